What follows belongs to an exercise in optimizing a design on an open flow for small area, a short achievable clock period and few clock cycles; a production flow would make more cautious choices. RTL that was checked went through simulation tests only; none was proved equivalent to the original. Runs are listed by start time; runs that overlapped did not see each other's results, and the first one shown may already differ from the original design. The series may have gaps, and a smaller design here may also do less where the tests do not look. Function not checked in runs 1, 4 to 6, 10 to 12, 14, 15 and 17 to 28: the RTL went through the layout flow alone.

==> design/flow/design.v <==
module SP_wocg(
	clk,
	rst_n,
	in_valid,
	in_data,
	in_mode,
	out_valid,
	out_data
);
input clk, rst_n, in_valid;
input [2:0] in_mode;
input [8:0] in_data;
output reg out_valid;
output reg [8:0] out_data;
genvar idx;
integer i;
localparam IDLE = 4'b0000;
localparam INV  = 4'b0001;
localparam MUL  = 4'b0010;
localparam SORT = 4'b0100;
localparam SUM  = 4'b1000;
reg [3:0] cur_state,next_state;
reg [4:0] cnt;
reg [2:0] cnt_data;
reg [8:0] data_temp;
reg [10:0] data_sum [0:5]; 
reg [2:0] mode_r;
wire idle_state = cur_state == IDLE;
wire inv_in_valid  = cur_state[0] && cnt < 6;
wire mul_in_valid  = cur_state[1] && cnt < 6;
wire sort_in_valid = cur_state[2] && cnt < 6;
wire sum_in_valid  = cur_state[3] && cnt < 6;
wire inv_out_valid,mul_out_valid,sort_out_valid;
wire [8:0] inv_out_data,mul_out_data,sort_out_data;
wire [8:0] sum_mod_out_w;   
wire inv_done  = cur_state[0] && cnt == 'd18;
wire mul_done  = cur_state[1] && cnt == 'd12;
wire sort_done = cur_state[2] && cnt == 'd11;
reg  sum_done ;
wire mode0_cnt_flag = cur_state[3] && mode_r == 'd0 && cnt == 'd5;
always @(posedge clk or negedge rst_n) begin
	if (!rst_n) begin
		cur_state <= IDLE;
	end
	else begin
		cur_state <= next_state;
	end
end
always @(*) begin
	case(cur_state)
		IDLE : next_state = in_valid  ? in_mode[0] ? INV : in_mode[1] ? MUL : in_mode[2] ? SORT : SUM : IDLE;
		INV  : next_state = inv_done  ? mode_r[1] ? MUL : mode_r[2] ? SORT : SUM : INV;
		MUL  : next_state = mul_done  ? mode_r[2] ? SORT : SUM : MUL;
		SORT : next_state = sort_done ? SUM : SORT;
		SUM  : next_state = sum_done  ? IDLE : SUM;
		default : next_state = IDLE;
	endcase
end
always @(*) begin 
	if(cur_state[3]) begin
		if(mode_r == 'd0) sum_done = cnt == 'd12;
		else sum_done = cnt == 'd7;
	end
	else sum_done = 0;
end
always @(posedge clk or negedge rst_n) begin
	if (!rst_n) begin
		cnt <= 'd0;
	end
	else begin
		if(idle_state) cnt <= 'd0;
		else if(inv_done | mul_done | sort_done) cnt <= 'd0;
		else cnt <= cnt + 'd1;
	end
end
always @(posedge clk or negedge rst_n) begin
	if (!rst_n) begin
		cnt_data <= 'd0;
	end
	else begin
		if(inv_in_valid)  cnt_data <= cnt_data + 'd1;
		else if(mul_in_valid)  cnt_data <= cnt_data + 'd1;
		else if(sort_in_valid) cnt_data <= cnt_data + 'd1;
		else if(mode0_cnt_flag) cnt_data <= 'd1;
		else if(cur_state[3])  cnt_data <= cnt_data + 'd1;
		else if(inv_done | mul_done | sort_done | sum_done) cnt_data <= 'd0;
	end
end
always @(posedge clk or negedge rst_n) begin
	if (!rst_n) begin
		mode_r <= 'd0;
	end
	else if(in_valid && idle_state)begin
		mode_r <= in_mode;
	end
end
always @(posedge clk or negedge rst_n) begin
	if (!rst_n) begin
		data_temp <= 'd0;
	end
	else begin
		if(in_valid) data_temp <= in_data;
		else if(inv_out_valid)  data_temp <= inv_out_data;
		else if(mul_out_valid)  data_temp <= mul_out_data;
		else if(sort_out_valid) data_temp <= sort_out_data;
	end
end
always @(posedge clk or negedge rst_n) begin
	if (!rst_n) begin
		for(i=0;i<6;i=i+1) begin
			data_sum[i] <= 'd0;
		end
	end
	else begin
		if(inv_in_valid) begin
			data_sum[cnt_data] <= data_sum[cnt_data] + data_temp;   
		end
		else if(mul_in_valid)  begin 
			if(mode_r[0]) data_sum[cnt_data] <= data_sum[cnt_data] + data_temp;   
			else data_sum[cnt_data] <= data_sum[cnt_data] + (data_temp << 1);   
		end
		else if(sort_in_valid) begin
			if(mode_r[1:0] == 'd0) data_sum[cnt_data] <= (data_sum[cnt_data] + data_temp) + (data_temp << 1);   
			else if(mode_r[1]) data_sum[cnt_data] <= data_sum[cnt_data] + data_temp;  
			else data_sum[cnt_data] <= data_sum[cnt_data] + (data_temp << 1);  
		end
		else if(sum_in_valid)  begin
			if(mode_r[2:0] == 'd0) data_sum[cnt_data] <= data_sum[cnt_data] + (data_temp << 2);   
			else if(mode_r[2]) data_sum[cnt_data] <= data_sum[cnt_data] + data_temp;  
			else if(mode_r[1]) data_sum[cnt_data] <= data_sum[cnt_data] + (data_temp << 1);  
			else data_sum[cnt_data] <= (data_sum[cnt_data] + data_temp) + (data_temp << 1);  
		end
		else if(idle_state) begin
			for(i=0;i<6;i=i+1) begin
				data_sum[i] <= 'd0;
			end
		end
	end
end
always @(posedge clk or negedge rst_n) begin
	if (!rst_n) begin
		out_data <= 'd0;
	end
	else begin
		if(sum_done) out_data <= 'd0;
		else if(cur_state[3]) begin 
			if(mode_r == 'd0) out_data <= cnt > 'd5 ? sum_mod_out_w : 'd0;
			else out_data <= cnt > 'd0 ? sum_mod_out_w : 'd0;
		end
	end
end
always @(posedge clk or negedge rst_n) begin
	if (!rst_n) begin
		out_valid <= 0;
	end
	else begin
		if(sum_done) out_valid <= 0;
		else if(cur_state[3]) begin 
			if(mode_r == 'd0) out_valid <= cnt > 'd5 ? 1 : 0;
			else out_valid <= cnt > 'd0 ? 1 : 0;
		end
	end
end
Modular_Inv Inv_inst (.clk(clk),.rst_n(rst_n),.in_valid(inv_in_valid),.in_data(data_temp),.out_valid(inv_out_valid) ,.out_data(inv_out_data));
Modular_Mul Mul_inst (.clk(clk),.rst_n(rst_n),.in_valid(mul_in_valid),.in_data(data_temp),.out_valid(mul_out_valid) ,.out_data(mul_out_data));
Sort      Sort_inst (.clk(clk),.rst_n(rst_n),.in_valid(sort_in_valid),.in_data(data_temp),.out_valid(sort_out_valid),.out_data(sort_out_data));
Modular_509 U_inst_C(.in_data({7'd0,data_sum[cnt_data - 1]}),.out_data(sum_mod_out_w));
endmodule
module Modular_509(in_data,out_data);
parameter BIAS = 9'd509;
input [17:0] in_data;
output reg [8:0] out_data;
wire  [10:0] tmp = (in_data[8:0] + in_data[17:9]) + (in_data[17:9] << 1);
wire  [10:0] tmp_bias_509  = tmp - BIAS;
wire  [10:0] tmp_bias_1018 = tmp - (BIAS<<1);
wire  [10:0] tmp_bias_1527 = tmp - (BIAS<<1) - BIAS;
wire  [10:0] tmp_bias_2036 = tmp - (BIAS<<2);
always @(*) begin
	if(tmp < BIAS) out_data = tmp;
	else if(tmp_bias_509  < BIAS) out_data = tmp_bias_509 ;
	else if(tmp_bias_1018 < BIAS) out_data = tmp_bias_1018;
	else if(tmp_bias_1527 < BIAS) out_data = tmp_bias_1527;
	else out_data = tmp_bias_2036;
end
endmodule
module Modular_Inv(clk,rst_n,in_valid,in_data,out_valid,out_data);
input  [8:0] in_data;
input  clk,rst_n,in_valid;
output out_valid;
output [8:0] out_data;
localparam IDLE = 2'b00;
localparam CAL  = 2'b01;
localparam OUT  = 2'b10;
reg [1:0] cur_state,next_state;
reg [5:0] st_end_flag_r;
reg pulse;
reg [3:0] cnt;
reg [17:0] data_A_r[0:5],data_B_r[0:5];
wire cal_done = cnt == 'd12;
wire out_done = cnt == 'd5 && cur_state[1];
reg  [5:0] stall_flag_r;
wire  [8:0] modA_out_w[0:2];
wire  [8:0] modB_out_w[0:2];
reg  [17:0] modA_in_w [0:2];
reg  [17:0] modB_in_w [0:2];
wire [17:0] mulA_out_w[0:2];
wire [17:0] mulB_out_w[0:2];
reg   [8:0] mulA_in_w [0:2];
reg   [8:0] mulB_in_w [0:2];
genvar idx;
integer i;
assign out_valid = cur_state[1];
assign out_data = out_valid ? data_A_r[cnt] : 'd0;
always @(posedge clk or negedge rst_n) begin
	if (!rst_n) begin
		cur_state <= IDLE;
	end
	else begin
		cur_state <= next_state;
	end
end
always @(*) begin
	case(cur_state)
		IDLE:next_state = in_valid ? CAL : IDLE;
		CAL :next_state = cal_done ? OUT : CAL ;
		OUT :next_state = out_done ? IDLE: OUT ;
		default: next_state = IDLE;
	endcase
end
generate
	for(idx=0;idx<3;idx=idx+1) begin
		Modular_509 U_inst_A(.in_data(modA_in_w[idx]),.out_data(modA_out_w[idx]));
		Modular_509 U_inst_B(.in_data(modB_in_w[idx]),.out_data(modB_out_w[idx]));
	end
endgenerate
generate
	for(idx=0;idx<3;idx=idx+1) begin
		assign mulA_out_w[idx] =  mulA_in_w[idx] * mulB_in_w[idx];
		assign mulB_out_w[idx] =  mulB_in_w[idx] * mulB_in_w[idx];
	end
endgenerate
always @(*) begin 
	for(i=0;i<3;i=i+1) begin
		if(pulse)
			mulA_in_w[i] = data_A_r[2*i];
		else
			mulA_in_w[i] = data_A_r[2*i+1];
	end
end
always @(*) begin 
	for(i=0;i<3;i=i+1) begin
		if(pulse)
			mulB_in_w[i] = data_B_r[2*i];
		else
			mulB_in_w[i] = data_B_r[2*i+1];
	end
end
always @(*) begin 
	for(i=0;i<3;i=i+1) begin
		if(!pulse)
			modA_in_w[i] = data_A_r[2*i];
		else
			modA_in_w[i] = data_A_r[2*i+1];
	end
end
always @(*) begin 
	for(i=0;i<3;i=i+1) begin
		if(!pulse)
			modB_in_w[i] = data_B_r[2*i];
		else
			modB_in_w[i] = data_B_r[2*i+1];
	end
end
always @(posedge clk or negedge rst_n) begin
	if (!rst_n) begin
		cnt <= 'd0;
	end
	else begin
		if(in_valid) cnt <= cnt + 'd1;
		else if(cal_done | out_done) cnt <= 'd0;
		else if(cur_state[1]) cnt <= cnt + 'd1;
		else if(pulse) cnt <= cnt + 'd1;
	end
end
always @(posedge clk or negedge rst_n) begin
	if (!rst_n) begin
		stall_flag_r <= 'd0;
	end
	else begin
		if(cnt == 'd3 && cur_state[0]) stall_flag_r <= 6'b000001;
		else if(cnt == 'd4 && cur_state[0]) stall_flag_r <= 6'b000011;
		else stall_flag_r <= stall_flag_r << 1;
	end
end
always @(posedge clk or negedge rst_n) begin
	if (!rst_n) begin
		pulse <= 0;
	end
	else begin
		if(out_done) pulse <= 0;
		else if(cur_state[0] | cur_state[1]) pulse <= ~pulse;
	end
end
always @(posedge clk or negedge rst_n) begin
	if (!rst_n) begin
		st_end_flag_r <= 'd0;
	end
	else begin
		if(in_valid) st_end_flag_r[cnt] <= 1;
		else if(cur_state[1]) st_end_flag_r[cnt] <= 0;
	end
end
always @(posedge clk or negedge rst_n) begin
	if (!rst_n) begin
		for(i=0;i<6;i=i+1) begin
			data_A_r[i] <= 'd0;
		end
	end
	else begin
		for(i=0;i<6;i=i+2) begin  
			if(in_valid && cnt == i)  data_A_r[i] <= in_data;
			else if(stall_flag_r[i])  data_A_r[i] <= data_A_r[i];
			else if(st_end_flag_r[i]) data_A_r[i] <= !pulse ? modA_out_w[i>>1] : mulA_out_w[i>>1];
			else data_A_r[i] <= 'd0;
		end
		for(i=1;i<6;i=i+2) begin  
			if(in_valid && cnt == i)  data_A_r[i] <= in_data;
			else if(stall_flag_r[i])  data_A_r[i] <= data_A_r[i];
			else if(st_end_flag_r[i]) data_A_r[i] <= !pulse ? mulA_out_w[i>>1] : modA_out_w[i>>1];
			else data_A_r[i] <= 'd0;
		end
	end
end
always @(posedge clk or negedge rst_n) begin
	if (!rst_n) begin
		for(i=0;i<6;i=i+1) begin
			data_B_r[i] <= 'd0;
		end
	end
	else begin
		for(i=0;i<6;i=i+2) begin  
			if(in_valid && cnt == i) data_B_r[i] <= in_data*in_data;
			else if(st_end_flag_r[i]) data_B_r[i] <= !pulse ? modB_out_w[i>>1] : mulB_out_w[i>>1] ;
			else data_B_r[i] <= 'd0;
		end
		for(i=1;i<6;i=i+2) begin  
			if(in_valid && cnt == i) data_B_r[i] <= in_data*in_data;
			else if(st_end_flag_r[i]) data_B_r[i] <= !pulse ? mulB_out_w[i>>1] : modB_out_w[i>>1];
			else data_B_r[i] <= 'd0;
		end
	end
end
endmodule
module Modular_Mul(clk,rst_n,in_valid,in_data,out_valid,out_data);
input  [8:0] in_data;
input  clk,rst_n,in_valid;
output out_valid;
output [8:0] out_data;
localparam IDLE = 2'b00;
localparam CAL  = 2'b01;
localparam OUT  = 2'b10;
reg [1:0] cur_state,next_state;
reg [3:0] cnt;
reg [8:0] b_r[0:5];
reg [8:0] tmp_mod_r;
reg [8:0] tmp1_r;
reg [8:0] tmp2_r;
reg [8:0] tmp3_r;
reg [8:0] tmp4_r;
reg [17:0] tmp_r;
genvar idx;
integer i;
wire [8:0] mod_out_w;
reg  [8:0] in_mul_A_w,in_mul_B_w;
Modular_509 U_inst_C(.in_data(tmp_r),.out_data(mod_out_w));
assign out_valid = cur_state[1];
assign out_data  = out_valid ? tmp_mod_r : 'd0;
always @(posedge clk or negedge rst_n) begin
	if (!rst_n) begin
		cur_state <= IDLE;
	end
	else begin
		cur_state <= next_state;
	end
end
always @(*) begin
	case(cur_state)
		IDLE:next_state = in_valid ? CAL : IDLE;
		CAL :next_state = cnt == 'd10 ? OUT : CAL ;
		OUT :next_state = cnt == 'd0 ? IDLE: OUT ;
		default: next_state = IDLE;
	endcase
end
always @(*) begin
	if(in_valid) begin
		in_mul_A_w = b_r[0];
	end
	else begin
		case(cnt)
			'd5 :in_mul_A_w = b_r[0];
			'd6 :in_mul_A_w = tmp_mod_r;
			'd7 :in_mul_A_w = tmp2_r;
			'd8 :in_mul_A_w = tmp1_r;
			'd9 :in_mul_A_w = b_r[0];
			'd10:in_mul_A_w = b_r[1];
			'd11:in_mul_A_w = b_r[2];
			'd12:in_mul_A_w = b_r[3];
			'd13:in_mul_A_w = b_r[4];
			'd14:in_mul_A_w = b_r[5];
			default:in_mul_A_w = 'd0;
		endcase
	end
end
always @(*) begin
	if(in_valid) begin
		in_mul_B_w = in_data;
	end
	else begin
		case(cnt)
			'd5 :in_mul_B_w = b_r[5];
			'd6 :in_mul_B_w = tmp4_r;
			'd7 :in_mul_B_w = tmp4_r;
			'd8 :in_mul_B_w = tmp4_r;
			'd9 :in_mul_B_w = tmp_mod_r;
			'd10:in_mul_B_w = tmp_mod_r;
			'd11:in_mul_B_w = tmp3_r;
			'd12:in_mul_B_w = tmp3_r;
			'd13:in_mul_B_w = tmp1_r;
			'd14:in_mul_B_w = tmp2_r;
			default:in_mul_B_w = 'd0;
		endcase
	end
end
always @(posedge clk or negedge rst_n) begin
	if (!rst_n) begin
		cnt <= 'd0;
	end
	else begin
		if(cur_state[0] | cur_state[1]) cnt <= cnt + 'd1; 
		else if(cur_state == IDLE) cnt <= 'd0;
	end
end
always @(posedge clk or negedge rst_n) begin
	if (!rst_n) begin
		for(i=0;i<6;i=i+1) begin
			b_r[i] <= 'd0;
		end
	end
	else begin
		if(in_valid) begin
			for(i=0;i<5;i=i+1) begin
				b_r[0] <= in_data;
				b_r[i+1] <= b_r[i];
			end
		end
	end
end
always @(posedge clk or negedge rst_n) begin
	if (!rst_n) begin
		tmp_r <= 'd0;
	end
	else begin
		tmp_r <= in_mul_A_w * in_mul_B_w;
	end
end
always @(posedge clk or negedge rst_n) begin
	if (!rst_n) begin
		tmp_mod_r <= 'd0;
	end
	else begin
		tmp_mod_r <= mod_out_w;
	end
end
always @(posedge clk or negedge rst_n) begin
	if (!rst_n) begin
		tmp1_r <= 'd0;
	end
	else begin
		tmp1_r <= cur_state[1] ? tmp1_r : tmp_mod_r;
	end
end
always @(posedge clk or negedge rst_n) begin
	if (!rst_n) begin
		tmp2_r <= 'd0;
	end
	else begin
		tmp2_r <= cur_state[1] ? tmp2_r : tmp1_r;
	end
end
always @(posedge clk or negedge rst_n) begin
	if (!rst_n) begin
		tmp3_r <= 'd0;
	end
	else begin
		tmp3_r <= cur_state[1] ? tmp3_r : tmp2_r;
	end
end
always @(posedge clk or negedge rst_n) begin
	if (!rst_n) begin
		tmp4_r <= 'd0;
	end
	else begin
		tmp4_r <= tmp3_r;
	end
end
endmodule
module Sort(clk,rst_n,in_valid,in_data,out_valid,out_data);
input  [8:0] in_data;
input  clk,rst_n,in_valid;
output out_valid;
output [8:0] out_data;
integer i;
reg [8:0] data_r[0:5];
reg [4:0] st_flag_r;
reg [1:0] cur_state,next_state;
localparam IDLE = 2'b00;
localparam RD   = 2'b01;
localparam SORT = 2'b10;
localparam OUT  = 2'b11;
wire sort_done = st_flag_r == 'd1 && cur_state == SORT;
wire rd_done = st_flag_r[0] && cur_state == RD;
wire out_done = st_flag_r == 0 && cur_state == OUT;
assign out_valid = cur_state == OUT;
assign out_data  = out_valid ? data_r[5] : 'd0;
always @(posedge clk or negedge rst_n) begin
	if (!rst_n) begin
		cur_state <= IDLE;
	end
	else begin
		cur_state <= next_state;
	end
end
always @(*) begin
	case(cur_state)
		IDLE:next_state = in_valid  ? RD   : IDLE;
		RD  :next_state = rd_done   ? SORT : RD  ;
		SORT:next_state = sort_done ? OUT  : SORT;
		OUT: next_state = out_done  ? IDLE : OUT ;
		default: next_state = IDLE;
	endcase
end
always @(posedge clk or negedge rst_n) begin
	if (!rst_n) begin
		st_flag_r <= 'd0;
	end
	else if (cur_state == IDLE || sort_done) begin
		st_flag_r <= 'b10000;
	end
	else if(rd_done) begin
		st_flag_r <= 'b10101;
	end
	else begin
		st_flag_r <= st_flag_r >> 1;
	end
end
always @(posedge clk or negedge rst_n) begin
	if (!rst_n) begin
		for(i=0;i<6;i=i+1) begin
			data_r[i] <= 'd0;
		end
	end
	else begin
		if(in_valid) begin
			if(in_data > data_r[0]) begin
				data_r[0] <= in_data;
				data_r[1] <= data_r[0];
				data_r[2] <= data_r[1];
				data_r[3] <= data_r[2];
				data_r[4] <= data_r[3];
				data_r[5] <= data_r[4];
			end
			else begin
				data_r[1] <= in_data;
				data_r[2] <= data_r[1];
				data_r[3] <= data_r[2];
				data_r[4] <= data_r[3];
				data_r[5] <= data_r[4];
			end
		end
		else if(cur_state == SORT && st_flag_r[0]) begin   
      		for(i=1;i<5;i=i+2)
      		begin
      		  data_r[i  ] <= (data_r[i] < data_r[i+1]) ? data_r[i+1] : data_r[i  ];
      		  data_r[i+1] <= (data_r[i] < data_r[i+1]) ? data_r[i  ] : data_r[i+1];
      		end
		end
		else if(cur_state == SORT && !st_flag_r[0]) begin
      		for(i=2;i<5;i=i+2)
      		begin
      		  data_r[i  ] <= (data_r[i] < data_r[i+1]) ? data_r[i+1] : data_r[i  ];
      		  data_r[i+1] <= (data_r[i] < data_r[i+1]) ? data_r[i  ] : data_r[i+1];
      		end
		end
		else if(cur_state == OUT) begin
      		for(i=0;i<5;i=i+1)
      		begin
      		  data_r[i+1] <= data_r[i];
      		end
		end
		else if(cur_state == IDLE) begin
			for(i=0;i<6;i=i+1) begin
				data_r[i] <= 'd0;
			end
		end
	end
end
endmodule
==> design/flow/run.sh <==
#!/bin/bash
# synth_recipe.tcl (not shown) runs the flow's synth.tcl, then flattens the netlist and writes it again
# the make line also repeats each setting of config.mk as NAME=value (left out here)
make -C /OpenROAD-flow-scripts/flow DESIGN_CONFIG=/design/flow/config.mk WORK_HOME=/design/flow/orfs CLKGATE_MAP_FILE= SYNTH_SCRIPT=/design/flow/synth_recipe.tcl finish
==> design/flow/config.mk <==
export PLATFORM = sky130hd
export DESIGN_NAME = SP_wocg
export DESIGN_NICKNAME = SP_wocg
export VERILOG_FILES = /design/flow/design.v
export SDC_FILE = /design/flow/constraint.sdc
export NUM_CORES = 4
export LEC_CHECK = 0
export CAP_MARGIN = 20
export CORE_MARGIN = 2
export CORE_UTILIZATION = 40
export SLEW_MARGIN = 20
export SYNTH_MEMORY_MAX_BITS = 16384
==> design/flow/constraint.sdc <==
create_clock -name core_clock -period 8.0 [get_ports {clk}]
set_input_delay 1.6000 -clock core_clock [delete_from_list [all_inputs] [get_ports {clk}]]
set_output_delay 1.6000 -clock core_clock [all_outputs]
set_load 0.01 [all_outputs]
==> notes.md, run 1 <==
outcome=no timing/DRC/antenna violations; relative slew slack=18.7%; Post-synth EDFFs=0; Wirelength per Cell=21.2 um; DRT iter0 DRCs=4444; vias in the first global route=51800; Crit. End Element=flop; postcts setup bufs=0; Num CTS Buffers=68; TNS Setup=0 ns; fill count=14500; count of pins over their slew limit=0; synth cell count leaders=nand2_1 (790), inv_1 (699), nor2_1 (574), ha_1 (538), dfrtp_1 (519); CP max FO=50; count leader, synth=nand2_1; Sink Count=519; Synth async-reset ratio=100%; Yosys top cell by area=dfrtp_1; max-cap violations=0; slowest CP cell=dfrtp_4; Post-DP HPWL=144000 um; hold-fix buffers at CTS=0; Syn Nets=7869; Layout area overhead=8.42%; Met3 Wirelength=12000 um; Antenna Nets Post-Route=0; Syn Inst Count=6903; cts repair resizes=0; count of cell types in the netlist=101; Worst EP required=8.51 ns; Top Layer Used=met5; IO Port Bufs=24; CTS max path bufs=3; Avg Cell Area, Syn=8.65 um^2; largest net degree at the start of global routing=176; full die area=0.152 mm^2; H-tree depth=3; RSZ-0062 raised after global routing=false; M1 WL=82000 um; top cell type's share of synthesized area=21.8%; first-pass GRT wire length=297000 um; worst hold path class=flop to flop; Synth Register Bits=519; Max stage delay on crit path=0.92 ns; Initial Util=40.3%; crit path cell chain=buf_12 -> mux2_2 -> fa_1 -> ha_1 -> fa_1 -> inv_1 -> ha_1 -> nand3b_1 -> o21ai_0 -> nand4_1 -> or3_1 -> or4_4 -> a221oi_4 -> or2_1 -> nor3_2 -> o31a_1 -> a21oi_1 -> o221ai_1; final setup fails=0; DIE HEIGHT=390 um; Worst-path clk slew=0.06 ns; Setup Skew=0.0574 ns; Detailed Route WL=187000 um; fraction of layout cells with a size suffix above 1=8.46%; met2 routed WL=86700 um; Cell Rows=141; register area=0.0130 mm^2; routability cong.=0.933; GRT Residual Overflow=0; Final min period=7.30 ns; Tcrit/Tclk final=91.2%; Remaining DRCs=0; CTS tree=yes; ys flop type=dfrtp_1; num ports=25; Multi-input gate area=0.0430 mm^2; initial antenna violation count=7; Pre-Repair DR Iteration Count=10; Startpoint Class=flop; Synth Warn #=14; Root Driver=clkbuf_16; Worst EP arrival=7.80 ns; worst-margin pin slew=1.21 ns; most area-consuming cells after synthesis=dfrtp_1 (22%), fa_1 (14%), ha_1 (11%); clk latency of the worst-skew pair=0.68 ns; kind of critical path=flop to flop; NumNets Final=7816; width of the die=390 um; via count=52400; core area=0.148 mm^2; Mapped Area=0.0597 mm^2; vias per cell=5.93; Fmax=137 MHz; post-synthesis sequential area ratio=21.8%; Total GRT Usage=24.4%; final hold vios=0
[placed cells by master (no fill, tap or decap), types with 29 or more instances in the layout]
cell and instances:
mux2i_1 129, nand2b_1 49, o22ai_1 93, a22o_1 78, a222oi_1 49, ha_1 538, and2_1 65, xor2_1 75
o31ai_1 35, nor2_1 574, and3_1 41, nand4_1 41, inv_1 699, buf_4 137, a21o_1 99, o21a_1 59
nand3_1 109, mux2_2 241, nor2b_1 60, a21oi_1 320, fa_1 413, or3_1 37, o21ai_0 317, clkbuf_16 69
nor4_1 36, o211ai_1 45, nand2_1 789, o21bai_1 35, nor3_1 122, a221oi_1 78, a22oi_1 71, a211oi_1 86
o221ai_1 29, a31oi_1 52, xnor2_1 198, dfrtp_1 517
[area by class of cell]
class                           instances  share of cell area (%)
Multi-Input combinational cell       5378                    66.4
Sequential cell                       519                    20.1
Inverter                              719                    4.17
Tap cell                             1930                    3.73
Clock buffer                           94                    2.97
Timing Repair Buffer                  164                    2.06
Clock inverter                         28                   0.576
Antenna cell                            1                 0.00387
[flip-flops by register name (all words and copies together) (netlist names), 4 cells and up]
name	flops
Sort_inst.st_flag_r	5
Inv_inst.cnt	4
Inv_inst.st_end_flag_r	6
Mul_inst.tmp2_r	9
Inv_inst.data_B_r	108
cnt	5
cur_state	4
data_sum	66
Inv_inst.stall_flag_r	6
out_data	9
Mul_inst.b_r	54
Inv_inst.data_A_r	108
Sort_inst.data_r	54
data_temp	9
Mul_inst.tmp4_r	9
Mul_inst.cnt	4
Mul_inst.tmp3_r	9
Mul_inst.tmp_r	18
Mul_inst.tmp1_r	9
Mul_inst.tmp_mod_r	9
[stage by stage]
stage | util, % | area [um^2] | instances | hold WS [ns] | worst slack (ns)
2_1_floorplan | - | 59700 | 6903 | 0.370 | 1.35
3_3_place_gp | 42.2 | 62400 | 8710 | 0.381 | 0.955
3_5_place_dp | 42.2 | 62400 | 8710 | 0.396 | 0.798
4_1_cts | 43.7 | 64700 | 8832 | 0.388 | 0.763
5_1_grt | 43.7 | 64700 | 8832 | 0.402 | 0.124
6_report | 43.7 | 64700 | 8833 | 0.403 | 0.703
[kinds of logic (layout without fill, tap and decap cells)]
kind of cell    Yosys count  count (layout)  share of synthesized area [%]
simple gates           2038            2038                           15.5
compound gates         1728            1728                           20.0
buf+inv                1006            1005                           6.35
fa+ha+maj               951             951                           25.1
flops                   519             519                           21.8
mux                     370             370                           6.71
xor+xnor                291             291                           4.55
other cells               0               1                              0
[per-layer routing]
| layer | up-vias | GRT usage (%) |
|---|---|---|
| met5 | - | 0 |
| met4 | 10 | 8.13 |
| met3 | 366 | 3.93 |
| met2 | 1709 | 39.6 |
| met1 | 26000 | 33.1 |
| li1 | 24300 | - |
[final timing paths]
path / slack (ns) / end / from / cells after the start
worst min-delay path: 0.40 / Mul_inst.tmp4_r[2] / Mul_inst.tmp3_r[2] / 0
min in group asynchronous: 0.89 / out_data[1] / rst_n / 1
max in group asynchronous: 5.37 / Inv_inst.data_A_r[5][13] / rst_n / 3
worst max register to register: 0.70 / Inv_inst.data_B_r[1][8] / Inv_inst.pulse / 18
worst max-delay path: 0.70 / Inv_inst.data_B_r[1][8] / Inv_inst.pulse / 18
worst min register to register: 0.40 / Mul_inst.tmp4_r[2] / Mul_inst.tmp3_r[2] / 0
[critical path: cells and delay by family (launching register included)]
family,cells,cell delay [ns]
simple gates,6,2.08
fa+ha+maj,4,1.75
compound gates,5,1.41
flops,1,0.92
buf+inv,2,0.53
mux,1,0.40
Power of run 1 is not shown: the default activity estimate is doubtful for this run.
==> run 2: changes to the inputs <==
==> design/flow/design.v (replaced) <==
module SP_wocg(
	clk,
	rst_n,
	in_valid,
	in_data,
	in_mode,
	out_valid,
	out_data
);
input clk, rst_n, in_valid;
input [2:0] in_mode;
input [8:0] in_data;
output reg out_valid;
output reg [8:0] out_data;
integer k;
reg [4:0] cnt;           
reg [2:0] mode;
wire start = (cnt == 5'd0) && in_valid;
reg [4:0] os;
always @(*) begin
	case ({mode[2], mode[1]})
		2'b00: os = 5'd6;
		2'b10: os = 5'd9;
		2'b01: os = 5'd11;
		default: os = 5'd16;
	endcase
end
wire last = (cnt == os + 5'd5);
always @(posedge clk or negedge rst_n) begin
	if (!rst_n) cnt <= 5'd0;
	else if (start) cnt <= 5'd1;
	else if (cnt != 5'd0) cnt <= last ? 5'd0 : cnt + 5'd1;
end
always @(posedge clk) if (start) mode <= in_mode;
wire ph_in   = (cnt >= 5'd1)  && (cnt <= 5'd6);    
wire ph_nl   = (cnt >= 5'd2)  && (cnt <= 5'd7);    
wire ph_b    = (cnt >= 5'd3)  && (cnt <= 5'd8);    
wire ph_k    = mode[1] && (cnt >= 5'd8)  && (cnt <= 5'd13);   
wire ph_c    = mode[1] && (cnt >= 5'd10) && (cnt <= 5'd15);   
wire ph_out;              
reg  [2:0] oc;
reg  ph_o;
assign ph_out = ph_o;
always @(posedge clk or negedge rst_n) begin
	if (!rst_n) begin
		ph_o <= 1'b0;
		oc   <= 3'd0;
	end else begin
		ph_o <= (cnt != 5'd0) && (cnt + 5'd1 >= os) && !last;
		oc   <= ph_o ? oc + 3'd1 : 3'd0;
	end
end
function [8:0] qadd;     
	input [8:0] x, y;
	reg [8:0] s, s2;
	begin
		s  = {1'b0, x[7:0]} + {1'b0, y[7:0]};
		s2 = s - 9'd254;
		if (s >= 9'd254) qadd = {~(x[8] ^ y[8]), s2[7:0]};
		else             qadd = {x[8] ^ y[8], s[7:0]};
	end
endfunction
function [8:0] qsub;     
	input [8:0] x, y;
	reg [8:0] d, d2;
	begin
		d  = {1'b0, x[7:0]} - {1'b0, y[7:0]};
		d2 = d + 9'd254;
		if (d[8]) qsub = {~(x[8] ^ y[8]), d2[7:0]};
		else      qsub = {x[8] ^ y[8], d[7:0]};
	end
endfunction
function [8:0] madd;     
	input [8:0] x, y;
	reg [9:0] s, s1;
	begin
		s  = {1'b0, x} + {1'b0, y};
		s1 = s - 10'd509;
		madd = s1[9] ? s[8:0] : s1[8:0];
	end
endfunction
function [8:0] madd3;    
	input [8:0] x, y, z;
	reg [10:0] s, s1, s2;
	begin
		s  = {2'b0, x} + {2'b0, y} + {2'b0, z};
		s1 = s - 11'd509;
		s2 = s - 11'd1018;
		madd3 = !s2[10] ? s2[8:0] : !s1[10] ? s1[8:0] : s[8:0];
	end
endfunction
reg [8:0] a_r;
always @(posedge clk) a_r <= in_data;
wire       a_hi = a_r > 9'd254;
wire [8:0] a_f  = a_hi ? 9'd509 - a_r : a_r;
reg  [8:0] nlog_t;
always @(*) begin
	case (a_f[7:0])
      8'd0: nlog_t = 9'd0;
      8'd1: nlog_t = 9'd0;
      8'd2: nlog_t = 9'd509;
      8'd3: nlog_t = 9'd501;
      8'd4: nlog_t = 9'd508;
      8'd5: nlog_t = 9'd420;
      8'd6: nlog_t = 9'd500;
      8'd7: nlog_t = 9'd185;
      8'd8: nlog_t = 9'd507;
      8'd9: nlog_t = 9'd492;
      8'd10: nlog_t = 9'd419;
      8'd11: nlog_t = 9'd38;
      8'd12: nlog_t = 9'd499;
      8'd13: nlog_t = 9'd131;
      8'd14: nlog_t = 9'd184;
      8'd15: nlog_t = 9'd411;
      8'd16: nlog_t = 9'd506;
      8'd17: nlog_t = 9'd100;
      8'd18: nlog_t = 9'd491;
      8'd19: nlog_t = 9'd25;
      8'd20: nlog_t = 9'd418;
      8'd21: nlog_t = 9'd176;
      8'd22: nlog_t = 9'd37;
      8'd23: nlog_t = 9'd208;
      8'd24: nlog_t = 9'd498;
      8'd25: nlog_t = 9'd330;
      8'd26: nlog_t = 9'd130;
      8'd27: nlog_t = 9'd483;
      8'd28: nlog_t = 9'd183;
      8'd29: nlog_t = 9'd150;
      8'd30: nlog_t = 9'd410;
      8'd31: nlog_t = 9'd391;
      8'd32: nlog_t = 9'd505;
      8'd33: nlog_t = 9'd29;
      8'd34: nlog_t = 9'd99;
      8'd35: nlog_t = 9'd95;
      8'd36: nlog_t = 9'd490;
      8'd37: nlog_t = 9'd308;
      8'd38: nlog_t = 9'd24;
      8'd39: nlog_t = 9'd122;
      8'd40: nlog_t = 9'd417;
      8'd41: nlog_t = 9'd367;
      8'd42: nlog_t = 9'd175;
      8'd43: nlog_t = 9'd196;
      8'd44: nlog_t = 9'd36;
      8'd45: nlog_t = 9'd402;
      8'd46: nlog_t = 9'd207;
      8'd47: nlog_t = 9'd469;
      8'd48: nlog_t = 9'd497;
      8'd49: nlog_t = 9'd372;
      8'd50: nlog_t = 9'd329;
      8'd51: nlog_t = 9'd91;
      8'd52: nlog_t = 9'd129;
      8'd53: nlog_t = 9'd269;
      8'd54: nlog_t = 9'd482;
      8'd55: nlog_t = 9'd458;
      8'd56: nlog_t = 9'd182;
      8'd57: nlog_t = 9'd16;
      8'd58: nlog_t = 9'd149;
      8'd59: nlog_t = 9'd55;
      8'd60: nlog_t = 9'd409;
      8'd61: nlog_t = 9'd435;
      8'd62: nlog_t = 9'd390;
      8'd63: nlog_t = 9'd167;
      8'd64: nlog_t = 9'd504;
      8'd65: nlog_t = 9'd41;
      8'd66: nlog_t = 9'd28;
      8'd67: nlog_t = 9'd486;
      8'd68: nlog_t = 9'd98;
      8'd69: nlog_t = 9'd199;
      8'd70: nlog_t = 9'd94;
      8'd71: nlog_t = 9'd58;
      8'd72: nlog_t = 9'd489;
      8'd73: nlog_t = 9'd324;
      8'd74: nlog_t = 9'd307;
      8'd75: nlog_t = 9'd321;
      8'd76: nlog_t = 9'd23;
      8'd77: nlog_t = 9'd223;
      8'd78: nlog_t = 9'd121;
      8'd79: nlog_t = 9'd361;
      8'd80: nlog_t = 9'd416;
      8'd81: nlog_t = 9'd474;
      8'd82: nlog_t = 9'd366;
      8'd83: nlog_t = 9'd304;
      8'd84: nlog_t = 9'd174;
      8'd85: nlog_t = 9'd10;
      8'd86: nlog_t = 9'd195;
      8'd87: nlog_t = 9'd141;
      8'd88: nlog_t = 9'd35;
      8'd89: nlog_t = 9'd340;
      8'd90: nlog_t = 9'd401;
      8'd91: nlog_t = 9'd318;
      8'd92: nlog_t = 9'd206;
      8'd93: nlog_t = 9'd382;
      8'd94: nlog_t = 9'd468;
      8'd95: nlog_t = 9'd445;
      8'd96: nlog_t = 9'd496;
      8'd97: nlog_t = 9'd334;
      8'd98: nlog_t = 9'd371;
      8'd99: nlog_t = 9'd20;
      8'd100: nlog_t = 9'd328;
      8'd101: nlog_t = 9'd344;
      8'd102: nlog_t = 9'd90;
      8'd103: nlog_t = 9'd80;
      8'd104: nlog_t = 9'd128;
      8'd105: nlog_t = 9'd86;
      8'd106: nlog_t = 9'd268;
      8'd107: nlog_t = 9'd220;
      8'd108: nlog_t = 9'd481;
      8'd109: nlog_t = 9'd70;
      8'd110: nlog_t = 9'd457;
      8'd111: nlog_t = 9'd299;
      8'd112: nlog_t = 9'd181;
      8'd113: nlog_t = 9'd274;
      8'd114: nlog_t = 9'd15;
      8'd115: nlog_t = 9'd118;
      8'd116: nlog_t = 9'd148;
      8'd117: nlog_t = 9'd113;
      8'd118: nlog_t = 9'd54;
      8'd119: nlog_t = 9'd287;
      8'd120: nlog_t = 9'd408;
      8'd121: nlog_t = 9'd76;
      8'd122: nlog_t = 9'd434;
      8'd123: nlog_t = 9'd358;
      8'd124: nlog_t = 9'd389;
      8'd125: nlog_t = 9'd238;
      8'd126: nlog_t = 9'd166;
      8'd127: nlog_t = 9'd258;
      8'd128: nlog_t = 9'd503;
      8'd129: nlog_t = 9'd187;
      8'd130: nlog_t = 9'd40;
      8'd131: nlog_t = 9'd413;
      8'd132: nlog_t = 9'd27;
      8'd133: nlog_t = 9'd210;
      8'd134: nlog_t = 9'd485;
      8'd135: nlog_t = 9'd393;
      8'd136: nlog_t = 9'd97;
      8'd137: nlog_t = 9'd124;
      8'd138: nlog_t = 9'd198;
      8'd139: nlog_t = 9'd471;
      8'd140: nlog_t = 9'd93;
      8'd141: nlog_t = 9'd460;
      8'd142: nlog_t = 9'd57;
      8'd143: nlog_t = 9'd169;
      8'd144: nlog_t = 9'd488;
      8'd145: nlog_t = 9'd60;
      8'd146: nlog_t = 9'd323;
      8'd147: nlog_t = 9'd363;
      8'd148: nlog_t = 9'd306;
      8'd149: nlog_t = 9'd143;
      8'd150: nlog_t = 9'd320;
      8'd151: nlog_t = 9'd447;
      8'd152: nlog_t = 9'd22;
      8'd153: nlog_t = 9'd82;
      8'd154: nlog_t = 9'd222;
      8'd155: nlog_t = 9'd301;
      8'd156: nlog_t = 9'd120;
      8'd157: nlog_t = 9'd289;
      8'd158: nlog_t = 9'd360;
      8'd159: nlog_t = 9'd260;
      8'd160: nlog_t = 9'd415;
      8'd161: nlog_t = 9'd395;
      8'd162: nlog_t = 9'd473;
      8'd163: nlog_t = 9'd171;
      8'd164: nlog_t = 9'd365;
      8'd165: nlog_t = 9'd449;
      8'd166: nlog_t = 9'd303;
      8'd167: nlog_t = 9'd262;
      8'd168: nlog_t = 9'd173;
      8'd169: nlog_t = 9'd264;
      8'd170: nlog_t = 9'd9;
      8'd171: nlog_t = 9'd7;
      8'd172: nlog_t = 9'd194;
      8'd173: nlog_t = 9'd428;
      8'd174: nlog_t = 9'd140;
      8'd175: nlog_t = 9'd5;
      8'd176: nlog_t = 9'd34;
      8'd177: nlog_t = 9'd46;
      8'd178: nlog_t = 9'd339;
      8'd179: nlog_t = 9'd192;
      8'd180: nlog_t = 9'd400;
      8'd181: nlog_t = 9'd108;
      8'd182: nlog_t = 9'd317;
      8'd183: nlog_t = 9'd426;
      8'd184: nlog_t = 9'd205;
      8'd185: nlog_t = 9'd216;
      8'd186: nlog_t = 9'd381;
      8'd187: nlog_t = 9'd138;
      8'd188: nlog_t = 9'd467;
      8'd189: nlog_t = 9'd158;
      8'd190: nlog_t = 9'd444;
      8'd191: nlog_t = 9'd3;
      8'd192: nlog_t = 9'd495;
      8'd193: nlog_t = 9'd103;
      8'd194: nlog_t = 9'd333;
      8'd195: nlog_t = 9'd32;
      8'd196: nlog_t = 9'd370;
      8'd197: nlog_t = 9'd375;
      8'd198: nlog_t = 9'd19;
      8'd199: nlog_t = 9'd44;
      8'd200: nlog_t = 9'd327;
      8'd201: nlog_t = 9'd477;
      8'd202: nlog_t = 9'd343;
      8'd203: nlog_t = 9'd337;
      8'd204: nlog_t = 9'd89;
      8'd205: nlog_t = 9'd277;
      8'd206: nlog_t = 9'd79;
      8'd207: nlog_t = 9'd190;
      8'd208: nlog_t = 9'd127;
      8'd209: nlog_t = 9'd63;
      8'd210: nlog_t = 9'd85;
      8'd211: nlog_t = 9'd398;
      8'd212: nlog_t = 9'd267;
      8'd213: nlog_t = 9'd49;
      8'd214: nlog_t = 9'd219;
      8'd215: nlog_t = 9'd106;
      8'd216: nlog_t = 9'd480;
      8'd217: nlog_t = 9'd66;
      8'd218: nlog_t = 9'd69;
      8'd219: nlog_t = 9'd315;
      8'd220: nlog_t = 9'd456;
      8'd221: nlog_t = 9'd231;
      8'd222: nlog_t = 9'd298;
      8'd223: nlog_t = 9'd424;
      8'd224: nlog_t = 9'd180;
      8'd225: nlog_t = 9'd312;
      8'd226: nlog_t = 9'd273;
      8'd227: nlog_t = 9'd203;
      8'd228: nlog_t = 9'd14;
      8'd229: nlog_t = 9'd348;
      8'd230: nlog_t = 9'd117;
      8'd231: nlog_t = 9'd214;
      8'd232: nlog_t = 9'd147;
      8'd233: nlog_t = 9'd453;
      8'd234: nlog_t = 9'd112;
      8'd235: nlog_t = 9'd379;
      8'd236: nlog_t = 9'd53;
      8'd237: nlog_t = 9'd352;
      8'd238: nlog_t = 9'd286;
      8'd239: nlog_t = 9'd136;
      8'd240: nlog_t = 9'd407;
      8'd241: nlog_t = 9'd228;
      8'd242: nlog_t = 9'd75;
      8'd243: nlog_t = 9'd465;
      8'd244: nlog_t = 9'd433;
      8'd245: nlog_t = 9'd282;
      8'd246: nlog_t = 9'd357;
      8'd247: nlog_t = 9'd156;
      8'd248: nlog_t = 9'd388;
      8'd249: nlog_t = 9'd295;
      8'd250: nlog_t = 9'd237;
      8'd251: nlog_t = 9'd442;
      8'd252: nlog_t = 9'd165;
      8'd253: nlog_t = 9'd246;
      8'd254: nlog_t = 9'd257;
      8'd255: nlog_t = 9'd0;
	endcase
end
wire [8:0] nl_a = {nlog_t[8] ^ a_hi, nlog_t[7:0]};
reg  [8:0] e_in;
reg  [8:0] v_r;
reg  [8:0] ns;
reg  [8:0] exp_t;
always @(*) begin
	case (e_in[7:0])
      8'd0: exp_t = 9'd1;
      8'd1: exp_t = 9'd2;
      8'd2: exp_t = 9'd4;
      8'd3: exp_t = 9'd8;
      8'd4: exp_t = 9'd16;
      8'd5: exp_t = 9'd32;
      8'd6: exp_t = 9'd64;
      8'd7: exp_t = 9'd128;
      8'd8: exp_t = 9'd256;
      8'd9: exp_t = 9'd3;
      8'd10: exp_t = 9'd6;
      8'd11: exp_t = 9'd12;
      8'd12: exp_t = 9'd24;
      8'd13: exp_t = 9'd48;
      8'd14: exp_t = 9'd96;
      8'd15: exp_t = 9'd192;
      8'd16: exp_t = 9'd384;
      8'd17: exp_t = 9'd259;
      8'd18: exp_t = 9'd9;
      8'd19: exp_t = 9'd18;
      8'd20: exp_t = 9'd36;
      8'd21: exp_t = 9'd72;
      8'd22: exp_t = 9'd144;
      8'd23: exp_t = 9'd288;
      8'd24: exp_t = 9'd67;
      8'd25: exp_t = 9'd134;
      8'd26: exp_t = 9'd268;
      8'd27: exp_t = 9'd27;
      8'd28: exp_t = 9'd54;
      8'd29: exp_t = 9'd108;
      8'd30: exp_t = 9'd216;
      8'd31: exp_t = 9'd432;
      8'd32: exp_t = 9'd355;
      8'd33: exp_t = 9'd201;
      8'd34: exp_t = 9'd402;
      8'd35: exp_t = 9'd295;
      8'd36: exp_t = 9'd81;
      8'd37: exp_t = 9'd162;
      8'd38: exp_t = 9'd324;
      8'd39: exp_t = 9'd139;
      8'd40: exp_t = 9'd278;
      8'd41: exp_t = 9'd47;
      8'd42: exp_t = 9'd94;
      8'd43: exp_t = 9'd188;
      8'd44: exp_t = 9'd376;
      8'd45: exp_t = 9'd243;
      8'd46: exp_t = 9'd486;
      8'd47: exp_t = 9'd463;
      8'd48: exp_t = 9'd417;
      8'd49: exp_t = 9'd325;
      8'd50: exp_t = 9'd141;
      8'd51: exp_t = 9'd282;
      8'd52: exp_t = 9'd55;
      8'd53: exp_t = 9'd110;
      8'd54: exp_t = 9'd220;
      8'd55: exp_t = 9'd440;
      8'd56: exp_t = 9'd371;
      8'd57: exp_t = 9'd233;
      8'd58: exp_t = 9'd466;
      8'd59: exp_t = 9'd423;
      8'd60: exp_t = 9'd337;
      8'd61: exp_t = 9'd165;
      8'd62: exp_t = 9'd330;
      8'd63: exp_t = 9'd151;
      8'd64: exp_t = 9'd302;
      8'd65: exp_t = 9'd95;
      8'd66: exp_t = 9'd190;
      8'd67: exp_t = 9'd380;
      8'd68: exp_t = 9'd251;
      8'd69: exp_t = 9'd502;
      8'd70: exp_t = 9'd495;
      8'd71: exp_t = 9'd481;
      8'd72: exp_t = 9'd453;
      8'd73: exp_t = 9'd397;
      8'd74: exp_t = 9'd285;
      8'd75: exp_t = 9'd61;
      8'd76: exp_t = 9'd122;
      8'd77: exp_t = 9'd244;
      8'd78: exp_t = 9'd488;
      8'd79: exp_t = 9'd467;
      8'd80: exp_t = 9'd425;
      8'd81: exp_t = 9'd341;
      8'd82: exp_t = 9'd173;
      8'd83: exp_t = 9'd346;
      8'd84: exp_t = 9'd183;
      8'd85: exp_t = 9'd366;
      8'd86: exp_t = 9'd223;
      8'd87: exp_t = 9'd446;
      8'd88: exp_t = 9'd383;
      8'd89: exp_t = 9'd257;
      8'd90: exp_t = 9'd5;
      8'd91: exp_t = 9'd10;
      8'd92: exp_t = 9'd20;
      8'd93: exp_t = 9'd40;
      8'd94: exp_t = 9'd80;
      8'd95: exp_t = 9'd160;
      8'd96: exp_t = 9'd320;
      8'd97: exp_t = 9'd131;
      8'd98: exp_t = 9'd262;
      8'd99: exp_t = 9'd15;
      8'd100: exp_t = 9'd30;
      8'd101: exp_t = 9'd60;
      8'd102: exp_t = 9'd120;
      8'd103: exp_t = 9'd240;
      8'd104: exp_t = 9'd480;
      8'd105: exp_t = 9'd451;
      8'd106: exp_t = 9'd393;
      8'd107: exp_t = 9'd277;
      8'd108: exp_t = 9'd45;
      8'd109: exp_t = 9'd90;
      8'd110: exp_t = 9'd180;
      8'd111: exp_t = 9'd360;
      8'd112: exp_t = 9'd211;
      8'd113: exp_t = 9'd422;
      8'd114: exp_t = 9'd335;
      8'd115: exp_t = 9'd161;
      8'd116: exp_t = 9'd322;
      8'd117: exp_t = 9'd135;
      8'd118: exp_t = 9'd270;
      8'd119: exp_t = 9'd31;
      8'd120: exp_t = 9'd62;
      8'd121: exp_t = 9'd124;
      8'd122: exp_t = 9'd248;
      8'd123: exp_t = 9'd496;
      8'd124: exp_t = 9'd483;
      8'd125: exp_t = 9'd457;
      8'd126: exp_t = 9'd405;
      8'd127: exp_t = 9'd301;
      8'd128: exp_t = 9'd93;
      8'd129: exp_t = 9'd186;
      8'd130: exp_t = 9'd372;
      8'd131: exp_t = 9'd235;
      8'd132: exp_t = 9'd470;
      8'd133: exp_t = 9'd431;
      8'd134: exp_t = 9'd353;
      8'd135: exp_t = 9'd197;
      8'd136: exp_t = 9'd394;
      8'd137: exp_t = 9'd279;
      8'd138: exp_t = 9'd49;
      8'd139: exp_t = 9'd98;
      8'd140: exp_t = 9'd196;
      8'd141: exp_t = 9'd392;
      8'd142: exp_t = 9'd275;
      8'd143: exp_t = 9'd41;
      8'd144: exp_t = 9'd82;
      8'd145: exp_t = 9'd164;
      8'd146: exp_t = 9'd328;
      8'd147: exp_t = 9'd147;
      8'd148: exp_t = 9'd294;
      8'd149: exp_t = 9'd79;
      8'd150: exp_t = 9'd158;
      8'd151: exp_t = 9'd316;
      8'd152: exp_t = 9'd123;
      8'd153: exp_t = 9'd246;
      8'd154: exp_t = 9'd492;
      8'd155: exp_t = 9'd475;
      8'd156: exp_t = 9'd441;
      8'd157: exp_t = 9'd373;
      8'd158: exp_t = 9'd237;
      8'd159: exp_t = 9'd474;
      8'd160: exp_t = 9'd439;
      8'd161: exp_t = 9'd369;
      8'd162: exp_t = 9'd229;
      8'd163: exp_t = 9'd458;
      8'd164: exp_t = 9'd407;
      8'd165: exp_t = 9'd305;
      8'd166: exp_t = 9'd101;
      8'd167: exp_t = 9'd202;
      8'd168: exp_t = 9'd404;
      8'd169: exp_t = 9'd299;
      8'd170: exp_t = 9'd89;
      8'd171: exp_t = 9'd178;
      8'd172: exp_t = 9'd356;
      8'd173: exp_t = 9'd203;
      8'd174: exp_t = 9'd406;
      8'd175: exp_t = 9'd303;
      8'd176: exp_t = 9'd97;
      8'd177: exp_t = 9'd194;
      8'd178: exp_t = 9'd388;
      8'd179: exp_t = 9'd267;
      8'd180: exp_t = 9'd25;
      8'd181: exp_t = 9'd50;
      8'd182: exp_t = 9'd100;
      8'd183: exp_t = 9'd200;
      8'd184: exp_t = 9'd400;
      8'd185: exp_t = 9'd291;
      8'd186: exp_t = 9'd73;
      8'd187: exp_t = 9'd146;
      8'd188: exp_t = 9'd292;
      8'd189: exp_t = 9'd75;
      8'd190: exp_t = 9'd150;
      8'd191: exp_t = 9'd300;
      8'd192: exp_t = 9'd91;
      8'd193: exp_t = 9'd182;
      8'd194: exp_t = 9'd364;
      8'd195: exp_t = 9'd219;
      8'd196: exp_t = 9'd438;
      8'd197: exp_t = 9'd367;
      8'd198: exp_t = 9'd225;
      8'd199: exp_t = 9'd450;
      8'd200: exp_t = 9'd391;
      8'd201: exp_t = 9'd273;
      8'd202: exp_t = 9'd37;
      8'd203: exp_t = 9'd74;
      8'd204: exp_t = 9'd148;
      8'd205: exp_t = 9'd296;
      8'd206: exp_t = 9'd83;
      8'd207: exp_t = 9'd166;
      8'd208: exp_t = 9'd332;
      8'd209: exp_t = 9'd155;
      8'd210: exp_t = 9'd310;
      8'd211: exp_t = 9'd111;
      8'd212: exp_t = 9'd222;
      8'd213: exp_t = 9'd444;
      8'd214: exp_t = 9'd379;
      8'd215: exp_t = 9'd249;
      8'd216: exp_t = 9'd498;
      8'd217: exp_t = 9'd487;
      8'd218: exp_t = 9'd465;
      8'd219: exp_t = 9'd421;
      8'd220: exp_t = 9'd333;
      8'd221: exp_t = 9'd157;
      8'd222: exp_t = 9'd314;
      8'd223: exp_t = 9'd119;
      8'd224: exp_t = 9'd238;
      8'd225: exp_t = 9'd476;
      8'd226: exp_t = 9'd443;
      8'd227: exp_t = 9'd377;
      8'd228: exp_t = 9'd245;
      8'd229: exp_t = 9'd490;
      8'd230: exp_t = 9'd471;
      8'd231: exp_t = 9'd433;
      8'd232: exp_t = 9'd357;
      8'd233: exp_t = 9'd205;
      8'd234: exp_t = 9'd410;
      8'd235: exp_t = 9'd311;
      8'd236: exp_t = 9'd113;
      8'd237: exp_t = 9'd226;
      8'd238: exp_t = 9'd452;
      8'd239: exp_t = 9'd395;
      8'd240: exp_t = 9'd281;
      8'd241: exp_t = 9'd53;
      8'd242: exp_t = 9'd106;
      8'd243: exp_t = 9'd212;
      8'd244: exp_t = 9'd424;
      8'd245: exp_t = 9'd339;
      8'd246: exp_t = 9'd169;
      8'd247: exp_t = 9'd338;
      8'd248: exp_t = 9'd167;
      8'd249: exp_t = 9'd334;
      8'd250: exp_t = 9'd159;
      8'd251: exp_t = 9'd318;
      8'd252: exp_t = 9'd127;
      8'd253: exp_t = 9'd254;
      8'd254: exp_t = 9'd0;
      8'd255: exp_t = 9'd0;
	endcase
end
always @(posedge clk) v_r <= e_in[8] ? 9'd509 - exp_t : exp_t;
reg [8:0] rs [0:5];      
reg [8:0] rc [0:5];      
reg [2:0] rk [0:5];      
reg       rv [0:5];      
wire [8:0] kexp = mode[0] ? qsub(ns, rc[0]) : qsub(rc[0], ns);
always @(posedge clk) e_in <= ph_k ? kexp : nl_a;
always @(posedge clk) if (ph_nl) ns <= (cnt == 5'd2) ? e_in : qadd(ns, e_in);
wire [8:0] bval = mode[0] ? v_r : rs[1];
wire [8:0] sval = madd(rs[1], bval);
wire       ins_b = mode[2] && !mode[1] && ph_b;    
wire       ins_c = mode[2] && ph_c;                
wire       ins   = ins_b || ins_c;
wire [8:0] ins_x = mode[1] ? v_r : bval;
reg  [5:0] lt;
reg  [2:0] nrank;
always @(*) begin
	nrank = 3'd0;
	for (k = 0; k < 6; k = k + 1) begin
		lt[k] = ins_x < rc[k];
		nrank = nrank + {2'b0, rv[k] & ~lt[k]};
	end
end
always @(posedge clk) begin
	for (k = 0; k < 6; k = k + 1) begin
		rs[(k+1)%6] <= rs[k];
		rc[(k+1)%6] <= rc[k];
		rk[(k+1)%6] <= rk[k] + {2'b0, ins & rv[k] & lt[k]};
		rv[(k+1)%6] <= rv[k] & ~start;
	end
	if (ph_in) rs[0] <= a_r;
	if (ph_nl) rc[1] <= e_in;
	if (ph_b) begin
		rs[2] <= sval;
		rc[2] <= mode[1] ? rc[1] : bval;
	end
	if (ins_b) begin
		rk[2] <= nrank;
		rv[2] <= 1'b1;
	end
	if (ph_c) rc[3] <= v_r;
	if (ins_c) begin
		rk[3] <= nrank;
		rv[3] <= 1'b1;
	end
end
reg  [8:0] o_s, o_c, o_d;
always @(*) begin
	case ({mode[2], mode[1]})
		2'b10:   begin o_s = rs[1]; o_c = rc[1]; end
		2'b11:   begin o_s = rs[2]; o_c = rc[2]; end
		2'b01:   begin o_s = rs[3]; o_c = rc[3]; end
		default: begin o_s = rs[4]; o_c = rc[4]; end
	endcase
	o_d = 9'd0;
	for (k = 0; k < 6; k = k + 1)
		o_d = o_d | ((rk[k] == oc) ? rc[k] : 9'd0);
	if (!mode[2]) o_d = o_c;
end
wire [8:0] e_val = madd3(o_s, o_c, o_d);
always @(posedge clk or negedge rst_n) begin
	if (!rst_n) begin
		out_valid <= 1'b0;
		out_data  <= 9'd0;
	end else begin
		out_valid <= ph_out;
		out_data  <= ph_out ? e_val : 9'd0;
	end
end
endmodule
--- a/design/flow/config.mk
+++ b/design/flow/config.mk
@@ -5,8 +5,11 @@
 export SDC_FILE = /design/flow/constraint.sdc
 export NUM_CORES = 4
 export LEC_CHECK = 0
+export ABC_AREA = 1
+export ABC_CLOCK_PERIOD_IN_PS = 4000
 export CAP_MARGIN = 20
 export CORE_MARGIN = 2
 export CORE_UTILIZATION = 40
+export SETUP_SLACK_MARGIN = 4.0
 export SLEW_MARGIN = 20
 export SYNTH_MEMORY_MAX_BITS = 16384
==> run 2 against run 1 <==
Against the previous run: cell count down 59%; still clean; sequential cell count down 320; critical path depth up 9; synthesized area down 69%; worst setup slack better by 2.6 ns; register-to-register slack better by 2.6 ns; hold slack worse by 0.079 ns; critical path type unchanged.
==> notes.md, run 2 <==
ys flop type=dfxtp_1; Post-synth EDFFs=12 (+12); Mapped Area=0.0182 mm^2 (-69%); via count=22500 (-57%); Antenna Nets Post-Route=0 (unchanged); Cell Rows=78 (-45%); Final min period=4.71 ns (-2.58 ns); Max stage delay on crit path=0.49 ns (-0.43 ns); Worst Hold End=rs[1][1]; count leader, synth=nand2_1; Worst EP arrival=5.10 ns (-2.70 ns); Crit. End Element=flop; most area-consuming cells after synthesis=dfxtp_1 (18%), nand3_1 (17%), nand2_1 (13%); Post-DP HPWL=52500 um (-63%); Remaining DRCs=0 (unchanged); CP max FO=8 (-84%); CTS max path bufs=2 (-1); Worst-path clk slew=0.08 ns (+0.02 ns); Initial Util=40.3% (about the same); Worst EP required=8.39 ns (-0.12 ns); hold-fix buffers at CTS=0 (unchanged); Fmax=212 MHz (+55%); GRT Residual Overflow=0 (unchanged); Pre-Repair DR Iteration Count=12 (+2); Sink Count=199 (-62%); largest net degree at the start of global routing=58 (-67%); Avg Cell Area, Syn=6.52 um^2 (-25%); clk latency of the worst-skew pair=0.46 ns (-0.22 ns); H-tree depth=4 (+1); post-synthesis sequential area ratio=23.0% (+1.3 points); worst-margin pin slew=0.843 ns (-0.372 ns); worst reg2reg path endpoint=out_data[5]; most common cell after layout, fill and taps aside=nand2_1; NumNets Final=3165 (-60%); Synth async-reset ratio=9.55% (-90 points); Syn Inst Count=2794 (-60%); top cell type's share of synthesized area=18.5% (-3.3 points); fraction of layout cells with a size suffix above 1=25.2% (+17 points); most frequent cells in the layout=nand2_1 (529), nand3_1 (486), inv_1 (244); WHS Path Cells=0 (unchanged); Layout area overhead=32.9%; Num CTS Buffers=17 (-75%); Yosys top cell by area=dfxtp_1; relative slew slack=43.6% (+25 points); Detailed Route WL=85200 um (-54%); Wirelength per Cell=23.8 um (+12%); routability cong.=1.07 (+14%); Synth Register Bits=199 (-62%); DIE HEIGHT=217 um (-44%); max-cap violations=0 (unchanged); Regs by FF count=rc x54, rs x54, rk x18; Critical R2R Launch=mode[2]; full die area=0.0473 mm^2 (-69%); Synth Warn #=5 (-9); synth cell count leaders=nand2_1 (615), nand3_1 (603), inv_1 (283), o21ai_0 (180), dfxtp_1 (168); num ports=25 (unchanged); critical hold path startpoint=rs[0][1]; final setup fails=0 (unchanged); final hold vios=0 (unchanged); first-pass GRT wire length=122000 um (-59%); outcome=no timing/DRC/antenna violations; IO Port Bufs=24 (unchanged); vias per cell=6.28 (+5.9%); RSZ-0062 raised after global routing=true; Root Driver=clkbuf_16; Startpoint Class=flop; Antenna diodes=0 (-1); CTS tree=yes; Tcrit/Tclk final=58.9% (-32 points); Syn Nets=2990 (-62%); Setup Skew=0.0190 ns (-0.0385 ns); width of the die=217 um (-44%); Total GRT Usage=33.3% (+8.9 points); DRT iter0 DRCs=3352 (-25%); slowest CP cell=fa_1; initial antenna violation count=0 (-7); count of cell types in the netlist=55 (-46%); vias in the first global route=20900 (-60%); kind of critical path=flop to flop; flop2flop setup slack=3.29 ns (+2.58 ns); worst hold path class=flop to flop; core area=0.0452 mm^2 (-69%); Reg2Reg Depth=27 (+9); TNS Setup=0 ns (unchanged); count of pins over their slew limit=0 (unchanged)
[run 2: changes by cell type after synthesis, moves of 217 or more]
cell / change
clkbuf_1: -217
nand3_1: +494
mux2_2: -240
fa_1: -396
nor2_1: -439
dfrtp_1: -500
ha_1: -374
inv_1: -416
[run 2: metal layers]
| metal | up-vias | GRT usage, % | share of wire (%) |
|---|---|---|---|
| li1 | 9836 | - | - |
| met1 | 10300 | 40.7 | 37 |
| met2 | 1719 | 51.5 | 42 |
| met3 | 614 | 8.40 | 12 |
| met4 | 2 | 22.7 | 8.7 |
| met5 | - | 0.729 | 0.077 |
[run 2: worst max-delay path by stage]
stage	depth (start not counted)	slack, ns	end	startpoint
final	27	3.29	out_data[5]	mode[2]
after global routing	27	3.03	out_data[5]	mode[2]
after CTS	28	3.59	out_data[7]	mode[1]
after detailed placement	26	2.09	exp_t[8]	a_r[1]
after global placement	28	2.00	exp_t[4]	a_r[1]
after floorplan	31	3.49	out_data[7]	mode[1]
[run 2: through the flow]
stage                     instance area [um^2]  setup slack (ns)  hold slack (ns)  instances  util (%)
after floorplan                          18400              3.49            0.310       2794         -
after global placement                   18800              2.00            0.310       3300      41.5
after detailed placement                 18800              2.09            0.315       3300      41.5
after CTS                                22200              3.59            0.331       3485      49.0
after global routing                     24200              3.03            0.334       3582      53.6
final                                    24200              3.29            0.324       3582      53.6
[run 2: cells by family (layout without fill, tap and decap cells)]
family	Yosys count	after routing	synth area share, %
compound gates	475	475	14.9
xor+xnor	74	74	3.60
fa+ha+maj	181	181	13.1
buf+inv	433	605	10.3
flops	199	199	23.0
mux	1	1	0.0618
simple gates	1431	1447	35.0
[run 2: timing repair]
item                       4_1_cts  5_1_grt
buffers inserted               134       87
gates cloned                    19       10
setup endpoints to repair       46       27
pin swaps                       99      129
gates resized for setup        367      287
[run 2: final cells by class]
| type | count | area [um^2] |
|---|---|---|
| fill | 4230 | 21000 |
| tap | 600 | 751 |
| sequential | 199 | 4230 |
| timing repair inverter | 7 | 61.3 |
| multi-input combinational | 2178 | 14800 |
| inverter | 297 | 1240 |
| timing repair buffer | 269 | 2590 |
| clock inverter | 15 | 158 |
| clock buffer | 17 | 425 |
[run 2: worst max-delay path, delay by kind of cell (launching register included)]
kind / cells / cell delay (ns)
DFF: 1 / 0.38
adders and majority gates: 3 / 1.03
and+or+nand+nor: 10 / 1.03
buffers and inverters: 5 / 0.52
AOI/OAI and AO/OA: 8 / 1.50
xor gates and xnor gates: 1 / 0.19
Testbench counts for the RTL of run 2, summed over its fixed seeds: cycles 6,715.
Power of run 2 is not shown: the default activity estimate is doubtful for this run.
==> run 3: changes to the inputs <==
--- a/design/flow/config.mk
+++ b/design/flow/config.mk
@@ -6,10 +6,10 @@
 export NUM_CORES = 4
 export LEC_CHECK = 0
 export ABC_AREA = 1
-export ABC_CLOCK_PERIOD_IN_PS = 4000
+export ABC_CLOCK_PERIOD_IN_PS = 3000
 export CAP_MARGIN = 20
 export CORE_MARGIN = 2
 export CORE_UTILIZATION = 40
-export SETUP_SLACK_MARGIN = 4.0
+export SETUP_SLACK_MARGIN = 5.0
 export SLEW_MARGIN = 20
 export SYNTH_MEMORY_MAX_BITS = 16384
==> run 3 against run 2 <==
Against the previous run: register-to-register slack gained 0.07 ns; critical path type unchanged; fmax is 1.6% higher; sequential share of layout area is 2.0 points lower; largest cell class unchanged; die area unchanged; routed wire length is 7.3% higher; clock skew decreased by 0.0055 ns; final area increased by 13%; synthesized area unchanged; still clean on timing, DRC and antenna.
==> notes.md, run 3 <==
Synth Register Bits=199 (unchanged); Worst EP required=8.39 ns (about the same); CTS tree=yes; Synth Area in Compound Gates=14.9% (unchanged); final hold vios=0 (unchanged); count of pins over their slew limit=0 (unchanged); Fmax=216 MHz (+1.6%); relative slew slack=32.4% (-11 points); Regs by FF count=rc x54, rs x54, rk x18; fill count=3887 (-8.1%); Root Driver=clkbuf_16; CP max FO=8 (unchanged); H-tree depth=4 (unchanged); mux share of post-synthesis cell area=0.0618% (unchanged); final setup fails=0 (unchanged); Finished Layout Cells=3722 (+3.9%); Final min period=4.64 ns (-0.0745 ns); width of the die=217 um (unchanged); count leader, synth=nand2_1; Simple-Gate Fraction of Synth Area=35.0% (unchanged); most frequent cells in the layout=nand2_1 (478), nand3_1 (407), buf_4 (268); Yosys top cell by area=dfxtp_1; Worst-path clk slew=0.08 ns (about the same); Pre-Repair DR Iteration Count=13 (+1); Crit. End Element=flop; Layout area overhead=50.1%; kind of critical path=flop to flop; Syn Nets=2990 (unchanged); Syn Inst Count=2794 (unchanged); via count=23200 (+3.1%); clk latency of the worst-skew pair=0.47 ns (about the same); Tcrit/Tclk final=58.0% (-0.93 points); Startpoint Class=flop; TNS Setup=0 ns (unchanged); DP Cell Count=3302 (+0.061%); max-cap violations=0 (unchanged); Post-synth EDFFs=12 (unchanged); routability cong.=0.997 (-6.5%); initial antenna violation count=3 (+3); worst-margin pin slew=1.01 ns (+0.167 ns); num ports=25 (unchanged); core area=0.0452 mm^2 (unchanged); Detailed Route WL=91400 um (+7.3%); largest net degree at the start of global routing=53 (-8.6%); full die area=0.0473 mm^2 (unchanged); gr busiest metal=met2; outcome=no timing/DRC/antenna violations; first-pass GRT wire length=131000 um (+6.9%); RSZ-0062 raised after global routing=true; most common cell after layout, fill and taps aside=nand2_1; main combinational cell family by area after synthesis=simple AND/OR/NAND/NOR gates; met2 usage in global routing=56.9% (+5.4 points); Setup Skew=0.0135 ns (-0.00547 ns); count of cell types in the netlist=55 (unchanged); worst hold path class=flop to flop; Initial Util=40.3% (unchanged); met3 Resource Use GR=9.04% (+0.64 points); post-synthesis sequential area ratio=23.0% (unchanged); Worst EP arrival=5.03 ns (-0.07 ns); met1 usage=43.0% (+2.4 points); design area=0.0274 mm^2 (+13%); fraction of layout cells with a size suffix above 1=35.9% (+11 points); DIE HEIGHT=217 um (unchanged); Antenna Nets Post-Route=0 (unchanged); Synth Area in XOR/XNOR=3.60% (unchanged); DRT iter0 DRCs=3404 (+1.6%); Remaining DRCs=0 (unchanged); top cell type's share of synthesized area=18.5% (unchanged); Post-Synth Adder-Cell Area=13.1% (unchanged); Cell Rows=78 (unchanged); Num CTS Buffers=17 (unchanged); synth cell count leaders=nand2_1 (615), nand3_1 (603), inv_1 (283), o21ai_0 (180), dfxtp_1 (168); Synth async-reset ratio=9.55% (unchanged); most area-consuming cells after synthesis=dfxtp_1 (18%), nand3_1 (17%), nand2_1 (13%); ys flop type=dfxtp_1; Wirelength per Cell=24.6 um (+3.2%); Placement Cell Area=0.0191 mm^2 (+1.6%); vias per cell=6.23 (-0.77%); GRT Residual Overflow=0 (unchanged); Avg Cell Area, Syn=6.52 um^2 (unchanged); IO Port Bufs=24 (unchanged); Synth Warn #=5 (unchanged); Post-DP HPWL=54300 um (+3.4%); CTS max path bufs=2 (unchanged); Mapped Area=0.0182 mm^2 (unchanged); Sink Count=199 (unchanged); NumNets Final=3304 (+4.4%); vias in the first global route=21900 (+4.8%); Total GRT Usage=36.1% (+2.8 points)
run 3: cell counts after synthesis:
No cell type changed its count.
run 3: through the flow:
step	utilization, %	setup slack (ns)	hold slack [ns]
finish	60.5	3.36	0.328
global route	60.5	3.23	0.336
CTS	54.4	3.56	0.328
detailed placement	42.2	2.40	0.312
global placement	42.2	2.46	0.310
floorplan	-	3.49	0.310
run 3: cells by family after synthesis:
kind of cell,count (synthesis)
muxes,1
and+or+nand+nor,1431
DFF,199
adders and majority gates,181
xor gates and xnor gates,74
AOI/OAI and AO/OA,475
buffers and inverters,433
run 3: metal layers:
layer  up-vias  share of wire (%)
li1      10100                  -
met1     10700                 36
met2      1701                 44
met4         0                8.3
met5         -                  0
met3       630                 11
run 3: cell type report:
| type | count | area, um^2 | area share, % |
|---|---|---|---|
| repair buffers | 402 | 3930 | 14.4 |
| repair inverters | 6 | 65.1 | 0.238 |
| clock buffers | 18 | 450 | 1.65 |
| inverters | 297 | 1310 | 4.79 |
| multi-input cells | 2185 | 16500 | 60.2 |
| flip-flops and latches | 199 | 4240 | 15.5 |
| diodes | 1 | 2.50 | 0.00915 |
| well taps | 600 | 751 | 2.74 |
| clock inverters | 14 | 151 | 0.554 |
run 3: final timing paths:
path	from	to	cells after the start	slack (ns)
setup / recovery	mode[2]	out_data[7]	25	3.36
hold / removal	rs[0][8]	rs[1][8]	0	0.33
setup reg to reg	mode[2]	out_data[7]	25	3.36
hold reg to reg	rs[0][8]	rs[1][8]	0	0.33
max in group asynchronous	rst_n	cnt[1]	1	5.83
min in group asynchronous	rst_n	oc[0]	1	1.60
run 3: worst max-delay path, stage by stage, from the launching register on:
cell	delay (ns)
edfxtp_1	0.52
buf_6	0.18
ha_4	0.16
buf_4	0.18
a221oi_2	0.24
a21oi_1	0.09
o32a_1	0.19
fa_1	0.56
ha_4	0.24
a21oi_2	0.15
inv_1	0.08
nand3_1	0.09
nand2_1	0.10
a21oi_4	0.18
xor2_2	0.10
nor2_1	0.10
nand2_1	0.10
nor2_1	0.23
a31oi_4	0.15
buf_4	0.18
nor2_1	0.19
nor2_4	0.06
nor2_2	0.11
nand2_1	0.09
o21a_1	0.18
nor2_1	0.11
run 3: repair_timing:
item	4_1_cts	5_1_grt
pin swaps	222	230
endpoints found under the setup margin	62	59
hold buffers	0	0
cloned	29	9
setup buffers	225	124
resized for setup	633	363
endpoints found under the hold margin	0	0
Power of run 3 is left out: the tool's default activity adds up to more than one toggle a clock period on the data nets, which glitch-free logic cannot reach.
==> run 4: changes to the inputs <==
--- a/design/flow/design.v
+++ b/design/flow/design.v
@@ -37,6 +37,7 @@
 wire ph_b    = (cnt >= 5'd3)  && (cnt <= 5'd8);    
 wire ph_k    = mode[1] && (cnt >= 5'd8)  && (cnt <= 5'd13);   
 wire ph_c    = mode[1] && (cnt >= 5'd10) && (cnt <= 5'd15);   
+wire ph_s    = ph_c || (!mode[1] && (cnt >= 5'd4) && (cnt <= 5'd9));   
 wire ph_out;              
 reg  [2:0] oc;
 reg  ph_o;
@@ -79,16 +80,6 @@
 		madd = s1[9] ? s[8:0] : s1[8:0];
 	end
 endfunction
-function [8:0] madd3;    
-	input [8:0] x, y, z;
-	reg [10:0] s, s1, s2;
-	begin
-		s  = {2'b0, x} + {2'b0, y} + {2'b0, z};
-		s1 = s - 11'd509;
-		s2 = s - 11'd1018;
-		madd3 = !s2[10] ? s2[8:0] : !s1[10] ? s1[8:0] : s[8:0];
-	end
-endfunction
 reg [8:0] a_r;
 always @(posedge clk) a_r <= in_data;
 wire       a_hi = a_r > 9'd254;
@@ -624,7 +615,7 @@
 reg [8:0] rc [0:5];      
 reg [2:0] rk [0:5];      
 reg       rv [0:5];      
-wire [8:0] kexp = mode[0] ? qsub(ns, rc[0]) : qsub(rc[0], ns);
+wire [8:0] kexp = qsub(mode[0] ? ns : rc[0], mode[0] ? rc[0] : ns);
 always @(posedge clk) e_in <= ph_k ? kexp : nl_a;
 always @(posedge clk) if (ph_nl) ns <= (cnt == 5'd2) ? e_in : qadd(ns, e_in);
 wire [8:0] bval = mode[0] ? v_r : rs[1];
@@ -660,6 +651,7 @@
 		rv[2] <= 1'b1;
 	end
 	if (ph_c) rc[3] <= v_r;
+	if (ph_s) rs[3] <= madd(rs[2], mode[1] ? v_r : rc[2]);
 	if (ins_c) begin
 		rk[3] <= nrank;
 		rv[3] <= 1'b1;
@@ -678,7 +670,7 @@
 		o_d = o_d | ((rk[k] == oc) ? rc[k] : 9'd0);
 	if (!mode[2]) o_d = o_c;
 end
-wire [8:0] e_val = madd3(o_s, o_c, o_d);
+wire [8:0] e_val = madd(o_s, o_d);
 always @(posedge clk or negedge rst_n) begin
 	if (!rst_n) begin
 		out_valid <= 1'b0;
--- a/design/flow/config.mk
+++ b/design/flow/config.mk
@@ -6,10 +6,11 @@
 export NUM_CORES = 4
 export LEC_CHECK = 0
 export ABC_AREA = 1
-export ABC_CLOCK_PERIOD_IN_PS = 3000
+export ABC_CLOCK_PERIOD_IN_PS = 4000
 export CAP_MARGIN = 20
 export CORE_MARGIN = 2
 export CORE_UTILIZATION = 40
-export SETUP_SLACK_MARGIN = 5.0
+export SETUP_SLACK_MARGIN = 4.5
 export SLEW_MARGIN = 20
 export SYNTH_MEMORY_MAX_BITS = 16384
+export TNS_END_PERCENT = 5
==> run 4 against run 3 <==
Against the previous run: still clean; synthesized cell count increased by 3.5%; register-to-register slack improved by 0.38 ns; first-iteration DRC count shrank 2.4%; die area rose by 1.9%; non-clock buffer count decreased by 205; synthesized area grew 1.9%; count of clock-buffer cells in the layout stayed put; global-route usage is 0.32 points lower; clock skew increased by 0.0017 ns; highest routed layer is now met5.
==> notes.md, run 4 <==
ys flop type=dfxtp_1; Crit. End Element=flop; Root Driver=clkbuf_16; most frequent cells in the layout=nand2_1 (646), nand3_1 (534), inv_1 (252); count leader, synth=nand2_1; Mapped Area=0.0186 mm^2 (+1.9%); width of the die=219 um (+0.93%); initial antenna violation count=1 (-2); Pre-Repair DR Iteration Count=8 (-5); max-cap violations=0 (unchanged); TNS Setup=0 ns (unchanged); DRT iter0 DRCs=3323 (-2.4%); core area=0.0456 mm^2 (+0.86%); Sink Count=199 (unchanged); kind of critical path=flop to flop; relative slew slack=42.6% (+10 points); Post-synth EDFFs=12 (unchanged); worst-margin pin slew=0.859 ns (-0.151 ns); Regs by FF count=rc x54, rs x54, rk x18; vias per cell=6.20 (-0.45%); Worst EP arrival=4.60 ns (-0.43 ns); RSZ-0062 raised after global routing=true; num ports=25 (unchanged); Synth Warn #=5 (unchanged); Worst EP required=8.34 ns (-0.05 ns); Max stage delay on crit path=0.53 ns (-0.03 ns); top cell type's share of synthesized area=18.1% (-0.34 points); CP max FO=8 (unchanged); largest net degree at the start of global routing=38 (-28%); Setup Skew=0.0152 ns (+0.00168 ns); slowest CP cell=dfrtp_2; Simple-Gate Fraction of Synth Area=36.8% (+1.8 points); DIE HEIGHT=219 um (+0.93%); CTS max path bufs=2 (unchanged); Antenna Nets Post-Route=0 (unchanged); mux share of post-synthesis cell area=0.728% (+0.67 points); Remaining DRCs=0 (unchanged); Post-DP HPWL=56700 um (+4.6%); routability cong.=1.07 (+7.4%); hold-fix buffers at CTS=0 (unchanged); first-pass GRT wire length=130000 um (-0.36%); Post-Synth Adder-Cell Area=11.8% (-1.3 points); Wirelength per Cell=24.0 um (-2.3%); Cell Rows=78 (unchanged); final setup fails=0 (unchanged); Fmax=235 MHz (+8.9%); NumNets Final=3170 (-4.1%); via count=22300 (-3.8%); vias in the first global route=21400 (-2.3%); Synth Area in Compound Gates=13.8% (-1.1 points); Yosys top cell by area=dfxtp_1; Synth Register Bits=199 (unchanged); Syn Nets=3078 (+2.9%); worst hold path class=flop to flop; fin util=50.9% (-9.6 points); Antenna diodes=0 (-1); Final min period=4.26 ns (-0.380 ns); main combinational cell family by area after synthesis=simple AND/OR/NAND/NOR gates; outcome=no timing/DRC/antenna violations; Layout area overhead=25.0%; Worst-path clk slew=0.08 ns (about the same); synth cell count leaders=nand2_1 (704), nand3_1 (599), inv_1 (275), dfxtp_1 (168), nor2_1 (164); Tcrit/Tclk final=53.3% (-4.7 points); GRT Residual Overflow=0 (unchanged); Detailed Route WL=86300 um (-5.6%); full die area=0.0482 mm^2 (+1.9%); Startpoint Class=flop; count of pins over their slew limit=0 (unchanged); most numerous cell on the critical path=nand2_1; final hold vios=0 (unchanged); IO Port Bufs=24 (unchanged); Syn Inst Count=2892 (+3.5%); Avg Cell Area, Syn=6.42 um^2 (-1.6%); post-synthesis sequential area ratio=22.6% (-0.43 points); most common cell after layout, fill and taps aside=nand2_1; fraction of layout cells with a size suffix above 1=18.3% (-18 points); Synth Area in XOR/XNOR=4.01% (+0.41 points); CTS tree=yes; count of cell types in the netlist=53 (-3.6%); Synth async-reset ratio=9.55% (unchanged); Initial Util=40.7% (+0.42 points); Num CTS Buffers=17 (unchanged); most area-consuming cells after synthesis=dfxtp_1 (18%), nand3_1 (16%), nand2_1 (14%); Total GRT Usage=35.8% (-0.32 points); clk latency of the worst-skew pair=0.46 ns (about the same); H-tree depth=4 (unchanged)
run 4: changes by cell type after synthesis, moves of 8 or more:
cell / previous run / this run
nand2_1: 615 / 704
nor2_1: 135 / 164
o22ai_1: 29 / 48
o21ai_0: 180 / 163
mux2_2: 1 / 12
a21oi_1: 144 / 134
fa_1: 17 / 8
nand3_2: 6 / 15
inv_1: 283 / 275
run 4: area by class of cell:
cell class	instances	area (um^2)
timing repair buffer	197	2100
clock buffer	18	429
sequential	199	4220
clock inverter	14	135
timing repair inverter	5	31.3
tap	600	751
inverter	285	1150
fill	4447	22400
multi-input combinational	2279	14400
run 4: critical path, delay by kind of cell (launching register included):
family                     cells  cell delay [ns]
xor gates and xnor gates       2             0.42
AOI/OAI and AO/OA              6             0.91
DFF                            1             0.53
adders and majority gates      1             0.29
buffers and inverters          4             0.59
and+or+nand+nor               13             1.36
run 4: metal layers:
layer | part of all wire, % | track usage, % | routed length, um
met3 | 11 | 9.24 | 9360
met4 | 6.8 | 21.4 | 5830
met2 | 44 | 56.1 | 37700
met5 | 0.012 | 0 | 10
met1 | 39 | 43.9 | 33400
run 4: logic make-up (layout without fill, tap and decap cells):
family	after synthesis	in the layout
xor gates and xnor gates	85	85
AOI/OAI and AO/OA	448	449
DFF	199	199
buffers and inverters	430	519
muxes	12	12
adders and majority gates	171	171
and+or+nand+nor	1547	1562
run 4: metrics by stage:
| step | cell area (um^2) | std cells | hold slack, ns | setup slack (ns) |
|---|---|---|---|---|
| after floorplan | 18700 | 2892 | 0.310 | 4.09 |
| after global placement | 19000 | 3398 | 0.311 | 2.10 |
| after detailed placement | 19000 | 3398 | 0.312 | 2.08 |
| after CTS | 22700 | 3579 | 0.328 | 3.73 |
| after global routing | 23200 | 3597 | 0.335 | 3.49 |
| final | 23200 | 3597 | 0.329 | 3.74 |
run 4: path summary, 6_finish.rpt:
check	start	to	slack (ns)	depth (start not counted)
hold / removal	rs[0][1]	rs[1][1]	0.33	0
setup / recovery	oc[2]	out_data[4]	3.74	26
setup reg to reg	oc[2]	out_data[4]	3.74	26
max in group asynchronous	rst_n	oc[0]	5.79	1
min in group asynchronous	rst_n	out_data[5]	1.63	1
hold reg to reg	rs[0][1]	rs[1][1]	0.33	0
run 4: timing repair:
item	in CTS	in global routing
endpoints found under the hold margin	0	0
gates resized for setup	368	69
setup endpoints to repair	60	65
pin swaps	76	43
gates cloned	29	0
setup buffers	120	18
Power of run 4 is not shown: the default activity estimate is doubtful for this run.
==> run 5: changes to the inputs <==
--- a/design/flow/design.v
+++ b/design/flow/design.v
@@ -13,52 +13,14 @@
 output reg out_valid;
 output reg [8:0] out_data;
 integer k;
-reg [4:0] cnt;           
-reg [2:0] mode;
-wire start = (cnt == 5'd0) && in_valid;
-reg [4:0] os;
-always @(*) begin
-	case ({mode[2], mode[1]})
-		2'b00: os = 5'd6;
-		2'b10: os = 5'd9;
-		2'b01: os = 5'd11;
-		default: os = 5'd16;
-	endcase
-end
-wire last = (cnt == os + 5'd5);
-always @(posedge clk or negedge rst_n) begin
-	if (!rst_n) cnt <= 5'd0;
-	else if (start) cnt <= 5'd1;
-	else if (cnt != 5'd0) cnt <= last ? 5'd0 : cnt + 5'd1;
-end
-always @(posedge clk) if (start) mode <= in_mode;
-wire ph_in   = (cnt >= 5'd1)  && (cnt <= 5'd6);    
-wire ph_nl   = (cnt >= 5'd2)  && (cnt <= 5'd7);    
-wire ph_b    = (cnt >= 5'd3)  && (cnt <= 5'd8);    
-wire ph_k    = mode[1] && (cnt >= 5'd8)  && (cnt <= 5'd13);   
-wire ph_c    = mode[1] && (cnt >= 5'd10) && (cnt <= 5'd15);   
-wire ph_s    = ph_c || (!mode[1] && (cnt >= 5'd4) && (cnt <= 5'd9));   
-wire ph_out;              
-reg  [2:0] oc;
-reg  ph_o;
-assign ph_out = ph_o;
-always @(posedge clk or negedge rst_n) begin
-	if (!rst_n) begin
-		ph_o <= 1'b0;
-		oc   <= 3'd0;
-	end else begin
-		ph_o <= (cnt != 5'd0) && (cnt + 5'd1 >= os) && !last;
-		oc   <= ph_o ? oc + 3'd1 : 3'd0;
-	end
-end
 function [8:0] qadd;     
 	input [8:0] x, y;
-	reg [8:0] s, s2;
+	reg [9:0] s, s2;
 	begin
-		s  = {1'b0, x[7:0]} + {1'b0, y[7:0]};
-		s2 = s - 9'd254;
-		if (s >= 9'd254) qadd = {~(x[8] ^ y[8]), s2[7:0]};
-		else             qadd = {x[8] ^ y[8], s[7:0]};
+		s  = {2'b0, x[7:0]} + {2'b0, y[7:0]};
+		s2 = {2'b0, x[7:0]} + {2'b0, y[7:0]} + 10'd258;   
+		if (s2[9]) qadd = {~(x[8] ^ y[8]), s2[7:0]};
+		else       qadd = {x[8] ^ y[8], s[7:0]};
 	end
 endfunction
 function [8:0] qsub;     
@@ -66,27 +28,162 @@
 	reg [8:0] d, d2;
 	begin
 		d  = {1'b0, x[7:0]} - {1'b0, y[7:0]};
-		d2 = d + 9'd254;
+		d2 = {1'b0, x[7:0]} - {1'b0, y[7:0]} + 9'd254;
 		if (d[8]) qsub = {~(x[8] ^ y[8]), d2[7:0]};
 		else      qsub = {x[8] ^ y[8], d[7:0]};
 	end
 endfunction
-function [8:0] madd;     
+function [8:0] maddq;    
 	input [8:0] x, y;
+	input       n;
 	reg [9:0] s, s1;
 	begin
-		s  = {1'b0, x} + {1'b0, y};
-		s1 = s - 10'd509;
-		madd = s1[9] ? s[8:0] : s1[8:0];
+		if (n) begin
+			s  = {1'b0, x} - {1'b0, y};
+			s1 = {1'b0, x} - {1'b0, y} + 10'd509;
+			maddq = s[9] ? s1[8:0] : s[8:0];
+		end else begin
+			s  = {1'b0, x} + {1'b0, y};
+			s1 = {1'b0, x} + {1'b0, y} + 10'd3;      
+			maddq = (s1[9] | s[9]) ? s1[8:0] : s[8:0];
+		end
+	end
+endfunction
+function [2:0] pop6;
+	input [5:0] v;
+	begin
+		case (v)
+			6'd0: pop6 = 3'd0;
+			6'd1: pop6 = 3'd1;
+			6'd2: pop6 = 3'd1;
+			6'd3: pop6 = 3'd2;
+			6'd4: pop6 = 3'd1;
+			6'd5: pop6 = 3'd2;
+			6'd6: pop6 = 3'd2;
+			6'd7: pop6 = 3'd3;
+			6'd8: pop6 = 3'd1;
+			6'd9: pop6 = 3'd2;
+			6'd10: pop6 = 3'd2;
+			6'd11: pop6 = 3'd3;
+			6'd12: pop6 = 3'd2;
+			6'd13: pop6 = 3'd3;
+			6'd14: pop6 = 3'd3;
+			6'd15: pop6 = 3'd4;
+			6'd16: pop6 = 3'd1;
+			6'd17: pop6 = 3'd2;
+			6'd18: pop6 = 3'd2;
+			6'd19: pop6 = 3'd3;
+			6'd20: pop6 = 3'd2;
+			6'd21: pop6 = 3'd3;
+			6'd22: pop6 = 3'd3;
+			6'd23: pop6 = 3'd4;
+			6'd24: pop6 = 3'd2;
+			6'd25: pop6 = 3'd3;
+			6'd26: pop6 = 3'd3;
+			6'd27: pop6 = 3'd4;
+			6'd28: pop6 = 3'd3;
+			6'd29: pop6 = 3'd4;
+			6'd30: pop6 = 3'd4;
+			6'd31: pop6 = 3'd5;
+			6'd32: pop6 = 3'd1;
+			6'd33: pop6 = 3'd2;
+			6'd34: pop6 = 3'd2;
+			6'd35: pop6 = 3'd3;
+			6'd36: pop6 = 3'd2;
+			6'd37: pop6 = 3'd3;
+			6'd38: pop6 = 3'd3;
+			6'd39: pop6 = 3'd4;
+			6'd40: pop6 = 3'd2;
+			6'd41: pop6 = 3'd3;
+			6'd42: pop6 = 3'd3;
+			6'd43: pop6 = 3'd4;
+			6'd44: pop6 = 3'd3;
+			6'd45: pop6 = 3'd4;
+			6'd46: pop6 = 3'd4;
+			6'd47: pop6 = 3'd5;
+			6'd48: pop6 = 3'd2;
+			6'd49: pop6 = 3'd3;
+			6'd50: pop6 = 3'd3;
+			6'd51: pop6 = 3'd4;
+			6'd52: pop6 = 3'd3;
+			6'd53: pop6 = 3'd4;
+			6'd54: pop6 = 3'd4;
+			6'd55: pop6 = 3'd5;
+			6'd56: pop6 = 3'd3;
+			6'd57: pop6 = 3'd4;
+			6'd58: pop6 = 3'd4;
+			6'd59: pop6 = 3'd5;
+			6'd60: pop6 = 3'd4;
+			6'd61: pop6 = 3'd5;
+			6'd62: pop6 = 3'd5;
+			6'd63: pop6 = 3'd6;
+		endcase
 	end
 endfunction
+reg [4:0] cnt;           
+reg [2:0] mode;
+wire start = (cnt == 5'd0) && in_valid;
+reg [4:0] os;            
+always @(*) begin
+	case ({mode[2], mode[1]})
+		2'b00: os = 5'd6;
+		2'b10: os = 5'd10;
+		2'b01: os = 5'd11;
+		default: os = 5'd17;
+	endcase
+end
+wire last = (cnt == os + 5'd5);
+wire [4:0] cnt_n = start ? 5'd1 : (cnt == 5'd0 || last) ? 5'd0 : cnt + 5'd1;
+wire [2:0] mode_n = start ? in_mode : mode;
+always @(posedge clk or negedge rst_n) begin
+	if (!rst_n) cnt <= 5'd0;
+	else        cnt <= cnt_n;
+end
+always @(posedge clk) if (start) mode <= in_mode;
+reg ph_in;       
+reg ph_nl;       
+reg ph_b;        
+reg ph_k;        
+reg ph_c;        
+reg ph_s;        
+reg ins_3;       
+reg ins_4;       
+reg ph_o;        
+reg first;       
+reg [2:0] oc;
+always @(posedge clk or negedge rst_n) begin
+	if (!rst_n) begin
+		ph_in <= 1'b0; ph_nl <= 1'b0; ph_b <= 1'b0; ph_k <= 1'b0;
+		ph_c <= 1'b0; ph_s <= 1'b0; ins_3 <= 1'b0; ins_4 <= 1'b0;
+		ph_o <= 1'b0; first <= 1'b0; oc <= 3'd0;
+	end else begin
+		ph_in <= (cnt_n >= 5'd1) && (cnt_n <= 5'd6);
+		ph_nl <= (cnt_n >= 5'd2) && (cnt_n <= 5'd7);
+		first <= (cnt_n == 5'd2);
+		ph_b  <= (cnt_n >= 5'd3) && (cnt_n <= 5'd8);
+		ph_k  <= mode_n[1] && (cnt_n >= 5'd8) && (cnt_n <= 5'd13);
+		ph_c  <= mode_n[1] && (cnt_n >= 5'd10) && (cnt_n <= 5'd15);
+		ph_s  <= mode_n[1] ? (cnt_n >= 5'd10) && (cnt_n <= 5'd15)
+		                   : (cnt_n >= 5'd4) && (cnt_n <= 5'd9);
+		ins_3 <= mode_n[2] && !mode_n[1] && (cnt_n >= 5'd4) && (cnt_n <= 5'd9);
+		ins_4 <= mode_n[2] && mode_n[1] && (cnt_n >= 5'd11) && (cnt_n <= 5'd16);
+		ph_o  <= (cnt_n != 5'd0) && (cnt_n >= os);
+		oc    <= ph_o ? oc + 3'd1 : 3'd0;
+	end
+end
 reg [8:0] a_r;
-always @(posedge clk) a_r <= in_data;
-wire       a_hi = a_r > 9'd254;
-wire [8:0] a_f  = a_hi ? 9'd509 - a_r : a_r;
+reg [7:0] af_r;          
+reg       ahi_r;         
+wire      in_hi = in_data > 9'd254;
+wire [8:0] in_f = in_hi ? 9'd509 - in_data : in_data;
+always @(posedge clk) begin
+	a_r   <= in_data;
+	af_r  <= in_f[7:0];
+	ahi_r <= in_hi;
+end
 reg  [8:0] nlog_t;
 always @(*) begin
-	case (a_f[7:0])
+	case (af_r)
       8'd0: nlog_t = 9'd0;
       8'd1: nlog_t = 9'd0;
       8'd2: nlog_t = 9'd509;
@@ -345,10 +442,11 @@
       8'd255: nlog_t = 9'd0;
 	endcase
 end
-wire [8:0] nl_a = {nlog_t[8] ^ a_hi, nlog_t[7:0]};
+wire [8:0] nl_a = {nlog_t[8] ^ ahi_r, nlog_t[7:0]};
 reg  [8:0] e_in;
-reg  [8:0] v_r;
 reg  [8:0] ns;
+reg  [8:0] t_r;          
+reg        tq_r;         
 reg  [8:0] exp_t;
 always @(*) begin
 	case (e_in[7:0])
@@ -610,29 +708,32 @@
       8'd255: exp_t = 9'd0;
 	endcase
 end
-always @(posedge clk) v_r <= e_in[8] ? 9'd509 - exp_t : exp_t;
+always @(posedge clk) begin
+	t_r  <= exp_t;
+	tq_r <= e_in[8];
+end
+wire [8:0] v_r = tq_r ? 9'd509 - t_r : t_r;
 reg [8:0] rs [0:5];      
 reg [8:0] rc [0:5];      
 reg [2:0] rk [0:5];      
 reg       rv [0:5];      
-wire [8:0] kexp = qsub(mode[0] ? ns : rc[0], mode[0] ? rc[0] : ns);
-always @(posedge clk) e_in <= ph_k ? kexp : nl_a;
-always @(posedge clk) if (ph_nl) ns <= (cnt == 5'd2) ? e_in : qadd(ns, e_in);
+reg [8:0] x_r;           
+wire [8:0] k_x = mode[0] ? ns : rc[0];
+wire [8:0] k_y = mode[0] ? rc[0] : ns;
+always @(posedge clk) e_in <= ph_k ? qsub(k_x, k_y) : nl_a;
+always @(posedge clk) if (ph_nl) ns <= first ? e_in : qadd(ns, e_in);
 wire [8:0] bval = mode[0] ? v_r : rs[1];
-wire [8:0] sval = madd(rs[1], bval);
-wire       ins_b = mode[2] && !mode[1] && ph_b;    
-wire       ins_c = mode[2] && ph_c;                
-wire       ins   = ins_b || ins_c;
-wire [8:0] ins_x = mode[1] ? v_r : bval;
+always @(posedge clk) x_r <= mode[1] ? v_r : bval;
+wire       ins = ins_3 || ins_4;
 reg  [5:0] lt;
-reg  [2:0] nrank;
+reg  [5:0] ge;
 always @(*) begin
-	nrank = 3'd0;
 	for (k = 0; k < 6; k = k + 1) begin
-		lt[k] = ins_x < rc[k];
-		nrank = nrank + {2'b0, rv[k] & ~lt[k]};
+		lt[k] = x_r < rc[k];
+		ge[k] = rv[k] & ~lt[k];
 	end
 end
+wire [2:0] nrank = pop6(ge);
 always @(posedge clk) begin
 	for (k = 0; k < 6; k = k + 1) begin
 		rs[(k+1)%6] <= rs[k];
@@ -643,41 +744,40 @@
 	if (ph_in) rs[0] <= a_r;
 	if (ph_nl) rc[1] <= e_in;
 	if (ph_b) begin
-		rs[2] <= sval;
+		rs[2] <= maddq(rs[1], mode[0] ? t_r : rs[1], mode[0] & tq_r);
 		rc[2] <= mode[1] ? rc[1] : bval;
 	end
-	if (ins_b) begin
-		rk[2] <= nrank;
-		rv[2] <= 1'b1;
-	end
 	if (ph_c) rc[3] <= v_r;
-	if (ph_s) rs[3] <= madd(rs[2], mode[1] ? v_r : rc[2]);
-	if (ins_c) begin
+	if (ph_s) rs[3] <= maddq(rs[2], mode[1] ? t_r : rc[2], mode[1] & tq_r);
+	if (ins_3) begin
 		rk[3] <= nrank;
 		rv[3] <= 1'b1;
 	end
+	if (ins_4) begin
+		rk[4] <= nrank;
+		rv[4] <= 1'b1;
+	end
 end
 reg  [8:0] o_s, o_c, o_d;
 always @(*) begin
 	case ({mode[2], mode[1]})
-		2'b10:   begin o_s = rs[1]; o_c = rc[1]; end
-		2'b11:   begin o_s = rs[2]; o_c = rc[2]; end
-		2'b01:   begin o_s = rs[3]; o_c = rc[3]; end
-		default: begin o_s = rs[4]; o_c = rc[4]; end
+		2'b00:   begin o_s = rs[4]; o_c = rc[4]; end
+		2'b10:   begin o_s = rs[2]; o_c = rc[2]; end
+		default: begin o_s = rs[3]; o_c = rc[3]; end
 	endcase
 	o_d = 9'd0;
 	for (k = 0; k < 6; k = k + 1)
 		o_d = o_d | ((rk[k] == oc) ? rc[k] : 9'd0);
 	if (!mode[2]) o_d = o_c;
 end
-wire [8:0] e_val = madd(o_s, o_d);
+wire [8:0] e_val = maddq(o_s, o_d, 1'b0);
 always @(posedge clk or negedge rst_n) begin
 	if (!rst_n) begin
 		out_valid <= 1'b0;
 		out_data  <= 9'd0;
 	end else begin
-		out_valid <= ph_out;
-		out_data  <= ph_out ? e_val : 9'd0;
+		out_valid <= ph_o;
+		out_data  <= ph_o ? e_val : 9'd0;
 	end
 end
 endmodule
--- a/design/flow/config.mk
+++ b/design/flow/config.mk
@@ -6,7 +6,7 @@
 export NUM_CORES = 4
 export LEC_CHECK = 0
 export ABC_AREA = 1
-export ABC_CLOCK_PERIOD_IN_PS = 4000
+export ABC_CLOCK_PERIOD_IN_PS = 3500
 export CAP_MARGIN = 20
 export CORE_MARGIN = 2
 export CORE_UTILIZATION = 40
==> run 5 against run 4 <==
Against the previous run: via count grew 6.9%; worst setup slack gained 0.70 ns; still clean; fmax grew 20%; synthesized area grew 11%; hold slack lost 0.0042 ns; critical path type unchanged; core utilization shrank 3.8 points.
==> notes.md, run 5 <==
Crit. End Element=flop; GRT Residual Overflow=0 (unchanged); Fmax=281 MHz (+20%); fraction of layout cells with a size suffix above 1=11.4% (-6.9 points); core area=0.0511 mm^2 (+12%); synth cell count leaders=nand2_1 (821), nand3_1 (526), inv_1 (352), o21ai_0 (239), nor2_1 (209); Tcrit/Tclk final=44.5% (-8.7 points); Worst EP required=8.47 ns (+0.13 ns); count of pins over their slew limit=0 (unchanged); H-tree depth=1 (-3); final setup fails=0 (unchanged); Critical path origin=mode[1]; Synth Warn #=5 (unchanged); Post-synth EDFFs=10 (-2); Synth async-reset ratio=12.8% (+3.2 points); Num CTS Buffers=27 (+10); most common cell after layout, fill and taps aside=nand2_1; Mapped Area=0.0206 mm^2 (+11%); CP max FO=20 (+12); Regs by FF count=rc x54, rs x54, rk x18; ys flop type=dfxtp_1; Syn Inst Count=3261 (+13%); RSZ-0062 raised after global routing=true; WHS Path Cells=0 (unchanged); CTS max path bufs=3 (+1); Detailed Route WL=86700 um (+0.53%); clk latency of the worst-skew pair=0.56 ns (+0.10 ns); initial antenna violation count=1 (unchanged); vias in the first global route=22400 (+4.8%); Syn Nets=3458 (+12%); Worst-path clk slew=0.06 ns (-0.02 ns); Synth Register Bits=219 (+10%); full die area=0.0532 mm^2 (+10%); Layout area overhead=17.1%; Post-DP HPWL=60800 um (+7.2%); via count=23800 (+6.9%); Root Driver=clkbuf_16; top cell type's share of synthesized area=17.6% (-0.48 points); Antenna Nets Post-Route=0 (unchanged); max-cap violations=0 (unchanged); largest net degree at the start of global routing=61 (+61%); num ports=25 (unchanged); Sink Count=219 (+10%); Finished Layout Cells=3979 (+11%); kind of critical path=flop to flop; Initial Util=40.2% (-0.52 points); critical hold path startpoint=rs[0][4]; worst-margin pin slew=0.911 ns (+0.0518 ns); width of the die=231 um (+5.1%); count leader, synth=nand2_1; NumNets Final=3474 (+9.6%); DRT iter0 DRCs=2890 (-13%); Reg2Reg Depth=20 (-23%); Worst EP arrival=4.03 ns (-0.57 ns); relative slew slack=39.3% (-3.3 points); Remaining DRCs=0 (unchanged); outcome=no timing/DRC/antenna violations; Cell Rows=83 (+6.4%); Avg Cell Area, Syn=6.30 um^2 (-1.8%); Startpoint Class=flop; Wirelength per Cell=21.8 um (-9.1%); Setup Skew=0.0291 ns (+0.0139 ns); DIE HEIGHT=231 um (+5.1%); Yosys top cell by area=dfxtp_1; routability cong.=1.02 (-4.7%); vias per cell=5.99 (-3.4%); Critical R2R Launch=mode[1]; final hold vios=0 (unchanged); DP Cell Count=3841 (+13%); post-synthesis sequential area ratio=22.5% (-0.11 points); Final min period=3.56 ns (-0.698 ns); count of cell types in the netlist=59 (+11%); worst hold path class=flop to flop; most area-consuming cells after synthesis=dfxtp_1 (18%), nand2_1 (15%), nand3_1 (13%); fill count=5320 (+20%); hold-fix buffers at CTS=0 (unchanged); Total GRT Usage=31.2% (-4.5 points); TNS Setup=0 ns (unchanged); Pre-Repair DR Iteration Count=8 (unchanged); first-pass GRT wire length=131000 um (+0.22%); most frequent cells in the layout=nand2_1 (790), nand3_1 (495), inv_1 (334); CTS tree=yes; IO Port Bufs=24 (unchanged); Hold WS=0.324 ns (-0.00418 ns); flop2flop setup slack=4.44 ns (+0.70 ns)
run 5: final timing paths:
check / end
min: rs[1][4]
min in group asynchronous: out_data[7]
max reg2reg: out_data[0]
max: out_data[0]
max in group asynchronous: oc[1]
min reg2reg: rs[1][4]
run 5: per-stage QoR:
stage / cell area, um^2 / setup slack [ns] / util (%)
floorplan: 20600 / 4.46 / -
global placement: 21200 / 2.55 / 41.5
detailed placement: 21200 / 2.59 / 41.5
CTS: 23400 / 4.30 / 45.7
global route: 24100 / 4.29 / 47.1
finish: 24100 / 4.44 / 47.1
run 5: kinds of logic after synthesis:
group	Yosys count	share of synthesized area (%)
AND/OR/NAND/NOR	1672	35.4
AO/OA/AOI/OAI	571	16.2
buffers and inverters	514	10.0
flip-flops	219	22.5
adder cells (fa/ha/maj)	182	11.3
XOR/XNOR	94	4.13
multiplexers	9	0.493
run 5: per-layer routing:
layer	part of all wire, %	vias up	global-route usage, %
met5	0	-	0
li1	-	11000	-
met3	8.5	392	4.50
met4	6.6	0	17.6
met2	45	1376	50.6
met1	40	11100	39.9
run 5: final cells by class:
cell class / instances / area, um^2 / area share, %
Clock inverter: 11 / 124 / 0.515
Tap cell: 680 / 851 / 3.53
Timing Repair Buffer: 123 / 1290 / 5.35
Multi-Input combinational cell: 2537 / 14900 / 62.1
Sequential cell: 219 / 4640 / 19.3
Clock buffer: 39 / 792 / 3.29
Inverter: 366 / 1420 / 5.90
Timing Repair inverter: 3 / 17.5 / 0.0728
Antenna cell: 1 / 2.50 / 0.0104
run 5: critical path, stage by stage, from the launching register on:
cell,delay (ns)
dfxtp_4,0.36
clkinvlp_4,0.20
ha_4,0.22
buf_6,0.16
nor2_4,0.27
buf_4,0.19
a221oi_1,0.09
a21oi_2,0.26
ha_4,0.28
nand2_1,0.09
inv_1,0.05
nand4_1,0.06
o211ai_1,0.08
buf_4,0.16
xor2_4,0.21
nand3_2,0.14
nor2_4,0.16
nand2_4,0.11
nand2_8,0.11
o21ai_1,0.07
nor2_2,0.17
run 5: timing repair:
action                                 in CTS  in global routing
endpoints found under the hold margin       0                  0
pin swaps                                  19                 35
cloned                                     14                  4
setup endpoints to repair                  43                 44
gates resized for setup                   163                110
setup buffers                              44                 25
Power of run 5 is left out: the tool's default activity adds up to more than one toggle a clock period on the data nets, which glitch-free logic cannot reach.
==> run 6: changes to the inputs <==
--- a/design/flow/config.mk
+++ b/design/flow/config.mk
@@ -10,7 +10,5 @@
 export CAP_MARGIN = 20
 export CORE_MARGIN = 2
 export CORE_UTILIZATION = 40
-export SETUP_SLACK_MARGIN = 4.5
 export SLEW_MARGIN = 20
 export SYNTH_MEMORY_MAX_BITS = 16384
-export TNS_END_PERCENT = 5
==> run 6 against run 5 <==
Against the previous run: via count shrank 3.4%; sequential cell count is the same; clock skew shrank 0.0035 ns; still clean on timing, DRC and antenna; die area is the same; sequential share of layout area grew 1.7 points; first-iteration DRC count grew 1.3%; core utilization shrank 4.0 points; non-clock buffer count shrank 72; critical path depth shrank 4; final area shrank 8.4%; critical path type is now primary input to flop.
==> notes.md, run 6 <==
num ports=25 (unchanged); final hold vios=0 (unchanged); Synth async-reset ratio=12.8% (unchanged); full die area=0.0532 mm^2 (unchanged); Yosys top cell by area=dfxtp_1; Tcrit/Tclk final=69.6% (+25 points); Fmax=180 MHz (-36%); Setup Skew=0.0257 ns (-0.00347 ns); most common cell after layout, fill and taps aside=nand2_1; post-synthesis sequential area ratio=22.5% (unchanged); Place WS=2.04 ns (-0.544 ns); RSZ-0062 raised after global routing=false; CTS tree=yes; Root Driver=clkbuf_16; final setup fails=0 (unchanged); synth cell count leaders=nand2_1 (821), nand3_1 (526), inv_1 (352), o21ai_0 (239), nor2_1 (209); Crit. End Element=flop; count of pins over their slew limit=0 (unchanged); Synth Register Bits=219 (unchanged); count of cell types in the netlist=59 (unchanged); crit path cell chain=clkdlybuf4s50_1 -> ha_1 -> nand3_1 -> nor2_1 -> nand2_4 -> nand3_1 -> nand2_1 -> ha_1 -> inv_1 -> nand3_1 -> nand3_1 -> nand3_1 -> nand3_1 -> nand3_1 -> nand3_1 -> nand2_1; largest net degree at the start of global routing=78 (+28%); slowest CP cell=clkdlybuf4s50_1; TNS Setup=0 ns (unchanged); postcts setup bufs=0 (-100%); Cell Rows=83 (unchanged); Worst EP arrival=6.02 ns (+1.99 ns); vias in the first global route=21400 (-4.5%); Antenna Nets Post-Route=0 (unchanged); Antenna diodes=0 (-1); via count=23000 (-3.4%); DIE HEIGHT=231 um (unchanged); Initial Util=40.2% (unchanged); worst-margin pin slew=1.09 ns (+0.178 ns); most frequent cells in the layout=nand2_1 (818), nand3_1 (526), inv_1 (352); Layout area overhead=7.29%; final worst setup slack=2.43 ns (-2.01 ns); width of the die=231 um (unchanged); Sink Count=219 (unchanged); max-cap violations=0 (unchanged); Avg Cell Area, Syn=6.30 um^2 (unchanged); most numerous cell on the critical path=nand3_1; Post-synth EDFFs=10 (unchanged); Worst-path clk slew=0.07 ns (about the same); NumNets Final=3390 (-2.4%); count leader, synth=nand2_1; Final min period=5.57 ns (+2.01 ns); Remaining DRCs=0 (unchanged); core area=0.0511 mm^2 (unchanged); top cell type's share of synthesized area=17.6% (unchanged); Worst EP required=8.45 ns (-0.02 ns); vias per cell=5.92 (-1.2%); Startpoint Class=primary input; outcome=no timing/DRC/antenna violations; kind of critical path=primary input to flop; Wirelength per Cell=20.8 um (-4.7%); IO Port Bufs=24 (unchanged); worst hold path class=flop to flop; Mapped Area=0.0206 mm^2 (unchanged); Pre-Repair DR Iteration Count=9 (+1); clk latency of the worst-skew pair=0.56 ns (about the same); Syn Inst Count=3261 (unchanged); first-pass GRT wire length=123000 um (-5.8%); Post-DP HPWL=60300 um (-0.81%); buffer and inverter count on the worst path=2 (-3); Num CTS Buffers=27 (unchanged); Hold WS=0.327 ns (+0.00246 ns); relative slew slack=27.2% (-12 points); Syn Nets=3458 (unchanged); CP top delay family=simple AND/OR/NAND/NOR gates; routability cong.=1.04 (+2.0%); initial antenna violation count=4 (+3); Regs by FF count=rc x54, rs x54, rk x18; CP max FO=18 (-10%); H-tree depth=1 (unchanged); Detailed Route WL=80800 um (-6.8%); DRT iter0 DRCs=2929 (+1.3%); hold-fix buffers at CTS=0 (unchanged); GRT Residual Overflow=0 (unchanged); Total GRT Usage=29.3% (-2.0 points); Synth Warn #=5 (unchanged); most area-consuming cells after synthesis=dfxtp_1 (18%), nand2_1 (15%), nand3_1 (13%); Max stage delay on crit path=1.19 ns (+0.83 ns); CTS max path bufs=3 (unchanged); ys flop type=dfxtp_1; fraction of layout cells with a size suffix above 1=4.33% (-7.1 points); cts repair resizes=0 (-100%)
run 6: cell type report:
class | count | area, um^2
Sequential cell | 219 | 4630
Tap cell | 680 | 851
Clock inverter | 9 | 78.8
Fill cell | 5514 | 29000
Inverter | 366 | 1370
Timing Repair Buffer | 51 | 443
Clock buffer | 39 | 792
Multi-Input combinational cell | 2528 | 13900
run 6: path summary, 6_finish.rpt:
check / from / to / slack [ns] / cells after the start
min: rs[0][1] / rs[1][1] / 0.33 / 0
min reg2reg: rs[0][1] / rs[1][1] / 0.33 / 0
max reg2reg: mode[1] / out_data[1] / 2.73 / 19
max: in_data[1] / nlog_t[8] / 2.43 / 16
min in group asynchronous: rst_n / out_data[5] / 1.45 / 2
max in group asynchronous: rst_n / cnt[3] / 6.23 / 2
run 6: stage by stage:
step / area, um^2 / util (%) / std cells
3_5_place_dp: 21200 / 41.5 / 3844
6_report: 22000 / 43.2 / 3892
4_1_cts: 22000 / 43.2 / 3892
2_1_floorplan: 20600 / - / 3261
3_3_place_gp: 21200 / 41.5 / 3844
5_1_grt: 22000 / 43.2 / 3892
run 6: cells by family (layout without fill, tap and decap cells):
kind of cell / count (synthesis) / after routing / synth area share [%]
compound gates: 571 / 571 / 16.2
simple gates: 1672 / 1672 / 35.4
fa+ha+maj: 182 / 182 / 11.3
xor+xnor: 94 / 94 / 4.13
buf+inv: 514 / 465 / 10.0
flops: 219 / 219 / 22.5
mux: 9 / 9 / 0.493
run 6: layer usage:
| layer | up-vias | part of all wire (%) | GRT usage, % |
|---|---|---|---|
| met5 | - | 0.053 | 0 |
| met4 | 6 | 5.8 | 15.3 |
| met3 | 316 | 9.1 | 4.76 |
| met2 | 1287 | 45 | 47.2 |
| met1 | 10600 | 40 | 37.6 |
| li1 | 10800 | - | - |
Power of run 6 is left out for the same reason.
==> run 7: changes to the inputs <==
--- a/design/flow/design.v
+++ b/design/flow/design.v
@@ -38,15 +38,18 @@
 	input       n;
 	reg [9:0] s, s1;
 	begin
-		if (n) begin
-			s  = {1'b0, x} - {1'b0, y};
-			s1 = {1'b0, x} - {1'b0, y} + 10'd509;
-			maddq = s[9] ? s1[8:0] : s[8:0];
-		end else begin
-			s  = {1'b0, x} + {1'b0, y};
-			s1 = {1'b0, x} + {1'b0, y} + 10'd3;      
-			maddq = (s1[9] | s[9]) ? s1[8:0] : s[8:0];
-		end
+		s  = {1'b0, x} + {1'b0, y ^ {9{n}}} + {9'd0, n};    
+		s1 = s + (n ? 10'd509 : 10'd3);                     
+		maddq = (n ? ~s[9] : s1[9]) ? s1[8:0] : s[8:0];
+	end
+endfunction
+function [8:0] madd;     
+	input [8:0] x, y;
+	reg [9:0] s, s1;
+	begin
+		s  = {1'b0, x} + {1'b0, y};
+		s1 = {1'b0, x} + {1'b0, y} + 10'd3;      
+		madd = s1[9] ? s1[8:0] : s[8:0];
 	end
 endfunction
 function [2:0] pop6;
@@ -770,7 +773,7 @@
 		o_d = o_d | ((rk[k] == oc) ? rc[k] : 9'd0);
 	if (!mode[2]) o_d = o_c;
 end
-wire [8:0] e_val = maddq(o_s, o_d, 1'b0);
+wire [8:0] e_val = madd(o_s, o_d);
 always @(posedge clk or negedge rst_n) begin
 	if (!rst_n) begin
 		out_valid <= 1'b0;
--- a/design/flow/config.mk
+++ b/design/flow/config.mk
@@ -10,5 +10,7 @@
 export CAP_MARGIN = 20
 export CORE_MARGIN = 2
 export CORE_UTILIZATION = 40
+export SETUP_SLACK_MARGIN = 4.5
 export SLEW_MARGIN = 20
 export SYNTH_MEMORY_MAX_BITS = 16384
+export TNS_END_PERCENT = 5
==> run 7 against run 6 <==
Against the previous run: sequential cell count is the same; synthesized area down 3.9%; largest cell class unchanged; core utilization grew 3.2 points; synthesized cell count shrank 5.2%; global-route usage rose by 1.0 points; routed wire length shrank 1.2%; critical path depth fell by 1.
==> notes.md, run 7 <==
outcome=no timing/DRC/antenna violations; Avg Cell Area, Syn=6.39 um^2 (+1.4%); Synth async-reset ratio=12.8% (unchanged); gr busiest metal=met2; NumNets Final=3259 (-3.9%); post-synthesis sequential area ratio=23.4% (+0.92 points); met1 usage=38.2% (+0.61 points); initial antenna violation count=1 (-3); buffer and inverter count on the worst path=5 (+3); final setup fails=0 (unchanged); Synth Warn #=5 (unchanged); width of the die=226 um (-2.0%); routability cong.=1.02 (-1.6%); Critical R2R Launch=mode[0]; max-cap violations=0 (unchanged); count of cell types in the netlist=61 (+3.4%); Fmax=264 MHz (+47%); Num CTS Buffers=27 (unchanged); core area=0.0488 mm^2 (-4.4%); Worst EP required=8.44 ns (about the same); flop2flop setup slack=4.32 ns (+1.59 ns); count leader, synth=nand2_1; Syn Nets=3273 (-5.3%); most area-consuming cells after synthesis=dfxtp_1 (18%), nand2_1 (15%), nand3_1 (13%); fraction of layout cells with a size suffix above 1=10.3% (+6.0 points); Max stage delay on crit path=0.54 ns (-0.65 ns); met3 Resource Use GR=5.14% (+0.38 points); DRT iter0 DRCs=2852 (-2.6%); CTS tree=yes; Reg2Reg Depth=23 (+4); Worst Setup EP=nlog_t[7]; vias in the first global route=21000 (-1.7%); worst-margin pin slew=1.05 ns (-0.0363 ns); Worst-path clk slew=0.06 ns (about the same); vias per cell=5.94 (+0.28%); Hold WS=0.324 ns (-0.00330 ns); most common cell after layout, fill and taps aside=nand2_1; Startpoint Class=primary input; hold-fix buffers at CTS=0 (unchanged); DIE HEIGHT=226 um (-2.0%); Layout area overhead=14.6%; Sink Count=219 (unchanged); first-pass GRT wire length=121000 um (-1.4%); H-tree depth=1 (unchanged); full die area=0.0511 mm^2 (-3.9%); Place WS=2.45 ns (+0.410 ns); Pre-Repair DR Iteration Count=8 (-1); met2 usage in global routing=49.7% (+2.5 points); Wirelength per Cell=21.2 um (+2.2%); Post-synth EDFFs=10 (unchanged); Worst EP arrival=4.23 ns (-1.79 ns); Post-DP HPWL=56400 um (-6.5%); Syn Inst Count=3090 (-5.2%); count of pins over their slew limit=0 (unchanged); Synth Register Bits=219 (unchanged); RSZ-0062 raised after global routing=true; Antenna Nets Post-Route=0 (unchanged); Crit. End Element=flop; final worst setup slack=4.21 ns (+1.78 ns); Mapped Area=0.0197 mm^2 (-3.9%); critical path depth in cells=15 (-1); CP max FO=8 (-10); Final min period=3.79 ns (-1.78 ns); Root Driver=clkbuf_16; Regs by FF count=rc x54, rs x54, rk x18; kind of critical path=primary input to flop; ys flop type=dfxtp_1; num ports=25 (unchanged); clk latency of the worst-skew pair=0.56 ns (about the same); Initial Util=40.4% (+0.19 points); Total GRT Usage=30.3% (+1.0 points); most frequent cells in the layout=nand2_1 (754), nand3_1 (481), inv_1 (302); Finished Layout Cells=3763 (-3.3%); worst hold path class=flop to flop; most numerous cell on the critical path=nand3_1; relative slew slack=29.5% (+2.4 points); worst reg2reg path endpoint=rs[2][1]; GRT Residual Overflow=0 (unchanged); slowest CP cell=clkdlybuf4s50_1; largest net degree at the start of global routing=67 (-14%); CP top delay family=simple AND/OR/NAND/NOR gates; via count=22300 (-3.0%); Detailed Route WL=79900 um (-1.2%); synth cell count leaders=nand2_1 (775), nand3_1 (509), inv_1 (318), o21ai_0 (217), nor2_1 (202); Setup Skew=0.0207 ns (-0.00499 ns); Tcrit/Tclk final=47.4% (-22 points); Cell Rows=81 (-2.4%); crit path cell chain=clkdlybuf4s50_1 -> clkinvlp_4 -> buf_4 -> buf_12 -> nand3_2 -> nand2_8 -> ha_4 -> inv_1 -> nand3_2 -> nand3_1 -> nand3_1 -> nand3_1 -> nand3_1 -> nand3_1 -> nand2_1; Yosys top cell by area=dfxtp_1; final hold vios=0 (unchanged); top cell type's share of synthesized area=18.4% (+0.72 points); CTS max path bufs=3 (unchanged); Critical path origin=in_data[8]; TNS Setup=0 ns (unchanged); Remaining DRCs=0 (unchanged); DP Cell Count=3661 (-4.8%); IO Port Bufs=24 (unchanged)
-- run 7: cell families after synthesis --
logic type               share of synthesized area, %
AND/OR/NAND/NOR                                  34.8
AO/OA/AOI/OAI                                    16.2
buffers and inverters                            9.67
flip-flops                                       23.4
adder cells (fa/ha/maj)                          10.8
XOR/XNOR                                         4.58
multiplexers                                    0.513
-- run 7: routing by layer --
metal | share of wire (%) | vias to the layer above
met5 | 0 | -
met4 | 5.8 | 0
met2 | 45 | 1266
met3 | 9.0 | 324
li1 | - | 10400
met1 | 40 | 10300
-- run 7: worst reg2reg max path, delay by kind of cell (launching register included) --
family,cells,cell delay (ns)
AO/OA/AOI/OAI,6,0.90
XOR/XNOR,1,0.22
AND/OR/NAND/NOR,9,0.90
adder cells (fa/ha/maj),2,0.62
flip-flops,1,0.43
buffers and inverters,5,0.58
-- run 7: worst min path at each step --
stage,start,slack (ns),end,cells after the start
6_report,rs[0][3],0.32,rs[1][3],0
5_1_grt,rs[0][2],0.33,rs[1][2],0
4_1_cts,rs[0][3],0.33,rs[1][3],0
3_5_place_dp,rs[0][4],0.31,rs[1][4],0
3_3_place_gp,rs[0][3],0.31,rs[1][3],0
2_1_floorplan,rs[0][0],0.31,rs[1][0],0
-- run 7: layout make-up --
type                    count  area (um^2)
well taps                 664          831
repair inverters            3         16.3
multi-input cells        2405        14100
clock inverters            17          194
diodes                      2         5.00
repair buffers             91          818
clock buffers              33          761
inverters                 329         1280
flip-flops and latches    219         4640
fillers                  5037        26200
-- run 7: what timing repair did --
item / 4_1_cts / 5_1_grt
buffers inserted: 28 / 12
hold endpoints to repair: 0 / 0
cloned: 7 / 3
resized for setup: 149 / 68
endpoints found under the setup margin: 37 / 46
pin swaps: 23 / 24
-- run 7: metrics by stage --
step                      cell area, um^2  utilization [%]
after CTS                           22200             45.5
after floorplan                     19900                -
after detailed placement            20400             41.8
final                               22600             46.3
after global routing                22600             46.3
after global placement              20400             41.8
Testbench counts for the RTL of run 7, summed over its fixed seeds: cycles 6,903.
Power of run 7 is left out for the same reason.
==> run 8: too many edits to list; what changed since run 7 <==
design/flow/design.v: 786 -> 782 lines; modules unchanged: 0
  SP_wocg: edited, 786 -> 782 lines, shown in part
==> module SP_wocg, changes in run 8, first 50 of 1143 lines <==
@@ -143,24 +143,22 @@
 	else        cnt <= cnt_n;
 end
 always @(posedge clk) if (start) mode <= in_mode;
-reg ph_in;       
 reg ph_nl;       
 reg ph_b;        
 reg ph_k;        
 reg ph_c;        
 reg ph_s;        
-reg ins_3;       
 reg ins_4;       
+reg ins_5;       
 reg ph_o;        
 reg first;       
 reg [2:0] oc;
 always @(posedge clk or negedge rst_n) begin
 	if (!rst_n) begin
-		ph_in <= 1'b0; ph_nl <= 1'b0; ph_b <= 1'b0; ph_k <= 1'b0;
-		ph_c <= 1'b0; ph_s <= 1'b0; ins_3 <= 1'b0; ins_4 <= 1'b0;
+		ph_nl <= 1'b0; ph_b <= 1'b0; ph_k <= 1'b0;
+		ph_c <= 1'b0; ph_s <= 1'b0; ins_4 <= 1'b0; ins_5 <= 1'b0;
 		ph_o <= 1'b0; first <= 1'b0; oc <= 3'd0;
 	end else begin
-		ph_in <= (cnt_n >= 5'd1) && (cnt_n <= 5'd6);
 		ph_nl <= (cnt_n >= 5'd2) && (cnt_n <= 5'd7);
 		first <= (cnt_n == 5'd2);
 		ph_b  <= (cnt_n >= 5'd3) && (cnt_n <= 5'd8);
@@ -168,20 +166,18 @@
 		ph_c  <= mode_n[1] && (cnt_n >= 5'd10) && (cnt_n <= 5'd15);
 		ph_s  <= mode_n[1] ? (cnt_n >= 5'd10) && (cnt_n <= 5'd15)
 		                   : (cnt_n >= 5'd4) && (cnt_n <= 5'd9);
-		ins_3 <= mode_n[2] && !mode_n[1] && (cnt_n >= 5'd4) && (cnt_n <= 5'd9);
-		ins_4 <= mode_n[2] && mode_n[1] && (cnt_n >= 5'd11) && (cnt_n <= 5'd16);
+		ins_4 <= mode_n[2] && !mode_n[1] && (cnt_n >= 5'd4) && (cnt_n <= 5'd9);
+		ins_5 <= mode_n[2] && mode_n[1] && (cnt_n >= 5'd11) && (cnt_n <= 5'd16);
 		ph_o  <= (cnt_n != 5'd0) && (cnt_n >= os);
 		oc    <= ph_o ? oc + 3'd1 : 3'd0;
 	end
 end
-reg [8:0] a_r;
 reg [7:0] af_r;          
 reg       ahi_r;         
-wire      in_hi = in_data > 9'd254;
-wire [8:0] in_f = in_hi ? 9'd509 - in_data : in_data;
+wire      in_hi = in_data[8];
+wire [7:0] in_f = in_hi ? ~in_data[7:0] - 8'd2 : in_data[7:0];    
 always @(posedge clk) begin
-	a_r   <= in_data;
-	af_r  <= in_f[7:0];
==> run 8 against run 7 <==
Against the previous run: clock skew is 0.0025 ns lower; sequential cell count is 10 lower; synthesized cell count is 4.3% lower; largest cell class unchanged; critical endpoint is now nlog_t[2]; count of clock-buffer cells in the layout is 3 higher; non-clock buffer count is 47 higher; global-route usage is 2.9 points higher; fmax is 0.13% lower; final area is 1.7% lower.
==> notes.md, run 8 <==
worst hold path class=flop to flop; Pre-Repair DR Iteration Count=9 (+1); worst-margin pin slew=1.09 ns (+0.0359 ns); Simple-Gate Fraction of Synth Area=31.6% (-3.2 points); met2 routed WL=38800 um (+7.9%); Post-Synth Adder-Cell Area=11.3% (+0.42 points); TNS Setup=0 ns (unchanged); Antenna Nets Post-Route=0 (unchanged); routability cong.=1.03 (+0.93%); most frequent cells in the layout=nand2_1 (728), inv_1 (341), nand3_1 (329); Max stage delay on crit path=0.43 ns (-0.11 ns); fraction of layout cells with a size suffix above 1=11.9% (+1.6 points); Post-DP HPWL=61300 um (+8.6%); max-cap violations=0 (unchanged); Hold WS=0.319 ns (-0.00466 ns); RSZ-0062 raised after global routing=true; GRT Residual Overflow=0 (unchanged); M1 WL=32300 um (+0.50%); post-synthesis sequential area ratio=23.5% (+0.040 points); largest net degree at the start of global routing=51 (-24%); Fmax=264 MHz (-0.13%); Detailed Route WL=85000 um (+6.5%); Worst-path clk slew=0.08 ns (+0.02 ns); relative slew slack=27.4% (-2.1 points); most area-consuming cells after synthesis=dfxtp_1 (18%), nand2_1 (15%), ha_1 (11%); Startpoint Class=primary input; CTS tree=yes; IO Port Bufs=24 (unchanged); Tcrit/Tclk final=47.4% (+0.063 points); final hold vios=0 (unchanged); synth cell count leaders=nand2_1 (767), inv_1 (360), nand3_1 (339), o21ai_0 (241), nor2_1 (192); Crit. End Element=flop; Antenna diodes=0 (-2); Syn Inst Count=2956 (-4.3%); num ports=25 (unchanged); Yosys top cell by area=dfxtp_1; count of pins over their slew limit=0 (unchanged); core area=0.0466 mm^2 (-4.7%); vias per cell=6.06 (+2.2%); DIE HEIGHT=221 um (-2.3%); CP max FO=8 (unchanged); Post-synth EDFFs=10 (unchanged); Num CTS Buffers=24 (-11%); full die area=0.0488 mm^2 (-4.5%); Synth async-reset ratio=12.9% (+0.13 points); most common cell after layout, fill and taps aside=nand2_1; Final min period=3.79 ns (+0.00504 ns); Worst EP arrival=4.24 ns (about the same); buffer and inverter count on the worst path=5 (unchanged); Mapped Area=0.0188 mm^2 (-4.6%); NumNets Final=3198 (-1.9%); Root Driver=clkbuf_16; kind of critical path=primary input to flop; final setup fails=0 (unchanged); Synth Area in Compound Gates=19.4% (+3.2 points); Avg Cell Area, Syn=6.37 um^2 (-0.28%); Syn Nets=3138 (-4.1%); Regs by FF count=rc x54, rs x54, rk x18; clk latency of the worst-skew pair=0.54 ns (-0.02 ns); H-tree depth=1 (unchanged); outcome=no timing/DRC/antenna violations; Total GRT Usage=33.2% (+2.9 points); register area=0.00444 mm^2 (-4.3%); initial antenna violation count=0 (-1); Top Layer Used=met4; fill count=4758 (-5.5%); Wirelength per Cell=23.4 um (+10%); Initial Util=40.4% (about the same); count leader, synth=nand2_1; Remaining DRCs=0 (unchanged); Cell Rows=79 (-2.5%); Sink Count=209 (-4.6%); top cell type's share of synthesized area=18.3% (-0.071 points); ys flop type=dfxtp_1; main combinational cell family by area after synthesis=simple AND/OR/NAND/NOR gates; mux share of post-synthesis cell area=0% (-0.51 points); CP top delay family=simple AND/OR/NAND/NOR gates; Worst EP required=8.44 ns (about the same); count of cell types in the netlist=53 (-13%); Setup Skew=0.0182 ns (-0.00248 ns); width of the die=221 um (-2.3%); fin util=47.8% (+1.5 points); Synth Register Bits=209 (-4.6%); slowest CP cell=clkdlybuf4s50_1; Synth Warn #=5 (unchanged); DRT iter0 DRCs=2476 (-13%); Synth Area in XOR/XNOR=4.42% (-0.15 points); crit path cell chain=clkdlybuf4s50_1 -> buf_8 -> ha_1 -> inv_1 -> nand2_2 -> nand2_8 -> nor2_1 -> buf_4 -> clkinvlp_4 -> nor2_1 -> nor2_2 -> nand3_2 -> o211ai_1 -> nand3_1 -> nand3_1 -> nand2_1; Met3 Wirelength=7630 um (+5.6%); CTS max path bufs=3 (unchanged); via count=22100 (-1.2%); Layout area overhead=18.1%; first-pass GRT wire length=127000 um (+4.3%); vias in the first global route=21100 (+0.12%); Multi-input gate area=0.0134 mm^2 (-4.7%)
## run 8: worst register-to-register path, delay by kind of cell, from the launching register on
| family | cells | cell delay [ns] |
|---|---|---|
| fa+ha+maj | 1 | 0.54 |
| flops | 1 | 0.62 |
| buf+inv | 3 | 0.75 |
| simple gates | 3 | 0.87 |
| compound gates | 3 | 0.74 |
## run 8: repair_timing
item | CTS | global route
hold buffers | 0 | 0
cloned | 9 | 2
pin swaps | 46 | 24
endpoints found under the setup margin | 45 | 43
setup buffers | 68 | 14
resized for setup | 186 | 84
## run 8: cell type report
type                    count  area share, %
repair buffers            138           5.96
clock buffers              36           3.36
well taps                 607           3.42
flip-flops and latches    209           20.0
multi-input cells        2269           60.3
inverters                 372           6.71
clock inverters             8          0.219
repair inverters            2         0.0731
## run 8: worst paths after layout
kind / slack (ns) / start / depth (start not counted) / to
min: 0.32 / rs[1][6] / 0 / rs[2][6]
max in group asynchronous: 6.27 / rst_n / 2 / oc[1]
max: 4.21 / in_data[1] / 16 / nlog_t[2]
min in group asynchronous: 1.44 / rst_n / 2 / out_valid
max reg2reg: 4.25 / e_in[1] / 10 / t_r[4]
min reg2reg: 0.32 / rs[1][6] / 0 / rs[2][6]
## run 8: layer usage
layer	GRT usage (%)	vias to the layer above
met3	5.92	397
li1	-	10100
met5	0	-
met2	54.7	1333
met1	40.0	10200
met4	20.7	0
## run 8: stage by stage
step / cells / cell area (um^2) / worst slack, ns
global placement: 3504 / 19600 / 2.58
global route: 3641 / 22200 / 4.07
floorplan: 2956 / 18900 / 4.43
detailed placement: 3504 / 19600 / 2.65
CTS: 3625 / 21800 / 4.30
finish: 3641 / 22200 / 4.21
## run 8: cells by family (layout without fill, tap and decap cells)
family          after synthesis  after routing
xor+xnor                     93             93
compound gates              605            605
buf+inv                     483            556
simple gates               1399           1404
flops                       209            209
fa+ha+maj                   167            167
Testbench counts for the RTL of run 8, summed over its fixed seeds: cycles 6,903.
Power of run 8 is left out for the same reason.
==> run 9: changes to the inputs <==
--- a/design/flow/design.v
+++ b/design/flow/design.v
@@ -131,8 +131,8 @@
 	case ({mode[2], mode[1]})
 		2'b00: os = 5'd6;
 		2'b10: os = 5'd10;
-		2'b01: os = 5'd11;
-		default: os = 5'd17;
+		2'b01: os = 5'd10;
+		default: os = 5'd16;
 	endcase
 end
 wire last = (cnt == os + 5'd5);
@@ -146,28 +146,28 @@
 reg ph_nl;       
 reg ph_b;        
 reg ph_k;        
+reg k_first;     
 reg ph_c;        
 reg ph_s;        
-reg ins_4;       
-reg ins_5;       
+reg ins;         
 reg ph_o;        
 reg first;       
 reg [2:0] oc;
 always @(posedge clk or negedge rst_n) begin
 	if (!rst_n) begin
 		ph_nl <= 1'b0; ph_b <= 1'b0; ph_k <= 1'b0;
-		ph_c <= 1'b0; ph_s <= 1'b0; ins_4 <= 1'b0; ins_5 <= 1'b0;
+		ph_c <= 1'b0; ph_s <= 1'b0; ins <= 1'b0; k_first <= 1'b0;
 		ph_o <= 1'b0; first <= 1'b0; oc <= 3'd0;
 	end else begin
 		ph_nl <= (cnt_n >= 5'd2) && (cnt_n <= 5'd7);
 		first <= (cnt_n == 5'd2);
 		ph_b  <= (cnt_n >= 5'd3) && (cnt_n <= 5'd8);
-		ph_k  <= mode_n[1] && (cnt_n >= 5'd8) && (cnt_n <= 5'd13);
-		ph_c  <= mode_n[1] && (cnt_n >= 5'd10) && (cnt_n <= 5'd15);
-		ph_s  <= mode_n[1] ? (cnt_n >= 5'd10) && (cnt_n <= 5'd15)
-		                   : (cnt_n >= 5'd4) && (cnt_n <= 5'd9);
-		ins_4 <= mode_n[2] && !mode_n[1] && (cnt_n >= 5'd4) && (cnt_n <= 5'd9);
-		ins_5 <= mode_n[2] && mode_n[1] && (cnt_n >= 5'd11) && (cnt_n <= 5'd16);
+		ph_k  <= mode_n[1] && (cnt_n >= 5'd7) && (cnt_n <= 5'd12);
+		k_first <= (cnt_n == 5'd7);
+		ph_c  <= mode_n[1] && (cnt_n >= 5'd9) && (cnt_n <= 5'd14);
+		ph_s  <= !mode_n[1] && (cnt_n >= 5'd4) && (cnt_n <= 5'd9);
+		ins   <= mode_n[2] && (mode_n[1] ? (cnt_n >= 5'd10) && (cnt_n <= 5'd15)
+		                                 : (cnt_n >= 5'd4) && (cnt_n <= 5'd9));
 		ph_o  <= (cnt_n != 5'd0) && (cnt_n >= os);
 		oc    <= ph_o ? oc + 3'd1 : 3'd0;
 	end
@@ -717,19 +717,22 @@
 reg [2:0] rk [0:5];      
 reg       rv [0:5];      
 reg [8:0] x_r;           
-wire [8:0] k_x = mode[0] ? ns : rc[1];
-wire [8:0] k_y = mode[0] ? rc[1] : ns;
+wire [8:0] ns_n = first ? e_in : qadd(ns, e_in);
+wire [8:0] ns_x = k_first ? ns_n : ns;
+wire [8:0] k_x = mode[0] ? ns_x : rc[0];
+wire [8:0] k_y = mode[0] ? rc[0] : ns_x;
 always @(posedge clk) e_in <= ph_k ? qsub(k_x, k_y) : nl_a;
-always @(posedge clk) if (ph_nl) ns <= first ? e_in : qadd(ns, e_in);
+always @(posedge clk) if (ph_nl) ns <= ns_n;
 wire [8:0] bval = mode[0] ? v_r : rs[2];
 always @(posedge clk) x_r <= mode[1] ? v_r : bval;
-wire       ins = ins_4 || ins_5;
+wire [8:0] s_y = (mode[0] | ph_c) ? t_r : rs[2];
+wire       s_n = (mode[0] | ph_c) & tq_r;
 reg  [5:0] lt;
 reg  [5:0] ge;
 always @(*) begin
 	for (k = 0; k < 6; k = k + 1) begin
-		lt[k] = x_r < rc[k];
-		ge[k] = rv[k] & ~lt[k];
+		lt[k] = (k != 3) && (x_r < rc[k]);
+		ge[k] = (k != 3) && rv[k] && !lt[k];
 	end
 end
 wire [2:0] nrank = pop6(ge);
@@ -742,28 +745,20 @@
 	end
 	if (in_valid) rs[0] <= in_data;
 	if (ph_nl) rc[2] <= e_in;
-	if (ph_b) begin
-		rs[3] <= maddq(rs[2], mode[0] ? t_r : rs[2], mode[0] & tq_r);
-		rc[3] <= mode[1] ? rc[2] : bval;
+	if (ph_b || ph_c) begin
+		rs[3] <= maddq(rs[2], s_y, s_n);
+		rc[3] <= ph_c ? v_r : mode[1] ? rc[2] : bval;
 	end
-	if (ph_c) rc[4] <= v_r;
-	if (ph_s) rs[4] <= maddq(rs[3], mode[1] ? t_r : rc[3], mode[1] & tq_r);
-	if (ins_4) begin
+	if (ph_s) rs[4] <= madd(rs[3], rc[3]);
+	if (ins) begin
 		rk[4] <= nrank;
 		rv[4] <= 1'b1;
 	end
-	if (ins_5) begin
-		rk[5] <= nrank;
-		rv[5] <= 1'b1;
-	end
 end
 reg  [8:0] o_s, o_c, o_d;
 always @(*) begin
-	case ({mode[2], mode[1]})
-		2'b00:   begin o_s = rs[5]; o_c = rc[5]; end
-		2'b10:   begin o_s = rs[3]; o_c = rc[3]; end
-		default: begin o_s = rs[4]; o_c = rc[4]; end
-	endcase
+	if (mode[2] | mode[1]) begin o_s = rs[3]; o_c = rc[3]; end
+	else                   begin o_s = rs[5]; o_c = rc[5]; end
 	o_d = 9'd0;
 	for (k = 0; k < 6; k = k + 1)
 		o_d = o_d | ((rk[k] == oc) ? rc[k] : 9'd0);
==> run 9 against run 8 <==
Against the previous run: synthesized cell count down 6.6%; non-clock buffer count is 12 lower; first-iteration DRC count is 21% higher; via count fell by 6.6%; count of clock-buffer cells in the layout shrank 5.
==> notes.md, run 9 <==
main combinational cell family by area after synthesis=simple AND/OR/NAND/NOR gates; Crit. End Element=flop; num ports=25 (unchanged); largest net degree at the start of global routing=66 (+29%); vias per cell=6.05 (-0.19%); Setup Skew=0.0158 ns (-0.00241 ns); Total GRT Usage=33.0% (-0.20 points); GRT Residual Overflow=0 (unchanged); most common cell after layout, fill and taps aside=nand2_1; Wirelength per Cell=23.2 um (-0.48%); H-tree depth=1 (unchanged); Post-Synth Adder-Cell Area=11.3% (about the same); Regs by FF count=rc x54, rs x54, rk x18; slowest CP cell=dlygate4sd2_1; RSZ-0062 raised after global routing=true; Layout area overhead=16.8%; CP top delay family=simple AND/OR/NAND/NOR gates; Worst EP arrival=4.75 ns (+0.51 ns); CTS tree=yes; count of pins over their slew limit=0 (unchanged); TNS Setup=0 ns (unchanged); Max stage delay on crit path=0.46 ns (+0.03 ns); Num CTS Buffers=24 (unchanged); DIE HEIGHT=216 um (-2.2%); ys flop type=dfxtp_1; Synth async-reset ratio=12.9% (unchanged); most frequent cells in the layout=nand2_1 (616), inv_1 (301), nor2_1 (220); Post-synth EDFFs=10 (unchanged); max-cap violations=0 (unchanged); Syn Nets=2935 (-6.5%); outcome=no timing/DRC/antenna violations; Synth Register Bits=209 (unchanged); CTS max path bufs=3 (unchanged); Initial Util=40.6% (+0.15 points); most area-consuming cells after synthesis=dfxtp_1 (19%), nand2_1 (13%), ha_1 (11%); buffer and inverter count on the worst path=4 (-1); Syn Inst Count=2761 (-6.6%); full die area=0.0467 mm^2 (-4.4%); top cell type's share of synthesized area=19.1% (+0.85 points); NumNets Final=2973 (-7.0%); Remaining DRCs=0 (unchanged); width of the die=216 um (-2.2%); Synth Warn #=5 (unchanged); worst-margin pin slew=1.14 ns (+0.0545 ns); final hold vios=0 (unchanged); count leader, synth=nand2_1; Simple-Gate Fraction of Synth Area=26.6% (-5.0 points); Startpoint Class=primary input; post-synthesis sequential area ratio=24.6% (+1.1 points); CP max FO=15 (+7); Mapped Area=0.0180 mm^2 (-4.5%); Synth Area in XOR/XNOR=4.42% (about the same); Avg Cell Area, Syn=6.52 um^2 (+2.3%); Pre-Repair DR Iteration Count=7 (-2); crit path cell chain=dlygate4sd2_1 -> inv_1 -> nand2_1 -> nand2_2 -> ha_1 -> inv_1 -> nand2_1 -> inv_1 -> nor2_1 -> nand2_1 -> a31oi_1 -> o21ai_0 -> nand3_1 -> nand3_1 -> nand2_1; Final min period=4.28 ns (+0.485 ns); Worst-path clk slew=0.07 ns (about the same); Tcrit/Tclk final=53.5% (+6.1 points); worst hold path class=flop to flop; initial antenna violation count=0 (unchanged); kind of critical path=primary input to flop; via count=20600 (-6.6%); DRT iter0 DRCs=2986 (+21%); Fmax=234 MHz (-11%); Synth Area in Compound Gates=23.5% (+4.1 points); final setup fails=0 (unchanged); clk latency of the worst-skew pair=0.55 ns (about the same); Detailed Route WL=79200 um (-6.8%); vias in the first global route=19700 (-6.6%); hold-fix buffers at CTS=0 (unchanged); Yosys top cell by area=dfxtp_1; fraction of layout cells with a size suffix above 1=11.5% (-0.47 points); Worst EP required=8.47 ns (+0.03 ns); relative slew slack=23.7% (-3.7 points); Antenna diodes=0 (unchanged); Antenna Nets Post-Route=0 (unchanged); synth cell count leaders=nand2_1 (633), inv_1 (312), nor2_1 (237), o21ai_0 (226), nand3_1 (197); most numerous cell on the critical path=nand2_1; Sink Count=209 (unchanged); routability cong.=1.04 (+0.39%); mux share of post-synthesis cell area=0.118% (+0.12 points); count of cell types in the netlist=66 (+25%); IO Port Bufs=24 (unchanged); Cell Rows=77 (-2.5%); first-pass GRT wire length=120000 um (-5.6%); Post-DP HPWL=57100 um (-6.7%); core area=0.0443 mm^2 (-4.8%); Root Driver=clkbuf_16
## run 9: changes by cell type in the layout (fill, tap and decap cells not counted), sizes merged, moves of 9 or more
cell	previous run	this run
a31oi	23	33
o22ai	12	32
a21oi	135	181
nand4	30	20
nand3	343	198
ha	163	154
nor2	196	241
inv	361	324
a211oi	7	22
buf	110	99
a221oi	19	6
nand2	780	640
## run 9: final cells by class
| cell class | instances | area, um^2 |
|---|---|---|
| clock inverters | 13 | 146 |
| flip-flops and latches | 209 | 4440 |
| multi-input cells | 2107 | 12600 |
| fillers | 4561 | 23300 |
| inverters | 331 | 1290 |
| clock buffers | 31 | 657 |
| well taps | 592 | 741 |
| repair buffers | 126 | 1160 |
## run 9: logic make-up (layout without fill, tap and decap cells)
kind of cell | after synthesis | count (layout)
flip-flops | 209 | 209
XOR/XNOR | 90 | 90
AO/OA/AOI/OAI | 701 | 701
adder cells (fa/ha/maj) | 159 | 159
AND/OR/NAND/NOR | 1153 | 1155
buffers and inverters | 447 | 501
multiplexers | 2 | 2
## run 9: final timing paths
check	from	to	slack, ns	cells past startpoint
min in group asynchronous	rst_n	out_valid	1.43	2
max in group asynchronous	rst_n	ph_c	6.27	2
worst max register to register	ns[0]	e_in[6]	3.83	28
worst min register to register	rs[0][3]	rs[1][3]	0.32	0
worst max-delay path	in_data[8]	nlog_t[4]	3.72	15
worst min-delay path	rs[0][3]	rs[1][3]	0.32	0
## run 9: timing repair
action,CTS,global route
endpoints found under the setup margin,48,52
gates resized for setup,152,35
setup buffers,55,16
pin swaps,47,29
gates cloned,4,1
## run 9: per-layer routing
layer | vias up | global-route usage [%] | part of all wire (%)
met5 | - | 0 | 0
met4 | 0 | 13.2 | 4.7
met3 | 228 | 5.38 | 9.7
met2 | 1147 | 50.9 | 43
met1 | 9787 | 45.8 | 43
li1 | 9471 | - | -
## run 9: stage by stage
step	util [%]	cell area (um^2)	cells	hold slack, ns	setup WS [ns]
CTS	46.8	20700	3392	0.321	3.94
detailed placement	42.5	18800	3289	0.312	2.38
finish	47.4	21000	3409	0.318	3.72
global route	47.4	21000	3409	0.327	3.60
floorplan	-	18100	2761	0.310	4.02
global placement	42.5	18800	3289	0.310	2.25
Testbench counts for the RTL of run 9, summed over its fixed seeds: cycles 6,708.
Power of run 9 is not shown: the default activity estimate is doubtful for this run.
==> run 10: changes to the inputs <==
--- a/design/flow/design.v
+++ b/design/flow/design.v
@@ -131,7 +131,7 @@
 	case ({mode[2], mode[1]})
 		2'b00: os = 5'd6;
 		2'b10: os = 5'd10;
-		2'b01: os = 5'd10;
+		2'b01: os = 5'd11;
 		default: os = 5'd16;
 	endcase
 end
@@ -149,14 +149,15 @@
 reg k_first;     
 reg ph_c;        
 reg ph_s;        
-reg ins;         
+reg ins_4;       
+reg ins_5;       
 reg ph_o;        
 reg first;       
 reg [2:0] oc;
 always @(posedge clk or negedge rst_n) begin
 	if (!rst_n) begin
 		ph_nl <= 1'b0; ph_b <= 1'b0; ph_k <= 1'b0;
-		ph_c <= 1'b0; ph_s <= 1'b0; ins <= 1'b0; k_first <= 1'b0;
+		ph_c <= 1'b0; ph_s <= 1'b0; ins_4 <= 1'b0; ins_5 <= 1'b0; k_first <= 1'b0;
 		ph_o <= 1'b0; first <= 1'b0; oc <= 3'd0;
 	end else begin
 		ph_nl <= (cnt_n >= 5'd2) && (cnt_n <= 5'd7);
@@ -165,9 +166,10 @@
 		ph_k  <= mode_n[1] && (cnt_n >= 5'd7) && (cnt_n <= 5'd12);
 		k_first <= (cnt_n == 5'd7);
 		ph_c  <= mode_n[1] && (cnt_n >= 5'd9) && (cnt_n <= 5'd14);
-		ph_s  <= !mode_n[1] && (cnt_n >= 5'd4) && (cnt_n <= 5'd9);
-		ins   <= mode_n[2] && (mode_n[1] ? (cnt_n >= 5'd10) && (cnt_n <= 5'd15)
-		                                 : (cnt_n >= 5'd4) && (cnt_n <= 5'd9));
+		ph_s  <= mode_n[1] ? (cnt_n >= 5'd9) && (cnt_n <= 5'd14)
+		                   : (cnt_n >= 5'd4) && (cnt_n <= 5'd9);
+		ins_4 <= mode_n[2] && !mode_n[1] && (cnt_n >= 5'd4) && (cnt_n <= 5'd9);
+		ins_5 <= mode_n[2] && mode_n[1] && (cnt_n >= 5'd10) && (cnt_n <= 5'd15);
 		ph_o  <= (cnt_n != 5'd0) && (cnt_n >= os);
 		oc    <= ph_o ? oc + 3'd1 : 3'd0;
 	end
@@ -716,23 +718,19 @@
 reg [8:0] rc [0:5];      
 reg [2:0] rk [0:5];      
 reg       rv [0:5];      
-reg [8:0] x_r;           
-wire [8:0] ns_n = first ? e_in : qadd(ns, e_in);
-wire [8:0] ns_x = k_first ? ns_n : ns;
-wire [8:0] k_x = mode[0] ? ns_x : rc[0];
-wire [8:0] k_y = mode[0] ? rc[0] : ns_x;
+wire [8:0] k_z = k_first ? 9'd0 : rc[1];
+wire [8:0] k_x = mode[0] ? ns : k_z;
+wire [8:0] k_y = mode[0] ? k_z : ns;
 always @(posedge clk) e_in <= ph_k ? qsub(k_x, k_y) : nl_a;
-always @(posedge clk) if (ph_nl) ns <= ns_n;
+always @(posedge clk) if (ph_nl) ns <= first ? e_in : qadd(ns, e_in);
 wire [8:0] bval = mode[0] ? v_r : rs[2];
-always @(posedge clk) x_r <= mode[1] ? v_r : bval;
-wire [8:0] s_y = (mode[0] | ph_c) ? t_r : rs[2];
-wire       s_n = (mode[0] | ph_c) & tq_r;
+wire       ins = ins_4 || ins_5;
 reg  [5:0] lt;
 reg  [5:0] ge;
 always @(*) begin
 	for (k = 0; k < 6; k = k + 1) begin
-		lt[k] = (k != 3) && (x_r < rc[k]);
-		ge[k] = (k != 3) && rv[k] && !lt[k];
+		lt[k] = (ins_5 ? rc[4] : rc[3]) < rc[k];    
+		ge[k] = rv[k] & ~lt[k];
 	end
 end
 wire [2:0] nrank = pop6(ge);
@@ -745,20 +743,28 @@
 	end
 	if (in_valid) rs[0] <= in_data;
 	if (ph_nl) rc[2] <= e_in;
-	if (ph_b || ph_c) begin
-		rs[3] <= maddq(rs[2], s_y, s_n);
-		rc[3] <= ph_c ? v_r : mode[1] ? rc[2] : bval;
+	if (ph_b) begin
+		rs[3] <= maddq(rs[2], mode[0] ? t_r : rs[2], mode[0] & tq_r);
+		rc[3] <= mode[1] ? rc[2] : bval;
 	end
-	if (ph_s) rs[4] <= madd(rs[3], rc[3]);
-	if (ins) begin
+	if (ph_c) rc[4] <= v_r;
+	if (ph_s) rs[4] <= maddq(rs[3], mode[1] ? t_r : rc[3], mode[1] & tq_r);
+	if (ins_4) begin
 		rk[4] <= nrank;
 		rv[4] <= 1'b1;
 	end
+	if (ins_5) begin
+		rk[5] <= nrank;
+		rv[5] <= 1'b1;
+	end
 end
 reg  [8:0] o_s, o_c, o_d;
 always @(*) begin
-	if (mode[2] | mode[1]) begin o_s = rs[3]; o_c = rc[3]; end
-	else                   begin o_s = rs[5]; o_c = rc[5]; end
+	case ({mode[2], mode[1]})
+		2'b00:   begin o_s = rs[5]; o_c = rc[5]; end
+		2'b01:   begin o_s = rs[4]; o_c = rc[4]; end
+		default: begin o_s = rs[3]; o_c = rc[3]; end
+	endcase
 	o_d = 9'd0;
 	for (k = 0; k < 6; k = k + 1)
 		o_d = o_d | ((rk[k] == oc) ? rc[k] : 9'd0);
--- a/design/flow/config.mk
+++ b/design/flow/config.mk
@@ -10,7 +10,7 @@
 export CAP_MARGIN = 20
 export CORE_MARGIN = 2
 export CORE_UTILIZATION = 40
-export SETUP_SLACK_MARGIN = 4.5
+export SETUP_SLACK_MARGIN = 4.0
 export SLEW_MARGIN = 20
 export SYNTH_MEMORY_MAX_BITS = 16384
 export TNS_END_PERCENT = 5
==> run 10 against run 9 <==
Against the previous run: core utilization down 2.1 points; routed wire length up 0.93%; non-clock buffer count down 42; final area up 0.68%; sequential cell count down 8; die area up 5.4%; fmax up 7.6%; cell count up 4.7%; synthesized cell count up 7.0%; clock skew up 0.011 ns.
==> notes.md, run 10 <==
core area=0.0467 mm^2 (+5.3%); Pre-Repair DR Iteration Count=6 (-1); M1 WL=33100 um (-2.2%); Setup Skew=0.0272 ns (+0.0114 ns); Crit. End Element=flop; CTS max path bufs=3 (unchanged); routability cong.=1.04 (+0.74%); Num CTS Buffers=24 (unchanged); Yosys top cell by area=dfxtp_1; Met3 Wirelength=6680 um (-13%); Final min period=3.98 ns (-0.302 ns); initial antenna violation count=1 (+1); clk latency of the worst-skew pair=0.56 ns (about the same); via count=21300 (+3.3%); hold-fix buffers at CTS=0 (unchanged); relative slew slack=34.8% (+11 points); Fmax=251 MHz (+7.6%); first-pass GRT wire length=120000 um (+0.64%); fraction of layout cells with a size suffix above 1=7.90% (-3.6 points); vias per cell=5.97 (-1.3%); final setup fails=0 (unchanged); top cell type's share of synthesized area=17.2% (-2.0 points); Layout area overhead=11.4%; kind of critical path=primary input to flop; slowest CP cell=clkdlybuf4s50_1; largest net degree at the start of global routing=61 (-7.6%); ys flop type=dfxtp_1; full die area=0.0492 mm^2 (+5.4%); most common cell after layout, fill and taps aside=nand2_1; Mapped Area=0.0190 mm^2 (+5.5%); Synth Register Bits=201 (-3.8%); RSZ-0062 raised after global routing=true; synth cell count leaders=nand2_1 (784), inv_1 (329), nand3_1 (322), o21ai_0 (212), nor2_1 (181); max-cap violations=0 (unchanged); count leader, synth=nand2_1; Synth Warn #=5 (unchanged); final hold vios=0 (unchanged); Placement Cell Area=0.0196 mm^2 (+4.3%); Max stage delay on crit path=0.54 ns (+0.08 ns); Antenna diodes=0 (unchanged); DIE HEIGHT=222 um (+2.7%); CP max FO=14 (-1); Top Layer Used=met4; Regs by FF count=rc x54, rs x54, rk x18; TNS Setup=0 ns (unchanged); Remaining DRCs=0 (unchanged); H-tree depth=1 (unchanged); Tcrit/Tclk final=49.7% (-3.8 points); Root Driver=clkbuf_16; Avg Cell Area, Syn=6.43 um^2 (-1.4%); Post-synth EDFFs=10 (unchanged); num ports=25 (unchanged); worst-margin pin slew=0.977 ns (-0.166 ns); Worst EP required=8.46 ns (about the same); Cell Rows=79 (+2.6%); Initial Util=40.7% (+0.096 points); crit path cell chain=clkdlybuf4s50_1 -> inv_1 -> nand2_1 -> nand2_2 -> inv_4 -> ha_1 -> inv_1 -> nor2_1 -> nand2_2 -> inv_1 -> nor2_1 -> o211ai_1 -> nand3_1 -> nand3_1 -> nand3_1 -> nand2_1; vias in the first global route=20300 (+3.3%); worst hold path class=flop to flop; width of the die=222 um (+2.7%); CTS tree=yes; DRT iter0 DRCs=2076 (-30%); Antenna Nets Post-Route=0 (unchanged); Sink Count=201 (-3.8%); Worst EP arrival=4.44 ns (-0.31 ns); Detailed Route WL=80000 um (+0.93%); GRT Residual Overflow=0 (unchanged); most frequent cells in the layout=nand2_1 (774), inv_1 (324), nand3_1 (321); fill count=4831 (+5.9%); met2 routed WL=35300 um (+3.8%); Syn Nets=3147 (+7.2%); Post-DP HPWL=59600 um (+4.4%); post-synthesis sequential area ratio=22.5% (-2.1 points); count of cell types in the netlist=59 (-11%); count of pins over their slew limit=0 (unchanged); IO Port Bufs=24 (unchanged); NumNets Final=3138 (+5.5%); Wirelength per Cell=22.4 um (-3.6%); design area=0.0212 mm^2 (+0.68%); Worst-path clk slew=0.08 ns (about the same); Synth async-reset ratio=13.9% (+1.0 points); Startpoint Class=primary input; Total GRT Usage=31.2% (-1.8 points); most area-consuming cells after synthesis=dfxtp_1 (17%), nand2_1 (16%), ha_1 (11%); Syn Inst Count=2954 (+7.0%); outcome=no timing/DRC/antenna violations
-- run 10: layout make-up --
class / count / area, um^2 / share of cell area, %
repair buffers: 84 / 766 / 3.62
multi-input cells: 2286 / 13200 / 62.4
inverters: 348 / 1380 / 6.51
clock inverters: 15 / 123 / 0.580
well taps: 607 / 759 / 3.59
clock buffers: 28 / 658 / 3.11
flip-flops and latches: 201 / 4280 / 20.2
-- run 10: worst paths after layout --
path,from,to,slack [ns],cells after the start
max,in_data[0],nlog_t[8],4.02,16
min,rs[1][3],rs[2][3],0.32,0
max reg2reg,mode[0],rs[3][8],4.08,26
min reg2reg,rs[1][3],rs[2][3],0.32,0
max in group asynchronous,rst_n,oc[2],6.27,2
min in group asynchronous,rst_n,out_data[3],1.44,2
-- run 10: cells by family after synthesis --
group	count (synthesis)	synth area share, %
flip-flops	201	22.5
adder cells (fa/ha/maj)	178	11.9
AND/OR/NAND/NOR	1385	30.8
buffers and inverters	469	9.94
AO/OA/AOI/OAI	623	20.2
XOR/XNOR	98	4.68
-- run 10: worst max-delay path, delay by kind of cell --
| family | cells | cell delay (ns) |
|---|---|---|
| and+or+nand+nor | 9 | 1.20 |
| buffers and inverters | 5 | 1.17 |
| adders and majority gates | 1 | 0.27 |
| AOI/OAI and AO/OA | 1 | 0.19 |
-- run 10: stage by stage --
stage               instances  hold slack, ns  utilization, %  worst slack [ns]
floorplan                2954           0.310               -              4.24
global placement         3492           0.310            42.1              2.52
detailed placement       3492           0.315            42.1              2.60
CTS                      3549           0.317            44.4              3.96
global route             3569           0.332            45.3              3.77
finish                   3569           0.320            45.3              4.02
-- run 10: what timing repair did --
item | CTS | global route
gates cloned | 1 | 2
hold endpoints to repair | 0 | 0
gates resized for setup | 51 | 72
pin swaps | 5 | 15
setup endpoints to repair | 36 | 39
setup buffers | 13 | 18
-- run 10: routing by layer --
metal | vias up | track usage, %
li1 | 9960 | -
met1 | 9869 | 39.9
met2 | 1170 | 50.0
met3 | 312 | 5.25
met4 | 0 | 17.1
met5 | - | 0
Power of run 10 is not shown: default switching activity piles up to over one toggle a cycle in this logic, so the estimate is an artifact.
==> run 11: changes to the inputs <==
--- a/design/flow/config.mk
+++ b/design/flow/config.mk
@@ -10,7 +10,7 @@
 export CAP_MARGIN = 20
 export CORE_MARGIN = 2
 export CORE_UTILIZATION = 40
-export SETUP_SLACK_MARGIN = 4.0
+export SETUP_SLACK_MARGIN = 4.4
 export SLEW_MARGIN = 20
 export SYNTH_MEMORY_MAX_BITS = 16384
 export TNS_END_PERCENT = 5
==> run 11 against run 10 <==
Against the previous run: non-clock buffer count is 19 higher; count of clock-buffer cells in the layout increased by 6; register-to-register slack improved by 0.11 ns; critical endpoint unchanged; critical path depth is 3 lower; sequential cell count unchanged; highest routed layer unchanged; via count grew 1.2%; synthesized area did not move; clock skew down 0.012 ns; routed wire length rose by 3.1%; worst setup slack improved by 0.054 ns.
==> notes.md, run 11 <==
outcome=no timing/DRC/antenna violations; ys flop type=dfxtp_1; Cell Rows=79 (unchanged); critical path depth in cells=13 (-3); relative slew slack=30.5% (-4.3 points); full die area=0.0492 mm^2 (unchanged); Worst EP arrival=4.35 ns (-0.09 ns); num ports=25 (unchanged); DP Cell Count=3495 (+0.086%); Post-DP HPWL=60600 um (+1.7%); Worst-path clk slew=0.07 ns (about the same); Antenna diodes=0 (unchanged); Synth Warn #=5 (unchanged); Synth Register Bits=201 (unchanged); RSZ-0062 raised after global routing=true; worst hold path class=flop to flop; Regs by FF count=rc x54, rs x54, rk x18; kind of critical path=primary input to flop; Finished Layout Cells=3593 (+0.67%); worst-margin pin slew=1.03 ns (+0.0539 ns); Initial Util=40.7% (unchanged); slowest CP cell=clkdlybuf4s50_1; Tcrit/Tclk final=49.0% (-0.68 points); DIE HEIGHT=222 um (unchanged); Startpoint Class=primary input; Total GRT Usage=32.3% (+1.1 points); most area-consuming cells after synthesis=dfxtp_1 (17%), nand2_1 (16%), ha_1 (11%); initial antenna violation count=0 (-1); vias per cell=6.00 (+0.54%); Fmax=255 MHz (+1.4%); Mapped Area=0.0190 mm^2 (unchanged); GRT Residual Overflow=0 (unchanged); Worst EP required=8.43 ns (-0.03 ns); core area=0.0467 mm^2 (unchanged); largest net degree at the start of global routing=61 (unchanged); post-synthesis sequential area ratio=22.5% (unchanged); Reg2Reg Depth=25 (-3.8%); top cell type's share of synthesized area=17.2% (unchanged); Yosys top cell by area=dfxtp_1; vias in the first global route=20500 (+1.0%); most common cell after layout, fill and taps aside=nand2_1; max-cap violations=0 (unchanged); Setup Skew=0.0148 ns (-0.0124 ns); via count=21600 (+1.2%); most numerous cell on the critical path=nand2_1; count of pins over their slew limit=0 (unchanged); H-tree depth=1 (unchanged); crit path cell chain=clkdlybuf4s50_1 -> nand2_1 -> nand2_4 -> inv_6 -> ha_2 -> inv_1 -> nand2_2 -> nand2_1 -> nand2_1 -> o221ai_1 -> nand3_1 -> nand3_1 -> nand2_1; Detailed Route WL=82500 um (+3.1%); Avg Cell Area, Syn=6.43 um^2 (unchanged); TNS Setup=0 ns (unchanged); flop2flop setup slack=4.19 ns (+0.11 ns); Antenna Nets Post-Route=0 (unchanged); CTS max path bufs=3 (unchanged); DRT iter0 DRCs=2338 (+13%); worst reg2reg path endpoint=rs[3][8]; Wirelength per Cell=22.9 um (+2.4%); NumNets Final=3160 (+0.70%); clk latency of the worst-skew pair=0.55 ns (about the same); fraction of layout cells with a size suffix above 1=9.78% (+1.9 points); CP top delay family=simple AND/OR/NAND/NOR gates; Synth async-reset ratio=13.9% (unchanged); Syn Nets=3147 (unchanged); Critical path origin=in_data[0]; final hold vios=0 (unchanged); most frequent cells in the layout=nand2_1 (767), inv_1 (319), nand3_1 (318); Max stage delay on crit path=0.57 ns (+0.03 ns); width of the die=222 um (unchanged); first-pass GRT wire length=124000 um (+3.2%); CP max FO=14 (unchanged); Num CTS Buffers=25 (+4.2%); Syn Inst Count=2954 (unchanged); synth cell count leaders=nand2_1 (784), inv_1 (329), nand3_1 (322), o21ai_0 (212), nor2_1 (181); Critical R2R Launch=mode[0]; Sink Count=201 (unchanged); Worst Setup EP=nlog_t[8]; Crit. End Element=flop; Final min period=3.92 ns (-0.0542 ns); CTS tree=yes; Root Driver=clkbuf_16; Remaining DRCs=0 (unchanged); routability cong.=1.05 (+0.75%); count of cell types in the netlist=59 (unchanged); Pre-Repair DR Iteration Count=6 (unchanged); IO Port Bufs=24 (unchanged); buffer and inverter count on the worst path=3 (-2); count leader, synth=nand2_1; Hold WS=0.319 ns (-0.000509 ns); Layout area overhead=13.8%; Post-synth EDFFs=10 (unchanged); final setup fails=0 (unchanged)
-- run 11: cell counts after synthesis --
No cell type changed its count.
-- run 11: logic make-up (layout without fill, tap and decap cells) --
logic type	count (synthesis)	after routing	synth area share (%)
buffers and inverters	469	499	9.94
AOI/OAI and AO/OA	623	623	20.2
xor gates and xnor gates	98	98	4.68
DFF	201	201	22.5
and+or+nand+nor	1385	1387	30.8
adders and majority gates	178	178	11.9
-- run 11: area by class of cell --
type | instances | area, um^2
Multi-Input combinational cell | 2286 | 13400
Timing Repair inverter | 2 | 17.5
Tap cell | 607 | 759
Timing Repair Buffer | 103 | 931
Inverter | 348 | 1380
Clock inverter | 12 | 160
Fill cell | 4876 | 25100
Clock buffer | 34 | 711
Sequential cell | 201 | 4290
-- run 11: worst min-delay path by stage --
stage	end	from	slack (ns)	cells after the start
6_report	rs[2][6]	rs[1][6]	0.32	0
5_1_grt	rs[1][1]	rs[0][1]	0.33	0
4_1_cts	rs[1][4]	rs[0][4]	0.32	0
3_5_place_dp	rs[2][0]	rs[1][0]	0.31	0
3_3_place_gp	rs[2][2]	rs[1][2]	0.31	0
2_1_floorplan	rs[1][0]	rs[0][0]	0.31	0
-- run 11: metal layers --
metal / GRT usage, % / routed length, um / up-vias
met5: 0 / 0 / -
met4: 15.4 / 4440 / 0
met3: 5.06 / 6950 / 292
met2: 52.8 / 37200 / 1160
met1: 41.7 / 33800 / 10100
li1: - / - / 10000
-- run 11: metrics by stage --
step | util (%) | instance area, um^2 | worst slack, ns
3_5_place_dp | 42.1 | 19700 | 2.50
4_1_cts | 45.5 | 21200 | 4.16
5_1_grt | 46.3 | 21600 | 3.97
6_report | 46.3 | 21600 | 4.08
3_3_place_gp | 42.1 | 19700 | 2.48
2_1_floorplan | - | 19000 | 4.40
-- run 11: what timing repair did --
item	CTS	global route
pin swaps	17	29
cloned	5	1
hold buffers	0	0
setup buffers	25	21
resized for setup	122	55
setup endpoints to repair	40	47
Power of run 11 is left out for the same reason.
==> run 12: changes to the inputs <==
--- a/design/flow/design.v
+++ b/design/flow/design.v
@@ -23,6 +23,13 @@
 		else       qadd = {x[8] ^ y[8], s[7:0]};
 	end
 endfunction
+function [8:0] qneg;     
+	input [8:0] x;
+	begin
+		if (x[7:0] == 8'd0) qneg = x;
+		else                qneg = {~x[8], 8'd254 - x[7:0]};
+	end
+endfunction
 function [8:0] qsub;     
 	input [8:0] x, y;
 	reg [8:0] d, d2;
@@ -131,7 +138,7 @@
 	case ({mode[2], mode[1]})
 		2'b00: os = 5'd6;
 		2'b10: os = 5'd10;
-		2'b01: os = 5'd11;
+		2'b01: os = 5'd10;
 		default: os = 5'd16;
 	endcase
 end
@@ -147,17 +154,19 @@
 reg ph_b;        
 reg ph_k;        
 reg k_first;     
+reg ph_z;        
+reg z_first;
 reg ph_c;        
 reg ph_s;        
-reg ins_4;       
-reg ins_5;       
+reg ins;         
 reg ph_o;        
 reg first;       
 reg [2:0] oc;
 always @(posedge clk or negedge rst_n) begin
 	if (!rst_n) begin
 		ph_nl <= 1'b0; ph_b <= 1'b0; ph_k <= 1'b0;
-		ph_c <= 1'b0; ph_s <= 1'b0; ins_4 <= 1'b0; ins_5 <= 1'b0; k_first <= 1'b0;
+		ph_c <= 1'b0; ph_s <= 1'b0; ins <= 1'b0; k_first <= 1'b0;
+		ph_z <= 1'b0; z_first <= 1'b0;
 		ph_o <= 1'b0; first <= 1'b0; oc <= 3'd0;
 	end else begin
 		ph_nl <= (cnt_n >= 5'd2) && (cnt_n <= 5'd7);
@@ -165,11 +174,12 @@
 		ph_b  <= (cnt_n >= 5'd3) && (cnt_n <= 5'd8);
 		ph_k  <= mode_n[1] && (cnt_n >= 5'd7) && (cnt_n <= 5'd12);
 		k_first <= (cnt_n == 5'd7);
+		ph_z  <= (cnt_n >= 5'd3) && (cnt_n <= 5'd6);
+		z_first <= (cnt_n == 5'd3);
 		ph_c  <= mode_n[1] && (cnt_n >= 5'd9) && (cnt_n <= 5'd14);
-		ph_s  <= mode_n[1] ? (cnt_n >= 5'd9) && (cnt_n <= 5'd14)
-		                   : (cnt_n >= 5'd4) && (cnt_n <= 5'd9);
-		ins_4 <= mode_n[2] && !mode_n[1] && (cnt_n >= 5'd4) && (cnt_n <= 5'd9);
-		ins_5 <= mode_n[2] && mode_n[1] && (cnt_n >= 5'd10) && (cnt_n <= 5'd15);
+		ph_s  <= !mode_n[1] && (cnt_n >= 5'd4) && (cnt_n <= 5'd9);
+		ins   <= mode_n[2] && (mode_n[1] ? (cnt_n >= 5'd10) && (cnt_n <= 5'd15)
+		                                 : (cnt_n >= 5'd4) && (cnt_n <= 5'd9));
 		ph_o  <= (cnt_n != 5'd0) && (cnt_n >= os);
 		oc    <= ph_o ? oc + 3'd1 : 3'd0;
 	end
@@ -718,19 +728,23 @@
 reg [8:0] rc [0:5];      
 reg [2:0] rk [0:5];      
 reg       rv [0:5];      
-wire [8:0] k_z = k_first ? 9'd0 : rc[1];
-wire [8:0] k_x = mode[0] ? ns : k_z;
-wire [8:0] k_y = mode[0] ? k_z : ns;
-always @(posedge clk) e_in <= ph_k ? qsub(k_x, k_y) : nl_a;
+reg  [8:0] zs;           
+wire [8:0] z_t = mode[0] ? e_in : qneg(e_in);
+wire [8:0] z_n = qadd(zs, z_t);
+always @(posedge clk) if (ph_z) zs <= z_first ? z_t : z_n;
+wire [8:0] k_x = mode[0] ? ns : rc[0];
+wire [8:0] k_y = mode[0] ? rc[0] : ns;
+always @(posedge clk) e_in <= ph_k ? (k_first ? z_n : qsub(k_x, k_y)) : nl_a;
 always @(posedge clk) if (ph_nl) ns <= first ? e_in : qadd(ns, e_in);
 wire [8:0] bval = mode[0] ? v_r : rs[2];
-wire       ins = ins_4 || ins_5;
+wire [8:0] s_y = (mode[0] | ph_c) ? t_r : rs[2];
+wire       s_n = (mode[0] | ph_c) & tq_r;
 reg  [5:0] lt;
 reg  [5:0] ge;
 always @(*) begin
 	for (k = 0; k < 6; k = k + 1) begin
-		lt[k] = (ins_5 ? rc[4] : rc[3]) < rc[k];    
-		ge[k] = rv[k] & ~lt[k];
+		lt[k] = (k != 3) && (rc[3] < rc[k]);
+		ge[k] = (k != 3) && rv[k] && !lt[k];
 	end
 end
 wire [2:0] nrank = pop6(ge);
@@ -743,28 +757,20 @@
 	end
 	if (in_valid) rs[0] <= in_data;
 	if (ph_nl) rc[2] <= e_in;
-	if (ph_b) begin
-		rs[3] <= maddq(rs[2], mode[0] ? t_r : rs[2], mode[0] & tq_r);
-		rc[3] <= mode[1] ? rc[2] : bval;
-	end
-	if (ph_c) rc[4] <= v_r;
-	if (ph_s) rs[4] <= maddq(rs[3], mode[1] ? t_r : rc[3], mode[1] & tq_r);
-	if (ins_4) begin
+	if (ph_b || ph_c) begin
+		rs[3] <= maddq(rs[2], s_y, s_n);
+		rc[3] <= ph_c ? v_r : mode[1] ? rc[2] : bval;
+	end
+	if (ph_s) rs[4] <= madd(rs[3], rc[3]);
+	if (ins) begin
 		rk[4] <= nrank;
 		rv[4] <= 1'b1;
 	end
-	if (ins_5) begin
-		rk[5] <= nrank;
-		rv[5] <= 1'b1;
-	end
 end
 reg  [8:0] o_s, o_c, o_d;
 always @(*) begin
-	case ({mode[2], mode[1]})
-		2'b00:   begin o_s = rs[5]; o_c = rc[5]; end
-		2'b01:   begin o_s = rs[4]; o_c = rc[4]; end
-		default: begin o_s = rs[3]; o_c = rc[3]; end
-	endcase
+	if (mode[2] | mode[1]) begin o_s = rs[3]; o_c = rc[3]; end
+	else                   begin o_s = rs[5]; o_c = rc[5]; end
 	o_d = 9'd0;
 	for (k = 0; k < 6; k = k + 1)
 		o_d = o_d | ((rk[k] == oc) ? rc[k] : 9'd0);
--- a/design/flow/config.mk
+++ b/design/flow/config.mk
@@ -10,7 +10,7 @@
 export CAP_MARGIN = 20
 export CORE_MARGIN = 2
 export CORE_UTILIZATION = 40
-export SETUP_SLACK_MARGIN = 4.4
+export SETUP_SLACK_MARGIN = 4.0
 export SLEW_MARGIN = 20
 export SYNTH_MEMORY_MAX_BITS = 16384
 export TNS_END_PERCENT = 5
==> run 12 against run 11 <==
Against the previous run: fmax is 4.0% lower; critical endpoint is now nlog_t[2]; synthesized cell count rose by 2.9%; critical path type unchanged; non-clock buffer count unchanged; global-route usage up 0.47 points; core utilization fell by 0.083 points; first-iteration DRC count increased by 22%; sequential cell count is 10 higher; sequential share of layout area is 0.93 points higher; routed wire length increased by 2.1%; critical path depth is 2 higher; clock skew up 0.0034 ns.
==> notes.md, run 12 <==
top cell type's share of synthesized area=16.9% (-0.25 points); Syn Nets=3221 (+2.4%); DRT iter0 DRCs=2842 (+22%); Startpoint Class=primary input; CTS max path bufs=3 (unchanged); Sink Count=211 (+5.0%); outcome=no timing/DRC/antenna violations; Num CTS Buffers=25 (unchanged); Synth Warn #=5 (unchanged); num ports=25 (unchanged); Root Driver=clkbuf_16; Setup Skew=0.0182 ns (+0.00340 ns); NumNets Final=3237 (+2.4%); initial antenna violation count=2 (+2); RSZ-0062 raised after global routing=true; Mapped Area=0.0193 mm^2 (+1.5%); count of cell types in the netlist=56 (-5.1%); worst hold path class=flop to flop; most numerous cell on the critical path=nand2_1; Tcrit/Tclk final=51.1% (+2.1 points); final setup fails=0 (unchanged); vias in the first global route=20900 (+2.0%); Post-DP HPWL=62400 um (+2.8%); fraction of layout cells with a size suffix above 1=8.62% (-1.2 points); GRT Residual Overflow=0 (unchanged); most common cell after layout, fill and taps aside=nand2_1; Pre-Repair DR Iteration Count=8 (+2); core area=0.0476 mm^2 (+2.1%); Synth async-reset ratio=13.7% (-0.19 points); Worst-path clk slew=0.07 ns (about the same); Cell Rows=80 (+1.3%); post-synthesis sequential area ratio=23.7% (+1.2 points); Antenna Nets Post-Route=0 (unchanged); Yosys top cell by area=dfxtp_1; Wirelength per Cell=22.8 um (-0.68%); Worst EP required=8.46 ns (+0.03 ns); worst-margin pin slew=1.11 ns (+0.0791 ns); Remaining DRCs=0 (unchanged); Synth Register Bits=211 (+5.0%); TNS Setup=0 ns (unchanged); kind of critical path=primary input to flop; Placement Cell Area=0.0201 mm^2 (+2.1%); via count=22200 (+2.8%); most area-consuming cells after synthesis=dfxtp_1 (17%), nand2_1 (16%), ha_1 (10%); slowest CP cell=clkdlybuf4s50_1; Post-synth EDFFs=19 (+9); Worst EP arrival=4.54 ns (+0.19 ns); Regs by FF count=rc x54, rs x54, rk x18; DIE HEIGHT=223 um (+0.74%); crit path cell chain=clkdlybuf4s50_1 -> inv_1 -> ha_1 -> nand2_1 -> o21ai_2 -> buf_6 -> nand2_1 -> nand2_1 -> inv_1 -> a21oi_1 -> nor2_1 -> o21ai_0 -> nand3_1 -> nand3_1 -> nand2_1; Total GRT Usage=32.8% (+0.47 points); Layout area overhead=14.3%; width of the die=223 um (+0.74%); vias per cell=6.01 (about the same); count of pins over their slew limit=0 (unchanged); fill count=5027 (+3.1%); final hold vios=0 (unchanged); ys flop type=dfxtp_1; DP Cell Count=3597 (+2.9%); max-cap violations=0 (unchanged); most frequent cells in the layout=nand2_1 (789), inv_1 (338), nand3_1 (307); CTS tree=yes; relative slew slack=25.2% (-5.3 points); Finished Layout Cells=3692 (+2.8%); clk latency of the worst-skew pair=0.56 ns (about the same); Initial Util=40.4% (-0.25 points); first-pass GRT wire length=126000 um (+1.8%); count leader, synth=nand2_1; CP max FO=27 (+13); Fmax=245 MHz (-4.0%); full die area=0.0500 mm^2 (+1.5%); H-tree depth=1 (unchanged); Syn Inst Count=3040 (+2.9%); Avg Cell Area, Syn=6.34 um^2 (-1.4%); IO Port Bufs=24 (unchanged); hold-fix buffers at CTS=0 (unchanged); routability cong.=1.04 (-1.2%); flop2flop setup slack=3.94 ns (-0.25 ns); design area=0.0220 mm^2 (+1.9%); Final min period=4.09 ns (+0.165 ns); synth cell count leaders=nand2_1 (809), inv_1 (346), nand3_1 (316), nor2_1 (229), o21ai_0 (225); register area=0.00457 mm^2 (+6.7%); Multi-input gate area=0.0134 mm^2 (+0.35%); Crit. End Element=flop; Detailed Route WL=84100 um (+2.1%); largest net degree at the start of global routing=71 (+16%); Max stage delay on crit path=0.55 ns (-0.02 ns)
-- run 12: changes by cell type in the layout (fill, tap and decap cells not counted), moves of 16 or more --
cell      before  now
nand2_1      767  789
o21ai_1       34   15
a21oi_1      126  148
inv_1        319  338
a221oi_1      19    3
nand4_1       24   54
nor2_1       166  216
-- run 12: per-stage QoR --
stage / setup slack, ns / utilization, % / hold WS [ns]
final: 3.91 / 46.2 / 0.326
after floorplan: 4.16 / - / 0.310
after global placement: 2.89 / 42.1 / 0.310
after CTS: 3.88 / 44.7 / 0.328
after global routing: 3.75 / 46.2 / 0.331
after detailed placement: 2.89 / 42.1 / 0.312
-- run 12: what timing repair did --
item | in CTS | in global routing
pin swaps | 4 | 34
resized for setup | 52 | 102
endpoints found under the setup margin | 43 | 44
gates cloned | 1 | 1
setup buffers | 11 | 34
-- run 12: kinds of logic after synthesis --
family / after synthesis / synth area share [%]
flops: 211 / 23.7
simple gates: 1472 / 32.3
buf+inv: 477 / 9.56
compound gates: 617 / 19.0
fa+ha+maj: 166 / 11.0
xor+xnor: 97 / 4.53
-- run 12: critical path, delay by kind of cell --
family | cells | cell delay [ns]
AO/OA/AOI/OAI | 3 | 0.47
adder cells (fa/ha/maj) | 1 | 0.31
buffers and inverters | 4 | 1.14
AND/OR/NAND/NOR | 7 | 0.99
-- run 12: per-layer routing --
metal	GRT usage (%)	vias up	wire length (um)
met5	0	-	8
met3	5.76	286	7450
met4	15.6	2	4460
li1	-	10300	-
met1	44.4	10400	35800
met2	50.5	1228	36400
-- run 12: path summary, 6_finish.rpt --
kind / cells past startpoint / end / startpoint
min reg2reg: 0 / rs[1][5] / rs[0][5]
max: 15 / nlog_t[2] / in_data[2]
max reg2reg: 26 / rs[3][4] / ph_c
min in group asynchronous: 1 / oc[2] / rst_n
min: 0 / rs[1][5] / rs[0][5]
max in group asynchronous: 1 / ph_c / rst_n
-- run 12: layout make-up --
| type | count | area share, % |
|---|---|---|
| antenna | 2 | 0.0227 |
| clock inverter | 15 | 1.02 |
| tap | 615 | 3.49 |
| sequential | 211 | 20.8 |
| multi-input combinational | 2353 | 60.9 |
| timing repair buffer | 103 | 4.16 |
| inverter | 362 | 6.40 |
| clock buffer | 31 | 3.27 |
Power of run 12 is left out for the same reason.
==> run 13: changes to the inputs <==
--- a/design/flow/design.v
+++ b/design/flow/design.v
@@ -23,13 +23,6 @@
 		else       qadd = {x[8] ^ y[8], s[7:0]};
 	end
 endfunction
-function [8:0] qneg;     
-	input [8:0] x;
-	begin
-		if (x[7:0] == 8'd0) qneg = x;
-		else                qneg = {~x[8], 8'd254 - x[7:0]};
-	end
-endfunction
 function [8:0] qsub;     
 	input [8:0] x, y;
 	reg [8:0] d, d2;
@@ -154,8 +147,6 @@
 reg ph_b;        
 reg ph_k;        
 reg k_first;     
-reg ph_z;        
-reg z_first;
 reg ph_c;        
 reg ph_s;        
 reg ins;         
@@ -166,7 +157,6 @@
 	if (!rst_n) begin
 		ph_nl <= 1'b0; ph_b <= 1'b0; ph_k <= 1'b0;
 		ph_c <= 1'b0; ph_s <= 1'b0; ins <= 1'b0; k_first <= 1'b0;
-		ph_z <= 1'b0; z_first <= 1'b0;
 		ph_o <= 1'b0; first <= 1'b0; oc <= 3'd0;
 	end else begin
 		ph_nl <= (cnt_n >= 5'd2) && (cnt_n <= 5'd7);
@@ -174,8 +164,6 @@
 		ph_b  <= (cnt_n >= 5'd3) && (cnt_n <= 5'd8);
 		ph_k  <= mode_n[1] && (cnt_n >= 5'd7) && (cnt_n <= 5'd12);
 		k_first <= (cnt_n == 5'd7);
-		ph_z  <= (cnt_n >= 5'd3) && (cnt_n <= 5'd6);
-		z_first <= (cnt_n == 5'd3);
 		ph_c  <= mode_n[1] && (cnt_n >= 5'd9) && (cnt_n <= 5'd14);
 		ph_s  <= !mode_n[1] && (cnt_n >= 5'd4) && (cnt_n <= 5'd9);
 		ins   <= mode_n[2] && (mode_n[1] ? (cnt_n >= 5'd10) && (cnt_n <= 5'd15)
@@ -728,14 +716,12 @@
 reg [8:0] rc [0:5];      
 reg [2:0] rk [0:5];      
 reg       rv [0:5];      
-reg  [8:0] zs;           
-wire [8:0] z_t = mode[0] ? e_in : qneg(e_in);
-wire [8:0] z_n = qadd(zs, z_t);
-always @(posedge clk) if (ph_z) zs <= z_first ? z_t : z_n;
-wire [8:0] k_x = mode[0] ? ns : rc[0];
-wire [8:0] k_y = mode[0] ? rc[0] : ns;
-always @(posedge clk) e_in <= ph_k ? (k_first ? z_n : qsub(k_x, k_y)) : nl_a;
-always @(posedge clk) if (ph_nl) ns <= first ? e_in : qadd(ns, e_in);
+wire [8:0] ns_n = first ? e_in : qadd(ns, e_in);
+wire [8:0] ns_x = k_first ? ns_n : ns;
+wire [8:0] k_x = mode[0] ? ns_x : rc[0];
+wire [8:0] k_y = mode[0] ? rc[0] : ns_x;
+always @(posedge clk) e_in <= ph_k ? qsub(k_x, k_y) : nl_a;
+always @(posedge clk) if (ph_nl) ns <= ns_n;
 wire [8:0] bval = mode[0] ? v_r : rs[2];
 wire [8:0] s_y = (mode[0] | ph_c) ? t_r : rs[2];
 wire       s_n = (mode[0] | ph_c) & tq_r;
==> run 13 against run 12 <==
Against the previous run: still clean on timing, DRC and antenna; register-to-register slack lost 0.10 ns; routed wire length shrank 5.8%; final area down 9.7%; worst setup slack got worse by 0.19 ns; critical endpoint is now nlog_t[6]; largest cell class unchanged.
==> notes.md, run 13 <==
Mapped Area=0.0177 mm^2 (-8.0%); Regs by FF count=rc x54, rs x54, rk x18; Num CTS Buffers=17 (-32%); Antenna Nets Post-Route=0 (unchanged); Total GRT Usage=33.5% (+0.75 points); vias per cell=6.07 (+1.0%); Critical R2R Launch=ns[0]; worst reg2reg path endpoint=e_in[7]; Post-Synth Adder-Cell Area=11.4% (+0.47 points); most common cell after layout, fill and taps aside=nand2_1; Wirelength per Cell=23.9 um (+4.9%); main combinational cell family by area after synthesis=simple AND/OR/NAND/NOR gates; worst hold path class=flop to flop; flop2flop setup slack=3.84 ns (-0.10 ns); relative slew slack=34.5% (+9.4 points); critical hold path startpoint=rs[4][4]; Post-synth EDFFs=10 (-9); NumNets Final=2886 (-11%); Worst EP arrival=4.68 ns (+0.14 ns); Crit. End Element=flop; post-synthesis sequential area ratio=23.9% (+0.26 points); H-tree depth=4 (+3); Post-DP HPWL=59200 um (-5.1%); Avg Cell Area, Syn=6.54 um^2 (+3.2%); Pre-Repair DR Iteration Count=6 (-2); count of pins over their slew limit=0 (unchanged); Syn Nets=2884 (-10%); kind of critical path=primary input to flop; Root Driver=clkbuf_16; DIE HEIGHT=214 um (-4.0%); full die area=0.0460 mm^2 (-7.9%); Synth Register Bits=200 (-5.2%); core area=0.0439 mm^2 (-7.8%); worst-margin pin slew=0.972 ns (-0.139 ns); first-pass GRT wire length=118000 um (-6.7%); outcome=no timing/DRC/antenna violations; count of cell types in the netlist=68 (+21%); vias in the first global route=18900 (-9.6%); WHS Path Cells=0 (unchanged); final hold vios=0 (unchanged); synth cell count leaders=nand2_1 (577), inv_1 (321), nor2_1 (236), o21ai_0 (236), nand3_1 (230); Layout area overhead=12.2%; routability cong.=1.02 (-2.1%); initial antenna violation count=2 (unchanged); Sink Count=200 (-5.2%); Startpoint Class=primary input; Reg2Reg Depth=23 (-12%); Tcrit/Tclk final=53.5% (+2.4 points); Remaining DRCs=0 (unchanged); Initial Util=40.3% (-0.11 points); Synth async-reset ratio=13.5% (-0.24 points); Antenna diodes=0 (-2); Yosys top cell by area=dfxtp_1; clk latency of the worst-skew pair=0.46 ns (-0.10 ns); most frequent cells in the layout=nand2_1 (558), inv_1 (316), nand3_1 (227); via count=20100 (-9.2%); RSZ-0062 raised after global routing=true; top cell type's share of synthesized area=18.4% (+1.5 points); CTS tree=yes; TNS Setup=0 ns (unchanged); Synth Area in Compound Gates=22.8% (+3.8 points); Setup Skew=0.0158 ns (-0.00239 ns); Syn Inst Count=2710 (-11%); GRT Residual Overflow=0 (unchanged); Synth Warn #=5 (unchanged); largest net degree at the start of global routing=59 (-17%); fin util=45.2% (-0.97 points); width of the die=214 um (-4.0%); Cell Rows=77 (-3.8%); DRT iter0 DRCs=2527 (-11%); most area-consuming cells after synthesis=dfxtp_1 (18%), nand2_1 (12%), ha_1 (11%); CTS max path bufs=2 (-1); Worst-path clk slew=0.08 ns (about the same); max-cap violations=0 (unchanged); mux share of post-synthesis cell area=0.0565% (+0.056 points); final setup fails=0 (unchanged); num ports=25 (unchanged); Synth Area in XOR/XNOR=5.01% (+0.49 points); Fmax=234 MHz (-4.4%); Simple-Gate Fraction of Synth Area=27.1% (-5.2 points); count leader, synth=nand2_1; IO Port Bufs=24 (unchanged); CP max FO=21 (-22%); Worst Hold End=rs[5][4]; hold-fix buffers at CTS=0 (unchanged); Final min period=4.28 ns (+0.189 ns); fraction of layout cells with a size suffix above 1=8.51% (-0.10 points); Worst EP required=8.40 ns (-0.06 ns); Detailed Route WL=79300 um (-5.8%); ys flop type=dfxtp_1
run 13: cell count changes after synthesis, moves of 9 or more:
cell / previous run / this run
a31oi_1: 27 / 37
clkbuf_1: 83 / 69
edfxtp_1: 19 / 10
inv_1: 346 / 321
nand2_1: 809 / 577
nand3_1: 316 / 230
nand4_1: 54 / 28
o21ai_0: 225 / 236
o21ai_1: 8 / 31
o311ai_0: 6 / 17
run 13: kinds of logic after synthesis:
family / Yosys count
flops: 200
simple gates: 1134
compound gates: 675
buf+inv: 443
xor+xnor: 98
mux: 1
fa+ha+maj: 159
run 13: how the worst max path moves through the flow:
stage | from | end
floorplan | e_in[0] | e_in[6]
global placement | in_data[1] | nlog_t[0]
detailed placement | in_data[1] | nlog_t[0]
CTS | mode[0] | rs[3][7]
global route | ns[0] | e_in[2]
finish | in_data[2] | nlog_t[6]
run 13: layout make-up:
class                           count  area (um^2)
Clock buffer                       18          439
Clock inverter                     14          163
Fill cell                        4644        24100
Inverter                          336         1290
Multi-Input combinational cell   2067        12200
Sequential cell                   200         4260
Tap cell                          592          741
Timing Repair Buffer               90          778
run 13: per-layer routing:
layer  track usage [%]  routed length (um)  vias up
met1              43.7               32200     9402
li1                  -                   -     9214
met5                 0                   0        -
met3              6.13                7710      262
met2              52.5               34600     1256
met4              18.2                4730        0
run 13: worst max-delay path: stages:
cell	delay, ns
clkdlybuf4s50_1	0.56
inv_1	0.14
ha_1	0.29
nand2_1	0.08
nand2_4	0.21
inv_6	0.13
nand2_1	0.28
inv_1	0.16
o311ai_0	0.75
nand3_1	0.17
nand3_1	0.13
nand3_1	0.07
nand2_1	0.10
run 13: what timing repair did:
item / in CTS / in global routing
setup buffers: 23 / 11
pin swaps: 24 / 35
setup endpoints to repair: 35 / 35
gates resized for setup: 65 / 61
run 13: per-stage QoR:
stage          area (um^2)  hold slack (ns)  setup slack [ns]  cells
2_1_floorplan        17700            0.310              4.02   2710
3_3_place_gp         18500            0.311              2.64   3251
3_5_place_dp         18500            0.312              2.71   3251
4_1_cts              19500            0.329              3.89   3306
5_1_grt              19900            0.336              3.62   3317
6_report             19900            0.329              3.72   3317
Testbench counts for the RTL of run 13, summed over its fixed seeds: cycles 6,708.
Power of run 13 is not shown: the default activity estimate is doubtful for this run.
==> run 14: changes to the inputs <==
--- a/design/flow/design.v
+++ b/design/flow/design.v
@@ -52,77 +52,6 @@
 		madd = s1[9] ? s1[8:0] : s[8:0];
 	end
 endfunction
-function [2:0] pop6;
-	input [5:0] v;
-	begin
-		case (v)
-			6'd0: pop6 = 3'd0;
-			6'd1: pop6 = 3'd1;
-			6'd2: pop6 = 3'd1;
-			6'd3: pop6 = 3'd2;
-			6'd4: pop6 = 3'd1;
-			6'd5: pop6 = 3'd2;
-			6'd6: pop6 = 3'd2;
-			6'd7: pop6 = 3'd3;
-			6'd8: pop6 = 3'd1;
-			6'd9: pop6 = 3'd2;
-			6'd10: pop6 = 3'd2;
-			6'd11: pop6 = 3'd3;
-			6'd12: pop6 = 3'd2;
-			6'd13: pop6 = 3'd3;
-			6'd14: pop6 = 3'd3;
-			6'd15: pop6 = 3'd4;
-			6'd16: pop6 = 3'd1;
-			6'd17: pop6 = 3'd2;
-			6'd18: pop6 = 3'd2;
-			6'd19: pop6 = 3'd3;
-			6'd20: pop6 = 3'd2;
-			6'd21: pop6 = 3'd3;
-			6'd22: pop6 = 3'd3;
-			6'd23: pop6 = 3'd4;
-			6'd24: pop6 = 3'd2;
-			6'd25: pop6 = 3'd3;
-			6'd26: pop6 = 3'd3;
-			6'd27: pop6 = 3'd4;
-			6'd28: pop6 = 3'd3;
-			6'd29: pop6 = 3'd4;
-			6'd30: pop6 = 3'd4;
-			6'd31: pop6 = 3'd5;
-			6'd32: pop6 = 3'd1;
-			6'd33: pop6 = 3'd2;
-			6'd34: pop6 = 3'd2;
-			6'd35: pop6 = 3'd3;
-			6'd36: pop6 = 3'd2;
-			6'd37: pop6 = 3'd3;
-			6'd38: pop6 = 3'd3;
-			6'd39: pop6 = 3'd4;
-			6'd40: pop6 = 3'd2;
-			6'd41: pop6 = 3'd3;
-			6'd42: pop6 = 3'd3;
-			6'd43: pop6 = 3'd4;
-			6'd44: pop6 = 3'd3;
-			6'd45: pop6 = 3'd4;
-			6'd46: pop6 = 3'd4;
-			6'd47: pop6 = 3'd5;
-			6'd48: pop6 = 3'd2;
-			6'd49: pop6 = 3'd3;
-			6'd50: pop6 = 3'd3;
-			6'd51: pop6 = 3'd4;
-			6'd52: pop6 = 3'd3;
-			6'd53: pop6 = 3'd4;
-			6'd54: pop6 = 3'd4;
-			6'd55: pop6 = 3'd5;
-			6'd56: pop6 = 3'd3;
-			6'd57: pop6 = 3'd4;
-			6'd58: pop6 = 3'd4;
-			6'd59: pop6 = 3'd5;
-			6'd60: pop6 = 3'd4;
-			6'd61: pop6 = 3'd5;
-			6'd62: pop6 = 3'd5;
-			6'd63: pop6 = 3'd6;
-		endcase
-	end
-endfunction
 reg [4:0] cnt;           
 reg [2:0] mode;
 wire start = (cnt == 5'd0) && in_valid;
@@ -152,12 +81,11 @@
 reg ins;         
 reg ph_o;        
 reg first;       
-reg [2:0] oc;
 always @(posedge clk or negedge rst_n) begin
 	if (!rst_n) begin
 		ph_nl <= 1'b0; ph_b <= 1'b0; ph_k <= 1'b0;
 		ph_c <= 1'b0; ph_s <= 1'b0; ins <= 1'b0; k_first <= 1'b0;
-		ph_o <= 1'b0; first <= 1'b0; oc <= 3'd0;
+		ph_o <= 1'b0; first <= 1'b0;
 	end else begin
 		ph_nl <= (cnt_n >= 5'd2) && (cnt_n <= 5'd7);
 		first <= (cnt_n == 5'd2);
@@ -169,7 +97,6 @@
 		ins   <= mode_n[2] && (mode_n[1] ? (cnt_n >= 5'd10) && (cnt_n <= 5'd15)
 		                                 : (cnt_n >= 5'd4) && (cnt_n <= 5'd9));
 		ph_o  <= (cnt_n != 5'd0) && (cnt_n >= os);
-		oc    <= ph_o ? oc + 3'd1 : 3'd0;
 	end
 end
 reg [7:0] af_r;          
@@ -714,7 +641,6 @@
 wire [8:0] v_r = tq_r ? 9'd509 - t_r : t_r;
 reg [8:0] rs [0:5];      
 reg [8:0] rc [0:5];      
-reg [2:0] rk [0:5];      
 reg       rv [0:5];      
 wire [8:0] ns_n = first ? e_in : qadd(ns, e_in);
 wire [8:0] ns_x = k_first ? ns_n : ns;
@@ -725,20 +651,16 @@
 wire [8:0] bval = mode[0] ? v_r : rs[2];
 wire [8:0] s_y = (mode[0] | ph_c) ? t_r : rs[2];
 wire       s_n = (mode[0] | ph_c) & tq_r;
-reg  [5:0] lt;
-reg  [5:0] ge;
+reg  [5:0] gt;           
 always @(*) begin
-	for (k = 0; k < 6; k = k + 1) begin
-		lt[k] = (k != 3) && (rc[3] < rc[k]);
-		ge[k] = (k != 3) && rv[k] && !lt[k];
-	end
+	for (k = 0; k < 6; k = k + 1)
+		gt[k] = (k == 3) || (rv[k] && (rc[3] < rc[k]));
 end
-wire [2:0] nrank = pop6(ge);
 always @(posedge clk) begin
 	for (k = 0; k < 6; k = k + 1) begin
 		rs[(k+1)%6] <= rs[k];
-		rc[(k+1)%6] <= rc[k];
-		rk[(k+1)%6] <= rk[k] + {2'b0, ins & rv[k] & lt[k]};
+		if (ins && gt[k]) rc[(k+1)%6] <= gt[(k+1)%6] ? rc[(k+1)%6] : rc[3];
+		else              rc[(k+1)%6] <= rc[k];
 		rv[(k+1)%6] <= rv[k] & ~start;
 	end
 	if (in_valid) rs[0] <= in_data;
@@ -748,21 +670,10 @@
 		rc[3] <= ph_c ? v_r : mode[1] ? rc[2] : bval;
 	end
 	if (ph_s) rs[4] <= madd(rs[3], rc[3]);
-	if (ins) begin
-		rk[4] <= nrank;
-		rv[4] <= 1'b1;
-	end
-end
-reg  [8:0] o_s, o_c, o_d;
-always @(*) begin
-	if (mode[2] | mode[1]) begin o_s = rs[3]; o_c = rc[3]; end
-	else                   begin o_s = rs[5]; o_c = rc[5]; end
-	o_d = 9'd0;
-	for (k = 0; k < 6; k = k + 1)
-		o_d = o_d | ((rk[k] == oc) ? rc[k] : 9'd0);
-	if (!mode[2]) o_d = o_c;
+	if (ins) rv[4] <= 1'b1;
 end
-wire [8:0] e_val = madd(o_s, o_d);
+wire       o_3 = mode[2] | mode[1];
+wire [8:0] e_val = madd(o_3 ? rs[3] : rs[5], o_3 ? rc[3] : rc[5]);
 always @(posedge clk or negedge rst_n) begin
 	if (!rst_n) begin
 		out_valid <= 1'b0;
==> run 14 against run 13 <==
Against the previous run: register-to-register slack better by 0.03 ns; count of clock-buffer cells in the layout stayed put; sequential cell count is 21 lower; hold slack worse by 0.0082 ns; core utilization is 0.17 points higher; global-route usage is 0.41 points lower; synthesized area is 2.5% lower; highest routed layer is now met5; routed wire length is 4.5% lower.
==> notes.md, run 14 <==
outcome=no timing/DRC/antenna violations; Wirelength per Cell=23.4 um (-2.0%); Worst EP required=8.36 ns (-0.04 ns); core area=0.0429 mm^2 (-2.4%); fill count=4466 (-3.8%); first-pass GRT wire length=112000 um (-5.2%); clk latency of the worst-skew pair=0.49 ns (+0.03 ns); top cell type's share of synthesized area=13.5% (-4.9 points); Initial Util=40.3% (about the same); CTS tree=yes; met2 usage in global routing=49.6% (-2.9 points); Final min period=4.16 ns (-0.120 ns); Post-synth EDFFs=64 (+54); final setup fails=0 (unchanged); via count=19700 (-2.4%); Tcrit/Tclk final=52.0% (-1.5 points); flop2flop setup slack=3.87 ns (+0.03 ns); Antenna diodes=0 (unchanged); hold-fix buffers at CTS=0 (unchanged); kind of critical path=primary input to flop; Worst EP arrival=4.52 ns (-0.16 ns); vias in the first global route=18200 (-4.0%); Synth async-reset ratio=13.4% (-0.092 points); count of pins over their slew limit=0 (unchanged); Cell Rows=76 (-1.3%); H-tree depth=4 (unchanged); num ports=25 (unchanged); met3 Resource Use GR=6.75% (+0.62 points); Antenna Nets Post-Route=0 (unchanged); Synth Area in XOR/XNOR=3.76% (-1.2 points); most common cell after layout, fill and taps aside=nand2_1; max-cap violations=0 (unchanged); count leader, synth=nand2_1; Synth Register Bits=179 (-11%); NumNets Final=2788 (-3.4%); Setup Skew=0.0320 ns (+0.0162 ns); worst-margin pin slew=1.06 ns (+0.0837 ns); Crit. End Element=flop; post-synthesis sequential area ratio=25.1% (+1.2 points); Simple-Gate Fraction of Synth Area=29.2% (+2.0 points); Num CTS Buffers=17 (unchanged); IO Port Bufs=24 (unchanged); vias per cell=6.08 (+0.22%); GRT Residual Overflow=0 (unchanged); met1 usage=45.4% (+1.7 points); Yosys top cell by area=nand2_1; relative slew slack=29.4% (-5.2 points); Finished Layout Cells=3231 (-2.6%); DRT iter0 DRCs=2398 (-5.1%); Root Driver=clkbuf_16; most frequent cells in the layout=nand2_1 (602), inv_1 (285), nand3_1 (252); Avg Cell Area, Syn=6.56 um^2 (+0.26%); Syn Nets=2791 (-3.2%); Worst-path clk slew=0.07 ns (about the same); DP Cell Count=3156 (-2.9%); Sink Count=179 (-11%); Regs by FF count=rc x54, rs x54; initial antenna violation count=1 (-1); ys flop type=dfxtp_1; synth cell count leaders=nand2_1 (622), inv_1 (291), nand3_1 (261), nor2_1 (196), o21ai_0 (194); Post-Synth Adder-Cell Area=10.4% (-1.1 points); Startpoint Class=primary input; Remaining DRCs=0 (unchanged); Layout area overhead=12.7%; Detailed Route WL=75700 um (-4.5%); RSZ-0062 raised after global routing=true; DIE HEIGHT=212 um (-1.2%); Post-DP HPWL=55900 um (-5.6%); final hold vios=0 (unchanged); Synth Area in Compound Gates=21.1% (-1.6 points); Mapped Area=0.0173 mm^2 (-2.5%); CTS max path bufs=2 (unchanged); Fmax=241 MHz (+2.9%); TNS Setup=0 ns (unchanged); Syn Inst Count=2636 (-2.7%); mux share of post-synthesis cell area=0.384% (+0.33 points); largest net degree at the start of global routing=69 (+17%); routability cong.=1.09 (+7.1%); Total GRT Usage=33.1% (-0.41 points); count of cell types in the netlist=68 (unchanged); fraction of layout cells with a size suffix above 1=10.3% (+1.8 points); Synth Warn #=4 (-1); CP max FO=36 (+71%); full die area=0.0449 mm^2 (-2.4%); most area-consuming cells after synthesis=nand2_1 (14%), edfxtp_1 (11%), dfxtp_1 (11%); gr busiest metal=met2; worst hold path class=flop to flop; Pre-Repair DR Iteration Count=8 (+2); width of the die=212 um (-1.2%); main combinational cell family by area after synthesis=simple AND/OR/NAND/NOR gates
[run 14: changes by cell type in the layout (fill, tap and decap cells not counted), sizes merged, moves of 11 or more]
cell    change
dfxtp      -72
edfxtp     +54
ha         -19
nand2      +42
nand3      +30
nor2       -36
o211ai     +11
o21ai      -15
o22ai      -17
xnor2      -13
xor2       -15
[run 14: cell type report]
type	count	area (um^2)	share of cell area, %
inverter	332	1270	6.54
clock buffer	18	439	2.25
multi-input combinational	2014	11700	60.2
clock inverter	14	153	0.784
timing repair buffer	89	785	4.03
tap	585	732	3.76
sequential	179	4360	22.4
[run 14: stage by stage]
stage	setup slack [ns]	utilization [%]	hold WS (ns)	cell area (um^2)
after floorplan	4.01	-	0.310	17300
after global placement	2.68	42.0	0.310	18000
after detailed placement	2.69	42.0	0.312	18000
after CTS	3.77	44.1	0.325	18900
after global routing	3.63	45.4	0.323	19500
final	3.84	45.4	0.321	19500
[run 14: repair_timing]
action,in CTS,in global routing
cloned,1,2
endpoints found under the setup margin,35,37
buffers inserted,21,19
pin swaps,18,45
gates resized for setup,47,100
[run 14: worst max-delay path: stages]
cell,delay (ns)
clkdlybuf4s50_1,0.54
nand3_1,0.14
nand2_1,0.18
xor2_4,0.58
inv_4,0.34
or2_1,0.45
o31ai_1,0.29
nand3_1,0.11
nand3_1,0.18
nand2_1,0.07
[run 14: worst paths after layout]
check	startpoint	to	cells past startpoint
max in group asynchronous	rst_n	ph_c	1
min in group asynchronous	rst_n	out_valid	1
worst max-delay path	in_data[2]	nlog_t[6]	10
worst min register to register	rs[0][1]	rs[1][1]	0
worst min-delay path	rs[0][1]	rs[1][1]	0
worst max register to register	mode[0]	rs[3][7]	24
[run 14: kinds of logic (layout without fill, tap and decap cells)]
kind of cell    after synthesis  count (layout)
compound gates              615             616
xor+xnor                     70              70
fa+ha+maj                   140             140
buf+inv                     445             453
flops                       179             179
mux                           6               6
simple gates               1181            1182
[run 14: layer usage]
layer,up-vias,routed length [um]
met2,1226,32600
met5,-,12
met3,266,7460
met4,2,3770
met1,9197,31900
li1,8964,-
Power of run 14 is not shown: the default activity estimate is doubtful for this run.
==> run 15: changes to the inputs <==
--- a/design/flow/design.v
+++ b/design/flow/design.v
@@ -38,8 +38,8 @@
 	input       n;
 	reg [9:0] s, s1;
 	begin
-		s  = {1'b0, x} + {1'b0, y ^ {9{n}}} + {9'd0, n};    
-		s1 = s + (n ? 10'd509 : 10'd3);                     
+		s  = {1'b0, x} + {1'b0, y ^ {9{n}}} + {9'd0, n};             
+		s1 = {1'b0, x} + {1'b0, y ^ {9{n}}} + (n ? 10'd510 : 10'd3);  
 		maddq = (n ? ~s[9] : s1[9]) ? s1[8:0] : s[8:0];
 	end
 endfunction
@@ -79,13 +79,15 @@
 reg ph_c;        
 reg ph_s;        
 reg ins;         
+reg s3_t;        
+reg s3_n;        
 reg ph_o;        
 reg first;       
 always @(posedge clk or negedge rst_n) begin
 	if (!rst_n) begin
 		ph_nl <= 1'b0; ph_b <= 1'b0; ph_k <= 1'b0;
 		ph_c <= 1'b0; ph_s <= 1'b0; ins <= 1'b0; k_first <= 1'b0;
-		ph_o <= 1'b0; first <= 1'b0;
+		ph_o <= 1'b0; first <= 1'b0; s3_t <= 1'b0; s3_n <= 1'b0;
 	end else begin
 		ph_nl <= (cnt_n >= 5'd2) && (cnt_n <= 5'd7);
 		first <= (cnt_n == 5'd2);
@@ -97,6 +99,8 @@
 		ins   <= mode_n[2] && (mode_n[1] ? (cnt_n >= 5'd10) && (cnt_n <= 5'd15)
 		                                 : (cnt_n >= 5'd4) && (cnt_n <= 5'd9));
 		ph_o  <= (cnt_n != 5'd0) && (cnt_n >= os);
+		s3_t  <= mode_n[0] || (mode_n[1] && (cnt_n >= 5'd9) && (cnt_n <= 5'd14));
+		s3_n  <= (mode_n[0] || (mode_n[1] && (cnt_n >= 5'd9) && (cnt_n <= 5'd14))) && e_in[8];
 	end
 end
 reg [7:0] af_r;          
@@ -649,8 +653,8 @@
 always @(posedge clk) e_in <= ph_k ? qsub(k_x, k_y) : nl_a;
 always @(posedge clk) if (ph_nl) ns <= ns_n;
 wire [8:0] bval = mode[0] ? v_r : rs[2];
-wire [8:0] s_y = (mode[0] | ph_c) ? t_r : rs[2];
-wire       s_n = (mode[0] | ph_c) & tq_r;
+wire [8:0] s_y = s3_t ? t_r : rs[2];
+wire       s_n = s3_n;
 reg  [5:0] gt;           
 always @(*) begin
 	for (k = 0; k < 6; k = k + 1)
==> run 15 against run 14 <==
Against the previous run: critical path type unchanged; synthesized cell count is 1.1% lower; cell count is 1.1% lower; largest cell class unchanged; hold slack better by 0.0050 ns; synthesized area increased by 0.78%; via count decreased by 1.9%.
==> notes.md, run 15 <==
outcome=no timing/DRC/antenna violations; kind of critical path=primary input to flop; IO Port Bufs=24 (unchanged); Num CTS Buffers=17 (unchanged); max-cap violations=0 (unchanged); Fmax=226 MHz (-6.0%); Post-synth EDFFs=63 (-1.6%); relative slew slack=26.5% (-2.8 points); Setup Skew=0.0153 ns (-0.0167 ns); Tcrit/Tclk final=55.3% (+3.3 points); Simple-Gate Fraction of Synth Area=27.8% (-1.4 points); H-tree depth=4 (unchanged); top cell type's share of synthesized area=12.8% (-0.67 points); main combinational cell family by area after synthesis=simple AND/OR/NAND/NOR gates; Syn Inst Count=2607 (-1.1%); CP max FO=42 (+17%); Cell Rows=76 (unchanged); TNS Setup=0 ns (unchanged); GRT Residual Overflow=0 (unchanged); clk latency of the worst-skew pair=0.45 ns (-0.04 ns); Layout area overhead=10.9%; most area-consuming cells after synthesis=nand2_1 (13%), edfxtp_1 (11%), dfxtp_1 (11%); routability cong.=1.05 (-3.3%); DRT iter0 DRCs=2580 (+7.6%); Synth Area in Compound Gates=22.1% (+0.92 points); NumNets Final=2754 (-1.2%); Synth Warn #=4 (unchanged); CTS tree=yes; most common cell after layout, fill and taps aside=nand2_1; vias per cell=6.03 (-0.80%); Startpoint Class=primary input; Crit. End Element=flop; fraction of layout cells with a size suffix above 1=8.59% (-1.7 points); Synth Area in XOR/XNOR=4.31% (+0.55 points); final setup fails=0 (unchanged); largest net degree at the start of global routing=75 (+8.7%); Pre-Repair DR Iteration Count=7 (-1); synth cell count leaders=nand2_1 (596), inv_1 (310), o21ai_0 (245), nand3_1 (233), nor2_1 (191); Worst EP required=8.31 ns (-0.05 ns); most frequent cells in the layout=nand2_1 (579), inv_1 (309), o21ai_0 (238); Worst EP arrival=4.73 ns (+0.21 ns); count leader, synth=nand2_1; CTS max path bufs=2 (unchanged); Synth async-reset ratio=14.4% (+0.96 points); Regs by FF count=rc x54, rs x54; Post-DP HPWL=56100 um (+0.46%); vias in the first global route=18300 (+0.76%); Sink Count=181 (+1.1%); post-synthesis sequential area ratio=25.2% (+0.035 points); Initial Util=40.5% (+0.23 points); first-pass GRT wire length=113000 um (+1.1%); hold-fix buffers at CTS=0 (unchanged); Mapped Area=0.0174 mm^2 (+0.78%); Root Driver=clkbuf_16; final hold vios=0 (unchanged); worst-margin pin slew=1.10 ns (+0.0425 ns); core area=0.0430 mm^2 (+0.22%); initial antenna violation count=2 (+1); worst hold path class=flop to flop; ys flop type=dfxtp_1; RSZ-0062 raised after global routing=true; count of pins over their slew limit=0 (unchanged); width of the die=213 um (+0.38%); Worst-path clk slew=0.08 ns (about the same); Final min period=4.42 ns (+0.265 ns); Detailed Route WL=75800 um (+0.17%); DIE HEIGHT=213 um (+0.38%); mux share of post-synthesis cell area=0.172% (-0.21 points); num ports=25 (unchanged); Post-Synth Adder-Cell Area=10.6% (+0.21 points); count of cell types in the netlist=74 (+8.8%); via count=19300 (-1.9%); Yosys top cell by area=nand2_1; Avg Cell Area, Syn=6.68 um^2 (+1.9%); full die area=0.0452 mm^2 (+0.77%); Synth Register Bits=181 (+1.1%); fill count=4533 (+1.5%); Wirelength per Cell=23.7 um (+1.3%); Syn Nets=2766 (-0.90%); Remaining DRCs=0 (unchanged); Total GRT Usage=33.5% (+0.33 points); Antenna Nets Post-Route=0 (unchanged)
run 15: changes by cell type in the layout (fill, tap and decap cells not counted), sizes merged, moves of 9 or more:
cell    previous run  this run
nor3              29        19
o21ai            254       272
inv              336       322
a21oi            155       143
nand3            264       237
buf               65        56
nor2             207       198
o221ai             9        21
xor2              46        56
nand2            630       615
run 15: layout make-up:
cell class	instances	area, um^2	share of cell area, %
diodes	1	2.50	0.0130
clock buffers	23	499	2.58
clock inverters	9	80.1	0.415
inverters	325	1230	6.35
multi-input cells	1990	11700	60.5
flip-flops and latches	181	4390	22.8
well taps	585	732	3.79
repair buffers	80	701	3.63
run 15: through the flow:
| step | utilization (%) | cells | hold WS, ns | instance area [um^2] | worst slack (ns) |
|---|---|---|---|---|---|
| after global placement | 42.4 | 3139 | 0.311 | 18200 | 2.60 |
| final | 44.9 | 3194 | 0.326 | 19300 | 3.58 |
| after detailed placement | 42.4 | 3139 | 0.314 | 18200 | 2.65 |
| after floorplan | - | 2607 | 0.310 | 17500 | 4.00 |
| after global routing | 44.9 | 3193 | 0.328 | 19300 | 3.40 |
| after CTS | 44.5 | 3187 | 0.327 | 19100 | 3.78 |
run 15: critical path: stages:
cell and delay (ns):
clkdlybuf4s50_1 0.61, nand3_1 0.15, nand2_1 0.18, xor2_4 0.33, buf_4 0.39, buf_4 0.47, nand4_1 0.26, nand3_1 0.15
a21oi_1 0.07, o21ai_0 0.33, o21ai_0 0.15
run 15: what timing repair did:
item | 4_1_cts | 5_1_grt
setup endpoints to repair | 40 | 45
setup buffers | 16 | 6
resized for setup | 59 | 29
hold endpoints to repair | 0 | 0
pin swaps | 24 | 31
run 15: cell families after synthesis:
logic type | Yosys count
xor gates and xnor gates | 81
muxes | 3
buffers and inverters | 436
DFF | 181
adders and majority gates | 144
and+or+nand+nor | 1127
AOI/OAI and AO/OA | 635
run 15: per-layer routing:
layer  routed length (um)  vias to the layer above  global-route usage (%)
li1                     -                     8877                       -
met1                31000                     8972                    44.2
met4                 4400                        0                    17.1
met2                33600                     1158                    53.1
met5                    0                        -                       0
met3                 6840                      268                    5.02
run 15: worst paths after layout:
| check | start | to | slack [ns] | depth (start not counted) |
|---|---|---|---|---|
| min in group asynchronous | rst_n | s3_t | 1.53 | 2 |
| hold reg to reg | rs[1][3] | rs[2][3] | 0.33 | 0 |
| setup / recovery | in_data[2] | nlog_t[8] | 3.58 | 11 |
| hold / removal | rs[1][3] | rs[2][3] | 0.33 | 0 |
| max in group asynchronous | rst_n | out_data[7] | 6.13 | 2 |
| setup reg to reg | ns[0] | e_in[6] | 3.60 | 26 |
Power of run 15 is left out: the tool's default activity adds up to more than one toggle a clock period on the data nets, which glitch-free logic cannot reach.
==> run 16: changes to the inputs <==
--- a/design/flow/design.v
+++ b/design/flow/design.v
@@ -38,8 +38,8 @@
 	input       n;
 	reg [9:0] s, s1;
 	begin
-		s  = {1'b0, x} + {1'b0, y ^ {9{n}}} + {9'd0, n};             
-		s1 = {1'b0, x} + {1'b0, y ^ {9{n}}} + (n ? 10'd510 : 10'd3);  
+		s  = {1'b0, x} + {1'b0, y ^ {9{n}}} + {9'd0, n};    
+		s1 = s + (n ? 10'd509 : 10'd3);                     
 		maddq = (n ? ~s[9] : s1[9]) ? s1[8:0] : s[8:0];
 	end
 endfunction
@@ -75,32 +75,28 @@
 reg ph_nl;       
 reg ph_b;        
 reg ph_k;        
-reg k_first;     
+reg ph_ns;       
 reg ph_c;        
 reg ph_s;        
 reg ins;         
-reg s3_t;        
-reg s3_n;        
 reg ph_o;        
 reg first;       
 always @(posedge clk or negedge rst_n) begin
 	if (!rst_n) begin
 		ph_nl <= 1'b0; ph_b <= 1'b0; ph_k <= 1'b0;
-		ph_c <= 1'b0; ph_s <= 1'b0; ins <= 1'b0; k_first <= 1'b0;
-		ph_o <= 1'b0; first <= 1'b0; s3_t <= 1'b0; s3_n <= 1'b0;
+		ph_c <= 1'b0; ph_s <= 1'b0; ins <= 1'b0; ph_ns <= 1'b0;
+		ph_o <= 1'b0; first <= 1'b0;
 	end else begin
 		ph_nl <= (cnt_n >= 5'd2) && (cnt_n <= 5'd7);
-		first <= (cnt_n == 5'd2);
+		first <= (cnt_n == 5'd1);
+		ph_ns <= (cnt_n >= 5'd1) && (cnt_n <= 5'd6);
 		ph_b  <= (cnt_n >= 5'd3) && (cnt_n <= 5'd8);
 		ph_k  <= mode_n[1] && (cnt_n >= 5'd7) && (cnt_n <= 5'd12);
-		k_first <= (cnt_n == 5'd7);
 		ph_c  <= mode_n[1] && (cnt_n >= 5'd9) && (cnt_n <= 5'd14);
 		ph_s  <= !mode_n[1] && (cnt_n >= 5'd4) && (cnt_n <= 5'd9);
 		ins   <= mode_n[2] && (mode_n[1] ? (cnt_n >= 5'd10) && (cnt_n <= 5'd15)
 		                                 : (cnt_n >= 5'd4) && (cnt_n <= 5'd9));
 		ph_o  <= (cnt_n != 5'd0) && (cnt_n >= os);
-		s3_t  <= mode_n[0] || (mode_n[1] && (cnt_n >= 5'd9) && (cnt_n <= 5'd14));
-		s3_n  <= (mode_n[0] || (mode_n[1] && (cnt_n >= 5'd9) && (cnt_n <= 5'd14))) && e_in[8];
 	end
 end
 reg [7:0] af_r;          
@@ -646,15 +642,13 @@
 reg [8:0] rs [0:5];      
 reg [8:0] rc [0:5];      
 reg       rv [0:5];      
-wire [8:0] ns_n = first ? e_in : qadd(ns, e_in);
-wire [8:0] ns_x = k_first ? ns_n : ns;
-wire [8:0] k_x = mode[0] ? ns_x : rc[0];
-wire [8:0] k_y = mode[0] ? rc[0] : ns_x;
+wire [8:0] k_x = mode[0] ? ns : rc[0];
+wire [8:0] k_y = mode[0] ? rc[0] : ns;
 always @(posedge clk) e_in <= ph_k ? qsub(k_x, k_y) : nl_a;
-always @(posedge clk) if (ph_nl) ns <= ns_n;
+always @(posedge clk) if (ph_ns) ns <= first ? nl_a : qadd(ns, nl_a);
 wire [8:0] bval = mode[0] ? v_r : rs[2];
-wire [8:0] s_y = s3_t ? t_r : rs[2];
-wire       s_n = s3_n;
+wire [8:0] s_y = (mode[0] | ph_c) ? t_r : rs[2];
+wire       s_n = (mode[0] | ph_c) & tq_r;
 reg  [5:0] gt;           
 always @(*) begin
 	for (k = 0; k < 6; k = k + 1)
==> run 16 against run 15 <==
Against the previous run: sequential cell count down 2; synthesized area shrank 2.6%; via count decreased by 2.5%; clock skew up 0.0096 ns; fmax rose by 9.3%; worst setup slack gained 0.38 ns; synthesized cell count decreased by 1.3%; sequential share of layout area up 0.59 points; critical path depth fell by 1; core utilization fell by 0.51 points; die area shrank 2.6%.
==> notes.md, run 16 <==
Initial Util=40.4% (-0.083 points); most frequent cells in the layout=nand2_1 (608), inv_1 (289), o21ai_0 (225); Crit. End Element=flop; most common cell after layout, fill and taps aside=nand2_1; num ports=25 (unchanged); fraction of layout cells with a size suffix above 1=7.22% (-1.4 points); RSZ-0062 raised after global routing=true; Worst Hold End=rs[2][3]; CTS max path bufs=2 (unchanged); Worst EP required=8.34 ns (+0.03 ns); Cell Rows=75 (-1.3%); full die area=0.0441 mm^2 (-2.6%); post-synthesis sequential area ratio=25.6% (+0.44 points); initial antenna violation count=2 (unchanged); GRT Residual Overflow=0 (unchanged); Max stage delay on crit path=0.49 ns (-0.12 ns); worst reg2reg path endpoint=t_r[3]; critical hold path startpoint=rs[1][3]; Syn Inst Count=2572 (-1.3%); Worst EP arrival=4.39 ns (-0.34 ns); kind of critical path=primary input to flop; vias in the first global route=17900 (-2.3%); WHS Path Cells=0 (unchanged); Synth Register Bits=179 (-1.1%); Remaining DRCs=0 (unchanged); final setup fails=0 (unchanged); CTS tree=yes; NumNets Final=2704 (-1.8%); DRT iter0 DRCs=2276 (-12%); Tcrit/Tclk final=50.5% (-4.7 points); IO Port Bufs=24 (unchanged); worst-margin pin slew=1.24 ns (+0.137 ns); Final min period=4.04 ns (-0.377 ns); Synth Warn #=4 (unchanged); TNS Setup=0 ns (unchanged); Root Driver=clkbuf_16; worst hold path class=flop to flop; core area=0.0419 mm^2 (-2.4%); Antenna diodes=0 (-1); DP Cell Count=3057 (-2.6%); first-pass GRT wire length=110000 um (-2.5%); slowest CP cell=clkdlybuf4s50_1; final hold vios=0 (unchanged); largest net degree at the start of global routing=63 (-16%); Post-DP HPWL=55500 um (-1.1%); Finished Layout Cells=3103 (-2.8%); design area=0.0186 mm^2 (-3.5%); count of cell types in the netlist=63 (-15%); Post-synth EDFFs=64 (+1.6%); Placement Cell Area=0.0177 mm^2 (-3.0%); Mapped Area=0.0170 mm^2 (-2.6%); Antenna Nets Post-Route=0 (unchanged); Layout area overhead=9.88%; Detailed Route WL=74000 um (-2.4%); relative slew slack=15.5% (-11 points); clk latency of the worst-skew pair=0.47 ns (+0.02 ns); Hold WS=0.324 ns (-0.00184 ns); Avg Cell Area, Syn=6.60 um^2 (-1.3%); Reg2Reg Depth=10 (-62%); Total GRT Usage=33.3% (-0.19 points); flop2flop setup slack=4.05 ns (+0.45 ns); count leader, synth=nand2_1; top cell type's share of synthesized area=13.6% (+0.76 points); count of pins over their slew limit=0 (unchanged); max-cap violations=0 (unchanged); Critical R2R Launch=e_in[2]; via count=18800 (-2.5%); synth cell count leaders=nand2_1 (615), inv_1 (294), nor2_1 (237), o21ai_0 (234), nand3_1 (201); crit path cell chain=clkdlybuf4s50_1 -> ha_1 -> o21ai_2 -> nand2_8 -> buf_16 -> nand2_1 -> nor2_1 -> o221ai_1 -> a31oi_1 -> a22o_1; vias per cell=6.06 (+0.35%); outcome=no timing/DRC/antenna violations; CP max FO=49 (+17%); Syn Nets=2725 (-1.5%); Sink Count=179 (-1.1%); DIE HEIGHT=210 um (-1.3%); Yosys top cell by area=nand2_1; ys flop type=dfxtp_1; Fmax=247 MHz (+9.3%); Synth async-reset ratio=13.4% (-0.96 points); Worst-path clk slew=0.08 ns (about the same); Pre-Repair DR Iteration Count=6 (-1); Startpoint Class=primary input; most area-consuming cells after synthesis=nand2_1 (14%), edfxtp_1 (11%), dfxtp_1 (11%); Regs by FF count=rc x54, rs x54; routability cong.=1.02 (-2.7%); width of the die=210 um (-1.3%); Wirelength per Cell=23.9 um (+0.48%); Setup Skew=0.0248 ns (+0.00957 ns); Num CTS Buffers=17 (unchanged); H-tree depth=4 (unchanged)
run 16: critical path: cells and delay by family:
family          cells  cell delay, ns
fa+ha+maj           1            0.26
compound gates      4            1.14
buf+inv             2            0.73
simple gates        3            0.62
run 16: per-layer routing:
layer | global-route usage, % | wire length, um | vias up
li1 | - | - | 8694
met1 | 41.8 | 29600 | 8796
met2 | 53.4 | 33200 | 1013
met3 | 4.80 | 5710 | 289
met4 | 21.6 | 5490 | 0
met5 | 0 | 0 | -
run 16: stage by stage:
step	util [%]	setup slack (ns)
finish	44.4	3.96
global route	44.4	3.91
CTS	43.7	3.78
detailed placement	42.2	2.66
global placement	42.2	2.50
floorplan	-	4.16
run 16: cells by family after synthesis:
| family | after synthesis | synth area share, % |
|---|---|---|
| buffers and inverters | 424 | 9.66 |
| AOI/OAI and AO/OA | 602 | 21.4 |
| muxes | 3 | 0.199 |
| and+or+nand+nor | 1151 | 28.8 |
| adders and majority gates | 138 | 10.4 |
| xor gates and xnor gates | 75 | 3.92 |
| DFF | 179 | 25.6 |
run 16: area by class of cell:
cell class	instances	area [um^2]
Inverter	316	1220
Clock buffer	19	454
Timing Repair Buffer	66	612
Fill cell	4419	23300
Multi-Input combinational cell	1970	11200
Sequential cell	179	4350
Timing Repair inverter	1	5.00
Tap cell	539	674
Clock inverter	13	154
run 16: worst max-delay path by stage:
stage	startpoint	slack, ns	depth (start not counted)	endpoint
3_5_place_dp	in_data[1]	2.66	14	nlog_t[6]
4_1_cts	in_data[2]	3.78	11	nlog_t[7]
3_3_place_gp	in_data[1]	2.50	14	nlog_t[8]
2_1_floorplan	in_data[8]	4.16	13	nlog_t[2]
5_1_grt	in_data[2]	3.91	13	nlog_t[1]
6_report	in_data[2]	3.96	10	nlog_t[7]
run 16: timing repair:
action	CTS	global route
endpoints found under the setup margin	19	29
hold buffers	0	0
gates cloned	0	2
gates resized for setup	14	75
pin swaps	0	6
setup buffers	1	11
endpoints found under the hold margin	0	0
Testbench counts for the RTL of run 16, summed over its fixed seeds: cycles 6,708.
Power of run 16 is not shown: the default activity estimate is doubtful for this run.
==> run 17: changes to the inputs <==
--- a/design/flow/design.v
+++ b/design/flow/design.v
@@ -66,7 +66,6 @@
 end
 wire last = (cnt == os + 5'd5);
 wire [4:0] cnt_n = start ? 5'd1 : (cnt == 5'd0 || last) ? 5'd0 : cnt + 5'd1;
-wire [2:0] mode_n = start ? in_mode : mode;
 always @(posedge clk or negedge rst_n) begin
 	if (!rst_n) cnt <= 5'd0;
 	else        cnt <= cnt_n;
@@ -87,16 +86,16 @@
 		ph_c <= 1'b0; ph_s <= 1'b0; ins <= 1'b0; ph_ns <= 1'b0;
 		ph_o <= 1'b0; first <= 1'b0;
 	end else begin
-		ph_nl <= (cnt_n >= 5'd2) && (cnt_n <= 5'd7);
-		first <= (cnt_n == 5'd1);
-		ph_ns <= (cnt_n >= 5'd1) && (cnt_n <= 5'd6);
-		ph_b  <= (cnt_n >= 5'd3) && (cnt_n <= 5'd8);
-		ph_k  <= mode_n[1] && (cnt_n >= 5'd7) && (cnt_n <= 5'd12);
-		ph_c  <= mode_n[1] && (cnt_n >= 5'd9) && (cnt_n <= 5'd14);
-		ph_s  <= !mode_n[1] && (cnt_n >= 5'd4) && (cnt_n <= 5'd9);
-		ins   <= mode_n[2] && (mode_n[1] ? (cnt_n >= 5'd10) && (cnt_n <= 5'd15)
-		                                 : (cnt_n >= 5'd4) && (cnt_n <= 5'd9));
-		ph_o  <= (cnt_n != 5'd0) && (cnt_n >= os);
+		ph_nl <= (cnt >= 5'd1) && (cnt <= 5'd6);
+		first <= start;
+		ph_ns <= start || ((cnt >= 5'd1) && (cnt <= 5'd5));
+		ph_b  <= (cnt >= 5'd2) && (cnt <= 5'd7);
+		ph_k  <= mode[1] && (cnt >= 5'd6) && (cnt <= 5'd11);
+		ph_c  <= mode[1] && (cnt >= 5'd8) && (cnt <= 5'd13);
+		ph_s  <= !mode[1] && (cnt >= 5'd3) && (cnt <= 5'd8);
+		ins   <= mode[2] && (mode[1] ? (cnt >= 5'd9) && (cnt <= 5'd14)
+		                             : (cnt >= 5'd3) && (cnt <= 5'd8));
+		ph_o  <= (cnt != 5'd0) && !last && (cnt + 5'd1 >= os);
 	end
 end
 reg [7:0] af_r;          
==> run 17 against run 16 <==
Against the previous run: sequential share of layout area about the same; die area decreased by 0.73%; register-to-register slack about the same; worst setup slack improved by 0.0089 ns; critical endpoint is now nlog_t[6].
==> notes.md, run 17 <==
Crit. End Element=flop; CTS tree=yes; via count=19000 (+0.98%); Regs by FF count=rc x54, rs x54; width of the die=209 um (-0.36%); Simple-Gate Fraction of Synth Area=26.4% (-2.4 points); Yosys top cell by area=nand2_1; Post-Synth Adder-Cell Area=10.5% (+0.078 points); Syn Nets=2678 (-1.7%); most area-consuming cells after synthesis=nand2_1 (13%), edfxtp_1 (12%), dfxtp_1 (11%); outcome=no timing/DRC/antenna violations; Synth async-reset ratio=13.4% (unchanged); most common cell after layout, fill and taps aside=nand2_1; Synth Area in XOR/XNOR=4.00% (+0.081 points); RSZ-0062 raised after global routing=true; mux share of post-synthesis cell area=0.327% (+0.13 points); final worst setup slack=3.96 ns (+0.00891 ns); Antenna Nets Post-Route=0 (unchanged); Avg Cell Area, Syn=6.67 um^2 (+1.1%); DRT iter0 DRCs=2650 (+16%); fin util=44.8% (+0.33 points); Post-DP HPWL=58100 um (+4.6%); final setup fails=0 (unchanged); Num CTS Buffers=17 (unchanged); Remaining DRCs=0 (unchanged); Pre-Repair DR Iteration Count=9 (+3); Synth Warn #=4 (unchanged); worst-margin pin slew=1.05 ns (-0.183 ns); Detailed Route WL=77600 um (+4.8%); kind of critical path=primary input to flop; full die area=0.0437 mm^2 (-0.73%); Cell Rows=75 (unchanged); largest net degree at the start of global routing=67 (+6.3%); DIE HEIGHT=209 um (-0.36%); CP max FO=15 (-69%); relative slew slack=29.1% (+14 points); ys flop type=dfxtp_1; most frequent cells in the layout=nand2_1 (562), inv_1 (306), o21ai_0 (254); GRT Residual Overflow=0 (unchanged); Sink Count=179 (unchanged); Root Driver=clkbuf_16; Synth Area in Compound Gates=22.9% (+1.5 points); Fmax=248 MHz (+0.22%); clk latency of the worst-skew pair=0.51 ns (+0.04 ns); NumNets Final=2676 (-1.0%); post-synthesis sequential area ratio=25.9% (+0.31 points); Antenna diodes=0 (unchanged); count of cell types in the netlist=67 (+6.3%); worst hold path class=flop to flop; max-cap violations=0 (unchanged); vias per cell=6.17 (+1.9%); Worst-path clk slew=0.09 ns (about the same); H-tree depth=4 (unchanged); fraction of layout cells with a size suffix above 1=7.29% (+0.080 points); Place WS=2.58 ns (-0.0800 ns); Tcrit/Tclk final=50.4% (-0.11 points); IO Port Bufs=24 (unchanged); top cell type's share of synthesized area=12.7% (-0.88 points); vias in the first global route=17600 (-1.5%); Layout area overhead=11.0%; Synth Register Bits=179 (unchanged); final hold vios=0 (unchanged); core area=0.0418 mm^2 (-0.45%); CTS max path bufs=2 (unchanged); Worst EP required=8.39 ns (+0.05 ns); routability cong.=1.09 (+6.3%); Setup Skew=0.0379 ns (+0.0130 ns); count leader, synth=nand2_1; initial antenna violation count=2 (unchanged); Syn Inst Count=2525 (-1.8%); first-pass GRT wire length=114000 um (+2.9%); Final min period=4.04 ns (-0.00891 ns); num ports=25 (unchanged); Startpoint Class=primary input; synth cell count leaders=nand2_1 (571), inv_1 (311), o21ai_0 (270), nor2_1 (206), nand3_1 (193); Mapped Area=0.0168 mm^2 (-0.75%); fill count=4342 (-1.7%); count of pins over their slew limit=0 (unchanged); Worst EP arrival=4.43 ns (+0.04 ns); main combinational cell family by area after synthesis=simple AND/OR/NAND/NOR gates; Wirelength per Cell=25.2 um (+5.8%); TNS Setup=0 ns (unchanged); Initial Util=40.3% (-0.12 points); Post-synth EDFFs=66 (+3.1%); Total GRT Usage=34.8% (+1.5 points)
[run 17: changes by cell type after synthesis, sizes merged, moves of 5 or more]
cell     change
nand2       -50
nor2        -35
o21ai       +24
a21oi       +21
nand3        -9
a31oi        -7
o31ai        +6
a211oi       -5
inv          +5
nand3b       -5
nor3         -5
o2111ai      -5
o211ai       +5
[run 17: worst paths after layout]
| check | depth (start not counted) | to | startpoint | slack, ns |
|---|---|---|---|---|
| max in group asynchronous | 2 | first | rst_n | 6.22 |
| max | 10 | nlog_t[6] | in_data[1] | 3.96 |
| max reg2reg | 16 | out_data[8] | mode[1] | 4.06 |
| min reg2reg | 0 | rs[2][1] | rs[1][1] | 0.33 |
| min in group asynchronous | 2 | out_data[4] | rst_n | 1.45 |
| min | 0 | rs[2][1] | rs[1][1] | 0.33 |
[run 17: area by class of cell]
class                           instances  area (um^2)  area share (%)
Timing Repair Buffer                   83          764            4.09
Tap cell                              539          674            3.61
Multi-Input combinational cell       1917        11100            59.1
Clock inverter                         15          159           0.850
Sequential cell                       179         4370            23.4
Clock buffer                           17          425            2.28
Timing Repair inverter                  1         5.00          0.0268
Inverter                              324         1240            6.66
[run 17: repair_timing]
action | in CTS | in global routing
hold endpoints to repair | 0 | 0
cloned | 0 | 3
pin swaps | 2 | 3
setup buffers | 5 | 19
resized for setup | 51 | 51
setup endpoints to repair | 27 | 27
hold buffers | 0 | 0
[run 17: critical path, stage by stage]
cell and delay (ns):
clkdlybuf4s15_2 0.44, ha_1 0.31, inv_1 0.12, o41ai_1 0.53
xor2_1 0.12, buf_4 0.24, inv_1 0.51, nand3_1 0.28
o211ai_1 0.18, nand2_1 0.08
[run 17: through the flow]
step,hold WS (ns),cells,instance area (um^2)
global placement,0.311,3016,17600
detailed placement,0.312,3016,17600
CTS,0.329,3053,18300
global route,0.330,3075,18700
floorplan,0.310,2525,16800
finish,0.328,3075,18700
[run 17: kinds of logic (layout without fill, tap and decap cells)]
kind of cell	Yosys count	in the layout
xor+xnor	76	76
mux	5	5
compound gates	648	648
buf+inv	430	440
simple gates	1049	1050
flops	179	179
fa+ha+maj	138	138
[run 17: layer usage]
| metal | part of all wire (%) | wire length, um | vias to the layer above | track usage, % |
|---|---|---|---|---|
| met5 | 0.030 | 23 | - | 0 |
| met3 | 11 | 8350 | 292 | 9.38 |
| li1 | - | - | 8619 | - |
| met2 | 42 | 32300 | 1224 | 51.7 |
| met4 | 6.3 | 4860 | 4 | 18.6 |
| met1 | 41 | 32000 | 8837 | 45.9 |
Power of run 17 is not shown: the default activity estimate is doubtful for this run.
==> run 18: changes to the inputs <==
--- a/design/flow/design.v
+++ b/design/flow/design.v
@@ -59,9 +59,9 @@
 always @(*) begin
 	case ({mode[2], mode[1]})
 		2'b00: os = 5'd6;
-		2'b10: os = 5'd10;
+		2'b10: os = 5'd9;
 		2'b01: os = 5'd10;
-		default: os = 5'd16;
+		default: os = 5'd15;
 	endcase
 end
 wire last = (cnt == os + 5'd5);
@@ -93,8 +93,8 @@
 		ph_k  <= mode[1] && (cnt >= 5'd6) && (cnt <= 5'd11);
 		ph_c  <= mode[1] && (cnt >= 5'd8) && (cnt <= 5'd13);
 		ph_s  <= !mode[1] && (cnt >= 5'd3) && (cnt <= 5'd8);
-		ins   <= mode[2] && (mode[1] ? (cnt >= 5'd9) && (cnt <= 5'd14)
-		                             : (cnt >= 5'd3) && (cnt <= 5'd8));
+		ins   <= mode[2] && (mode[1] ? (cnt >= 5'd8) && (cnt <= 5'd13)
+		                             : (cnt >= 5'd2) && (cnt <= 5'd7));
 		ph_o  <= (cnt != 5'd0) && !last && (cnt + 5'd1 >= os);
 	end
 end
@@ -641,6 +641,7 @@
 reg [8:0] rs [0:5];      
 reg [8:0] rc [0:5];      
 reg       rv [0:5];      
+reg [8:0] x_r;           
 wire [8:0] k_x = mode[0] ? ns : rc[0];
 wire [8:0] k_y = mode[0] ? rc[0] : ns;
 always @(posedge clk) e_in <= ph_k ? qsub(k_x, k_y) : nl_a;
@@ -648,15 +649,16 @@
 wire [8:0] bval = mode[0] ? v_r : rs[2];
 wire [8:0] s_y = (mode[0] | ph_c) ? t_r : rs[2];
 wire       s_n = (mode[0] | ph_c) & tq_r;
+wire [8:0] x = mode[1] ? v_r : bval;
 reg  [5:0] gt;           
 always @(*) begin
 	for (k = 0; k < 6; k = k + 1)
-		gt[k] = (k == 3) || (rv[k] && (rc[3] < rc[k]));
+		gt[k] = (k == 2) || (rv[k] && (x < rc[k]));
 end
 always @(posedge clk) begin
 	for (k = 0; k < 6; k = k + 1) begin
 		rs[(k+1)%6] <= rs[k];
-		if (ins && gt[k]) rc[(k+1)%6] <= gt[(k+1)%6] ? rc[(k+1)%6] : rc[3];
+		if (ins && gt[k]) rc[(k+1)%6] <= (gt[(k+1)%6] && k != 1) ? rc[(k+1)%6] : x;
 		else              rc[(k+1)%6] <= rc[k];
 		rv[(k+1)%6] <= rv[k] & ~start;
 	end
@@ -664,13 +666,21 @@
 	if (ph_nl) rc[2] <= e_in;
 	if (ph_b || ph_c) begin
 		rs[3] <= maddq(rs[2], s_y, s_n);
-		rc[3] <= ph_c ? v_r : mode[1] ? rc[2] : bval;
+		if (!ins) rc[3] <= ph_c ? v_r : mode[1] ? rc[2] : bval;
 	end
-	if (ph_s) rs[4] <= madd(rs[3], rc[3]);
-	if (ins) rv[4] <= 1'b1;
+	x_r <= bval;
+	if (ph_s) rs[4] <= madd(rs[3], x_r);
+	if (ins) rv[3] <= 1'b1;
 end
-wire       o_3 = mode[2] | mode[1];
-wire [8:0] e_val = madd(o_3 ? rs[3] : rs[5], o_3 ? rc[3] : rc[5]);
+reg [8:0] o_s, o_c;
+always @(*) begin
+	case ({mode[2], mode[1]})
+		2'b00:   begin o_s = rs[5]; o_c = rc[5]; end
+		2'b01:   begin o_s = rs[3]; o_c = rc[3]; end
+		default: begin o_s = rs[2]; o_c = rc[2]; end
+	endcase
+end
+wire [8:0] e_val = madd(o_s, o_c);
 always @(posedge clk or negedge rst_n) begin
 	if (!rst_n) begin
 		out_valid <= 1'b0;
==> run 18 against run 17 <==
Against the previous run: die area grew 4.5%; synthesized area rose by 4.6%; final area is 6.6% higher; clock skew fell by 0.021 ns; global-route usage shrank 1.5 points; via count rose by 5.2%; worst setup slack got worse by 0.013 ns; non-clock buffer count rose by 11; cell count up 7.1%; routed wire length down 0.89%; fmax is 0.31% lower.
==> notes.md, run 18 <==
outcome=no timing/DRC/antenna violations; Total GRT Usage=33.3% (-1.5 points); Post-synth EDFFs=48 (-27%); first-pass GRT wire length=114000 um (+0.23%); routability cong.=1.10 (+1.3%); ys flop type=dfxtp_1; num ports=25 (unchanged); GRT Residual Overflow=0 (unchanged); Antenna Nets Post-Route=0 (unchanged); top cell type's share of synthesized area=13.3% (+0.53 points); CTS tree=yes; Finished Layout Cells=3293 (+7.1%); worst-margin pin slew=1.15 ns (+0.102 ns); final worst setup slack=3.95 ns (-0.0126 ns); Pre-Repair DR Iteration Count=6 (-3); Wirelength per Cell=23.3 um (-7.5%); Multi-input gate area=0.0119 mm^2 (+8.0%); most numerous cell on the critical path=nand2_1; vias in the first global route=18700 (+5.8%); Remaining DRCs=0 (unchanged); Root Driver=clkbuf_16; H-tree depth=4 (unchanged); RSZ-0062 raised after global routing=true; initial antenna violation count=0 (-2); max-cap violations=0 (unchanged); count of pins over their slew limit=0 (unchanged); Max stage delay on crit path=0.45 ns (-0.08 ns); Syn Nets=2847 (+6.3%); buffer and inverter count on the worst path=5 (+1); IO Port Bufs=24 (unchanged); count of cell types in the netlist=69 (+3.0%); Cell Rows=76 (+1.3%); fill count=4501 (+3.7%); Synth async-reset ratio=12.8% (-0.64 points); final hold vios=0 (unchanged); register area=0.00437 mm^2 (about the same); Post-DP HPWL=56900 um (-2.0%); Initial Util=40.7% (+0.38 points); kind of critical path=primary input to flop; TNS Setup=0 ns (unchanged); core area=0.0433 mm^2 (+3.6%); Layout area overhead=13.2%; Sink Count=188 (+5.0%); Worst EP required=8.41 ns (+0.02 ns); NumNets Final=2853 (+6.6%); largest net degree at the start of global routing=61 (-9.0%); Num CTS Buffers=17 (unchanged); fraction of layout cells with a size suffix above 1=9.98% (+2.7 points); most area-consuming cells after synthesis=nand2_1 (13%), dfxtp_1 (13%), ha_1 (10%); Synth Register Bits=188 (+5.0%); DRT iter0 DRCs=2698 (+1.8%); Tcrit/Tclk final=50.6% (+0.16 points); vias per cell=6.06 (-1.8%); most common cell after layout, fill and taps aside=nand2_1; final setup fails=0 (unchanged); Worst EP arrival=4.45 ns (+0.02 ns); post-synthesis sequential area ratio=24.8% (-1.1 points); CP max FO=30 (+15); Final min period=4.05 ns (+0.0126 ns); Place WS=2.46 ns (-0.119 ns); Setup Skew=0.0171 ns (-0.0208 ns); crit path cell chain=clkdlybuf4s50_1 -> buf_12 -> ha_2 -> inv_1 -> nand3_2 -> nand2_8 -> buf_8 -> nand2_2 -> inv_1 -> nand2_1 -> nand2_1 -> nand2_1 -> a21oi_2 -> o221ai_1 -> nand2_1; count leader, synth=nand2_1; Startpoint Class=primary input; hold-fix buffers at CTS=0 (unchanged); full die area=0.0457 mm^2 (+4.5%); Synth Warn #=4 (unchanged); relative slew slack=22.9% (-6.1 points); clk latency of the worst-skew pair=0.47 ns (-0.04 ns); synth cell count leaders=nand2_1 (622), inv_1 (336), o21ai_0 (269), nor2_1 (215), nand3_1 (214); Mapped Area=0.0176 mm^2 (+4.6%); Crit. End Element=flop; Regs by FF count=rc x54, rs x54; slowest CP cell=clkdlybuf4s50_1; Syn Inst Count=2687 (+6.4%); Yosys top cell by area=nand2_1; DP Cell Count=3216 (+6.6%); Detailed Route WL=76900 um (-0.89%); most frequent cells in the layout=nand2_1 (606), inv_1 (322), o21ai_0 (254); Fmax=247 MHz (-0.31%); width of the die=214 um (+2.2%); Avg Cell Area, Syn=6.55 um^2 (-1.7%); Worst-path clk slew=0.08 ns (about the same); worst hold path class=flop to flop; CTS max path bufs=2 (unchanged); via count=20000 (+5.2%); CP top delay family=buffers and inverters; DIE HEIGHT=214 um (+2.2%)
-- run 18: cell families (layout without fill, tap and decap cells) --
| group | Yosys count | after routing | synth area share [%] |
|---|---|---|---|
| compound gates | 680 | 680 | 23.4 |
| xor+xnor | 67 | 67 | 3.42 |
| fa+ha+maj | 145 | 145 | 10.5 |
| buf+inv | 464 | 478 | 10.3 |
| flops | 188 | 188 | 24.8 |
| other cells | 0 | 2 | 0 |
| simple gates | 1143 | 1148 | 27.6 |
-- run 18: through the flow --
stage / hold slack, ns / area, um^2 / utilization (%)
after detailed placement: 0.312 / 18400 / 42.4
after CTS: 0.328 / 19300 / 44.7
after global placement: 0.311 / 18400 / 42.4
final: 0.328 / 19900 / 46.0
after floorplan: 0.310 / 17600 / -
after global routing: 0.333 / 19900 / 46.0
-- run 18: what timing repair did --
action / 4_1_cts / 5_1_grt
gates resized for setup: 90 / 89
setup endpoints to repair: 126 / 111
setup buffers: 11 / 24
pin swaps: 4 / 18
gates cloned: 2 / 6
-- run 18: cell type report --
cell class	instances	area share, %
multi-input cells	2040	59.9
clock buffers	19	2.27
diodes	2	0.0251
well taps	585	3.67
flip-flops and latches	188	21.9
clock inverters	13	0.710
inverters	351	6.90
repair buffers	94	4.55
repair inverters	1	0.0251
-- run 18: path summary, 6_finish.rpt --
kind	start	end	slack (ns)	cells past startpoint
max in group asynchronous	rst_n	ph_c	6.26	2
min in group asynchronous	rst_n	ph_c	1.48	2
setup reg to reg	e_in[0]	t_r[6]	3.96	11
setup / recovery	in_data[1]	nlog_t[6]	3.95	15
hold / removal	rs[4][3]	rs[5][3]	0.33	0
hold reg to reg	rs[4][3]	rs[5][3]	0.33	0
-- run 18: per-layer routing --
layer | wire length, um | vias to the layer above | track usage, %
met5 | 0 | - | 0
li1 | - | 9170 | -
met3 | 7640 | 295 | 6.21
met2 | 34500 | 1226 | 53.6
met1 | 30100 | 9270 | 42.0
met4 | 4630 | 0 | 18.7
Power of run 18 is not shown: the default activity estimate is doubtful for this run.
==> run 19: changes to the inputs <==
--- a/design/flow/design.v
+++ b/design/flow/design.v
@@ -59,9 +59,9 @@
 always @(*) begin
 	case ({mode[2], mode[1]})
 		2'b00: os = 5'd6;
-		2'b10: os = 5'd9;
-		2'b01: os = 5'd10;
-		default: os = 5'd15;
+		2'b10: os = 5'd8;
+		2'b01: os = 5'd9;
+		default: os = 5'd14;
 	endcase
 end
 wire last = (cnt == os + 5'd5);
@@ -72,43 +72,41 @@
 end
 always @(posedge clk) if (start) mode <= in_mode;
 reg ph_nl;       
+reg first;       
 reg ph_b;        
 reg ph_k;        
-reg ph_ns;       
 reg ph_c;        
 reg ph_s;        
 reg ins;         
 reg ph_o;        
-reg first;       
 always @(posedge clk or negedge rst_n) begin
 	if (!rst_n) begin
 		ph_nl <= 1'b0; ph_b <= 1'b0; ph_k <= 1'b0;
-		ph_c <= 1'b0; ph_s <= 1'b0; ins <= 1'b0; ph_ns <= 1'b0;
+		ph_c <= 1'b0; ph_s <= 1'b0; ins <= 1'b0;
 		ph_o <= 1'b0; first <= 1'b0;
 	end else begin
-		ph_nl <= (cnt >= 5'd1) && (cnt <= 5'd6);
+		ph_nl <= start || ((cnt >= 5'd1) && (cnt <= 5'd5));
 		first <= start;
-		ph_ns <= start || ((cnt >= 5'd1) && (cnt <= 5'd5));
-		ph_b  <= (cnt >= 5'd2) && (cnt <= 5'd7);
+		ph_b  <= (cnt >= 5'd1) && (cnt <= 5'd6);
 		ph_k  <= mode[1] && (cnt >= 5'd6) && (cnt <= 5'd11);
-		ph_c  <= mode[1] && (cnt >= 5'd8) && (cnt <= 5'd13);
-		ph_s  <= !mode[1] && (cnt >= 5'd3) && (cnt <= 5'd8);
-		ins   <= mode[2] && (mode[1] ? (cnt >= 5'd8) && (cnt <= 5'd13)
-		                             : (cnt >= 5'd2) && (cnt <= 5'd7));
+		ph_c  <= mode[1] && (cnt >= 5'd7) && (cnt <= 5'd12);
+		ph_s  <= !mode[1] && (cnt >= 5'd2) && (cnt <= 5'd7);
+		ins   <= mode[2] && (mode[1] ? (cnt >= 5'd7) && (cnt <= 5'd12)
+		                             : (cnt >= 5'd1) && (cnt <= 5'd6));
 		ph_o  <= (cnt != 5'd0) && !last && (cnt + 5'd1 >= os);
 	end
 end
-reg [7:0] af_r;          
-reg       ahi_r;         
-wire      in_hi = in_data[8];
+reg  [8:0] nlog_r;
+reg        ahi_r;        
+wire       in_hi = in_data[8];
 wire [7:0] in_f = in_hi ? ~in_data[7:0] - 8'd2 : in_data[7:0];    
+reg  [8:0] nlog_t;
 always @(posedge clk) begin
-	af_r  <= in_f;
-	ahi_r <= in_hi;
+	nlog_r <= nlog_t;
+	ahi_r  <= in_hi;
 end
-reg  [8:0] nlog_t;
 always @(*) begin
-	case (af_r)
+	case (in_f)
       8'd0: nlog_t = 9'd0;
       8'd1: nlog_t = 9'd0;
       8'd2: nlog_t = 9'd169;
@@ -367,8 +365,8 @@
       8'd255: nlog_t = 9'd341;
 	endcase
 end
-wire [8:0] nl_a = {nlog_t[8] ^ ahi_r, nlog_t[7:0]};
-reg  [8:0] e_in;
+wire [8:0] nl_a = {nlog_r[8] ^ ahi_r, nlog_r[7:0]};
+wire [8:0] e_in;         
 reg  [8:0] ns;
 reg  [8:0] t_r;          
 reg        tq_r;         
@@ -644,40 +642,40 @@
 reg [8:0] x_r;           
 wire [8:0] k_x = mode[0] ? ns : rc[0];
 wire [8:0] k_y = mode[0] ? rc[0] : ns;
-always @(posedge clk) e_in <= ph_k ? qsub(k_x, k_y) : nl_a;
-always @(posedge clk) if (ph_ns) ns <= first ? nl_a : qadd(ns, nl_a);
-wire [8:0] bval = mode[0] ? v_r : rs[2];
-wire [8:0] s_y = (mode[0] | ph_c) ? t_r : rs[2];
+assign e_in = ph_k ? qsub(k_x, k_y) : nl_a;
+always @(posedge clk) if (ph_nl) ns <= first ? nl_a : qadd(ns, nl_a);
+wire [8:0] bval = mode[0] ? v_r : rs[1];
+wire [8:0] s_y = (mode[0] | ph_c) ? t_r : rs[1];
 wire       s_n = (mode[0] | ph_c) & tq_r;
 wire [8:0] x = mode[1] ? v_r : bval;
 reg  [5:0] gt;           
 always @(*) begin
 	for (k = 0; k < 6; k = k + 1)
-		gt[k] = (k == 2) || (rv[k] && (x < rc[k]));
+		gt[k] = (k == 1) || (rv[k] && (x < rc[k]));
 end
 always @(posedge clk) begin
 	for (k = 0; k < 6; k = k + 1) begin
 		rs[(k+1)%6] <= rs[k];
-		if (ins && gt[k]) rc[(k+1)%6] <= (gt[(k+1)%6] && k != 1) ? rc[(k+1)%6] : x;
+		if (ins && gt[k]) rc[(k+1)%6] <= (gt[(k+1)%6] && k != 0) ? rc[(k+1)%6] : x;
 		else              rc[(k+1)%6] <= rc[k];
 		rv[(k+1)%6] <= rv[k] & ~start;
 	end
 	if (in_valid) rs[0] <= in_data;
-	if (ph_nl) rc[2] <= e_in;
+	if (ph_nl) rc[1] <= nl_a;
 	if (ph_b || ph_c) begin
-		rs[3] <= maddq(rs[2], s_y, s_n);
-		if (!ins) rc[3] <= ph_c ? v_r : mode[1] ? rc[2] : bval;
+		rs[2] <= maddq(rs[1], s_y, s_n);
+		if (!ins) rc[2] <= ph_c ? v_r : mode[1] ? rc[1] : bval;
 	end
 	x_r <= bval;
-	if (ph_s) rs[4] <= madd(rs[3], x_r);
-	if (ins) rv[3] <= 1'b1;
+	if (ph_s) rs[3] <= madd(rs[2], x_r);
+	if (ins) rv[2] <= 1'b1;
 end
 reg [8:0] o_s, o_c;
 always @(*) begin
 	case ({mode[2], mode[1]})
 		2'b00:   begin o_s = rs[5]; o_c = rc[5]; end
-		2'b01:   begin o_s = rs[3]; o_c = rc[3]; end
-		default: begin o_s = rs[2]; o_c = rc[2]; end
+		2'b01:   begin o_s = rs[2]; o_c = rc[2]; end
+		default: begin o_s = rs[1]; o_c = rc[1]; end
 	endcase
 end
 wire [8:0] e_val = madd(o_s, o_c);
==> run 19 against run 18 <==
Against the previous run: still clean; register-to-register slack improved by 0.16 ns; first-iteration DRC count decreased by 0.41%; count of clock-buffer cells in the layout decreased by 1; sequential cell count decreased by 10; largest cell class unchanged; highest routed layer unchanged.
==> notes.md, run 19 <==
outcome=no timing/DRC/antenna violations; Placement Cell Area=0.0184 mm^2 (about the same); max-cap violations=0 (unchanged); CTS max path bufs=2 (unchanged); Sink Count=178 (-5.3%); Synth async-reset ratio=12.9% (+0.16 points); top cell type's share of synthesized area=14.8% (+1.5 points); final setup fails=0 (unchanged); clk latency of the worst-skew pair=0.46 ns (about the same); IO Port Bufs=24 (unchanged); largest net degree at the start of global routing=76 (+25%); Startpoint Class=primary input; DRT iter0 DRCs=2687 (-0.41%); count leader, synth=nand2_1; Mapped Area=0.0178 mm^2 (+0.91%); RSZ-0062 raised after global routing=true; Syn Nets=2953 (+3.7%); Finished Layout Cells=3416 (+3.7%); CTS tree=yes; count of pins over their slew limit=0 (unchanged); vias in the first global route=19000 (+1.6%); width of the die=215 um (+0.44%); Remaining DRCs=0 (unchanged); Setup Skew=0.0239 ns (+0.00686 ns); Post-DP HPWL=52300 um (-8.1%); Final min period=4.01 ns (-0.0370 ns); TNS Setup=0 ns (unchanged); Regs by FF count=rc x54, rs x54; most common cell after layout, fill and taps aside=nand2_1; Post-synth EDFFs=48 (unchanged); initial antenna violation count=0 (unchanged); Tcrit/Tclk final=50.1% (-0.46 points); kind of critical path=primary input to flop; Worst EP required=8.33 ns (-0.08 ns); design area=0.0202 mm^2 (+1.4%); Cell Rows=77 (+1.3%); post-synthesis sequential area ratio=23.4% (-1.4 points); Synth Register Bits=178 (-5.3%); Synth Warn #=4 (unchanged); DP Cell Count=3316 (+3.1%); slowest CP cell=clkdlybuf4s50_1; Detailed Route WL=75600 um (-1.7%); num ports=25 (unchanged); ys flop type=dfxtp_1; CP max FO=13 (-57%); fraction of layout cells with a size suffix above 1=10.5% (+0.50 points); vias per cell=6.04 (-0.43%); DIE HEIGHT=215 um (+0.44%); Total GRT Usage=31.1% (-2.2 points); relative slew slack=22.4% (-0.57 points); most frequent cells in the layout=nand2_1 (677), nand3_1 (448), inv_1 (302); Antenna Nets Post-Route=0 (unchanged); full die area=0.0461 mm^2 (+0.89%); Layout area overhead=13.7%; Max stage delay on crit path=0.65 ns (+0.20 ns); synth cell count leaders=nand2_1 (700), nand3_1 (459), inv_1 (312), o21ai_0 (213), nor2_1 (185); CP top delay family=buffers and inverters; Yosys top cell by area=nand2_1; Crit. End Element=flop; H-tree depth=4 (unchanged); routability cong.=1.05 (-5.0%); Wirelength per Cell=22.1 um (-5.3%); crit path cell chain=clkdlybuf4s50_1 -> nand4_1 -> o21ai_0 -> xor2_4 -> inv_1 -> a21oi_1 -> o32ai_1; Num CTS Buffers=17 (unchanged); count of cell types in the netlist=60 (-13%); first-pass GRT wire length=112000 um (-1.7%); Worst-path clk slew=0.08 ns (about the same); NumNets Final=2964 (+3.9%); worst hold path class=flop to flop; Syn Inst Count=2800 (+4.2%); most area-consuming cells after synthesis=nand2_1 (15%), nand3_1 (13%), dfxtp_1 (12%); Root Driver=clkbuf_16; final hold vios=0 (unchanged); Antenna diodes=0 (-2); via count=20600 (+3.3%); core area=0.0440 mm^2 (+1.8%); buffer and inverter count on the worst path=2 (-3); Fmax=249 MHz (+0.92%); Avg Cell Area, Syn=6.35 um^2 (-3.2%); worst-margin pin slew=1.16 ns (+0.00958 ns); Pre-Repair DR Iteration Count=9 (+3); Worst EP arrival=4.34 ns (-0.11 ns); GRT Residual Overflow=0 (unchanged); Initial Util=40.4% (-0.34 points)
==> run 19: cells by family after synthesis <==
kind of cell	synth area share [%]
fa+ha+maj	9.89
simple gates	35.5
flops	23.4
buf+inv	10.5
xor+xnor	3.25
compound gates	17.4
==> run 19: final timing paths <==
path | start | end | slack [ns] | cells after the start
worst max-delay path | in_data[3] | nlog_r[6] | 3.99 | 7
worst max register to register | mode[0] | t_r[7] | 4.12 | 23
max in group asynchronous | rst_n | ph_c | 6.49 | 1
worst min-delay path | rs[0][7] | rs[1][7] | 0.33 | 0
min in group asynchronous | rst_n | ins | 1.12 | 1
worst min register to register | rs[0][7] | rs[1][7] | 0.33 | 0
==> run 19: metal layers <==
layer  global-route usage [%]  share of wire [%]  routed length (um)
met4                     19.6                6.9                5180
met1                     39.7                 39               29500
met2                     47.9                 44               32900
met3                     6.38                 10                7910
met5                        0                  0                   0
==> run 19: what timing repair did <==
action	in CTS	in global routing
endpoints found under the setup margin	109	100
buffers inserted	23	34
hold buffers	0	0
hold endpoints to repair	0	0
gates cloned	6	5
pin swaps	7	20
resized for setup	91	113
==> run 19: layout make-up <==
| type | count | area (um^2) |
|---|---|---|
| Timing Repair inverter | 3 | 20.0 |
| Clock inverter | 14 | 125 |
| Fill cell | 4629 | 23800 |
| Timing Repair Buffer | 106 | 1000 |
| Clock buffer | 18 | 429 |
| Inverter | 332 | 1290 |
| Multi-Input combinational cell | 2173 | 12400 |
| Tap cell | 592 | 741 |
| Sequential cell | 178 | 4170 |
==> run 19: stage by stage <==
step | util (%) | hold WS, ns | setup slack, ns
detailed placement | 41.7 | 0.312 | 2.25
global route | 45.9 | 0.335 | 3.91
floorplan | - | 0.310 | 3.99
CTS | 44.1 | 0.324 | 3.88
finish | 45.9 | 0.327 | 3.99
global placement | 41.7 | 0.311 | 2.12
Power of run 19 is not shown: the default activity estimate is doubtful for this run.
==> run 20: changes to the inputs <==
--- a/design/flow/config.mk
+++ b/design/flow/config.mk
@@ -10,7 +10,7 @@
 export CAP_MARGIN = 20
 export CORE_MARGIN = 2
 export CORE_UTILIZATION = 40
-export SETUP_SLACK_MARGIN = 4.0
+export SETUP_SLACK_MARGIN = 3.8
 export SLEW_MARGIN = 20
 export SYNTH_MEMORY_MAX_BITS = 16384
 export TNS_END_PERCENT = 5
==> run 20 against run 19 <==
Against the previous run: still clean on timing, DRC and antenna; fmax decreased by 5.7%; largest cell class unchanged; sequential share of layout area rose by 0.83 points; clock skew is 0.0020 ns higher.
==> notes.md, run 20 <==
outcome=no timing/DRC/antenna violations; critical hold path startpoint=rs[0][0]; M1 WL=29200 um (-1.2%); Synth Warn #=4 (unchanged); vias per cell=5.96 (-1.2%); Max stage delay on crit path=0.41 ns (-0.24 ns); vias in the first global route=18500 (-2.4%); Post-synth EDFFs=48 (unchanged); GRT Residual Overflow=0 (unchanged); Reg2Reg Depth=25 (+8.7%); CP max FO=13 (unchanged); top cell type's share of synthesized area=14.8% (unchanged); most numerous cell on the critical path=inv_1; Top Layer Used=met4; routability cong.=1.06 (+1.2%); Fmax=235 MHz (-5.7%); ys flop type=dfxtp_1; Wirelength per Cell=21.1 um (-4.5%); count leader, synth=nand2_1; count of pins over their slew limit=0 (unchanged); num ports=25 (unchanged); TNS Setup=0 ns (unchanged); first-pass GRT wire length=108000 um (-3.2%); NumNets Final=2919 (-1.5%); largest net degree at the start of global routing=76 (unchanged); via count=20100 (-2.5%); most common cell after layout, fill and taps aside=nand2_1; slowest CP cell=dlygate4sd2_1; Worst EP arrival=4.60 ns (+0.26 ns); fraction of layout cells with a size suffix above 1=6.84% (-3.6 points); Regs by FF count=rc x54, rs x54; core area=0.0440 mm^2 (unchanged); Setup Skew=0.0259 ns (+0.00197 ns); met2 routed WL=31600 um (-4.1%); Worst EP required=8.34 ns (about the same); final setup fails=0 (unchanged); Mapped Area=0.0178 mm^2 (unchanged); CTS max path bufs=2 (unchanged); fin util=44.0% (-1.8 points); Syn Nets=2953 (unchanged); Cell Rows=77 (unchanged); flop2flop setup slack=3.81 ns (-0.31 ns); most area-consuming cells after synthesis=nand2_1 (15%), nand3_1 (13%), dfxtp_1 (12%); max-cap violations=0 (unchanged); worst reg2reg path endpoint=t_r[1]; Avg Cell Area, Syn=6.35 um^2 (unchanged); Final min period=4.25 ns (+0.241 ns); kind of critical path=primary input to flop; final hold vios=0 (unchanged); Tcrit/Tclk final=53.1% (+3.0 points); full die area=0.0461 mm^2 (unchanged); clk latency of the worst-skew pair=0.46 ns (about the same); Worst-path clk slew=0.09 ns (about the same); Syn Inst Count=2800 (unchanged); count of cell types in the netlist=60 (unchanged); Num CTS Buffers=17 (unchanged); Layout area overhead=9.14%; Detailed Route WL=71200 um (-5.8%); Worst Hold End=rs[1][0]; Startpoint Class=primary input; width of the die=215 um (unchanged); Antenna Nets Post-Route=0 (unchanged); relative slew slack=21.7% (-0.72 points); WHS Path Cells=0 (unchanged); Total GRT Usage=29.8% (-1.3 points); design area=0.0194 mm^2 (-4.0%); Yosys top cell by area=nand2_1; CTS tree=yes; Pre-Repair DR Iteration Count=6 (-3); Post-DP HPWL=51900 um (-0.79%); RSZ-0062 raised after global routing=true; crit path cell chain=dlygate4sd2_1 -> or2_2 -> nand2_4 -> clkinvlp_4 -> ha_1 -> nor2_2 -> inv_1 -> nand2_1 -> inv_1 -> a211oi_1 -> nor3_1 -> o31ai_1 -> o22ai_1; Antenna diodes=0 (unchanged); initial antenna violation count=1 (+1); Sink Count=178 (unchanged); most frequent cells in the layout=nand2_1 (687), nand3_1 (457), inv_1 (308); Critical R2R Launch=mode[0]; IO Port Bufs=24 (unchanged); DRT iter0 DRCs=2430 (-9.6%); Root Driver=clkbuf_16; Placement Cell Area=0.0184 mm^2 (about the same); CP top delay family=simple AND/OR/NAND/NOR gates; DIE HEIGHT=215 um (unchanged); Synth async-reset ratio=12.9% (unchanged); Initial Util=40.4% (unchanged); Crit. End Element=flop; buffer and inverter count on the worst path=4 (+2); Met3 Wirelength=6330 um (-20%); worst hold path class=flop to flop; synth cell count leaders=nand2_1 (700), nand3_1 (459), inv_1 (312), o21ai_0 (213), nor2_1 (185); post-synthesis sequential area ratio=23.4% (unchanged); worst-margin pin slew=1.18 ns (+0.0109 ns); Remaining DRCs=0 (unchanged); Synth Register Bits=178 (unchanged); H-tree depth=4 (unchanged)
## run 20: layer usage
metal	vias to the layer above	track usage [%]
li1	9403	-
met1	9207	38.6
met2	1209	47.6
met3	278	5.17
met4	0	15.5
met5	-	0
## run 20: cell families after synthesis
logic type / after synthesis / share of synthesized area [%]
AOI/OAI and AO/OA: 517 / 17.4
DFF: 178 / 23.4
buffers and inverters: 455 / 10.5
xor gates and xnor gates: 66 / 3.25
and+or+nand+nor: 1446 / 35.5
adders and majority gates: 138 / 9.89
## run 20: stage by stage
| step | hold WS, ns | setup slack, ns | instances |
|---|---|---|---|
| floorplan | 0.310 | 3.83 | 2800 |
| global placement | 0.310 | 2.10 | 3318 |
| detailed placement | 0.312 | 2.24 | 3318 |
| CTS | 0.324 | 3.70 | 3360 |
| global route | 0.326 | 3.59 | 3371 |
| finish | 0.324 | 3.75 | 3371 |
## run 20: timing repair
item,in CTS,in global routing
endpoints found under the setup margin,81,113
endpoints found under the hold margin,0,0
pin swaps,1,5
resized for setup,60,32
gates cloned,1,2
hold buffers,0,0
setup buffers,9,9
## run 20: final cells by class
class	count	area [um^2]
clock buffers	22	508
well taps	592	741
clock inverters	10	106
repair inverters	1	7.51
repair buffers	67	606
fillers	4594	24600
multi-input cells	2169	12000
flip-flops and latches	178	4160
inverters	332	1280
## run 20: worst max path at each step
stage | end | slack, ns | cells past startpoint | startpoint
5_1_grt | out_data[5] | 3.59 | 20 | mode[2]
4_1_cts | t_r[1] | 3.70 | 24 | mode[0]
3_5_place_dp | nlog_r[8] | 2.24 | 14 | in_data[1]
3_3_place_gp | nlog_r[0] | 2.10 | 16 | in_data[1]
2_1_floorplan | out_data[2] | 3.83 | 23 | mode[1]
6_report | nlog_r[4] | 3.75 | 13 | in_data[8]
## run 20: worst register-to-register path, cell delays in order, from the launching register on
cell	delay (ns)
edfxtp_1	0.38
buf_6	0.19
nand2_1	0.09
o21ai_0	0.08
ha_1	0.20
inv_1	0.11
ha_1	0.16
inv_1	0.05
nand2_1	0.08
nand2_1	0.06
nand2_1	0.10
inv_1	0.06
ha_1	0.27
inv_1	0.03
nand3_1	0.11
nand3_4	0.30
nand2_8	0.35
inv_2	0.20
nand2_2	0.35
nand3_1	0.24
nand2_1	0.12
nand2_1	0.07
nand3_1	0.15
nand3_1	0.08
nand3_1	0.12
nand2_1	0.11
Power of run 20 is not shown: the default activity estimate is doubtful for this run.
==> run 21: changes to the inputs <==
--- a/design/flow/design.v
+++ b/design/flow/design.v
@@ -96,276 +96,284 @@
 		ph_o  <= (cnt != 5'd0) && !last && (cnt + 5'd1 >= os);
 	end
 end
-reg  [8:0] nlog_r;
+reg  [8:0] nlog0_r, nlog1_r;
+reg        af7_r;        
 reg        ahi_r;        
 wire       in_hi = in_data[8];
 wire [7:0] in_f = in_hi ? ~in_data[7:0] - 8'd2 : in_data[7:0];    
-reg  [8:0] nlog_t;
+reg  [8:0] nlog0_t, nlog1_t;
 always @(posedge clk) begin
-	nlog_r <= nlog_t;
-	ahi_r  <= in_hi;
+	nlog0_r <= nlog0_t;
+	nlog1_r <= nlog1_t;
+	af7_r   <= in_f[7];
+	ahi_r   <= in_hi;
 end
 always @(*) begin
-	case (in_f)
-      8'd0: nlog_t = 9'd0;
-      8'd1: nlog_t = 9'd0;
-      8'd2: nlog_t = 9'd169;
-      8'd3: nlog_t = 9'd507;
-      8'd4: nlog_t = 9'd340;
-      8'd5: nlog_t = 9'd480;
-      8'd6: nlog_t = 9'd166;
-      8'd7: nlog_t = 9'd231;
-      8'd8: nlog_t = 9'd509;
-      8'd9: nlog_t = 9'd504;
-      8'd10: nlog_t = 9'd139;
-      8'd11: nlog_t = 9'd182;
-      8'd12: nlog_t = 9'd337;
-      8'd13: nlog_t = 9'd213;
-      8'd14: nlog_t = 9'd402;
-      8'd15: nlog_t = 9'd477;
-      8'd16: nlog_t = 9'd168;
-      8'd17: nlog_t = 9'd374;
-      8'd18: nlog_t = 9'd163;
-      8'd19: nlog_t = 9'd349;
-      8'd20: nlog_t = 9'd310;
-      8'd21: nlog_t = 9'd228;
-      8'd22: nlog_t = 9'd353;
-      8'd23: nlog_t = 9'd410;
-      8'd24: nlog_t = 9'd506;
-      8'd25: nlog_t = 9'd450;
-      8'd26: nlog_t = 9'd384;
-      8'd27: nlog_t = 9'd501;
-      8'd28: nlog_t = 9'd61;
-      8'd29: nlog_t = 9'd50;
-      8'd30: nlog_t = 9'd136;
-      8'd31: nlog_t = 9'd301;
-      8'd32: nlog_t = 9'd339;
-      8'd33: nlog_t = 9'd179;
-      8'd34: nlog_t = 9'd33;
-      8'd35: nlog_t = 9'd201;
-      8'd36: nlog_t = 9'd334;
-      8'd37: nlog_t = 9'd102;
-      8'd38: nlog_t = 9'd8;
-      8'd39: nlog_t = 9'd210;
-      8'd40: nlog_t = 9'd479;
-      8'd41: nlog_t = 9'd293;
-      8'd42: nlog_t = 9'd399;
-      8'd43: nlog_t = 9'd406;
-      8'd44: nlog_t = 9'd12;
-      8'd45: nlog_t = 9'd474;
-      8'd46: nlog_t = 9'd69;
-      8'd47: nlog_t = 9'd327;
-      8'd48: nlog_t = 9'd165;
-      8'd49: nlog_t = 9'd464;
-      8'd50: nlog_t = 9'd109;
-      8'd51: nlog_t = 9'd371;
-      8'd52: nlog_t = 9'd43;
-      8'd53: nlog_t = 9'd89;
-      8'd54: nlog_t = 9'd160;
-      8'd55: nlog_t = 9'd152;
-      8'd56: nlog_t = 9'd230;
-      8'd57: nlog_t = 9'd346;
-      8'd58: nlog_t = 9'd219;
-      8'd59: nlog_t = 9'd359;
-      8'd60: nlog_t = 9'd307;
-      8'd61: nlog_t = 9'd485;
-      8'd62: nlog_t = 9'd470;
-      8'd63: nlog_t = 9'd225;
-      8'd64: nlog_t = 9'd508;
-      8'd65: nlog_t = 9'd183;
-      8'd66: nlog_t = 9'd350;
-      8'd67: nlog_t = 9'd502;
-      8'd68: nlog_t = 9'd202;
-      8'd69: nlog_t = 9'd407;
-      8'd70: nlog_t = 9'd372;
-      8'd71: nlog_t = 9'd360;
-      8'd72: nlog_t = 9'd503;
-      8'd73: nlog_t = 9'd448;
-      8'd74: nlog_t = 9'd273;
-      8'd75: nlog_t = 9'd447;
-      8'd76: nlog_t = 9'd177;
-      8'd77: nlog_t = 9'd415;
-      8'd78: nlog_t = 9'd381;
-      8'd79: nlog_t = 9'd291;
-      8'd80: nlog_t = 9'd138;
-      8'd81: nlog_t = 9'd498;
-      8'd82: nlog_t = 9'd462;
-      8'd83: nlog_t = 9'd272;
-      8'd84: nlog_t = 9'd58;
-      8'd85: nlog_t = 9'd344;
-      8'd86: nlog_t = 9'd65;
-      8'd87: nlog_t = 9'd47;
-      8'd88: nlog_t = 9'd181;
-      8'd89: nlog_t = 9'd284;
-      8'd90: nlog_t = 9'd133;
-      8'd91: nlog_t = 9'd446;
-      8'd92: nlog_t = 9'd238;
-      8'd93: nlog_t = 9'd298;
-      8'd94: nlog_t = 9'd496;
-      8'd95: nlog_t = 9'd319;
-      8'd96: nlog_t = 9'd336;
-      8'd97: nlog_t = 9'd282;
-      8'd98: nlog_t = 9'd123;
-      8'd99: nlog_t = 9'd176;
-      8'd100: nlog_t = 9'd280;
-      8'd101: nlog_t = 9'd114;
-      8'd102: nlog_t = 9'd30;
-      8'd103: nlog_t = 9'd196;
-      8'd104: nlog_t = 9'd212;
-      8'd105: nlog_t = 9'd198;
-      8'd106: nlog_t = 9'd260;
-      8'd107: nlog_t = 9'd414;
-      8'd108: nlog_t = 9'd331;
-      8'd109: nlog_t = 9'd364;
-      8'd110: nlog_t = 9'd323;
-      8'd111: nlog_t = 9'd99;
-      8'd112: nlog_t = 9'd401;
-      8'd113: nlog_t = 9'd262;
-      8'd114: nlog_t = 9'd5;
-      8'd115: nlog_t = 9'd380;
-      8'd116: nlog_t = 9'd390;
-      8'd117: nlog_t = 9'd207;
-      8'd118: nlog_t = 9'd18;
-      8'd119: nlog_t = 9'd95;
-      8'd120: nlog_t = 9'd476;
-      8'd121: nlog_t = 9'd366;
-      8'd122: nlog_t = 9'd144;
-      8'd123: nlog_t = 9'd290;
-      8'd124: nlog_t = 9'd129;
-      8'd125: nlog_t = 9'd420;
-      8'd126: nlog_t = 9'd396;
-      8'd127: nlog_t = 9'd426;
-      8'd128: nlog_t = 9'd167;
-      8'd129: nlog_t = 9'd403;
-      8'd130: nlog_t = 9'd354;
-      8'd131: nlog_t = 9'd137;
-      8'd132: nlog_t = 9'd9;
-      8'd133: nlog_t = 9'd70;
-      8'd134: nlog_t = 9'd161;
-      8'd135: nlog_t = 9'd471;
-      8'd136: nlog_t = 9'd373;
-      8'd137: nlog_t = 9'd382;
-      8'd138: nlog_t = 9'd66;
-      8'd139: nlog_t = 9'd497;
-      8'd140: nlog_t = 9'd31;
-      8'd141: nlog_t = 9'd324;
-      8'd142: nlog_t = 9'd19;
-      8'd143: nlog_t = 9'd397;
-      8'd144: nlog_t = 9'd162;
-      8'd145: nlog_t = 9'd20;
-      8'd146: nlog_t = 9'd107;
-      8'd147: nlog_t = 9'd461;
-      8'd148: nlog_t = 9'd442;
-      8'd149: nlog_t = 9'd217;
-      8'd150: nlog_t = 9'd106;
-      8'd151: nlog_t = 9'd489;
-      8'd152: nlog_t = 9'd348;
-      8'd153: nlog_t = 9'd368;
-      8'd154: nlog_t = 9'd74;
-      8'd155: nlog_t = 9'd271;
-      8'd156: nlog_t = 9'd40;
-      8'd157: nlog_t = 9'd267;
-      8'd158: nlog_t = 9'd460;
-      8'd159: nlog_t = 9'd86;
-      8'd160: nlog_t = 9'd309;
-      8'd161: nlog_t = 9'd131;
-      8'd162: nlog_t = 9'd157;
-      8'd163: nlog_t = 9'd57;
-      8'd164: nlog_t = 9'd121;
-      8'd165: nlog_t = 9'd149;
-      8'd166: nlog_t = 9'd441;
-      8'd167: nlog_t = 9'd258;
-      8'd168: nlog_t = 9'd227;
-      8'd169: nlog_t = 9'd428;
-      8'd170: nlog_t = 9'd3;
-      8'd171: nlog_t = 9'd343;
-      8'd172: nlog_t = 9'd234;
-      8'd173: nlog_t = 9'd142;
-      8'd174: nlog_t = 9'd216;
-      8'd175: nlog_t = 9'd171;
-      8'd176: nlog_t = 9'd352;
-      8'd177: nlog_t = 9'd356;
-      8'd178: nlog_t = 9'd453;
-      8'd179: nlog_t = 9'd64;
-      8'd180: nlog_t = 9'd304;
-      8'd181: nlog_t = 9'd36;
-      8'd182: nlog_t = 9'd105;
-      8'd183: nlog_t = 9'd482;
-      8'd184: nlog_t = 9'd409;
-      8'd185: nlog_t = 9'd72;
-      8'd186: nlog_t = 9'd467;
-      8'd187: nlog_t = 9'd46;
-      8'd188: nlog_t = 9'd155;
-      8'd189: nlog_t = 9'd222;
-      8'd190: nlog_t = 9'd488;
-      8'd191: nlog_t = 9'd1;
-      8'd192: nlog_t = 9'd505;
-      8'd193: nlog_t = 9'd375;
-      8'd194: nlog_t = 9'd451;
-      8'd195: nlog_t = 9'd180;
-      8'd196: nlog_t = 9'd294;
-      8'd197: nlog_t = 9'd465;
-      8'd198: nlog_t = 9'd347;
-      8'd199: nlog_t = 9'd184;
-      8'd200: nlog_t = 9'd449;
-      8'd201: nlog_t = 9'd499;
-      8'd202: nlog_t = 9'd285;
-      8'd203: nlog_t = 9'd283;
-      8'd204: nlog_t = 9'd199;
-      8'd205: nlog_t = 9'd263;
-      8'd206: nlog_t = 9'd367;
-      8'd207: nlog_t = 9'd404;
-      8'd208: nlog_t = 9'd383;
-      8'd209: nlog_t = 9'd21;
-      8'd210: nlog_t = 9'd369;
-      8'd211: nlog_t = 9'd132;
-      8'd212: nlog_t = 9'd429;
-      8'd213: nlog_t = 9'd357;
-      8'd214: nlog_t = 9'd73;
-      8'd215: nlog_t = 9'd376;
-      8'd216: nlog_t = 9'd500;
-      8'd217: nlog_t = 9'd22;
-      8'd218: nlog_t = 9'd23;
-      8'd219: nlog_t = 9'd445;
-      8'd220: nlog_t = 9'd492;
-      8'd221: nlog_t = 9'd77;
-      8'd222: nlog_t = 9'd270;
-      8'd223: nlog_t = 9'd312;
-      8'd224: nlog_t = 9'd60;
-      8'd225: nlog_t = 9'd444;
-      8'd226: nlog_t = 9'd431;
-      8'd227: nlog_t = 9'd237;
-      8'd228: nlog_t = 9'd174;
-      8'd229: nlog_t = 9'd456;
-      8'd230: nlog_t = 9'd39;
-      8'd231: nlog_t = 9'd412;
-      8'd232: nlog_t = 9'd49;
-      8'd233: nlog_t = 9'd491;
-      8'd234: nlog_t = 9'd378;
-      8'd235: nlog_t = 9'd297;
-      8'd236: nlog_t = 9'd187;
-      8'd237: nlog_t = 9'd288;
-      8'd238: nlog_t = 9'd266;
-      8'd239: nlog_t = 9'd386;
-      8'd240: nlog_t = 9'd135;
-      8'd241: nlog_t = 9'd76;
-      8'd242: nlog_t = 9'd25;
-      8'd243: nlog_t = 9'd495;
-      8'd244: nlog_t = 9'd315;
-      8'd245: nlog_t = 9'd434;
-      8'd246: nlog_t = 9'd459;
-      8'd247: nlog_t = 9'd52;
-      8'd248: nlog_t = 9'd300;
-      8'd249: nlog_t = 9'd269;
-      8'd250: nlog_t = 9'd79;
-      8'd251: nlog_t = 9'd318;
-      8'd252: nlog_t = 9'd55;
-      8'd253: nlog_t = 9'd82;
-      8'd254: nlog_t = 9'd85;
-      8'd255: nlog_t = 9'd341;
+	case (in_f[6:0])
+      7'd0: nlog0_t = 9'd0;
+      7'd1: nlog0_t = 9'd0;
+      7'd2: nlog0_t = 9'd169;
+      7'd3: nlog0_t = 9'd507;
+      7'd4: nlog0_t = 9'd340;
+      7'd5: nlog0_t = 9'd480;
+      7'd6: nlog0_t = 9'd166;
+      7'd7: nlog0_t = 9'd231;
+      7'd8: nlog0_t = 9'd509;
+      7'd9: nlog0_t = 9'd504;
+      7'd10: nlog0_t = 9'd139;
+      7'd11: nlog0_t = 9'd182;
+      7'd12: nlog0_t = 9'd337;
+      7'd13: nlog0_t = 9'd213;
+      7'd14: nlog0_t = 9'd402;
+      7'd15: nlog0_t = 9'd477;
+      7'd16: nlog0_t = 9'd168;
+      7'd17: nlog0_t = 9'd374;
+      7'd18: nlog0_t = 9'd163;
+      7'd19: nlog0_t = 9'd349;
+      7'd20: nlog0_t = 9'd310;
+      7'd21: nlog0_t = 9'd228;
+      7'd22: nlog0_t = 9'd353;
+      7'd23: nlog0_t = 9'd410;
+      7'd24: nlog0_t = 9'd506;
+      7'd25: nlog0_t = 9'd450;
+      7'd26: nlog0_t = 9'd384;
+      7'd27: nlog0_t = 9'd501;
+      7'd28: nlog0_t = 9'd61;
+      7'd29: nlog0_t = 9'd50;
+      7'd30: nlog0_t = 9'd136;
+      7'd31: nlog0_t = 9'd301;
+      7'd32: nlog0_t = 9'd339;
+      7'd33: nlog0_t = 9'd179;
+      7'd34: nlog0_t = 9'd33;
+      7'd35: nlog0_t = 9'd201;
+      7'd36: nlog0_t = 9'd334;
+      7'd37: nlog0_t = 9'd102;
+      7'd38: nlog0_t = 9'd8;
+      7'd39: nlog0_t = 9'd210;
+      7'd40: nlog0_t = 9'd479;
+      7'd41: nlog0_t = 9'd293;
+      7'd42: nlog0_t = 9'd399;
+      7'd43: nlog0_t = 9'd406;
+      7'd44: nlog0_t = 9'd12;
+      7'd45: nlog0_t = 9'd474;
+      7'd46: nlog0_t = 9'd69;
+      7'd47: nlog0_t = 9'd327;
+      7'd48: nlog0_t = 9'd165;
+      7'd49: nlog0_t = 9'd464;
+      7'd50: nlog0_t = 9'd109;
+      7'd51: nlog0_t = 9'd371;
+      7'd52: nlog0_t = 9'd43;
+      7'd53: nlog0_t = 9'd89;
+      7'd54: nlog0_t = 9'd160;
+      7'd55: nlog0_t = 9'd152;
+      7'd56: nlog0_t = 9'd230;
+      7'd57: nlog0_t = 9'd346;
+      7'd58: nlog0_t = 9'd219;
+      7'd59: nlog0_t = 9'd359;
+      7'd60: nlog0_t = 9'd307;
+      7'd61: nlog0_t = 9'd485;
+      7'd62: nlog0_t = 9'd470;
+      7'd63: nlog0_t = 9'd225;
+      7'd64: nlog0_t = 9'd508;
+      7'd65: nlog0_t = 9'd183;
+      7'd66: nlog0_t = 9'd350;
+      7'd67: nlog0_t = 9'd502;
+      7'd68: nlog0_t = 9'd202;
+      7'd69: nlog0_t = 9'd407;
+      7'd70: nlog0_t = 9'd372;
+      7'd71: nlog0_t = 9'd360;
+      7'd72: nlog0_t = 9'd503;
+      7'd73: nlog0_t = 9'd448;
+      7'd74: nlog0_t = 9'd273;
+      7'd75: nlog0_t = 9'd447;
+      7'd76: nlog0_t = 9'd177;
+      7'd77: nlog0_t = 9'd415;
+      7'd78: nlog0_t = 9'd381;
+      7'd79: nlog0_t = 9'd291;
+      7'd80: nlog0_t = 9'd138;
+      7'd81: nlog0_t = 9'd498;
+      7'd82: nlog0_t = 9'd462;
+      7'd83: nlog0_t = 9'd272;
+      7'd84: nlog0_t = 9'd58;
+      7'd85: nlog0_t = 9'd344;
+      7'd86: nlog0_t = 9'd65;
+      7'd87: nlog0_t = 9'd47;
+      7'd88: nlog0_t = 9'd181;
+      7'd89: nlog0_t = 9'd284;
+      7'd90: nlog0_t = 9'd133;
+      7'd91: nlog0_t = 9'd446;
+      7'd92: nlog0_t = 9'd238;
+      7'd93: nlog0_t = 9'd298;
+      7'd94: nlog0_t = 9'd496;
+      7'd95: nlog0_t = 9'd319;
+      7'd96: nlog0_t = 9'd336;
+      7'd97: nlog0_t = 9'd282;
+      7'd98: nlog0_t = 9'd123;
+      7'd99: nlog0_t = 9'd176;
+      7'd100: nlog0_t = 9'd280;
+      7'd101: nlog0_t = 9'd114;
+      7'd102: nlog0_t = 9'd30;
+      7'd103: nlog0_t = 9'd196;
+      7'd104: nlog0_t = 9'd212;
+      7'd105: nlog0_t = 9'd198;
+      7'd106: nlog0_t = 9'd260;
+      7'd107: nlog0_t = 9'd414;
+      7'd108: nlog0_t = 9'd331;
+      7'd109: nlog0_t = 9'd364;
+      7'd110: nlog0_t = 9'd323;
+      7'd111: nlog0_t = 9'd99;
+      7'd112: nlog0_t = 9'd401;
+      7'd113: nlog0_t = 9'd262;
+      7'd114: nlog0_t = 9'd5;
+      7'd115: nlog0_t = 9'd380;
+      7'd116: nlog0_t = 9'd390;
+      7'd117: nlog0_t = 9'd207;
+      7'd118: nlog0_t = 9'd18;
+      7'd119: nlog0_t = 9'd95;
+      7'd120: nlog0_t = 9'd476;
+      7'd121: nlog0_t = 9'd366;
+      7'd122: nlog0_t = 9'd144;
+      7'd123: nlog0_t = 9'd290;
+      7'd124: nlog0_t = 9'd129;
+      7'd125: nlog0_t = 9'd420;
+      7'd126: nlog0_t = 9'd396;
+      7'd127: nlog0_t = 9'd426;
 	endcase
 end
-wire [8:0] nl_a = {nlog_r[8] ^ ahi_r, nlog_r[7:0]};
+always @(*) begin
+	case (in_f[6:0])
+      7'd0: nlog1_t = 9'd167;
+      7'd1: nlog1_t = 9'd403;
+      7'd2: nlog1_t = 9'd354;
+      7'd3: nlog1_t = 9'd137;
+      7'd4: nlog1_t = 9'd9;
+      7'd5: nlog1_t = 9'd70;
+      7'd6: nlog1_t = 9'd161;
+      7'd7: nlog1_t = 9'd471;
+      7'd8: nlog1_t = 9'd373;
+      7'd9: nlog1_t = 9'd382;
+      7'd10: nlog1_t = 9'd66;
+      7'd11: nlog1_t = 9'd497;
+      7'd12: nlog1_t = 9'd31;
+      7'd13: nlog1_t = 9'd324;
+      7'd14: nlog1_t = 9'd19;
+      7'd15: nlog1_t = 9'd397;
+      7'd16: nlog1_t = 9'd162;
+      7'd17: nlog1_t = 9'd20;
+      7'd18: nlog1_t = 9'd107;
+      7'd19: nlog1_t = 9'd461;
+      7'd20: nlog1_t = 9'd442;
+      7'd21: nlog1_t = 9'd217;
+      7'd22: nlog1_t = 9'd106;
+      7'd23: nlog1_t = 9'd489;
+      7'd24: nlog1_t = 9'd348;
+      7'd25: nlog1_t = 9'd368;
+      7'd26: nlog1_t = 9'd74;
+      7'd27: nlog1_t = 9'd271;
+      7'd28: nlog1_t = 9'd40;
+      7'd29: nlog1_t = 9'd267;
+      7'd30: nlog1_t = 9'd460;
+      7'd31: nlog1_t = 9'd86;
+      7'd32: nlog1_t = 9'd309;
+      7'd33: nlog1_t = 9'd131;
+      7'd34: nlog1_t = 9'd157;
+      7'd35: nlog1_t = 9'd57;
+      7'd36: nlog1_t = 9'd121;
+      7'd37: nlog1_t = 9'd149;
+      7'd38: nlog1_t = 9'd441;
+      7'd39: nlog1_t = 9'd258;
+      7'd40: nlog1_t = 9'd227;
+      7'd41: nlog1_t = 9'd428;
+      7'd42: nlog1_t = 9'd3;
+      7'd43: nlog1_t = 9'd343;
+      7'd44: nlog1_t = 9'd234;
+      7'd45: nlog1_t = 9'd142;
+      7'd46: nlog1_t = 9'd216;
+      7'd47: nlog1_t = 9'd171;
+      7'd48: nlog1_t = 9'd352;
+      7'd49: nlog1_t = 9'd356;
+      7'd50: nlog1_t = 9'd453;
+      7'd51: nlog1_t = 9'd64;
+      7'd52: nlog1_t = 9'd304;
+      7'd53: nlog1_t = 9'd36;
+      7'd54: nlog1_t = 9'd105;
+      7'd55: nlog1_t = 9'd482;
+      7'd56: nlog1_t = 9'd409;
+      7'd57: nlog1_t = 9'd72;
+      7'd58: nlog1_t = 9'd467;
+      7'd59: nlog1_t = 9'd46;
+      7'd60: nlog1_t = 9'd155;
+      7'd61: nlog1_t = 9'd222;
+      7'd62: nlog1_t = 9'd488;
+      7'd63: nlog1_t = 9'd1;
+      7'd64: nlog1_t = 9'd505;
+      7'd65: nlog1_t = 9'd375;
+      7'd66: nlog1_t = 9'd451;
+      7'd67: nlog1_t = 9'd180;
+      7'd68: nlog1_t = 9'd294;
+      7'd69: nlog1_t = 9'd465;
+      7'd70: nlog1_t = 9'd347;
+      7'd71: nlog1_t = 9'd184;
+      7'd72: nlog1_t = 9'd449;
+      7'd73: nlog1_t = 9'd499;
+      7'd74: nlog1_t = 9'd285;
+      7'd75: nlog1_t = 9'd283;
+      7'd76: nlog1_t = 9'd199;
+      7'd77: nlog1_t = 9'd263;
+      7'd78: nlog1_t = 9'd367;
+      7'd79: nlog1_t = 9'd404;
+      7'd80: nlog1_t = 9'd383;
+      7'd81: nlog1_t = 9'd21;
+      7'd82: nlog1_t = 9'd369;
+      7'd83: nlog1_t = 9'd132;
+      7'd84: nlog1_t = 9'd429;
+      7'd85: nlog1_t = 9'd357;
+      7'd86: nlog1_t = 9'd73;
+      7'd87: nlog1_t = 9'd376;
+      7'd88: nlog1_t = 9'd500;
+      7'd89: nlog1_t = 9'd22;
+      7'd90: nlog1_t = 9'd23;
+      7'd91: nlog1_t = 9'd445;
+      7'd92: nlog1_t = 9'd492;
+      7'd93: nlog1_t = 9'd77;
+      7'd94: nlog1_t = 9'd270;
+      7'd95: nlog1_t = 9'd312;
+      7'd96: nlog1_t = 9'd60;
+      7'd97: nlog1_t = 9'd444;
+      7'd98: nlog1_t = 9'd431;
+      7'd99: nlog1_t = 9'd237;
+      7'd100: nlog1_t = 9'd174;
+      7'd101: nlog1_t = 9'd456;
+      7'd102: nlog1_t = 9'd39;
+      7'd103: nlog1_t = 9'd412;
+      7'd104: nlog1_t = 9'd49;
+      7'd105: nlog1_t = 9'd491;
+      7'd106: nlog1_t = 9'd378;
+      7'd107: nlog1_t = 9'd297;
+      7'd108: nlog1_t = 9'd187;
+      7'd109: nlog1_t = 9'd288;
+      7'd110: nlog1_t = 9'd266;
+      7'd111: nlog1_t = 9'd386;
+      7'd112: nlog1_t = 9'd135;
+      7'd113: nlog1_t = 9'd76;
+      7'd114: nlog1_t = 9'd25;
+      7'd115: nlog1_t = 9'd495;
+      7'd116: nlog1_t = 9'd315;
+      7'd117: nlog1_t = 9'd434;
+      7'd118: nlog1_t = 9'd459;
+      7'd119: nlog1_t = 9'd52;
+      7'd120: nlog1_t = 9'd300;
+      7'd121: nlog1_t = 9'd269;
+      7'd122: nlog1_t = 9'd79;
+      7'd123: nlog1_t = 9'd318;
+      7'd124: nlog1_t = 9'd55;
+      7'd125: nlog1_t = 9'd82;
+      7'd126: nlog1_t = 9'd85;
+      7'd127: nlog1_t = 9'd341;
+	endcase
+end
+wire [8:0] nlog_v = af7_r ? nlog1_r : nlog0_r;
+wire [8:0] nl_a = {nlog_v[8] ^ ahi_r, nlog_v[7:0]};
 wire [8:0] e_in;         
 reg  [8:0] ns;
 reg  [8:0] t_r;          
--- a/design/flow/config.mk
+++ b/design/flow/config.mk
@@ -10,7 +10,7 @@
 export CAP_MARGIN = 20
 export CORE_MARGIN = 2
 export CORE_UTILIZATION = 40
-export SETUP_SLACK_MARGIN = 3.8
+export SETUP_SLACK_MARGIN = 4.0
 export SLEW_MARGIN = 20
 export SYNTH_MEMORY_MAX_BITS = 16384
 export TNS_END_PERCENT = 5
==> run 21 against run 20 <==
Against the previous run: global-route usage rose by 3.5 points; routed wire length increased by 13%; critical path depth unchanged; die area is 0.66% lower; critical path type unchanged; sequential cell count increased by 10; register-to-register slack improved by 0.13 ns; non-clock buffer count up 77; cell count grew 1.1%; still clean; via count up 4.0%.
==> notes.md, run 21 <==
slowest CP cell=clkdlybuf4s50_1; Mapped Area=0.0176 mm^2 (-0.67%); H-tree depth=4 (unchanged); fraction of layout cells with a size suffix above 1=13.2% (+6.3 points); Avg Cell Area, Syn=6.41 um^2 (+1.1%); largest net degree at the start of global routing=53 (-30%); synth cell count leaders=nand2_1 (678), nand3_1 (357), inv_1 (316), o21ai_0 (240), nor2_1 (207); Syn Nets=2906 (-1.6%); final hold vios=0 (unchanged); Crit. End Element=flop; Tcrit/Tclk final=51.6% (-1.6 points); Antenna Nets Post-Route=0 (unchanged); Yosys top cell by area=nand2_1; top cell type's share of synthesized area=14.4% (-0.37 points); width of the die=214 um (-0.33%); flop2flop setup slack=3.94 ns (+0.13 ns); Syn Inst Count=2752 (-1.7%); post-synthesis sequential area ratio=24.7% (+1.3 points); CTS max path bufs=2 (unchanged); Worst EP arrival=4.51 ns (-0.09 ns); Worst EP required=8.39 ns (+0.05 ns); Worst-path clk slew=0.07 ns (-0.02 ns); Total GRT Usage=33.3% (+3.5 points); Num CTS Buffers=17 (unchanged); IO Port Bufs=24 (unchanged); most frequent cells in the layout=nand2_1 (648), nand3_1 (336), inv_1 (297); Layout area overhead=18.1%; worst hold path class=flop to flop; Synth Warn #=4 (unchanged); Synth Register Bits=188 (+5.6%); NumNets Final=2964 (+1.5%); Post-synth EDFFs=48 (unchanged); CP max FO=22 (+9); full die area=0.0458 mm^2 (-0.66%); kind of critical path=primary input to flop; count leader, synth=nand2_1; ys flop type=dfxtp_1; core area=0.0433 mm^2 (-1.7%); routability cong.=1.08 (+2.0%); DIE HEIGHT=214 um (-0.33%); Regs by FF count=rc x54, rs x54; RSZ-0062 raised after global routing=true; vias in the first global route=19000 (+2.4%); Post-DP HPWL=56800 um (+9.3%); most area-consuming cells after synthesis=nand2_1 (14%), dfxtp_1 (13%), nand3_1 (10%); Cell Rows=76 (-1.3%); GRT Residual Overflow=0 (unchanged); TNS Setup=0 ns (unchanged); first-pass GRT wire length=117000 um (+8.2%); count of cell types in the netlist=56 (-6.7%); Detailed Route WL=80300 um (+13%); count of pins over their slew limit=0 (unchanged); final setup fails=0 (unchanged); Fmax=242 MHz (+3.1%); CP top delay family=buffers and inverters; Sink Count=188 (+5.6%); Synth async-reset ratio=12.2% (-0.69 points); buffer and inverter count on the worst path=5 (+1); crit path cell chain=clkdlybuf4s50_1 -> buf_6 -> ha_1 -> nand2_1 -> nand2_4 -> buf_4 -> nor2_1 -> inv_1 -> nor2_1 -> inv_1 -> o2111ai_1 -> a31oi_1 -> a32oi_1; initial antenna violation count=1 (unchanged); outcome=no timing/DRC/antenna violations; Startpoint Class=primary input; Pre-Repair DR Iteration Count=7 (+1); most common cell after layout, fill and taps aside=nand2_1; Max stage delay on crit path=0.48 ns (+0.07 ns); Wirelength per Cell=23.6 um (+12%); Final min period=4.12 ns (-0.128 ns); vias per cell=6.13 (+2.9%); relative slew slack=43.8% (+22 points); via count=20900 (+4.0%); Remaining DRCs=0 (unchanged); CTS tree=yes; clk latency of the worst-skew pair=0.49 ns (+0.03 ns); Root Driver=clkbuf_16; Setup Skew=0.0272 ns (+0.00134 ns); max-cap violations=0 (unchanged); DRT iter0 DRCs=3193 (+31%); Initial Util=40.8% (+0.44 points); worst-margin pin slew=0.840 ns (-0.335 ns); num ports=25 (unchanged); Antenna diodes=0 (unchanged)
run 21: cell types whose count changed in the layout (fill, tap and decap cells not counted), sizes merged, moves of 8 or more:
cell	delta
clkinvlp	+10
nand3	-101
nand2	-20
buf	+73
a31oi	+14
nor2	+21
dfxtp	+10
o21ai	+30
o311ai	+8
a21oi	+9
run 21: cells by family (layout without fill, tap and decap cells):
logic type | Yosys count | after routing | share of synthesized area (%)
XOR/XNOR | 69 | 69 | 3.51
AO/OA/AOI/OAI | 572 | 572 | 19.2
adder cells (fa/ha/maj) | 139 | 139 | 10.0
multiplexers | 1 | 1 | 0.0567
buffers and inverters | 443 | 510 | 9.99
flip-flops | 188 | 188 | 24.7
AND/OR/NAND/NOR | 1340 | 1344 | 32.6
run 21: timing repair:
action                     CTS  global route
hold buffers                 0             0
setup endpoints to repair  127           131
hold endpoints to repair     0             0
gates cloned                 4             6
setup buffers               35            53
resized for setup          107           173
pin swaps                    9            35
run 21: per-layer routing:
metal	global-route usage (%)	wire (um)
met1	45.0	32500
met2	50.6	34500
met3	6.72	8700
met4	16.7	4580
met5	0	13
run 21: per-stage QoR:
step	util [%]	cell area [um^2]	worst slack (ns)	cells	hold WS (ns)
floorplan	-	17700	4.00	2752	0.310
global placement	42.4	18400	2.10	3278	0.310
detailed placement	42.4	18400	2.18	3278	0.312
CTS	45.4	19600	3.90	3349	0.328
global route	48.2	20800	3.76	3408	0.333
finish	48.2	20800	3.88	3408	0.328
run 21: worst paths after layout:
path	startpoint	end	cells after the start
worst max-delay path	in_data[1]	nlog0_r[6]	13
worst min-delay path	rs[0][3]	rs[1][3]	0
worst max register to register	mode[0]	t_r[4]	22
worst min register to register	rs[0][3]	rs[1][3]	0
max in group asynchronous	rst_n	ph_c	2
min in group asynchronous	rst_n	out_data[4]	2
run 21: cell type report:
type,count,area [um^2]
clock inverter,14,123
fill,4465,22400
multi-input combinational,2125,12400
timing repair buffer,144,1380
timing repair inverter,4,25.0
clock buffer,18,450
tap,585,732
inverter,330,1320
sequential,188,4370
Power of run 21 is not shown: the default activity estimate is doubtful for this run.
==> run 22: changes to the inputs <==
--- a/design/flow/design.v
+++ b/design/flow/design.v
@@ -59,9 +59,9 @@
 always @(*) begin
 	case ({mode[2], mode[1]})
 		2'b00: os = 5'd6;
-		2'b10: os = 5'd8;
+		2'b10: os = 5'd9;
 		2'b01: os = 5'd9;
-		default: os = 5'd14;
+		default: os = 5'd15;
 	endcase
 end
 wire last = (cnt == os + 5'd5);
@@ -91,289 +91,281 @@
 		ph_k  <= mode[1] && (cnt >= 5'd6) && (cnt <= 5'd11);
 		ph_c  <= mode[1] && (cnt >= 5'd7) && (cnt <= 5'd12);
 		ph_s  <= !mode[1] && (cnt >= 5'd2) && (cnt <= 5'd7);
-		ins   <= mode[2] && (mode[1] ? (cnt >= 5'd7) && (cnt <= 5'd12)
-		                             : (cnt >= 5'd1) && (cnt <= 5'd6));
+		ins   <= mode[2] && (mode[1] ? (cnt >= 5'd8) && (cnt <= 5'd13)
+		                             : (cnt >= 5'd2) && (cnt <= 5'd7));
 		ph_o  <= (cnt != 5'd0) && !last && (cnt + 5'd1 >= os);
 	end
 end
-reg  [8:0] nlog0_r, nlog1_r;
-reg        af7_r;        
+reg  [8:0] nlog_r;
 reg        ahi_r;        
 wire       in_hi = in_data[8];
 wire [7:0] in_f = in_hi ? ~in_data[7:0] - 8'd2 : in_data[7:0];    
-reg  [8:0] nlog0_t, nlog1_t;
+reg  [8:0] nlog_t;
 always @(posedge clk) begin
-	nlog0_r <= nlog0_t;
-	nlog1_r <= nlog1_t;
-	af7_r   <= in_f[7];
-	ahi_r   <= in_hi;
+	nlog_r <= nlog_t;
+	ahi_r  <= in_hi;
 end
 always @(*) begin
-	case (in_f[6:0])
-      7'd0: nlog0_t = 9'd0;
-      7'd1: nlog0_t = 9'd0;
-      7'd2: nlog0_t = 9'd169;
-      7'd3: nlog0_t = 9'd507;
-      7'd4: nlog0_t = 9'd340;
-      7'd5: nlog0_t = 9'd480;
-      7'd6: nlog0_t = 9'd166;
-      7'd7: nlog0_t = 9'd231;
-      7'd8: nlog0_t = 9'd509;
-      7'd9: nlog0_t = 9'd504;
-      7'd10: nlog0_t = 9'd139;
-      7'd11: nlog0_t = 9'd182;
-      7'd12: nlog0_t = 9'd337;
-      7'd13: nlog0_t = 9'd213;
-      7'd14: nlog0_t = 9'd402;
-      7'd15: nlog0_t = 9'd477;
-      7'd16: nlog0_t = 9'd168;
-      7'd17: nlog0_t = 9'd374;
-      7'd18: nlog0_t = 9'd163;
-      7'd19: nlog0_t = 9'd349;
-      7'd20: nlog0_t = 9'd310;
-      7'd21: nlog0_t = 9'd228;
-      7'd22: nlog0_t = 9'd353;
-      7'd23: nlog0_t = 9'd410;
-      7'd24: nlog0_t = 9'd506;
-      7'd25: nlog0_t = 9'd450;
-      7'd26: nlog0_t = 9'd384;
-      7'd27: nlog0_t = 9'd501;
-      7'd28: nlog0_t = 9'd61;
-      7'd29: nlog0_t = 9'd50;
-      7'd30: nlog0_t = 9'd136;
-      7'd31: nlog0_t = 9'd301;
-      7'd32: nlog0_t = 9'd339;
-      7'd33: nlog0_t = 9'd179;
-      7'd34: nlog0_t = 9'd33;
-      7'd35: nlog0_t = 9'd201;
-      7'd36: nlog0_t = 9'd334;
-      7'd37: nlog0_t = 9'd102;
-      7'd38: nlog0_t = 9'd8;
-      7'd39: nlog0_t = 9'd210;
-      7'd40: nlog0_t = 9'd479;
-      7'd41: nlog0_t = 9'd293;
-      7'd42: nlog0_t = 9'd399;
-      7'd43: nlog0_t = 9'd406;
-      7'd44: nlog0_t = 9'd12;
-      7'd45: nlog0_t = 9'd474;
-      7'd46: nlog0_t = 9'd69;
-      7'd47: nlog0_t = 9'd327;
-      7'd48: nlog0_t = 9'd165;
-      7'd49: nlog0_t = 9'd464;
-      7'd50: nlog0_t = 9'd109;
-      7'd51: nlog0_t = 9'd371;
-      7'd52: nlog0_t = 9'd43;
-      7'd53: nlog0_t = 9'd89;
-      7'd54: nlog0_t = 9'd160;
-      7'd55: nlog0_t = 9'd152;
-      7'd56: nlog0_t = 9'd230;
-      7'd57: nlog0_t = 9'd346;
-      7'd58: nlog0_t = 9'd219;
-      7'd59: nlog0_t = 9'd359;
-      7'd60: nlog0_t = 9'd307;
-      7'd61: nlog0_t = 9'd485;
-      7'd62: nlog0_t = 9'd470;
-      7'd63: nlog0_t = 9'd225;
-      7'd64: nlog0_t = 9'd508;
-      7'd65: nlog0_t = 9'd183;
-      7'd66: nlog0_t = 9'd350;
-      7'd67: nlog0_t = 9'd502;
-      7'd68: nlog0_t = 9'd202;
-      7'd69: nlog0_t = 9'd407;
-      7'd70: nlog0_t = 9'd372;
-      7'd71: nlog0_t = 9'd360;
-      7'd72: nlog0_t = 9'd503;
-      7'd73: nlog0_t = 9'd448;
-      7'd74: nlog0_t = 9'd273;
-      7'd75: nlog0_t = 9'd447;
-      7'd76: nlog0_t = 9'd177;
-      7'd77: nlog0_t = 9'd415;
-      7'd78: nlog0_t = 9'd381;
-      7'd79: nlog0_t = 9'd291;
-      7'd80: nlog0_t = 9'd138;
-      7'd81: nlog0_t = 9'd498;
-      7'd82: nlog0_t = 9'd462;
-      7'd83: nlog0_t = 9'd272;
-      7'd84: nlog0_t = 9'd58;
-      7'd85: nlog0_t = 9'd344;
-      7'd86: nlog0_t = 9'd65;
-      7'd87: nlog0_t = 9'd47;
-      7'd88: nlog0_t = 9'd181;
-      7'd89: nlog0_t = 9'd284;
-      7'd90: nlog0_t = 9'd133;
-      7'd91: nlog0_t = 9'd446;
-      7'd92: nlog0_t = 9'd238;
-      7'd93: nlog0_t = 9'd298;
-      7'd94: nlog0_t = 9'd496;
-      7'd95: nlog0_t = 9'd319;
-      7'd96: nlog0_t = 9'd336;
-      7'd97: nlog0_t = 9'd282;
-      7'd98: nlog0_t = 9'd123;
-      7'd99: nlog0_t = 9'd176;
-      7'd100: nlog0_t = 9'd280;
-      7'd101: nlog0_t = 9'd114;
-      7'd102: nlog0_t = 9'd30;
-      7'd103: nlog0_t = 9'd196;
-      7'd104: nlog0_t = 9'd212;
-      7'd105: nlog0_t = 9'd198;
-      7'd106: nlog0_t = 9'd260;
-      7'd107: nlog0_t = 9'd414;
-      7'd108: nlog0_t = 9'd331;
-      7'd109: nlog0_t = 9'd364;
-      7'd110: nlog0_t = 9'd323;
-      7'd111: nlog0_t = 9'd99;
-      7'd112: nlog0_t = 9'd401;
-      7'd113: nlog0_t = 9'd262;
-      7'd114: nlog0_t = 9'd5;
-      7'd115: nlog0_t = 9'd380;
-      7'd116: nlog0_t = 9'd390;
-      7'd117: nlog0_t = 9'd207;
-      7'd118: nlog0_t = 9'd18;
-      7'd119: nlog0_t = 9'd95;
-      7'd120: nlog0_t = 9'd476;
-      7'd121: nlog0_t = 9'd366;
-      7'd122: nlog0_t = 9'd144;
-      7'd123: nlog0_t = 9'd290;
-      7'd124: nlog0_t = 9'd129;
-      7'd125: nlog0_t = 9'd420;
-      7'd126: nlog0_t = 9'd396;
-      7'd127: nlog0_t = 9'd426;
+	case (in_f)
+      8'd0: nlog_t = 9'd0;
+      8'd1: nlog_t = 9'd0;
+      8'd2: nlog_t = 9'd169;
+      8'd3: nlog_t = 9'd507;
+      8'd4: nlog_t = 9'd340;
+      8'd5: nlog_t = 9'd480;
+      8'd6: nlog_t = 9'd166;
+      8'd7: nlog_t = 9'd231;
+      8'd8: nlog_t = 9'd509;
+      8'd9: nlog_t = 9'd504;
+      8'd10: nlog_t = 9'd139;
+      8'd11: nlog_t = 9'd182;
+      8'd12: nlog_t = 9'd337;
+      8'd13: nlog_t = 9'd213;
+      8'd14: nlog_t = 9'd402;
+      8'd15: nlog_t = 9'd477;
+      8'd16: nlog_t = 9'd168;
+      8'd17: nlog_t = 9'd374;
+      8'd18: nlog_t = 9'd163;
+      8'd19: nlog_t = 9'd349;
+      8'd20: nlog_t = 9'd310;
+      8'd21: nlog_t = 9'd228;
+      8'd22: nlog_t = 9'd353;
+      8'd23: nlog_t = 9'd410;
+      8'd24: nlog_t = 9'd506;
+      8'd25: nlog_t = 9'd450;
+      8'd26: nlog_t = 9'd384;
+      8'd27: nlog_t = 9'd501;
+      8'd28: nlog_t = 9'd61;
+      8'd29: nlog_t = 9'd50;
+      8'd30: nlog_t = 9'd136;
+      8'd31: nlog_t = 9'd301;
+      8'd32: nlog_t = 9'd339;
+      8'd33: nlog_t = 9'd179;
+      8'd34: nlog_t = 9'd33;
+      8'd35: nlog_t = 9'd201;
+      8'd36: nlog_t = 9'd334;
+      8'd37: nlog_t = 9'd102;
+      8'd38: nlog_t = 9'd8;
+      8'd39: nlog_t = 9'd210;
+      8'd40: nlog_t = 9'd479;
+      8'd41: nlog_t = 9'd293;
+      8'd42: nlog_t = 9'd399;
+      8'd43: nlog_t = 9'd406;
+      8'd44: nlog_t = 9'd12;
+      8'd45: nlog_t = 9'd474;
+      8'd46: nlog_t = 9'd69;
+      8'd47: nlog_t = 9'd327;
+      8'd48: nlog_t = 9'd165;
+      8'd49: nlog_t = 9'd464;
+      8'd50: nlog_t = 9'd109;
+      8'd51: nlog_t = 9'd371;
+      8'd52: nlog_t = 9'd43;
+      8'd53: nlog_t = 9'd89;
+      8'd54: nlog_t = 9'd160;
+      8'd55: nlog_t = 9'd152;
+      8'd56: nlog_t = 9'd230;
+      8'd57: nlog_t = 9'd346;
+      8'd58: nlog_t = 9'd219;
+      8'd59: nlog_t = 9'd359;
+      8'd60: nlog_t = 9'd307;
+      8'd61: nlog_t = 9'd485;
+      8'd62: nlog_t = 9'd470;
+      8'd63: nlog_t = 9'd225;
+      8'd64: nlog_t = 9'd508;
+      8'd65: nlog_t = 9'd183;
+      8'd66: nlog_t = 9'd350;
+      8'd67: nlog_t = 9'd502;
+      8'd68: nlog_t = 9'd202;
+      8'd69: nlog_t = 9'd407;
+      8'd70: nlog_t = 9'd372;
+      8'd71: nlog_t = 9'd360;
+      8'd72: nlog_t = 9'd503;
+      8'd73: nlog_t = 9'd448;
+      8'd74: nlog_t = 9'd273;
+      8'd75: nlog_t = 9'd447;
+      8'd76: nlog_t = 9'd177;
+      8'd77: nlog_t = 9'd415;
+      8'd78: nlog_t = 9'd381;
+      8'd79: nlog_t = 9'd291;
+      8'd80: nlog_t = 9'd138;
+      8'd81: nlog_t = 9'd498;
+      8'd82: nlog_t = 9'd462;
+      8'd83: nlog_t = 9'd272;
+      8'd84: nlog_t = 9'd58;
+      8'd85: nlog_t = 9'd344;
+      8'd86: nlog_t = 9'd65;
+      8'd87: nlog_t = 9'd47;
+      8'd88: nlog_t = 9'd181;
+      8'd89: nlog_t = 9'd284;
+      8'd90: nlog_t = 9'd133;
+      8'd91: nlog_t = 9'd446;
+      8'd92: nlog_t = 9'd238;
+      8'd93: nlog_t = 9'd298;
+      8'd94: nlog_t = 9'd496;
+      8'd95: nlog_t = 9'd319;
+      8'd96: nlog_t = 9'd336;
+      8'd97: nlog_t = 9'd282;
+      8'd98: nlog_t = 9'd123;
+      8'd99: nlog_t = 9'd176;
+      8'd100: nlog_t = 9'd280;
+      8'd101: nlog_t = 9'd114;
+      8'd102: nlog_t = 9'd30;
+      8'd103: nlog_t = 9'd196;
+      8'd104: nlog_t = 9'd212;
+      8'd105: nlog_t = 9'd198;
+      8'd106: nlog_t = 9'd260;
+      8'd107: nlog_t = 9'd414;
+      8'd108: nlog_t = 9'd331;
+      8'd109: nlog_t = 9'd364;
+      8'd110: nlog_t = 9'd323;
+      8'd111: nlog_t = 9'd99;
+      8'd112: nlog_t = 9'd401;
+      8'd113: nlog_t = 9'd262;
+      8'd114: nlog_t = 9'd5;
+      8'd115: nlog_t = 9'd380;
+      8'd116: nlog_t = 9'd390;
+      8'd117: nlog_t = 9'd207;
+      8'd118: nlog_t = 9'd18;
+      8'd119: nlog_t = 9'd95;
+      8'd120: nlog_t = 9'd476;
+      8'd121: nlog_t = 9'd366;
+      8'd122: nlog_t = 9'd144;
+      8'd123: nlog_t = 9'd290;
+      8'd124: nlog_t = 9'd129;
+      8'd125: nlog_t = 9'd420;
+      8'd126: nlog_t = 9'd396;
+      8'd127: nlog_t = 9'd426;
+      8'd128: nlog_t = 9'd167;
+      8'd129: nlog_t = 9'd403;
+      8'd130: nlog_t = 9'd354;
+      8'd131: nlog_t = 9'd137;
+      8'd132: nlog_t = 9'd9;
+      8'd133: nlog_t = 9'd70;
+      8'd134: nlog_t = 9'd161;
+      8'd135: nlog_t = 9'd471;
+      8'd136: nlog_t = 9'd373;
+      8'd137: nlog_t = 9'd382;
+      8'd138: nlog_t = 9'd66;
+      8'd139: nlog_t = 9'd497;
+      8'd140: nlog_t = 9'd31;
+      8'd141: nlog_t = 9'd324;
+      8'd142: nlog_t = 9'd19;
+      8'd143: nlog_t = 9'd397;
+      8'd144: nlog_t = 9'd162;
+      8'd145: nlog_t = 9'd20;
+      8'd146: nlog_t = 9'd107;
+      8'd147: nlog_t = 9'd461;
+      8'd148: nlog_t = 9'd442;
+      8'd149: nlog_t = 9'd217;
+      8'd150: nlog_t = 9'd106;
+      8'd151: nlog_t = 9'd489;
+      8'd152: nlog_t = 9'd348;
+      8'd153: nlog_t = 9'd368;
+      8'd154: nlog_t = 9'd74;
+      8'd155: nlog_t = 9'd271;
+      8'd156: nlog_t = 9'd40;
+      8'd157: nlog_t = 9'd267;
+      8'd158: nlog_t = 9'd460;
+      8'd159: nlog_t = 9'd86;
+      8'd160: nlog_t = 9'd309;
+      8'd161: nlog_t = 9'd131;
+      8'd162: nlog_t = 9'd157;
+      8'd163: nlog_t = 9'd57;
+      8'd164: nlog_t = 9'd121;
+      8'd165: nlog_t = 9'd149;
+      8'd166: nlog_t = 9'd441;
+      8'd167: nlog_t = 9'd258;
+      8'd168: nlog_t = 9'd227;
+      8'd169: nlog_t = 9'd428;
+      8'd170: nlog_t = 9'd3;
+      8'd171: nlog_t = 9'd343;
+      8'd172: nlog_t = 9'd234;
+      8'd173: nlog_t = 9'd142;
+      8'd174: nlog_t = 9'd216;
+      8'd175: nlog_t = 9'd171;
+      8'd176: nlog_t = 9'd352;
+      8'd177: nlog_t = 9'd356;
+      8'd178: nlog_t = 9'd453;
+      8'd179: nlog_t = 9'd64;
+      8'd180: nlog_t = 9'd304;
+      8'd181: nlog_t = 9'd36;
+      8'd182: nlog_t = 9'd105;
+      8'd183: nlog_t = 9'd482;
+      8'd184: nlog_t = 9'd409;
+      8'd185: nlog_t = 9'd72;
+      8'd186: nlog_t = 9'd467;
+      8'd187: nlog_t = 9'd46;
+      8'd188: nlog_t = 9'd155;
+      8'd189: nlog_t = 9'd222;
+      8'd190: nlog_t = 9'd488;
+      8'd191: nlog_t = 9'd1;
+      8'd192: nlog_t = 9'd505;
+      8'd193: nlog_t = 9'd375;
+      8'd194: nlog_t = 9'd451;
+      8'd195: nlog_t = 9'd180;
+      8'd196: nlog_t = 9'd294;
+      8'd197: nlog_t = 9'd465;
+      8'd198: nlog_t = 9'd347;
+      8'd199: nlog_t = 9'd184;
+      8'd200: nlog_t = 9'd449;
+      8'd201: nlog_t = 9'd499;
+      8'd202: nlog_t = 9'd285;
+      8'd203: nlog_t = 9'd283;
+      8'd204: nlog_t = 9'd199;
+      8'd205: nlog_t = 9'd263;
+      8'd206: nlog_t = 9'd367;
+      8'd207: nlog_t = 9'd404;
+      8'd208: nlog_t = 9'd383;
+      8'd209: nlog_t = 9'd21;
+      8'd210: nlog_t = 9'd369;
+      8'd211: nlog_t = 9'd132;
+      8'd212: nlog_t = 9'd429;
+      8'd213: nlog_t = 9'd357;
+      8'd214: nlog_t = 9'd73;
+      8'd215: nlog_t = 9'd376;
+      8'd216: nlog_t = 9'd500;
+      8'd217: nlog_t = 9'd22;
+      8'd218: nlog_t = 9'd23;
+      8'd219: nlog_t = 9'd445;
+      8'd220: nlog_t = 9'd492;
+      8'd221: nlog_t = 9'd77;
+      8'd222: nlog_t = 9'd270;
+      8'd223: nlog_t = 9'd312;
+      8'd224: nlog_t = 9'd60;
+      8'd225: nlog_t = 9'd444;
+      8'd226: nlog_t = 9'd431;
+      8'd227: nlog_t = 9'd237;
+      8'd228: nlog_t = 9'd174;
+      8'd229: nlog_t = 9'd456;
+      8'd230: nlog_t = 9'd39;
+      8'd231: nlog_t = 9'd412;
+      8'd232: nlog_t = 9'd49;
+      8'd233: nlog_t = 9'd491;
+      8'd234: nlog_t = 9'd378;
+      8'd235: nlog_t = 9'd297;
+      8'd236: nlog_t = 9'd187;
+      8'd237: nlog_t = 9'd288;
+      8'd238: nlog_t = 9'd266;
+      8'd239: nlog_t = 9'd386;
+      8'd240: nlog_t = 9'd135;
+      8'd241: nlog_t = 9'd76;
+      8'd242: nlog_t = 9'd25;
+      8'd243: nlog_t = 9'd495;
+      8'd244: nlog_t = 9'd315;
+      8'd245: nlog_t = 9'd434;
+      8'd246: nlog_t = 9'd459;
+      8'd247: nlog_t = 9'd52;
+      8'd248: nlog_t = 9'd300;
+      8'd249: nlog_t = 9'd269;
+      8'd250: nlog_t = 9'd79;
+      8'd251: nlog_t = 9'd318;
+      8'd252: nlog_t = 9'd55;
+      8'd253: nlog_t = 9'd82;
+      8'd254: nlog_t = 9'd85;
+      8'd255: nlog_t = 9'd341;
 	endcase
 end
-always @(*) begin
-	case (in_f[6:0])
-      7'd0: nlog1_t = 9'd167;
-      7'd1: nlog1_t = 9'd403;
-      7'd2: nlog1_t = 9'd354;
-      7'd3: nlog1_t = 9'd137;
-      7'd4: nlog1_t = 9'd9;
-      7'd5: nlog1_t = 9'd70;
-      7'd6: nlog1_t = 9'd161;
-      7'd7: nlog1_t = 9'd471;
-      7'd8: nlog1_t = 9'd373;
-      7'd9: nlog1_t = 9'd382;
-      7'd10: nlog1_t = 9'd66;
-      7'd11: nlog1_t = 9'd497;
-      7'd12: nlog1_t = 9'd31;
-      7'd13: nlog1_t = 9'd324;
-      7'd14: nlog1_t = 9'd19;
-      7'd15: nlog1_t = 9'd397;
-      7'd16: nlog1_t = 9'd162;
-      7'd17: nlog1_t = 9'd20;
-      7'd18: nlog1_t = 9'd107;
-      7'd19: nlog1_t = 9'd461;
-      7'd20: nlog1_t = 9'd442;
-      7'd21: nlog1_t = 9'd217;
-      7'd22: nlog1_t = 9'd106;
-      7'd23: nlog1_t = 9'd489;
-      7'd24: nlog1_t = 9'd348;
-      7'd25: nlog1_t = 9'd368;
-      7'd26: nlog1_t = 9'd74;
-      7'd27: nlog1_t = 9'd271;
-      7'd28: nlog1_t = 9'd40;
-      7'd29: nlog1_t = 9'd267;
-      7'd30: nlog1_t = 9'd460;
-      7'd31: nlog1_t = 9'd86;
-      7'd32: nlog1_t = 9'd309;
-      7'd33: nlog1_t = 9'd131;
-      7'd34: nlog1_t = 9'd157;
-      7'd35: nlog1_t = 9'd57;
-      7'd36: nlog1_t = 9'd121;
-      7'd37: nlog1_t = 9'd149;
-      7'd38: nlog1_t = 9'd441;
-      7'd39: nlog1_t = 9'd258;
-      7'd40: nlog1_t = 9'd227;
-      7'd41: nlog1_t = 9'd428;
-      7'd42: nlog1_t = 9'd3;
-      7'd43: nlog1_t = 9'd343;
-      7'd44: nlog1_t = 9'd234;
-      7'd45: nlog1_t = 9'd142;
-      7'd46: nlog1_t = 9'd216;
-      7'd47: nlog1_t = 9'd171;
-      7'd48: nlog1_t = 9'd352;
-      7'd49: nlog1_t = 9'd356;
-      7'd50: nlog1_t = 9'd453;
-      7'd51: nlog1_t = 9'd64;
-      7'd52: nlog1_t = 9'd304;
-      7'd53: nlog1_t = 9'd36;
-      7'd54: nlog1_t = 9'd105;
-      7'd55: nlog1_t = 9'd482;
-      7'd56: nlog1_t = 9'd409;
-      7'd57: nlog1_t = 9'd72;
-      7'd58: nlog1_t = 9'd467;
-      7'd59: nlog1_t = 9'd46;
-      7'd60: nlog1_t = 9'd155;
-      7'd61: nlog1_t = 9'd222;
-      7'd62: nlog1_t = 9'd488;
-      7'd63: nlog1_t = 9'd1;
-      7'd64: nlog1_t = 9'd505;
-      7'd65: nlog1_t = 9'd375;
-      7'd66: nlog1_t = 9'd451;
-      7'd67: nlog1_t = 9'd180;
-      7'd68: nlog1_t = 9'd294;
-      7'd69: nlog1_t = 9'd465;
-      7'd70: nlog1_t = 9'd347;
-      7'd71: nlog1_t = 9'd184;
-      7'd72: nlog1_t = 9'd449;
-      7'd73: nlog1_t = 9'd499;
-      7'd74: nlog1_t = 9'd285;
-      7'd75: nlog1_t = 9'd283;
-      7'd76: nlog1_t = 9'd199;
-      7'd77: nlog1_t = 9'd263;
-      7'd78: nlog1_t = 9'd367;
-      7'd79: nlog1_t = 9'd404;
-      7'd80: nlog1_t = 9'd383;
-      7'd81: nlog1_t = 9'd21;
-      7'd82: nlog1_t = 9'd369;
-      7'd83: nlog1_t = 9'd132;
-      7'd84: nlog1_t = 9'd429;
-      7'd85: nlog1_t = 9'd357;
-      7'd86: nlog1_t = 9'd73;
-      7'd87: nlog1_t = 9'd376;
-      7'd88: nlog1_t = 9'd500;
-      7'd89: nlog1_t = 9'd22;
-      7'd90: nlog1_t = 9'd23;
-      7'd91: nlog1_t = 9'd445;
-      7'd92: nlog1_t = 9'd492;
-      7'd93: nlog1_t = 9'd77;
-      7'd94: nlog1_t = 9'd270;
-      7'd95: nlog1_t = 9'd312;
-      7'd96: nlog1_t = 9'd60;
-      7'd97: nlog1_t = 9'd444;
-      7'd98: nlog1_t = 9'd431;
-      7'd99: nlog1_t = 9'd237;
-      7'd100: nlog1_t = 9'd174;
-      7'd101: nlog1_t = 9'd456;
-      7'd102: nlog1_t = 9'd39;
-      7'd103: nlog1_t = 9'd412;
-      7'd104: nlog1_t = 9'd49;
-      7'd105: nlog1_t = 9'd491;
-      7'd106: nlog1_t = 9'd378;
-      7'd107: nlog1_t = 9'd297;
-      7'd108: nlog1_t = 9'd187;
-      7'd109: nlog1_t = 9'd288;
-      7'd110: nlog1_t = 9'd266;
-      7'd111: nlog1_t = 9'd386;
-      7'd112: nlog1_t = 9'd135;
-      7'd113: nlog1_t = 9'd76;
-      7'd114: nlog1_t = 9'd25;
-      7'd115: nlog1_t = 9'd495;
-      7'd116: nlog1_t = 9'd315;
-      7'd117: nlog1_t = 9'd434;
-      7'd118: nlog1_t = 9'd459;
-      7'd119: nlog1_t = 9'd52;
-      7'd120: nlog1_t = 9'd300;
-      7'd121: nlog1_t = 9'd269;
-      7'd122: nlog1_t = 9'd79;
-      7'd123: nlog1_t = 9'd318;
-      7'd124: nlog1_t = 9'd55;
-      7'd125: nlog1_t = 9'd82;
-      7'd126: nlog1_t = 9'd85;
-      7'd127: nlog1_t = 9'd341;
-	endcase
-end
-wire [8:0] nlog_v = af7_r ? nlog1_r : nlog0_r;
-wire [8:0] nl_a = {nlog_v[8] ^ ahi_r, nlog_v[7:0]};
+wire [8:0] nl_a = {nlog_r[8] ^ ahi_r, nlog_r[7:0]};
 wire [8:0] e_in;         
 reg  [8:0] ns;
 reg  [8:0] t_r;          
@@ -647,7 +639,6 @@
 reg [8:0] rs [0:5];      
 reg [8:0] rc [0:5];      
 reg       rv [0:5];      
-reg [8:0] x_r;           
 wire [8:0] k_x = mode[0] ? ns : rc[0];
 wire [8:0] k_y = mode[0] ? rc[0] : ns;
 assign e_in = ph_k ? qsub(k_x, k_y) : nl_a;
@@ -655,16 +646,15 @@
 wire [8:0] bval = mode[0] ? v_r : rs[1];
 wire [8:0] s_y = (mode[0] | ph_c) ? t_r : rs[1];
 wire       s_n = (mode[0] | ph_c) & tq_r;
-wire [8:0] x = mode[1] ? v_r : bval;
 reg  [5:0] gt;           
 always @(*) begin
 	for (k = 0; k < 6; k = k + 1)
-		gt[k] = (k == 1) || (rv[k] && (x < rc[k]));
+		gt[k] = (k == 2) || (rv[k] && (rc[2] < rc[k]));
 end
 always @(posedge clk) begin
 	for (k = 0; k < 6; k = k + 1) begin
 		rs[(k+1)%6] <= rs[k];
-		if (ins && gt[k]) rc[(k+1)%6] <= (gt[(k+1)%6] && k != 0) ? rc[(k+1)%6] : x;
+		if (ins && gt[k]) rc[(k+1)%6] <= gt[(k+1)%6] ? rc[(k+1)%6] : rc[2];
 		else              rc[(k+1)%6] <= rc[k];
 		rv[(k+1)%6] <= rv[k] & ~start;
 	end
@@ -672,21 +662,13 @@
 	if (ph_nl) rc[1] <= nl_a;
 	if (ph_b || ph_c) begin
 		rs[2] <= maddq(rs[1], s_y, s_n);
-		if (!ins) rc[2] <= ph_c ? v_r : mode[1] ? rc[1] : bval;
+		rc[2] <= ph_c ? v_r : mode[1] ? rc[1] : bval;
 	end
-	x_r <= bval;
-	if (ph_s) rs[3] <= madd(rs[2], x_r);
-	if (ins) rv[2] <= 1'b1;
-end
-reg [8:0] o_s, o_c;
-always @(*) begin
-	case ({mode[2], mode[1]})
-		2'b00:   begin o_s = rs[5]; o_c = rc[5]; end
-		2'b01:   begin o_s = rs[2]; o_c = rc[2]; end
-		default: begin o_s = rs[1]; o_c = rc[1]; end
-	endcase
+	if (ph_s) rs[3] <= madd(rs[2], rc[2]);
+	if (ins) rv[3] <= 1'b1;
 end
-wire [8:0] e_val = madd(o_s, o_c);
+wire       o_2 = mode[2] | mode[1];
+wire [8:0] e_val = madd(o_2 ? rs[2] : rs[5], o_2 ? rc[2] : rc[5]);
 always @(posedge clk or negedge rst_n) begin
 	if (!rst_n) begin
 		out_valid <= 1'b0;
==> run 22 against run 21 <==
Against the previous run: routed wire length fell by 13%; critical path depth fell by 1; sequential share of layout area rose by 0.40 points; global-route usage fell by 2.4 points; synthesized area fell by 2.7%; die area fell by 2.6%; clock skew fell by 0.014 ns; cell count fell by 5.4%; first-iteration DRC count fell by 27%; register-to-register slack improved by 0.19 ns; critical path type unchanged; critical endpoint is now nlog_r[7]; highest routed layer is now met4.
==> notes.md, run 22 <==
outcome=no timing/DRC/antenna violations; NumNets Final=2826 (-4.7%); Tcrit/Tclk final=50.6% (-0.94 points); first-pass GRT wire length=106000 um (-9.4%); most common cell after layout, fill and taps aside=nand2_1; final worst setup slack=3.95 ns (+0.0755 ns); Startpoint Class=primary input; WHS Path Cells=0 (unchanged); max-cap violations=0 (unchanged); Post-DP HPWL=50500 um (-11%); Synth Register Bits=169 (-10%); design area=0.0195 mm^2 (-6.5%); most frequent cells in the layout=nand2_1 (670), nand3_1 (408), inv_1 (276); Worst Hold End=rs[1][5]; flop2flop setup slack=4.13 ns (+0.19 ns); top cell type's share of synthesized area=15.4% (+0.94 points); Regs by FF count=rc x54, rs x54; ys flop type=dfxtp_1; met2 routed WL=31600 um (-8.7%); fin util=46.3% (-1.9 points); CP max FO=10 (-55%); initial antenna violation count=0 (-1); count leader, synth=nand2_1; Mapped Area=0.0172 mm^2 (-2.7%); worst hold path class=flop to flop; final hold vios=0 (unchanged); slowest CP cell=clkdlybuf4s50_1; Simple-Gate Fraction of Synth Area=35.2% (+2.6 points); TNS Setup=0 ns (unchanged); Yosys top cell by area=nand2_1; Initial Util=40.8% (about the same); Sink Count=169 (-10%); count of pins over their slew limit=0 (unchanged); Multi-input gate area=0.0121 mm^2 (-3.1%); Place WS=2.57 ns (+0.393 ns); Fmax=247 MHz (+1.9%); vias per cell=5.95 (-3.0%); RSZ-0062 raised after global routing=true; Synth Warn #=4 (unchanged); width of the die=211 um (-1.3%); M1 WL=28200 um (-13%); Total GRT Usage=30.9% (-2.4 points); Layout area overhead=13.5%; count of cell types in the netlist=61 (+8.9%); worst-margin pin slew=1.05 ns (+0.213 ns); largest net degree at the start of global routing=90 (+70%); Crit. End Element=flop; clk latency of the worst-skew pair=0.44 ns (-0.05 ns); post-synthesis sequential area ratio=24.2% (-0.49 points); Post-synth EDFFs=66 (+38%); worst reg2reg path endpoint=t_r[2]; Cell Rows=75 (-1.3%); num ports=25 (unchanged); DRT iter0 DRCs=2324 (-27%); Remaining DRCs=0 (unchanged); Critical R2R Launch=mode[0]; H-tree depth=4 (unchanged); synth cell count leaders=nand2_1 (703), nand3_1 (423), inv_1 (287), o21ai_0 (199), nor2_1 (175); crit path cell chain=clkdlybuf4s50_1 -> or2_2 -> and2_1 -> clkinv_4 -> ha_2 -> inv_2 -> nor2_1 -> nand2_1 -> a31oi_1 -> o21ai_0 -> nand3_1 -> a32o_1; Synth async-reset ratio=13.6% (+1.4 points); Wirelength per Cell=21.8 um (-7.5%); fill count=4399 (-1.5%); Post-Synth Adder-Cell Area=10.4% (+0.35 points); register area=0.00416 mm^2 (-4.7%); Antenna Nets Post-Route=0 (unchanged); Worst-path clk slew=0.07 ns (about the same); DIE HEIGHT=211 um (-1.3%); CTS tree=yes; CP top delay family=simple AND/OR/NAND/NOR gates; main combinational cell family by area after synthesis=simple AND/OR/NAND/NOR gates; Placement Cell Area=0.0178 mm^2 (-3.3%); relative slew slack=29.8% (-14 points); most area-consuming cells after synthesis=nand2_1 (15%), nand3_1 (12%), edfxtp_1 (12%); vias in the first global route=18300 (-3.6%); Pre-Repair DR Iteration Count=6 (-1); Detailed Route WL=70300 um (-13%); Synth Area in XOR/XNOR=3.57% (+0.060 points); mux share of post-synthesis cell area=0.0656% (+0.0088 points); critical hold path startpoint=rs[0][5]; Syn Inst Count=2681 (-2.6%); Num CTS Buffers=17 (unchanged); routability cong.=1.07 (-1.5%); Top Layer Used=met4; fraction of layout cells with a size suffix above 1=10.4% (-2.8 points); buffer and inverter count on the worst path=3 (-2); Final min period=4.05 ns (-0.0755 ns); hold-fix buffers at CTS=0 (unchanged); Setup Skew=0.0128 ns (-0.0144 ns); Worst EP required=8.38 ns (about the same); Worst EP arrival=4.43 ns (-0.08 ns); IO Port Bufs=24 (unchanged); Syn Nets=2836 (-2.4%); kind of critical path=primary input to flop; GRT Residual Overflow=0 (unchanged); via count=19200 (-8.2%); Met3 Wirelength=6380 um (-27%); Max stage delay on crit path=0.47 ns (about the same); core area=0.0421 mm^2 (-2.6%); CTS max path bufs=2 (unchanged); Root Driver=clkbuf_16; Reg2Reg Depth=20 (-9.1%); full die area=0.0446 mm^2 (-2.6%); final setup fails=0 (unchanged); Avg Cell Area, Syn=6.41 um^2 (about the same); Synth Area in Compound Gates=16.7% (-2.4 points)
run 22: final cells by class:
| class | count | share of cell area [%] |
|---|---|---|
| multi-input combinational | 2098 | 61.9 |
| inverter | 299 | 5.86 |
| clock inverter | 11 | 0.475 |
| timing repair inverter | 1 | 0.0385 |
| clock buffer | 21 | 2.58 |
| timing repair buffer | 85 | 4.35 |
| tap | 539 | 3.46 |
| sequential | 169 | 21.4 |
| antenna | 1 | 0.0128 |
run 22: cell families after synthesis:
kind of cell | after synthesis
buf+inv | 419
fa+ha+maj | 140
flops | 169
simple gates | 1393
xor+xnor | 70
mux | 1
compound gates | 489
run 22: worst max path at each step:
stage          startpoint        end  cells past startpoint
3_5_place_dp   in_data[1]  nlog_r[1]                     13
6_report       in_data[0]  nlog_r[7]                     12
2_1_floorplan  in_data[8]  nlog_r[1]                     15
3_3_place_gp   in_data[1]  nlog_r[6]                     13
5_1_grt           mode[0]   rs[2][6]                     24
4_1_cts           mode[0]     t_r[3]                     21
run 22: metal layers:
| metal | global-route usage, % | vias to the layer above |
|---|---|---|
| met2 | 49.5 | 1026 |
| met3 | 5.46 | 286 |
| met4 | 17.9 | 0 |
| met1 | 39.1 | 8820 |
| met5 | 0 | - |
| li1 | - | 9047 |
run 22: through the flow:
step                      std cells  hold WS (ns)
after global placement         3148         0.311
after global routing           3223         0.321
after CTS                      3196         0.321
after floorplan                2681         0.310
after detailed placement       3148         0.312
final                          3224         0.317
run 22: timing repair:
item	in CTS	in global routing
gates resized for setup	79	141
setup endpoints to repair	36	44
gates cloned	4	3
pin swaps	6	21
setup buffers	12	24
Power of run 22 is not shown: the default activity estimate is doubtful for this run.
==> run 23: changes to the inputs <==
--- a/design/flow/config.mk
+++ b/design/flow/config.mk
@@ -10,7 +10,7 @@
 export CAP_MARGIN = 20
 export CORE_MARGIN = 2
 export CORE_UTILIZATION = 40
-export SETUP_SLACK_MARGIN = 4.0
+export SETUP_SLACK_MARGIN = 3.9
 export SLEW_MARGIN = 20
 export SYNTH_MEMORY_MAX_BITS = 16384
 export TNS_END_PERCENT = 5
==> run 23 against run 22 <==
Against the previous run: synthesized cell count did not move; cell count fell by 0.22%; core utilization fell by 1.1 points; sequential share of layout area rose by 0.49 points; non-clock buffer count fell by 5; sequential cell count did not move; clock skew rose by 0.0042 ns; critical endpoint is now nlog_r[2].
==> notes.md, run 23 <==
outcome=no timing/DRC/antenna violations; Mapped Area=0.0172 mm^2 (unchanged); fraction of layout cells with a size suffix above 1=7.99% (-2.4 points); Avg Cell Area, Syn=6.41 um^2 (unchanged); H-tree depth=4 (unchanged); CP top delay family=simple AND/OR/NAND/NOR gates; final setup fails=0 (unchanged); Fmax=237 MHz (-3.9%); first-pass GRT wire length=106000 um (+0.14%); worst hold path class=flop to flop; Pre-Repair DR Iteration Count=7 (+1); count of cell types in the netlist=61 (unchanged); relative slew slack=19.7% (-10 points); Setup Skew=0.0170 ns (+0.00417 ns); Worst EP required=8.33 ns (-0.05 ns); DRT iter0 DRCs=2396 (+3.1%); worst-margin pin slew=1.20 ns (+0.143 ns); full die area=0.0446 mm^2 (unchanged); width of the die=211 um (unchanged); Wirelength per Cell=21.9 um (+0.46%); initial antenna violation count=2 (+2); Total GRT Usage=30.9% (about the same); Critical R2R Launch=mode[0]; Num CTS Buffers=17 (unchanged); top cell type's share of synthesized area=15.4% (unchanged); Post-DP HPWL=51000 um (+1.2%); max-cap violations=0 (unchanged); Worst-path clk slew=0.08 ns (about the same); Tcrit/Tclk final=52.7% (+2.0 points); Top Layer Used=met5; routability cong.=1.03 (-3.5%); fin util=45.2% (-1.1 points); Sink Count=169 (unchanged); vias per cell=5.98 (+0.46%); worst reg2reg path endpoint=t_r[4]; Antenna Nets Post-Route=0 (unchanged); CP max FO=11 (+1); Reg2Reg Depth=21 (+5.0%); Synth async-reset ratio=13.6% (unchanged); vias in the first global route=18100 (-0.77%); NumNets Final=2819 (-0.25%); register area=0.00416 mm^2 (about the same); most common cell after layout, fill and taps aside=nand2_1; Worst Hold End=rs[1][8]; Met3 Wirelength=6330 um (-0.88%); fill count=4384 (-0.34%); Syn Nets=2836 (unchanged); crit path cell chain=clkdlybuf4s50_1 -> or2_2 -> and2_4 -> ha_1 -> nor2_1 -> buf_4 -> inv_1 -> nand2_1 -> inv_1 -> nand2_1 -> nand3_1 -> a32o_1 -> o211ai_1 -> nand2_1; most area-consuming cells after synthesis=nand2_1 (15%), nand3_1 (12%), edfxtp_1 (12%); Worst EP arrival=4.54 ns (+0.11 ns); Remaining DRCs=0 (unchanged); largest net degree at the start of global routing=90 (unchanged); Startpoint Class=primary input; ys flop type=dfxtp_1; Max stage delay on crit path=0.48 ns (about the same); Layout area overhead=10.9%; Synth Warn #=4 (unchanged); core area=0.0421 mm^2 (unchanged); RSZ-0062 raised after global routing=true; CTS tree=yes; post-synthesis sequential area ratio=24.2% (unchanged); WHS Path Cells=0 (unchanged); M1 WL=28300 um (+0.56%); IO Port Bufs=24 (unchanged); hold-fix buffers at CTS=0 (unchanged); final hold vios=0 (unchanged); CTS max path bufs=2 (unchanged); num ports=25 (unchanged); flop2flop setup slack=3.99 ns (-0.14 ns); synth cell count leaders=nand2_1 (703), nand3_1 (423), inv_1 (287), o21ai_0 (199), nor2_1 (175); Root Driver=clkbuf_16; count of pins over their slew limit=0 (unchanged); most numerous cell on the critical path=nand2_1; via count=19200 (+0.24%); kind of critical path=primary input to flop; met2 routed WL=32600 um (+3.5%); Yosys top cell by area=nand2_1; GRT Residual Overflow=0 (unchanged); Crit. End Element=flop; count leader, synth=nand2_1; buffer and inverter count on the worst path=4 (+1); most frequent cells in the layout=nand2_1 (685), nand3_1 (411), inv_1 (285); Final min period=4.21 ns (+0.163 ns); TNS Setup=0 ns (unchanged); Synth Register Bits=169 (unchanged); clk latency of the worst-skew pair=0.44 ns (about the same); Initial Util=40.8% (unchanged); Detailed Route WL=70400 um (+0.24%); Cell Rows=75 (unchanged); critical hold path startpoint=rs[0][8]; Multi-input gate area=0.0117 mm^2 (-2.6%); DIE HEIGHT=211 um (unchanged); Syn Inst Count=2681 (unchanged); Regs by FF count=rc x54, rs x54; slowest CP cell=clkdlybuf4s50_1; Post-synth EDFFs=66 (unchanged)
run 23: worst max-delay path by stage:
stage                          start         to  cells past startpoint
after floorplan           in_data[8]  nlog_r[1]                     15
after global placement    in_data[1]  nlog_r[1]                     14
after detailed placement  in_data[1]  nlog_r[1]                     14
after CTS                    mode[0]     t_r[8]                     21
after global routing         mode[0]   rs[2][3]                     24
final                     in_data[0]  nlog_r[2]                     14
run 23: per-layer routing:
metal  GRT usage (%)  vias up
met5               0        -
met3            5.65      234
met4            13.7        2
met1            39.2     8898
met2            51.3     1078
li1                -     9013
run 23: kinds of logic (layout without fill, tap and decap cells):
logic type | after synthesis | in the layout | share of synthesized area (%)
AO/OA/AOI/OAI | 489 | 489 | 16.7
XOR/XNOR | 70 | 70 | 3.57
adder cells (fa/ha/maj) | 140 | 140 | 10.4
buffers and inverters | 419 | 411 | 9.87
flip-flops | 169 | 169 | 24.2
multiplexers | 1 | 1 | 0.0656
other | 0 | 1 | 0
AND/OR/NAND/NOR | 1393 | 1397 | 35.2
run 23: layout make-up:
| cell class | count | area share [%] |
|---|---|---|
| tap | 539 | 3.54 |
| timing repair buffer | 80 | 3.86 |
| inverter | 299 | 5.93 |
| multi-input combinational | 2097 | 61.7 |
| clock buffer | 19 | 2.33 |
| sequential | 169 | 21.8 |
| antenna | 1 | 0.0131 |
| clock inverter | 13 | 0.821 |
run 23: stage by stage:
stage               cells  hold slack [ns]  instance area [um^2]  setup WS (ns)
floorplan            2681            0.310                 17200           3.94
global placement     3153            0.310                 17800           2.17
detailed placement   3153            0.312                 17800           2.31
CTS                  3194            0.320                 18600           3.85
global route         3216            0.322                 19000           3.75
finish               3217            0.318                 19000           3.79
run 23: timing repair:
item / CTS / global route
gates resized for setup: 54 / 68
buffers inserted: 7 / 19
cloned: 2 / 2
pin swaps: 3 / 11
endpoints found under the setup margin: 29 / 36
Power of run 23 is not shown: the default activity estimate is doubtful for this run.
==> run 24: changes to the inputs <==
--- a/design/flow/config.mk
+++ b/design/flow/config.mk
@@ -10,7 +10,7 @@
 export CAP_MARGIN = 20
 export CORE_MARGIN = 2
 export CORE_UTILIZATION = 40
-export SETUP_SLACK_MARGIN = 3.9
+export SETUP_SLACK_MARGIN = 4.0
 export SLEW_MARGIN = 20
 export SYNTH_MEMORY_MAX_BITS = 16384
-export TNS_END_PERCENT = 5
+export TNS_END_PERCENT = 0
==> run 24 against run 23 <==
Against the previous run: sequential share of layout area fell by 0.40 points; hold slack got worse by 0.00073 ns; cell count barely moved; synthesized area did not move; routed wire length fell by 0.21%; via count rose by 0.19%; final area rose by 1.9%; register-to-register slack improved by 0.11 ns; critical path depth fell by 1; non-clock buffer count fell by 1; count of clock-buffer cells in the layout rose by 2.
==> notes.md, run 24 <==
max-cap violations=0 (unchanged); relative slew slack=30.6% (+11 points); Crit. End Element=flop; Setup Skew=0.0141 ns (-0.00290 ns); Synth Warn #=4 (unchanged); Initial Util=40.8% (unchanged); vias in the first global route=18300 (+0.78%); register area=0.00416 mm^2 (about the same); most area-consuming cells after synthesis=nand2_1 (15%), nand3_1 (12%), edfxtp_1 (12%); gr busiest metal=met2; IO Port Bufs=24 (unchanged); Layout area overhead=13.0%; routability cong.=1.07 (+3.6%); final worst setup slack=3.96 ns (+0.168 ns); clk latency of the worst-skew pair=0.44 ns (about the same); Cell Rows=75 (unchanged); Antenna Nets Post-Route=0 (unchanged); Synth async-reset ratio=13.6% (unchanged); fill count=4415 (+0.71%); count leader, synth=nand2_1; Remaining DRCs=0 (unchanged); Worst EP arrival=4.36 ns (-0.18 ns); Pre-Repair DR Iteration Count=6 (-1); RSZ-0062 raised after global routing=true; worst-margin pin slew=1.04 ns (-0.156 ns); Startpoint Class=primary input; Detailed Route WL=70300 um (-0.21%); Syn Nets=2836 (unchanged); DRT iter0 DRCs=2327 (-2.9%); Synth Register Bits=169 (unchanged); fin util=46.0% (+0.85 points); count of pins over their slew limit=0 (unchanged); Yosys top cell by area=nand2_1; design area=0.0194 mm^2 (+1.9%); Avg Cell Area, Syn=6.41 um^2 (unchanged); Worst EP required=8.31 ns (-0.02 ns); top cell type's share of synthesized area=15.4% (unchanged); Sink Count=169 (unchanged); Worst-path clk slew=0.07 ns (about the same); core area=0.0421 mm^2 (unchanged); met2 usage in global routing=49.5% (-1.8 points); Syn Inst Count=2681 (unchanged); synth cell count leaders=nand2_1 (703), nand3_1 (423), inv_1 (287), o21ai_0 (199), nor2_1 (175); final setup fails=0 (unchanged); TNS Setup=0 ns (unchanged); full die area=0.0446 mm^2 (unchanged); num ports=25 (unchanged); Num CTS Buffers=17 (unchanged); width of the die=211 um (unchanged); CTS tree=yes; fraction of layout cells with a size suffix above 1=10.1% (+2.1 points); Mapped Area=0.0172 mm^2 (unchanged); Root Driver=clkbuf_16; CP max FO=9 (-2); Post-synth EDFFs=66 (unchanged); Wirelength per Cell=21.8 um (-0.25%); DIE HEIGHT=211 um (unchanged); CTS max path bufs=2 (unchanged); most common cell after layout, fill and taps aside=nand2_1; most frequent cells in the layout=nand2_1 (672), nand3_1 (408), inv_1 (276); largest net degree at the start of global routing=90 (unchanged); Regs by FF count=rc x54, rs x54; Final min period=4.04 ns (-0.168 ns); post-synthesis sequential area ratio=24.2% (unchanged); met1 usage=39.1% (-0.13 points); outcome=no timing/DRC/antenna violations; count of cell types in the netlist=61 (unchanged); Fmax=247 MHz (+4.1%); Multi-input gate area=0.0120 mm^2 (+2.5%); initial antenna violation count=0 (-2); GRT Residual Overflow=0 (unchanged); H-tree depth=4 (unchanged); Tcrit/Tclk final=50.6% (-2.1 points); first-pass GRT wire length=106000 um (-0.14%); Place WS=2.57 ns (+0.265 ns); final hold vios=0 (unchanged); ys flop type=dfxtp_1; via count=19300 (+0.19%); hold-fix buffers at CTS=0 (unchanged); kind of critical path=primary input to flop; Total GRT Usage=30.9% (about the same); met3 Resource Use GR=5.46% (-0.19 points); Post-DP HPWL=50500 um (-1.1%); Placement Cell Area=0.0178 mm^2 (-0.14%); NumNets Final=2820 (+0.035%); vias per cell=5.99 (+0.16%); worst hold path class=flop to flop
## run 24: cell types whose count changed in the layout (fill, tap and decap cells not counted), moves of 6 or more
cell     before  now
buf_4        44   37
o21ai_0     192  186
nor2_1      161  152
inv_1       285  276
nand2_2      27   36
nand2_1     685  672
ha_1        131  125
inv_2         6   14
nand3_4       5   11
o21ai_2       4   10
## run 24: worst max-delay path, cell delays in order
cell and delay [ns]:
clkdlybuf4s50_1 0.54, or2_2 0.13, and2_1 0.21, buf_6 0.19, ha_2 0.25, inv_1 0.12
o21ai_2 0.19, inv_1 0.13, nor3_2 0.19, o21ai_0 0.15, a32o_1 0.23, o211ai_1 0.34
nand2_1 0.09
## run 24: routing by layer
layer | share of wire, % | routed length [um]
met5 | 0 | 0
met4 | 5.9 | 4150
met3 | 8.7 | 6130
met2 | 45 | 31600
met1 | 40 | 28400
## run 24: logic make-up (layout without fill, tap and decap cells)
kind of cell               Yosys count  in the layout  synth area share (%)
adders and majority gates          140            140                  10.4
DFF                                169            169                  24.2
buffers and inverters              419            411                  9.87
muxes                                1              1                0.0656
other                                0              1                     0
AOI/OAI and AO/OA                  489            489                  16.7
and+or+nand+nor                   1393           1398                  35.2
xor gates and xnor gates            70             70                  3.57
## run 24: final timing paths
check	from	end	slack [ns]	cells after the start
setup / recovery	in_data[0]	nlog_r[2]	3.96	13
hold / removal	rs[0][5]	rs[1][5]	0.32	0
setup reg to reg	mode[0]	t_r[3]	4.10	23
hold reg to reg	rs[0][5]	rs[1][5]	0.32	0
max in group asynchronous	rst_n	ph_c	6.49	1
min in group asynchronous	rst_n	cnt[1]	1.12	1
## run 24: final cells by class
cell class	count	share of cell area (%)
timing repair inverter	1	0.0387
multi-input combinational	2098	62.0
timing repair buffer	79	4.07
antenna	1	0.0129
tap	539	3.48
inverter	299	5.89
sequential	169	21.4
clock buffer	21	2.59
clock inverter	11	0.477
## run 24: what timing repair did
item / in CTS / in global routing
setup endpoints to repair: 36 / 44
pin swaps: 6 / 17
cloned: 4 / 3
resized for setup: 79 / 134
setup buffers: 12 / 18
## run 24: metrics by stage
step / instances / hold slack (ns)
floorplan: 2681 / 0.310
finish: 3218 / 0.317
detailed placement: 3148 / 0.312
global route: 3217 / 0.321
CTS: 3196 / 0.321
global placement: 3148 / 0.311
Power of run 24 is not shown: the default activity estimate is doubtful for this run.
==> run 25: changes to the inputs <==
--- a/design/flow/config.mk
+++ b/design/flow/config.mk
@@ -9,8 +9,8 @@
 export ABC_CLOCK_PERIOD_IN_PS = 3500
 export CAP_MARGIN = 20
 export CORE_MARGIN = 2
-export CORE_UTILIZATION = 40
+export CORE_UTILIZATION = 55
 export SETUP_SLACK_MARGIN = 4.0
 export SLEW_MARGIN = 20
 export SYNTH_MEMORY_MAX_BITS = 16384
-export TNS_END_PERCENT = 0
+export TNS_END_PERCENT = 5
==> run 25 against run 24 <==
Against the previous run: synthesized cell count is the same; still clean on timing, DRC and antenna; cell count fell by 4.6%; worst setup slack worse by 0.17 ns; fmax shrank 4.0%; synthesized area did not move; critical path type unchanged.
==> notes.md, run 25 <==
full die area=0.0327 mm^2 (-27%); via count=20000 (+3.9%); largest net degree at the start of global routing=72 (-20%); initial antenna violation count=1 (+1); Setup Skew=0.0166 ns (+0.00258 ns); max-cap violations=0 (unchanged); Total GRT Usage=40.0% (+9.1 points); post-synthesis sequential area ratio=24.2% (unchanged); Num CTS Buffers=17 (unchanged); num ports=25 (unchanged); Syn Inst Count=2681 (unchanged); most area-consuming cells after synthesis=nand2_1 (15%), nand3_1 (12%), edfxtp_1 (12%); Worst Hold End=rs[5][3]; routability cong.=1.07 (+0.88%); Layout area overhead=9.51%; Final min period=4.21 ns (+0.167 ns); Yosys top cell by area=nand2_1; Post-DP HPWL=48700 um (-3.5%); worst reg2reg path endpoint=t_r[4]; DIE HEIGHT=181 um (-14%); Pre-Repair DR Iteration Count=8 (+2); count leader, synth=nand2_1; Crit. End Element=flop; GRT Residual Overflow=0 (unchanged); synth cell count leaders=nand2_1 (703), nand3_1 (423), inv_1 (287), o21ai_0 (199), nor2_1 (175); vias in the first global route=18200 (-0.63%); width of the die=181 um (-14%); ys flop type=dfxtp_1; Initial Util=56.0% (+15 points); most frequent cells in the layout=nand2_1 (687), nand3_1 (415), inv_1 (284); relative slew slack=21.5% (-9.1 points); RSZ-0062 raised after global routing=true; Wirelength per Cell=22.4 um (+2.4%); critical hold path startpoint=rs[4][3]; Cell Rows=64 (-15%); outcome=no timing/DRC/antenna violations; IO Port Bufs=24 (unchanged); WHS Path Cells=0 (unchanged); Synth async-reset ratio=13.6% (unchanged); core area=0.0307 mm^2 (-27%); count of pins over their slew limit=0 (unchanged); count of cell types in the netlist=61 (unchanged); Avg Cell Area, Syn=6.41 um^2 (unchanged); worst hold path class=flop to flop; clk latency of the worst-skew pair=0.45 ns (about the same); Mapped Area=0.0172 mm^2 (unchanged); Post-synth EDFFs=66 (unchanged); top cell type's share of synthesized area=15.4% (unchanged); Regs by FF count=rc x54, rs x54; first-pass GRT wire length=103000 um (-3.5%); CTS max path bufs=2 (unchanged); NumNets Final=2816 (-0.14%); most common cell after layout, fill and taps aside=nand2_1; Place WS=2.61 ns (+0.0389 ns); Tcrit/Tclk final=52.6% (+2.1 points); CTS tree=yes; CP max FO=29 (+20); final setup fails=0 (unchanged); Antenna Nets Post-Route=0 (unchanged); Startpoint Class=primary input; Worst-path clk slew=0.08 ns (about the same); Root Driver=clkbuf_16; Fmax=237 MHz (-4.0%); Hold WS=0.327 ns (+0.0102 ns); Reg2Reg Depth=22 (-4.3%); TNS Setup=0 ns (unchanged); Worst EP arrival=4.54 ns (+0.18 ns); final worst setup slack=3.79 ns (-0.167 ns); final hold vios=0 (unchanged); Sink Count=169 (unchanged); Synth Register Bits=169 (unchanged); Detailed Route WL=68700 um (-2.3%); DRT iter0 DRCs=3270 (+41%); flop2flop setup slack=3.90 ns (-0.20 ns); Antenna diodes=0 (-1); worst-margin pin slew=1.17 ns (+0.130 ns); fin util=61.3% (+15 points); Worst EP required=8.33 ns (+0.02 ns); Critical R2R Launch=mode[0]; H-tree depth=4 (unchanged); vias per cell=6.52 (+9.0%); kind of critical path=primary input to flop; fraction of layout cells with a size suffix above 1=7.78% (-2.3 points); Synth Warn #=4 (unchanged); Syn Nets=2836 (unchanged); Remaining DRCs=0 (unchanged)
## run 25: cell counts after synthesis
Identical to the previous run, type by type.
## run 25: cells by family after synthesis
group           share of synthesized area (%)
xor+xnor                                 3.57
mux                                    0.0656
simple gates                             35.2
compound gates                           16.7
fa+ha+maj                                10.4
buf+inv                                  9.87
flops                                    24.2
## run 25: worst max path at each step
stage	from	slack, ns	cells after the start	end
5_1_grt	mode[0]	3.74	22	t_r[4]
2_1_floorplan	in_data[8]	4.02	15	nlog_r[1]
3_3_place_gp	in_data[1]	2.60	15	nlog_r[1]
6_report	in_data[1]	3.79	15	nlog_r[6]
3_5_place_dp	in_data[1]	2.61	15	nlog_r[1]
4_1_cts	in_data[0]	3.82	15	nlog_r[8]
## run 25: critical path: stages
cell and delay (ns):
clkdlybuf4s15_2 0.37, ha_1 0.37, nand2_1 0.05, nand2_1 0.12, buf_8 0.26, inv_1 0.10
buf_4 0.25, nand2_2 0.21, nor2_1 0.15, a31oi_2 0.27, nand2_1 0.08, nand2_1 0.07
a21oi_1 0.09, o21ai_0 0.42, nand2_1 0.10
## run 25: timing repair
action | in CTS | in global routing
pin swaps | 0 | 12
setup buffers | 5 | 17
cloned | 0 | 9
hold buffers | 0 | 0
resized for setup | 40 | 67
setup endpoints to repair | 36 | 39
## run 25: stage by stage
stage          std cells  cell area [um^2]
3_3_place_gp        3007             17600
5_1_grt             3070             18800
4_1_cts             3044             18300
2_1_floorplan       2681             17200
3_5_place_dp        3007             17600
6_report            3070             18800
## run 25: routing by layer
| layer | vias to the layer above | global-route usage, % | routed length [um] |
|---|---|---|---|
| met3 | 363 | 9.55 | 8610 |
| li1 | 9019 | - | - |
| met1 | 9093 | 50.9 | 25200 |
| met5 | - | 0 | 13 |
| met2 | 1544 | 61.7 | 29900 |
| met4 | 2 | 23.8 | 4970 |
## run 25: area by class of cell
class | instances | area (um^2)
multi-input cells | 2101 | 11800
clock inverters | 13 | 131
clock buffers | 19 | 454
repair buffers | 72 | 658
fillers | 2815 | 11900
well taps | 396 | 495
inverters | 299 | 1130
flip-flops and latches | 169 | 4160
repair inverters | 1 | 5.00
Power of run 25 is not shown: the default activity estimate is doubtful for this run.
==> run 26: changes to the inputs <==
==> design/flow/design.v (replaced) <==
module SP_wocg(
	clk,
	rst_n,
	in_valid,
	in_data,
	in_mode,
	out_valid,
	out_data
);
input clk, rst_n, in_valid;
input [2:0] in_mode;
input [8:0] in_data;
output reg out_valid;
output reg [8:0] out_data;
integer k;
function [8:0] qadd;     
	input [8:0] x, y;
	reg [9:0] s, s2;
	begin
		s  = {2'b0, x[7:0]} + {2'b0, y[7:0]};
		s2 = {2'b0, x[7:0]} + {2'b0, y[7:0]} + 10'd258;   
		if (s2[9]) qadd = {~(x[8] ^ y[8]), s2[7:0]};
		else       qadd = {x[8] ^ y[8], s[7:0]};
	end
endfunction
function [8:0] qsub;     
	input [8:0] x, y;
	reg [8:0] d, d2;
	begin
		d  = {1'b0, x[7:0]} - {1'b0, y[7:0]};
		d2 = {1'b0, x[7:0]} - {1'b0, y[7:0]} + 9'd254;
		if (d[8]) qsub = {~(x[8] ^ y[8]), d2[7:0]};
		else      qsub = {x[8] ^ y[8], d[7:0]};
	end
endfunction
function [8:0] maddq;    
	input [8:0] x, y;
	input       n;
	reg [9:0] s, s1;
	begin
		s  = {1'b0, x} + {1'b0, y ^ {9{n}}} + {9'd0, n};    
		s1 = s + (n ? 10'd509 : 10'd3);                     
		maddq = (n ? ~s[9] : s1[9]) ? s1[8:0] : s[8:0];
	end
endfunction
function [8:0] madd;     
	input [8:0] x, y;
	reg [9:0] s, s1;
	begin
		s  = {1'b0, x} + {1'b0, y};
		s1 = {1'b0, x} + {1'b0, y} + 10'd3;      
		madd = s1[9] ? s1[8:0] : s[8:0];
	end
endfunction
reg [4:0] cnt;           
reg [2:0] mode;
wire start = (cnt == 5'd0) && in_valid;
reg [4:0] os;            
always @(*) begin
	case ({mode[2], mode[1]})
		2'b00: os = 5'd6;
		2'b10: os = 5'd10;
		2'b01: os = 5'd10;
		default: os = 5'd16;
	endcase
end
wire last = (cnt == os + 5'd5);
wire [4:0] cnt_n = start ? 5'd1 : (cnt == 5'd0 || last) ? 5'd0 : cnt + 5'd1;
wire [2:0] mode_n = start ? in_mode : mode;
always @(posedge clk or negedge rst_n) begin
	if (!rst_n) cnt <= 5'd0;
	else        cnt <= cnt_n;
end
always @(posedge clk) if (start) mode <= in_mode;
reg ph_nl;       
reg ph_b;        
reg ph_k;        
reg ph_ns;       
reg ph_c;        
reg ph_s;        
reg ins;         
reg ph_o;        
reg first;       
always @(posedge clk or negedge rst_n) begin
	if (!rst_n) begin
		ph_nl <= 1'b0; ph_b <= 1'b0; ph_k <= 1'b0;
		ph_c <= 1'b0; ph_s <= 1'b0; ins <= 1'b0; ph_ns <= 1'b0;
		ph_o <= 1'b0; first <= 1'b0;
	end else begin
		ph_nl <= (cnt_n >= 5'd2) && (cnt_n <= 5'd7);
		first <= (cnt_n == 5'd1);
		ph_ns <= (cnt_n >= 5'd1) && (cnt_n <= 5'd6);
		ph_b  <= (cnt_n >= 5'd3) && (cnt_n <= 5'd8);
		ph_k  <= mode_n[1] && (cnt_n >= 5'd7) && (cnt_n <= 5'd12);
		ph_c  <= mode_n[1] && (cnt_n >= 5'd9) && (cnt_n <= 5'd14);
		ph_s  <= !mode_n[1] && (cnt_n >= 5'd4) && (cnt_n <= 5'd9);
		ins   <= mode_n[2] && (mode_n[1] ? (cnt_n >= 5'd10) && (cnt_n <= 5'd15)
		                                 : (cnt_n >= 5'd4) && (cnt_n <= 5'd9));
		ph_o  <= (cnt_n != 5'd0) && (cnt_n >= os);
	end
end
reg [7:0] af_r;          
reg       ahi_r;         
wire      in_hi = in_data[8];
wire [7:0] in_f = in_hi ? ~in_data[7:0] - 8'd2 : in_data[7:0];    
always @(posedge clk) begin
	af_r  <= in_f;
	ahi_r <= in_hi;
end
reg  [8:0] nlog_t;
always @(*) begin
	case (af_r)
      8'd0: nlog_t = 9'd0;
      8'd1: nlog_t = 9'd0;
      8'd2: nlog_t = 9'd123;
      8'd3: nlog_t = 9'd91;
      8'd4: nlog_t = 9'd246;
      8'd5: nlog_t = 9'd404;
      8'd6: nlog_t = 9'd214;
      8'd7: nlog_t = 9'd105;
      8'd8: nlog_t = 9'd371;
      8'd9: nlog_t = 9'd182;
      8'd10: nlog_t = 9'd17;
      8'd11: nlog_t = 9'd408;
      8'd12: nlog_t = 9'd339;
      8'd13: nlog_t = 9'd143;
      8'd14: nlog_t = 9'd228;
      8'd15: nlog_t = 9'd495;
      8'd16: nlog_t = 9'd494;
      8'd17: nlog_t = 9'd402;
      8'd18: nlog_t = 9'd307;
      8'd19: nlog_t = 9'd483;
      8'd20: nlog_t = 9'd140;
      8'd21: nlog_t = 9'd196;
      8'd22: nlog_t = 9'd21;
      8'd23: nlog_t = 9'd326;
      8'd24: nlog_t = 9'd462;
      8'd25: nlog_t = 9'd298;
      8'd26: nlog_t = 9'd268;
      8'd27: nlog_t = 9'd275;
      8'd28: nlog_t = 9'd353;
      8'd29: nlog_t = 9'd348;
      8'd30: nlog_t = 9'd108;
      8'd31: nlog_t = 9'd415;
      8'd32: nlog_t = 9'd107;
      8'd33: nlog_t = 9'd499;
      8'd34: nlog_t = 9'd15;
      8'd35: nlog_t = 9'd509;
      8'd36: nlog_t = 9'd430;
      8'd37: nlog_t = 9'd464;
      8'd38: nlog_t = 9'd96;
      8'd39: nlog_t = 9'd234;
      8'd40: nlog_t = 9'd265;
      8'd41: nlog_t = 9'd319;
      8'd42: nlog_t = 9'd321;
      8'd43: nlog_t = 9'd278;
      8'd44: nlog_t = 9'd144;
      8'd45: nlog_t = 9'd76;
      8'd46: nlog_t = 9'd449;
      8'd47: nlog_t = 9'd473;
      8'd48: nlog_t = 9'd75;
      8'd49: nlog_t = 9'd210;
      8'd50: nlog_t = 9'd421;
      8'd51: nlog_t = 9'd493;
      8'd52: nlog_t = 9'd391;
      8'd53: nlog_t = 9'd179;
      8'd54: nlog_t = 9'd398;
      8'd55: nlog_t = 9'd302;
      8'd56: nlog_t = 9'd476;
      8'd57: nlog_t = 9'd64;
      8'd58: nlog_t = 9'd471;
      8'd59: nlog_t = 9'd349;
      8'd60: nlog_t = 9'd231;
      8'd61: nlog_t = 9'd81;
      8'd62: nlog_t = 9'd28;
      8'd63: nlog_t = 9'd289;
      8'd64: nlog_t = 9'd230;
      8'd65: nlog_t = 9'd37;
      8'd66: nlog_t = 9'd112;
      8'd67: nlog_t = 9'd414;
      8'd68: nlog_t = 9'd138;
      8'd69: nlog_t = 9'd417;
      8'd70: nlog_t = 9'd122;
      8'd71: nlog_t = 9'd488;
      8'd72: nlog_t = 9'd43;
      8'd73: nlog_t = 9'd18;
      8'd74: nlog_t = 9'd77;
      8'd75: nlog_t = 9'd389;
      8'd76: nlog_t = 9'd219;
      8'd77: nlog_t = 9'd3;
      8'd78: nlog_t = 9'd359;
      8'd79: nlog_t = 9'd39;
      8'd80: nlog_t = 9'd388;
      8'd81: nlog_t = 9'd366;
      8'd82: nlog_t = 9'd442;
      8'd83: nlog_t = 9'd448;
      8'd84: nlog_t = 9'd444;
      8'd85: nlog_t = 9'd296;
      8'd86: nlog_t = 9'd401;
      8'd87: nlog_t = 9'd439;
      8'd88: nlog_t = 9'd269;
      8'd89: nlog_t = 9'd82;
      8'd90: nlog_t = 9'd199;
      8'd91: nlog_t = 9'd248;
      8'd92: nlog_t = 9'd62;
      8'd93: nlog_t = 9'd506;
      8'd94: nlog_t = 9'd86;
      8'd95: nlog_t = 9'd377;
      8'd96: nlog_t = 9'd198;
      8'd97: nlog_t = 9'd314;
      8'd98: nlog_t = 9'd335;
      8'd99: nlog_t = 9'd80;
      8'd100: nlog_t = 9'd34;
      8'd101: nlog_t = 9'd98;
      8'd102: nlog_t = 9'd106;
      8'd103: nlog_t = 9'd322;
      8'd104: nlog_t = 9'd4;
      8'd105: nlog_t = 9'd90;
      8'd106: nlog_t = 9'd304;
      8'd107: nlog_t = 9'd374;
      8'd108: nlog_t = 9'd11;
      8'd109: nlog_t = 9'd26;
      8'd110: nlog_t = 9'd425;
      8'd111: nlog_t = 9'd45;
      8'd112: nlog_t = 9'd89;
      8'd113: nlog_t = 9'd72;
      8'd114: nlog_t = 9'd187;
      8'd115: nlog_t = 9'd218;
      8'd116: nlog_t = 9'd84;
      8'd117: nlog_t = 9'd327;
      8'd118: nlog_t = 9'd472;
      8'd119: nlog_t = 9'd507;
      8'd120: nlog_t = 9'd356;
      8'd121: nlog_t = 9'd306;
      8'd122: nlog_t = 9'd204;
      8'd123: nlog_t = 9'd410;
      8'd124: nlog_t = 9'd151;
      8'd125: nlog_t = 9'd190;
      8'd126: nlog_t = 9'd412;
      8'd127: nlog_t = 9'd8;
      8'd128: nlog_t = 9'd355;
      8'd129: nlog_t = 9'd369;
      8'd130: nlog_t = 9'd160;
      8'd131: nlog_t = 9'd247;
      8'd132: nlog_t = 9'd235;
      8'd133: nlog_t = 9'd78;
      8'd134: nlog_t = 9'd27;
      8'd135: nlog_t = 9'd167;
      8'd136: nlog_t = 9'd263;
      8'd137: nlog_t = 9'd498;
      8'd138: nlog_t = 9'd30;
      8'd139: nlog_t = 9'd225;
      8'd140: nlog_t = 9'd245;
      8'd141: nlog_t = 9'd54;
      8'd142: nlog_t = 9'd101;
      8'd143: nlog_t = 9'd41;
      8'd144: nlog_t = 9'd166;
      8'd145: nlog_t = 9'd240;
      8'd146: nlog_t = 9'd141;
      8'd147: nlog_t = 9'd303;
      8'd148: nlog_t = 9'd200;
      8'd149: nlog_t = 9'd191;
      8'd150: nlog_t = 9'd2;
      8'd151: nlog_t = 9'd129;
      8'd152: nlog_t = 9'd344;
      8'd153: nlog_t = 9'd74;
      8'd154: nlog_t = 9'd126;
      8'd155: nlog_t = 9'd309;
      8'd156: nlog_t = 9'd482;
      8'd157: nlog_t = 9'd261;
      8'd158: nlog_t = 9'd162;
      8'd159: nlog_t = 9'd272;
      8'd160: nlog_t = 9'd1;
      8'd161: nlog_t = 9'd431;
      8'd162: nlog_t = 9'd489;
      8'd163: nlog_t = 9'd305;
      8'd164: nlog_t = 9'd55;
      8'd165: nlog_t = 9'd393;
      8'd166: nlog_t = 9'd61;
      8'd167: nlog_t = 9'd24;
      8'd168: nlog_t = 9'd57;
      8'd169: nlog_t = 9'd288;
      8'd170: nlog_t = 9'd419;
      8'd171: nlog_t = 9'd155;
      8'd172: nlog_t = 9'd14;
      8'd173: nlog_t = 9'd436;
      8'd174: nlog_t = 9'd52;
      8'd175: nlog_t = 9'd403;
      8'd176: nlog_t = 9'd392;
      8'd177: nlog_t = 9'd440;
      8'd178: nlog_t = 9'd205;
      8'd179: nlog_t = 9'd262;
      8'd180: nlog_t = 9'd324;
      8'd181: nlog_t = 9'd434;
      8'd182: nlog_t = 9'd373;
      8'd183: nlog_t = 9'd172;
      8'd184: nlog_t = 9'd185;
      8'd185: nlog_t = 9'd358;
      8'd186: nlog_t = 9'd119;
      8'd187: nlog_t = 9'd300;
      8'd188: nlog_t = 9'd209;
      8'd189: nlog_t = 9'd380;
      8'd190: nlog_t = 9'd500;
      8'd191: nlog_t = 9'd139;
      8'd192: nlog_t = 9'd323;
      8'd193: nlog_t = 9'd31;
      8'd194: nlog_t = 9'd437;
      8'd195: nlog_t = 9'd128;
      8'd196: nlog_t = 9'd458;
      8'd197: nlog_t = 9'd351;
      8'd198: nlog_t = 9'd203;
      8'd199: nlog_t = 9'd176;
      8'd200: nlog_t = 9'd157;
      8'd201: nlog_t = 9'd505;
      8'd202: nlog_t = 9'd221;
      8'd203: nlog_t = 9'd453;
      8'd204: nlog_t = 9'd229;
      8'd205: nlog_t = 9'd211;
      8'd206: nlog_t = 9'd445;
      8'd207: nlog_t = 9'd508;
      8'd208: nlog_t = 9'd127;
      8'd209: nlog_t = 9'd381;
      8'd210: nlog_t = 9'd213;
      8'd211: nlog_t = 9'd60;
      8'd212: nlog_t = 9'd427;
      8'd213: nlog_t = 9'd69;
      8'd214: nlog_t = 9'd497;
      8'd215: nlog_t = 9'd170;
      8'd216: nlog_t = 9'd134;
      8'd217: nlog_t = 9'd10;
      8'd218: nlog_t = 9'd149;
      8'd219: nlog_t = 9'd109;
      8'd220: nlog_t = 9'd38;
      8'd221: nlog_t = 9'd35;
      8'd222: nlog_t = 9'd168;
      8'd223: nlog_t = 9'd420;
      8'd224: nlog_t = 9'd212;
      8'd225: nlog_t = 9'd480;
      8'd226: nlog_t = 9'd195;
      8'd227: nlog_t = 9'd433;
      8'd228: nlog_t = 9'd312;
      8'd229: nlog_t = 9'd114;
      8'd230: nlog_t = 9'd343;
      8'd231: nlog_t = 9'd94;
      8'd232: nlog_t = 9'd207;
      8'd233: nlog_t = 9'd409;
      8'd234: nlog_t = 9'd450;
      8'd235: nlog_t = 9'd367;
      8'd236: nlog_t = 9'd85;
      8'd237: nlog_t = 9'd130;
      8'd238: nlog_t = 9'd120;
      8'd239: nlog_t = 9'd36;
      8'd240: nlog_t = 9'd479;
      8'd241: nlog_t = 9'd406;
      8'd242: nlog_t = 9'd429;
      8'd243: nlog_t = 9'd457;
      8'd244: nlog_t = 9'd329;
      8'd245: nlog_t = 9'd104;
      8'd246: nlog_t = 9'd23;
      8'd247: nlog_t = 9'd116;
      8'd248: nlog_t = 9'd276;
      8'd249: nlog_t = 9'd29;
      8'd250: nlog_t = 9'd315;
      8'd251: nlog_t = 9'd236;
      8'd252: nlog_t = 9'd25;
      8'd253: nlog_t = 9'd222;
      8'd254: nlog_t = 9'd131;
      8'd255: nlog_t = 9'd387;
	endcase
end
wire [8:0] nl_a = {nlog_t[8] ^ ahi_r, nlog_t[7:0]};
reg  [8:0] e_in;
reg  [8:0] ns;
reg  [8:0] t_r;          
reg        tq_r;         
reg  [8:0] exp_t;
always @(*) begin
	case (e_in[7:0])
      8'd0: exp_t = 9'd1;
      8'd1: exp_t = 9'd35;
      8'd2: exp_t = 9'd207;
      8'd3: exp_t = 9'd119;
      8'd4: exp_t = 9'd93;
      8'd5: exp_t = 9'd201;
      8'd6: exp_t = 9'd418;
      8'd7: exp_t = 9'd378;
      8'd8: exp_t = 9'd505;
      8'd9: exp_t = 9'd369;
      8'd10: exp_t = 9'd190;
      8'd11: exp_t = 9'd33;
      8'd12: exp_t = 9'd137;
      8'd13: exp_t = 9'd214;
      8'd14: exp_t = 9'd364;
      8'd15: exp_t = 9'd15;
      8'd16: exp_t = 9'd16;
      8'd17: exp_t = 9'd51;
      8'd18: exp_t = 9'd258;
      8'd19: exp_t = 9'd377;
      8'd20: exp_t = 9'd470;
      8'd21: exp_t = 9'd162;
      8'd22: exp_t = 9'd71;
      8'd23: exp_t = 9'd449;
      8'd24: exp_t = 9'd445;
      8'd25: exp_t = 9'd305;
      8'd26: exp_t = 9'd495;
      8'd27: exp_t = 9'd19;
      8'd28: exp_t = 9'd156;
      8'd29: exp_t = 9'd370;
      8'd30: exp_t = 9'd225;
      8'd31: exp_t = 9'd240;
      8'd32: exp_t = 9'd256;
      8'd33: exp_t = 9'd307;
      8'd34: exp_t = 9'd56;
      8'd35: exp_t = 9'd433;
      8'd36: exp_t = 9'd394;
      8'd37: exp_t = 9'd47;
      8'd38: exp_t = 9'd118;
      8'd39: exp_t = 9'd58;
      8'd40: exp_t = 9'd503;
      8'd41: exp_t = 9'd299;
      8'd42: exp_t = 9'd285;
      8'd43: exp_t = 9'd304;
      8'd44: exp_t = 9'd460;
      8'd45: exp_t = 9'd321;
      8'd46: exp_t = 9'd37;
      8'd47: exp_t = 9'd277;
      8'd48: exp_t = 9'd24;
      8'd49: exp_t = 9'd331;
      8'd50: exp_t = 9'd387;
      8'd51: exp_t = 9'd311;
      8'd52: exp_t = 9'd196;
      8'd53: exp_t = 9'd243;
      8'd54: exp_t = 9'd361;
      8'd55: exp_t = 9'd419;
      8'd56: exp_t = 9'd413;
      8'd57: exp_t = 9'd203;
      8'd58: exp_t = 9'd488;
      8'd59: exp_t = 9'd283;
      8'd60: exp_t = 9'd234;
      8'd61: exp_t = 9'd46;
      8'd62: exp_t = 9'd83;
      8'd63: exp_t = 9'd360;
      8'd64: exp_t = 9'd384;
      8'd65: exp_t = 9'd206;
      8'd66: exp_t = 9'd84;
      8'd67: exp_t = 9'd395;
      8'd68: exp_t = 9'd82;
      8'd69: exp_t = 9'd325;
      8'd70: exp_t = 9'd177;
      8'd71: exp_t = 9'd87;
      8'd72: exp_t = 9'd500;
      8'd73: exp_t = 9'd194;
      8'd74: exp_t = 9'd173;
      8'd75: exp_t = 9'd456;
      8'd76: exp_t = 9'd181;
      8'd77: exp_t = 9'd227;
      8'd78: exp_t = 9'd310;
      8'd79: exp_t = 9'd161;
      8'd80: exp_t = 9'd36;
      8'd81: exp_t = 9'd242;
      8'd82: exp_t = 9'd326;
      8'd83: exp_t = 9'd212;
      8'd84: exp_t = 9'd294;
      8'd85: exp_t = 9'd110;
      8'd86: exp_t = 9'd287;
      8'd87: exp_t = 9'd374;
      8'd88: exp_t = 9'd365;
      8'd89: exp_t = 9'd50;
      8'd90: exp_t = 9'd223;
      8'd91: exp_t = 9'd170;
      8'd92: exp_t = 9'd351;
      8'd93: exp_t = 9'd69;
      8'd94: exp_t = 9'd379;
      8'd95: exp_t = 9'd31;
      8'd96: exp_t = 9'd67;
      8'd97: exp_t = 9'd309;
      8'd98: exp_t = 9'd126;
      8'd99: exp_t = 9'd338;
      8'd100: exp_t = 9'd123;
      8'd101: exp_t = 9'd233;
      8'd102: exp_t = 9'd11;
      8'd103: exp_t = 9'd385;
      8'd104: exp_t = 9'd241;
      8'd105: exp_t = 9'd291;
      8'd106: exp_t = 9'd5;
      8'd107: exp_t = 9'd175;
      8'd108: exp_t = 9'd17;
      8'd109: exp_t = 9'd86;
      8'd110: exp_t = 9'd465;
      8'd111: exp_t = 9'd496;
      8'd112: exp_t = 9'd54;
      8'd113: exp_t = 9'd363;
      8'd114: exp_t = 9'd489;
      8'd115: exp_t = 9'd318;
      8'd116: exp_t = 9'd441;
      8'd117: exp_t = 9'd165;
      8'd118: exp_t = 9'd176;
      8'd119: exp_t = 9'd52;
      8'd120: exp_t = 9'd293;
      8'd121: exp_t = 9'd75;
      8'd122: exp_t = 9'd80;
      8'd123: exp_t = 9'd255;
      8'd124: exp_t = 9'd272;
      8'd125: exp_t = 9'd358;
      8'd126: exp_t = 9'd314;
      8'd127: exp_t = 9'd301;
      8'd128: exp_t = 9'd355;
      8'd129: exp_t = 9'd209;
      8'd130: exp_t = 9'd189;
      8'd131: exp_t = 9'd507;
      8'd132: exp_t = 9'd439;
      8'd133: exp_t = 9'd95;
      8'd134: exp_t = 9'd271;
      8'd135: exp_t = 9'd323;
      8'd136: exp_t = 9'd107;
      8'd137: exp_t = 9'd182;
      8'd138: exp_t = 9'd262;
      8'd139: exp_t = 9'd8;
      8'd140: exp_t = 9'd280;
      8'd141: exp_t = 9'd129;
      8'd142: exp_t = 9'd443;
      8'd143: exp_t = 9'd235;
      8'd144: exp_t = 9'd81;
      8'd145: exp_t = 9'd290;
      8'd146: exp_t = 9'd479;
      8'd147: exp_t = 9'd477;
      8'd148: exp_t = 9'd407;
      8'd149: exp_t = 9'd502;
      8'd150: exp_t = 9'd264;
      8'd151: exp_t = 9'd78;
      8'd152: exp_t = 9'd185;
      8'd153: exp_t = 9'd367;
      8'd154: exp_t = 9'd120;
      8'd155: exp_t = 9'd128;
      8'd156: exp_t = 9'd408;
      8'd157: exp_t = 9'd28;
      8'd158: exp_t = 9'd471;
      8'd159: exp_t = 9'd197;
      8'd160: exp_t = 9'd278;
      8'd161: exp_t = 9'd59;
      8'd162: exp_t = 9'd29;
      8'd163: exp_t = 9'd506;
      8'd164: exp_t = 9'd404;
      8'd165: exp_t = 9'd397;
      8'd166: exp_t = 9'd152;
      8'd167: exp_t = 9'd230;
      8'd168: exp_t = 9'd415;
      8'd169: exp_t = 9'd273;
      8'd170: exp_t = 9'd393;
      8'd171: exp_t = 9'd12;
      8'd172: exp_t = 9'd420;
      8'd173: exp_t = 9'd448;
      8'd174: exp_t = 9'd410;
      8'd175: exp_t = 9'd98;
      8'd176: exp_t = 9'd376;
      8'd177: exp_t = 9'd435;
      8'd178: exp_t = 9'd464;
      8'd179: exp_t = 9'd461;
      8'd180: exp_t = 9'd356;
      8'd181: exp_t = 9'd244;
      8'd182: exp_t = 9'd396;
      8'd183: exp_t = 9'd117;
      8'd184: exp_t = 9'd23;
      8'd185: exp_t = 9'd296;
      8'd186: exp_t = 9'd180;
      8'd187: exp_t = 9'd192;
      8'd188: exp_t = 9'd103;
      8'd189: exp_t = 9'd42;
      8'd190: exp_t = 9'd452;
      8'd191: exp_t = 9'd41;
      8'd192: exp_t = 9'd417;
      8'd193: exp_t = 9'd343;
      8'd194: exp_t = 9'd298;
      8'd195: exp_t = 9'd250;
      8'd196: exp_t = 9'd97;
      8'd197: exp_t = 9'd341;
      8'd198: exp_t = 9'd228;
      8'd199: exp_t = 9'd345;
      8'd200: exp_t = 9'd368;
      8'd201: exp_t = 9'd155;
      8'd202: exp_t = 9'd335;
      8'd203: exp_t = 9'd18;
      8'd204: exp_t = 9'd121;
      8'd205: exp_t = 9'd163;
      8'd206: exp_t = 9'd106;
      8'd207: exp_t = 9'd147;
      8'd208: exp_t = 9'd55;
      8'd209: exp_t = 9'd398;
      8'd210: exp_t = 9'd187;
      8'd211: exp_t = 9'd437;
      8'd212: exp_t = 9'd25;
      8'd213: exp_t = 9'd366;
      8'd214: exp_t = 9'd85;
      8'd215: exp_t = 9'd430;
      8'd216: exp_t = 9'd289;
      8'd217: exp_t = 9'd444;
      8'd218: exp_t = 9'd270;
      8'd219: exp_t = 9'd288;
      8'd220: exp_t = 9'd409;
      8'd221: exp_t = 9'd63;
      8'd222: exp_t = 9'd169;
      8'd223: exp_t = 9'd316;
      8'd224: exp_t = 9'd371;
      8'd225: exp_t = 9'd260;
      8'd226: exp_t = 9'd447;
      8'd227: exp_t = 9'd375;
      8'd228: exp_t = 9'd400;
      8'd229: exp_t = 9'd257;
      8'd230: exp_t = 9'd342;
      8'd231: exp_t = 9'd263;
      8'd232: exp_t = 9'd43;
      8'd233: exp_t = 9'd487;
      8'd234: exp_t = 9'd248;
      8'd235: exp_t = 9'd27;
      8'd236: exp_t = 9'd436;
      8'd237: exp_t = 9'd499;
      8'd238: exp_t = 9'd159;
      8'd239: exp_t = 9'd475;
      8'd240: exp_t = 9'd337;
      8'd241: exp_t = 9'd88;
      8'd242: exp_t = 9'd26;
      8'd243: exp_t = 9'd401;
      8'd244: exp_t = 9'd292;
      8'd245: exp_t = 9'd40;
      8'd246: exp_t = 9'd382;
      8'd247: exp_t = 9'd136;
      8'd248: exp_t = 9'd179;
      8'd249: exp_t = 9'd157;
      8'd250: exp_t = 9'd405;
      8'd251: exp_t = 9'd432;
      8'd252: exp_t = 9'd359;
      8'd253: exp_t = 9'd349;
      8'd254: exp_t = 9'd0;
      8'd255: exp_t = 9'd0;
	endcase
end
always @(posedge clk) begin
	t_r  <= exp_t;
	tq_r <= e_in[8];
end
wire [8:0] v_r = tq_r ? 9'd509 - t_r : t_r;
reg [8:0] rs [0:5];      
reg [8:0] rc [0:5];      
reg       rv [0:5];      
wire [8:0] k_x = mode[0] ? ns : rc[0];
wire [8:0] k_y = mode[0] ? rc[0] : ns;
always @(posedge clk) e_in <= ph_k ? qsub(k_x, k_y) : nl_a;
always @(posedge clk) if (ph_ns) ns <= first ? nl_a : qadd(ns, nl_a);
wire [8:0] bval = mode[0] ? v_r : rs[2];
wire [8:0] s_y = (mode[0] | ph_c) ? t_r : rs[2];
wire       s_n = (mode[0] | ph_c) & tq_r;
reg  [5:0] gt;           
always @(*) begin
	for (k = 0; k < 6; k = k + 1)
		gt[k] = (k == 3) || (rv[k] && (rc[3] < rc[k]));
end
always @(posedge clk) begin
	for (k = 0; k < 6; k = k + 1) begin
		rs[(k+1)%6] <= rs[k];
		if (ins && gt[k]) rc[(k+1)%6] <= gt[(k+1)%6] ? rc[(k+1)%6] : rc[3];
		else              rc[(k+1)%6] <= rc[k];
		rv[(k+1)%6] <= rv[k] & ~start;
	end
	if (in_valid) rs[0] <= in_data;
	if (ph_nl) rc[2] <= e_in;
	if (ph_b || ph_c) begin
		rs[3] <= maddq(rs[2], s_y, s_n);
		rc[3] <= ph_c ? v_r : mode[1] ? rc[2] : bval;
	end
	if (ph_s) rs[4] <= madd(rs[3], rc[3]);
	if (ins) rv[4] <= 1'b1;
end
wire       o_3 = mode[2] | mode[1];
wire [8:0] e_val = madd(o_3 ? rs[3] : rs[5], o_3 ? rc[3] : rc[5]);
always @(posedge clk or negedge rst_n) begin
	if (!rst_n) begin
		out_valid <= 1'b0;
		out_data  <= 9'd0;
	end else begin
		out_valid <= ph_o;
		out_data  <= ph_o ? e_val : 9'd0;
	end
end
endmodule
--- a/design/flow/config.mk
+++ b/design/flow/config.mk
@@ -9,7 +9,7 @@
 export ABC_CLOCK_PERIOD_IN_PS = 3500
 export CAP_MARGIN = 20
 export CORE_MARGIN = 2
-export CORE_UTILIZATION = 55
+export CORE_UTILIZATION = 40
 export SETUP_SLACK_MARGIN = 4.0
 export SLEW_MARGIN = 20
 export SYNTH_MEMORY_MAX_BITS = 16384
==> run 26 against run 25 <==
Against the previous run: core utilization decreased by 17 points; count of clock-buffer cells in the layout fell by 1; critical path depth shrank 3; hold slack improved by 0.00092 ns; still clean; register-to-register slack better by 0.28 ns; sequential cell count rose by 10; worst setup slack improved by 0.19 ns; sequential share of layout area grew 1.3 points; clock skew decreased by 0.0020 ns; critical path type unchanged; cell count decreased by 1.6%; via count fell by 7.9%.
==> notes.md, run 26 <==
NumNets Final=2622 (-6.9%); Synth Register Bits=179 (+5.9%); Sink Count=179 (+5.9%); Worst EP required=8.35 ns (+0.02 ns); outcome=no timing/DRC/antenna violations; Final min period=4.03 ns (-0.185 ns); CTS max path bufs=2 (unchanged); kind of critical path=primary input to flop; Crit. End Element=flop; top cell type's share of synthesized area=11.7% (-3.7 points); final setup fails=0 (unchanged); largest net degree at the start of global routing=71 (-1.4%); Initial Util=40.3% (-16 points); Antenna Nets Post-Route=0 (unchanged); count of pins over their slew limit=0 (unchanged); Post-synth EDFFs=64 (-3.0%); ys flop type=dfxtp_1; Mapped Area=0.0168 mm^2 (-2.1%); RSZ-0062 raised after global routing=true; DRT iter0 DRCs=2408 (-26%); width of the die=209 um (+16%); vias per cell=6.10 (-6.5%); Detailed Route WL=71400 um (+3.9%); hold-fix buffers at CTS=0 (unchanged); buffer and inverter count on the worst path=6 (+2); Cell Rows=75 (+17%); count of cell types in the netlist=70 (+15%); Post-DP HPWL=54200 um (+11%); core area=0.0418 mm^2 (+36%); TNS Setup=0 ns (unchanged); Syn Nets=2641 (-6.9%); post-synthesis sequential area ratio=25.8% (+1.6 points); Regs by FF count=rc x54, rs x54; Placement Cell Area=0.0175 mm^2 (-0.31%); crit path cell chain=clkdlybuf4s50_1 -> inv_1 -> xor2_4 -> buf_4 -> inv_6 -> buf_8 -> nand2_1 -> inv_1 -> nand2_1 -> a31oi_1 -> o21ai_0 -> a32o_1; design area=0.0186 mm^2 (-1.4%); synth cell count leaders=nand2_1 (524), inv_1 (294), o21ai_0 (248), nor2_1 (236), nand3_1 (177); Tcrit/Tclk final=50.3% (-2.3 points); Worst-path clk slew=0.08 ns (about the same); full die area=0.0437 mm^2 (+34%); Total GRT Usage=32.0% (-8.0 points); H-tree depth=4 (unchanged); GRT Residual Overflow=0 (unchanged); Layout area overhead=10.3%; final hold vios=0 (unchanged); Worst EP arrival=4.38 ns (-0.16 ns); Syn Inst Count=2488 (-7.2%); Synth Warn #=4 (unchanged); CP max FO=34 (+17%); worst hold path class=flop to flop; most area-consuming cells after synthesis=nand2_1 (12%), edfxtp_1 (11%), dfxtp_1 (11%); Setup Skew=0.0146 ns (-0.00204 ns); worst-margin pin slew=0.989 ns (-0.181 ns); slowest CP cell=clkdlybuf4s50_1; initial antenna violation count=3 (+2); Max stage delay on crit path=0.60 ns (+0.18 ns); Wirelength per Cell=23.6 um (+5.6%); clk latency of the worst-skew pair=0.46 ns (about the same); first-pass GRT wire length=106000 um (+3.7%); fraction of layout cells with a size suffix above 1=7.94% (+0.16 points); CP top delay family=buffers and inverters; routability cong.=1.03 (-3.7%); count leader, synth=nand2_1; Num CTS Buffers=17 (unchanged); Synth async-reset ratio=13.4% (-0.20 points); Pre-Repair DR Iteration Count=6 (-2); max-cap violations=0 (unchanged); most frequent cells in the layout=nand2_1 (519), inv_1 (286), o21ai_0 (241); most common cell after layout, fill and taps aside=nand2_1; CTS tree=yes; relative slew slack=32.3% (+11 points); Fmax=248 MHz (+4.6%); DIE HEIGHT=209 um (+16%); Remaining DRCs=0 (unchanged); Yosys top cell by area=nand2_1; IO Port Bufs=24 (unchanged); num ports=25 (unchanged); vias in the first global route=17200 (-5.2%); Avg Cell Area, Syn=6.76 um^2 (+5.5%); via count=18400 (-7.9%); Root Driver=clkbuf_16; fill count=4303 (+53%); Startpoint Class=primary input
## run 26: path summary, 6_finish.rpt
| path | slack, ns | to | cells past startpoint | start |
|---|---|---|---|---|
| worst max-delay path | 3.97 | nlog_t[8] | 12 | in_data[4] |
| worst min-delay path | 0.33 | rs[1][5] | 0 | rs[0][5] |
| worst max register to register | 4.18 | out_data[6] | 17 | mode[1] |
| worst min register to register | 0.33 | rs[1][5] | 0 | rs[0][5] |
| max in group asynchronous | 6.22 | ph_c | 2 | rst_n |
| min in group asynchronous | 1.51 | out_data[2] | 2 | rst_n |
## run 26: area by class of cell
cell class | instances | area [um^2] | area share [%]
multi-input cells | 1893 | 11100 | 59.6
diodes | 1 | 2.50 | 0.0135
clock inverters | 14 | 184 | 0.991
clock buffers | 18 | 429 | 2.31
repair buffers | 69 | 657 | 3.54
inverters | 309 | 1200 | 6.46
flip-flops and latches | 179 | 4350 | 23.4
well taps | 539 | 674 | 3.64
## run 26: repair_timing
| item | 4_1_cts | 5_1_grt |
|---|---|---|
| endpoints found under the setup margin | 27 | 30 |
| gates resized for setup | 49 | 50 |
| setup buffers | 3 | 8 |
| cloned | 0 | 4 |
| pin swaps | 1 | 7 |
| endpoints found under the hold margin | 0 | 0 |
## run 26: cell families after synthesis
| family | count (synthesis) | synth area share [%] |
|---|---|---|
| AOI/OAI and AO/OA | 626 | 22.7 |
| xor gates and xnor gates | 73 | 4.03 |
| adders and majority gates | 138 | 10.5 |
| buffers and inverters | 418 | 9.70 |
| DFF | 179 | 25.8 |
| muxes | 4 | 0.268 |
| and+or+nand+nor | 1050 | 27.0 |
## run 26: per-layer routing
metal  share of wire (%)  up-vias  GRT usage [%]
li1                    -     8502              -
met1                  43     8660           44.4
met2                  42     1026           47.6
met3                 9.4      241           6.82
met4                 4.7        6           14.2
met5               0.062        -              0
## run 26: through the flow
stage | cells | utilization [%] | setup WS (ns) | hold WS [ns]
floorplan | 2488 | - | 4.31 | 0.310
global placement | 2974 | 42.0 | 2.30 | 0.310
detailed placement | 2974 | 42.0 | 2.44 | 0.312
CTS | 3009 | 43.8 | 3.85 | 0.330
global route | 3021 | 44.4 | 3.92 | 0.334
finish | 3022 | 44.4 | 3.97 | 0.328
Power of run 26 is not shown: the default activity estimate is doubtful for this run.
==> run 27: changes to the inputs <==
--- a/design/flow/design.v
+++ b/design/flow/design.v
@@ -59,57 +59,64 @@
 always @(*) begin
 	case ({mode[2], mode[1]})
 		2'b00: os = 5'd6;
-		2'b10: os = 5'd10;
-		2'b01: os = 5'd10;
-		default: os = 5'd16;
+		2'b10: os = 5'd9;
+		2'b01: os = 5'd9;
+		default: os = 5'd15;
 	endcase
 end
 wire last = (cnt == os + 5'd5);
 wire [4:0] cnt_n = start ? 5'd1 : (cnt == 5'd0 || last) ? 5'd0 : cnt + 5'd1;
-wire [2:0] mode_n = start ? in_mode : mode;
 always @(posedge clk or negedge rst_n) begin
 	if (!rst_n) cnt <= 5'd0;
 	else        cnt <= cnt_n;
 end
 always @(posedge clk) if (start) mode <= in_mode;
 reg ph_nl;       
+reg first;       
 reg ph_b;        
 reg ph_k;        
-reg ph_ns;       
 reg ph_c;        
 reg ph_s;        
 reg ins;         
 reg ph_o;        
-reg first;       
 always @(posedge clk or negedge rst_n) begin
 	if (!rst_n) begin
 		ph_nl <= 1'b0; ph_b <= 1'b0; ph_k <= 1'b0;
-		ph_c <= 1'b0; ph_s <= 1'b0; ins <= 1'b0; ph_ns <= 1'b0;
+		ph_c <= 1'b0; ph_s <= 1'b0; ins <= 1'b0;
 		ph_o <= 1'b0; first <= 1'b0;
 	end else begin
-		ph_nl <= (cnt_n >= 5'd2) && (cnt_n <= 5'd7);
-		first <= (cnt_n == 5'd1);
-		ph_ns <= (cnt_n >= 5'd1) && (cnt_n <= 5'd6);
-		ph_b  <= (cnt_n >= 5'd3) && (cnt_n <= 5'd8);
-		ph_k  <= mode_n[1] && (cnt_n >= 5'd7) && (cnt_n <= 5'd12);
-		ph_c  <= mode_n[1] && (cnt_n >= 5'd9) && (cnt_n <= 5'd14);
-		ph_s  <= !mode_n[1] && (cnt_n >= 5'd4) && (cnt_n <= 5'd9);
-		ins   <= mode_n[2] && (mode_n[1] ? (cnt_n >= 5'd10) && (cnt_n <= 5'd15)
-		                                 : (cnt_n >= 5'd4) && (cnt_n <= 5'd9));
-		ph_o  <= (cnt_n != 5'd0) && (cnt_n >= os);
+		ph_nl <= start || ((cnt >= 5'd1) && (cnt <= 5'd5));
+		first <= start;
+		ph_b  <= (cnt >= 5'd1) && (cnt <= 5'd6);
+		ph_k  <= mode[1] && (cnt >= 5'd6) && (cnt <= 5'd11);
+		ph_c  <= mode[1] && (cnt >= 5'd7) && (cnt <= 5'd12);
+		ph_s  <= !mode[1] && (cnt >= 5'd2) && (cnt <= 5'd7);
+		ins   <= mode[2] && (mode[1] ? (cnt >= 5'd8) && (cnt <= 5'd13)
+		                             : (cnt >= 5'd2) && (cnt <= 5'd7));
+		ph_o  <= (cnt != 5'd0) && !last && (cnt + 5'd1 >= os);
 	end
 end
-reg [7:0] af_r;          
-reg       ahi_r;         
-wire      in_hi = in_data[8];
-wire [7:0] in_f = in_hi ? ~in_data[7:0] - 8'd2 : in_data[7:0];    
-always @(posedge clk) begin
-	af_r  <= in_f;
-	ahi_r <= in_hi;
+reg  [8:0] nlog_r;
+reg        ahi_r;        
+wire       in_hi = in_data[8];
+reg  [7:0] in_f;
+reg        in_all1;
+always @(*) begin
+	in_f[0] = in_data[0] ^ in_hi;
+	in_f[1] = in_data[1];
+	in_all1 = in_data[1];
+	for (k = 2; k < 8; k = k + 1) begin
+		in_f[k] = in_data[k] ^ (in_hi & ~in_all1);
+		in_all1 = in_all1 & in_data[k];
+	end
 end
 reg  [8:0] nlog_t;
+always @(posedge clk) begin
+	nlog_r <= nlog_t;
+	ahi_r  <= in_hi;
+end
 always @(*) begin
-	case (af_r)
+	case (in_f)
       8'd0: nlog_t = 9'd0;
       8'd1: nlog_t = 9'd0;
       8'd2: nlog_t = 9'd123;
@@ -368,8 +375,8 @@
       8'd255: nlog_t = 9'd387;
 	endcase
 end
-wire [8:0] nl_a = {nlog_t[8] ^ ahi_r, nlog_t[7:0]};
-reg  [8:0] e_in;
+wire [8:0] nl_a = {nlog_r[8] ^ ahi_r, nlog_r[7:0]};
+wire [8:0] e_in;         
 reg  [8:0] ns;
 reg  [8:0] t_r;          
 reg        tq_r;         
@@ -644,34 +651,34 @@
 reg       rv [0:5];      
 wire [8:0] k_x = mode[0] ? ns : rc[0];
 wire [8:0] k_y = mode[0] ? rc[0] : ns;
-always @(posedge clk) e_in <= ph_k ? qsub(k_x, k_y) : nl_a;
-always @(posedge clk) if (ph_ns) ns <= first ? nl_a : qadd(ns, nl_a);
-wire [8:0] bval = mode[0] ? v_r : rs[2];
-wire [8:0] s_y = (mode[0] | ph_c) ? t_r : rs[2];
+assign e_in = ph_k ? qsub(k_x, k_y) : nl_a;
+always @(posedge clk) if (ph_nl) ns <= first ? nl_a : qadd(ns, nl_a);
+wire [8:0] bval = mode[0] ? v_r : rs[1];
+wire [8:0] s_y = (mode[0] | ph_c) ? t_r : rs[1];
 wire       s_n = (mode[0] | ph_c) & tq_r;
 reg  [5:0] gt;           
 always @(*) begin
 	for (k = 0; k < 6; k = k + 1)
-		gt[k] = (k == 3) || (rv[k] && (rc[3] < rc[k]));
+		gt[k] = (k == 2) || (rv[k] && (rc[2] < rc[k]));
 end
 always @(posedge clk) begin
 	for (k = 0; k < 6; k = k + 1) begin
 		rs[(k+1)%6] <= rs[k];
-		if (ins && gt[k]) rc[(k+1)%6] <= gt[(k+1)%6] ? rc[(k+1)%6] : rc[3];
+		if (ins && gt[k]) rc[(k+1)%6] <= gt[(k+1)%6] ? rc[(k+1)%6] : rc[2];
 		else              rc[(k+1)%6] <= rc[k];
 		rv[(k+1)%6] <= rv[k] & ~start;
 	end
 	if (in_valid) rs[0] <= in_data;
-	if (ph_nl) rc[2] <= e_in;
+	if (ph_nl) rc[1] <= nl_a;
 	if (ph_b || ph_c) begin
-		rs[3] <= maddq(rs[2], s_y, s_n);
-		rc[3] <= ph_c ? v_r : mode[1] ? rc[2] : bval;
+		rs[2] <= maddq(rs[1], s_y, s_n);
+		rc[2] <= ph_c ? v_r : mode[1] ? rc[1] : bval;
 	end
-	if (ph_s) rs[4] <= madd(rs[3], rc[3]);
-	if (ins) rv[4] <= 1'b1;
+	if (ph_s) rs[3] <= madd(rs[2], rc[2]);
+	if (ins) rv[3] <= 1'b1;
 end
-wire       o_3 = mode[2] | mode[1];
-wire [8:0] e_val = madd(o_3 ? rs[3] : rs[5], o_3 ? rc[3] : rc[5]);
+wire       o_2 = mode[2] | mode[1];
+wire [8:0] e_val = madd(o_2 ? rs[2] : rs[5], o_2 ? rc[2] : rc[5]);
 always @(posedge clk or negedge rst_n) begin
 	if (!rst_n) begin
 		out_valid <= 1'b0;
==> run 27 against run 26 <==
Against the previous run: still clean; critical path depth up 2; worst setup slack got worse by 0.037 ns; final area grew 7.3%; fmax decreased by 0.92%; synthesized cell count grew 5.9%; synthesized area grew 1.3%; global-route usage increased by 0.49 points; critical endpoint is now nlog_r[1].
==> notes.md, run 27 <==
Final min period=4.06 ns (+0.0374 ns); CP max FO=13 (-62%); CTS tree=yes; Worst EP required=8.36 ns (about the same); Regs by FF count=rc x54, rs x54; Root Driver=clkbuf_16; max-cap violations=0 (unchanged); Avg Cell Area, Syn=6.47 um^2 (-4.3%); count of pins over their slew limit=0 (unchanged); top cell type's share of synthesized area=14.8% (+3.1 points); Yosys top cell by area=nand3_1; Antenna diodes=0 (-1); Post-DP HPWL=53300 um (-1.7%); Syn Inst Count=2634 (+5.9%); clk latency of the worst-skew pair=0.47 ns (about the same); Worst EP arrival=4.43 ns (+0.05 ns); Simple-Gate Fraction of Synth Area=37.1% (+10 points); final setup fails=0 (unchanged); worst hold path class=flop to flop; fin util=47.4% (+2.9 points); TNS Setup=0 ns (unchanged); core area=0.0420 mm^2 (+0.67%); most common cell after layout, fill and taps aside=nand2_1; Synth async-reset ratio=13.6% (+0.20 points); Cell Rows=75 (unchanged); ys flop type=dfxtp_1; fraction of layout cells with a size suffix above 1=13.1% (+5.1 points); worst-margin pin slew=0.997 ns (+0.00722 ns); Post-Synth Adder-Cell Area=10.0% (-0.48 points); DRT iter0 DRCs=2515 (+4.4%); CTS max path bufs=2 (unchanged); GRT Residual Overflow=0 (unchanged); final hold vios=0 (unchanged); Worst-path clk slew=0.08 ns (about the same); Syn Nets=2783 (+5.4%); count of cell types in the netlist=61 (-13%); Synth Area in Compound Gates=15.1% (-7.6 points); post-synthesis sequential area ratio=24.4% (-1.4 points); Synth Register Bits=169 (-5.6%); synth cell count leaders=nand2_1 (627), nand3_1 (505), inv_1 (260), nor2_1 (195), o21ai_0 (168); flop2flop setup slack=4.10 ns (-0.08 ns); Sink Count=169 (-5.6%); DIE HEIGHT=210 um (+0.66%); NumNets Final=2830 (+7.9%); Remaining DRCs=0 (unchanged); RSZ-0062 raised after global routing=true; Num CTS Buffers=17 (unchanged); Synth Area in XOR/XNOR=3.53% (-0.49 points); fill count=4357 (+1.3%); count leader, synth=nand2_1; Post-synth EDFFs=66 (+3.1%); Antenna Nets Post-Route=0 (unchanged); vias in the first global route=18200 (+5.8%); width of the die=210 um (+0.66%); H-tree depth=4 (unchanged); vias per cell=6.09 (-0.18%); Tcrit/Tclk final=50.8% (+0.47 points); kind of critical path=primary input to flop; Synth Warn #=4 (unchanged); Initial Util=40.5% (+0.27 points); outcome=no timing/DRC/antenna violations; mux share of post-synthesis cell area=0.132% (-0.14 points); IO Port Bufs=24 (unchanged); relative slew slack=33.6% (+1.2 points); routability cong.=1.08 (+4.7%); main combinational cell family by area after synthesis=simple AND/OR/NAND/NOR gates; most area-consuming cells after synthesis=nand3_1 (15%), nand2_1 (14%), edfxtp_1 (12%); num ports=25 (unchanged); Wirelength per Cell=23.3 um (-1.4%); first-pass GRT wire length=110000 um (+3.6%); largest net degree at the start of global routing=65 (-8.5%); full die area=0.0443 mm^2 (+1.3%); Mapped Area=0.0170 mm^2 (+1.3%); Pre-Repair DR Iteration Count=6 (unchanged); via count=19700 (+6.8%); Crit. End Element=flop; Setup Skew=0.0182 ns (+0.00363 ns); most frequent cells in the layout=nand2_1 (596), nand3_1 (483), inv_1 (244); Layout area overhead=16.8%; Detailed Route WL=75300 um (+5.5%); Startpoint Class=primary input; Fmax=246 MHz (-0.92%); initial antenna violation count=0 (-3); Total GRT Usage=32.5% (+0.49 points)
## run 27: changes by cell type after synthesis, moves of 10 or more
cell | before | now
nand2_1 | 524 | 627
buf_4 | 3 | 13
buf_2 | 24 | 44
o221ai_1 | 24 | 4
nor2_1 | 236 | 195
inv_1 | 294 | 260
nand3_1 | 177 | 505
o21ai_0 | 248 | 168
clkbuf_1 | 70 | 51
dfxtp_1 | 91 | 80
o211ai_1 | 77 | 34
o311ai_0 | 20 | 7
## run 27: through the flow
| step | hold WS [ns] | setup WS, ns | cells | area [um^2] |
|---|---|---|---|---|
| 2_1_floorplan | 0.310 | 4.09 | 2634 | 17000 |
| 3_3_place_gp | 0.311 | 2.66 | 3109 | 17600 |
| 3_5_place_dp | 0.312 | 2.76 | 3109 | 17600 |
| 4_1_cts | 0.320 | 3.96 | 3157 | 18600 |
| 5_1_grt | 0.332 | 3.88 | 3233 | 19900 |
| 6_report | 0.321 | 3.94 | 3233 | 19900 |
## run 27: repair_timing
item	4_1_cts	5_1_grt
hold buffers	0	0
endpoints found under the setup margin	36	36
pin swaps	1	24
resized for setup	64	170
cloned	4	10
buffers inserted	12	65
## run 27: path summary, 6_finish.rpt
check / start / endpoint / cells past startpoint
max: in_data[1] / nlog_r[1] / 14
min: rs[0][1] / rs[1][1] / 0
max reg2reg: ph_c / rs[2][7] / 23
min reg2reg: rs[0][1] / rs[1][1] / 0
max in group asynchronous: rst_n / ph_c / 1
min in group asynchronous: rst_n / out_data[7] / 1
## run 27: logic make-up after synthesis
kind of cell,count (synthesis)
flops,169
xor+xnor,67
simple gates,1432
fa+ha+maj,134
mux,2
buf+inv,396
compound gates,434
## run 27: cell type report
class | count | area [um^2] | area share, %
Timing Repair inverter | 3 | 22.5 | 0.113
Tap cell | 539 | 674 | 3.39
Inverter | 275 | 1080 | 5.43
Clock buffer | 23 | 523 | 2.63
Multi-Input combinational cell | 2076 | 12000 | 60.1
Timing Repair Buffer | 139 | 1400 | 7.04
Sequential cell | 169 | 4160 | 20.9
Clock inverter | 9 | 73.8 | 0.371
## run 27: worst max-delay path, cell delays in order
cell and delay [ns]:
clkdlybuf4s50_1 0.41, buf_6 0.16, clkinvlp_4 0.13, nand3_1 0.14, nand2_4 0.14, buf_12 0.17
clkinvlp_4 0.18, buf_6 0.20, nor2_1 0.09, buf_4 0.19, nor2_1 0.13, o311ai_0 0.46
nand3_1 0.14, a32o_1 0.25
## run 27: per-layer routing
metal	track usage (%)	vias to the layer above	routed length, um
met3	5.66	286	6900
li1	-	9054	-
met5	0	-	0
met2	52.3	1178	33700
met4	18.6	0	4900
met1	41.1	9169	29800
Power of run 27 is not shown: the default activity estimate is doubtful for this run.
==> run 28: changes to the inputs <==
--- a/design/flow/design.v
+++ b/design/flow/design.v
@@ -13,6 +13,7 @@
 output reg out_valid;
 output reg [8:0] out_data;
 integer k;
+wire [8:0] e_in;         
 function [8:0] qadd;     
 	input [8:0] x, y;
 	reg [9:0] s, s2;
@@ -38,8 +39,8 @@
 	input       n;
 	reg [9:0] s, s1;
 	begin
-		s  = {1'b0, x} + {1'b0, y ^ {9{n}}} + {9'd0, n};    
-		s1 = s + (n ? 10'd509 : 10'd3);                     
+		s  = {1'b0, x} + {1'b0, y ^ {9{n}}} + {9'd0, n};             
+		s1 = {1'b0, x} + {1'b0, y ^ {9{n}}} + (n ? 10'd510 : 10'd3);  
 		maddq = (n ? ~s[9] : s1[9]) ? s1[8:0] : s[8:0];
 	end
 endfunction
@@ -78,12 +79,14 @@
 reg ph_c;        
 reg ph_s;        
 reg ins;         
+reg s2_t;        
+reg s2_n;        
 reg ph_o;        
 always @(posedge clk or negedge rst_n) begin
 	if (!rst_n) begin
 		ph_nl <= 1'b0; ph_b <= 1'b0; ph_k <= 1'b0;
 		ph_c <= 1'b0; ph_s <= 1'b0; ins <= 1'b0;
-		ph_o <= 1'b0; first <= 1'b0;
+		ph_o <= 1'b0; first <= 1'b0; s2_t <= 1'b0; s2_n <= 1'b0;
 	end else begin
 		ph_nl <= start || ((cnt >= 5'd1) && (cnt <= 5'd5));
 		first <= start;
@@ -94,6 +97,8 @@
 		ins   <= mode[2] && (mode[1] ? (cnt >= 5'd8) && (cnt <= 5'd13)
 		                             : (cnt >= 5'd2) && (cnt <= 5'd7));
 		ph_o  <= (cnt != 5'd0) && !last && (cnt + 5'd1 >= os);
+		s2_t  <= mode[0] || (mode[1] && (cnt >= 5'd7) && (cnt <= 5'd12));
+		s2_n  <= (mode[0] || (mode[1] && (cnt >= 5'd7) && (cnt <= 5'd12))) && e_in[8];
 	end
 end
 reg  [8:0] nlog_r;
@@ -376,7 +381,6 @@
 	endcase
 end
 wire [8:0] nl_a = {nlog_r[8] ^ ahi_r, nlog_r[7:0]};
-wire [8:0] e_in;         
 reg  [8:0] ns;
 reg  [8:0] t_r;          
 reg        tq_r;         
@@ -654,8 +658,8 @@
 assign e_in = ph_k ? qsub(k_x, k_y) : nl_a;
 always @(posedge clk) if (ph_nl) ns <= first ? nl_a : qadd(ns, nl_a);
 wire [8:0] bval = mode[0] ? v_r : rs[1];
-wire [8:0] s_y = (mode[0] | ph_c) ? t_r : rs[1];
-wire       s_n = (mode[0] | ph_c) & tq_r;
+wire [8:0] s_y = s2_t ? t_r : rs[1];
+wire       s_n = s2_n;
 reg  [5:0] gt;           
 always @(*) begin
 	for (k = 0; k < 6; k = k + 1)
==> run 28 against run 27 <==
Against the previous run: highest routed layer is now met5; clock skew is 0.014 ns higher; still clean; final area is 2.7% lower; count of clock-buffer cells in the layout is 3 lower; core utilization is 1.5 points lower; register-to-register slack better by 0.03 ns; critical path depth is 1 lower; global-route usage is 1.6 points lower; hold slack better by 0.0055 ns; routed wire length is 6.6% lower; cell count is 0.90% lower; fmax is 0.22% higher.
==> notes.md, run 28 <==
outcome=no timing/DRC/antenna violations; Total GRT Usage=30.8% (-1.6 points); Cell Rows=75 (unchanged); CTS max path bufs=2 (unchanged); hold-fix buffers at CTS=0 (unchanged); max-cap violations=0 (unchanged); DIE HEIGHT=211 um (+0.44%); synth cell count leaders=nand2_1 (650), nand3_1 (429), inv_1 (293), o21ai_0 (188), nor2_1 (177); Sink Count=171 (+1.2%); full die area=0.0447 mm^2 (+0.89%); count leader, synth=nand2_1; IO Port Bufs=24 (unchanged); DRT iter0 DRCs=2788 (+11%); Synth Area in XOR/XNOR=3.96% (+0.43 points); Detailed Route WL=70300 um (-6.6%); fill count=4414 (+1.3%); Fmax=247 MHz (+0.22%); via count=19300 (-2.0%); Tcrit/Tclk final=50.7% (-0.11 points); Syn Nets=2813 (+1.1%); initial antenna violation count=1 (+1); Avg Cell Area, Syn=6.47 um^2 (about the same); Post-synth EDFFs=66 (unchanged); routability cong.=1.07 (-0.78%); post-synthesis sequential area ratio=24.5% (+0.073 points); final setup fails=0 (unchanged); Antenna Nets Post-Route=0 (unchanged); count of cell types in the netlist=64 (+4.9%); mux share of post-synthesis cell area=0.124% (-0.0085 points); Initial Util=40.7% (+0.18 points); most numerous cell on the critical path=nand2_1; Post-Synth Adder-Cell Area=10.6% (+0.54 points); Pre-Repair DR Iteration Count=9 (+3); final worst setup slack=3.95 ns (+0.00876 ns); Regs by FF count=rc x54, rs x54; width of the die=211 um (+0.44%); num ports=25 (unchanged); ys flop type=dfxtp_1; Wirelength per Cell=21.9 um (-5.7%); vias in the first global route=17800 (-2.2%); top cell type's share of synthesized area=14.2% (-0.64 points); Yosys top cell by area=nand2_1; main combinational cell family by area after synthesis=simple AND/OR/NAND/NOR gates; Synth Warn #=4 (unchanged); first-pass GRT wire length=106000 um (-4.1%); GRT Residual Overflow=0 (unchanged); vias per cell=6.02 (-1.1%); Remaining DRCs=0 (unchanged); crit path cell chain=clkdlybuf4s50_1 -> nand2_2 -> nand2_1 -> nand2_1 -> nand2_8 -> buf_6 -> nor2_1 -> nor3_1 -> a21oi_1 -> o211ai_1 -> nand3_1 -> nand3_1 -> nand2_1; Antenna diodes=0 (unchanged); worst-margin pin slew=0.999 ns (+0.00221 ns); clk latency of the worst-skew pair=0.48 ns (about the same); Synth Register Bits=171 (+1.2%); worst hold path class=flop to flop; Place WS=2.31 ns (-0.445 ns); Max stage delay on crit path=0.55 ns (+0.09 ns); H-tree depth=4 (unchanged); NumNets Final=2809 (-0.74%); Worst-path clk slew=0.07 ns (about the same); most common cell after layout, fill and taps aside=nand2_1; most frequent cells in the layout=nand2_1 (630), nand3_1 (420), inv_1 (278); final hold vios=0 (unchanged); relative slew slack=33.2% (-0.39 points); CTS tree=yes; CP max FO=40 (+27); Root Driver=clkbuf_16; Synth Area in Compound Gates=16.6% (+1.5 points); Post-DP HPWL=51000 um (-4.2%); Crit. End Element=flop; Worst EP required=8.34 ns (-0.02 ns); core area=0.0422 mm^2 (+0.45%); Setup Skew=0.0319 ns (+0.0136 ns); TNS Setup=0 ns (unchanged); most area-consuming cells after synthesis=nand2_1 (14%), nand3_1 (12%), edfxtp_1 (12%); kind of critical path=primary input to flop; CP top delay family=simple AND/OR/NAND/NOR gates; slowest CP cell=clkdlybuf4s50_1; Layout area overhead=12.6%; RSZ-0062 raised after global routing=true; fraction of layout cells with a size suffix above 1=10.0% (-3.0 points); Simple-Gate Fraction of Synth Area=34.0% (-3.1 points); Synth async-reset ratio=14.6% (+1.0 points); Num CTS Buffers=17 (unchanged); Startpoint Class=primary input; Worst EP arrival=4.40 ns (-0.03 ns); Mapped Area=0.0172 mm^2 (+0.90%); largest net degree at the start of global routing=75 (+15%); buffer and inverter count on the worst path=2 (-5); Syn Inst Count=2656 (+0.84%); Final min period=4.05 ns (-0.00876 ns); count of pins over their slew limit=0 (unchanged)
run 28: cell count changes after synthesis, moves of 9 or more:
cell / before / now
nand3_1: 505 / 429
inv_1: 260 / 293
nand2_1: 627 / 650
o21ai_0: 168 / 188
nor2_1: 195 / 177
a21oi_1: 116 / 126
xor2_1: 43 / 52
run 28: cell families after synthesis:
| group | count (synthesis) |
|---|---|
| AOI/OAI and AO/OA | 484 |
| buffers and inverters | 430 |
| and+or+nand+nor | 1351 |
| DFF | 171 |
| muxes | 2 |
| adders and majority gates | 142 |
| xor gates and xnor gates | 76 |
run 28: final cells by class:
type / instances / area [um^2] / area share (%)
clock inverters: 12 / 87.6 / 0.452
inverters: 305 / 1190 / 6.15
repair buffers: 98 / 935 / 4.83
well taps: 539 / 674 / 3.48
flip-flops and latches: 171 / 4210 / 21.8
repair inverters: 2 / 15.0 / 0.0775
multi-input cells: 2057 / 11800 / 60.8
clock buffers: 20 / 468 / 2.42
run 28: stage by stage:
step,utilization (%),std cells,hold slack (ns),cell area (um^2)
finish,45.9,3204,0.326,19400
global route,45.9,3204,0.331,19400
CTS,44.0,3167,0.328,18600
detailed placement,42.0,3121,0.312,17700
global placement,42.0,3121,0.311,17700
floorplan,-,2656,0.310,17200
run 28: worst paths after layout:
path,from,end,slack [ns],cells after the start
setup / recovery,in_data[2],nlog_r[4],3.95,13
hold / removal,rs[0][4],rs[1][4],0.33,0
setup reg to reg,s2_t,rs[2][2],4.13,27
hold reg to reg,rs[0][4],rs[1][4],0.33,0
max in group asynchronous,rst_n,s2_n,6.12,2
min in group asynchronous,rst_n,out_valid,1.54,2
run 28: layer usage:
layer  routed length, um  share of wire (%)  global-route usage (%)  vias to the layer above
met5                  13              0.018                       0                        -
met4                3810                5.4                    15.0                        2
met3                6580                9.4                    4.78                      260
met2               31400                 45                    49.5                     1121
met1               28600                 41                    40.5                     8921
li1                    -                  -                       -                     8993
run 28: timing repair:
action                                  in CTS  in global routing
cloned                                       2                  3
pin swaps                                    5                 24
buffers inserted                            12                 34
endpoints found under the setup margin      36                 36
resized for setup                           60                137
Power of run 28 is not shown: the default activity estimate is doubtful for this run.
==> run 29: changes to the inputs <==
--- a/design/flow/design.v
+++ b/design/flow/design.v
@@ -13,7 +13,6 @@
 output reg out_valid;
 output reg [8:0] out_data;
 integer k;
-wire [8:0] e_in;         
 function [8:0] qadd;     
 	input [8:0] x, y;
 	reg [9:0] s, s2;
@@ -39,8 +38,8 @@
 	input       n;
 	reg [9:0] s, s1;
 	begin
-		s  = {1'b0, x} + {1'b0, y ^ {9{n}}} + {9'd0, n};             
-		s1 = {1'b0, x} + {1'b0, y ^ {9{n}}} + (n ? 10'd510 : 10'd3);  
+		s  = {1'b0, x} + {1'b0, y ^ {9{n}}} + {9'd0, n};    
+		s1 = s + (n ? 10'd509 : 10'd3);                     
 		maddq = (n ? ~s[9] : s1[9]) ? s1[8:0] : s[8:0];
 	end
 endfunction
@@ -79,14 +78,12 @@
 reg ph_c;        
 reg ph_s;        
 reg ins;         
-reg s2_t;        
-reg s2_n;        
 reg ph_o;        
 always @(posedge clk or negedge rst_n) begin
 	if (!rst_n) begin
 		ph_nl <= 1'b0; ph_b <= 1'b0; ph_k <= 1'b0;
 		ph_c <= 1'b0; ph_s <= 1'b0; ins <= 1'b0;
-		ph_o <= 1'b0; first <= 1'b0; s2_t <= 1'b0; s2_n <= 1'b0;
+		ph_o <= 1'b0; first <= 1'b0;
 	end else begin
 		ph_nl <= start || ((cnt >= 5'd1) && (cnt <= 5'd5));
 		first <= start;
@@ -97,24 +94,12 @@
 		ins   <= mode[2] && (mode[1] ? (cnt >= 5'd8) && (cnt <= 5'd13)
 		                             : (cnt >= 5'd2) && (cnt <= 5'd7));
 		ph_o  <= (cnt != 5'd0) && !last && (cnt + 5'd1 >= os);
-		s2_t  <= mode[0] || (mode[1] && (cnt >= 5'd7) && (cnt <= 5'd12));
-		s2_n  <= (mode[0] || (mode[1] && (cnt >= 5'd7) && (cnt <= 5'd12))) && e_in[8];
 	end
 end
 reg  [8:0] nlog_r;
 reg        ahi_r;        
 wire       in_hi = in_data[8];
-reg  [7:0] in_f;
-reg        in_all1;
-always @(*) begin
-	in_f[0] = in_data[0] ^ in_hi;
-	in_f[1] = in_data[1];
-	in_all1 = in_data[1];
-	for (k = 2; k < 8; k = k + 1) begin
-		in_f[k] = in_data[k] ^ (in_hi & ~in_all1);
-		in_all1 = in_all1 & in_data[k];
-	end
-end
+wire [7:0] in_f = in_hi ? ~in_data[7:0] - 8'd2 : in_data[7:0];    
 reg  [8:0] nlog_t;
 always @(posedge clk) begin
 	nlog_r <= nlog_t;
@@ -381,6 +366,7 @@
 	endcase
 end
 wire [8:0] nl_a = {nlog_r[8] ^ ahi_r, nlog_r[7:0]};
+wire [8:0] e_in;         
 reg  [8:0] ns;
 reg  [8:0] t_r;          
 reg        tq_r;         
@@ -658,8 +644,8 @@
 assign e_in = ph_k ? qsub(k_x, k_y) : nl_a;
 always @(posedge clk) if (ph_nl) ns <= first ? nl_a : qadd(ns, nl_a);
 wire [8:0] bval = mode[0] ? v_r : rs[1];
-wire [8:0] s_y = s2_t ? t_r : rs[1];
-wire       s_n = s2_n;
+wire [8:0] s_y = (mode[0] | ph_c) ? t_r : rs[1];
+wire       s_n = (mode[0] | ph_c) & tq_r;
 reg  [5:0] gt;           
 always @(*) begin
 	for (k = 0; k < 6; k = k + 1)
==> run 29 against run 28 <==
Against the previous run: register-to-register slack worse by 0.02 ns; cell count is 0.62% higher; worst setup slack better by 0.042 ns; still clean; sequential cell count is 2 lower.
==> notes.md, run 29 <==
worst hold path class=flop to flop; worst-margin pin slew=1.07 ns (+0.0670 ns); kind of critical path=primary input to flop; GRT Residual Overflow=0 (unchanged); Hold WS=0.322 ns (-0.00420 ns); most frequent cells in the layout=nand2_1 (693), nand3_1 (417), inv_1 (275); Tcrit/Tclk final=50.2% (-0.52 points); routability cong.=1.05 (-2.2%); top cell type's share of synthesized area=15.4% (+1.2 points); clk latency of the worst-skew pair=0.46 ns (-0.02 ns); most area-consuming cells after synthesis=nand2_1 (15%), nand3_1 (12%), edfxtp_1 (11%); Fmax=249 MHz (+1.0%); DIE HEIGHT=212 um (+0.16%); Initial Util=40.3% (-0.41 points); Mapped Area=0.0173 mm^2 (+0.32%); Sink Count=169 (-1.2%); slowest CP cell=clkdlybuf4s50_1; Synth async-reset ratio=13.6% (-1.0 points); Post-DP HPWL=52700 um (+3.2%); final setup fails=0 (unchanged); register area=0.00416 mm^2 (-1.2%); via count=19300 (+0.093%); Num CTS Buffers=17 (unchanged); post-synthesis sequential area ratio=24.1% (-0.37 points); outcome=no timing/DRC/antenna violations; DP Cell Count=3152 (+0.99%); hold-fix buffers at CTS=0 (unchanged); fill count=4507 (+2.1%); most common cell after layout, fill and taps aside=nand2_1; width of the die=212 um (+0.16%); fraction of layout cells with a size suffix above 1=9.63% (-0.38 points); IO Port Bufs=24 (unchanged); ys flop type=dfxtp_1; vias per cell=5.99 (-0.53%); Crit. End Element=flop; Startpoint Class=primary input; DRT iter0 DRCs=2207 (-21%); num ports=25 (unchanged); most numerous cell on the critical path=inv_2; Worst-path clk slew=0.08 ns (about the same); count of cell types in the netlist=61 (-4.7%); Yosys top cell by area=nand2_1; full die area=0.0448 mm^2 (+0.31%); Total GRT Usage=31.8% (+0.99 points); largest net degree at the start of global routing=78 (+4.0%); Post-synth EDFFs=66 (unchanged); count of pins over their slew limit=0 (unchanged); final hold vios=0 (unchanged); Final min period=4.01 ns (-0.0417 ns); Antenna diodes=0 (unchanged); Syn Nets=2826 (+0.46%); CP top delay family=buffers and inverters; synth cell count leaders=nand2_1 (708), nand3_1 (428), inv_1 (280), o21ai_0 (205), nor2_1 (169); Detailed Route WL=72400 um (+2.9%); Remaining DRCs=0 (unchanged); NumNets Final=2817 (+0.28%); Finished Layout Cells=3224 (+0.62%); Avg Cell Area, Syn=6.45 um^2 (-0.36%); count leader, synth=nand2_1; crit path cell chain=clkdlybuf4s50_1 -> or2_2 -> nand2_1 -> inv_2 -> ha_2 -> inv_2 -> nor2_4 -> inv_1 -> nor2_1 -> inv_2 -> o21ai_0 -> o221ai_1 -> nand3_1 -> a32o_1; max-cap violations=0 (unchanged); initial antenna violation count=1 (unchanged); CTS tree=yes; Multi-input gate area=0.0119 mm^2 (+0.89%); Regs by FF count=rc x54, rs x54; CTS max path bufs=2 (unchanged); Worst EP arrival=4.37 ns (-0.03 ns); buffer and inverter count on the worst path=5 (+3); Cell Rows=76 (+1.3%); Max stage delay on crit path=0.46 ns (-0.09 ns); Wirelength per Cell=22.4 um (+2.2%); Synth Warn #=4 (unchanged); Worst EP required=8.36 ns (+0.02 ns); Root Driver=clkbuf_16; Pre-Repair DR Iteration Count=7 (-2); CP max FO=7 (-83%); Layout area overhead=12.1%; vias in the first global route=18100 (+1.6%); TNS Setup=0 ns (unchanged); relative slew slack=28.9% (-4.3 points); first-pass GRT wire length=108000 um (+2.4%); core area=0.0428 mm^2 (+1.3%); fin util=45.2% (-0.69 points); H-tree depth=4 (unchanged); RSZ-0062 raised after global routing=true; Synth Register Bits=169 (-1.2%); Setup Skew=0.0178 ns (-0.0140 ns); Syn Inst Count=2674 (+0.68%); Antenna Nets Post-Route=0 (unchanged)
run 29: changes by cell type in the layout (fill, tap and decap cells not counted), moves of 7 or more:
cell,before,now
o21ai_0,169,186
nor3_1,26,34
nand2_1,630,693
clkinvlp_4,13,3
nor2_1,154,141
a21oi_1,117,97
buf_4,56,42
o21ai_1,24,17
xor2_1,49,36
o211ai_1,41,34
nand3_2,8,15
run 29: layout make-up:
class	count	area share, %
Clock inverter	15	0.919
Timing Repair Buffer	83	4.17
Tap cell	546	3.53
Multi-Input combinational cell	2091	61.5
Sequential cell	169	21.5
Clock buffer	17	2.20
Inverter	302	6.12
Timing Repair inverter	1	0.0259
run 29: metal layers:
layer  part of all wire [%]  global-route usage, %  wire, um  vias to the layer above
met3                    7.9                   4.05      5750                      220
met2                     46                   52.9     33500                     1008
met4                    5.0                   15.1      3620                        0
met1                     41                   40.9     29500                     9049
met5                      0                      0         0                        -
li1                       -                      -         -                     9038
run 29: path summary, 6_finish.rpt:
| check | from | cells after the start | slack, ns | to |
|---|---|---|---|---|
| max | in_data[0] | 14 | 3.99 | nlog_r[1] |
| min | rs[0][7] | 0 | 0.32 | rs[1][7] |
| max reg2reg | ph_k | 12 | 4.11 | t_r[3] |
| min reg2reg | rs[0][7] | 0 | 0.32 | rs[1][7] |
| max in group asynchronous | rst_n | 1 | 6.51 | ph_k |
| min in group asynchronous | rst_n | 1 | 1.12 | out_data[5] |
run 29: repair_timing:
| item | CTS | global route |
|---|---|---|
| endpoints found under the setup margin | 36 | 36 |
| gates cloned | 2 | 2 |
| pin swaps | 4 | 21 |
| buffers inserted | 9 | 27 |
| resized for setup | 74 | 108 |
run 29: worst reg2reg max path: cells and delay by family, from the launching register on:
family                   cells  cell delay [ns]
AND/OR/NAND/NOR              7             1.11
AO/OA/AOI/OAI                1             0.58
adder cells (fa/ha/maj)      1             0.55
flip-flops                   1             0.63
buffers and inverters        3             0.97
run 29: per-stage QoR:
stage / worst slack (ns) / instance area [um^2]
3_5_place_dp: 2.32 / 17800
4_1_cts: 3.94 / 18700
2_1_floorplan: 4.06 / 17300
6_report: 3.99 / 19300
3_3_place_gp: 2.18 / 17800
5_1_grt: 3.88 / 19300
run 29: cell families (layout without fill, tap and decap cells):
logic type               after synthesis  in the layout  synth area share (%)
flip-flops                           169            169                  24.1
XOR/XNOR                              65             66                  3.43
multiplexers                           2              2                 0.131
AO/OA/AOI/OAI                        464            464                  15.9
AND/OR/NAND/NOR                     1420           1422                  36.2
adder cells (fa/ha/maj)              137            137                  10.1
buffers and inverters                417            418                  10.2
Testbench counts for the RTL of run 29, summed over its fixed seeds: cycles 6,421.
Power of run 29 is not shown: the default activity estimate is doubtful for this run.
==> run 30: changes to the inputs <==
--- a/design/flow/config.mk
+++ b/design/flow/config.mk
@@ -9,7 +9,7 @@
 export ABC_CLOCK_PERIOD_IN_PS = 3500
 export CAP_MARGIN = 20
 export CORE_MARGIN = 2
-export CORE_UTILIZATION = 40
+export CORE_UTILIZATION = 50
 export SETUP_SLACK_MARGIN = 4.0
 export SLEW_MARGIN = 20
 export SYNTH_MEMORY_MAX_BITS = 16384
==> run 30 against run 29 <==
Against the previous run: die area decreased by 20%; core utilization is 11 points higher; final area down 0.49%; hold slack improved by 0.0079 ns; cell count down 2.9%; global-route usage increased by 5.9 points; via count rose by 2.0%; synthesized area did not move; sequential cell count unchanged; worst setup slack got worse by 0.0051 ns; critical endpoint is now nlog_r[3].
==> notes.md, run 30 <==
outcome=no timing/DRC/antenna violations; DIE HEIGHT=190 um (-10%); Fmax=249 MHz (-0.13%); Worst EP arrival=4.36 ns (about the same); Cell Rows=68 (-11%); num ports=25 (unchanged); top cell type's share of synthesized area=15.4% (unchanged); CTS max path bufs=2 (unchanged); CP max FO=63 (+56); Root Driver=clkbuf_16; critical hold path startpoint=rs[4][2]; NumNets Final=2814 (-0.11%); final worst setup slack=3.98 ns (-0.00506 ns); GRT Residual Overflow=0 (unchanged); Startpoint Class=primary input; Num CTS Buffers=17 (unchanged); most area-consuming cells after synthesis=nand2_1 (15%), nand3_1 (12%), edfxtp_1 (11%); synth cell count leaders=nand2_1 (708), nand3_1 (428), inv_1 (280), o21ai_0 (205), nor2_1 (169); Worst-path clk slew=0.09 ns (about the same); final setup fails=0 (unchanged); most common cell after layout, fill and taps aside=nand2_1; WHS Path Cells=0 (unchanged); count of pins over their slew limit=0 (unchanged); Detailed Route WL=69800 um (-3.5%); worst hold path class=flop to flop; Syn Nets=2826 (unchanged); Synth Warn #=4 (unchanged); Remaining DRCs=0 (unchanged); flop2flop setup slack=4.04 ns (-0.07 ns); Post-DP HPWL=50700 um (-3.8%); TNS Setup=0 ns (unchanged); fraction of layout cells with a size suffix above 1=9.61% (-0.027 points); Crit. End Element=flop; Synth Register Bits=169 (unchanged); ys flop type=dfxtp_1; Initial Util=50.3% (+10 points); Syn Inst Count=2674 (unchanged); CTS tree=yes; count leader, synth=nand2_1; Avg Cell Area, Syn=6.45 um^2 (unchanged); width of the die=190 um (-10%); Place WS=2.35 ns (+0.0337 ns); Layout area overhead=11.5%; Mapped Area=0.0173 mm^2 (unchanged); max-cap violations=0 (unchanged); Regs by FF count=rc x54, rs x54; count of cell types in the netlist=61 (unchanged); Reg2Reg Depth=22 (+10); Critical R2R Launch=mode[0]; Sink Count=169 (unchanged); initial antenna violation count=2 (+1); H-tree depth=4 (unchanged); Post-synth EDFFs=66 (unchanged); DRT iter0 DRCs=2755 (+25%); relative slew slack=25.0% (-3.9 points); Synth async-reset ratio=13.6% (unchanged); Yosys top cell by area=nand2_1; Total GRT Usage=37.8% (+5.9 points); main combinational cell family by area after synthesis=simple AND/OR/NAND/NOR gates; vias in the first global route=18400 (+1.5%); Final min period=4.02 ns (+0.00506 ns); largest net degree at the start of global routing=89 (+14%); Post-Synth Adder-Cell Area=10.1% (unchanged); first-pass GRT wire length=105000 um (-2.7%); RSZ-0062 raised after global routing=true; clk latency of the worst-skew pair=0.45 ns (about the same); Wirelength per Cell=22.3 um (-0.62%); routability cong.=1.08 (+2.7%); Tcrit/Tclk final=50.2% (+0.063 points); worst-margin pin slew=1.12 ns (+0.0548 ns); Setup Skew=0.0147 ns (-0.00314 ns); kind of critical path=primary input to flop; core area=0.0343 mm^2 (-20%); post-synthesis sequential area ratio=24.1% (unchanged); full die area=0.0360 mm^2 (-20%); most frequent cells in the layout=nand2_1 (693), nand3_1 (415), inv_1 (273); worst reg2reg path endpoint=t_r[8]; IO Port Bufs=24 (unchanged); Simple-Gate Fraction of Synth Area=36.2% (unchanged); fill count=3282 (-27%); vias per cell=6.29 (+5.0%); Pre-Repair DR Iteration Count=7 (unchanged); Worst EP required=8.35 ns (about the same); Synth Area in XOR/XNOR=3.43% (unchanged); final hold vios=0 (unchanged); via count=19700 (+2.0%); Synth Area in Compound Gates=15.9% (unchanged); mux share of post-synthesis cell area=0.131% (unchanged); Hold WS=0.330 ns (+0.00794 ns); Worst Hold End=rs[5][2]; Antenna Nets Post-Route=0 (unchanged)
==> run 30: cell types whose count changed in the layout (fill, tap and decap cells not counted), sizes merged <==
cell	change
buf	-5
clkbuf	+4
diode	+2
bufinv	-1
clkdlybuf4s50	-1
clkinv	+1
clkinvlp	-1
inv	+1
xor2	-1
==> run 30: worst max-delay path, stage by stage <==
cell	delay (ns)
clkbuf_4	0.23
ha_1	0.28
o21ai_0	0.32
nand2_4	0.28
clkinv_1	0.16
buf_12	0.26
nor2_2	0.15
nor2_2	0.24
o21ai_0	0.18
o221ai_2	0.28
nand3_1	0.12
o211ai_1	0.11
o21ai_1	0.09
==> run 30: what timing repair did <==
item / CTS / global route
pin swaps: 1 / 18
hold buffers: 0 / 0
gates resized for setup: 93 / 95
buffers inserted: 4 / 29
endpoints found under the hold margin: 0 / 0
endpoints found under the setup margin: 36 / 36
cloned: 0 / 5
==> run 30: layout make-up <==
type	instances	area, um^2	share of cell area, %
multi-input cells	2090	11900	61.6
flip-flops and latches	169	4170	21.7
inverters	302	1170	6.08
repair buffers	81	825	4.29
well taps	455	569	2.96
clock buffers	17	425	2.21
clock inverters	15	211	1.10
repair inverters	1	7.51	0.0390
diodes	2	5.00	0.0260
==> run 30: worst max-delay path by stage <==
| stage | from | to | slack [ns] | cells after the start |
|---|---|---|---|---|
| 6_report | in_data[1] | nlog_r[3] | 3.98 | 13 |
| 5_1_grt | mode[0] | rs[2][0] | 3.91 | 24 |
| 4_1_cts | in_data[3] | nlog_r[1] | 3.97 | 12 |
| 3_5_place_dp | in_data[1] | nlog_r[3] | 2.35 | 15 |
| 3_3_place_gp | in_data[1] | nlog_r[3] | 2.18 | 15 |
| 2_1_floorplan | mode[1] | out_data[4] | 4.06 | 20 |
==> run 30: kinds of logic after synthesis <==
group	after synthesis
flip-flops	169
adder cells (fa/ha/maj)	137
AND/OR/NAND/NOR	1420
multiplexers	2
buffers and inverters	417
AO/OA/AOI/OAI	464
XOR/XNOR	65
==> run 30: stage by stage <==
stage,utilization (%),instances,area (um^2)
global placement,51.5,3059,17700
finish,56.1,3132,19200
detailed placement,51.5,3059,17700
floorplan,-,2674,17300
CTS,54.2,3095,18600
global route,56.1,3130,19200
==> run 30: routing by layer <==
metal  GRT usage [%]  part of all wire (%)
met4            23.6                   7.6
met3            7.30                    10
met5               0                     0
met1            46.4                    38
met2            61.1                    44
Power of run 30 is not shown: the default activity estimate is doubtful for this run.
==> run 31: changes to the inputs <==
--- a/design/flow/config.mk
+++ b/design/flow/config.mk
@@ -9,7 +9,8 @@
 export ABC_CLOCK_PERIOD_IN_PS = 3500
 export CAP_MARGIN = 20
 export CORE_MARGIN = 2
-export CORE_UTILIZATION = 50
+export CORE_UTILIZATION = 40
+export CTS_BUF_LIST = sky130_fd_sc_hd__clkbuf_4 sky130_fd_sc_hd__clkbuf_8
 export SETUP_SLACK_MARGIN = 4.0
 export SLEW_MARGIN = 20
 export SYNTH_MEMORY_MAX_BITS = 16384
==> run 31 against run 30 <==
Against the previous run: still clean on timing, DRC and antenna; count of clock-buffer cells in the layout unchanged; via count down 1.9%; first-iteration DRC count down 11%; non-clock buffer count up 7; synthesized cell count unchanged; global-route usage down 6.0 points; sequential cell count unchanged; core utilization down 11 points; hold slack worse by 0.0062 ns; synthesized area unchanged; critical path type unchanged.
==> notes.md, run 31 <==
Max stage delay on crit path=0.46 ns (+0.14 ns); CTS max path bufs=2 (unchanged); count of cell types in the netlist=61 (unchanged); worst hold path class=flop to flop; DIE HEIGHT=212 um (+12%); Syn Nets=2826 (unchanged); via count=19300 (-1.9%); ys flop type=dfxtp_1; Sink Count=169 (unchanged); Synth async-reset ratio=13.6% (unchanged); most area-consuming cells after synthesis=nand2_1 (15%), nand3_1 (12%), edfxtp_1 (11%); Syn Inst Count=2674 (unchanged); Detailed Route WL=72600 um (+4.0%); outcome=no timing/DRC/antenna violations; num ports=25 (unchanged); Finished Layout Cells=3231 (+3.2%); GRT Residual Overflow=0 (unchanged); max-cap violations=0 (unchanged); Avg Cell Area, Syn=6.45 um^2 (unchanged); Post-DP HPWL=52700 um (+4.0%); synth cell count leaders=nand2_1 (708), nand3_1 (428), inv_1 (280), o21ai_0 (205), nor2_1 (169); Total GRT Usage=31.8% (-6.0 points); Remaining DRCs=0 (unchanged); count of pins over their slew limit=0 (unchanged); Num CTS Buffers=17 (unchanged); most numerous cell on the critical path=inv_1; vias in the first global route=18000 (-1.8%); most frequent cells in the layout=nand2_1 (693), nand3_1 (417), inv_1 (275); CTS tree=yes; hold-fix buffers at CTS=0 (unchanged); DRT iter0 DRCs=2447 (-11%); CP max FO=7 (-89%); Regs by FF count=rc x54, rs x54; Worst-path clk slew=0.12 ns (+0.03 ns); Startpoint Class=primary input; full die area=0.0448 mm^2 (+24%); flop2flop setup slack=4.08 ns (+0.04 ns); Setup Skew=0.0323 ns (+0.0176 ns); NumNets Final=2823 (+0.32%); width of the die=212 um (+12%); DP Cell Count=3152 (+3.0%); Fmax=250 MHz (+0.28%); IO Port Bufs=24 (unchanged); post-synthesis sequential area ratio=24.1% (unchanged); top cell type's share of synthesized area=15.4% (unchanged); count leader, synth=nand2_1; Synth Register Bits=169 (unchanged); fill count=4530 (+38%); largest net degree at the start of global routing=78 (-12%); most common cell after layout, fill and taps aside=nand2_1; worst-margin pin slew=1.11 ns (-0.0138 ns); H-tree depth=4 (unchanged); routability cong.=1.05 (-2.7%); final setup fails=0 (unchanged); relative slew slack=26.1% (+1.1 points); Crit. End Element=flop; RSZ-0062 raised after global routing=true; Tcrit/Tclk final=50.1% (-0.14 points); fraction of layout cells with a size suffix above 1=9.84% (+0.23 points); kind of critical path=primary input to flop; Synth Warn #=4 (unchanged); TNS Setup=0 ns (unchanged); Post-synth EDFFs=66 (unchanged); first-pass GRT wire length=108000 um (+2.7%); Worst EP arrival=4.43 ns (+0.07 ns); initial antenna violation count=2 (unchanged); Layout area overhead=11.2%; vias per cell=5.98 (-4.9%); Yosys top cell by area=nand2_1; Pre-Repair DR Iteration Count=6 (-1); core area=0.0428 mm^2 (+25%); Antenna Nets Post-Route=0 (unchanged); crit path cell chain=clkdlybuf4s50_1 -> or2_2 -> nand2_1 -> inv_2 -> ha_1 -> inv_1 -> nor2_1 -> inv_1 -> nand2_1 -> inv_1 -> o21ai_0 -> nand3_1 -> nand3_1 -> a32o_1; Root Driver=clkbuf_8; Final min period=4.01 ns (-0.0112 ns); Wirelength per Cell=22.5 um (+0.81%); Worst EP required=8.43 ns (+0.08 ns); Cell Rows=76 (+12%); clk latency of the worst-skew pair=0.52 ns (+0.07 ns); Mapped Area=0.0173 mm^2 (unchanged); final hold vios=0 (unchanged); slowest CP cell=clkdlybuf4s50_1; Initial Util=40.3% (-10 points)
==> run 31: area by class of cell <==
type | count | area, um^2 | share of cell area [%]
Clock buffer | 17 | 234 | 1.22
Multi-Input combinational cell | 2092 | 11900 | 62.0
Sequential cell | 169 | 4160 | 21.7
Inverter | 302 | 1180 | 6.18
Antenna cell | 1 | 2.50 | 0.0130
Tap cell | 546 | 683 | 3.56
Clock inverter | 15 | 178 | 0.926
Timing Repair inverter | 1 | 5.00 | 0.0261
Timing Repair Buffer | 88 | 832 | 4.34
==> run 31: worst max-delay path, delay by kind of cell <==
kind	cells	cell delay (ns)
buf+inv	5	1.21
compound gates	2	0.42
simple gates	6	0.95
fa+ha+maj	1	0.23
==> run 31: kinds of logic (layout without fill, tap and decap cells) <==
| kind of cell | Yosys count | count (layout) | synth area share [%] |
|---|---|---|---|
| buf+inv | 417 | 423 | 10.2 |
| other cells | 0 | 1 | 0 |
| fa+ha+maj | 137 | 137 | 10.1 |
| simple gates | 1420 | 1423 | 36.2 |
| compound gates | 464 | 464 | 15.9 |
| mux | 2 | 2 | 0.131 |
| flops | 169 | 169 | 24.1 |
| xor+xnor | 65 | 66 | 3.43 |
==> run 31: path summary, 6_finish.rpt <==
check | startpoint | to | cells after the start
hold reg to reg | rs[0][7] | rs[1][7] | 0
hold / removal | rs[0][7] | rs[1][7] | 0
setup / recovery | in_data[0] | nlog_r[1] | 14
max in group asynchronous | rst_n | ph_k | 1
min in group asynchronous | rst_n | out_data[8] | 1
setup reg to reg | mode[0] | t_r[8] | 24
==> run 31: timing repair <==
item	4_1_cts	5_1_grt
gates resized for setup	65	118
endpoints found under the hold margin	0	0
buffers inserted	8	33
pin swaps	2	23
setup endpoints to repair	36	36
gates cloned	2	3
==> run 31: stage by stage <==
stage	hold WS, ns	util [%]	area [um^2]	setup WS, ns
2_1_floorplan	0.310	-	17300	4.06
3_3_place_gp	0.311	41.6	17800	2.18
3_5_place_dp	0.312	41.6	17800	2.32
4_1_cts	0.322	43.1	18500	3.91
5_1_grt	0.327	44.8	19200	3.85
6_report	0.324	44.8	19200	3.99
==> run 31: metal layers <==
layer / up-vias / global-route usage, % / part of all wire (%)
li1: 9040 / - / -
met1: 9058 / 40.8 / 41
met2: 1013 / 53.0 / 46
met3: 205 / 4.33 / 7.8
met4: 0 / 14.5 / 4.8
met5: - / 0 / 0
Power of run 31 is not shown: the default activity estimate is doubtful for this run.
==> run 32: changes to the inputs <==
--- a/design/flow/config.mk
+++ b/design/flow/config.mk
@@ -10,7 +10,7 @@
 export CAP_MARGIN = 20
 export CORE_MARGIN = 2
 export CORE_UTILIZATION = 40
-export CTS_BUF_LIST = sky130_fd_sc_hd__clkbuf_4 sky130_fd_sc_hd__clkbuf_8
+export CTS_BUF_LIST = sky130_fd_sc_hd__clkbuf_8
 export SETUP_SLACK_MARGIN = 4.0
 export SLEW_MARGIN = 20
 export SYNTH_MEMORY_MAX_BITS = 16384
==> run 32 against run 31 <==
Against the previous run: still clean on timing, DRC and antenna; synthesized area stayed put; routed wire length stayed put; critical path type unchanged; sequential cell count unchanged; register-to-register slack hardly changed; sequential share of layout area stayed put; global-route usage is the same.
==> notes.md, run 32 <==
Reg2Reg Depth=24 (unchanged); num ports=25 (unchanged); Worst EP required=8.43 ns (about the same); most common cell after layout, fill and taps aside=nand2_1; Layout area overhead=11.2% (unchanged); Worst-path clk slew=0.12 ns (about the same); most frequent cells in the layout=nand2_1 (693), nand3_1 (417), inv_1 (275); ys flop type=dfxtp_1; Final min period=4.01 ns (unchanged); routability cong.=1.05 (unchanged); worst hold path class=flop to flop; Root Driver=clkbuf_8; relative slew slack=26.1% (unchanged); DIE HEIGHT=212 um (unchanged); first-pass GRT wire length=108000 um (unchanged); kind of critical path=primary input to flop; hold-fix buffers at CTS=0 (unchanged); Synth Warn #=4 (unchanged); final worst setup slack=3.99 ns (unchanged); Worst EP arrival=4.43 ns (about the same); largest net degree at the start of global routing=78 (unchanged); IO Port Bufs=24 (unchanged); NumNets Final=2823 (unchanged); Total GRT Usage=31.8% (unchanged); fraction of layout cells with a size suffix above 1=9.84% (unchanged); worst reg2reg path endpoint=t_r[8]; H-tree depth=4 (unchanged); Synth async-reset ratio=13.6% (unchanged); Crit. End Element=flop; via count=19300 (unchanged); RSZ-0062 raised after global routing=true; worst-margin pin slew=1.11 ns (unchanged); final setup fails=0 (unchanged); Startpoint Class=primary input; Detailed Route WL=72600 um (unchanged); Synth Register Bits=169 (unchanged); top cell type's share of synthesized area=15.4% (unchanged); TNS Setup=0 ns (unchanged); outcome=no timing/DRC/antenna violations; Cell Rows=76 (unchanged); CP max FO=7 (unchanged); DRT iter0 DRCs=2447 (unchanged); CP top delay family=buffers and inverters; WHS Path Cells=0 (unchanged); width of the die=212 um (unchanged); clk latency of the worst-skew pair=0.52 ns (about the same); Regs by FF count=rc x54, rs x54; Avg Cell Area, Syn=6.45 um^2 (unchanged); Place WS=2.32 ns (unchanged); core area=0.0428 mm^2 (unchanged); synth cell count leaders=nand2_1 (708), nand3_1 (428), inv_1 (280), o21ai_0 (205), nor2_1 (169); full die area=0.0448 mm^2 (unchanged); slowest CP cell=clkdlybuf4s50_1; vias in the first global route=18000 (unchanged); post-synthesis sequential area ratio=24.1% (unchanged); Post-synth EDFFs=66 (unchanged); most area-consuming cells after synthesis=nand2_1 (15%), nand3_1 (12%), edfxtp_1 (11%); Tcrit/Tclk final=50.1% (unchanged); fill count=4530 (unchanged); vias per cell=5.98 (unchanged); count of pins over their slew limit=0 (unchanged); Worst Hold End=rs[1][7]; buffer and inverter count on the worst path=5 (unchanged); count of cell types in the netlist=61 (unchanged); Yosys top cell by area=nand2_1; CTS max path bufs=2 (unchanged); fin util=44.8% (unchanged); final hold vios=0 (unchanged); Antenna Nets Post-Route=0 (unchanged); Critical R2R Launch=mode[0]; Multi-input gate area=0.0119 mm^2 (unchanged); Fmax=250 MHz (unchanged); most numerous cell on the critical path=inv_1; Max stage delay on crit path=0.46 ns (about the same); Setup Skew=0.0323 ns (unchanged); register area=0.00416 mm^2 (unchanged); crit path cell chain=clkdlybuf4s50_1 -> or2_2 -> nand2_1 -> inv_2 -> ha_1 -> inv_1 -> nor2_1 -> inv_1 -> nand2_1 -> inv_1 -> o21ai_0 -> nand3_1 -> nand3_1 -> a32o_1; Mapped Area=0.0173 mm^2 (unchanged); Syn Inst Count=2674 (unchanged); Initial Util=40.3% (unchanged); critical hold path startpoint=rs[0][7]; flop2flop setup slack=4.08 ns (about the same); Post-DP HPWL=52700 um (unchanged); initial antenna violation count=2 (unchanged); count leader, synth=nand2_1; Sink Count=169 (unchanged); Pre-Repair DR Iteration Count=6 (unchanged); Wirelength per Cell=22.5 um (unchanged); Remaining DRCs=0 (unchanged); Syn Nets=2826 (unchanged); GRT Residual Overflow=0 (unchanged); max-cap violations=0 (unchanged); Num CTS Buffers=17 (unchanged); CTS tree=yes
## run 32: cell counts in the layout (fill, tap and decap cells not counted)
No cell type changed its count.
## run 32: layout make-up
| class | instances | area share, % |
|---|---|---|
| clock inverters | 15 | 0.926 |
| repair inverters | 1 | 0.0261 |
| clock buffers | 17 | 1.22 |
| repair buffers | 88 | 4.34 |
| inverters | 302 | 6.18 |
| diodes | 1 | 0.0130 |
| multi-input cells | 2092 | 62.0 |
| flip-flops and latches | 169 | 21.7 |
| well taps | 546 | 3.56 |
## run 32: logic make-up (layout without fill, tap and decap cells)
| family | count (synthesis) | count (layout) | share of synthesized area [%] |
|---|---|---|---|
| buffers and inverters | 417 | 423 | 10.2 |
| DFF | 169 | 169 | 24.1 |
| other | 0 | 1 | 0 |
| AOI/OAI and AO/OA | 464 | 464 | 15.9 |
| and+or+nand+nor | 1420 | 1423 | 36.2 |
| xor gates and xnor gates | 65 | 66 | 3.43 |
| adders and majority gates | 137 | 137 | 10.1 |
| muxes | 2 | 2 | 0.131 |
## run 32: worst max path at each step
stage,start,end,slack (ns),depth (start not counted)
5_1_grt,mode[0],rs[2][4],3.85,26
6_report,in_data[0],nlog_r[1],3.99,14
4_1_cts,mode[0],t_r[5],3.91,20
3_3_place_gp,in_data[1],nlog_r[5],2.18,14
2_1_floorplan,mode[1],out_data[4],4.06,20
3_5_place_dp,in_data[1],nlog_r[2],2.32,16
## run 32: stage by stage
step | hold slack [ns] | std cells | cell area, um^2
finish | 0.324 | 3231 | 19200
CTS | 0.322 | 3194 | 18500
global placement | 0.311 | 3152 | 17800
global route | 0.327 | 3230 | 19200
floorplan | 0.310 | 2674 | 17300
detailed placement | 0.312 | 3152 | 17800
## run 32: repair_timing
action                                  4_1_cts  5_1_grt
setup buffers                                 8       33
pin swaps                                     2       23
gates resized for setup                      65      118
endpoints found under the setup margin       36       36
cloned                                        2        3
## run 32: routing by layer
metal  vias to the layer above  GRT usage [%]  part of all wire [%]
met2                      1013           53.0                    46
met4                         0           14.5                   4.8
li1                       9040              -                     -
met5                         -              0                     0
met1                      9058           40.8                    41
met3                       205           4.33                   7.8
Power of run 32 is not shown: the default activity estimate is doubtful for this run.
==> run 33: changes to the inputs <==
--- a/design/flow/config.mk
+++ b/design/flow/config.mk
@@ -11,6 +11,7 @@
 export CORE_MARGIN = 2
 export CORE_UTILIZATION = 40
 export CTS_BUF_LIST = sky130_fd_sc_hd__clkbuf_8
+export CTS_CLUSTER_SIZE = 10
 export SETUP_SLACK_MARGIN = 4.0
 export SLEW_MARGIN = 20
 export SYNTH_MEMORY_MAX_BITS = 16384
==> run 33 against run 32 <==
Against the previous run: largest cell class unchanged; hold slack did not move; synthesized area did not move; still clean; cell count unchanged.
==> notes.md, run 33 <==
outcome=no timing/DRC/antenna violations; H-tree depth=4 (unchanged); first-pass GRT wire length=108000 um (unchanged); Synth async-reset ratio=13.6% (unchanged); Avg Cell Area, Syn=6.45 um^2 (unchanged); relative slew slack=26.1% (unchanged); GRT Residual Overflow=0 (unchanged); initial antenna violation count=2 (unchanged); largest net degree at the start of global routing=78 (unchanged); fill count=4530 (unchanged); CTS max path bufs=2 (unchanged); most common cell after layout, fill and taps aside=nand2_1; slowest CP cell=clkdlybuf4s50_1; Layout area overhead=11.2% (unchanged); IO Port Bufs=24 (unchanged); synth cell count leaders=nand2_1 (708), nand3_1 (428), inv_1 (280), o21ai_0 (205), nor2_1 (169); CP top delay family=buffers and inverters; fin util=44.8% (unchanged); Post-DP HPWL=52700 um (unchanged); routability cong.=1.05 (unchanged); Max stage delay on crit path=0.46 ns (about the same); Setup Skew=0.0323 ns (unchanged); Tcrit/Tclk final=50.1% (unchanged); Total GRT Usage=31.8% (unchanged); final setup fails=0 (unchanged); Syn Inst Count=2674 (unchanged); vias in the first global route=18000 (unchanged); core area=0.0428 mm^2 (unchanged); Crit. End Element=flop; hold-fix buffers at CTS=0 (unchanged); TNS Setup=0 ns (unchanged); buffer and inverter count on the worst path=5 (unchanged); Startpoint Class=primary input; Mapped Area=0.0173 mm^2 (unchanged); Sink Count=169 (unchanged); Final min period=4.01 ns (unchanged); count of cell types in the netlist=61 (unchanged); post-synthesis sequential area ratio=24.1% (unchanged); Initial Util=40.3% (unchanged); Worst EP required=8.43 ns (about the same); Remaining DRCs=0 (unchanged); Synth Warn #=4 (unchanged); Fmax=250 MHz (unchanged); Num CTS Buffers=17 (unchanged); Regs by FF count=rc x54, rs x54; Syn Nets=2826 (unchanged); ys flop type=dfxtp_1; final hold vios=0 (unchanged); fraction of layout cells with a size suffix above 1=9.84% (unchanged); most area-consuming cells after synthesis=nand2_1 (15%), nand3_1 (12%), edfxtp_1 (11%); kind of critical path=primary input to flop; clk latency of the worst-skew pair=0.52 ns (about the same); most frequent cells in the layout=nand2_1 (693), nand3_1 (417), inv_1 (275); Yosys top cell by area=nand2_1; Worst EP arrival=4.43 ns (about the same); Post-synth EDFFs=66 (unchanged); worst-margin pin slew=1.11 ns (unchanged); vias per cell=5.98 (unchanged); CTS tree=yes; CP max FO=7 (unchanged); count leader, synth=nand2_1; width of the die=212 um (unchanged); top cell type's share of synthesized area=15.4% (unchanged); Wirelength per Cell=22.5 um (unchanged); Root Driver=clkbuf_8; flop2flop setup slack=4.08 ns (about the same); RSZ-0062 raised after global routing=true; Worst-path clk slew=0.12 ns (about the same); crit path cell chain=clkdlybuf4s50_1 -> or2_2 -> nand2_1 -> inv_2 -> ha_1 -> inv_1 -> nor2_1 -> inv_1 -> nand2_1 -> inv_1 -> o21ai_0 -> nand3_1 -> nand3_1 -> a32o_1; Cell Rows=76 (unchanged); max-cap violations=0 (unchanged); full die area=0.0448 mm^2 (unchanged); num ports=25 (unchanged); count of pins over their slew limit=0 (unchanged); Pre-Repair DR Iteration Count=6 (unchanged); NumNets Final=2823 (unchanged); worst hold path class=flop to flop; most numerous cell on the critical path=inv_1; Synth Register Bits=169 (unchanged); DIE HEIGHT=212 um (unchanged); via count=19300 (unchanged); Antenna Nets Post-Route=0 (unchanged); Detailed Route WL=72600 um (unchanged); DRT iter0 DRCs=2447 (unchanged)
-- run 33: worst register-to-register path, cell delays in order (launching register included) --
cell and delay (ns):
edfxtp_1 0.46, buf_4 0.17, buf_6 0.15, nand2_1 0.08, o21ai_1 0.08, ha_1 0.32
inv_1 0.17, nor2_1 0.09, nand2_2 0.09, nand2_4 0.08, nand2_4 0.09, nand2_2 0.11
nand2_1 0.10, nand3_2 0.14, nand2_4 0.20, ha_1 0.19, inv_1 0.16, nand2_1 0.26
nand2_1 0.08, nand2_1 0.19, nand3_1 0.15, nand3_1 0.12, nand3_1 0.08, nand3_1 0.11
nand2_1 0.13
-- run 33: layout make-up --
class	instances	area (um^2)	share of cell area, %
repair buffers	88	832	4.34
clock inverters	15	178	0.926
diodes	1	2.50	0.0130
repair inverters	1	5.00	0.0261
inverters	302	1180	6.18
flip-flops and latches	169	4160	21.7
multi-input cells	2092	11900	62.0
clock buffers	17	234	1.22
well taps	546	683	3.56
-- run 33: worst paths after layout --
path                            startpoint          end  cells after the start
worst max-delay path            in_data[0]    nlog_r[1]                     14
worst min-delay path              rs[0][7]     rs[1][7]                      0
worst max register to register     mode[0]       t_r[8]                     24
worst min register to register    rs[0][7]     rs[1][7]                      0
max in group asynchronous            rst_n         ph_k                      1
min in group asynchronous            rst_n  out_data[8]                      1
-- run 33: routing by layer --
metal	up-vias	wire length [um]	global-route usage [%]
met1	9058	29700	40.8
met3	205	5660	4.33
met4	0	3510	14.5
met5	-	0	0
li1	9040	-	-
met2	1013	33700	53.0
-- run 33: cell families (layout without fill, tap and decap cells) --
| group | Yosys count | after routing | share of synthesized area [%] |
|---|---|---|---|
| AOI/OAI and AO/OA | 464 | 464 | 15.9 |
| xor gates and xnor gates | 65 | 66 | 3.43 |
| adders and majority gates | 137 | 137 | 10.1 |
| buffers and inverters | 417 | 423 | 10.2 |
| DFF | 169 | 169 | 24.1 |
| muxes | 2 | 2 | 0.131 |
| other | 0 | 1 | 0 |
| and+or+nand+nor | 1420 | 1423 | 36.2 |
-- run 33: what timing repair did --
| item | 4_1_cts | 5_1_grt |
|---|---|---|
| pin swaps | 2 | 23 |
| gates cloned | 2 | 3 |
| gates resized for setup | 65 | 118 |
| endpoints found under the setup margin | 36 | 36 |
| setup buffers | 8 | 33 |
-- run 33: metrics by stage --
stage / area, um^2 / setup WS (ns) / hold slack [ns] / cells
2_1_floorplan: 17300 / 4.06 / 0.310 / 2674
6_report: 19200 / 3.99 / 0.324 / 3231
5_1_grt: 19200 / 3.85 / 0.327 / 3230
4_1_cts: 18500 / 3.91 / 0.322 / 3194
3_3_place_gp: 17800 / 2.18 / 0.311 / 3152
3_5_place_dp: 17800 / 2.32 / 0.312 / 3152
Power of run 33 is not shown: the default activity estimate is doubtful for this run.

-- separate check: timing with driven ports --
The flow's constraints put no driver on any port. The routed layouts listed below were extracted and timed again, unchanged, in two steps.
Step 1: set_driving_cell puts a clkbuf_16 on clk and a buf_2 on each other input, an assumption about the parent block.
Step 2 times the ports against the registers' clock, not the clock port: input delays grow and output delays shrink by t, the midpoint of the rising clock arrivals with the driver on.
Slacks: ideal / step 1 / step 2; pairs: ideal / step 1.
run | t (ns) | setup slack, ns | worst hold slack (ns) | latest minus earliest clock arrival (ns) | worst slew at a driven data input, ns
run 1 | 0.738 | 0.703 / 0.703 / 0.703 | 0.403 / 0.403 / 0.403 | 0.067 / 0.067 | 0.13
run 2 | 0.498 | 3.285 / 3.285 / 3.285 | 0.324 / 0.324 / 0.324 | 0.021 / 0.020 | 0.04
run 3 | 0.510 | 3.360 / 3.360 / 3.360 | 0.328 / 0.328 / 0.328 | 0.013 / 0.014 | 0.05
run 4 | 0.512 | 3.740 / 3.740 / 3.740 | 0.329 / 0.329 / 0.329 | 0.016 / 0.016 | 0.04
run 5 | 0.601 | 4.437 / 4.437 / 3.874 | 0.324 / 0.324 / 0.324 | 0.029 / 0.029 | 0.04
run 6 | 0.603 | 2.432 / 2.461 / 1.858 | 0.327 / 0.327 / 0.327 | 0.026 / 0.025 | 0.04
run 7 | 0.601 | 4.211 / 4.238 / 3.637 | 0.324 / 0.324 / 0.324 | 0.024 / 0.024 | 0.03
run 8 | 0.583 | 4.206 / 4.235 / 3.652 | 0.319 / 0.319 / 0.319 | 0.022 / 0.021 | 0.04
run 9 | 0.591 | 3.721 / 3.755 / 3.164 | 0.318 / 0.318 / 0.318 | 0.017 / 0.017 | 0.04
run 10 | 0.605 | 4.023 / 4.063 / 3.458 | 0.320 / 0.320 / 0.320 | 0.034 / 0.034 | 0.04
run 11 | 0.599 | 4.077 / 4.110 / 3.511 | 0.319 / 0.319 / 0.319 | 0.018 / 0.017 | 0.04
run 12 | 0.605 | 3.912 / 3.940 / 3.336 | 0.326 / 0.326 / 0.326 | 0.019 / 0.019 | 0.04
run 13 | 0.504 | 3.724 / 3.753 / 3.249 | 0.329 / 0.329 / 0.329 | 0.018 / 0.018 | 0.03
run 14 | 0.528 | 3.844 / 3.875 / 3.349 | 0.321 / 0.321 / 0.321 | 0.035 / 0.035 | 0.04
run 15 | 0.496 | 3.579 / 3.601 / 3.113 | 0.326 / 0.326 / 0.326 | 0.016 / 0.016 | 0.04
run 16 | 0.509 | 3.956 / 3.988 / 3.479 | 0.324 / 0.324 / 0.324 | 0.028 / 0.028 | 0.05
run 17 | 0.545 | 3.965 / 3.997 / 3.452 | 0.328 / 0.328 / 0.328 | 0.039 / 0.039 | 0.04
run 18 | 0.518 | 3.952 / 3.961 / 3.472 | 0.328 / 0.328 / 0.328 | 0.018 / 0.017 | 0.03
run 19 | 0.498 | 3.989 / 4.015 / 3.517 | 0.327 / 0.327 / 0.327 | 0.025 / 0.024 | 0.04
run 20 | 0.492 | 3.748 / 3.768 / 3.276 | 0.324 / 0.324 / 0.324 | 0.026 / 0.027 | 0.04
run 21 | 0.533 | 3.876 / 3.914 / 3.381 | 0.328 / 0.328 / 0.328 | 0.028 / 0.028 | 0.08
run 22 | 0.485 | 3.951 / 3.974 / 3.489 | 0.317 / 0.317 / 0.317 | 0.015 / 0.015 | 0.06
run 23 | 0.488 | 3.788 / 3.819 / 3.330 | 0.318 / 0.318 / 0.318 | 0.017 / 0.017 | 0.07
run 24 | 0.485 | 3.956 / 3.976 / 3.491 | 0.317 / 0.317 / 0.317 | 0.017 / 0.016 | 0.06
run 25 | 0.497 | 3.789 / 3.823 / 3.326 | 0.327 / 0.327 / 0.327 | 0.017 / 0.018 | 0.05
run 26 | 0.502 | 3.974 / 3.943 / 3.440 | 0.328 / 0.328 / 0.328 | 0.015 / 0.015 | 0.09
run 27 | 0.513 | 3.936 / 3.966 / 3.453 | 0.321 / 0.321 / 0.321 | 0.019 / 0.018 | 0.04
run 28 | 0.508 | 3.945 / 3.967 / 3.459 | 0.326 / 0.326 / 0.326 | 0.032 / 0.032 | 0.13
run 29 | 0.505 | 3.987 / 4.017 / 3.512 | 0.322 / 0.322 / 0.322 | 0.021 / 0.020 | 0.03
run 30 | 0.496 | 3.982 / 4.011 / 3.515 | 0.330 / 0.330 / 0.330 | 0.016 / 0.016 | 0.05
run 31 | 0.559 | 3.993 / 4.024 / 3.464 | 0.324 / 0.324 / 0.324 | 0.032 / 0.033 | 0.03
run 32 | 0.559 | 3.993 / 4.024 / 3.464 | 0.324 / 0.324 / 0.324 | 0.032 / 0.033 | 0.03
run 33 | 0.559 | 3.993 / 4.024 / 3.464 | 0.324 / 0.324 / 0.324 | 0.032 / 0.033 | 0.03
After both steps setup and hold are still met in every run listed. For run 12, which loses most, drivers alone change the setup slack by +0.028 ns; drivers and shift together by -0.576 ns.
